This design comes from an exercise in tuning for small area and a short achievable clock period on the open sky130 flow, not from production work. RTL that was checked went through simulation tests only; none was proved equivalent to the original. Order is by start time. A run may have started before the one above it ended, and the first run may already hold edits. Some runs may be left out. An edit can pass the tests and still lose a function that they never use. No functional check of the RTL was part of runs 1, 2, 5, 6, 8, 10, 14 and 24. No activity file was given, so power comes from the tool's default toggle rates.

==> design/flow/design.v <==
module mac (
        i_nrst,
        i_clk,
        i_a0,
        i_a1,
        i_a2,
        i_a3,
        i_a4,
        i_a5,
        i_a6,
        i_a7, 
        i_b0,
        i_b1,
        i_b2,
        i_b3,
        i_b4,
        i_b5,
        i_b6,
        i_b7,
        o_res
    );
    input                      i_nrst;
    input                      i_clk;
    input  logic signed  [7:0] i_a0, i_a1, i_a2, i_a3, i_a4, i_a5, i_a6, i_a7;  
    input  logic signed  [7:0] i_b0, i_b1, i_b2, i_b3, i_b4, i_b5, i_b6, i_b7;  
    output logic signed [18:0] o_res;                                           
    logic signed [15:0] mul2add_wire_0, mul2add_wire_1, mul2add_wire_2, mul2add_wire_3, mul2add_wire_4, mul2add_wire_5, mul2add_wire_6, mul2add_wire_7;
    logic signed [18:0] o_sum;
    multiplier_array mult_array
        (
            .i_nrst(i_nrst),
            .i_clk(i_clk),
            .i_a0(i_a0),
            .i_a1(i_a1),
            .i_a2(i_a2),
            .i_a3(i_a3),
            .i_a4(i_a4),
            .i_a5(i_a5),
            .i_a6(i_a6),
            .i_a7(i_a7), 
            .i_b0(i_b0),
            .i_b1(i_b1),
            .i_b2(i_b2),
            .i_b3(i_b3),
            .i_b4(i_b4),
            .i_b5(i_b5),
            .i_b6(i_b6),
            .i_b7(i_b7),
            .o_0(mul2add_wire_0),
            .o_1(mul2add_wire_1),
            .o_2(mul2add_wire_2),
            .o_3(mul2add_wire_3),
            .o_4(mul2add_wire_4),
            .o_5(mul2add_wire_5),
            .o_6(mul2add_wire_6),
            .o_7(mul2add_wire_7)
        );
    adder_tree adder_tree
        (
            .i_nrst(i_nrst),
            .i_clk(i_clk),
            .i_0(mul2add_wire_0),
            .i_1(mul2add_wire_1),
            .i_2(mul2add_wire_2),
            .i_3(mul2add_wire_3),
            .i_4(mul2add_wire_4),
            .i_5(mul2add_wire_5),
            .i_6(mul2add_wire_6),
            .i_7(mul2add_wire_7),
            .o_sum(o_sum)
        ); 
    assign o_res = o_sum;
endmodule
module adder_tree (
        i_nrst,
        i_clk,
        i_0,
        i_1,
        i_2,
        i_3,
        i_4,
        i_5,
        i_6,
        i_7,
        o_sum
    );
    input                      i_nrst;
    input                      i_clk;
    input  logic signed [15:0] i_0, i_1, i_2, i_3, i_4, i_5, i_6, i_7;
    output logic signed [18:0] o_sum;
    logic signed [16:0] sum_stage_0_0_wire, sum_stage_0_1_wire, sum_stage_0_2_wire, sum_stage_0_3_wire;  
    logic signed [17:0] sum_stage_1_0_wire, sum_stage_1_1_wire;                                          
    logic signed [18:0] sum_stage_2_0_wire;                                                              
    logic signed [16:0] sum_stage_0_0_reg, sum_stage_0_1_reg, sum_stage_0_2_reg, sum_stage_0_3_reg;  
    logic signed [18:0] sum_stage_2_0_reg;                                                           
    adder #(.BITWIDTH(16)) add_stage_0_0
        (
            .i_a(i_0),
            .i_b(i_1),
            .o_sum(sum_stage_0_0_wire)
        ); 
    adder #(.BITWIDTH(16)) add_stage_0_1
        (
            .i_a(i_2),
            .i_b(i_3),
            .o_sum(sum_stage_0_1_wire)
        ); 
    adder #(.BITWIDTH(16)) add_stage_0_2
        (
            .i_a(i_4),
            .i_b(i_5),
            .o_sum(sum_stage_0_2_wire)
        ); 
    adder #(.BITWIDTH(16)) add_stage_0_3
        (
            .i_a(i_6),
            .i_b(i_7),
            .o_sum(sum_stage_0_3_wire)
        ); 
    adder #(.BITWIDTH(17)) add_stage_1_0
        (
            .i_a(sum_stage_0_0_reg),
            .i_b(sum_stage_0_1_reg),
            .o_sum(sum_stage_1_0_wire)
        ); 
    adder #(.BITWIDTH(17)) add_stage_1_1
        (
            .i_a(sum_stage_0_2_reg),
            .i_b(sum_stage_0_3_reg),
            .o_sum(sum_stage_1_1_wire)
        ); 
    adder #(.BITWIDTH(18)) add_stage_2_0
        (
            .i_a(sum_stage_1_0_wire),
            .i_b(sum_stage_1_1_wire),
            .o_sum(sum_stage_2_0_wire)
        );
    always_ff @( posedge i_clk ) begin
        if ( !i_nrst ) begin
            sum_stage_0_0_reg <= 0;
            sum_stage_0_1_reg <= 0;
            sum_stage_0_2_reg <= 0;
            sum_stage_0_3_reg <= 0;
            sum_stage_2_0_reg <= 0;
        end else begin
            sum_stage_0_0_reg <= sum_stage_0_0_wire;
            sum_stage_0_1_reg <= sum_stage_0_1_wire;
            sum_stage_0_2_reg <= sum_stage_0_2_wire;
            sum_stage_0_3_reg <= sum_stage_0_3_wire;
            sum_stage_2_0_reg <= sum_stage_2_0_wire;
        end
    end
    assign o_sum = sum_stage_2_0_reg;
endmodule
module multiplier_array (
        i_nrst,
        i_clk,
        i_a0,
        i_a1,
        i_a2,
        i_a3,
        i_a4,
        i_a5,
        i_a6,
        i_a7, 
        i_b0,
        i_b1,
        i_b2,
        i_b3,
        i_b4,
        i_b5,
        i_b6,
        i_b7,
        o_0,
        o_1,
        o_2,
        o_3,
        o_4,
        o_5,
        o_6,
        o_7
    );
    input                      i_nrst;
    input                      i_clk;
    input  logic signed  [7:0] i_a0, i_a1, i_a2, i_a3, i_a4, i_a5, i_a6, i_a7;  
    input  logic signed  [7:0] i_b0, i_b1, i_b2, i_b3, i_b4, i_b5, i_b6, i_b7;  
    output logic signed [15:0] o_0, o_1, o_2, o_3, o_4, o_5, o_6, o_7;  
    logic signed [15:0] o_0_wire, o_1_wire, o_2_wire, o_3_wire, o_4_wire, o_5_wire, o_6_wire, o_7_wire;
    logic signed [15:0] o_0_reg, o_1_reg, o_2_reg, o_3_reg, o_4_reg, o_5_reg, o_6_reg, o_7_reg;
    multiplier mult_0
        (
            .i_a(i_a0),
            .i_b(i_b0),
            .o_p(o_0_wire)
        );
    multiplier mult_1
        (
            .i_a(i_a1),
            .i_b(i_b1),
            .o_p(o_1_wire)
        );
    multiplier mult_2
        (
            .i_a(i_a2),
            .i_b(i_b2),
            .o_p(o_2_wire)
        );
    multiplier mult_3
        (
            .i_a(i_a3),
            .i_b(i_b3),
            .o_p(o_3_wire)
        );
    multiplier mult_4
        (
            .i_a(i_a4),
            .i_b(i_b4),
            .o_p(o_4_wire)
        );
    multiplier mult_5
        (
            .i_a(i_a5),
            .i_b(i_b5),
            .o_p(o_5_wire)
        );
    multiplier mult_6
        (
            .i_a(i_a6),
            .i_b(i_b6),
            .o_p(o_6_wire)
        );
    multiplier mult_7
        (
            .i_a(i_a7),
            .i_b(i_b7),
            .o_p(o_7_wire)
        );
    always_ff @( posedge i_clk ) begin
        if ( !i_nrst ) begin
            o_0_reg <= 0;
            o_1_reg <= 0; 
            o_2_reg <= 0; 
            o_3_reg <= 0; 
            o_4_reg <= 0; 
            o_5_reg <= 0; 
            o_6_reg <= 0; 
            o_7_reg <= 0; 
        end else begin
            o_0_reg <= o_0_wire;
            o_1_reg <= o_1_wire; 
            o_2_reg <= o_2_wire; 
            o_3_reg <= o_3_wire; 
            o_4_reg <= o_4_wire; 
            o_5_reg <= o_5_wire; 
            o_6_reg <= o_6_wire; 
            o_7_reg <= o_7_wire; 
        end
    end
    assign o_0 = o_0_reg;
    assign o_1 = o_1_reg;
    assign o_2 = o_2_reg;
    assign o_3 = o_3_reg;
    assign o_4 = o_4_reg;
    assign o_5 = o_5_reg;
    assign o_6 = o_6_reg;
    assign o_7 = o_7_reg;
endmodule
module multiplier (
        i_a,
        i_b,
        o_p
    );
    input  logic signed  [7:0] i_a;
    input  logic signed  [7:0] i_b;
    output logic signed [15:0] o_p;
    assign o_p = $signed(i_a) * $signed(i_b);
endmodule
module adder #(parameter BITWIDTH = 8) (
        i_a,
        i_b,
        o_sum 
    );
    input  logic signed [BITWIDTH-1:0] i_a;
    input  logic signed [BITWIDTH-1:0] i_b;
    output logic signed   [BITWIDTH:0] o_sum;
    assign o_sum = $signed(i_a) + $signed(i_b);
endmodule
==> design/flow/run.sh <==
#!/bin/bash
# synth_recipe.tcl (not shown) runs the flow's synth.tcl, then flattens the netlist and writes it again
# the make line also repeats each setting of config.mk as NAME=value (left out here)
make -C /OpenROAD-flow-scripts/flow DESIGN_CONFIG=/design/flow/config.mk WORK_HOME=/design/flow/orfs CLKGATE_MAP_FILE= SYNTH_SCRIPT=/design/flow/synth_recipe.tcl finish
==> design/flow/config.mk <==
export PLATFORM = sky130hd
export DESIGN_NAME = mac
export DESIGN_NICKNAME = mac
export VERILOG_FILES = /design/flow/design.v
export SDC_FILE = /design/flow/constraint.sdc
export NUM_CORES = 4
export LEC_CHECK = 0
export CAP_MARGIN = 20
export CORE_MARGIN = 5
export CORE_UTILIZATION = 40
export SLEW_MARGIN = 20
==> design/flow/constraint.sdc <==
create_clock -name core_clock -period 5.5 [get_ports {i_clk}]
set_input_delay 1.1000 -clock core_clock [delete_from_list [all_inputs] [get_ports {i_clk}]]
set_output_delay 1.1000 -clock core_clock [all_outputs]
set_load 0.01 [all_outputs]
==> results of run 1 <==
==> kinds of logic after synthesis <==
family                   after synthesis
adder cells (fa/ha/maj)              793
AND/OR/NAND/NOR                      999
buffers and inverters                685
AO/OA/AOI/OAI                        374
multiplexers                          24
XOR/XNOR                             137
flip-flops                           215
==> per-stage QoR <==
stage / TNS (ns) / cells / hold WS [ns]
2_1_floorplan: 0 / 3227 / 0.522
3_3_place_gp: 0 / 4451 / 0.569
3_5_place_dp: -0.0346 / 4451 / 0.562
4_1_cts: 0 / 4499 / 0.585
5_1_grt: 0 / 4499 / 0.622
6_report: 0 / 4499 / 0.575
==> worst max-delay path by stage <==
| stage | endpoint | startpoint | slack, ns | cells after the start |
|---|---|---|---|---|
| final | mult_array.o_4_reg[15] | i_b4[4] | 0.50 | 16 |
| after detailed placement | mult_array.o_4_reg[15] | i_b4[4] | -0.03 | 16 |
| after floorplan | mult_array.o_1_reg[14] | i_a1[5] | 0.82 | 16 |
| after global placement | mult_array.o_4_reg[15] | i_b4[4] | 0.003 | 16 |
| after CTS | mult_array.o_4_reg[15] | i_b4[4] | 0.52 | 16 |
| after global routing | mult_array.o_4_reg[15] | i_b4[4] | 0.09 | 16 |
==> routing by layer <==
metal | share of wire | vias to the layer above | global-route usage
li1 | - | 10700 | -
met1 | 0.48 | 10400 | 0.229
met2 | 0.48 | 197 | 0.283
met3 | 0.023 | 35 | 0.0132
met4 | 0.012 | 0 | 0.0206
met5 | 0 | - | 0
==> placed cells by master, fill, tap and decap left out, types with 24 or more instances in the layout <==
master	n
xnor2_1	112
a211oi_1	36
clkbuf_16	26
nand2_1	184
xor2_1	25
fa_1	479
nand2b_1	47
o21ai_0	122
nor2b_1	88
buf_4	145
a21oi_1	93
inv_1	657
ha_1	314
clkdlybuf4s50_1	147
a21o_1	24
nor3_1	38
nor2_1	181
and2_1	370
dfxtp_1	215
==> power groups by stage <==
stage / Sequential (mW) / Clock (mW) / Combinational, mW
after CTS: 2.51 / 1.85 / 11.6
after global placement: 2.55 / 0 / 11.4
final: 2.48 / 1.80 / 11.5
after global routing: 2.54 / 1.92 / 13.3
after detailed placement: 2.53 / 0 / 11.5
after floorplan: 2.37 / 0 / 8.80
==> Yosys cell counts, drive strengths merged, types with 8 or more instances <==
| master | instances |
|---|---|
| a31oi | 11 |
| inv | 658 |
| nor2b | 89 |
| and3 | 9 |
| fa | 479 |
| o21a | 22 |
| and2 | 370 |
| nand2 | 184 |
| xor2 | 25 |
| xnor2 | 112 |
| nor3b | 15 |
| a21oi | 94 |
| dfxtp | 215 |
| nand2b | 47 |
| nand3 | 13 |
| o31a | 15 |
| a211oi | 39 |
| nand4b | 8 |
| mux2i | 13 |
| nor2 | 181 |
| ha | 314 |
| a21o | 24 |
| nor3 | 38 |
| o21ai | 127 |
| nor4 | 16 |
| mux2 | 11 |
| clkbuf | 21 |
| and3b | 9 |
==> final cells by class <==
type / count / area (sq um)
tap: 959 / 1200
clock inverter: 16 / 198
timing repair buffer: 292 / 2560
sequential: 215 / 4300
clock buffer: 32 / 723
fill: 7145 / 39000
inverter: 658 / 2470
multi-input combinational: 2327 / 22700
==> worst min-delay path, delay by kind of cell, from the launching register on <==
family / cells / cell delay (ns)
adder cells (fa/ha/maj): 1 / 0.12
flip-flops: 1 / 0.32
AND/OR/NAND/NOR: 1 / 0.11
==> impl_metrics.env, run 1 <==
export IMPL_run_status="timing/DRC/antenna clean"
export IMPL_grt_use_total=0.162
export IMPL_final_setup_viol_count=0
export IMPL_r2r_cells=11
export IMPL_wirelength_um=61900
export IMPL_ys_seq_area_frac=0.145
export IMPL_area_growth_pct=15.5
export IMPL_criticalPathCategory="in2reg"
export IMPL_synth_edf_count=0
export IMPL_holdPathEnd="adder_tree.sum_stage_0_1_reg[0]"
export IMPL_yosysTopAreaCellShare=0.324
export IMPL_cts_setup_buffers=0
export IMPL_crit_path_frequent_cell="fa_1"
export IMPL_syn_cell_area_sq_um=29600
export IMPL_setup_ws_ns=0.502
export IMPL_die_y_um=282
export IMPL_place_area_sq_um=33200
export IMPL_yosys_most_used_dff="dfxtp_1"
export IMPL_cts_tree="done"
export IMPL_io_buffers=148
export IMPL_synth_largest_area_cell="fa_1"
export IMPL_yosys_warnings=2
export IMPL_critPathMaxStageDelay_ns=0.68
export IMPL_grt_setup_unrepaired="no"
export IMPL_cts_buffers=26
export IMPL_p_comb_frac=0.728
export IMPL_drive_gt1_frac=0.0624
export IMPL_drt_pass1_iterations=7
export IMPL_ys_types=67
export IMPL_wl_per_cell_um=13.8
export IMPL_crit_family="adder cells"
export IMPL_htreeDepth=1
export IMPL_diodes=0
export IMPL_min_period_over_period=0.909
export IMPL_layout_min_cycle_time_ns=5.00
export IMPL_via_per_inst=4.73
export IMPL_hold_class="reg2reg"
export IMPL_power_density_nw_per_um2=462
export IMPL_row_count=99
export IMPL_synth_area_mux_share=0.00859
export IMPL_finalMaxSlewViolations=0
export IMPL_place_gp_congestion=0.848
export IMPL_post_place_ws_ns=-0.0346
export IMPL_core_area_sq_um=73200
export IMPL_min_path_cells=2
export IMPL_antenna_found_initial=0
export IMPL_required_ns=5.96
export IMPL_clkPwrFrac=0.114
export IMPL_finalClockSkew_ns=0.0157
export IMPL_cts_hold_buf=0
export IMPL_max_clock_path_buffers=3
export IMPL_vdd_drop_max_v=0.000333
export IMPL_synthSimpleGateAreaFrac=0.181
export IMPL_slew_headroom=0.471
export IMPL_vias=21300
export IMPL_internal_power_mw=8.62
export IMPL_numClockSinks=215
export IMPL_r2r_setup_slack_ns=2.00
export IMPL_worst_pin_slew_ns=0.794
export IMPL_grt_remaining_overflow=0
export IMPL_end_kind="register"
export IMPL_clock_fmax_mhz=200
export IMPL_p_switching_mw=7.16
export IMPL_rr_startpoint="adder_tree.sum_stage_0_3_reg[1]"
export IMPL_synth_top_family_by_area="adder cells"
export IMPL_design_area_sq_um=34200
export IMPL_p_leak_nw=16.5
export IMPL_sw_frac_of_total=0.454
export IMPL_cts_clk_slew_worst_paths_ns=0.06
export IMPL_cp_arrival_ns=5.46
export IMPL_cts_root_buffer="clkbuf_16"
export IMPL_grt_max_degree=77
export IMPL_start_util=0.404
export IMPL_ios=149
export IMPL_synthXorXnorAreaFrac=0.0406
export IMPL_synth_fa_ha_area_frac=0.457
export IMPL_clk_latency_ns=0.55
export IMPL_synthTopCellsByArea="fa_1 (32%), dfxtp_1 (15%), ha_1 (13%), inv_1 (8.3%), and2_1 (7.8%)"
export IMPL_synth_compound_area_frac=0.0801
export IMPL_maxCapViolCount=0
export IMPL_grt_pass1_vias=22700
export IMPL_dp_hpwl_um=53600
export IMPL_largest_reg_flops=19
export IMPL_ant_nets=0
export IMPL_p_seq_frac=0.157
export IMPL_utilization=0.467
export IMPL_critPathLaunchType="primary input"
export IMPL_grt_pass1_wl_um=109000
export IMPL_ys_ff_latch=215
export IMPL_hold_viol=0
export IMPL_total_power_mw=15.8
export IMPL_critical_path_cell_chain="clkdlybuf4s50_1 -> nand2_1 -> fa_1 -> inv_1 -> fa_1 -> fa_1 -> inv_1 -> fa_1 -> inv_1 -> ha_1 -> nor4_1 -> o21ai_0 -> nand4b_1 -> a21oi_1 -> or3_1 -> a21oi_1"
export IMPL_drcViolationCount=0
export IMPL_cp_max_fo=8
export IMPL_die_w_um=282
export IMPL_syn_avg_cell_area_sq_um=9.17
export IMPL_cts_resized=0
export IMPL_dieArea_sq_um=79500
export IMPL_ys_async_sr_fraction=0
export IMPL_hold_start="mult_array.o_3_reg[0]"
export IMPL_syn_inst=3227
export IMPL_nets=4443
export IMPL_cp_slowest_cell="clkdlybuf4s50_1"
export IMPL_worst_r2r_endpoint="adder_tree.sum_stage_2_0_reg[17]"
export IMPL_crit_buf_inv=4
export IMPL_drt_iter0_markers=719
==> inputs of run 2 (changes only) <==
==> design/flow/design.v (replaced) <==
module mac (
    input  logic               i_nrst,
    input  logic               i_clk,
    input  logic signed  [7:0] i_a0, i_a1, i_a2, i_a3, i_a4, i_a5, i_a6, i_a7,
    input  logic signed  [7:0] i_b0, i_b1, i_b2, i_b3, i_b4, i_b5, i_b6, i_b7,
    output logic signed [18:0] o_res
);
    logic [7:0] ra0, rb0;
    logic [7:0] ra1, rb1;
    logic [7:0] ra2, rb2;
    logic [7:0] ra3, rb3;
    logic [7:0] ra4, rb4;
    logic [7:0] ra5, rb5;
    logic [7:0] ra6, rb6;
    logic [7:0] ra7, rb7;
    always_ff @(posedge i_clk) begin
        ra0 <= i_a0;
        rb0 <= i_b0;
        ra1 <= i_a1;
        rb1 <= i_b1;
        ra2 <= i_a2;
        rb2 <= i_b2;
        ra3 <= i_a3;
        rb3 <= i_b3;
        ra4 <= i_a4;
        rb4 <= i_b4;
        ra5 <= i_a5;
        rb5 <= i_b5;
        ra6 <= i_a6;
        rb6 <= i_b6;
        ra7 <= i_a7;
        rb7 <= i_b7;
    end
    logic p1;
    logic p2;
    logic p3;
    logic p4;
    logic p5;
    logic p6;
    logic p7;
    logic p8;
    logic p9;
    logic p10;
    logic p11;
    logic p12;
    logic p13;
    logic p14;
    logic p15;
    logic p16;
    logic p17;
    logic p18;
    logic p19;
    logic p20;
    logic p21;
    logic p22;
    logic p23;
    logic p24;
    logic p25;
    logic p26;
    logic p27;
    logic p28;
    logic p29;
    logic p30;
    logic p31;
    logic p32;
    logic p33;
    logic p34;
    logic p35;
    logic p36;
    logic p37;
    logic p38;
    logic p39;
    logic p40;
    logic p41;
    logic p42;
    logic p43;
    logic p44;
    logic p45;
    logic p46;
    logic p47;
    logic p48;
    logic p49;
    logic p50;
    logic p51;
    logic p52;
    logic p53;
    logic p54;
    logic p55;
    logic p56;
    logic p57;
    logic p58;
    logic p59;
    logic p60;
    logic p61;
    logic p62;
    logic p63;
    logic p64;
    logic p65;
    logic p66;
    logic p67;
    logic p68;
    logic p69;
    logic p70;
    logic p71;
    logic p72;
    logic p73;
    logic p74;
    logic p75;
    logic p76;
    logic p77;
    logic p78;
    logic p79;
    logic p80;
    logic p81;
    logic p82;
    logic p83;
    logic p84;
    logic p85;
    logic p86;
    logic p87;
    logic p88;
    logic p89;
    logic p90;
    logic p91;
    logic p92;
    logic p93;
    logic p94;
    logic p95;
    logic p96;
    logic p97;
    logic p98;
    logic p99;
    logic p100;
    logic p101;
    logic p102;
    logic p103;
    logic p104;
    logic p105;
    logic p106;
    logic p107;
    logic p108;
    logic p109;
    logic p110;
    logic p111;
    logic p112;
    logic p113;
    logic p114;
    logic p115;
    logic p116;
    logic p117;
    logic p118;
    logic p119;
    logic p120;
    logic p121;
    logic p122;
    logic p123;
    logic p124;
    logic p125;
    logic p126;
    logic p127;
    logic p128;
    logic p129;
    logic p130;
    logic p131;
    logic p132;
    logic p133;
    logic p134;
    logic p135;
    logic p136;
    logic p137;
    logic p138;
    logic p139;
    logic p140;
    logic p141;
    logic p142;
    logic p143;
    logic p144;
    logic p145;
    logic p146;
    logic p147;
    logic p148;
    logic p149;
    logic p150;
    logic p151;
    logic p152;
    logic p153;
    logic p154;
    logic p155;
    logic p156;
    logic p157;
    logic p158;
    logic p159;
    logic p160;
    logic p161;
    logic p162;
    logic p163;
    logic p164;
    logic p165;
    logic p166;
    logic p167;
    logic p168;
    logic p169;
    logic p170;
    logic p171;
    logic p172;
    logic p173;
    logic p174;
    logic p175;
    logic p176;
    logic p177;
    logic p178;
    logic p179;
    logic p180;
    logic p181;
    logic p182;
    logic p183;
    logic p184;
    logic p185;
    logic p186;
    logic p187;
    logic p188;
    logic p189;
    logic p190;
    logic p191;
    logic p192;
    logic p193;
    logic p194;
    logic p195;
    logic p196;
    logic p197;
    logic p198;
    logic p199;
    logic p200;
    logic p201;
    logic p202;
    logic p203;
    logic p204;
    logic p205;
    logic p206;
    logic p207;
    logic p208;
    logic p209;
    logic p210;
    logic p211;
    logic p212;
    logic p213;
    logic p214;
    logic p215;
    logic p216;
    logic p217;
    logic p218;
    logic p219;
    logic p220;
    logic p221;
    logic p222;
    logic p223;
    logic p224;
    logic p225;
    logic p226;
    logic p227;
    logic p228;
    logic p229;
    logic p230;
    logic p231;
    logic p232;
    logic p233;
    logic p234;
    logic p235;
    logic p236;
    logic p237;
    logic p238;
    logic p239;
    logic p240;
    logic p241;
    logic p242;
    logic p243;
    logic p244;
    logic p245;
    logic p246;
    logic p247;
    logic p248;
    logic p249;
    logic p250;
    logic p251;
    logic p252;
    logic p253;
    logic p254;
    logic p255;
    logic p256;
    logic p257;
    logic p258;
    logic p259;
    logic p260;
    logic p261;
    logic p262;
    logic p263;
    logic p264;
    logic p265;
    logic p266;
    logic p267;
    logic p268;
    logic p269;
    logic p270;
    logic p271;
    logic p272;
    logic p273;
    logic p274;
    logic p275;
    logic p276;
    logic p277;
    logic p278;
    logic p279;
    logic p280;
    logic p281;
    logic p282;
    logic p283;
    logic p284;
    logic p285;
    logic p286;
    logic p287;
    logic p288;
    logic p289;
    logic p290;
    logic p291;
    logic p292;
    logic p293;
    logic p294;
    logic p295;
    logic p296;
    logic p297;
    logic p298;
    logic p299;
    logic p300;
    logic p301;
    logic p302;
    logic p303;
    logic p304;
    logic p305;
    logic p306;
    logic p307;
    logic p308;
    logic p309;
    logic p310;
    logic p311;
    logic p312;
    logic p313;
    logic p314;
    logic p315;
    logic p316;
    logic p317;
    logic p318;
    logic p319;
    logic p320;
    logic p321;
    logic p322;
    logic p323;
    logic p324;
    logic p325;
    logic p326;
    logic p327;
    logic p328;
    logic p329;
    logic p330;
    logic p331;
    logic p332;
    logic p333;
    logic p334;
    logic p335;
    logic p336;
    logic p337;
    logic p338;
    logic p339;
    logic p340;
    logic p341;
    logic p342;
    logic p343;
    logic p344;
    logic p345;
    logic p346;
    logic p347;
    logic p348;
    logic p349;
    logic p350;
    logic p351;
    logic p352;
    logic p353;
    logic p354;
    logic p355;
    logic p356;
    logic p357;
    logic p358;
    logic p359;
    logic p360;
    logic p361;
    logic p362;
    logic p363;
    logic p364;
    logic p365;
    logic p366;
    logic p367;
    logic p368;
    logic p369;
    logic p370;
    logic p371;
    logic p372;
    logic p373;
    logic p374;
    logic p375;
    logic p376;
    logic p377;
    logic p378;
    logic p379;
    logic p380;
    logic p381;
    logic p382;
    logic p383;
    logic p384;
    logic p385;
    logic p386;
    logic p387;
    logic p388;
    logic p389;
    logic p390;
    logic p391;
    logic p392;
    logic p393;
    logic p394;
    logic p395;
    logic p396;
    logic p397;
    logic p398;
    logic p399;
    logic p400;
    logic p401;
    logic p402;
    logic p403;
    logic p404;
    logic p405;
    logic p406;
    logic p407;
    logic p408;
    logic p409;
    logic p410;
    logic p411;
    logic p412;
    logic p413;
    logic p414;
    logic p415;
    logic p416;
    logic p417;
    logic p418;
    logic p419;
    logic p420;
    logic p421;
    logic p422;
    logic p423;
    logic p424;
    logic p425;
    logic p426;
    logic p427;
    logic p428;
    logic p429;
    logic p430;
    logic p431;
    logic p432;
    logic p433;
    logic p434;
    logic p435;
    logic p436;
    logic p437;
    logic p438;
    logic p439;
    logic p440;
    logic p441;
    logic p442;
    logic p443;
    logic p444;
    logic p445;
    logic p446;
    logic p447;
    logic p448;
    logic p449;
    logic p450;
    logic p451;
    logic p452;
    logic p453;
    logic p454;
    logic p455;
    logic p456;
    logic p457;
    logic p458;
    logic p459;
    logic p460;
    logic p461;
    logic p462;
    logic p463;
    logic p464;
    logic p465;
    logic p466;
    logic p467;
    logic p468;
    logic p469;
    logic p470;
    logic p471;
    logic p472;
    logic p473;
    logic p474;
    logic p475;
    logic p476;
    logic p477;
    logic p478;
    logic p479;
    logic p480;
    logic p481;
    logic p482;
    logic p483;
    logic p484;
    logic p485;
    logic p486;
    logic p487;
    logic p488;
    logic p489;
    logic p490;
    logic p491;
    logic p492;
    logic p493;
    logic p494;
    logic p495;
    logic p496;
    logic p497;
    logic p498;
    logic p499;
    logic p500;
    logic p501;
    logic p502;
    logic p503;
    logic p504;
    logic p505;
    logic p506;
    logic p507;
    logic p508;
    logic p509;
    logic p510;
    logic p511;
    logic p512;
    logic s513;
    logic c514;
    logic s515;
    logic c516;
    logic s517;
    logic c518;
    logic s519;
    logic c520;
    logic s521;
    logic c522;
    logic s523;
    logic c524;
    logic s525;
    logic c526;
    logic s527;
    logic c528;
    logic s529;
    logic c530;
    logic s531;
    logic c532;
    logic s533;
    logic c534;
    logic s535;
    logic c536;
    logic s537;
    logic c538;
    logic s539;
    logic c540;
    logic s541;
    logic c542;
    logic s543;
    logic c544;
    logic s545;
    logic c546;
    logic s547;
    logic c548;
    logic s549;
    logic c550;
    logic s551;
    logic c552;
    logic s553;
    logic c554;
    logic s555;
    logic c556;
    logic s557;
    logic c558;
    logic s559;
    logic c560;
    logic s561;
    logic c562;
    logic s563;
    logic c564;
    logic s565;
    logic c566;
    logic s567;
    logic c568;
    logic s569;
    logic c570;
    logic s571;
    logic c572;
    logic s573;
    logic c574;
    logic s575;
    logic c576;
    logic s577;
    logic c578;
    logic s579;
    logic c580;
    logic s581;
    logic c582;
    logic s583;
    logic c584;
    logic s585;
    logic c586;
    logic s587;
    logic c588;
    logic s589;
    logic c590;
    logic s591;
    logic c592;
    logic s593;
    logic c594;
    logic s595;
    logic c596;
    logic s597;
    logic c598;
    logic s599;
    logic c600;
    logic s601;
    logic c602;
    logic s603;
    logic c604;
    logic s605;
    logic c606;
    logic s607;
    logic c608;
    logic s609;
    logic c610;
    logic s611;
    logic c612;
    logic s613;
    logic c614;
    logic s615;
    logic c616;
    logic s617;
    logic c618;
    logic s619;
    logic c620;
    logic s621;
    logic c622;
    logic s623;
    logic c624;
    logic s625;
    logic c626;
    logic s627;
    logic c628;
    logic s629;
    logic c630;
    logic s631;
    logic c632;
    logic s633;
    logic c634;
    logic s635;
    logic c636;
    logic s637;
    logic c638;
    logic s639;
    logic c640;
    logic s641;
    logic c642;
    logic s643;
    logic c644;
    logic s645;
    logic c646;
    logic s647;
    logic c648;
    logic s649;
    logic c650;
    logic s651;
    logic c652;
    logic s653;
    logic c654;
    logic s655;
    logic c656;
    logic s657;
    logic c658;
    logic s659;
    logic c660;
    logic s661;
    logic c662;
    logic s663;
    logic c664;
    logic s665;
    logic c666;
    logic s667;
    logic c668;
    logic s669;
    logic c670;
    logic s671;
    logic c672;
    logic s673;
    logic c674;
    logic s675;
    logic c676;
    logic s677;
    logic c678;
    logic s679;
    logic c680;
    logic s681;
    logic c682;
    logic s683;
    logic c684;
    logic s685;
    logic c686;
    logic s687;
    logic c688;
    logic s689;
    logic c690;
    logic s691;
    logic c692;
    logic s693;
    logic c694;
    logic s695;
    logic c696;
    logic s697;
    logic c698;
    logic s699;
    logic c700;
    logic s701;
    logic c702;
    logic s703;
    logic c704;
    logic s705;
    logic c706;
    logic s707;
    logic c708;
    logic s709;
    logic c710;
    logic s711;
    logic c712;
    logic s713;
    logic c714;
    logic s715;
    logic c716;
    logic s717;
    logic c718;
    logic s719;
    logic c720;
    logic s721;
    logic c722;
    logic s723;
    logic c724;
    logic s725;
    logic c726;
    logic s727;
    logic c728;
    logic s729;
    logic c730;
    logic s731;
    logic c732;
    logic s733;
    logic c734;
    logic s735;
    logic c736;
    logic s737;
    logic c738;
    logic s739;
    logic c740;
    logic s741;
    logic c742;
    logic s743;
    logic c744;
    logic s745;
    logic c746;
    logic s747;
    logic c748;
    logic s749;
    logic c750;
    logic s751;
    logic c752;
    logic s753;
    logic c754;
    logic s755;
    logic c756;
    logic s757;
    logic c758;
    logic s759;
    logic c760;
    logic s761;
    logic c762;
    logic s763;
    logic c764;
    logic s765;
    logic c766;
    logic s767;
    logic c768;
    logic s769;
    logic c770;
    logic s771;
    logic c772;
    logic s773;
    logic c774;
    logic s775;
    logic c776;
    logic s777;
    logic c778;
    logic s779;
    logic c780;
    logic s781;
    logic c782;
    logic s783;
    logic c784;
    logic s785;
    logic c786;
    logic s787;
    logic c788;
    logic s789;
    logic c790;
    logic s791;
    logic c792;
    logic s793;
    logic c794;
    logic s795;
    logic c796;
    logic s797;
    logic c798;
    logic s799;
    logic c800;
    logic s801;
    logic c802;
    logic s803;
    logic c804;
    logic s805;
    logic c806;
    logic s807;
    logic c808;
    logic s809;
    logic c810;
    logic s811;
    logic c812;
    logic s813;
    logic c814;
    logic s815;
    logic c816;
    logic s817;
    logic c818;
    logic s819;
    logic c820;
    logic s821;
    logic c822;
    logic s823;
    logic c824;
    logic s825;
    logic c826;
    logic s827;
    logic c828;
    logic s829;
    logic c830;
    logic s831;
    logic c832;
    logic s833;
    logic c834;
    logic s835;
    logic c836;
    logic s837;
    logic c838;
    logic s839;
    logic c840;
    logic s841;
    logic c842;
    logic s843;
    logic c844;
    logic s845;
    logic c846;
    logic s847;
    logic c848;
    logic s849;
    logic c850;
    logic s851;
    logic c852;
    logic s853;
    logic c854;
    logic s855;
    logic c856;
    logic s857;
    logic c858;
    logic s859;
    logic c860;
    logic s861;
    logic c862;
    logic s863;
    logic c864;
    logic s865;
    logic c866;
    logic s867;
    logic c868;
    logic s869;
    logic c870;
    logic s871;
    logic c872;
    logic s873;
    logic c874;
    logic s875;
    logic c876;
    logic s877;
    logic c878;
    logic s879;
    logic c880;
    logic s881;
    logic c882;
    logic s883;
    logic c884;
    logic s885;
    logic c886;
    logic s887;
    logic c888;
    logic s889;
    logic c890;
    logic s891;
    logic c892;
    logic s893;
    logic c894;
    logic s895;
    logic c896;
    logic s897;
    logic c898;
    logic s899;
    logic c900;
    logic s901;
    logic c902;
    logic s903;
    logic c904;
    logic s905;
    logic c906;
    logic s907;
    logic c908;
    logic s909;
    logic c910;
    logic s911;
    logic c912;
    logic s913;
    logic c914;
    logic s915;
    logic c916;
    logic s917;
    logic c918;
    logic s919;
    logic c920;
    logic s921;
    logic c922;
    logic s923;
    logic c924;
    logic s925;
    logic c926;
    logic s927;
    logic c928;
    logic s929;
    logic c930;
    logic s931;
    logic c932;
    logic s933;
    logic c934;
    logic s935;
    logic c936;
    logic s937;
    logic c938;
    logic s939;
    logic c940;
    logic s941;
    logic c942;
    logic s943;
    logic c944;
    logic s945;
    logic c946;
    logic s947;
    logic c948;
    logic s949;
    logic c950;
    logic s951;
    logic c952;
    logic s953;
    logic c954;
    logic s955;
    logic c956;
    logic s957;
    logic c958;
    logic s959;
    logic c960;
    logic s961;
    logic c962;
    logic s963;
    logic c964;
    logic s965;
    logic c966;
    logic s967;
    logic c968;
    logic s969;
    logic c970;
    logic s971;
    logic c972;
    logic s973;
    logic c974;
    logic s975;
    logic c976;
    logic s977;
    logic c978;
    logic s979;
    logic c980;
    logic s981;
    logic c982;
    logic s983;
    logic c984;
    logic s985;
    logic c986;
    logic s987;
    logic c988;
    logic s989;
    logic c990;
    logic s991;
    logic c992;
    logic s993;
    logic c994;
    logic s995;
    logic c996;
    logic s997;
    logic c998;
    logic s999;
    logic c1000;
    logic s1001;
    logic c1002;
    logic s1003;
    logic c1004;
    logic s1005;
    logic c1006;
    logic s1007;
    logic c1008;
    logic s1009;
    logic c1010;
    logic s1011;
    logic c1012;
    logic s1013;
    logic c1014;
    logic s1015;
    logic c1016;
    logic s1017;
    logic c1018;
    logic s1019;
    logic c1020;
    logic s1021;
    logic c1022;
    logic s1023;
    logic c1024;
    logic s1025;
    logic c1026;
    logic s1027;
    logic c1028;
    logic s1029;
    logic c1030;
    logic s1031;
    logic c1032;
    logic s1033;
    logic c1034;
    logic s1035;
    logic c1036;
    logic s1037;
    logic c1038;
    logic s1039;
    logic c1040;
    logic s1041;
    logic c1042;
    logic s1043;
    logic c1044;
    logic s1045;
    logic c1046;
    logic s1047;
    logic c1048;
    logic s1049;
    logic c1050;
    logic s1051;
    logic c1052;
    logic s1053;
    logic c1054;
    logic s1055;
    logic c1056;
    logic s1057;
    logic c1058;
    logic s1059;
    logic c1060;
    logic s1061;
    logic c1062;
    logic s1063;
    logic c1064;
    logic s1065;
    logic c1066;
    logic s1067;
    logic c1068;
    logic s1069;
    logic c1070;
    logic s1071;
    logic c1072;
    logic s1073;
    logic c1074;
    logic s1075;
    logic c1076;
    logic s1077;
    logic c1078;
    logic s1079;
    logic c1080;
    logic s1081;
    logic c1082;
    logic s1083;
    logic c1084;
    logic s1085;
    logic c1086;
    logic s1087;
    logic c1088;
    logic s1089;
    logic c1090;
    logic s1091;
    logic c1092;
    logic s1093;
    logic c1094;
    logic s1095;
    logic c1096;
    logic s1097;
    logic c1098;
    logic s1099;
    logic c1100;
    logic s1101;
    logic c1102;
    logic s1103;
    logic c1104;
    logic s1105;
    logic c1106;
    logic s1107;
    logic c1108;
    logic s1109;
    logic c1110;
    logic s1111;
    logic c1112;
    logic s1113;
    logic c1114;
    logic s1115;
    logic c1116;
    logic s1117;
    logic c1118;
    logic s1119;
    logic c1120;
    logic s1121;
    logic c1122;
    logic s1123;
    logic c1124;
    logic s1125;
    logic c1126;
    logic s1127;
    logic c1128;
    logic s1129;
    logic c1130;
    logic s1131;
    logic c1132;
    logic s1133;
    logic c1134;
    logic s1135;
    logic c1136;
    logic s1137;
    logic c1138;
    logic s1139;
    logic c1140;
    logic s1141;
    logic c1142;
    logic s1143;
    logic c1144;
    logic s1145;
    logic c1146;
    logic s1147;
    logic c1148;
    logic s1149;
    logic c1150;
    logic s1151;
    logic c1152;
    logic s1153;
    logic c1154;
    logic s1155;
    logic c1156;
    logic s1157;
    logic c1158;
    logic s1159;
    logic c1160;
    logic s1161;
    logic c1162;
    logic s1163;
    logic c1164;
    logic s1165;
    logic c1166;
    logic s1167;
    logic c1168;
    logic s1169;
    logic c1170;
    logic s1171;
    logic c1172;
    logic s1173;
    logic c1174;
    logic s1175;
    logic c1176;
    logic s1177;
    logic c1178;
    logic s1179;
    logic c1180;
    logic s1181;
    logic c1182;
    logic s1183;
    logic c1184;
    logic s1185;
    logic c1186;
    logic s1187;
    logic c1188;
    logic s1189;
    logic c1190;
    logic s1191;
    logic c1192;
    logic s1193;
    logic c1194;
    logic s1195;
    logic c1196;
    logic s1197;
    logic c1198;
    logic s1199;
    logic c1200;
    logic s1201;
    logic c1202;
    logic s1203;
    logic c1204;
    logic s1205;
    logic c1206;
    logic s1207;
    logic c1208;
    logic s1209;
    logic c1210;
    logic s1211;
    logic c1212;
    logic s1213;
    logic c1214;
    logic s1215;
    logic c1216;
    logic s1217;
    logic c1218;
    logic s1219;
    logic c1220;
    logic s1221;
    logic c1222;
    logic s1223;
    logic c1224;
    logic s1225;
    logic c1226;
    logic s1227;
    logic c1228;
    logic s1229;
    logic c1230;
    logic s1231;
    logic c1232;
    logic s1233;
    logic c1234;
    logic s1235;
    logic c1236;
    logic s1237;
    logic c1238;
    logic s1239;
    logic c1240;
    logic s1241;
    logic c1242;
    logic s1243;
    logic c1244;
    logic s1245;
    logic c1246;
    logic s1247;
    logic c1248;
    logic s1249;
    logic c1250;
    logic s1251;
    logic c1252;
    logic s1253;
    logic c1254;
    logic s1255;
    logic c1256;
    logic s1257;
    logic c1258;
    logic s1259;
    logic c1260;
    logic s1261;
    logic c1262;
    logic s1263;
    logic c1264;
    logic s1265;
    logic c1266;
    logic s1267;
    logic c1268;
    logic s1269;
    logic c1270;
    logic s1271;
    logic c1272;
    logic s1273;
    logic c1274;
    logic s1275;
    logic c1276;
    logic s1277;
    logic c1278;
    logic s1279;
    logic c1280;
    logic s1281;
    logic c1282;
    logic s1283;
    logic c1284;
    logic s1285;
    logic c1286;
    logic s1287;
    logic c1288;
    logic s1289;
    logic c1290;
    logic s1291;
    logic c1292;
    logic s1293;
    logic c1294;
    logic s1295;
    logic c1296;
    logic s1297;
    logic c1298;
    logic s1299;
    logic c1300;
    logic s1301;
    logic c1302;
    logic s1303;
    logic c1304;
    logic s1305;
    logic c1306;
    logic s1307;
    logic c1308;
    logic s1309;
    logic c1310;
    logic s1311;
    logic c1312;
    logic s1313;
    logic c1314;
    logic s1315;
    logic c1316;
    logic s1317;
    logic c1318;
    logic s1319;
    logic c1320;
    logic s1321;
    logic c1322;
    logic s1323;
    logic c1324;
    logic s1325;
    logic c1326;
    logic s1327;
    logic c1328;
    logic s1329;
    logic c1330;
    logic s1331;
    logic c1332;
    logic s1333;
    logic c1334;
    logic s1335;
    logic c1336;
    logic s1337;
    logic c1338;
    logic s1339;
    logic c1340;
    logic s1341;
    logic c1342;
    logic s1343;
    logic c1344;
    logic s1345;
    logic c1346;
    logic s1347;
    logic c1348;
    logic s1349;
    logic c1350;
    logic s1351;
    logic c1352;
    logic s1353;
    logic c1354;
    logic s1355;
    logic c1356;
    logic s1357;
    logic c1358;
    logic s1359;
    logic c1360;
    logic s1361;
    logic c1362;
    logic s1363;
    logic c1364;
    logic s1365;
    logic c1366;
    logic [84:0] r2;
    logic s1367;
    logic c1368;
    logic s1369;
    logic c1370;
    logic s1371;
    logic c1372;
    logic s1373;
    logic c1374;
    logic s1375;
    logic c1376;
    logic s1377;
    logic c1378;
    logic s1379;
    logic c1380;
    logic s1381;
    logic c1382;
    logic s1383;
    logic c1384;
    logic s1385;
    logic c1386;
    logic s1387;
    logic c1388;
    logic s1389;
    logic c1390;
    logic s1391;
    logic c1392;
    logic s1393;
    logic c1394;
    logic s1395;
    logic c1396;
    logic s1397;
    logic c1398;
    logic s1399;
    logic c1400;
    logic s1401;
    logic c1402;
    logic s1403;
    logic c1404;
    logic s1405;
    logic c1406;
    logic s1407;
    logic c1408;
    logic s1409;
    logic c1410;
    logic s1411;
    logic c1412;
    logic s1413;
    logic c1414;
    logic s1415;
    logic c1416;
    logic s1417;
    logic c1418;
    logic s1419;
    logic c1420;
    logic s1421;
    logic c1422;
    logic s1423;
    logic c1424;
    logic s1425;
    logic c1426;
    logic s1427;
    logic c1428;
    logic s1429;
    logic c1430;
    logic s1431;
    logic c1432;
    logic s1433;
    logic c1434;
    logic s1435;
    logic c1436;
    logic s1437;
    logic c1438;
    logic s1439;
    logic c1440;
    logic s1441;
    logic c1442;
    logic s1443;
    logic c1444;
    logic s1445;
    logic c1446;
    logic s1447;
    logic c1448;
    logic s1449;
    logic c1450;
    logic s1451;
    logic c1452;
    logic s1453;
    logic c1454;
    logic s1455;
    logic c1456;
    logic s1457;
    logic c1458;
    logic s1459;
    logic c1460;
    logic s1461;
    logic c1462;
    logic s1463;
    logic c1464;
    logic s1465;
    logic c1466;
    logic s1467;
    logic c1468;
    logic s1469;
    logic c1470;
    logic s1471;
    logic c1472;
    logic s1473;
    logic c1474;
    logic s1475;
    logic c1476;
    logic s1477;
    logic c1478;
    logic s1479;
    logic c1480;
    logic s1481;
    logic c1482;
    logic s1483;
    logic c1484;
    logic [18:0] nx, ny, sum;
    assign p1 = ~(ra0[0] & rb0[0]);
    assign p2 = ~(ra0[0] & rb0[1]);
    assign p3 = ~(ra0[0] & rb0[2]);
    assign p4 = ~(ra0[0] & rb0[3]);
    assign p5 = ~(ra0[0] & rb0[4]);
    assign p6 = ~(ra0[0] & rb0[5]);
    assign p7 = ~(ra0[0] & rb0[6]);
    assign p8 = ra0[0] & rb0[7];
    assign p9 = ~(ra0[1] & rb0[0]);
    assign p10 = ~(ra0[1] & rb0[1]);
    assign p11 = ~(ra0[1] & rb0[2]);
    assign p12 = ~(ra0[1] & rb0[3]);
    assign p13 = ~(ra0[1] & rb0[4]);
    assign p14 = ~(ra0[1] & rb0[5]);
    assign p15 = ~(ra0[1] & rb0[6]);
    assign p16 = ra0[1] & rb0[7];
    assign p17 = ~(ra0[2] & rb0[0]);
    assign p18 = ~(ra0[2] & rb0[1]);
    assign p19 = ~(ra0[2] & rb0[2]);
    assign p20 = ~(ra0[2] & rb0[3]);
    assign p21 = ~(ra0[2] & rb0[4]);
    assign p22 = ~(ra0[2] & rb0[5]);
    assign p23 = ~(ra0[2] & rb0[6]);
    assign p24 = ra0[2] & rb0[7];
    assign p25 = ~(ra0[3] & rb0[0]);
    assign p26 = ~(ra0[3] & rb0[1]);
    assign p27 = ~(ra0[3] & rb0[2]);
    assign p28 = ~(ra0[3] & rb0[3]);
    assign p29 = ~(ra0[3] & rb0[4]);
    assign p30 = ~(ra0[3] & rb0[5]);
    assign p31 = ~(ra0[3] & rb0[6]);
    assign p32 = ra0[3] & rb0[7];
    assign p33 = ~(ra0[4] & rb0[0]);
    assign p34 = ~(ra0[4] & rb0[1]);
    assign p35 = ~(ra0[4] & rb0[2]);
    assign p36 = ~(ra0[4] & rb0[3]);
    assign p37 = ~(ra0[4] & rb0[4]);
    assign p38 = ~(ra0[4] & rb0[5]);
    assign p39 = ~(ra0[4] & rb0[6]);
    assign p40 = ra0[4] & rb0[7];
    assign p41 = ~(ra0[5] & rb0[0]);
    assign p42 = ~(ra0[5] & rb0[1]);
    assign p43 = ~(ra0[5] & rb0[2]);
    assign p44 = ~(ra0[5] & rb0[3]);
    assign p45 = ~(ra0[5] & rb0[4]);
    assign p46 = ~(ra0[5] & rb0[5]);
    assign p47 = ~(ra0[5] & rb0[6]);
    assign p48 = ra0[5] & rb0[7];
    assign p49 = ~(ra0[6] & rb0[0]);
    assign p50 = ~(ra0[6] & rb0[1]);
    assign p51 = ~(ra0[6] & rb0[2]);
    assign p52 = ~(ra0[6] & rb0[3]);
    assign p53 = ~(ra0[6] & rb0[4]);
    assign p54 = ~(ra0[6] & rb0[5]);
    assign p55 = ~(ra0[6] & rb0[6]);
    assign p56 = ra0[6] & rb0[7];
    assign p57 = ra0[7] & rb0[0];
    assign p58 = ra0[7] & rb0[1];
    assign p59 = ra0[7] & rb0[2];
    assign p60 = ra0[7] & rb0[3];
    assign p61 = ra0[7] & rb0[4];
    assign p62 = ra0[7] & rb0[5];
    assign p63 = ra0[7] & rb0[6];
    assign p64 = ~(ra0[7] & rb0[7]);
    assign p65 = ~(ra1[0] & rb1[0]);
    assign p66 = ~(ra1[0] & rb1[1]);
    assign p67 = ~(ra1[0] & rb1[2]);
    assign p68 = ~(ra1[0] & rb1[3]);
    assign p69 = ~(ra1[0] & rb1[4]);
    assign p70 = ~(ra1[0] & rb1[5]);
    assign p71 = ~(ra1[0] & rb1[6]);
    assign p72 = ra1[0] & rb1[7];
    assign p73 = ~(ra1[1] & rb1[0]);
    assign p74 = ~(ra1[1] & rb1[1]);
    assign p75 = ~(ra1[1] & rb1[2]);
    assign p76 = ~(ra1[1] & rb1[3]);
    assign p77 = ~(ra1[1] & rb1[4]);
    assign p78 = ~(ra1[1] & rb1[5]);
    assign p79 = ~(ra1[1] & rb1[6]);
    assign p80 = ra1[1] & rb1[7];
    assign p81 = ~(ra1[2] & rb1[0]);
    assign p82 = ~(ra1[2] & rb1[1]);
    assign p83 = ~(ra1[2] & rb1[2]);
    assign p84 = ~(ra1[2] & rb1[3]);
    assign p85 = ~(ra1[2] & rb1[4]);
    assign p86 = ~(ra1[2] & rb1[5]);
    assign p87 = ~(ra1[2] & rb1[6]);
    assign p88 = ra1[2] & rb1[7];
    assign p89 = ~(ra1[3] & rb1[0]);
    assign p90 = ~(ra1[3] & rb1[1]);
    assign p91 = ~(ra1[3] & rb1[2]);
    assign p92 = ~(ra1[3] & rb1[3]);
    assign p93 = ~(ra1[3] & rb1[4]);
    assign p94 = ~(ra1[3] & rb1[5]);
    assign p95 = ~(ra1[3] & rb1[6]);
    assign p96 = ra1[3] & rb1[7];
    assign p97 = ~(ra1[4] & rb1[0]);
    assign p98 = ~(ra1[4] & rb1[1]);
    assign p99 = ~(ra1[4] & rb1[2]);
    assign p100 = ~(ra1[4] & rb1[3]);
    assign p101 = ~(ra1[4] & rb1[4]);
    assign p102 = ~(ra1[4] & rb1[5]);
    assign p103 = ~(ra1[4] & rb1[6]);
    assign p104 = ra1[4] & rb1[7];
    assign p105 = ~(ra1[5] & rb1[0]);
    assign p106 = ~(ra1[5] & rb1[1]);
    assign p107 = ~(ra1[5] & rb1[2]);
    assign p108 = ~(ra1[5] & rb1[3]);
    assign p109 = ~(ra1[5] & rb1[4]);
    assign p110 = ~(ra1[5] & rb1[5]);
    assign p111 = ~(ra1[5] & rb1[6]);
    assign p112 = ra1[5] & rb1[7];
    assign p113 = ~(ra1[6] & rb1[0]);
    assign p114 = ~(ra1[6] & rb1[1]);
    assign p115 = ~(ra1[6] & rb1[2]);
    assign p116 = ~(ra1[6] & rb1[3]);
    assign p117 = ~(ra1[6] & rb1[4]);
    assign p118 = ~(ra1[6] & rb1[5]);
    assign p119 = ~(ra1[6] & rb1[6]);
    assign p120 = ra1[6] & rb1[7];
    assign p121 = ra1[7] & rb1[0];
    assign p122 = ra1[7] & rb1[1];
    assign p123 = ra1[7] & rb1[2];
    assign p124 = ra1[7] & rb1[3];
    assign p125 = ra1[7] & rb1[4];
    assign p126 = ra1[7] & rb1[5];
    assign p127 = ra1[7] & rb1[6];
    assign p128 = ~(ra1[7] & rb1[7]);
    assign p129 = ~(ra2[0] & rb2[0]);
    assign p130 = ~(ra2[0] & rb2[1]);
    assign p131 = ~(ra2[0] & rb2[2]);
    assign p132 = ~(ra2[0] & rb2[3]);
    assign p133 = ~(ra2[0] & rb2[4]);
    assign p134 = ~(ra2[0] & rb2[5]);
    assign p135 = ~(ra2[0] & rb2[6]);
    assign p136 = ra2[0] & rb2[7];
    assign p137 = ~(ra2[1] & rb2[0]);
    assign p138 = ~(ra2[1] & rb2[1]);
    assign p139 = ~(ra2[1] & rb2[2]);
    assign p140 = ~(ra2[1] & rb2[3]);
    assign p141 = ~(ra2[1] & rb2[4]);
    assign p142 = ~(ra2[1] & rb2[5]);
    assign p143 = ~(ra2[1] & rb2[6]);
    assign p144 = ra2[1] & rb2[7];
    assign p145 = ~(ra2[2] & rb2[0]);
    assign p146 = ~(ra2[2] & rb2[1]);
    assign p147 = ~(ra2[2] & rb2[2]);
    assign p148 = ~(ra2[2] & rb2[3]);
    assign p149 = ~(ra2[2] & rb2[4]);
    assign p150 = ~(ra2[2] & rb2[5]);
    assign p151 = ~(ra2[2] & rb2[6]);
    assign p152 = ra2[2] & rb2[7];
    assign p153 = ~(ra2[3] & rb2[0]);
    assign p154 = ~(ra2[3] & rb2[1]);
    assign p155 = ~(ra2[3] & rb2[2]);
    assign p156 = ~(ra2[3] & rb2[3]);
    assign p157 = ~(ra2[3] & rb2[4]);
    assign p158 = ~(ra2[3] & rb2[5]);
    assign p159 = ~(ra2[3] & rb2[6]);
    assign p160 = ra2[3] & rb2[7];
    assign p161 = ~(ra2[4] & rb2[0]);
    assign p162 = ~(ra2[4] & rb2[1]);
    assign p163 = ~(ra2[4] & rb2[2]);
    assign p164 = ~(ra2[4] & rb2[3]);
    assign p165 = ~(ra2[4] & rb2[4]);
    assign p166 = ~(ra2[4] & rb2[5]);
    assign p167 = ~(ra2[4] & rb2[6]);
    assign p168 = ra2[4] & rb2[7];
    assign p169 = ~(ra2[5] & rb2[0]);
    assign p170 = ~(ra2[5] & rb2[1]);
    assign p171 = ~(ra2[5] & rb2[2]);
    assign p172 = ~(ra2[5] & rb2[3]);
    assign p173 = ~(ra2[5] & rb2[4]);
    assign p174 = ~(ra2[5] & rb2[5]);
    assign p175 = ~(ra2[5] & rb2[6]);
    assign p176 = ra2[5] & rb2[7];
    assign p177 = ~(ra2[6] & rb2[0]);
    assign p178 = ~(ra2[6] & rb2[1]);
    assign p179 = ~(ra2[6] & rb2[2]);
    assign p180 = ~(ra2[6] & rb2[3]);
    assign p181 = ~(ra2[6] & rb2[4]);
    assign p182 = ~(ra2[6] & rb2[5]);
    assign p183 = ~(ra2[6] & rb2[6]);
    assign p184 = ra2[6] & rb2[7];
    assign p185 = ra2[7] & rb2[0];
    assign p186 = ra2[7] & rb2[1];
    assign p187 = ra2[7] & rb2[2];
    assign p188 = ra2[7] & rb2[3];
    assign p189 = ra2[7] & rb2[4];
    assign p190 = ra2[7] & rb2[5];
    assign p191 = ra2[7] & rb2[6];
    assign p192 = ~(ra2[7] & rb2[7]);
    assign p193 = ~(ra3[0] & rb3[0]);
    assign p194 = ~(ra3[0] & rb3[1]);
    assign p195 = ~(ra3[0] & rb3[2]);
    assign p196 = ~(ra3[0] & rb3[3]);
    assign p197 = ~(ra3[0] & rb3[4]);
    assign p198 = ~(ra3[0] & rb3[5]);
    assign p199 = ~(ra3[0] & rb3[6]);
    assign p200 = ra3[0] & rb3[7];
    assign p201 = ~(ra3[1] & rb3[0]);
    assign p202 = ~(ra3[1] & rb3[1]);
    assign p203 = ~(ra3[1] & rb3[2]);
    assign p204 = ~(ra3[1] & rb3[3]);
    assign p205 = ~(ra3[1] & rb3[4]);
    assign p206 = ~(ra3[1] & rb3[5]);
    assign p207 = ~(ra3[1] & rb3[6]);
    assign p208 = ra3[1] & rb3[7];
    assign p209 = ~(ra3[2] & rb3[0]);
    assign p210 = ~(ra3[2] & rb3[1]);
    assign p211 = ~(ra3[2] & rb3[2]);
    assign p212 = ~(ra3[2] & rb3[3]);
    assign p213 = ~(ra3[2] & rb3[4]);
    assign p214 = ~(ra3[2] & rb3[5]);
    assign p215 = ~(ra3[2] & rb3[6]);
    assign p216 = ra3[2] & rb3[7];
    assign p217 = ~(ra3[3] & rb3[0]);
    assign p218 = ~(ra3[3] & rb3[1]);
    assign p219 = ~(ra3[3] & rb3[2]);
    assign p220 = ~(ra3[3] & rb3[3]);
    assign p221 = ~(ra3[3] & rb3[4]);
    assign p222 = ~(ra3[3] & rb3[5]);
    assign p223 = ~(ra3[3] & rb3[6]);
    assign p224 = ra3[3] & rb3[7];
    assign p225 = ~(ra3[4] & rb3[0]);
    assign p226 = ~(ra3[4] & rb3[1]);
    assign p227 = ~(ra3[4] & rb3[2]);
    assign p228 = ~(ra3[4] & rb3[3]);
    assign p229 = ~(ra3[4] & rb3[4]);
    assign p230 = ~(ra3[4] & rb3[5]);
    assign p231 = ~(ra3[4] & rb3[6]);
    assign p232 = ra3[4] & rb3[7];
    assign p233 = ~(ra3[5] & rb3[0]);
    assign p234 = ~(ra3[5] & rb3[1]);
    assign p235 = ~(ra3[5] & rb3[2]);
    assign p236 = ~(ra3[5] & rb3[3]);
    assign p237 = ~(ra3[5] & rb3[4]);
    assign p238 = ~(ra3[5] & rb3[5]);
    assign p239 = ~(ra3[5] & rb3[6]);
    assign p240 = ra3[5] & rb3[7];
    assign p241 = ~(ra3[6] & rb3[0]);
    assign p242 = ~(ra3[6] & rb3[1]);
    assign p243 = ~(ra3[6] & rb3[2]);
    assign p244 = ~(ra3[6] & rb3[3]);
    assign p245 = ~(ra3[6] & rb3[4]);
    assign p246 = ~(ra3[6] & rb3[5]);
    assign p247 = ~(ra3[6] & rb3[6]);
    assign p248 = ra3[6] & rb3[7];
    assign p249 = ra3[7] & rb3[0];
    assign p250 = ra3[7] & rb3[1];
    assign p251 = ra3[7] & rb3[2];
    assign p252 = ra3[7] & rb3[3];
    assign p253 = ra3[7] & rb3[4];
    assign p254 = ra3[7] & rb3[5];
    assign p255 = ra3[7] & rb3[6];
    assign p256 = ~(ra3[7] & rb3[7]);
    assign p257 = ~(ra4[0] & rb4[0]);
    assign p258 = ~(ra4[0] & rb4[1]);
    assign p259 = ~(ra4[0] & rb4[2]);
    assign p260 = ~(ra4[0] & rb4[3]);
    assign p261 = ~(ra4[0] & rb4[4]);
    assign p262 = ~(ra4[0] & rb4[5]);
    assign p263 = ~(ra4[0] & rb4[6]);
    assign p264 = ra4[0] & rb4[7];
    assign p265 = ~(ra4[1] & rb4[0]);
    assign p266 = ~(ra4[1] & rb4[1]);
    assign p267 = ~(ra4[1] & rb4[2]);
    assign p268 = ~(ra4[1] & rb4[3]);
    assign p269 = ~(ra4[1] & rb4[4]);
    assign p270 = ~(ra4[1] & rb4[5]);
    assign p271 = ~(ra4[1] & rb4[6]);
    assign p272 = ra4[1] & rb4[7];
    assign p273 = ~(ra4[2] & rb4[0]);
    assign p274 = ~(ra4[2] & rb4[1]);
    assign p275 = ~(ra4[2] & rb4[2]);
    assign p276 = ~(ra4[2] & rb4[3]);
    assign p277 = ~(ra4[2] & rb4[4]);
    assign p278 = ~(ra4[2] & rb4[5]);
    assign p279 = ~(ra4[2] & rb4[6]);
    assign p280 = ra4[2] & rb4[7];
    assign p281 = ~(ra4[3] & rb4[0]);
    assign p282 = ~(ra4[3] & rb4[1]);
    assign p283 = ~(ra4[3] & rb4[2]);
    assign p284 = ~(ra4[3] & rb4[3]);
    assign p285 = ~(ra4[3] & rb4[4]);
    assign p286 = ~(ra4[3] & rb4[5]);
    assign p287 = ~(ra4[3] & rb4[6]);
    assign p288 = ra4[3] & rb4[7];
    assign p289 = ~(ra4[4] & rb4[0]);
    assign p290 = ~(ra4[4] & rb4[1]);
    assign p291 = ~(ra4[4] & rb4[2]);
    assign p292 = ~(ra4[4] & rb4[3]);
    assign p293 = ~(ra4[4] & rb4[4]);
    assign p294 = ~(ra4[4] & rb4[5]);
    assign p295 = ~(ra4[4] & rb4[6]);
    assign p296 = ra4[4] & rb4[7];
    assign p297 = ~(ra4[5] & rb4[0]);
    assign p298 = ~(ra4[5] & rb4[1]);
    assign p299 = ~(ra4[5] & rb4[2]);
    assign p300 = ~(ra4[5] & rb4[3]);
    assign p301 = ~(ra4[5] & rb4[4]);
    assign p302 = ~(ra4[5] & rb4[5]);
    assign p303 = ~(ra4[5] & rb4[6]);
    assign p304 = ra4[5] & rb4[7];
    assign p305 = ~(ra4[6] & rb4[0]);
    assign p306 = ~(ra4[6] & rb4[1]);
    assign p307 = ~(ra4[6] & rb4[2]);
    assign p308 = ~(ra4[6] & rb4[3]);
    assign p309 = ~(ra4[6] & rb4[4]);
    assign p310 = ~(ra4[6] & rb4[5]);
    assign p311 = ~(ra4[6] & rb4[6]);
    assign p312 = ra4[6] & rb4[7];
    assign p313 = ra4[7] & rb4[0];
    assign p314 = ra4[7] & rb4[1];
    assign p315 = ra4[7] & rb4[2];
    assign p316 = ra4[7] & rb4[3];
    assign p317 = ra4[7] & rb4[4];
    assign p318 = ra4[7] & rb4[5];
    assign p319 = ra4[7] & rb4[6];
    assign p320 = ~(ra4[7] & rb4[7]);
    assign p321 = ~(ra5[0] & rb5[0]);
    assign p322 = ~(ra5[0] & rb5[1]);
    assign p323 = ~(ra5[0] & rb5[2]);
    assign p324 = ~(ra5[0] & rb5[3]);
    assign p325 = ~(ra5[0] & rb5[4]);
    assign p326 = ~(ra5[0] & rb5[5]);
    assign p327 = ~(ra5[0] & rb5[6]);
    assign p328 = ra5[0] & rb5[7];
    assign p329 = ~(ra5[1] & rb5[0]);
    assign p330 = ~(ra5[1] & rb5[1]);
    assign p331 = ~(ra5[1] & rb5[2]);
    assign p332 = ~(ra5[1] & rb5[3]);
    assign p333 = ~(ra5[1] & rb5[4]);
    assign p334 = ~(ra5[1] & rb5[5]);
    assign p335 = ~(ra5[1] & rb5[6]);
    assign p336 = ra5[1] & rb5[7];
    assign p337 = ~(ra5[2] & rb5[0]);
    assign p338 = ~(ra5[2] & rb5[1]);
    assign p339 = ~(ra5[2] & rb5[2]);
    assign p340 = ~(ra5[2] & rb5[3]);
    assign p341 = ~(ra5[2] & rb5[4]);
    assign p342 = ~(ra5[2] & rb5[5]);
    assign p343 = ~(ra5[2] & rb5[6]);
    assign p344 = ra5[2] & rb5[7];
    assign p345 = ~(ra5[3] & rb5[0]);
    assign p346 = ~(ra5[3] & rb5[1]);
    assign p347 = ~(ra5[3] & rb5[2]);
    assign p348 = ~(ra5[3] & rb5[3]);
    assign p349 = ~(ra5[3] & rb5[4]);
    assign p350 = ~(ra5[3] & rb5[5]);
    assign p351 = ~(ra5[3] & rb5[6]);
    assign p352 = ra5[3] & rb5[7];
    assign p353 = ~(ra5[4] & rb5[0]);
    assign p354 = ~(ra5[4] & rb5[1]);
    assign p355 = ~(ra5[4] & rb5[2]);
    assign p356 = ~(ra5[4] & rb5[3]);
    assign p357 = ~(ra5[4] & rb5[4]);
    assign p358 = ~(ra5[4] & rb5[5]);
    assign p359 = ~(ra5[4] & rb5[6]);
    assign p360 = ra5[4] & rb5[7];
    assign p361 = ~(ra5[5] & rb5[0]);
    assign p362 = ~(ra5[5] & rb5[1]);
    assign p363 = ~(ra5[5] & rb5[2]);
    assign p364 = ~(ra5[5] & rb5[3]);
    assign p365 = ~(ra5[5] & rb5[4]);
    assign p366 = ~(ra5[5] & rb5[5]);
    assign p367 = ~(ra5[5] & rb5[6]);
    assign p368 = ra5[5] & rb5[7];
    assign p369 = ~(ra5[6] & rb5[0]);
    assign p370 = ~(ra5[6] & rb5[1]);
    assign p371 = ~(ra5[6] & rb5[2]);
    assign p372 = ~(ra5[6] & rb5[3]);
    assign p373 = ~(ra5[6] & rb5[4]);
    assign p374 = ~(ra5[6] & rb5[5]);
    assign p375 = ~(ra5[6] & rb5[6]);
    assign p376 = ra5[6] & rb5[7];
    assign p377 = ra5[7] & rb5[0];
    assign p378 = ra5[7] & rb5[1];
    assign p379 = ra5[7] & rb5[2];
    assign p380 = ra5[7] & rb5[3];
    assign p381 = ra5[7] & rb5[4];
    assign p382 = ra5[7] & rb5[5];
    assign p383 = ra5[7] & rb5[6];
    assign p384 = ~(ra5[7] & rb5[7]);
    assign p385 = ~(ra6[0] & rb6[0]);
    assign p386 = ~(ra6[0] & rb6[1]);
    assign p387 = ~(ra6[0] & rb6[2]);
    assign p388 = ~(ra6[0] & rb6[3]);
    assign p389 = ~(ra6[0] & rb6[4]);
    assign p390 = ~(ra6[0] & rb6[5]);
    assign p391 = ~(ra6[0] & rb6[6]);
    assign p392 = ra6[0] & rb6[7];
    assign p393 = ~(ra6[1] & rb6[0]);
    assign p394 = ~(ra6[1] & rb6[1]);
    assign p395 = ~(ra6[1] & rb6[2]);
    assign p396 = ~(ra6[1] & rb6[3]);
    assign p397 = ~(ra6[1] & rb6[4]);
    assign p398 = ~(ra6[1] & rb6[5]);
    assign p399 = ~(ra6[1] & rb6[6]);
    assign p400 = ra6[1] & rb6[7];
    assign p401 = ~(ra6[2] & rb6[0]);
    assign p402 = ~(ra6[2] & rb6[1]);
    assign p403 = ~(ra6[2] & rb6[2]);
    assign p404 = ~(ra6[2] & rb6[3]);
    assign p405 = ~(ra6[2] & rb6[4]);
    assign p406 = ~(ra6[2] & rb6[5]);
    assign p407 = ~(ra6[2] & rb6[6]);
    assign p408 = ra6[2] & rb6[7];
    assign p409 = ~(ra6[3] & rb6[0]);
    assign p410 = ~(ra6[3] & rb6[1]);
    assign p411 = ~(ra6[3] & rb6[2]);
    assign p412 = ~(ra6[3] & rb6[3]);
    assign p413 = ~(ra6[3] & rb6[4]);
    assign p414 = ~(ra6[3] & rb6[5]);
    assign p415 = ~(ra6[3] & rb6[6]);
    assign p416 = ra6[3] & rb6[7];
    assign p417 = ~(ra6[4] & rb6[0]);
    assign p418 = ~(ra6[4] & rb6[1]);
    assign p419 = ~(ra6[4] & rb6[2]);
    assign p420 = ~(ra6[4] & rb6[3]);
    assign p421 = ~(ra6[4] & rb6[4]);
    assign p422 = ~(ra6[4] & rb6[5]);
    assign p423 = ~(ra6[4] & rb6[6]);
    assign p424 = ra6[4] & rb6[7];
    assign p425 = ~(ra6[5] & rb6[0]);
    assign p426 = ~(ra6[5] & rb6[1]);
    assign p427 = ~(ra6[5] & rb6[2]);
    assign p428 = ~(ra6[5] & rb6[3]);
    assign p429 = ~(ra6[5] & rb6[4]);
    assign p430 = ~(ra6[5] & rb6[5]);
    assign p431 = ~(ra6[5] & rb6[6]);
    assign p432 = ra6[5] & rb6[7];
    assign p433 = ~(ra6[6] & rb6[0]);
    assign p434 = ~(ra6[6] & rb6[1]);
    assign p435 = ~(ra6[6] & rb6[2]);
    assign p436 = ~(ra6[6] & rb6[3]);
    assign p437 = ~(ra6[6] & rb6[4]);
    assign p438 = ~(ra6[6] & rb6[5]);
    assign p439 = ~(ra6[6] & rb6[6]);
    assign p440 = ra6[6] & rb6[7];
    assign p441 = ra6[7] & rb6[0];
    assign p442 = ra6[7] & rb6[1];
    assign p443 = ra6[7] & rb6[2];
    assign p444 = ra6[7] & rb6[3];
    assign p445 = ra6[7] & rb6[4];
    assign p446 = ra6[7] & rb6[5];
    assign p447 = ra6[7] & rb6[6];
    assign p448 = ~(ra6[7] & rb6[7]);
    assign p449 = ~(ra7[0] & rb7[0]);
    assign p450 = ~(ra7[0] & rb7[1]);
    assign p451 = ~(ra7[0] & rb7[2]);
    assign p452 = ~(ra7[0] & rb7[3]);
    assign p453 = ~(ra7[0] & rb7[4]);
    assign p454 = ~(ra7[0] & rb7[5]);
    assign p455 = ~(ra7[0] & rb7[6]);
    assign p456 = ra7[0] & rb7[7];
    assign p457 = ~(ra7[1] & rb7[0]);
    assign p458 = ~(ra7[1] & rb7[1]);
    assign p459 = ~(ra7[1] & rb7[2]);
    assign p460 = ~(ra7[1] & rb7[3]);
    assign p461 = ~(ra7[1] & rb7[4]);
    assign p462 = ~(ra7[1] & rb7[5]);
    assign p463 = ~(ra7[1] & rb7[6]);
    assign p464 = ra7[1] & rb7[7];
    assign p465 = ~(ra7[2] & rb7[0]);
    assign p466 = ~(ra7[2] & rb7[1]);
    assign p467 = ~(ra7[2] & rb7[2]);
    assign p468 = ~(ra7[2] & rb7[3]);
    assign p469 = ~(ra7[2] & rb7[4]);
    assign p470 = ~(ra7[2] & rb7[5]);
    assign p471 = ~(ra7[2] & rb7[6]);
    assign p472 = ra7[2] & rb7[7];
    assign p473 = ~(ra7[3] & rb7[0]);
    assign p474 = ~(ra7[3] & rb7[1]);
    assign p475 = ~(ra7[3] & rb7[2]);
    assign p476 = ~(ra7[3] & rb7[3]);
    assign p477 = ~(ra7[3] & rb7[4]);
    assign p478 = ~(ra7[3] & rb7[5]);
    assign p479 = ~(ra7[3] & rb7[6]);
    assign p480 = ra7[3] & rb7[7];
    assign p481 = ~(ra7[4] & rb7[0]);
    assign p482 = ~(ra7[4] & rb7[1]);
    assign p483 = ~(ra7[4] & rb7[2]);
    assign p484 = ~(ra7[4] & rb7[3]);
    assign p485 = ~(ra7[4] & rb7[4]);
    assign p486 = ~(ra7[4] & rb7[5]);
    assign p487 = ~(ra7[4] & rb7[6]);
    assign p488 = ra7[4] & rb7[7];
    assign p489 = ~(ra7[5] & rb7[0]);
    assign p490 = ~(ra7[5] & rb7[1]);
    assign p491 = ~(ra7[5] & rb7[2]);
    assign p492 = ~(ra7[5] & rb7[3]);
    assign p493 = ~(ra7[5] & rb7[4]);
    assign p494 = ~(ra7[5] & rb7[5]);
    assign p495 = ~(ra7[5] & rb7[6]);
    assign p496 = ra7[5] & rb7[7];
    assign p497 = ~(ra7[6] & rb7[0]);
    assign p498 = ~(ra7[6] & rb7[1]);
    assign p499 = ~(ra7[6] & rb7[2]);
    assign p500 = ~(ra7[6] & rb7[3]);
    assign p501 = ~(ra7[6] & rb7[4]);
    assign p502 = ~(ra7[6] & rb7[5]);
    assign p503 = ~(ra7[6] & rb7[6]);
    assign p504 = ra7[6] & rb7[7];
    assign p505 = ra7[7] & rb7[0];
    assign p506 = ra7[7] & rb7[1];
    assign p507 = ra7[7] & rb7[2];
    assign p508 = ra7[7] & rb7[3];
    assign p509 = ra7[7] & rb7[4];
    assign p510 = ra7[7] & rb7[5];
    assign p511 = ra7[7] & rb7[6];
    assign p512 = ~(ra7[7] & rb7[7]);
    mac_fa us513 (.a(p1), .b(p65), .ci(p129), .s(s513), .co(c514));
    mac_fa us515 (.a(p193), .b(p257), .ci(p321), .s(s515), .co(c516));
    mac_fa us517 (.a(p2), .b(p9), .ci(p66), .s(s517), .co(c518));
    mac_fa us519 (.a(p73), .b(p130), .ci(p137), .s(s519), .co(c520));
    mac_fa us521 (.a(p194), .b(p201), .ci(p258), .s(s521), .co(c522));
    mac_fa us523 (.a(p265), .b(p322), .ci(p329), .s(s523), .co(c524));
    mac_fa us525 (.a(p386), .b(p393), .ci(p450), .s(s525), .co(c526));
    mac_fa us527 (.a(p3), .b(p10), .ci(p17), .s(s527), .co(c528));
    mac_fa us529 (.a(p67), .b(p74), .ci(p81), .s(s529), .co(c530));
    mac_fa us531 (.a(p131), .b(p138), .ci(p145), .s(s531), .co(c532));
    mac_fa us533 (.a(p195), .b(p202), .ci(p209), .s(s533), .co(c534));
    mac_fa us535 (.a(p259), .b(p266), .ci(p273), .s(s535), .co(c536));
    mac_fa us537 (.a(p323), .b(p330), .ci(p337), .s(s537), .co(c538));
    mac_fa us539 (.a(p387), .b(p394), .ci(p401), .s(s539), .co(c540));
    mac_fa us541 (.a(p451), .b(p458), .ci(p465), .s(s541), .co(c542));
    mac_fa us543 (.a(p4), .b(p11), .ci(p18), .s(s543), .co(c544));
    mac_fa us545 (.a(p25), .b(p68), .ci(p75), .s(s545), .co(c546));
    mac_fa us547 (.a(p82), .b(p89), .ci(p132), .s(s547), .co(c548));
    mac_fa us549 (.a(p139), .b(p146), .ci(p153), .s(s549), .co(c550));
    mac_fa us551 (.a(p196), .b(p203), .ci(p210), .s(s551), .co(c552));
    mac_fa us553 (.a(p217), .b(p260), .ci(p267), .s(s553), .co(c554));
    mac_fa us555 (.a(p274), .b(p281), .ci(p324), .s(s555), .co(c556));
    mac_fa us557 (.a(p331), .b(p338), .ci(p345), .s(s557), .co(c558));
    mac_fa us559 (.a(p388), .b(p395), .ci(p402), .s(s559), .co(c560));
    mac_fa us561 (.a(p409), .b(p452), .ci(p459), .s(s561), .co(c562));
    mac_fa us563 (.a(p5), .b(p12), .ci(p19), .s(s563), .co(c564));
    mac_fa us565 (.a(p26), .b(p33), .ci(p69), .s(s565), .co(c566));
    mac_fa us567 (.a(p76), .b(p83), .ci(p90), .s(s567), .co(c568));
    mac_fa us569 (.a(p97), .b(p133), .ci(p140), .s(s569), .co(c570));
    mac_fa us571 (.a(p147), .b(p154), .ci(p161), .s(s571), .co(c572));
    mac_fa us573 (.a(p197), .b(p204), .ci(p211), .s(s573), .co(c574));
    mac_fa us575 (.a(p218), .b(p225), .ci(p261), .s(s575), .co(c576));
    mac_fa us577 (.a(p268), .b(p275), .ci(p282), .s(s577), .co(c578));
    mac_fa us579 (.a(p289), .b(p325), .ci(p332), .s(s579), .co(c580));
    mac_fa us581 (.a(p339), .b(p346), .ci(p353), .s(s581), .co(c582));
    mac_fa us583 (.a(p389), .b(p396), .ci(p403), .s(s583), .co(c584));
    mac_fa us585 (.a(p410), .b(p417), .ci(p453), .s(s585), .co(c586));
    mac_fa us587 (.a(p460), .b(p467), .ci(p474), .s(s587), .co(c588));
    mac_fa us589 (.a(p6), .b(p13), .ci(p20), .s(s589), .co(c590));
    mac_fa us591 (.a(p27), .b(p34), .ci(p41), .s(s591), .co(c592));
    mac_fa us593 (.a(p70), .b(p77), .ci(p84), .s(s593), .co(c594));
    mac_fa us595 (.a(p91), .b(p98), .ci(p105), .s(s595), .co(c596));
    mac_fa us597 (.a(p134), .b(p141), .ci(p148), .s(s597), .co(c598));
    mac_fa us599 (.a(p155), .b(p162), .ci(p169), .s(s599), .co(c600));
    mac_fa us601 (.a(p198), .b(p205), .ci(p212), .s(s601), .co(c602));
    mac_fa us603 (.a(p219), .b(p226), .ci(p233), .s(s603), .co(c604));
    mac_fa us605 (.a(p262), .b(p269), .ci(p276), .s(s605), .co(c606));
    mac_fa us607 (.a(p283), .b(p290), .ci(p297), .s(s607), .co(c608));
    mac_fa us609 (.a(p326), .b(p333), .ci(p340), .s(s609), .co(c610));
    mac_fa us611 (.a(p347), .b(p354), .ci(p361), .s(s611), .co(c612));
    mac_fa us613 (.a(p390), .b(p397), .ci(p404), .s(s613), .co(c614));
    mac_fa us615 (.a(p411), .b(p418), .ci(p425), .s(s615), .co(c616));
    mac_fa us617 (.a(p454), .b(p461), .ci(p468), .s(s617), .co(c618));
    mac_fa us619 (.a(p475), .b(p482), .ci(p489), .s(s619), .co(c620));
    mac_fa us621 (.a(p7), .b(p14), .ci(p21), .s(s621), .co(c622));
    mac_fa us623 (.a(p28), .b(p35), .ci(p42), .s(s623), .co(c624));
    mac_fa us625 (.a(p49), .b(p71), .ci(p78), .s(s625), .co(c626));
    mac_fa us627 (.a(p85), .b(p92), .ci(p99), .s(s627), .co(c628));
    mac_fa us629 (.a(p106), .b(p113), .ci(p135), .s(s629), .co(c630));
    mac_fa us631 (.a(p142), .b(p149), .ci(p156), .s(s631), .co(c632));
    mac_fa us633 (.a(p163), .b(p170), .ci(p177), .s(s633), .co(c634));
    mac_fa us635 (.a(p199), .b(p206), .ci(p213), .s(s635), .co(c636));
    mac_fa us637 (.a(p220), .b(p227), .ci(p234), .s(s637), .co(c638));
    mac_fa us639 (.a(p241), .b(p263), .ci(p270), .s(s639), .co(c640));
    mac_fa us641 (.a(p277), .b(p284), .ci(p291), .s(s641), .co(c642));
    mac_fa us643 (.a(p298), .b(p305), .ci(p327), .s(s643), .co(c644));
    mac_fa us645 (.a(p334), .b(p341), .ci(p348), .s(s645), .co(c646));
    mac_fa us647 (.a(p355), .b(p362), .ci(p369), .s(s647), .co(c648));
    mac_fa us649 (.a(p391), .b(p398), .ci(p405), .s(s649), .co(c650));
    mac_fa us651 (.a(p412), .b(p419), .ci(p426), .s(s651), .co(c652));
    mac_fa us653 (.a(p433), .b(p455), .ci(p462), .s(s653), .co(c654));
    mac_fa us655 (.a(p469), .b(p476), .ci(p483), .s(s655), .co(c656));
    mac_fa us657 (.a(p8), .b(p15), .ci(p22), .s(s657), .co(c658));
    mac_fa us659 (.a(p29), .b(p36), .ci(p43), .s(s659), .co(c660));
    mac_fa us661 (.a(p50), .b(p57), .ci(p72), .s(s661), .co(c662));
    mac_fa us663 (.a(p79), .b(p86), .ci(p93), .s(s663), .co(c664));
    mac_fa us665 (.a(p100), .b(p107), .ci(p114), .s(s665), .co(c666));
    mac_fa us667 (.a(p121), .b(p136), .ci(p143), .s(s667), .co(c668));
    mac_fa us669 (.a(p150), .b(p157), .ci(p164), .s(s669), .co(c670));
    mac_fa us671 (.a(p171), .b(p178), .ci(p185), .s(s671), .co(c672));
    mac_fa us673 (.a(p200), .b(p207), .ci(p214), .s(s673), .co(c674));
    mac_fa us675 (.a(p221), .b(p228), .ci(p235), .s(s675), .co(c676));
    mac_fa us677 (.a(p242), .b(p249), .ci(p264), .s(s677), .co(c678));
    mac_fa us679 (.a(p271), .b(p278), .ci(p285), .s(s679), .co(c680));
    mac_fa us681 (.a(p292), .b(p299), .ci(p306), .s(s681), .co(c682));
    mac_fa us683 (.a(p313), .b(p328), .ci(p335), .s(s683), .co(c684));
    mac_fa us685 (.a(p342), .b(p349), .ci(p356), .s(s685), .co(c686));
    mac_fa us687 (.a(p363), .b(p370), .ci(p377), .s(s687), .co(c688));
    mac_fa us689 (.a(p392), .b(p399), .ci(p406), .s(s689), .co(c690));
    mac_fa us691 (.a(p413), .b(p420), .ci(p427), .s(s691), .co(c692));
    mac_fa us693 (.a(p434), .b(p441), .ci(p456), .s(s693), .co(c694));
    mac_fa us695 (.a(p463), .b(p470), .ci(p477), .s(s695), .co(c696));
    mac_fa us697 (.a(p484), .b(p491), .ci(p498), .s(s697), .co(c698));
    mac_fa us699 (.a(p16), .b(p23), .ci(p30), .s(s699), .co(c700));
    mac_fa us701 (.a(p37), .b(p44), .ci(p51), .s(s701), .co(c702));
    mac_fa us703 (.a(p58), .b(p80), .ci(p87), .s(s703), .co(c704));
    mac_fa us705 (.a(p94), .b(p101), .ci(p108), .s(s705), .co(c706));
    mac_fa us707 (.a(p115), .b(p122), .ci(p144), .s(s707), .co(c708));
    mac_fa us709 (.a(p151), .b(p158), .ci(p165), .s(s709), .co(c710));
    mac_fa us711 (.a(p172), .b(p179), .ci(p186), .s(s711), .co(c712));
    mac_fa us713 (.a(p208), .b(p215), .ci(p222), .s(s713), .co(c714));
    mac_fa us715 (.a(p229), .b(p236), .ci(p243), .s(s715), .co(c716));
    mac_fa us717 (.a(p250), .b(p272), .ci(p279), .s(s717), .co(c718));
    mac_fa us719 (.a(p286), .b(p293), .ci(p300), .s(s719), .co(c720));
    mac_fa us721 (.a(p307), .b(p314), .ci(p336), .s(s721), .co(c722));
    mac_fa us723 (.a(p343), .b(p350), .ci(p357), .s(s723), .co(c724));
    mac_fa us725 (.a(p364), .b(p371), .ci(p378), .s(s725), .co(c726));
    mac_fa us727 (.a(p400), .b(p407), .ci(p414), .s(s727), .co(c728));
    mac_fa us729 (.a(p421), .b(p428), .ci(p435), .s(s729), .co(c730));
    mac_fa us731 (.a(p442), .b(p464), .ci(p471), .s(s731), .co(c732));
    mac_fa us733 (.a(p478), .b(p485), .ci(p492), .s(s733), .co(c734));
    mac_fa us735 (.a(p24), .b(p31), .ci(p38), .s(s735), .co(c736));
    mac_fa us737 (.a(p45), .b(p52), .ci(p59), .s(s737), .co(c738));
    mac_fa us739 (.a(p88), .b(p95), .ci(p102), .s(s739), .co(c740));
    mac_fa us741 (.a(p109), .b(p116), .ci(p123), .s(s741), .co(c742));
    mac_fa us743 (.a(p152), .b(p159), .ci(p166), .s(s743), .co(c744));
    mac_fa us745 (.a(p173), .b(p180), .ci(p187), .s(s745), .co(c746));
    mac_fa us747 (.a(p216), .b(p223), .ci(p230), .s(s747), .co(c748));
    mac_fa us749 (.a(p237), .b(p244), .ci(p251), .s(s749), .co(c750));
    mac_fa us751 (.a(p280), .b(p287), .ci(p294), .s(s751), .co(c752));
    mac_fa us753 (.a(p301), .b(p308), .ci(p315), .s(s753), .co(c754));
    mac_fa us755 (.a(p344), .b(p351), .ci(p358), .s(s755), .co(c756));
    mac_fa us757 (.a(p365), .b(p372), .ci(p379), .s(s757), .co(c758));
    mac_fa us759 (.a(p408), .b(p415), .ci(p422), .s(s759), .co(c760));
    mac_fa us761 (.a(p429), .b(p436), .ci(p443), .s(s761), .co(c762));
    mac_fa us763 (.a(p472), .b(p479), .ci(p486), .s(s763), .co(c764));
    mac_fa us765 (.a(p493), .b(p500), .ci(p507), .s(s765), .co(c766));
    mac_fa us767 (.a(p32), .b(p39), .ci(p46), .s(s767), .co(c768));
    mac_fa us769 (.a(p53), .b(p60), .ci(p96), .s(s769), .co(c770));
    mac_fa us771 (.a(p103), .b(p110), .ci(p117), .s(s771), .co(c772));
    mac_fa us773 (.a(p124), .b(p160), .ci(p167), .s(s773), .co(c774));
    mac_fa us775 (.a(p174), .b(p181), .ci(p188), .s(s775), .co(c776));
    mac_fa us777 (.a(p224), .b(p231), .ci(p238), .s(s777), .co(c778));
    mac_fa us779 (.a(p245), .b(p252), .ci(p288), .s(s779), .co(c780));
    mac_fa us781 (.a(p295), .b(p302), .ci(p309), .s(s781), .co(c782));
    mac_fa us783 (.a(p316), .b(p352), .ci(p359), .s(s783), .co(c784));
    mac_fa us785 (.a(p366), .b(p373), .ci(p380), .s(s785), .co(c786));
    mac_fa us787 (.a(p416), .b(p423), .ci(p430), .s(s787), .co(c788));
    mac_fa us789 (.a(p437), .b(p444), .ci(p480), .s(s789), .co(c790));
    mac_fa us791 (.a(p487), .b(p494), .ci(p501), .s(s791), .co(c792));
    mac_fa us793 (.a(p40), .b(p47), .ci(p54), .s(s793), .co(c794));
    mac_fa us795 (.a(p61), .b(p104), .ci(p111), .s(s795), .co(c796));
    mac_fa us797 (.a(p118), .b(p125), .ci(p168), .s(s797), .co(c798));
    mac_fa us799 (.a(p175), .b(p182), .ci(p189), .s(s799), .co(c800));
    mac_fa us801 (.a(p232), .b(p239), .ci(p246), .s(s801), .co(c802));
    mac_fa us803 (.a(p253), .b(p296), .ci(p303), .s(s803), .co(c804));
    mac_fa us805 (.a(p310), .b(p317), .ci(p360), .s(s805), .co(c806));
    mac_fa us807 (.a(p367), .b(p374), .ci(p381), .s(s807), .co(c808));
    mac_fa us809 (.a(p424), .b(p431), .ci(p438), .s(s809), .co(c810));
    mac_fa us811 (.a(p445), .b(p488), .ci(p495), .s(s811), .co(c812));
    mac_fa us813 (.a(p48), .b(p55), .ci(p62), .s(s813), .co(c814));
    mac_fa us815 (.a(p112), .b(p119), .ci(p126), .s(s815), .co(c816));
    mac_fa us817 (.a(p176), .b(p183), .ci(p190), .s(s817), .co(c818));
    mac_fa us819 (.a(p240), .b(p247), .ci(p254), .s(s819), .co(c820));
    mac_fa us821 (.a(p304), .b(p311), .ci(p318), .s(s821), .co(c822));
    mac_fa us823 (.a(p368), .b(p375), .ci(p382), .s(s823), .co(c824));
    mac_fa us825 (.a(p432), .b(p439), .ci(p446), .s(s825), .co(c826));
    mac_fa us827 (.a(p496), .b(p503), .ci(p510), .s(s827), .co(c828));
    mac_fa us829 (.a(p56), .b(p63), .ci(p120), .s(s829), .co(c830));
    mac_fa us831 (.a(p127), .b(p184), .ci(p191), .s(s831), .co(c832));
    mac_fa us833 (.a(p248), .b(p255), .ci(p312), .s(s833), .co(c834));
    mac_fa us835 (.a(p319), .b(p376), .ci(p383), .s(s835), .co(c836));
    mac_fa us837 (.a(p440), .b(p447), .ci(p504), .s(s837), .co(c838));
    mac_fa us839 (.a(p64), .b(p128), .ci(p192), .s(s839), .co(c840));
    mac_fa us841 (.a(p256), .b(p320), .ci(p384), .s(s841), .co(c842));
    mac_fa us843 (.a(s513), .b(s515), .ci(p385), .s(s843), .co(c844));
    mac_fa us845 (.a(c514), .b(c516), .ci(s517), .s(s845), .co(c846));
    mac_fa us847 (.a(s519), .b(s521), .ci(s523), .s(s847), .co(c848));
    mac_fa us849 (.a(c518), .b(c520), .ci(c522), .s(s849), .co(c850));
    mac_fa us851 (.a(c524), .b(c526), .ci(s527), .s(s851), .co(c852));
    mac_fa us853 (.a(s529), .b(s531), .ci(s533), .s(s853), .co(c854));
    mac_fa us855 (.a(s535), .b(s537), .ci(s539), .s(s855), .co(c856));
    mac_fa us857 (.a(c528), .b(c530), .ci(c532), .s(s857), .co(c858));
    mac_fa us859 (.a(c534), .b(c536), .ci(c538), .s(s859), .co(c860));
    mac_fa us861 (.a(c540), .b(c542), .ci(s543), .s(s861), .co(c862));
    mac_fa us863 (.a(s545), .b(s547), .ci(s549), .s(s863), .co(c864));
    mac_fa us865 (.a(s551), .b(s553), .ci(s555), .s(s865), .co(c866));
    mac_fa us867 (.a(s557), .b(s559), .ci(s561), .s(s867), .co(c868));
    mac_fa us869 (.a(c544), .b(c546), .ci(c548), .s(s869), .co(c870));
    mac_fa us871 (.a(c550), .b(c552), .ci(c554), .s(s871), .co(c872));
    mac_fa us873 (.a(c556), .b(c558), .ci(c560), .s(s873), .co(c874));
    mac_fa us875 (.a(c562), .b(s563), .ci(s565), .s(s875), .co(c876));
    mac_fa us877 (.a(s567), .b(s569), .ci(s571), .s(s877), .co(c878));
    mac_fa us879 (.a(s573), .b(s575), .ci(s577), .s(s879), .co(c880));
    mac_fa us881 (.a(s579), .b(s581), .ci(s583), .s(s881), .co(c882));
    mac_fa us883 (.a(s585), .b(s587), .ci(p481), .s(s883), .co(c884));
    mac_fa us885 (.a(c564), .b(c566), .ci(c568), .s(s885), .co(c886));
    mac_fa us887 (.a(c570), .b(c572), .ci(c574), .s(s887), .co(c888));
    mac_fa us889 (.a(c576), .b(c578), .ci(c580), .s(s889), .co(c890));
    mac_fa us891 (.a(c582), .b(c584), .ci(c586), .s(s891), .co(c892));
    mac_fa us893 (.a(c588), .b(s589), .ci(s591), .s(s893), .co(c894));
    mac_fa us895 (.a(s593), .b(s595), .ci(s597), .s(s895), .co(c896));
    mac_fa us897 (.a(s599), .b(s601), .ci(s603), .s(s897), .co(c898));
    mac_fa us899 (.a(s605), .b(s607), .ci(s609), .s(s899), .co(c900));
    mac_fa us901 (.a(s611), .b(s613), .ci(s615), .s(s901), .co(c902));
    mac_fa us903 (.a(c590), .b(c592), .ci(c594), .s(s903), .co(c904));
    mac_fa us905 (.a(c596), .b(c598), .ci(c600), .s(s905), .co(c906));
    mac_fa us907 (.a(c602), .b(c604), .ci(c606), .s(s907), .co(c908));
    mac_fa us909 (.a(c608), .b(c610), .ci(c612), .s(s909), .co(c910));
    mac_fa us911 (.a(c614), .b(c616), .ci(c618), .s(s911), .co(c912));
    mac_fa us913 (.a(c620), .b(s621), .ci(s623), .s(s913), .co(c914));
    mac_fa us915 (.a(s625), .b(s627), .ci(s629), .s(s915), .co(c916));
    mac_fa us917 (.a(s631), .b(s633), .ci(s635), .s(s917), .co(c918));
    mac_fa us919 (.a(s637), .b(s639), .ci(s641), .s(s919), .co(c920));
    mac_fa us921 (.a(s643), .b(s645), .ci(s647), .s(s921), .co(c922));
    mac_fa us923 (.a(s649), .b(s651), .ci(s653), .s(s923), .co(c924));
    mac_fa us925 (.a(s655), .b(p490), .ci(p497), .s(s925), .co(c926));
    mac_fa us927 (.a(c622), .b(c624), .ci(c626), .s(s927), .co(c928));
    mac_fa us929 (.a(c628), .b(c630), .ci(c632), .s(s929), .co(c930));
    mac_fa us931 (.a(c634), .b(c636), .ci(c638), .s(s931), .co(c932));
    mac_fa us933 (.a(c640), .b(c642), .ci(c644), .s(s933), .co(c934));
    mac_fa us935 (.a(c646), .b(c648), .ci(c650), .s(s935), .co(c936));
    mac_fa us937 (.a(c652), .b(c654), .ci(c656), .s(s937), .co(c938));
    mac_fa us939 (.a(s657), .b(s659), .ci(s661), .s(s939), .co(c940));
    mac_fa us941 (.a(s663), .b(s665), .ci(s667), .s(s941), .co(c942));
    mac_fa us943 (.a(s669), .b(s671), .ci(s673), .s(s943), .co(c944));
    mac_fa us945 (.a(s675), .b(s677), .ci(s679), .s(s945), .co(c946));
    mac_fa us947 (.a(s681), .b(s683), .ci(s685), .s(s947), .co(c948));
    mac_fa us949 (.a(s687), .b(s689), .ci(s691), .s(s949), .co(c950));
    mac_fa us951 (.a(s693), .b(s695), .ci(s697), .s(s951), .co(c952));
    mac_fa us953 (.a(c658), .b(c660), .ci(c662), .s(s953), .co(c954));
    mac_fa us955 (.a(c664), .b(c666), .ci(c668), .s(s955), .co(c956));
    mac_fa us957 (.a(c670), .b(c672), .ci(c674), .s(s957), .co(c958));
    mac_fa us959 (.a(c676), .b(c678), .ci(c680), .s(s959), .co(c960));
    mac_fa us961 (.a(c682), .b(c684), .ci(c686), .s(s961), .co(c962));
    mac_fa us963 (.a(c688), .b(c690), .ci(c692), .s(s963), .co(c964));
    mac_fa us965 (.a(c694), .b(c696), .ci(c698), .s(s965), .co(c966));
    mac_fa us967 (.a(s699), .b(s701), .ci(s703), .s(s967), .co(c968));
    mac_fa us969 (.a(s705), .b(s707), .ci(s709), .s(s969), .co(c970));
    mac_fa us971 (.a(s711), .b(s713), .ci(s715), .s(s971), .co(c972));
    mac_fa us973 (.a(s717), .b(s719), .ci(s721), .s(s973), .co(c974));
    mac_fa us975 (.a(s723), .b(s725), .ci(s727), .s(s975), .co(c976));
    mac_fa us977 (.a(s729), .b(s731), .ci(s733), .s(s977), .co(c978));
    mac_fa us979 (.a(c700), .b(c702), .ci(c704), .s(s979), .co(c980));
    mac_fa us981 (.a(c706), .b(c708), .ci(c710), .s(s981), .co(c982));
    mac_fa us983 (.a(c712), .b(c714), .ci(c716), .s(s983), .co(c984));
    mac_fa us985 (.a(c718), .b(c720), .ci(c722), .s(s985), .co(c986));
    mac_fa us987 (.a(c724), .b(c726), .ci(c728), .s(s987), .co(c988));
    mac_fa us989 (.a(c730), .b(c732), .ci(c734), .s(s989), .co(c990));
    mac_fa us991 (.a(s735), .b(s737), .ci(s739), .s(s991), .co(c992));
    mac_fa us993 (.a(s741), .b(s743), .ci(s745), .s(s993), .co(c994));
    mac_fa us995 (.a(s747), .b(s749), .ci(s751), .s(s995), .co(c996));
    mac_fa us997 (.a(s753), .b(s755), .ci(s757), .s(s997), .co(c998));
    mac_fa us999 (.a(s759), .b(s761), .ci(s763), .s(s999), .co(c1000));
    mac_fa us1001 (.a(c736), .b(c738), .ci(c740), .s(s1001), .co(c1002));
    mac_fa us1003 (.a(c742), .b(c744), .ci(c746), .s(s1003), .co(c1004));
    mac_fa us1005 (.a(c748), .b(c750), .ci(c752), .s(s1005), .co(c1006));
    mac_fa us1007 (.a(c754), .b(c756), .ci(c758), .s(s1007), .co(c1008));
    mac_fa us1009 (.a(c760), .b(c762), .ci(c764), .s(s1009), .co(c1010));
    mac_fa us1011 (.a(c766), .b(s767), .ci(s769), .s(s1011), .co(c1012));
    mac_fa us1013 (.a(s771), .b(s773), .ci(s775), .s(s1013), .co(c1014));
    mac_fa us1015 (.a(s777), .b(s779), .ci(s781), .s(s1015), .co(c1016));
    mac_fa us1017 (.a(s783), .b(s785), .ci(s787), .s(s1017), .co(c1018));
    mac_fa us1019 (.a(s789), .b(s791), .ci(p508), .s(s1019), .co(c1020));
    mac_fa us1021 (.a(c768), .b(c770), .ci(c772), .s(s1021), .co(c1022));
    mac_fa us1023 (.a(c774), .b(c776), .ci(c778), .s(s1023), .co(c1024));
    mac_fa us1025 (.a(c780), .b(c782), .ci(c784), .s(s1025), .co(c1026));
    mac_fa us1027 (.a(c786), .b(c788), .ci(c790), .s(s1027), .co(c1028));
    mac_fa us1029 (.a(c792), .b(s793), .ci(s795), .s(s1029), .co(c1030));
    mac_fa us1031 (.a(s797), .b(s799), .ci(s801), .s(s1031), .co(c1032));
    mac_fa us1033 (.a(s803), .b(s805), .ci(s807), .s(s1033), .co(c1034));
    mac_fa us1035 (.a(s809), .b(s811), .ci(p502), .s(s1035), .co(c1036));
    mac_fa us1037 (.a(c794), .b(c796), .ci(c798), .s(s1037), .co(c1038));
    mac_fa us1039 (.a(c800), .b(c802), .ci(c804), .s(s1039), .co(c1040));
    mac_fa us1041 (.a(c806), .b(c808), .ci(c810), .s(s1041), .co(c1042));
    mac_fa us1043 (.a(c812), .b(s813), .ci(s815), .s(s1043), .co(c1044));
    mac_fa us1045 (.a(s817), .b(s819), .ci(s821), .s(s1045), .co(c1046));
    mac_fa us1047 (.a(s823), .b(s825), .ci(s827), .s(s1047), .co(c1048));
    mac_fa us1049 (.a(c814), .b(c816), .ci(c818), .s(s1049), .co(c1050));
    mac_fa us1051 (.a(c820), .b(c822), .ci(c824), .s(s1051), .co(c1052));
    mac_fa us1053 (.a(c826), .b(c828), .ci(s829), .s(s1053), .co(c1054));
    mac_fa us1055 (.a(s831), .b(s833), .ci(s835), .s(s1055), .co(c1056));
    mac_fa us1057 (.a(c830), .b(c832), .ci(c834), .s(s1057), .co(c1058));
    mac_fa us1059 (.a(c836), .b(c838), .ci(s839), .s(s1059), .co(c1060));
    mac_fa us1061 (.a(s841), .b(p448), .ci(p512), .s(s1061), .co(c1062));
    mac_fa us1063 (.a(c844), .b(s845), .ci(s847), .s(s1063), .co(c1064));
    mac_fa us1065 (.a(c846), .b(c848), .ci(s849), .s(s1065), .co(c1066));
    mac_fa us1067 (.a(s851), .b(s853), .ci(s855), .s(s1067), .co(c1068));
    mac_fa us1069 (.a(c850), .b(c852), .ci(c854), .s(s1069), .co(c1070));
    mac_fa us1071 (.a(c856), .b(s857), .ci(s859), .s(s1071), .co(c1072));
    mac_fa us1073 (.a(s861), .b(s863), .ci(s865), .s(s1073), .co(c1074));
    mac_fa us1075 (.a(s867), .b(p466), .ci(p473), .s(s1075), .co(c1076));
    mac_fa us1077 (.a(c858), .b(c860), .ci(c862), .s(s1077), .co(c1078));
    mac_fa us1079 (.a(c864), .b(c866), .ci(c868), .s(s1079), .co(c1080));
    mac_fa us1081 (.a(s869), .b(s871), .ci(s873), .s(s1081), .co(c1082));
    mac_fa us1083 (.a(s875), .b(s877), .ci(s879), .s(s1083), .co(c1084));
    mac_fa us1085 (.a(c870), .b(c872), .ci(c874), .s(s1085), .co(c1086));
    mac_fa us1087 (.a(c876), .b(c878), .ci(c880), .s(s1087), .co(c1088));
    mac_fa us1089 (.a(c882), .b(c884), .ci(s885), .s(s1089), .co(c1090));
    mac_fa us1091 (.a(s887), .b(s889), .ci(s891), .s(s1091), .co(c1092));
    mac_fa us1093 (.a(s893), .b(s895), .ci(s897), .s(s1093), .co(c1094));
    mac_fa us1095 (.a(s899), .b(s901), .ci(s617), .s(s1095), .co(c1096));
    mac_fa us1097 (.a(c886), .b(c888), .ci(c890), .s(s1097), .co(c1098));
    mac_fa us1099 (.a(c892), .b(c894), .ci(c896), .s(s1099), .co(c1100));
    mac_fa us1101 (.a(c898), .b(c900), .ci(c902), .s(s1101), .co(c1102));
    mac_fa us1103 (.a(s903), .b(s905), .ci(s907), .s(s1103), .co(c1104));
    mac_fa us1105 (.a(s909), .b(s911), .ci(s913), .s(s1105), .co(c1106));
    mac_fa us1107 (.a(s915), .b(s917), .ci(s919), .s(s1107), .co(c1108));
    mac_fa us1109 (.a(s921), .b(s923), .ci(s925), .s(s1109), .co(c1110));
    mac_fa us1111 (.a(c904), .b(c906), .ci(c908), .s(s1111), .co(c1112));
    mac_fa us1113 (.a(c910), .b(c912), .ci(c914), .s(s1113), .co(c1114));
    mac_fa us1115 (.a(c916), .b(c918), .ci(c920), .s(s1115), .co(c1116));
    mac_fa us1117 (.a(c922), .b(c924), .ci(c926), .s(s1117), .co(c1118));
    mac_fa us1119 (.a(s927), .b(s929), .ci(s931), .s(s1119), .co(c1120));
    mac_fa us1121 (.a(s933), .b(s935), .ci(s937), .s(s1121), .co(c1122));
    mac_fa us1123 (.a(s939), .b(s941), .ci(s943), .s(s1123), .co(c1124));
    mac_fa us1125 (.a(s945), .b(s947), .ci(s949), .s(s1125), .co(c1126));
    mac_fa us1127 (.a(c928), .b(c930), .ci(c932), .s(s1127), .co(c1128));
    mac_fa us1129 (.a(c934), .b(c936), .ci(c938), .s(s1129), .co(c1130));
    mac_fa us1131 (.a(c940), .b(c942), .ci(c944), .s(s1131), .co(c1132));
    mac_fa us1133 (.a(c946), .b(c948), .ci(c950), .s(s1133), .co(c1134));
    mac_fa us1135 (.a(c952), .b(s953), .ci(s955), .s(s1135), .co(c1136));
    mac_fa us1137 (.a(s957), .b(s959), .ci(s961), .s(s1137), .co(c1138));
    mac_fa us1139 (.a(s963), .b(s965), .ci(s967), .s(s1139), .co(c1140));
    mac_fa us1141 (.a(s969), .b(s971), .ci(s973), .s(s1141), .co(c1142));
    mac_fa us1143 (.a(s975), .b(s977), .ci(p499), .s(s1143), .co(c1144));
    mac_fa us1145 (.a(c954), .b(c956), .ci(c958), .s(s1145), .co(c1146));
    mac_fa us1147 (.a(c960), .b(c962), .ci(c964), .s(s1147), .co(c1148));
    mac_fa us1149 (.a(c966), .b(c968), .ci(c970), .s(s1149), .co(c1150));
    mac_fa us1151 (.a(c972), .b(c974), .ci(c976), .s(s1151), .co(c1152));
    mac_fa us1153 (.a(c978), .b(s979), .ci(s981), .s(s1153), .co(c1154));
    mac_fa us1155 (.a(s983), .b(s985), .ci(s987), .s(s1155), .co(c1156));
    mac_fa us1157 (.a(s989), .b(s991), .ci(s993), .s(s1157), .co(c1158));
    mac_fa us1159 (.a(s995), .b(s997), .ci(s999), .s(s1159), .co(c1160));
    mac_fa us1161 (.a(c980), .b(c982), .ci(c984), .s(s1161), .co(c1162));
    mac_fa us1163 (.a(c986), .b(c988), .ci(c990), .s(s1163), .co(c1164));
    mac_fa us1165 (.a(c992), .b(c994), .ci(c996), .s(s1165), .co(c1166));
    mac_fa us1167 (.a(c998), .b(c1000), .ci(s1001), .s(s1167), .co(c1168));
    mac_fa us1169 (.a(s1003), .b(s1005), .ci(s1007), .s(s1169), .co(c1170));
    mac_fa us1171 (.a(s1009), .b(s1011), .ci(s1013), .s(s1171), .co(c1172));
    mac_fa us1173 (.a(s1015), .b(s1017), .ci(s1019), .s(s1173), .co(c1174));
    mac_fa us1175 (.a(c1002), .b(c1004), .ci(c1006), .s(s1175), .co(c1176));
    mac_fa us1177 (.a(c1008), .b(c1010), .ci(c1012), .s(s1177), .co(c1178));
    mac_fa us1179 (.a(c1014), .b(c1016), .ci(c1018), .s(s1179), .co(c1180));
    mac_fa us1181 (.a(c1020), .b(s1021), .ci(s1023), .s(s1181), .co(c1182));
    mac_fa us1183 (.a(s1025), .b(s1027), .ci(s1029), .s(s1183), .co(c1184));
    mac_fa us1185 (.a(s1031), .b(s1033), .ci(s1035), .s(s1185), .co(c1186));
    mac_fa us1187 (.a(c1022), .b(c1024), .ci(c1026), .s(s1187), .co(c1188));
    mac_fa us1189 (.a(c1028), .b(c1030), .ci(c1032), .s(s1189), .co(c1190));
    mac_fa us1191 (.a(c1034), .b(c1036), .ci(s1037), .s(s1191), .co(c1192));
    mac_fa us1193 (.a(s1039), .b(s1041), .ci(s1043), .s(s1193), .co(c1194));
    mac_fa us1195 (.a(c1038), .b(c1040), .ci(c1042), .s(s1195), .co(c1196));
    mac_fa us1197 (.a(c1044), .b(c1046), .ci(c1048), .s(s1197), .co(c1198));
    mac_fa us1199 (.a(s1049), .b(s1051), .ci(s1053), .s(s1199), .co(c1200));
    mac_fa us1201 (.a(s1055), .b(s837), .ci(p511), .s(s1201), .co(c1202));
    mac_fa us1203 (.a(c1050), .b(c1052), .ci(c1054), .s(s1203), .co(c1204));
    mac_fa us1205 (.a(c1056), .b(s1057), .ci(s1059), .s(s1205), .co(c1206));
    mac_fa us1207 (.a(c1058), .b(c1060), .ci(c1062), .s(s1207), .co(c1208));
    mac_fa us1209 (.a(s1063), .b(s525), .ci(p457), .s(s1209), .co(c1210));
    mac_fa us1211 (.a(c1064), .b(s1065), .ci(s1067), .s(s1211), .co(c1212));
    mac_fa us1213 (.a(c1066), .b(c1068), .ci(s1069), .s(s1213), .co(c1214));
    mac_fa us1215 (.a(s1071), .b(s1073), .ci(s1075), .s(s1215), .co(c1216));
    mac_fa us1217 (.a(c1070), .b(c1072), .ci(c1074), .s(s1217), .co(c1218));
    mac_fa us1219 (.a(c1076), .b(s1077), .ci(s1079), .s(s1219), .co(c1220));
    mac_fa us1221 (.a(s1081), .b(s1083), .ci(s881), .s(s1221), .co(c1222));
    mac_fa us1223 (.a(c1078), .b(c1080), .ci(c1082), .s(s1223), .co(c1224));
    mac_fa us1225 (.a(c1084), .b(s1085), .ci(s1087), .s(s1225), .co(c1226));
    mac_fa us1227 (.a(s1089), .b(s1091), .ci(s1093), .s(s1227), .co(c1228));
    mac_fa us1229 (.a(c1086), .b(c1088), .ci(c1090), .s(s1229), .co(c1230));
    mac_fa us1231 (.a(c1092), .b(c1094), .ci(c1096), .s(s1231), .co(c1232));
    mac_fa us1233 (.a(s1097), .b(s1099), .ci(s1101), .s(s1233), .co(c1234));
    mac_fa us1235 (.a(s1103), .b(s1105), .ci(s1107), .s(s1235), .co(c1236));
    mac_fa us1237 (.a(c1098), .b(c1100), .ci(c1102), .s(s1237), .co(c1238));
    mac_fa us1239 (.a(c1104), .b(c1106), .ci(c1108), .s(s1239), .co(c1240));
    mac_fa us1241 (.a(c1110), .b(s1111), .ci(s1113), .s(s1241), .co(c1242));
    mac_fa us1243 (.a(s1115), .b(s1117), .ci(s1119), .s(s1243), .co(c1244));
    mac_fa us1245 (.a(s1121), .b(s1123), .ci(s1125), .s(s1245), .co(c1246));
    mac_fa us1247 (.a(c1112), .b(c1114), .ci(c1116), .s(s1247), .co(c1248));
    mac_fa us1249 (.a(c1118), .b(c1120), .ci(c1122), .s(s1249), .co(c1250));
    mac_fa us1251 (.a(c1124), .b(c1126), .ci(s1127), .s(s1251), .co(c1252));
    mac_fa us1253 (.a(s1129), .b(s1131), .ci(s1133), .s(s1253), .co(c1254));
    mac_fa us1255 (.a(s1135), .b(s1137), .ci(s1139), .s(s1255), .co(c1256));
    mac_fa us1257 (.a(s1141), .b(s1143), .ci(p506), .s(s1257), .co(c1258));
    mac_fa us1259 (.a(c1128), .b(c1130), .ci(c1132), .s(s1259), .co(c1260));
    mac_fa us1261 (.a(c1134), .b(c1136), .ci(c1138), .s(s1261), .co(c1262));
    mac_fa us1263 (.a(c1140), .b(c1142), .ci(c1144), .s(s1263), .co(c1264));
    mac_fa us1265 (.a(s1145), .b(s1147), .ci(s1149), .s(s1265), .co(c1266));
    mac_fa us1267 (.a(s1151), .b(s1153), .ci(s1155), .s(s1267), .co(c1268));
    mac_fa us1269 (.a(s1157), .b(s1159), .ci(s765), .s(s1269), .co(c1270));
    mac_fa us1271 (.a(c1146), .b(c1148), .ci(c1150), .s(s1271), .co(c1272));
    mac_fa us1273 (.a(c1152), .b(c1154), .ci(c1156), .s(s1273), .co(c1274));
    mac_fa us1275 (.a(c1158), .b(c1160), .ci(s1161), .s(s1275), .co(c1276));
    mac_fa us1277 (.a(s1163), .b(s1165), .ci(s1167), .s(s1277), .co(c1278));
    mac_fa us1279 (.a(s1169), .b(s1171), .ci(s1173), .s(s1279), .co(c1280));
    mac_fa us1281 (.a(c1162), .b(c1164), .ci(c1166), .s(s1281), .co(c1282));
    mac_fa us1283 (.a(c1168), .b(c1170), .ci(c1172), .s(s1283), .co(c1284));
    mac_fa us1285 (.a(c1174), .b(s1175), .ci(s1177), .s(s1285), .co(c1286));
    mac_fa us1287 (.a(s1179), .b(s1181), .ci(s1183), .s(s1287), .co(c1288));
    mac_fa us1289 (.a(c1176), .b(c1178), .ci(c1180), .s(s1289), .co(c1290));
    mac_fa us1291 (.a(c1182), .b(c1184), .ci(c1186), .s(s1291), .co(c1292));
    mac_fa us1293 (.a(s1187), .b(s1189), .ci(s1191), .s(s1293), .co(c1294));
    mac_fa us1295 (.a(s1193), .b(s1045), .ci(s1047), .s(s1295), .co(c1296));
    mac_fa us1297 (.a(c1188), .b(c1190), .ci(c1192), .s(s1297), .co(c1298));
    mac_fa us1299 (.a(c1194), .b(s1195), .ci(s1197), .s(s1299), .co(c1300));
    mac_fa us1301 (.a(c1196), .b(c1198), .ci(c1200), .s(s1301), .co(c1302));
    mac_fa us1303 (.a(c1202), .b(s1203), .ci(s1205), .s(s1303), .co(c1304));
    mac_fa us1305 (.a(c1204), .b(c1206), .ci(s1207), .s(s1305), .co(c1306));
    mac_fa us1307 (.a(c1210), .b(s1211), .ci(s541), .s(s1307), .co(c1308));
    mac_fa us1309 (.a(c1212), .b(s1213), .ci(s1215), .s(s1309), .co(c1310));
    mac_fa us1311 (.a(c1214), .b(c1216), .ci(s1217), .s(s1311), .co(c1312));
    mac_fa us1313 (.a(s1219), .b(s1221), .ci(s883), .s(s1313), .co(c1314));
    mac_fa us1315 (.a(c1218), .b(c1220), .ci(c1222), .s(s1315), .co(c1316));
    mac_fa us1317 (.a(s1223), .b(s1225), .ci(s1227), .s(s1317), .co(c1318));
    mac_fa us1319 (.a(c1224), .b(c1226), .ci(c1228), .s(s1319), .co(c1320));
    mac_fa us1321 (.a(s1229), .b(s1231), .ci(s1233), .s(s1321), .co(c1322));
    mac_fa us1323 (.a(c1230), .b(c1232), .ci(c1234), .s(s1323), .co(c1324));
    mac_fa us1325 (.a(c1236), .b(s1237), .ci(s1239), .s(s1325), .co(c1326));
    mac_fa us1327 (.a(s1241), .b(s1243), .ci(s1245), .s(s1327), .co(c1328));
    mac_fa us1329 (.a(c1238), .b(c1240), .ci(c1242), .s(s1329), .co(c1330));
    mac_fa us1331 (.a(c1244), .b(c1246), .ci(s1247), .s(s1331), .co(c1332));
    mac_fa us1333 (.a(s1249), .b(s1251), .ci(s1253), .s(s1333), .co(c1334));
    mac_fa us1335 (.a(c1248), .b(c1250), .ci(c1252), .s(s1335), .co(c1336));
    mac_fa us1337 (.a(c1254), .b(c1256), .ci(c1258), .s(s1337), .co(c1338));
    mac_fa us1339 (.a(s1259), .b(s1261), .ci(s1263), .s(s1339), .co(c1340));
    mac_fa us1341 (.a(s1265), .b(s1267), .ci(s1269), .s(s1341), .co(c1342));
    mac_fa us1343 (.a(c1260), .b(c1262), .ci(c1264), .s(s1343), .co(c1344));
    mac_fa us1345 (.a(c1266), .b(c1268), .ci(c1270), .s(s1345), .co(c1346));
    mac_fa us1347 (.a(s1271), .b(s1273), .ci(s1275), .s(s1347), .co(c1348));
    mac_fa us1349 (.a(c1272), .b(c1274), .ci(c1276), .s(s1349), .co(c1350));
    mac_fa us1351 (.a(c1278), .b(c1280), .ci(s1281), .s(s1351), .co(c1352));
    mac_fa us1353 (.a(s1283), .b(s1285), .ci(s1287), .s(s1353), .co(c1354));
    mac_fa us1355 (.a(c1282), .b(c1284), .ci(c1286), .s(s1355), .co(c1356));
    mac_fa us1357 (.a(c1288), .b(s1289), .ci(s1291), .s(s1357), .co(c1358));
    mac_fa us1359 (.a(c1290), .b(c1292), .ci(c1294), .s(s1359), .co(c1360));
    mac_fa us1361 (.a(c1296), .b(s1297), .ci(s1299), .s(s1361), .co(c1362));
    mac_fa us1363 (.a(c1298), .b(c1300), .ci(s1301), .s(s1363), .co(c1364));
    mac_fa us1365 (.a(c1302), .b(c1304), .ci(s1305), .s(s1365), .co(c1366));
    always_ff @(posedge i_clk) begin
        r2[0] <= s843;
        r2[1] <= p449;
        r2[2] <= s1209;
        r2[3] <= s1307;
        r2[4] <= c1308;
        r2[5] <= s1309;
        r2[6] <= c1310;
        r2[7] <= s1311;
        r2[8] <= s1313;
        r2[9] <= c1312;
        r2[10] <= c1314;
        r2[11] <= s1315;
        r2[12] <= s1317;
        r2[13] <= s1095;
        r2[14] <= s619;
        r2[15] <= c1316;
        r2[16] <= c1318;
        r2[17] <= s1319;
        r2[18] <= s1321;
        r2[19] <= s1235;
        r2[20] <= s1109;
        r2[21] <= c1320;
        r2[22] <= c1322;
        r2[23] <= s1323;
        r2[24] <= s1325;
        r2[25] <= s1327;
        r2[26] <= s951;
        r2[27] <= p505;
        r2[28] <= c1324;
        r2[29] <= c1326;
        r2[30] <= c1328;
        r2[31] <= s1329;
        r2[32] <= s1331;
        r2[33] <= s1333;
        r2[34] <= s1255;
        r2[35] <= s1257;
        r2[36] <= c1330;
        r2[37] <= c1332;
        r2[38] <= c1334;
        r2[39] <= s1335;
        r2[40] <= s1337;
        r2[41] <= s1339;
        r2[42] <= s1341;
        r2[43] <= c1336;
        r2[44] <= c1338;
        r2[45] <= c1340;
        r2[46] <= c1342;
        r2[47] <= s1343;
        r2[48] <= s1345;
        r2[49] <= s1347;
        r2[50] <= s1277;
        r2[51] <= s1279;
        r2[52] <= c1344;
        r2[53] <= c1346;
        r2[54] <= c1348;
        r2[55] <= s1349;
        r2[56] <= s1351;
        r2[57] <= s1353;
        r2[58] <= s1185;
        r2[59] <= p509;
        r2[60] <= c1350;
        r2[61] <= c1352;
        r2[62] <= c1354;
        r2[63] <= s1355;
        r2[64] <= s1357;
        r2[65] <= s1293;
        r2[66] <= s1295;
        r2[67] <= c1356;
        r2[68] <= c1358;
        r2[69] <= s1359;
        r2[70] <= s1361;
        r2[71] <= s1199;
        r2[72] <= s1201;
        r2[73] <= c1360;
        r2[74] <= c1362;
        r2[75] <= s1363;
        r2[76] <= s1303;
        r2[77] <= s1061;
        r2[78] <= c1364;
        r2[79] <= s1365;
        r2[80] <= c840;
        r2[81] <= c842;
        r2[82] <= c1366;
        r2[83] <= c1306;
        r2[84] <= c1208;
    end
    mac_ha us1367 (.a(r2[21]), .b(r2[22]), .s(s1367), .co(c1368));
    mac_fa us1369 (.a(r2[28]), .b(r2[29]), .ci(r2[30]), .s(s1369), .co(c1370));
    mac_ha us1371 (.a(r2[31]), .b(r2[32]), .s(s1371), .co(c1372));
    mac_fa us1373 (.a(r2[36]), .b(r2[37]), .ci(r2[38]), .s(s1373), .co(c1374));
    mac_ha us1375 (.a(r2[39]), .b(r2[40]), .s(s1375), .co(c1376));
    mac_fa us1377 (.a(r2[43]), .b(r2[44]), .ci(r2[45]), .s(s1377), .co(c1378));
    mac_fa us1379 (.a(r2[46]), .b(r2[47]), .ci(r2[48]), .s(s1379), .co(c1380));
    mac_ha us1381 (.a(r2[49]), .b(r2[50]), .s(s1381), .co(c1382));
    mac_fa us1383 (.a(r2[52]), .b(r2[53]), .ci(r2[54]), .s(s1383), .co(c1384));
    mac_fa us1385 (.a(r2[55]), .b(r2[56]), .ci(r2[57]), .s(s1385), .co(c1386));
    mac_ha us1387 (.a(r2[58]), .b(r2[59]), .s(s1387), .co(c1388));
    mac_fa us1389 (.a(r2[60]), .b(r2[61]), .ci(r2[62]), .s(s1389), .co(c1390));
    mac_fa us1391 (.a(r2[63]), .b(r2[64]), .ci(r2[65]), .s(s1391), .co(c1392));
    mac_fa us1393 (.a(r2[67]), .b(r2[68]), .ci(r2[69]), .s(s1393), .co(c1394));
    mac_fa us1395 (.a(r2[9]), .b(r2[10]), .ci(r2[11]), .s(s1395), .co(c1396));
    mac_fa us1397 (.a(r2[15]), .b(r2[16]), .ci(r2[17]), .s(s1397), .co(c1398));
    mac_ha us1399 (.a(r2[18]), .b(r2[19]), .s(s1399), .co(c1400));
    mac_fa us1401 (.a(s1367), .b(r2[23]), .ci(r2[24]), .s(s1401), .co(c1402));
    mac_fa us1403 (.a(r2[25]), .b(r2[26]), .ci(r2[27]), .s(s1403), .co(c1404));
    mac_fa us1405 (.a(c1368), .b(s1369), .ci(s1371), .s(s1405), .co(c1406));
    mac_fa us1407 (.a(r2[33]), .b(r2[34]), .ci(r2[35]), .s(s1407), .co(c1408));
    mac_fa us1409 (.a(c1370), .b(c1372), .ci(s1373), .s(s1409), .co(c1410));
    mac_fa us1411 (.a(s1375), .b(r2[41]), .ci(r2[42]), .s(s1411), .co(c1412));
    mac_fa us1413 (.a(c1374), .b(c1376), .ci(s1377), .s(s1413), .co(c1414));
    mac_fa us1415 (.a(s1379), .b(s1381), .ci(r2[51]), .s(s1415), .co(c1416));
    mac_fa us1417 (.a(c1378), .b(c1380), .ci(c1382), .s(s1417), .co(c1418));
    mac_fa us1419 (.a(s1383), .b(s1385), .ci(s1387), .s(s1419), .co(c1420));
    mac_fa us1421 (.a(c1384), .b(c1386), .ci(c1388), .s(s1421), .co(c1422));
    mac_fa us1423 (.a(s1389), .b(s1391), .ci(r2[66]), .s(s1423), .co(c1424));
    mac_fa us1425 (.a(c1390), .b(c1392), .ci(s1393), .s(s1425), .co(c1426));
    mac_fa us1427 (.a(r2[70]), .b(r2[71]), .ci(r2[72]), .s(s1427), .co(c1428));
    mac_fa us1429 (.a(c1394), .b(r2[73]), .ci(r2[74]), .s(s1429), .co(c1430));
    mac_fa us1431 (.a(r2[75]), .b(r2[76]), .ci(r2[77]), .s(s1431), .co(c1432));
    mac_fa us1433 (.a(r2[78]), .b(r2[79]), .ci(r2[80]), .s(s1433), .co(c1434));
    mac_ha us1435 (.a(s1395), .b(r2[12]), .s(s1435), .co(c1436));
    mac_fa us1437 (.a(c1396), .b(s1397), .ci(s1399), .s(s1437), .co(c1438));
    mac_fa us1439 (.a(c1398), .b(c1400), .ci(s1401), .s(s1439), .co(c1440));
    mac_fa us1441 (.a(c1402), .b(c1404), .ci(s1405), .s(s1441), .co(c1442));
    mac_fa us1443 (.a(c1406), .b(c1408), .ci(s1409), .s(s1443), .co(c1444));
    mac_fa us1445 (.a(c1410), .b(c1412), .ci(s1413), .s(s1445), .co(c1446));
    mac_fa us1447 (.a(c1414), .b(c1416), .ci(s1417), .s(s1447), .co(c1448));
    mac_fa us1449 (.a(c1418), .b(c1420), .ci(s1421), .s(s1449), .co(c1450));
    mac_fa us1451 (.a(c1422), .b(c1424), .ci(s1425), .s(s1451), .co(c1452));
    mac_fa us1453 (.a(c1426), .b(c1428), .ci(s1429), .s(s1453), .co(c1454));
    mac_fa us1455 (.a(c1430), .b(c1432), .ci(s1433), .s(s1455), .co(c1456));
    mac_fa us1457 (.a(c1434), .b(r2[82]), .ci(r2[83]), .s(s1457), .co(c1458));
    mac_ha us1459 (.a(r2[6]), .b(r2[7]), .s(s1459), .co(c1460));
    mac_fa us1461 (.a(s1435), .b(r2[13]), .ci(r2[14]), .s(s1461), .co(c1462));
    mac_fa us1463 (.a(c1436), .b(s1437), .ci(r2[20]), .s(s1463), .co(c1464));
    mac_fa us1465 (.a(c1438), .b(s1439), .ci(s1403), .s(s1465), .co(c1466));
    mac_fa us1467 (.a(c1440), .b(s1441), .ci(s1407), .s(s1467), .co(c1468));
    mac_fa us1469 (.a(c1442), .b(s1443), .ci(s1411), .s(s1469), .co(c1470));
    mac_fa us1471 (.a(c1444), .b(s1445), .ci(s1415), .s(s1471), .co(c1472));
    mac_fa us1473 (.a(c1446), .b(s1447), .ci(s1419), .s(s1473), .co(c1474));
    mac_fa us1475 (.a(c1448), .b(s1449), .ci(s1423), .s(s1475), .co(c1476));
    mac_fa us1477 (.a(c1450), .b(s1451), .ci(s1427), .s(s1477), .co(c1478));
    mac_fa us1479 (.a(c1452), .b(s1453), .ci(s1431), .s(s1479), .co(c1480));
    mac_fa us1481 (.a(c1454), .b(s1455), .ci(r2[81]), .s(s1481), .co(c1482));
    mac_fa us1483 (.a(c1456), .b(s1457), .ci(r2[84]), .s(s1483), .co(c1484));
    assign nx = {1'b1, c1484, c1482, c1480, c1478, c1476, c1474, c1472, c1470, c1468, c1466, c1464, c1462, c1460, s1459, r2[4], r2[3], r2[2], r2[0]};
    assign ny = {1'b1, c1458, s1483, s1481, s1479, s1477, s1475, s1473, s1471, s1469, s1467, s1465, s1463, s1461, r2[8], r2[5], 1'b1, 1'b1, r2[1]};
    logic nrst_d1, nrst_d2;
    logic [18:0] rx, ry;
    always_ff @(posedge i_clk) begin
        nrst_d1 <= i_nrst;
        nrst_d2 <= nrst_d1;
        if (!(i_nrst && nrst_d1 && nrst_d2)) begin
            rx <= '0;
            ry <= 19'd260096;
        end else begin
            rx <= ~nx;
            ry <= ~ny;
        end
    end
    assign o_res = rx + ry + 19'd264192;
endmodule
module mac_fa (input logic a, b, ci, output logic s, co);
    assign s  = a ^ b ^ ci;
    assign co = (a & b) | (a & ci) | (b & ci);
endmodule
module mac_ha (input logic a, b, output logic s, co);
    assign s  = ~(a ^ b);
    assign co = a | b;
endmodule
--- a/design/flow/config.mk
+++ b/design/flow/config.mk
@@ -10,2 +10,4 @@
 export CORE_UTILIZATION = 40
 export SLEW_MARGIN = 20
+export SYNTH_HIERARCHICAL = 1
+export SYNTH_MINIMUM_KEEP_SIZE = 0
==> run 2 against run 1 <==
- clock skew decreased by 0.0034 ns
- critical path type is now reg2out
- first-iteration DRC count increased by 2.1%
- still clean
- critical path depth decreased by 7
- largest power group unchanged
==> impl_metrics.env, run 2 <==
export IMPL_run_status="timing/DRC/antenna clean"
export IMPL_drcViolationCount=0
export IMPL_row_count=78
export IMPL_cts_resized=0
export IMPL_cp_max_fo=4
export IMPL_finalMaxSlewViolations=0
export IMPL_setup_ws_ns=1.01
export IMPL_min_path_cells=0
export IMPL_htreeDepth=1
export IMPL_holdWs_ns=0.371
export IMPL_min_period_over_period=0.817
export IMPL_utilization=0.464
export IMPL_drt_iter0_markers=734
export IMPL_yosysMostFrequentCell="fa_1"
export IMPL_final_cell_mix="fa_1 (478), nand2_1 (416), dfxtp_1 (249), clkdlybuf4s50_1 (148), and2_1 (112)"
export IMPL_grt_pass1_wl_um=78000
export IMPL_ys_types=33
export IMPL_die_w_um=225
export IMPL_clock_fmax_mhz=222
export IMPL_ys_seq_area_frac=0.270
export IMPL_cts_clk_slew_worst_paths_ns=0.06
export IMPL_cts_buffers=27
export IMPL_worst_pin_slew_ns=1.02
export IMPL_instances_no_fill=2223
export IMPL_finalClockSkew_ns=0.0123
export IMPL_ys_async_sr_fraction=0
export IMPL_largest_reg_flops=85
export IMPL_power_density_nw_per_um2=508
export IMPL_critPathLaunchType="register"
export IMPL_via_per_inst=5.04
export IMPL_numClockSinks=249
export IMPL_drive_gt1_frac=0.0283
export IMPL_syn_cell_area_sq_um=18500
export IMPL_grt_max_degree=28
export IMPL_syn_inst=1547
export IMPL_vias=11200
export IMPL_slew_headroom=0.321
export IMPL_worst_r2r_endpoint="r2[42]"
export IMPL_start_util=0.405
export IMPL_maxCapViolCount=0
export IMPL_die_y_um=225
export IMPL_synth_common_cells="fa_1 (478), nand2_1 (416), dfxtp_1 (249)"
export IMPL_r2r_setup_slack_ns=1.93
export IMPL_end_kind="output port"
export IMPL_wirelength_um=49800
export IMPL_wl_per_cell_um=22.4
export IMPL_final_common_cell="fa_1"
export IMPL_fin_setup_tns_ns=0
export IMPL_yosys_most_used_dff="dfxtp_1"
export IMPL_nets=2257
export IMPL_r2r_cells=6
export IMPL_vdd_drop_max_v=0.000325
export IMPL_place_gp_congestion=0.959
export IMPL_final_setup_viol_count=0
export IMPL_post_place_ws_ns=1.53
export IMPL_top_regs="r2: 85 flops, rx: 18 flops, ry: 16 flops"
export IMPL_core_area_sq_um=45600
export IMPL_cts_tree="done"
export IMPL_synth_edf_count=0
export IMPL_hold_start="nrst_d1"
export IMPL_holdPathEnd="nrst_d2"
export IMPL_ant_nets=0
export IMPL_hold_viol=0
export IMPL_cts_hold_buf=0
export IMPL_diodes=0
export IMPL_syn_avg_cell_area_sq_um=11.9
export IMPL_dp_cells=2180
export IMPL_layout_min_cycle_time_ns=4.49
export IMPL_clk_latency_ns=0.53
export IMPL_dieArea_sq_um=50600
export IMPL_synth_largest_area_cell="fa_1"
export IMPL_antenna_found_initial=0
export IMPL_drt_pass1_iterations=5
export IMPL_cts_root_buffer="clkbuf_16"
export IMPL_grt_remaining_overflow=0
export IMPL_max_clock_path_buffers=3
export IMPL_area_growth_pct=14.3
export IMPL_ios=149
export IMPL_yosysTopAreaCellShare=0.518
export IMPL_criticalPathCategory="reg2out"
export IMPL_synthTopCellsByArea="fa_1 (52%), dfxtp_1 (27%), nand2_1 (8.5%), and2_1 (3.8%), ha_1 (2.7%)"
export IMPL_ys_ff_latch=249
export IMPL_io_buffers=148
export IMPL_cts_setup_buffers=0
export IMPL_grt_use_total=0.203
export IMPL_p_leak_nw=8.04
export IMPL_required_ns=4.40
export IMPL_dp_hpwl_um=44300
export IMPL_fill_cells=4102
export IMPL_rr_startpoint="rb1[4]"
export IMPL_cp_arrival_ns=3.39
export IMPL_hold_class="reg2reg"
export IMPL_yosys_warnings=7
export IMPL_grt_setup_unrepaired="no"
export IMPL_grt_pass1_vias=13200
-- run 2: cell count changes after synthesis, moves of 82 or more --
cell,change
inv_1,-619
ha_1,-274
and2_1,-258
nand2_1,+232
nor2_1,-146
o21ai_0,-116
xnor2_1,-104
clkbuf_1,+94
nor2b_1,-86
a21oi_1,-82
-- run 2: critical path, cell delays in order (launching register included) --
cell and delay [ns]:
dfxtp_1 0.30, ha_1 0.30, ha_1 0.36, nand3_1 0.13, a211oi_2 0.32, a221oi_1 0.19, o21bai_1 0.23, o31ai_1 0.31
xor2_1 0.17, clkdlybuf4s50_1 0.55
-- run 2: worst max-delay path by stage --
stage | slack [ns] | endpoint | from | cells past startpoint
6_report | 1.01 | o_res[17] | rx[4] | 9
5_1_grt | 0.75 | o_res[18] | rx[5] | 9
4_1_cts | 0.96 | o_res[18] | rx[7] | 9
3_5_place_dp | 1.53 | o_res[17] | rx[4] | 9
3_3_place_gp | 1.56 | o_res[17] | rx[4] | 9
2_1_floorplan | 2.25 | o_res[18] | rx[6] | 8
-- run 2: cell families after synthesis --
family,share of synthesized area
simple gates,0.135
fa+ha+maj,0.545
flops,0.270
buf+inv,0.0311
compound gates,0.0114
xor+xnor,0.00711
mux,0.000542
-- run 2: through the flow --
| stage | cell area, sq um | power (mW) |
|---|---|---|
| 2_1_floorplan | 18500 | 6.49 |
| 3_3_place_gp | 20300 | 8.90 |
| 3_5_place_dp | 20300 | 9.04 |
| 4_1_cts | 21100 | 10.8 |
| 5_1_grt | 21100 | 11.8 |
| 6_report | 21100 | 10.7 |
-- run 2: layer usage --
metal	global-route usage	vias to the layer above	routed length, um
li1	-	4738	-
met1	0.269	5969	20400
met2	0.352	399	24900
met3	0.0350	98	3290
met4	0.0509	0	1200
met5	0	-	0
-- run 2: power by group --
part	total, mW	internal [mW]	switching [mW]
Combinational	6.38	3.02	3.36
Sequential	2.60	2.30	0.300
Clock	1.74	1.04	0.706
Total	10.7	6.36	4.37
-- run 2: layout make-up --
cell class,count,area (sq um),share of cell area
Clock buffer,34,742,0.0351
Clock inverter,9,108,0.00509
Inverter,38,143,0.00675
Multi-Input combinational cell,1145,12900,0.611
Sequential cell,249,4980,0.236
Tap cell,600,751,0.0355
Timing Repair Buffer,148,1480,0.0701
-- run 2: per-module statistics from Yosys (local to each module, per instance) --
module	cells	copies in the design
mac	1029	1
mac_fa	1	478
mac_ha	5	8
==> inputs of run 3 (changes only) <==
--- a/design/flow/design.v
+++ b/design/flow/design.v
@@ -2606,17 +2606,13 @@
     assign ny = {1'b1, c1458, s1483, s1481, s1479, s1477, s1475, s1473, s1471, s1469, s1467, s1465, s1463, s1461, r2[8], r2[5], 1'b1, 1'b1, r2[1]};
     logic nrst_d1, nrst_d2;
-    logic [18:0] rx, ry;
+    assign sum = ~nx + ~ny + 19'd264192;
+    logic [18:0] res;
     always_ff @(posedge i_clk) begin
         nrst_d1 <= i_nrst;
         nrst_d2 <= nrst_d1;
-        if (!(i_nrst && nrst_d1 && nrst_d2)) begin
-            rx <= '0;
-            ry <= 19'd260096;
-        end else begin
-            rx <= ~nx;
-            ry <= ~ny;
-        end
+        if (!(i_nrst && nrst_d1 && nrst_d2)) res <= '0;
+        else res <= sum;
     end
-    assign o_res = rx + ry + 19'd264192;
+    assign o_res = res;
 endmodule
 module mac_fa (input logic a, b, ci, output logic s, co);
==> run 3 against run 2 <==
- first-iteration DRC count fell by 14%
- worst hold slack barely moved
- die area decreased by 0.60%
- critical endpoint is now res[14]
- largest cell class unchanged
- synthesized cell count up 1.2%
==> impl_metrics.env, run 3 <==
export IMPL_final_cell_mix="fa_1 (478), nand2_1 (417), dfxtp_1 (234), clkdlybuf4s50_1 (148), and2_1 (116)"
export IMPL_dp_hpwl_um=44800
export IMPL_synth_compound_area_frac=0.0177
export IMPL_grt_max_degree=15
export IMPL_wl_per_cell_um=22.7
export IMPL_yosys_most_used_dff="dfxtp_1"
export IMPL_criticalPathCategory="reg2reg"
export IMPL_synth_largest_area_cell="fa_1"
export IMPL_ant_nets=0
export IMPL_layout_min_cycle_time_ns=4.26
export IMPL_drive_gt1_frac=0.0322
export IMPL_ios=149
export IMPL_finalMaxSlewViolations=0
export IMPL_worst_pin_slew_ns=0.606
export IMPL_max_clock_path_buffers=3
export IMPL_synthXorXnorAreaFrac=0.00382
export IMPL_synth_edf_count=0
export IMPL_run_status="timing/DRC/antenna clean"
export IMPL_yosysMostFrequentCell="fa_1"
export IMPL_cts_buffers=27
export IMPL_synth_common_cells="fa_1 (478), nand2_1 (417), dfxtp_1 (234)"
export IMPL_wirelength_um=50900
export IMPL_die_w_um=224
export IMPL_grt_use_total=0.208
export IMPL_die_y_um=224
export IMPL_via_per_inst=5.06
export IMPL_maxCapViolCount=0
export IMPL_drcViolationCount=0
export IMPL_end_kind="register"
export IMPL_yosysTopAreaCellShare=0.521
export IMPL_ys_seq_area_frac=0.255
export IMPL_ys_async_sr_fraction=0
export IMPL_htreeDepth=1
export IMPL_start_util=0.405
export IMPL_top_regs="r2: 85 flops, res: 19 flops"
export IMPL_hold_viol=0
export IMPL_diodes=0
export IMPL_drt_pass1_iterations=5
export IMPL_vias=11400
export IMPL_row_count=78
export IMPL_required_ns=5.95
export IMPL_yosys_warnings=7
export IMPL_worst_r2r_endpoint="res[14]"
export IMPL_nets=2276
export IMPL_grt_pass1_vias=13300
export IMPL_grt_setup_unrepaired="no"
export IMPL_synthTopCellsByArea="fa_1 (52%), dfxtp_1 (26%), nand2_1 (8.5%), and2_1 (4.0%), ha_1 (2.7%)"
export IMPL_cts_tree="done"
export IMPL_grt_pass1_wl_um=79300
export IMPL_ys_types=39
export IMPL_cp_max_fo=5
export IMPL_syn_cell_area_sq_um=18400
export IMPL_antenna_found_initial=0
export IMPL_grt_remaining_overflow=0
export IMPL_cts_root_buffer="clkbuf_16"
export IMPL_syn_avg_cell_area_sq_um=11.7
export IMPL_area_growth_pct=15.1
export IMPL_clk_latency_ns=0.54
export IMPL_critPathLaunchType="register"
export IMPL_final_common_cell="fa_1"
export IMPL_largest_reg_flops=85
export IMPL_synth_area_mux_share=0.00218
export IMPL_cts_hold_buf=0
export IMPL_synthSimpleGateAreaFrac=0.134
export IMPL_core_area_sq_um=45400
export IMPL_cp_arrival_ns=4.71
export IMPL_final_setup_viol_count=0
export IMPL_r2r_cells=12
export IMPL_cts_setup_buffers=0
export IMPL_cts_resized=0
export IMPL_min_path_cells=0
export IMPL_slew_headroom=0.595
export IMPL_fin_setup_tns_ns=0
export IMPL_rr_startpoint="r2[28]"
export IMPL_ys_ff_latch=234
export IMPL_place_gp_congestion=0.925
export IMPL_io_buffers=148
export IMPL_synth_fa_ha_area_frac=0.548
export IMPL_cts_clk_slew_worst_paths_ns=0.06
export IMPL_hold_class="reg2reg"
export IMPL_min_period_over_period=0.774
export IMPL_r2r_setup_slack_ns=1.24
export IMPL_hold_start="nrst_d1"
export IMPL_synth_top_family_by_area="adder cells"
export IMPL_dieArea_sq_um=50300
export IMPL_holdPathEnd="nrst_d2"
export IMPL_drt_iter0_markers=629
export IMPL_syn_inst=1566
export IMPL_clock_fmax_mhz=235
export IMPL_numClockSinks=234
export IMPL_finalClockSkew_ns=0.0130
run 3: worst max path at each step:
stage / endpoint / from / slack, ns
5_1_grt: res[14] / r2[28] / 0.94
4_1_cts: res[14] / r2[28] / 1.21
3_3_place_gp: res[18] / r2[28] / 1.34
3_5_place_dp: res[18] / r2[28] / 1.25
6_report: res[14] / r2[28] / 1.24
2_1_floorplan: res[17] / r2[60] / 1.65
run 3: critical path: stages (launching register included):
cell	delay, ns
dfxtp_1	0.33
fa_1	0.51
fa_1	0.44
fa_1	0.51
fa_1	0.51
inv_1	0.04
ha_1	0.28
ha_1	0.36
a21oi_1	0.34
nand2_1	0.08
o21ai_0	0.45
nand3_1	0.15
a21oi_1	0.17
run 3: layer usage:
metal | part of all wire | global-route usage | vias to the layer above
met3 | 0.070 | 0.0415 | 92
met1 | 0.40 | 0.269 | 6072
met5 | 0 | 0 | -
met4 | 0.024 | 0.0485 | 0
met2 | 0.50 | 0.364 | 407
li1 | - | - | 4796
run 3: logic make-up after synthesis:
kind of cell	Yosys count
AOI/OAI and AO/OA	48
adders and majority gates	518
and+or+nand+nor	567
DFF	234
buffers and inverters	187
muxes	4
xor gates and xnor gates	8
run 3: through the flow:
step           hold WS [ns]  setup WS (ns)   util  cell area (sq um)  cells
6_report              0.371           1.24  0.466              21100   2248
5_1_grt               0.382          0.937  0.466              21100   2248
4_1_cts               0.371           1.21  0.466              21100   2248
3_5_place_dp          0.357           1.25  0.444              20200   2199
3_3_place_gp          0.353           1.34  0.444              20200   2199
2_1_floorplan         0.343           1.65      -              18400   1566
run 3: area by class of cell:
cell class / instances / area, sq um
timing repair buffer: 148 / 1480
multi-input combinational: 1145 / 13000
sequential: 234 / 4680
fill: 4086 / 24200
clock buffer: 34 / 752
tap: 600 / 751
clock inverter: 15 / 228
inverter: 72 / 270
run 3: Yosys stat by module (local to each module, per instance):
module  cells  flip-flops and latches
mac      1048                     234
mac_ha      5                       0
mac_fa      1                       0
Power of run 3 is left out: the tool's default activity adds up to more than one toggle a clock period on the data nets, which glitch-free logic cannot reach.
==> inputs of run 4 (changes only) <==
--- a/design/flow/config.mk
+++ b/design/flow/config.mk
@@ -6,4 +6,5 @@
 export NUM_CORES = 4
 export LEC_CHECK = 0
+export ABC_CLOCK_PERIOD_IN_PS = 1000
 export CAP_MARGIN = 20
 export CORE_MARGIN = 5
==> run 4 against run 3 <==
- still clean
- critical path depth unchanged
- setup slack unchanged
- die area unchanged
- synthesized area unchanged
- cell count unchanged
- fmax unchanged
- sequential share of layout area unchanged
==> impl_metrics.env, run 4 <==
export IMPL_diodes=0
export IMPL_grt_remaining_overflow=0
export IMPL_syn_avg_cell_area_sq_um=11.7
export IMPL_rr_startpoint="r2[28]"
export IMPL_ys_seq_area_frac=0.255
export IMPL_finalClockSkew_ns=0.0130
export IMPL_via_per_inst=5.06
export IMPL_cp_max_fo=5
export IMPL_min_period_over_period=0.774
export IMPL_hold_class="reg2reg"
export IMPL_die_y_um=224
export IMPL_grt_use_total=0.208
export IMPL_ios=149
export IMPL_gr_usage_met1=0.269
export IMPL_crit_family="adder cells"
export IMPL_antenna_found_initial=0
export IMPL_required_ns=5.95
export IMPL_slew_headroom=0.595
export IMPL_final_common_cell="fa_1"
export IMPL_hold_viol=0
export IMPL_finalMaxSlewViolations=0
export IMPL_crit_buf_inv=1
export IMPL_min_path_cells=0
export IMPL_clock_fmax_mhz=235
export IMPL_vias=11400
export IMPL_cts_buffers=27
export IMPL_hold_start="nrst_d1"
export IMPL_top_regs="r2: 85 flops, res: 19 flops"
export IMPL_cp_slowest_cell="fa_1"
export IMPL_worst_r2r_endpoint="res[14]"
export IMPL_final_setup_viol_count=0
export IMPL_row_count=78
export IMPL_drive_gt1_frac=0.0322
export IMPL_syn_inst=1566
export IMPL_htreeDepth=1
export IMPL_io_buffers=148
export IMPL_fin_setup_tns_ns=0
export IMPL_ys_types=39
export IMPL_synth_edf_count=0
export IMPL_cts_setup_buffers=0
export IMPL_cts_tree="done"
export IMPL_yosysTopAreaCellShare=0.521
export IMPL_ant_nets=0
export IMPL_layout_min_cycle_time_ns=4.26
export IMPL_r2r_setup_slack_ns=1.24
export IMPL_crit_path_frequent_cell="fa_1"
export IMPL_grt_setup_unrepaired="no"
export IMPL_worst_pin_slew_ns=0.606
export IMPL_synthTopCellsByArea="fa_1 (52%), dfxtp_1 (26%), nand2_1 (8.5%), and2_1 (4.0%), ha_1 (2.7%)"
export IMPL_grt_pass1_wl_um=79300
export IMPL_place_gp_congestion=0.925
export IMPL_syn_cell_area_sq_um=18400
export IMPL_criticalPathCategory="reg2reg"
export IMPL_critPathMaxStageDelay_ns=0.51
export IMPL_cts_root_buffer="clkbuf_16"
export IMPL_wirelength_um=50900
export IMPL_yosys_warnings=7
export IMPL_clk_latency_ns=0.54
export IMPL_max_clock_path_buffers=3
export IMPL_dp_hpwl_um=44800
export IMPL_drt_iter0_markers=629
export IMPL_yosys_most_used_dff="dfxtp_1"
export IMPL_end_kind="register"
export IMPL_fill_cells=4086
export IMPL_dieArea_sq_um=50300
export IMPL_busiest_layer="met2"
export IMPL_ys_async_sr_fraction=0
export IMPL_critPathLaunchType="register"
export IMPL_cts_resized=0
export IMPL_synth_largest_area_cell="fa_1"
export IMPL_ys_ff_latch=234
export IMPL_largest_reg_flops=85
export IMPL_final_cell_mix="fa_1 (478), nand2_1 (417), dfxtp_1 (234), clkdlybuf4s50_1 (148), and2_1 (116)"
export IMPL_holdPathEnd="nrst_d2"
export IMPL_synth_common_cells="fa_1 (478), nand2_1 (417), dfxtp_1 (234)"
export IMPL_run_status="timing/DRC/antenna clean"
export IMPL_r2r_cells=12
export IMPL_grt_pass1_vias=13300
export IMPL_maxCapViolCount=0
export IMPL_grt_use_met3=0.0415
export IMPL_die_w_um=224
export IMPL_grt_max_degree=15
export IMPL_area_growth_pct=15.1
export IMPL_cts_clk_slew_worst_paths_ns=0.06
export IMPL_drcViolationCount=0
export IMPL_use_met2=0.364
export IMPL_drt_pass1_iterations=5
export IMPL_start_util=0.405
export IMPL_wl_per_cell_um=22.7
export IMPL_cp_arrival_ns=4.71
export IMPL_core_area_sq_um=45400
export IMPL_nets=2276
export IMPL_yosysMostFrequentCell="fa_1"
export IMPL_cts_hold_buf=0
export IMPL_numClockSinks=234
export IMPL_critical_path_cell_chain="fa_1 -> fa_1 -> fa_1 -> fa_1 -> inv_1 -> ha_1 -> ha_1 -> a21oi_1 -> nand2_1 -> o21ai_0 -> nand3_1 -> a21oi_1"
==> run 4: worst register-to-register path, delay by kind of cell, from the launching register on <==
family	cells	cell delay, ns
and+or+nand+nor	2	0.23
AOI/OAI and AO/OA	3	0.96
DFF	1	0.33
buffers and inverters	1	0.04
adders and majority gates	6	2.61
==> run 4: how the worst max path moves through the flow <==
stage / startpoint / end / depth (start not counted)
floorplan: r2[60] / res[17] / 13
global placement: r2[28] / res[18] / 12
detailed placement: r2[28] / res[18] / 12
CTS: r2[28] / res[14] / 12
global route: r2[28] / res[14] / 12
finish: r2[28] / res[14] / 12
==> run 4: metal layers <==
layer	up-vias	routed length [um]	share of wire
met2	407	25600	0.50
met3	92	3550	0.070
li1	4796	-	-
met4	0	1210	0.024
met1	6072	20600	0.40
met5	-	0	0
==> run 4: through the flow <==
step	instances	setup slack (ns)	hold WS, ns	utilization	instance area, sq um
finish	2248	1.24	0.371	0.466	21100
global route	2248	0.937	0.382	0.466	21100
CTS	2248	1.21	0.371	0.466	21100
detailed placement	2199	1.25	0.357	0.444	20200
global placement	2199	1.34	0.353	0.444	20200
floorplan	1566	1.65	0.343	-	18400
==> run 4: layout make-up <==
cell class                 count  area, sq um  area share
clock buffer                  34          752      0.0356
multi-input combinational   1145        13000       0.614
inverter                      72          270      0.0128
tap                          600          751      0.0355
sequential                   234         4680       0.222
timing repair buffer         148         1480      0.0701
clock inverter                15          228      0.0108
==> run 4: cell families (layout without fill, tap and decap cells) <==
kind of cell / after synthesis / in the layout / share of synthesized area
muxes: 4 / 4 / 0.00218
buffers and inverters: 187 / 269 / 0.0382
DFF: 234 / 234 / 0.255
adders and majority gates: 518 / 518 / 0.548
AOI/OAI and AO/OA: 48 / 48 / 0.0177
and+or+nand+nor: 567 / 567 / 0.134
xor gates and xnor gates: 8 / 8 / 0.00382
==> run 4: modules after synthesis (local to each module, per instance) <==
module,cells inside,copies in the design,flip-flops and latches
mac_fa,1,478,0
mac,1048,1,234
mac_ha,5,8,0
Power of run 4 is left out for the same reason.
## Run 5: large edit since run 4, in outline
design/flow/design.v: 2625 -> 2622 lines; modules unchanged: 1
  mac: edited, 2617 -> 2618 lines, shown in part
  removed: mac_ha
==> module mac as of run 5, first 95 of 2618 lines <==
module mac (
    input  logic               i_nrst,
    input  logic               i_clk,
    input  logic signed  [7:0] i_a0, i_a1, i_a2, i_a3, i_a4, i_a5, i_a6, i_a7,
    input  logic signed  [7:0] i_b0, i_b1, i_b2, i_b3, i_b4, i_b5, i_b6, i_b7,
    output logic signed [18:0] o_res
);
    logic [7:0] ra0, rb0;
    logic [7:0] ra1, rb1;
    logic [7:0] ra2, rb2;
    logic [7:0] ra3, rb3;
    logic [7:0] ra4, rb4;
    logic [7:0] ra5, rb5;
    logic [7:0] ra6, rb6;
    logic [7:0] ra7, rb7;
    always_ff @(posedge i_clk) begin
        ra0 <= i_a0;
        rb0 <= i_b0;
        ra1 <= i_a1;
        rb1 <= i_b1;
        ra2 <= i_a2;
        rb2 <= i_b2;
        ra3 <= i_a3;
        rb3 <= i_b3;
        ra4 <= i_a4;
        rb4 <= i_b4;
        ra5 <= i_a5;
        rb5 <= i_b5;
        ra6 <= i_a6;
        rb6 <= i_b6;
        ra7 <= i_a7;
        rb7 <= i_b7;
    end
    logic p1;
    logic p2;
    logic p3;
    logic p4;
    logic p5;
    logic p6;
    logic p7;
    logic p8;
    logic p9;
    logic p10;
    logic p11;
    logic p12;
    logic p13;
    logic p14;
    logic p15;
    logic p16;
    logic p17;
    logic p18;
    logic p19;
    logic p20;
    logic p21;
    logic p22;
    logic p23;
    logic p24;
    logic p25;
    logic p26;
    logic p27;
    logic p28;
    logic p29;
    logic p30;
    logic p31;
    logic p32;
    logic p33;
    logic p34;
    logic p35;
    logic p36;
    logic p37;
    logic p38;
    logic p39;
    logic p40;
    logic p41;
    logic p42;
    logic p43;
    logic p44;
    logic p45;
    logic p46;
    logic p47;
    logic p48;
    logic p49;
    logic p50;
    logic p51;
    logic p52;
    logic p53;
    logic p54;
    logic p55;
    logic p56;
    logic p57;
    logic p58;
    logic p59;
    logic p60;
    logic p61;
    logic p62;
--- a/design/flow/config.mk
+++ b/design/flow/config.mk
@@ -6,8 +6,8 @@
 export NUM_CORES = 4
 export LEC_CHECK = 0
-export ABC_CLOCK_PERIOD_IN_PS = 1000
 export CAP_MARGIN = 20
 export CORE_MARGIN = 5
 export CORE_UTILIZATION = 40
+export SETUP_SLACK_MARGIN = 2.5
 export SLEW_MARGIN = 20
 export SYNTH_HIERARCHICAL = 1
==> run 5 against run 4 <==
- fmax is 20% higher
- routed wire length up 19%
- cell count grew 2.2%
- worst hold slack lost 0.016 ns
- design area increased by 12%
- global-route usage increased by 3.9 points
- clock skew decreased by 0.00083 ns
- setup slack improved by 0.72 ns
- core utilization increased by 5.6 points
- non-clock buffer count is 88 higher
- critical path type is now reg2out
- critical endpoint is now o_res[18]
==> impl_metrics.env, run 5 <==
export IMPL_run_status="timing/DRC/antenna clean"
export IMPL_critical_path_cell_chain="ha_4 -> nand3_4 -> a211oi_4 -> buf_12 -> nand4_1 -> a311o_1 -> a31oi_1 -> buf_2"
export IMPL_drt_pass1_iterations=5
export IMPL_nets=2312
export IMPL_cts_hold_buf=0
export IMPL_final_common_cell="nand2_1"
export IMPL_critPathLaunchType="register"
export IMPL_synthTopCellsByArea="fa_1 (53%), dfxtp_1 (27%), nand2_1 (8.4%), and2_1 (3.8%), clkbuf_1 (2.4%)"
export IMPL_internal_power_mw=6.39
export IMPL_dp_cells=2162
export IMPL_fill_cells=3841
export IMPL_hold_viol=0
export IMPL_finalClockSkew_ns=0.0121
export IMPL_clock_fmax_mhz=282
export IMPL_dp_hpwl_um=49400
export IMPL_vias=12000
export IMPL_yosys_warnings=7
export IMPL_top_regs="r2: 82 flops, rx: 19 flops, ry: 16 flops"
export IMPL_die_w_um=224
export IMPL_cp_max_fo=4
export IMPL_drt_iter0_markers=1126
export IMPL_drcViolationCount=0
export IMPL_final_setup_viol_count=0
export IMPL_start_util=0.405
export IMPL_core_area_sq_um=45400
export IMPL_p_leak_nw=8.52
export IMPL_numClockSinks=247
export IMPL_grt_max_degree=36
export IMPL_hold_class="reg2reg"
export IMPL_p_comb_frac=0.569
export IMPL_row_count=78
export IMPL_wl_per_cell_um=26.5
export IMPL_end_kind="output port"
export IMPL_yosysMostFrequentCell="fa_1"
export IMPL_ys_ff_latch=247
export IMPL_dieArea_sq_um=50300
export IMPL_grt_pass1_vias=14100
export IMPL_area_growth_pct=29.0
export IMPL_grt_setup_unrepaired="yes"
export IMPL_cts_clk_slew_worst_paths_ns=0.06
export IMPL_yosysTopAreaCellShare=0.530
export IMPL_antenna_found_initial=0
export IMPL_ant_nets=0
export IMPL_finalMaxSlewViolations=0
export IMPL_syn_avg_cell_area_sq_um=12.0
export IMPL_die_y_um=224
export IMPL_yosys_most_used_dff="dfxtp_1"
export IMPL_cts_buffers=28
export IMPL_wirelength_um=60800
export IMPL_criticalPathCategory="reg2out"
export IMPL_layout_min_cycle_time_ns=3.54
export IMPL_largest_reg_flops=82
export IMPL_ios=149
export IMPL_required_ns=4.40
export IMPL_sw_frac_of_total=0.399
export IMPL_min_period_over_period=0.644
export IMPL_critPathMaxStageDelay_ns=0.33
export IMPL_htreeDepth=1
export IMPL_p_switching_mw=4.25
export IMPL_grt_pass1_wl_um=90800
export IMPL_ys_async_sr_fraction=0
export IMPL_synth_largest_area_cell="fa_1"
export IMPL_synth_edf_count=0
export IMPL_final_cell_mix="nand2_1 (361), fa_2 (265), fa_1 (221), clkdlybuf4s50_1 (131), dfxtp_4 (121)"
export IMPL_instances_no_fill=2297
export IMPL_fin_setup_tns_ns=0
export IMPL_max_clock_path_buffers=3
export IMPL_cts_tree="done"
export IMPL_grt_use_total=0.247
export IMPL_maxCapViolCount=0
export IMPL_cp_slowest_cell="dfxtp_2"
export IMPL_vdd_drop_max_v=0.000371
export IMPL_via_per_inst=5.22
export IMPL_io_buffers=148
export IMPL_grt_remaining_overflow=0
export IMPL_cts_root_buffer="clkbuf_16"
export IMPL_diodes=0
export IMPL_power_density_nw_per_um2=449
export IMPL_drive_gt1_frac=0.398
export IMPL_place_gp_congestion=1.01
export IMPL_syn_cell_area_sq_um=18400
export IMPL_ys_seq_area_frac=0.269
export IMPL_synth_common_cells="fa_1 (486), nand2_1 (413), dfxtp_1 (247)"
export IMPL_p_seq_frac=0.248
export IMPL_clkPwrFrac=0.182
export IMPL_syn_inst=1526
export IMPL_ys_types=38
export IMPL_clk_latency_ns=0.55
export IMPL_cp_arrival_ns=2.44
==> run 5: cell type report <==
| cell class | instances | area (sq um) | area share |
|---|---|---|---|
| multi-input combinational | 1163 | 14200 | 0.601 |
| clock buffer | 36 | 782 | 0.0330 |
| inverter | 3 | 11.3 | 0.000475 |
| timing repair buffer | 236 | 2300 | 0.0972 |
| clock inverter | 12 | 179 | 0.00755 |
| sequential | 247 | 5420 | 0.229 |
| tap | 600 | 751 | 0.0317 |
==> run 5: worst max-delay path, delay by kind of cell (launching register included) <==
kind / cells / cell delay [ns]
DFF: 1 / 0.33
and+or+nand+nor: 2 / 0.23
buffers and inverters: 2 / 0.31
AOI/OAI and AO/OA: 3 / 0.72
adders and majority gates: 1 / 0.30
==> run 5: logic make-up (layout without fill, tap and decap cells) <==
group                    Yosys count  in the layout  synth area share
flip-flops                       247            247             0.269
buffers and inverters            122            287            0.0251
adder cells (fa/ha/maj)          503            503             0.541
other                              2              8          0.000409
AO/OA/AOI/OAI                     43             43            0.0159
AND/OR/NAND/NOR                  595            595             0.141
XOR/XNOR                          14             14           0.00668
==> run 5: metal layers <==
metal | GRT usage | vias up | share of wire
li1 | - | 4899 | -
met1 | 0.315 | 6317 | 0.37
met2 | 0.412 | 621 | 0.49
met3 | 0.0611 | 163 | 0.094
met4 | 0.0943 | 0 | 0.046
met5 | 0 | - | 0
==> run 5: path summary, 6_finish.rpt <==
| check | cells after the start | from | endpoint | slack (ns) |
|---|---|---|---|---|
| min | 0 | nrst_d1 | nrst_d2 | 0.35 |
| max | 8 | rx[3] | o_res[18] | 1.96 |
| min reg2reg | 0 | nrst_d1 | nrst_d2 | 0.35 |
| max reg2reg | 7 | rb5[3] | r2[5] | 2.26 |
==> run 5: what timing repair did <==
| item | in CTS | in global routing |
|---|---|---|
| gates resized for setup | 574 | 169 |
| setup buffers | 51 | 36 |
| setup endpoints to repair | 92 | 69 |
| pin swaps | 155 | 153 |
==> run 5: power groups by stage <==
stage | Combinational (mW) | Sequential (mW) | Clock, mW
6_report | 6.06 | 2.64 | 1.94
3_5_place_dp | 5.65 | 2.69 | 0
2_1_floorplan | 3.61 | 2.48 | 0
5_1_grt | 6.88 | 2.69 | 2.07
4_1_cts | 5.96 | 2.64 | 2.00
3_3_place_gp | 5.53 | 2.68 | 0
==> run 5: through the flow <==
step	area (sq um)	hold slack (ns)	setup WS, ns	util	power [mW]
final	23700	0.355	1.96	0.522	10.6
after global routing	23700	0.361	1.85	0.522	11.6
after CTS	22900	0.357	1.87	0.504	10.6
after detailed placement	20200	0.349	1.79	0.446	8.34
after global placement	20200	0.339	1.79	0.446	8.21
after floorplan	18700	0.330	2.41	-	6.09
==> run 5: Yosys stat by module (local to each module, per instance) <==
module,flip-flops and latches,copies in the design
mac,247,1
mac_fa,0,486
==> inputs of run 6 (changes only) <==
--- a/design/flow/design.v
+++ b/design/flow/design.v
@@ -1406,5 +1406,4 @@
     logic s1373;
     logic c1374;
-    logic [81:0] r2;
     logic s1375;
     logic c1376;
@@ -1451,4 +1450,5 @@
     logic s1417;
     logic c1418;
+    logic [59:0] r2;
     logic s1419;
     logic c1420;
@@ -2461,4 +2461,26 @@
     mac_fa us1371 (.a(s1305), .b(c1304), .ci(s1307), .s(s1371), .co(c1372));
     mac_fa us1373 (.a(c1210), .b(s1211), .ci(c1306), .s(s1373), .co(c1374));
+    mac_fa us1375 (.a(s1315), .b(c1314), .ci(s1317), .s(s1375), .co(c1376));
+    mac_fa us1377 (.a(s1229), .b(s1231), .ci(s1319), .s(s1377), .co(c1378));
+    mac_fa us1379 (.a(c1316), .b(c1318), .ci(s1321), .s(s1379), .co(c1380));
+    mac_fa us1381 (.a(s1237), .b(s1239), .ci(c1320), .s(s1381), .co(c1382));
+    mac_fa us1383 (.a(c1322), .b(s1323), .ci(s1325), .s(s1383), .co(c1384));
+    mac_fa us1385 (.a(s1247), .b(s1249), .ci(c1324), .s(s1385), .co(c1386));
+    mac_fa us1387 (.a(s1327), .b(c1326), .ci(s1329), .s(s1387), .co(c1388));
+    mac_fa us1389 (.a(s1259), .b(s1261), .ci(c1328), .s(s1389), .co(c1390));
+    mac_fa us1391 (.a(c1330), .b(s1333), .ci(c1332), .s(s1391), .co(c1392));
+    mac_fa us1393 (.a(c1334), .b(c1336), .ci(s1339), .s(s1393), .co(c1394));
+    mac_fa us1395 (.a(c1338), .b(s1341), .ci(s1343), .s(s1395), .co(c1396));
+    mac_fa us1397 (.a(s1281), .b(s1283), .ci(c1340), .s(s1397), .co(c1398));
+    mac_fa us1399 (.a(c1342), .b(s1347), .ci(c1344), .s(s1399), .co(c1400));
+    mac_fa us1401 (.a(s1349), .b(c1346), .ci(s1351), .s(s1401), .co(c1402));
+    mac_fa us1403 (.a(s1291), .b(c1348), .ci(c1350), .s(s1403), .co(c1404));
+    mac_fa us1405 (.a(s1353), .b(c1352), .ci(s1355), .s(s1405), .co(c1406));
+    mac_fa us1407 (.a(c1354), .b(c1356), .ci(s1359), .s(s1407), .co(c1408));
+    mac_fa us1409 (.a(c1358), .b(s1361), .ci(s1363), .s(s1409), .co(c1410));
+    mac_fa us1411 (.a(c1360), .b(c1362), .ci(c1364), .s(s1411), .co(c1412));
+    mac_fa us1413 (.a(c1366), .b(s1369), .ci(c1368), .s(s1413), .co(c1414));
+    mac_fa us1415 (.a(s1309), .b(c1308), .ci(c1370), .s(s1415), .co(c1416));
+    mac_fa us1417 (.a(c1212), .b(c1310), .ci(c1374), .s(s1417), .co(c1418));
     always_ff @(posedge i_clk) begin
         r2[0] <= s515;
@@ -2468,138 +2490,94 @@
         r2[4] <= c1312;
         r2[5] <= s1313;
-        r2[6] <= c1314;
-        r2[7] <= s1315;
-        r2[8] <= s1317;
-        r2[9] <= c1316;
-        r2[10] <= c1318;
-        r2[11] <= s1319;
-        r2[12] <= s1321;
-        r2[13] <= s1229;
-        r2[14] <= s1231;
-        r2[15] <= c1320;
-        r2[16] <= c1322;
-        r2[17] <= s1323;
-        r2[18] <= s1325;
-        r2[19] <= s1237;
-        r2[20] <= s1239;
-        r2[21] <= c1324;
-        r2[22] <= c1326;
-        r2[23] <= s1327;
-        r2[24] <= s1329;
-        r2[25] <= s1331;
-        r2[26] <= s1247;
-        r2[27] <= s1249;
-        r2[28] <= c1328;
-        r2[29] <= c1330;
-        r2[30] <= c1332;
-        r2[31] <= s1333;
-        r2[32] <= s1335;
-        r2[33] <= s1337;
-        r2[34] <= s1259;
-        r2[35] <= s1261;
-        r2[36] <= c1334;
-        r2[37] <= c1336;
-        r2[38] <= c1338;
-        r2[39] <= s1339;
-        r2[40] <= s1341;
-        r2[41] <= s1343;
-        r2[42] <= s1345;
-        r2[43] <= c1340;
-        r2[44] <= c1342;
-        r2[45] <= c1344;
-        r2[46] <= c1346;
-        r2[47] <= s1347;
-        r2[48] <= s1349;
-        r2[49] <= s1351;
-        r2[50] <= s1281;
-        r2[51] <= s1283;
-        r2[52] <= c1348;
-        r2[53] <= c1350;
-        r2[54] <= c1352;
-        r2[55] <= s1353;
-        r2[56] <= s1355;
-        r2[57] <= s1357;
-        r2[58] <= s1291;
-        r2[59] <= c1354;
-        r2[60] <= c1356;
-        r2[61] <= c1358;
-        r2[62] <= s1359;
-        r2[63] <= s1361;
-        r2[64] <= s1363;
-        r2[65] <= c1360;
-        r2[66] <= c1362;
-        r2[67] <= c1364;
-        r2[68] <= s1365;
-        r2[69] <= s1367;
-        r2[70] <= c1366;
-        r2[71] <= c1368;
-        r2[72] <= s1369;
-        r2[73] <= s1371;
-        r2[74] <= c1370;
-        r2[75] <= c1372;
-        r2[76] <= s1373;
-        r2[77] <= s1309;
-        r2[78] <= c1308;
-        r2[79] <= c1374;
-        r2[80] <= c1212;
-        r2[81] <= c1310;
+        r2[6] <= s1375;
+        r2[7] <= c1376;
+        r2[8] <= s1377;
+        r2[9] <= s1379;
+        r2[10] <= c1378;
+        r2[11] <= c1380;
+        r2[12] <= s1381;
+        r2[13] <= s1383;
+        r2[14] <= c1382;
+        r2[15] <= c1384;
+        r2[16] <= s1385;
+        r2[17] <= s1387;
+        r2[18] <= s1331;
+        r2[19] <= c1386;
+        r2[20] <= c1388;
+        r2[21] <= s1389;
+        r2[22] <= s1391;
+        r2[23] <= s1335;
+        r2[24] <= s1337;
+        r2[25] <= c1390;
+        r2[26] <= c1392;
+        r2[27] <= s1393;
+        r2[28] <= s1395;
+        r2[29] <= s1345;
+        r2[30] <= c1394;
+        r2[31] <= c1396;
+        r2[32] <= s1397;
+        r2[33] <= s1399;
+        r2[34] <= s1401;
+        r2[35] <= c1398;
+        r2[36] <= c1400;
+        r2[37] <= c1402;
+        r2[38] <= s1403;
+        r2[39] <= s1405;
+        r2[40] <= s1357;
+        r2[41] <= c1404;
+        r2[42] <= c1406;
+        r2[43] <= s1407;
+        r2[44] <= s1409;
+        r2[45] <= c1408;
+        r2[46] <= c1410;
+        r2[47] <= s1411;
+        r2[48] <= s1365;
+        r2[49] <= s1367;
+        r2[50] <= c1412;
+        r2[51] <= s1413;
+        r2[52] <= s1371;
+        r2[53] <= c1414;
+        r2[54] <= s1415;
+        r2[55] <= s1373;
+        r2[56] <= c1372;
+        r2[57] <= c1416;
+        r2[58] <= s1417;
+        r2[59] <= c1418;
     end
-    mac_fa us1375 (.a(1'b1), .b(r2[21]), .ci(r2[22]), .s(s1375), .co(c1376));
-    mac_fa us1377 (.a(r2[28]), .b(r2[29]), .ci(r2[30]), .s(s1377), .co(c1378));
-    mac_fa us1379 (.a(1'b1), .b(r2[31]), .ci(r2[32]), .s(s1379), .co(c1380));
-    mac_fa us1381 (.a(r2[36]), .b(r2[37]), .ci(r2[38]), .s(s1381), .co(c1382));
-    mac_fa us1383 (.a(1'b1), .b(r2[39]), .ci(r2[40]), .s(s1383), .co(c1384));
-    mac_fa us1385 (.a(r2[43]), .b(r2[44]), .ci(r2[45]), .s(s1385), .co(c1386));
-    mac_fa us1387 (.a(r2[46]), .b(r2[47]), .ci(r2[48]), .s(s1387), .co(c1388));
-    mac_fa us1389 (.a(1'b1), .b(r2[49]), .ci(r2[50]), .s(s1389), .co(c1390));
-    mac_fa us1391 (.a(r2[52]), .b(r2[53]), .ci(r2[54]), .s(s1391), .co(c1392));
-    mac_fa us1393 (.a(r2[55]), .b(r2[56]), .ci(r2[57]), .s(s1393), .co(c1394));
-    mac_fa us1395 (.a(r2[59]), .b(r2[60]), .ci(r2[61]), .s(s1395), .co(c1396));
-    mac_fa us1397 (.a(r2[10]), .b(r2[11]), .ci(r2[12]), .s(s1397), .co(c1398));
-    mac_fa us1399 (.a(r2[15]), .b(r2[16]), .ci(r2[17]), .s(s1399), .co(c1400));
-    mac_fa us1401 (.a(1'b1), .b(r2[18]), .ci(r2[19]), .s(s1401), .co(c1402));
-    mac_fa us1403 (.a(r2[23]), .b(r2[24]), .ci(r2[25]), .s(s1403), .co(c1404));
-    mac_fa us1405 (.a(r2[26]), .b(r2[27]), .ci(s1375), .s(s1405), .co(c1406));
-    mac_fa us1407 (.a(r2[33]), .b(r2[34]), .ci(r2[35]), .s(s1407), .co(c1408));
-    mac_fa us1409 (.a(c1376), .b(s1377), .ci(s1379), .s(s1409), .co(c1410));
-    mac_fa us1411 (.a(r2[41]), .b(r2[42]), .ci(c1378), .s(s1411), .co(c1412));
-    mac_fa us1413 (.a(c1380), .b(s1381), .ci(s1383), .s(s1413), .co(c1414));
-    mac_fa us1415 (.a(r2[51]), .b(c1382), .ci(c1384), .s(s1415), .co(c1416));
-    mac_fa us1417 (.a(s1385), .b(s1387), .ci(s1389), .s(s1417), .co(c1418));
-    mac_fa us1419 (.a(r2[58]), .b(c1386), .ci(c1388), .s(s1419), .co(c1420));
-    mac_fa us1421 (.a(c1390), .b(s1391), .ci(s1393), .s(s1421), .co(c1422));
-    mac_fa us1423 (.a(r2[62]), .b(r2[63]), .ci(r2[64]), .s(s1423), .co(c1424));
-    mac_fa us1425 (.a(c1392), .b(c1394), .ci(s1395), .s(s1425), .co(c1426));
-    mac_fa us1427 (.a(r2[65]), .b(r2[66]), .ci(r2[67]), .s(s1427), .co(c1428));
-    mac_fa us1429 (.a(r2[68]), .b(r2[69]), .ci(c1396), .s(s1429), .co(c1430));
-    mac_fa us1431 (.a(r2[70]), .b(r2[71]), .ci(r2[72]), .s(s1431), .co(c1432));
-    mac_fa us1433 (.a(r2[74]), .b(r2[75]), .ci(r2[76]), .s(s1433), .co(c1434));
-    mac_fa us1435 (.a(1'b1), .b(r2[13]), .ci(r2[14]), .s(s1435), .co(c1436));
-    mac_fa us1437 (.a(r2[20]), .b(c1398), .ci(s1399), .s(s1437), .co(c1438));
-    mac_fa us1439 (.a(c1400), .b(c1402), .ci(s1403), .s(s1439), .co(c1440));
-    mac_fa us1441 (.a(c1404), .b(s1407), .ci(c1406), .s(s1441), .co(c1442));
-    mac_fa us1443 (.a(c1408), .b(c1410), .ci(s1411), .s(s1443), .co(c1444));
-    mac_fa us1445 (.a(c1412), .b(c1414), .ci(s1415), .s(s1445), .co(c1446));
-    mac_fa us1447 (.a(c1416), .b(c1418), .ci(s1419), .s(s1447), .co(c1448));
-    mac_fa us1449 (.a(s1423), .b(c1420), .ci(c1422), .s(s1449), .co(c1450));
-    mac_fa us1451 (.a(c1424), .b(s1427), .ci(c1426), .s(s1451), .co(c1452));
-    mac_fa us1453 (.a(r2[73]), .b(c1428), .ci(s1431), .s(s1453), .co(c1454));
-    mac_fa us1455 (.a(r2[77]), .b(r2[78]), .ci(c1432), .s(s1455), .co(c1456));
-    mac_fa us1457 (.a(r2[79]), .b(r2[80]), .ci(r2[81]), .s(s1457), .co(c1458));
-    mac_fa us1459 (.a(1'b1), .b(r2[6]), .ci(r2[7]), .s(s1459), .co(c1460));
-    mac_fa us1461 (.a(r2[9]), .b(s1397), .ci(s1435), .s(s1461), .co(c1462));
-    mac_fa us1463 (.a(c1436), .b(s1401), .ci(s1437), .s(s1463), .co(c1464));
-    mac_fa us1465 (.a(c1438), .b(s1405), .ci(s1439), .s(s1465), .co(c1466));
-    mac_fa us1467 (.a(c1440), .b(s1409), .ci(s1441), .s(s1467), .co(c1468));
-    mac_fa us1469 (.a(s1413), .b(c1442), .ci(s1443), .s(s1469), .co(c1470));
-    mac_fa us1471 (.a(s1417), .b(c1444), .ci(s1445), .s(s1471), .co(c1472));
-    mac_fa us1473 (.a(s1421), .b(c1446), .ci(s1447), .s(s1473), .co(c1474));
-    mac_fa us1475 (.a(s1425), .b(c1448), .ci(s1449), .s(s1475), .co(c1476));
-    mac_fa us1477 (.a(s1429), .b(c1450), .ci(s1451), .s(s1477), .co(c1478));
-    mac_fa us1479 (.a(c1430), .b(s1453), .ci(c1452), .s(s1479), .co(c1480));
-    mac_fa us1481 (.a(s1433), .b(c1454), .ci(s1455), .s(s1481), .co(c1482));
-    mac_fa us1483 (.a(c1434), .b(s1457), .ci(c1456), .s(s1483), .co(c1484));
-    assign nx = {1'b0, c1484, c1482, c1480, c1478, c1476, c1474, c1472, c1470, c1468, c1466, c1464, c1462, c1460, s1459, r2[4], r2[3], r2[2], r2[0]};
-    assign ny = {1'b1, c1458, s1483, s1481, s1479, s1477, s1475, s1473, s1471, s1469, s1467, s1465, s1463, s1461, r2[8], r2[5], 1'b1, 1'b1, r2[1]};
+    mac_fa us1419 (.a(1'b1), .b(r2[14]), .ci(r2[15]), .s(s1419), .co(c1420));
+    mac_fa us1421 (.a(r2[19]), .b(r2[20]), .ci(r2[21]), .s(s1421), .co(c1422));
+    mac_fa us1423 (.a(1'b1), .b(r2[22]), .ci(r2[23]), .s(s1423), .co(c1424));
+    mac_fa us1425 (.a(r2[25]), .b(r2[26]), .ci(r2[27]), .s(s1425), .co(c1426));
+    mac_fa us1427 (.a(1'b1), .b(r2[28]), .ci(r2[29]), .s(s1427), .co(c1428));
+    mac_fa us1429 (.a(r2[30]), .b(r2[31]), .ci(r2[32]), .s(s1429), .co(c1430));
+    mac_fa us1431 (.a(1'b1), .b(r2[33]), .ci(r2[34]), .s(s1431), .co(c1432));
+    mac_fa us1433 (.a(r2[35]), .b(r2[36]), .ci(r2[37]), .s(s1433), .co(c1434));
+    mac_fa us1435 (.a(r2[38]), .b(r2[39]), .ci(r2[40]), .s(s1435), .co(c1436));
+    mac_fa us1437 (.a(r2[41]), .b(r2[42]), .ci(r2[43]), .s(s1437), .co(c1438));
+    mac_fa us1439 (.a(r2[45]), .b(r2[46]), .ci(r2[47]), .s(s1439), .co(c1440));
+    mac_fa us1441 (.a(1'b1), .b(r2[10]), .ci(r2[11]), .s(s1441), .co(c1442));
+    mac_fa us1443 (.a(r2[16]), .b(r2[17]), .ci(r2[18]), .s(s1443), .co(c1444));
+    mac_fa us1445 (.a(r2[24]), .b(c1420), .ci(s1421), .s(s1445), .co(c1446));
+    mac_fa us1447 (.a(c1422), .b(c1424), .ci(s1425), .s(s1447), .co(c1448));
+    mac_fa us1449 (.a(c1426), .b(c1428), .ci(s1429), .s(s1449), .co(c1450));
+    mac_fa us1451 (.a(c1430), .b(c1432), .ci(s1433), .s(s1451), .co(c1452));
+    mac_fa us1453 (.a(r2[44]), .b(c1434), .ci(c1436), .s(s1453), .co(c1454));
+    mac_fa us1455 (.a(r2[48]), .b(r2[49]), .ci(c1438), .s(s1455), .co(c1456));
+    mac_fa us1457 (.a(r2[50]), .b(r2[51]), .ci(r2[52]), .s(s1457), .co(c1458));
+    mac_fa us1459 (.a(r2[53]), .b(r2[54]), .ci(r2[55]), .s(s1459), .co(c1460));
+    mac_fa us1461 (.a(1'b1), .b(r2[7]), .ci(r2[8]), .s(s1461), .co(c1462));
+    mac_fa us1463 (.a(r2[12]), .b(r2[13]), .ci(s1441), .s(s1463), .co(c1464));
+    mac_fa us1465 (.a(c1442), .b(s1419), .ci(s1443), .s(s1465), .co(c1466));
+    mac_fa us1467 (.a(c1444), .b(s1423), .ci(s1445), .s(s1467), .co(c1468));
+    mac_fa us1469 (.a(s1427), .b(c1446), .ci(s1447), .s(s1469), .co(c1470));
+    mac_fa us1471 (.a(s1431), .b(c1448), .ci(s1449), .s(s1471), .co(c1472));
+    mac_fa us1473 (.a(s1435), .b(c1450), .ci(s1451), .s(s1473), .co(c1474));
+    mac_fa us1475 (.a(s1437), .b(c1452), .ci(s1453), .s(s1475), .co(c1476));
+    mac_fa us1477 (.a(s1439), .b(c1454), .ci(s1455), .s(s1477), .co(c1478));
+    mac_fa us1479 (.a(c1440), .b(s1457), .ci(c1456), .s(s1479), .co(c1480));
+    mac_fa us1481 (.a(r2[56]), .b(c1458), .ci(s1459), .s(s1481), .co(c1482));
+    mac_fa us1483 (.a(r2[57]), .b(r2[58]), .ci(c1460), .s(s1483), .co(c1484));
+    assign nx = {1'b0, c1484, c1482, c1480, c1478, c1476, c1474, c1472, c1470, c1468, c1466, c1464, c1462, s1461, r2[6], r2[4], r2[3], r2[2], r2[0]};
+    assign ny = {1'b1, r2[59], s1483, s1481, s1479, s1477, s1475, s1473, s1471, s1469, s1467, s1465, s1463, r2[9], 1'b1, r2[5], 1'b1, 1'b1, r2[1]};
     logic nrst_d1, nrst_d2;
     logic [18:0] rx, ry;
==> run 6 against run 5 <==
- largest cell class unchanged
- sequential cell count is 23 lower
- worst hold slack got worse by 0.0011 ns
- largest power group unchanged
- design area is 1.2% lower
- routed wire length increased by 1.3%
- critical endpoint is now o_res[10]
- highest routed layer unchanged
- fmax fell by 3.1%
- die area shrank 2.4%
- total power fell by 0.52%
==> impl_metrics.env, run 6 <==
export IMPL_dp_hpwl_um=50300
export IMPL_cts_root_buffer="clkbuf_16"
export IMPL_antenna_found_initial=1
export IMPL_final_cell_mix="fa_2 (344), nand2_1 (338), fa_1 (142), clkdlybuf4s50_1 (131), dfxtp_4 (117)"
export IMPL_hold_viol=0
export IMPL_finalClockSkew_ns=0.00983
export IMPL_clock_fmax_mhz=274
export IMPL_cts_tree="done"
export IMPL_finalMaxSlewViolations=0
export IMPL_synth_edf_count=0
export IMPL_synthXorXnorAreaFrac=0.00587
export IMPL_syn_cell_area_sq_um=17900
export IMPL_drt_pass1_iterations=5
export IMPL_fin_setup_tns_ns=0
export IMPL_syn_avg_cell_area_sq_um=11.9
export IMPL_cts_buffers=25
export IMPL_htreeDepth=1
export IMPL_largest_reg_flops=60
export IMPL_run_status="timing/DRC/antenna clean"
export IMPL_ant_nets=0
export IMPL_die_w_um=222
export IMPL_p_leak_nw=8.33
export IMPL_yosys_most_used_dff="dfxtp_1"
export IMPL_clk_latency_ns=0.53
export IMPL_yosysMostFrequentCell="fa_1"
export IMPL_criticalPathCategory="reg2out"
export IMPL_numClockSinks=224
export IMPL_required_ns=4.40
export IMPL_design_area_sq_um=23400
export IMPL_grt_pass1_vias=13800
export IMPL_cp_slowest_cell="or3_4"
export IMPL_cp_max_fo=3
export IMPL_maxCapViolCount=0
export IMPL_syn_inst=1501
export IMPL_wl_per_cell_um=27.2
export IMPL_die_y_um=222
export IMPL_max_clock_path_buffers=3
export IMPL_drive_gt1_frac=0.460
export IMPL_grt_max_degree=35
export IMPL_layout_min_cycle_time_ns=3.65
export IMPL_synth_fa_ha_area_frac=0.555
export IMPL_cts_hold_buf=0
export IMPL_ios=149
export IMPL_vdd_drop_max_v=0.000268
export IMPL_area_growth_pct=30.8
export IMPL_critical_path_cell_chain="ha_4 -> ha_4 -> a311o_1 -> and3_4 -> or3_4 -> a21oi_4 -> xnor2_2 -> buf_2"
export IMPL_crit_path_frequent_cell="ha_4"
export IMPL_synth_largest_area_cell="fa_1"
export IMPL_grt_remaining_overflow=0
export IMPL_min_period_over_period=0.664
export IMPL_synthSimpleGateAreaFrac=0.143
export IMPL_yosys_warnings=7
export IMPL_end_kind="output port"
export IMPL_synth_common_cells="fa_1 (486), nand2_1 (408), dfxtp_1 (224)"
export IMPL_io_buffers=148
export IMPL_top_regs="r2: 60 flops, rx: 19 flops, ry: 15 flops"
export IMPL_final_setup_viol_count=0
export IMPL_drcViolationCount=0
export IMPL_nets=2285
export IMPL_wirelength_um=61600
export IMPL_row_count=77
export IMPL_grt_pass1_wl_um=90800
export IMPL_final_common_cell="fa_2"
export IMPL_place_gp_congestion=0.935
export IMPL_vias=11900
export IMPL_drt_iter0_markers=860
export IMPL_ys_types=44
export IMPL_total_power_mw=10.6
export IMPL_dieArea_sq_um=49100
export IMPL_start_util=0.405
export IMPL_critPathMaxStageDelay_ns=0.41
export IMPL_synth_top_family_by_area="adder cells"
export IMPL_core_area_sq_um=44200
export IMPL_ys_seq_area_frac=0.251
export IMPL_grt_setup_unrepaired="yes"
export IMPL_ys_async_sr_fraction=0
export IMPL_hold_class="reg2reg"
export IMPL_synthTopCellsByArea="fa_1 (54%), dfxtp_1 (25%), nand2_1 (8.6%), and2_1 (3.9%), clkbuf_1 (2.5%)"
export IMPL_power_density_nw_per_um2=452
export IMPL_yosysTopAreaCellShare=0.544
export IMPL_cts_clk_slew_worst_paths_ns=0.06
export IMPL_grt_use_total=0.253
export IMPL_via_per_inst=5.25
export IMPL_critPathLaunchType="register"
export IMPL_synth_compound_area_frac=0.0173
export IMPL_r2r_setup_slack_ns=1.89
export IMPL_fill_cells=3751
export IMPL_cp_arrival_ns=2.55
export IMPL_place_area_sq_um=20300
export IMPL_synth_area_mux_share=0.000839
export IMPL_ys_ff_latch=224
==> run 6: repair_timing <==
| item | 4_1_cts | 5_1_grt |
|---|---|---|
| buffers inserted | 56 | 37 |
| pin swaps | 154 | 115 |
| gates resized for setup | 518 | 106 |
| gates cloned | 0 | 0 |
| setup endpoints to repair | 75 | 71 |
==> run 6: per-module statistics from Yosys, one instance, submodules excluded <==
module	area, sq um	copies in the design
mac	8170	1
mac_fa	20.0	486
==> run 6: through the flow <==
| step | instances | hold WS [ns] | worst slack, ns | utilization |
|---|---|---|---|---|
| 2_1_floorplan | 1506 | 0.330 | 2.00 | - |
| 5_1_grt | 2263 | 0.374 | 1.75 | 0.529 |
| 6_report | 2264 | 0.354 | 1.85 | 0.529 |
| 4_1_cts | 2226 | 0.359 | 1.77 | 0.516 |
| 3_3_place_gp | 2125 | 0.335 | 1.54 | 0.460 |
| 3_5_place_dp | 2125 | 0.349 | 1.50 | 0.460 |
==> run 6: area by class of cell <==
cell class,count,area (sq um),share of cell area
multi-input combinational,1155,14500,0.620
clock inverter,11,120,0.00513
timing repair buffer,242,2380,0.102
sequential,224,4940,0.211
clock buffer,34,699,0.0299
tap,592,741,0.0316
inverter,5,18.8,0.000802
antenna,1,2.50,0.000107
==> run 6: where the power goes <==
group	leakage (nW)	internal, mW	switching, mW
clock network	0.408	0.987	0.665
registers	1.92	2.08	0.340
logic	6.00	3.22	3.29
total	8.33	6.28	4.30
==> run 6: worst paths after layout <==
| kind | start | end | cells after the start |
|---|---|---|---|
| setup / recovery | ry[0] | o_res[10] | 8 |
| setup reg to reg | ra4[4] | r2[44] | 7 |
| hold / removal | nrst_d1 | nrst_d2 | 0 |
| hold reg to reg | nrst_d1 | nrst_d2 | 0 |
==> run 6: logic make-up (layout without fill, tap and decap cells) <==
logic type                 count (synthesis)  after routing
muxes                                      1              1
AOI/OAI and AO/OA                         43             43
and+or+nand+nor                          590            590
buffers and inverters                    127            292
xor gates and xnor gates                  12             12
other                                      2              8
adders and majority gates                502            502
DFF                                      224            224
==> run 6: layer usage <==
layer / track usage / part of all wire / wire, um / up-vias
met5: 0 / 0 / 0 / -
met4: 0.117 / 0.060 / 3680 / 0
met3: 0.0596 / 0.090 / 5540 / 177
met2: 0.423 / 0.48 / 29700 / 616
met1: 0.313 / 0.37 / 22700 / 6259
li1: - / - / - / 4833
==> run 6: worst max-delay path, delay by kind of cell (launching register included) <==
family	cells	cell delay (ns)
flops	1	0.33
buf+inv	1	0.14
compound gates	2	0.50
simple gates	2	0.62
xor+xnor	1	0.11
fa+ha+maj	2	0.33
==> inputs of run 7 (changes only) <==
==> design/flow/design.v: back to that of run 3 <==
--- a/design/flow/config.mk
+++ b/design/flow/config.mk
@@ -6,8 +6,9 @@
 export NUM_CORES = 4
 export LEC_CHECK = 0
+export ABC_CLOCK_PERIOD_IN_PS = 1000
 export CAP_MARGIN = 20
 export CORE_MARGIN = 5
 export CORE_UTILIZATION = 40
-export SETUP_SLACK_MARGIN = 2.5
+export SETUP_SLACK_MARGIN = 2.0
 export SLEW_MARGIN = 20
 export SYNTH_HIERARCHICAL = 1
==> run 7 against run 6 <==
- fmax decreased by 2.3%
- setup slack lost 0.084 ns
- register-to-register slack lost 0.13 ns
- routed wire length fell by 17%
- design area decreased by 7.1%
- clock skew grew 0.016 ns
==> impl_metrics.env, run 7 <==
export IMPL_run_status="timing/DRC/antenna clean"
export IMPL_hold_class="reg2reg"
export IMPL_ys_seq_area_frac=0.255
export IMPL_ys_types=39
export IMPL_final_cell_mix="fa_1 (458), nand2_1 (414), dfxtp_1 (153), clkdlybuf4s50_1 (148), and2_1 (116)"
export IMPL_die_w_um=224
export IMPL_synth_largest_area_cell="fa_1"
export IMPL_rr_startpoint="r2[45]"
export IMPL_finalClockSkew_ns=0.0257
export IMPL_start_util=0.405
export IMPL_numClockSinks=234
export IMPL_drcViolationCount=0
export IMPL_cts_tree="done"
export IMPL_slew_headroom=0.561
export IMPL_synthTopCellsByArea="fa_1 (52%), dfxtp_1 (26%), nand2_1 (8.5%), and2_1 (4.0%), ha_1 (2.7%)"
export IMPL_syn_avg_cell_area_sq_um=11.7
export IMPL_max_clock_path_buffers=3
export IMPL_cts_clk_slew_worst_paths_ns=0.06
export IMPL_min_path_cells=0
export IMPL_fin_setup_tns_ns=0
export IMPL_final_setup_viol_count=0
export IMPL_cts_hold_buf=0
export IMPL_yosys_most_used_dff="dfxtp_1"
export IMPL_drt_iter0_markers=660
export IMPL_top_regs="r2: 85 flops, res: 19 flops"
export IMPL_nets=2288
export IMPL_maxCapViolCount=0
export IMPL_hold_start="nrst_d1"
export IMPL_grt_remaining_overflow=0
export IMPL_grt_pass1_wl_um=80000
export IMPL_via_per_inst=5.02
export IMPL_synth_common_cells="fa_1 (478), nand2_1 (417), dfxtp_1 (234)"
export IMPL_place_gp_congestion=0.940
export IMPL_largest_reg_flops=85
export IMPL_critPathLaunchType="register"
export IMPL_required_ns=5.91
export IMPL_hold_viol=0
export IMPL_dieArea_sq_um=50300
export IMPL_min_period_over_period=0.679
export IMPL_holdWs_ns=0.368
export IMPL_criticalPathCategory="reg2reg"
export IMPL_yosys_warnings=7
export IMPL_wl_per_cell_um=22.7
export IMPL_clk_latency_ns=0.57
export IMPL_cts_buffers=26
export IMPL_cp_arrival_ns=4.15
export IMPL_grt_max_degree=15
export IMPL_layout_min_cycle_time_ns=3.74
export IMPL_drt_pass1_iterations=5
export IMPL_core_area_sq_um=45400
export IMPL_synth_edf_count=0
export IMPL_end_kind="register"
export IMPL_area_growth_pct=18.4
export IMPL_vias=11300
export IMPL_worst_r2r_endpoint="res[13]"
export IMPL_die_y_um=224
export IMPL_wirelength_um=51200
export IMPL_r2r_cells=12
export IMPL_yosysTopAreaCellShare=0.521
export IMPL_ios=149
export IMPL_clock_fmax_mhz=268
export IMPL_final_common_cell="fa_1"
export IMPL_antenna_found_initial=1
export IMPL_ant_nets=0
export IMPL_holdPathEnd="nrst_d2"
export IMPL_io_buffers=148
export IMPL_yosysMostFrequentCell="fa_1"
export IMPL_dp_hpwl_um=44700
export IMPL_htreeDepth=1
export IMPL_r2r_setup_slack_ns=1.76
export IMPL_ys_ff_latch=234
export IMPL_grt_setup_unrepaired="yes"
export IMPL_finalMaxSlewViolations=0
export IMPL_drive_gt1_frac=0.131
export IMPL_row_count=78
export IMPL_cp_max_fo=6
export IMPL_syn_cell_area_sq_um=18400
export IMPL_grt_pass1_vias=13600
export IMPL_diodes=0
export IMPL_syn_inst=1566
export IMPL_cts_root_buffer="clkbuf_16"
export IMPL_worst_pin_slew_ns=0.656
export IMPL_grt_use_total=0.210
export IMPL_ys_async_sr_fraction=0
run 7: cell types whose count changed after synthesis, sizes merged, moves of 4 or more:
cell / change
ha: +24
nor2: -33
and2: +4
inv: +67
fa: -8
buf: -4
dfxtp: +10
nand2: +9
xnor2: -5
mux2i: +4
a21oi: +4
run 7: worst max-delay path: stages, from the launching register on:
cell and delay (ns):
dfxtp_2 0.32, fa_2 0.57, fa_2 0.44, fa_2 0.54
fa_1 0.41, inv_2 0.08, ha_4 0.20, ha_4 0.27
a21oi_4 0.14, o21ai_4 0.10, a221oi_2 0.27, xor2_1 0.18
nor2_1 0.05
run 7: area by class of cell:
class	count	area, sq um
clock inverters	12	141
flip-flops and latches	234	4790
fillers	4070	23600
inverters	72	270
clock buffers	33	727
multi-input cells	1145	13500
well taps	600	751
repair buffers	161	1590
run 7: how the worst max path moves through the flow:
stage / from / end / slack [ns] / cells past startpoint
2_1_floorplan: r2[69] / res[17] / 1.71 / 13
3_3_place_gp: r2[69] / res[17] / 1.60 / 12
3_5_place_dp: r2[69] / res[17] / 1.59 / 12
4_1_cts: r2[45] / res[13] / 1.75 / 12
5_1_grt: r2[45] / res[13] / 1.60 / 12
6_report: r2[45] / res[13] / 1.76 / 12
run 7: cell families after synthesis:
| logic type | after synthesis | synth area share |
|---|---|---|
| AOI/OAI and AO/OA | 48 | 0.0177 |
| xor gates and xnor gates | 8 | 0.00382 |
| adders and majority gates | 518 | 0.548 |
| buffers and inverters | 187 | 0.0382 |
| DFF | 234 | 0.255 |
| muxes | 4 | 0.00218 |
| and+or+nand+nor | 567 | 0.134 |
run 7: repair_timing:
action	CTS	global route
endpoints found under the setup margin	17	38
resized for setup	56	89
pin swaps	26	28
buffers inserted	5	8
run 7: per-module statistics from Yosys (local to each module, per instance):
module	area, sq um	flops+latches	cells
mac	8570	234	1048
mac_ha	27.5	0	5
mac_fa	20.0	0	1
run 7: metal layers:
| metal | part of all wire | wire [um] | global-route usage | vias to the layer above |
|---|---|---|---|---|
| met5 | 0 | 0 | 0 | - |
| li1 | - | - | - | 4816 |
| met1 | 0.40 | 20500 | 0.268 | 6004 |
| met2 | 0.50 | 25600 | 0.360 | 400 |
| met3 | 0.069 | 3520 | 0.0479 | 110 |
| met4 | 0.032 | 1660 | 0.0605 | 0 |
run 7: through the flow:
step | cells | util | cell area (sq um) | worst slack, ns
5_1_grt | 2257 | 0.479 | 21700 | 1.60
4_1_cts | 2249 | 0.474 | 21500 | 1.75
2_1_floorplan | 1566 | - | 18600 | 1.71
6_report | 2257 | 0.479 | 21700 | 1.76
3_3_place_gp | 2199 | 0.448 | 20400 | 1.60
3_5_place_dp | 2199 | 0.448 | 20400 | 1.59
Power of run 7 is left out: the tool's default activity adds up to more than one toggle a clock period on the data nets, which glitch-free logic cannot reach.
==> inputs of run 8 (changes only) <==
==> design/flow/design.v: back to that of run 5 <==
==> design/flow/flow/run.sh (new file) <==
#!/bin/bash
set -e
export BUFFER_PORTS_ARGS="-buffer_cell sky130_fd_sc_hd__buf_1"
bash standard.sh > standard.log 2>&1
==> design/flow/standard.sh (new file) <==
#!/bin/bash
# synth_recipe.tcl (not shown) runs the flow's synth.tcl, then flattens the netlist and writes it again
# the make line also repeats each setting of config.mk as NAME=value (left out here)
make -C /OpenROAD-flow-scripts/flow DESIGN_CONFIG=/design/flow/config.mk WORK_HOME=/design/flow/orfs CLKGATE_MAP_FILE= SYNTH_SCRIPT=/design/flow/synth_recipe.tcl "${@:-finish}"
--- a/design/flow/config.mk
+++ b/design/flow/config.mk
@@ -6,5 +6,4 @@
 export NUM_CORES = 4
 export LEC_CHECK = 0
-export ABC_CLOCK_PERIOD_IN_PS = 1000
 export CAP_MARGIN = 20
 export CORE_MARGIN = 5
removed: design/flow/run.sh
==> run 8 against run 7 <==
- synthesized area hardly changed
- design area is 5.5% lower
- worst hold slack worse by 0.017 ns
- sequential cell count is 13 higher
- setup slack better by 0.23 ns
- still clean on timing, DRC and antenna
- critical path depth is 4 lower
- via count is 2.5% higher
- fmax is 6.6% higher
- largest cell class unchanged
- sequential share of layout area is 2.4 points higher
==> impl_metrics.env, run 8 <==
export IMPL_run_status="timing/DRC/antenna clean"
export IMPL_vias=11600
export IMPL_wl_per_cell_um=27.1
export IMPL_grt_pass1_wl_um=89500
export IMPL_holdWs_ns=0.351
export IMPL_drt_iter0_markers=900
export IMPL_synth_area_mux_share=0
export IMPL_start_util=0.405
export IMPL_top_regs="r2: 82 flops, rx: 19 flops, ry: 16 flops"
export IMPL_place_gp_congestion=0.957
export IMPL_grt_pass1_vias=13700
export IMPL_row_count=78
export IMPL_p_switching_mw=4.30
export IMPL_ys_async_sr_fraction=0
export IMPL_dp_hpwl_um=50200
export IMPL_syn_cell_area_sq_um=18400
export IMPL_min_path_cells=0
export IMPL_final_setup_viol_count=0
export IMPL_via_per_inst=5.23
export IMPL_cts_clk_slew_worst_paths_ns=0.06
export IMPL_drive_gt1_frac=0.0988
export IMPL_hold_class="reg2reg"
export IMPL_sw_frac_of_total=0.420
export IMPL_synthSimpleGateAreaFrac=0.141
export IMPL_grt_max_degree=36
export IMPL_ys_seq_area_frac=0.269
export IMPL_end_kind="output port"
export IMPL_slew_headroom=0.650
export IMPL_required_ns=4.40
export IMPL_yosysMostFrequentCell="fa_1"
export IMPL_synthXorXnorAreaFrac=0.00668
export IMPL_clock_fmax_mhz=285
export IMPL_p_leak_nw=7.59
export IMPL_cp_arrival_ns=2.41
export IMPL_max_clock_path_buffers=3
export IMPL_grt_remaining_overflow=0
export IMPL_largest_reg_flops=82
export IMPL_grt_use_total=0.246
export IMPL_cts_root_buffer="clkbuf_16"
export IMPL_drt_pass1_iterations=5
export IMPL_cts_buffers=28
export IMPL_drcViolationCount=0
export IMPL_internal_power_mw=5.95
export IMPL_antenna_found_initial=1
export IMPL_core_area_sq_um=45400
export IMPL_vdd_drop_max_v=0.000369
export IMPL_yosysTopAreaCellShare=0.530
export IMPL_ys_types=38
export IMPL_die_w_um=224
export IMPL_numClockSinks=247
export IMPL_power_density_nw_per_um2=499
export IMPL_syn_inst=1526
export IMPL_yosys_most_used_dff="dfxtp_1"
export IMPL_criticalPathCategory="reg2out"
export IMPL_cts_tree="done"
export IMPL_fin_setup_tns_ns=0
export IMPL_ant_nets=0
export IMPL_wirelength_um=60200
export IMPL_min_period_over_period=0.637
export IMPL_nets=2232
export IMPL_synth_compound_area_frac=0.0159
export IMPL_finalMaxSlewViolations=0
export IMPL_diodes=0
export IMPL_maxCapViolCount=0
export IMPL_clk_latency_ns=0.57
export IMPL_final_cell_mix="fa_1 (486), nand2_1 (411), dfxtp_1 (182), buf_1 (138), and2_1 (113)"
export IMPL_grt_setup_unrepaired="yes"
export IMPL_hold_viol=0
export IMPL_finalClockSkew_ns=0.00776
export IMPL_ios=149
export IMPL_synth_common_cells="fa_1 (486), nand2_1 (413), dfxtp_1 (247)"
export IMPL_synth_fa_ha_area_frac=0.541
export IMPL_cp_max_fo=3
export IMPL_p_comb_frac=0.556
export IMPL_die_y_um=224
export IMPL_synthTopCellsByArea="fa_1 (53%), dfxtp_1 (27%), nand2_1 (8.4%), and2_1 (3.8%), clkbuf_1 (2.4%)"
export IMPL_dieArea_sq_um=50300
export IMPL_critPathLaunchType="register"
export IMPL_htreeDepth=1
export IMPL_yosys_warnings=7
export IMPL_final_common_cell="fa_1"
export IMPL_syn_avg_cell_area_sq_um=12.0
export IMPL_p_seq_frac=0.261
export IMPL_ys_ff_latch=247
export IMPL_r2r_cells=6
export IMPL_synth_largest_area_cell="fa_1"
export IMPL_area_growth_pct=11.9
export IMPL_synth_top_family_by_area="adder cells"
export IMPL_synth_edf_count=0
export IMPL_layout_min_cycle_time_ns=3.51
export IMPL_worst_pin_slew_ns=0.525
export IMPL_clkPwrFrac=0.183
export IMPL_io_buffers=148
==> run 8: cell count changes in the layout (fill, tap and decap cells not counted), moves of 9 or more <==
cell             delta
fa_1               +28
inv_1              -60
ha_4               -12
ha_1               -13
inv_2               -9
dfxtp_1            +29
buf_1             +138
dfxtp_2            -15
clkdlybuf4s50_1   -148
fa_2               -20
nor2_1             +31
==> run 8: kinds of logic after synthesis <==
group                    after synthesis
AO/OA/AOI/OAI                         43
AND/OR/NAND/NOR                      595
buffers and inverters                122
flip-flops                           247
XOR/XNOR                              14
adder cells (fa/ha/maj)              503
other                                  2
==> run 8: path summary, 6_finish.rpt <==
check	start	to	slack (ns)
setup / recovery	ry[0]	o_res[18]	1.99
hold / removal	nrst_d1	nrst_d2	0.35
setup reg to reg	rb4[0]	r2[25]	2.08
hold reg to reg	nrst_d1	nrst_d2	0.35
==> run 8: worst max-delay path, stage by stage, from the launching register on <==
cell      delay [ns]
dfxtp_2         0.34
ha_4            0.14
ha_4            0.14
nand3_4         0.07
a211oi_4        0.33
nand4_1         0.20
a311o_1         0.30
a31oi_1         0.15
buf_2           0.16
==> run 8: per-layer routing <==
metal | track usage | up-vias | part of all wire | routed length (um)
li1 | - | 4732 | - | -
met1 | 0.301 | 6157 | 0.37 | 22600
met2 | 0.418 | 539 | 0.49 | 29500
met3 | 0.0480 | 181 | 0.072 | 4350
met4 | 0.126 | 2 | 0.063 | 3770
met5 | 0 | - | 0.00022 | 13
==> run 8: modules after synthesis, one instance, submodules excluded <==
module,times used,cell area [sq um],cells inside,flops+latches
mac,1,8630,1040,247
mac_fa,486,20.0,1,0
==> run 8: cell type report <==
class | instances | area [sq um]
clock buffers | 37 | 806
clock inverters | 13 | 129
fillers | 4167 | 24800
inverters | 3 | 11.3
multi-input cells | 1163 | 13200
flip-flops and latches | 247 | 5030
well taps | 600 | 751
repair buffers | 156 | 632
==> run 8: what timing repair did <==
| action | in CTS | in global routing |
|---|---|---|
| pin swaps | 9 | 8 |
| endpoints found under the hold margin | 0 | 0 |
| buffers inserted | 6 | 1 |
| resized for setup | 46 | 75 |
| hold buffers | 0 | 0 |
| setup endpoints to repair | 39 | 34 |
==> run 8: per-stage QoR <==
step           cell area, sq um  setup slack (ns)  power [mW]   util  instances
5_1_grt                   20500              1.88        11.1  0.453       2219
4_1_cts                   20400              1.90        10.3  0.449       2218
3_3_place_gp              19300              1.90        8.18  0.424       2162
3_5_place_dp              19300              1.90        8.32  0.424       2162
6_report                  20500              1.99        10.3  0.453       2219
2_1_floorplan             18400              2.35        6.03      -       1532
==> run 8: power by group through the flow <==
| stage | sequential, mW | clock (mW) | combinational [mW] |
|---|---|---|---|
| after global routing | 2.72 | 2.00 | 6.39 |
| final | 2.67 | 1.88 | 5.70 |
| after detailed placement | 2.69 | 0 | 5.62 |
| after CTS | 2.67 | 1.93 | 5.67 |
| after global placement | 2.69 | 0 | 5.49 |
| after floorplan | 2.48 | 0 | 3.55 |
--- run 9: outline of the changes from run 8 ---
design/flow/design.v: 2622 -> 2662 lines; modules unchanged: 1
  mac: edited, 2618 -> 2658 lines, shown in part
==> module mac as of run 9, first 108 of 2658 lines <==
module mac (
    input  logic               i_nrst,
    input  logic               i_clk,
    input  logic signed  [7:0] i_a0, i_a1, i_a2, i_a3, i_a4, i_a5, i_a6, i_a7,
    input  logic signed  [7:0] i_b0, i_b1, i_b2, i_b3, i_b4, i_b5, i_b6, i_b7,
    output logic signed [18:0] o_res
);
    logic p1;
    logic p2;
    logic p3;
    logic p4;
    logic p5;
    logic p6;
    logic p7;
    logic p8;
    logic p9;
    logic p10;
    logic p11;
    logic p12;
    logic p13;
    logic p14;
    logic p15;
    logic p16;
    logic p17;
    logic p18;
    logic p19;
    logic p20;
    logic p21;
    logic p22;
    logic p23;
    logic p24;
    logic p25;
    logic p26;
    logic p27;
    logic p28;
    logic p29;
    logic p30;
    logic p31;
    logic p32;
    logic p33;
    logic p34;
    logic p35;
    logic p36;
    logic p37;
    logic p38;
    logic p39;
    logic p40;
    logic p41;
    logic p42;
    logic p43;
    logic p44;
    logic p45;
    logic p46;
    logic p47;
    logic p48;
    logic p49;
    logic p50;
    logic p51;
    logic p52;
    logic p53;
    logic p54;
    logic p55;
    logic p56;
    logic p57;
    logic p58;
    logic p59;
    logic p60;
    logic p61;
    logic p62;
    logic p63;
    logic p64;
    logic p65;
    logic p66;
    logic p67;
    logic p68;
    logic p69;
    logic p70;
    logic p71;
    logic p72;
    logic p73;
    logic p74;
    logic p75;
    logic p76;
    logic p77;
    logic p78;
    logic p79;
    logic p80;
    logic p81;
    logic p82;
    logic p83;
    logic p84;
    logic p85;
    logic p86;
    logic p87;
    logic p88;
    logic p89;
    logic p90;
    logic p91;
    logic p92;
    logic p93;
    logic p94;
    logic p95;
    logic p96;
    logic p97;
    logic p98;
    logic p99;
    logic p100;
    logic p101;
--- a/design/flow/config.mk
+++ b/design/flow/config.mk
@@ -9,5 +9,5 @@
 export CORE_MARGIN = 5
 export CORE_UTILIZATION = 40
-export SETUP_SLACK_MARGIN = 2.0
+export SETUP_SLACK_MARGIN = 2.5
 export SLEW_MARGIN = 20
 export SYNTH_HIERARCHICAL = 1
==> run 9 against run 8 <==
- still clean
- register-to-register slack improved by 0.50 ns
- core utilization rose by 4.6 points
- clock power fell by 34%
- synthesized cell count fell by 2.6%
- setup slack improved by 0.38 ns
- total power rose by 11%
- clock-buffer cell count fell by 20
- design area rose by 2.3%
- fmax rose by 12%
- global-route usage rose by 1.2 points
- critical path type is now in2reg
==> impl_metrics.env, run 9 <==
export IMPL_syn_inst=1487
export IMPL_min_period_over_period=0.569
export IMPL_grt_pass1_vias=12900
export IMPL_grt_remaining_overflow=0
export IMPL_synth_common_cells="fa_1 (486), nand2_1 (409), dfxtp_1 (170)"
export IMPL_holdWs_ns=0.333
export IMPL_grt_max_degree=22
export IMPL_numClockSinks=170
export IMPL_max_clock_path_buffers=2
export IMPL_cts_buffers=17
export IMPL_syn_cell_area_sq_um=17100
export IMPL_crit_buf_inv=1
export IMPL_die_y_um=217
export IMPL_drt_pass1_iterations=7
export IMPL_total_power_mw=11.4
export IMPL_drt_iter0_markers=1044
export IMPL_r2r_setup_slack_ns=2.58
export IMPL_power_density_nw_per_um2=541
export IMPL_ys_ff_latch=170
export IMPL_final_cell_mix="nand2_1 (316), fa_2 (309), fa_1 (177), dfxtp_1 (170), buf_6 (87)"
export IMPL_die_w_um=217
export IMPL_synth_edf_count=0
export IMPL_syn_avg_cell_area_sq_um=11.5
export IMPL_critPathLaunchType="primary input"
export IMPL_ys_types=51
export IMPL_dieArea_sq_um=46900
export IMPL_hold_viol=0
export IMPL_nets=2185
export IMPL_grt_use_total=0.258
export IMPL_clock_fmax_mhz=320
export IMPL_yosys_most_used_dff="dfxtp_1"
export IMPL_vdd_drop_max_v=0.000412
export IMPL_post_place_ws_ns=1.38
export IMPL_place_gp_congestion=0.958
export IMPL_antenna_found_initial=1
export IMPL_hold_class="reg2reg"
export IMPL_vias=11500
export IMPL_drcViolationCount=0
export IMPL_ys_async_sr_fraction=0
export IMPL_criticalPathCategory="in2reg"
export IMPL_crit_path_frequent_cell="fa_2"
export IMPL_clk_latency_ns=0.45
export IMPL_grt_setup_unrepaired="yes"
export IMPL_grt_pass1_wl_um=87400
export IMPL_required_ns=5.83
export IMPL_cts_hold_buf=0
export IMPL_run_status="timing/DRC/antenna clean"
export IMPL_slew_headroom=0.419
export IMPL_dp_hpwl_um=50200
export IMPL_ios=149
export IMPL_htreeDepth=4
export IMPL_synthTopCellsByArea="fa_1 (57%), dfxtp_1 (20%), nand2_1 (9.0%), and2_1 (4.2%), clkbuf_1 (2.5%)"
export IMPL_wirelength_um=58800
export IMPL_yosysMostFrequentCell="fa_1"
export IMPL_ant_nets=0
export IMPL_yosys_warnings=7
export IMPL_cp_arrival_ns=3.46
export IMPL_worst_pin_slew_ns=0.869
export IMPL_p_leak_nw=7.78
export IMPL_start_util=0.405
export IMPL_cp_max_fo=4
export IMPL_area_growth_pct=23.0
export IMPL_io_buffers=148
export IMPL_synth_largest_area_cell="fa_1"
export IMPL_critical_path_cell_chain="buf_8 -> and2_4 -> fa_2 -> fa_1 -> fa_2 -> fa_2"
export IMPL_row_count=75
export IMPL_cts_root_buffer="clkbuf_16"
export IMPL_setup_ws_ns=2.37
export IMPL_crit_family="adder cells"
export IMPL_maxCapViolCount=0
export IMPL_final_common_cell="nand2_1"
export IMPL_critPathMaxStageDelay_ns=0.63
export IMPL_end_kind="register"
export IMPL_yosysTopAreaCellShare=0.570
export IMPL_cts_clk_slew_worst_paths_ns=0.08
export IMPL_cts_tree="done"
export IMPL_via_per_inst=5.45
export IMPL_drive_gt1_frac=0.418
export IMPL_fin_setup_tns_ns=0
export IMPL_finalMaxSlewViolations=0
export IMPL_cp_slowest_cell="fa_2"
export IMPL_ys_seq_area_frac=0.199
export IMPL_finalClockSkew_ns=0.0129
export IMPL_layout_min_cycle_time_ns=3.13
export IMPL_largest_reg_flops=114
export IMPL_final_setup_viol_count=0
export IMPL_top_regs="r1: 114 flops, r2: 35 flops, res: 19 flops"
export IMPL_wl_per_cell_um=28.0
export IMPL_diodes=0
export IMPL_core_area_sq_um=42100
-- run 9: final timing paths --
path / start / to / depth (start not counted)
setup / recovery: i_b1[7] / r1[100] / 6
hold / removal: r1[0] / r2[0] / 0
setup reg to reg: r1[86] / r2[26] / 5
hold reg to reg: r1[0] / r2[0] / 0
-- run 9: layout make-up --
class                   instances  area, sq um
clock buffers                  17          425
fillers                      3671        21100
multi-input cells            1163        14500
flip-flops and latches        170         3400
repair buffers                157         1660
inverters                      42          158
clock inverters                15          209
well taps                     539          674
-- run 9: kinds of logic after synthesis --
kind of cell | share of synthesized area
and+or+nand+nor | 0.148
other | 0.000440
xor gates and xnor gates | 0.00256
DFF | 0.199
buffers and inverters | 0.0358
adders and majority gates | 0.583
AOI/OAI and AO/OA | 0.0283
muxes | 0.00293
-- run 9: where the power goes --
part	leakage, nW	switching (mW)	total (mW)	internal [mW]
clock network	0.306	0.622	1.25	0.632
registers	1.43	0.260	2.28	2.02
logic	6.05	4.28	7.83	3.55
-- run 9: modules after synthesis, one instance, submodules excluded --
module / flip-flops and latches / area [sq um] / cells / copies in the design
mac: 170 / 7350 / 1001 / 1
mac_fa: 0 / 20.0 / 1 / 486
-- run 9: what timing repair did --
action / CTS / global route
setup endpoints to repair: 107 / 27
buffers inserted: 6 / 1
gates resized for setup: 382 / 76
pin swaps: 57 / 61
-- run 9: per-stage QoR --
step | utilization | area, sq um | cells
floorplan | - | 20000 | 1494
global placement | 0.454 | 19100 | 2064
detailed placement | 0.454 | 19100 | 2064
CTS | 0.492 | 20700 | 2102
global route | 0.499 | 21000 | 2103
finish | 0.499 | 21000 | 2103
-- run 9: layer usage --
metal | GRT usage | part of all wire | vias up
met4 | 0.0608 | 0.026 | 2
met3 | 0.0745 | 0.10 | 93
met5 | 0.0125 | 0.0011 | -
met2 | 0.410 | 0.47 | 619
li1 | - | - | 4605
met1 | 0.352 | 0.40 | 6151
-- run 9: worst reg2reg max path: stages (launching register included) --
cell and delay (ns):
dfxtp_1 0.32, fa_1 0.56, fa_1 0.45, fa_1 0.43, fa_1 0.60, fa_1 0.44
==> inputs of run 10 (changes only) <==
--- a/design/flow/design.v
+++ b/design/flow/design.v
@@ -1461,4 +1461,5 @@
     logic s1453;
     logic c1454;
+    logic [48:0] r2;
     logic s1455;
     logic c1456;
@@ -1491,5 +1492,4 @@
     logic s1483;
     logic c1484;
-    logic [34:0] r2;
     logic [18:0] nx, ny, sum;
     assign p1 = ~(i_a0[0] & i_b0[0]);
@@ -2592,58 +2592,72 @@
     mac_fa us1451 (.a(c1422), .b(s1425), .ci(c1424), .s(s1451), .co(c1452));
     mac_fa us1453 (.a(r1[112]), .b(r1[113]), .ci(c1426), .s(s1453), .co(c1454));
-    mac_fa us1455 (.a(1'b1), .b(r1[3]), .ci(r1[4]), .s(s1455), .co(c1456));
-    mac_fa us1457 (.a(r1[6]), .b(r1[7]), .ci(r1[8]), .s(s1457), .co(c1458));
-    mac_fa us1459 (.a(r1[9]), .b(s1383), .ci(s1429), .s(s1459), .co(c1460));
-    mac_fa us1461 (.a(c1430), .b(s1387), .ci(s1431), .s(s1461), .co(c1462));
-    mac_fa us1463 (.a(c1432), .b(s1391), .ci(s1433), .s(s1463), .co(c1464));
-    mac_fa us1465 (.a(c1434), .b(s1395), .ci(s1435), .s(s1465), .co(c1466));
-    mac_fa us1467 (.a(c1436), .b(s1437), .ci(s1399), .s(s1467), .co(c1468));
-    mac_fa us1469 (.a(c1438), .b(s1403), .ci(s1439), .s(s1469), .co(c1470));
-    mac_fa us1471 (.a(s1407), .b(c1440), .ci(s1441), .s(s1471), .co(c1472));
-    mac_fa us1473 (.a(s1411), .b(c1442), .ci(s1443), .s(s1473), .co(c1474));
-    mac_fa us1475 (.a(s1415), .b(c1444), .ci(s1445), .s(s1475), .co(c1476));
-    mac_fa us1477 (.a(s1419), .b(c1446), .ci(s1447), .s(s1477), .co(c1478));
-    mac_fa us1479 (.a(c1420), .b(s1449), .ci(c1448), .s(s1479), .co(c1480));
-    mac_fa us1481 (.a(s1427), .b(c1450), .ci(s1451), .s(s1481), .co(c1482));
-    mac_fa us1483 (.a(c1428), .b(s1453), .ci(c1452), .s(s1483), .co(c1484));
     always_ff @(posedge i_clk) begin
         r2[0] <= r1[0];
         r2[1] <= r1[1];
         r2[2] <= r1[2];
-        r2[3] <= s1455;
-        r2[4] <= r1[5];
-        r2[5] <= c1456;
-        r2[6] <= s1457;
-        r2[7] <= c1458;
-        r2[8] <= s1459;
-        r2[9] <= c1460;
-        r2[10] <= s1461;
-        r2[11] <= c1462;
-        r2[12] <= s1463;
-        r2[13] <= c1464;
-        r2[14] <= s1465;
-        r2[15] <= c1466;
-        r2[16] <= s1467;
-        r2[17] <= c1468;
-        r2[18] <= s1469;
-        r2[19] <= c1470;
-        r2[20] <= s1471;
-        r2[21] <= c1472;
-        r2[22] <= s1473;
-        r2[23] <= c1474;
-        r2[24] <= s1475;
-        r2[25] <= c1476;
-        r2[26] <= s1477;
-        r2[27] <= c1478;
-        r2[28] <= s1479;
-        r2[29] <= c1480;
-        r2[30] <= s1481;
-        r2[31] <= c1482;
-        r2[32] <= s1483;
-        r2[33] <= c1484;
-        r2[34] <= c1454;
+        r2[3] <= r1[3];
+        r2[4] <= r1[4];
+        r2[5] <= r1[5];
+        r2[6] <= r1[6];
+        r2[7] <= r1[7];
+        r2[8] <= r1[8];
+        r2[9] <= s1429;
+        r2[10] <= r1[9];
+        r2[11] <= s1383;
+        r2[12] <= c1430;
+        r2[13] <= s1431;
+        r2[14] <= s1387;
+        r2[15] <= c1432;
+        r2[16] <= s1433;
+        r2[17] <= s1391;
+        r2[18] <= c1434;
+        r2[19] <= s1435;
+        r2[20] <= s1395;
+        r2[21] <= c1436;
+        r2[22] <= s1437;
+        r2[23] <= s1399;
+        r2[24] <= c1438;
+        r2[25] <= s1439;
+        r2[26] <= s1403;
+        r2[27] <= c1440;
+        r2[28] <= s1441;
+        r2[29] <= s1407;
+        r2[30] <= c1442;
+        r2[31] <= s1443;
+        r2[32] <= s1411;
+        r2[33] <= c1444;
+        r2[34] <= s1445;
+        r2[35] <= s1415;
+        r2[36] <= c1446;
+        r2[37] <= s1447;
+        r2[38] <= s1419;
+        r2[39] <= c1448;
+        r2[40] <= s1449;
+        r2[41] <= c1420;
+        r2[42] <= c1450;
+        r2[43] <= s1451;
+        r2[44] <= s1427;
+        r2[45] <= c1452;
+        r2[46] <= s1453;
+        r2[47] <= c1428;
+        r2[48] <= c1454;
     end
-    assign nx = {1'b0, r2[33], r2[31], r2[29], r2[27], r2[25], r2[23], r2[21], r2[19], r2[17], r2[15], r2[13], r2[11], r2[9], r2[7], r2[5], r2[3], r2[2], r2[0]};
-    assign ny = {1'b1, r2[34], r2[32], r2[30], r2[28], r2[26], r2[24], r2[22], r2[20], r2[18], r2[16], r2[14], r2[12], r2[10], r2[8], r2[6], r2[4], 1'b1, r2[1]};
+    mac_fa us1455 (.a(1'b1), .b(r2[3]), .ci(r2[4]), .s(s1455), .co(c1456));
+    mac_fa us1457 (.a(r2[6]), .b(r2[7]), .ci(r2[8]), .s(s1457), .co(c1458));
+    mac_fa us1459 (.a(r2[10]), .b(r2[11]), .ci(r2[9]), .s(s1459), .co(c1460));
+    mac_fa us1461 (.a(r2[12]), .b(r2[13]), .ci(r2[14]), .s(s1461), .co(c1462));
+    mac_fa us1463 (.a(r2[15]), .b(r2[16]), .ci(r2[17]), .s(s1463), .co(c1464));
+    mac_fa us1465 (.a(r2[18]), .b(r2[19]), .ci(r2[20]), .s(s1465), .co(c1466));
+    mac_fa us1467 (.a(r2[21]), .b(r2[22]), .ci(r2[23]), .s(s1467), .co(c1468));
+    mac_fa us1469 (.a(r2[24]), .b(r2[25]), .ci(r2[26]), .s(s1469), .co(c1470));
+    mac_fa us1471 (.a(r2[27]), .b(r2[28]), .ci(r2[29]), .s(s1471), .co(c1472));
+    mac_fa us1473 (.a(r2[30]), .b(r2[31]), .ci(r2[32]), .s(s1473), .co(c1474));
+    mac_fa us1475 (.a(r2[33]), .b(r2[34]), .ci(r2[35]), .s(s1475), .co(c1476));
+    mac_fa us1477 (.a(r2[36]), .b(r2[37]), .ci(r2[38]), .s(s1477), .co(c1478));
+    mac_fa us1479 (.a(r2[39]), .b(r2[40]), .ci(r2[41]), .s(s1479), .co(c1480));
+    mac_fa us1481 (.a(r2[42]), .b(r2[43]), .ci(r2[44]), .s(s1481), .co(c1482));
+    mac_fa us1483 (.a(r2[45]), .b(r2[46]), .ci(r2[47]), .s(s1483), .co(c1484));
+    assign nx = {1'b0, c1484, c1482, c1480, c1478, c1476, c1474, c1472, c1470, c1468, c1466, c1464, c1462, c1460, c1458, c1456, s1455, r2[2], r2[0]};
+    assign ny = {1'b1, r2[48], s1483, s1481, s1479, s1477, s1475, s1473, s1471, s1469, s1467, s1465, s1463, s1461, s1459, s1457, r2[5], 1'b1, r2[1]};
     assign sum = ~nx + ~ny;
     logic nrst_d1, nrst_d2;
==> run 10 against run 9 <==
- global-route usage grew 0.16 points
- setup slack improved by 0.0019 ns
- critical endpoint is now r1[64]
- synthesized cell count increased by 0.94%
- routed wire length rose by 2.2%
- sequential cell count rose by 14
- combinational power down 0.9%
- fmax barely moved
- register-to-register slack better by 0.27 ns
- first-iteration DRC count decreased by 14%
- largest power group unchanged
- total power rose by 1.2%
- critical path depth did not move
- still clean
- die area grew 1.6%
==> impl_metrics.env, run 10 <==
export IMPL_run_status="timing/DRC/antenna clean"
export IMPL_final_setup_viol_count=0
export IMPL_nets=2209
export IMPL_layout_min_cycle_time_ns=3.13
export IMPL_die_w_um=218
export IMPL_hold_viol=0
export IMPL_yosys_most_used_dff="dfxtp_1"
export IMPL_cts_hold_buf=0
export IMPL_synth_largest_area_cell="fa_1"
export IMPL_finalMaxSlewViolations=0
export IMPL_final_common_cell="nand2_1"
export IMPL_fin_setup_tns_ns=0
export IMPL_grt_use_total=0.259
export IMPL_critPathMaxStageDelay_ns=0.61
export IMPL_synth_edf_count=0
export IMPL_die_y_um=218
export IMPL_dieArea_sq_um=47700
export IMPL_met2_length_um=28900
export IMPL_vdd_drop_max_v=0.000287
export IMPL_holdPathEnd="r2[1]"
export IMPL_slew_headroom=0.394
export IMPL_largest_reg_flops=114
export IMPL_yosysMostFrequentCell="fa_1"
export IMPL_ys_seq_area_frac=0.212
export IMPL_crit_family="adder cells"
export IMPL_drcViolationCount=0
export IMPL_clk_latency_ns=0.46
export IMPL_syn_cell_area_sq_um=17400
export IMPL_cp_slowest_cell="fa_2"
export IMPL_drt_pass1_iterations=5
export IMPL_critPathLaunchType="primary input"
export IMPL_p_leak_nw=8.05
export IMPL_numClockSinks=184
export IMPL_finalClockSkew_ns=0.0145
export IMPL_setup_ws_ns=2.37
export IMPL_critical_path_cell_chain="buf_8 -> and2_4 -> fa_2 -> fa_2 -> fa_2 -> fa_1"
export IMPL_syn_avg_cell_area_sq_um=11.6
export IMPL_wirelength_um=60100
export IMPL_drt_met1_wl_um=23400
export IMPL_synthTopCellsByArea="fa_1 (56%), dfxtp_1 (21%), nand2_1 (8.8%), and2_1 (4.2%), clkbuf_1 (2.5%)"
export IMPL_worst_pin_slew_ns=0.906
export IMPL_maxCapViolCount=0
export IMPL_grt_remaining_overflow=0
export IMPL_r2r_cells=8
export IMPL_end_kind="register"
export IMPL_ys_async_sr_fraction=0
export IMPL_ys_types=51
export IMPL_cp_depth=6
export IMPL_cts_buffers=17
export IMPL_post_place_ws_ns=1.40
export IMPL_antenna_found_initial=0
export IMPL_cts_root_buffer="clkbuf_16"
export IMPL_htreeDepth=4
export IMPL_cp_max_fo=8
export IMPL_cts_tree="done"
export IMPL_required_ns=5.83
export IMPL_seq_area_sq_um=3680
export IMPL_min_period_over_period=0.569
export IMPL_grt_pass1_wl_um=89100
export IMPL_grt_max_degree=23
export IMPL_hold_class="reg2reg"
export IMPL_drt_iter0_markers=899
export IMPL_diodes=0
export IMPL_syn_inst=1501
export IMPL_grt_pass1_vias=13300
export IMPL_ios=149
export IMPL_top_regs="r1: 114 flops, r2: 49 flops, res: 19 flops"
export IMPL_yosys_warnings=7
export IMPL_criticalPathCategory="in2reg"
export IMPL_area_growth_pct=24.8
export IMPL_grt_setup_unrepaired="yes"
export IMPL_synth_common_cells="fa_1 (486), nand2_1 (409), dfxtp_1 (184)"
export IMPL_final_cell_mix="nand2_1 (309), fa_2 (304), dfxtp_1 (184), fa_1 (182), and2_4 (68)"
export IMPL_top_layer="met4"
export IMPL_via_per_inst=5.37
export IMPL_dp_hpwl_um=50500
export IMPL_cts_clk_slew_worst_paths_ns=0.08
export IMPL_multiInputGateArea_sq_um=14500
export IMPL_r2r_setup_slack_ns=2.85
export IMPL_power_density_nw_per_um2=531
export IMPL_worst_r2r_endpoint="res[18]"
export IMPL_start_util=0.404
export IMPL_vias=11700
export IMPL_min_path_cells=0
export IMPL_rr_startpoint="r2[10]"
export IMPL_crit_path_frequent_cell="fa_2"
export IMPL_place_gp_congestion=1.00
export IMPL_ys_ff_latch=184
export IMPL_yosysTopAreaCellShare=0.560
export IMPL_hold_start="r1[1]"
export IMPL_clock_fmax_mhz=320
export IMPL_wl_per_cell_um=27.6
export IMPL_drive_gt1_frac=0.416
export IMPL_utilization=0.504
export IMPL_max_clock_path_buffers=2
export IMPL_core_area_sq_um=43000
export IMPL_ant_nets=0
export IMPL_fill_cells=3724
export IMPL_io_buffers=148
export IMPL_crit_buf_inv=1
export IMPL_met3_length_um=5560
export IMPL_row_count=76
export IMPL_cp_arrival_ns=3.45
## run 10: stage by stage
stage | hold WS (ns) | instances | cell area, sq um | total power, mW
floorplan | 0.310 | 1508 | 20300 | 7.68
global placement | 0.313 | 2123 | 19500 | 9.91
detailed placement | 0.316 | 2123 | 19500 | 10.1
CTS | 0.336 | 2162 | 21200 | 11.5
global route | 0.348 | 2173 | 21700 | 12.6
finish | 0.333 | 2173 | 21700 | 11.5
## run 10: final cells by class
| type | count | area share |
|---|---|---|
| multi-input cells | 1163 | 0.669 |
| flip-flops and latches | 184 | 0.170 |
| repair buffers | 167 | 0.0905 |
| well taps | 585 | 0.0338 |
| clock buffers | 17 | 0.0196 |
| clock inverters | 15 | 0.00976 |
| inverters | 42 | 0.00728 |
## run 10: report_power, final
part | total (mW) | internal [mW] | switching (mW)
clock | 1.29 | 0.633 | 0.660
combinational | 7.76 | 3.45 | 4.31
sequential | 2.44 | 2.11 | 0.331
total | 11.5 | 6.19 | 5.30
## run 10: timing repair
item                       4_1_cts  5_1_grt
hold endpoints to repair         0        0
setup buffers                    7       11
gates resized for setup        411       95
pin swaps                       54       72
setup endpoints to repair      107       25
## run 10: worst max path at each step
stage	from	end	slack, ns
after global routing	i_b3[7]	r1[52]	2.38
after CTS	i_b3[7]	r1[52]	2.39
after floorplan	i_b0[3]	r1[75]	2.04
after global placement	i_a0[2]	r1[64]	1.38
after detailed placement	i_b0[6]	r1[64]	1.40
final	i_a3[7]	r1[64]	2.37
## run 10: logic make-up (layout without fill, tap and decap cells)
group	count (synthesis)	after routing	synth area share
AO/OA/AOI/OAI	68	68	0.0278
other	2	9	0.000433
buffers and inverters	161	241	0.0352
AND/OR/NAND/NOR	573	573	0.146
XOR/XNOR	5	5	0.00252
flip-flops	184	184	0.212
multiplexers	4	4	0.00288
adder cells (fa/ha/maj)	504	504	0.573
## run 10: layer usage
metal,vias to the layer above,track usage
li1,4674,-
met1,6218,0.339
met2,647,0.425
met3,134,0.0647
met4,0,0.0885
met5,-,0
## run 10: per-module statistics from Yosys (local to each module, per instance)
module / times used / flops+latches
mac: 1 / 184
mac_fa: 486 / 0
## run 10: worst reg2reg max path, stage by stage, from the launching register on
cell and delay (ns):
dfxtp_1 0.32, fa_1 0.53, inv_1 0.04, ha_1 0.34, a21o_1 0.24, a21o_1 0.21, o2111ai_1 0.29, nand3_1 0.20
a2111oi_2 0.35
==> inputs of run 11 (changes only) <==
==> design/flow/design.v: back to that of run 9 <==
--- a/design/flow/config.mk
+++ b/design/flow/config.mk
@@ -9,5 +9,5 @@
 export CORE_MARGIN = 5
 export CORE_UTILIZATION = 40
-export SETUP_SLACK_MARGIN = 2.5
+export SETUP_SLACK_MARGIN = 2.0
 export SLEW_MARGIN = 20
 export SYNTH_HIERARCHICAL = 1
==> run 11 against run 10 <==
- global-route usage fell by 0.69 points
- worst hold slack got worse by 0.0051 ns
- non-clock buffer count fell by 19
- core utilization fell by 6.4 points
- synthesized area fell by 1.6%
- clock power fell by 5%
- via count fell by 1.5%
- die area fell by 1.5%
- sequential power fell by 5%
- setup slack got worse by 0.38 ns
==> impl_metrics.env, run 11 <==
export IMPL_required_ns=5.81
export IMPL_min_period_over_period=0.637
export IMPL_largest_reg_flops=114
export IMPL_worst_pin_slew_ns=0.893
export IMPL_cts_root_buffer="clkbuf_16"
export IMPL_drive_gt1_frac=0.0624
export IMPL_utilization=0.440
export IMPL_place_gp_congestion=0.962
export IMPL_ios=149
export IMPL_synth_largest_area_cell="fa_1"
export IMPL_row_count=75
export IMPL_slew_headroom=0.403
export IMPL_die_w_um=217
export IMPL_cts_clk_slew_worst_paths_ns=0.07
export IMPL_fill_cells=3956
export IMPL_hold_viol=0
export IMPL_cp_slowest_cell="fa_1"
export IMPL_synth_common_cells="fa_1 (486), nand2_1 (409), dfxtp_1 (170)"
export IMPL_ys_async_sr_fraction=0
export IMPL_area_growth_pct=8.62
export IMPL_place_area_sq_um=17900
export IMPL_holdWs_ns=0.328
export IMPL_cp_max_fo=8
export IMPL_finalMaxSlewViolations=0
export IMPL_finalClockSkew_ns=0.0124
export IMPL_clk_latency_ns=0.45
export IMPL_synth_edf_count=0
export IMPL_cp_arrival_ns=3.82
export IMPL_vdd_drop_max_v=0.000412
export IMPL_wl_per_cell_um=27.2
export IMPL_power_density_nw_per_um2=576
export IMPL_dieArea_sq_um=46900
export IMPL_critPathMaxStageDelay_ns=0.61
export IMPL_design_area_sq_um=18600
export IMPL_antenna_found_initial=0
export IMPL_grt_remaining_overflow=0
export IMPL_numClockSinks=170
export IMPL_start_util=0.405
export IMPL_crit_path_frequent_cell="fa_1"
export IMPL_ys_types=51
export IMPL_top_regs="r1: 114 flops, r2: 35 flops, res: 19 flops"
export IMPL_final_setup_viol_count=0
export IMPL_drcViolationCount=0
export IMPL_p_leak_nw=7.01
export IMPL_critical_path_cell_chain="buf_1 -> and2_1 -> fa_1 -> fa_1 -> fa_1 -> fa_1"
export IMPL_via_per_inst=5.49
export IMPL_fin_setup_tns_ns=0
export IMPL_core_area_sq_um=42100
export IMPL_yosys_most_used_dff="dfxtp_1"
export IMPL_grt_pass1_wl_um=84900
export IMPL_cts_buffers=17
export IMPL_synthTopCellsByArea="fa_1 (57%), dfxtp_1 (20%), nand2_1 (9.0%), and2_1 (4.2%), clkbuf_1 (2.5%)"
export IMPL_criticalPathCategory="in2reg"
export IMPL_vias=11500
export IMPL_max_clock_path_buffers=2
export IMPL_critPathLaunchType="primary input"
export IMPL_maxCapViolCount=0
export IMPL_nets=2176
export IMPL_syn_cell_area_sq_um=17100
export IMPL_grt_setup_unrepaired="yes"
export IMPL_die_y_um=217
export IMPL_drt_iter0_markers=928
export IMPL_clock_fmax_mhz=286
export IMPL_grt_use_total=0.252
export IMPL_yosysMostFrequentCell="fa_1"
export IMPL_htreeDepth=4
export IMPL_drt_pass1_iterations=5
export IMPL_ys_ff_latch=170
export IMPL_end_kind="register"
export IMPL_syn_avg_cell_area_sq_um=11.5
export IMPL_cts_tree="done"
export IMPL_yosys_warnings=7
export IMPL_io_buffers=148
export IMPL_dp_hpwl_um=48100
export IMPL_yosysTopAreaCellShare=0.570
export IMPL_grt_pass1_vias=13200
export IMPL_layout_min_cycle_time_ns=3.50
export IMPL_ys_seq_area_frac=0.199
export IMPL_hold_class="reg2reg"
export IMPL_ant_nets=0
export IMPL_run_status="timing/DRC/antenna clean"
export IMPL_final_cell_mix="fa_1 (486), nand2_1 (409), dfxtp_1 (170), and2_1 (116), buf_1 (93)"
export IMPL_syn_inst=1487
export IMPL_grt_max_degree=22
export IMPL_wirelength_um=57100
export IMPL_final_common_cell="fa_1"
## run 11: changes by cell type in the layout (fill, tap and decap cells not counted), sizes merged
cell	previous run	this run
clkbuf	17	68
inv	50	48
buf	167	100
clkinv	7	2
clkinvlp	0	3
bufinv	0	1
diode	0	1
dfxtp	184	170
## run 11: stage by stage
step,power [mW],cells,worst slack (ns)
after CTS,10.8,2094,2.00
final,10.7,2095,2.00
after global routing,11.9,2094,1.99
after detailed placement,9.57,2062,1.44
after global placement,9.33,2062,1.47
after floorplan,7.07,1494,2.00
## run 11: logic make-up after synthesis
kind of cell,synth area share
buf+inv,0.0358
other cells,0.000440
mux,0.00293
simple gates,0.148
fa+ha+maj,0.583
flops,0.199
compound gates,0.0283
xor+xnor,0.00256
## run 11: final cells by class
class                           instances  area [sq um]  share of cell area
Multi-Input combinational cell       1163         13100               0.706
Sequential cell                       170          3400               0.183
Clock buffer                           20           467              0.0252
Tap cell                              539           674              0.0364
Antenna cell                            1          2.50            0.000135
Timing Repair Buffer                  148           624              0.0337
Clock inverter                         12           130             0.00701
Inverter                               42           158             0.00850
## run 11: timing repair
item | 4_1_cts | 5_1_grt
setup buffers | 0 | 0
pin swaps | 0 | 0
gates resized for setup | 7 | 48
endpoints found under the setup margin | 13 | 41
hold buffers | 0 | 0
## run 11: critical path, delay by kind of cell
kind / cells / cell delay, ns
fa+ha+maj: 4 / 2.08
buf+inv: 1 / 0.41
simple gates: 1 / 0.23
## run 11: final timing paths
check / from / endpoint / slack, ns / cells past startpoint
hold / removal: r1[5] / r2[4] / 0.33 / 0
setup / recovery: i_b4[7] / r1[52] / 2.00 / 6
hold reg to reg: r1[5] / r2[4] / 0.33 / 0
setup reg to reg: r1[31] / r2[20] / 2.68 / 5
## run 11: routing by layer
layer | wire length (um) | global-route usage | share of wire
met2 | 27100 | 0.404 | 0.47
met4 | 3430 | 0.132 | 0.060
met5 | 0 | 0 | 0
met3 | 5140 | 0.0643 | 0.090
met1 | 21400 | 0.318 | 0.38
## run 11: power by group
part | switching [mW] | internal, mW
logic | 3.96 | 3.17
clock network | 0.552 | 0.674
registers | 0.307 | 2.02
total | 4.82 | 5.86
## run 11: per-module statistics from Yosys, one instance, submodules excluded
module	flip-flops and latches	times used
mac	170	1
mac_fa	0	486
==> inputs of run 12 (changes only) <==
--- a/design/flow/config.mk
+++ b/design/flow/config.mk
@@ -9,5 +9,5 @@
 export CORE_MARGIN = 5
 export CORE_UTILIZATION = 40
-export SETUP_SLACK_MARGIN = 2.0
+export SETUP_SLACK_MARGIN = 2.3
 export SLEW_MARGIN = 20
 export SYNTH_HIERARCHICAL = 1
==> run 12 against run 11 <==
- synthesized cell count is the same
- sequential share of layout area fell by 0.95 points
- clock skew fell by 0.0028 ns
- setup slack better by 0.29 ns
==> impl_metrics.env, run 12 <==
export IMPL_finalMaxSlewViolations=0
export IMPL_grt_max_degree=22
export IMPL_worst_pin_slew_ns=0.853
export IMPL_wl_per_cell_um=27.8
export IMPL_synth_largest_area_cell="fa_1"
export IMPL_grt_remaining_overflow=0
export IMPL_cp_slowest_cell="fa_2"
export IMPL_total_power_mw=11.1
export IMPL_io_buffers=148
export IMPL_die_w_um=217
export IMPL_post_place_ws_ns=1.38
export IMPL_yosys_most_used_dff="dfxtp_1"
export IMPL_cp_arrival_ns=3.55
export IMPL_drt_pass1_iterations=5
export IMPL_r2r_cells=5
export IMPL_vias=11400
export IMPL_grt_setup_unrepaired="yes"
export IMPL_run_status="timing/DRC/antenna clean"
export IMPL_ys_async_sr_fraction=0
export IMPL_antenna_found_initial=1
export IMPL_layout_min_cycle_time_ns=3.22
export IMPL_vdd_drop_max_v=0.000353
export IMPL_p_seq_frac=0.207
export IMPL_final_cell_mix="nand2_1 (367), fa_1 (302), fa_2 (184), dfxtp_1 (170), buf_2 (71)"
export IMPL_start_util=0.405
export IMPL_power_density_nw_per_um2=569
export IMPL_die_y_um=217
export IMPL_synth_common_cells="fa_1 (486), nand2_1 (409), dfxtp_1 (170)"
export IMPL_maxCapViolCount=0
export IMPL_final_setup_viol_count=0
export IMPL_ant_nets=0
export IMPL_ios=149
export IMPL_syn_inst=1487
export IMPL_sw_frac_of_total=0.453
export IMPL_drcViolationCount=0
export IMPL_rr_startpoint="r1[76]"
export IMPL_cts_root_buffer="clkbuf_16"
export IMPL_syn_cell_area_sq_um=17100
export IMPL_core_area_sq_um=42100
export IMPL_p_switching_mw=5.05
export IMPL_wirelength_um=58200
export IMPL_ys_seq_area_frac=0.199
export IMPL_hold_start="r1[1]"
export IMPL_min_period_over_period=0.585
export IMPL_final_common_cell="nand2_1"
export IMPL_dieArea_sq_um=46900
export IMPL_cp_max_fo=8
export IMPL_clk_latency_ns=0.45
export IMPL_required_ns=5.83
export IMPL_critical_path_cell_chain="buf_2 -> nand2_1 -> fa_2 -> fa_2 -> fa_2 -> fa_2"
export IMPL_top_regs="r1: 114 flops, r2: 35 flops, res: 19 flops"
export IMPL_numClockSinks=170
export IMPL_place_gp_congestion=0.972
export IMPL_p_leak_nw=7.34
export IMPL_max_clock_path_buffers=2
export IMPL_grt_pass1_wl_um=86400
export IMPL_clock_fmax_mhz=311
export IMPL_holdPathEnd="r2[1]"
export IMPL_largest_reg_flops=114
export IMPL_critPathMaxStageDelay_ns=0.62
export IMPL_worst_r2r_endpoint="r2[24]"
export IMPL_end_kind="register"
export IMPL_grt_use_total=0.256
export IMPL_fin_setup_tns_ns=0
export IMPL_slew_headroom=0.429
export IMPL_ys_ff_latch=170
export IMPL_ys_types=51
export IMPL_yosysMostFrequentCell="fa_1"
export IMPL_r2r_setup_slack_ns=2.64
export IMPL_internal_power_mw=6.09
export IMPL_min_path_cells=0
export IMPL_clkPwrFrac=0.108
export IMPL_cts_tree="done"
export IMPL_synthTopCellsByArea="fa_1 (57%), dfxtp_1 (20%), nand2_1 (9.0%), and2_1 (4.2%), clkbuf_1 (2.5%)"
export IMPL_synth_edf_count=0
export IMPL_area_growth_pct=14.5
export IMPL_hold_class="reg2reg"
export IMPL_p_comb_frac=0.685
export IMPL_htreeDepth=4
export IMPL_finalClockSkew_ns=0.00962
export IMPL_criticalPathCategory="in2reg"
export IMPL_row_count=75
export IMPL_dp_hpwl_um=50300
export IMPL_yosysTopAreaCellShare=0.570
export IMPL_cts_clk_slew_worst_paths_ns=0.07
export IMPL_nets=2177
export IMPL_yosys_warnings=7
export IMPL_drive_gt1_frac=0.285
export IMPL_cts_buffers=17
export IMPL_diodes=0
export IMPL_grt_pass1_vias=13000
export IMPL_hold_viol=0
export IMPL_setup_ws_ns=2.28
export IMPL_syn_avg_cell_area_sq_um=11.5
export IMPL_critPathLaunchType="primary input"
export IMPL_via_per_inst=5.43
export IMPL_holdWs_ns=0.329
export IMPL_drt_iter0_markers=866
export IMPL_crit_path_frequent_cell="fa_2"
export IMPL_crit_path_start="i_a4[1]"
==> run 12: cell count changes in the layout (fill, tap and decap cells not counted), moves of 49 or more <==
| cell | delta |
|---|---|
| and2_4 | +49 |
| fa_1 | -184 |
| buf_1 | -72 |
| and2_1 | -49 |
| buf_2 | +64 |
| fa_2 | +184 |
==> run 12: worst max path at each step <==
stage | depth (start not counted) | endpoint
global route | 6 | r1[52]
floorplan | 6 | r1[75]
finish | 6 | r1[29]
global placement | 6 | r1[29]
CTS | 6 | r1[29]
detailed placement | 6 | r1[29]
==> run 12: modules after synthesis, one instance, submodules excluded <==
module	cell area [sq um]	flops+latches	times used
mac	7350	170	1
mac_fa	20.0	0	486
==> run 12: area by class of cell <==
class,instances,area [sq um]
inverters,42,158
well taps,539,674
flip-flops and latches,170,3400
fillers,3845,22600
clock inverters,13,150
clock buffers,19,443
repair buffers,149,866
multi-input cells,1163,13900
==> run 12: worst max-delay path: cells and delay by family <==
family | cells | cell delay, ns
and+or+nand+nor | 1 | 0.12
buffers and inverters | 1 | 0.23
adders and majority gates | 4 | 2.10
==> run 12: cells by family (layout without fill, tap and decap cells) <==
kind of cell | Yosys count | in the layout | share of synthesized area
muxes | 4 | 4 | 0.00293
DFF | 170 | 170 | 0.199
and+or+nand+nor | 573 | 573 | 0.148
buffers and inverters | 161 | 223 | 0.0358
AOI/OAI and AO/OA | 68 | 68 | 0.0283
adders and majority gates | 504 | 504 | 0.583
other | 2 | 9 | 0.000440
xor gates and xnor gates | 5 | 5 | 0.00256
==> run 12: power groups by stage <==
stage / clock network, mW / logic, mW / registers (mW)
after global placement: 0 / 7.45 / 2.32
after global routing: 1.29 / 8.76 / 2.37
after CTS: 1.24 / 7.72 / 2.31
after detailed placement: 0 / 7.61 / 2.33
after floorplan: 0 / 5.06 / 2.27
final: 1.21 / 7.63 / 2.30
==> run 12: routing by layer <==
layer | routed length (um) | vias up | GRT usage
met5 | 0 | - | 0
met4 | 1870 | 0 | 0.0808
met3 | 4830 | 96 | 0.0572
met2 | 28300 | 589 | 0.424
met1 | 23200 | 6095 | 0.339
li1 | - | 4590 | -
==> run 12: per-stage QoR <==
stage          cells  cell area (sq um)   util
2_1_floorplan   1494              19100      -
3_3_place_gp    2063              18600  0.442
3_5_place_dp    2063              18600  0.442
4_1_cts         2095              19400  0.462
5_1_grt         2095              19600  0.464
6_report        2095              19600  0.464
==> run 12: timing repair <==
item | 4_1_cts | 5_1_grt
pin swaps | 2 | 6
resized for setup | 149 | 45
hold buffers | 0 | 0
endpoints found under the setup margin | 94 | 16
setup buffers | 0 | 0
==> inputs of run 13 (changes only) <==
--- a/design/flow/design.v
+++ b/design/flow/design.v
@@ -1218,4 +1218,5 @@
     logic s1211;
     logic c1212;
+    logic [162:0] r1;
     logic s1213;
     logic c1214;
@@ -1316,5 +1317,4 @@
     logic s1309;
     logic c1310;
-    logic [113:0] r1;
     logic s1311;
     logic c1312;
@@ -1461,4 +1461,5 @@
     logic s1453;
     logic c1454;
+    logic [48:0] r2;
     logic s1455;
     logic c1456;
@@ -1491,5 +1492,4 @@
     logic s1483;
     logic c1484;
-    logic [34:0] r2;
     logic [18:0] nx, ny, sum;
     assign p1 = ~(i_a0[0] & i_b0[0]);
@@ -2355,209 +2355,258 @@
     mac_fa us1209 (.a(c1058), .b(s1059), .ci(s1061), .s(s1209), .co(c1210));
     mac_fa us1211 (.a(c842), .b(c844), .ci(c1060), .s(s1211), .co(c1212));
-    mac_fa us1213 (.a(s847), .b(s849), .ci(s1065), .s(s1213), .co(c1214));
-    mac_fa us1215 (.a(s857), .b(c1066), .ci(s1067), .s(s1215), .co(c1216));
-    mac_fa us1217 (.a(c1068), .b(s1071), .ci(c1070), .s(s1217), .co(c1218));
-    mac_fa us1219 (.a(s1073), .b(s1075), .ci(s1077), .s(s1219), .co(c1220));
-    mac_fa us1221 (.a(s883), .b(s885), .ci(c1072), .s(s1221), .co(c1222));
-    mac_fa us1223 (.a(c1074), .b(c1076), .ci(s1079), .s(s1223), .co(c1224));
-    mac_fa us1225 (.a(c1078), .b(s1081), .ci(s1083), .s(s1225), .co(c1226));
-    mac_fa us1227 (.a(s903), .b(c1080), .ci(c1082), .s(s1227), .co(c1228));
-    mac_fa us1229 (.a(c1084), .b(s1087), .ci(c1086), .s(s1229), .co(c1230));
-    mac_fa us1231 (.a(s1089), .b(s1091), .ci(s1093), .s(s1231), .co(c1232));
-    mac_fa us1233 (.a(c1088), .b(c1090), .ci(c1092), .s(s1233), .co(c1234));
-    mac_fa us1235 (.a(c1094), .b(s1099), .ci(c1096), .s(s1235), .co(c1236));
-    mac_fa us1237 (.a(c1098), .b(s1101), .ci(s1103), .s(s1237), .co(c1238));
-    mac_fa us1239 (.a(s1105), .b(s1107), .ci(s1109), .s(s1239), .co(c1240));
-    mac_fa us1241 (.a(s951), .b(s953), .ci(c1100), .s(s1241), .co(c1242));
-    mac_fa us1243 (.a(c1102), .b(c1104), .ci(c1106), .s(s1243), .co(c1244));
-    mac_fa us1245 (.a(c1108), .b(s1113), .ci(s1115), .s(s1245), .co(c1246));
-    mac_fa us1247 (.a(c1110), .b(c1112), .ci(s1117), .s(s1247), .co(c1248));
-    mac_fa us1249 (.a(s1119), .b(s1121), .ci(s1123), .s(s1249), .co(c1250));
-    mac_fa us1251 (.a(s979), .b(c1114), .ci(c1116), .s(s1251), .co(c1252));
-    mac_fa us1253 (.a(c1118), .b(c1120), .ci(c1122), .s(s1253), .co(c1254));
-    mac_fa us1255 (.a(c1124), .b(s1129), .ci(s1131), .s(s1255), .co(c1256));
-    mac_fa us1257 (.a(c1126), .b(c1128), .ci(s1133), .s(s1257), .co(c1258));
-    mac_fa us1259 (.a(s1135), .b(s1137), .ci(s1139), .s(s1259), .co(c1260));
-    mac_fa us1261 (.a(s1141), .b(s1143), .ci(s1145), .s(s1261), .co(c1262));
-    mac_fa us1263 (.a(s999), .b(c1130), .ci(c1132), .s(s1263), .co(c1264));
-    mac_fa us1265 (.a(c1134), .b(c1136), .ci(c1138), .s(s1265), .co(c1266));
-    mac_fa us1267 (.a(c1140), .b(c1142), .ci(s1147), .s(s1267), .co(c1268));
-    mac_fa us1269 (.a(s1149), .b(c1144), .ci(c1146), .s(s1269), .co(c1270));
-    mac_fa us1271 (.a(s1151), .b(s1153), .ci(s1155), .s(s1271), .co(c1272));
-    mac_fa us1273 (.a(s1157), .b(s1159), .ci(s1161), .s(s1273), .co(c1274));
-    mac_fa us1275 (.a(c1148), .b(c1150), .ci(c1152), .s(s1275), .co(c1276));
-    mac_fa us1277 (.a(c1154), .b(c1156), .ci(c1158), .s(s1277), .co(c1278));
-    mac_fa us1279 (.a(s1163), .b(s1165), .ci(c1160), .s(s1279), .co(c1280));
-    mac_fa us1281 (.a(c1162), .b(s1167), .ci(s1169), .s(s1281), .co(c1282));
-    mac_fa us1283 (.a(s1171), .b(s1173), .ci(s1175), .s(s1283), .co(c1284));
-    mac_fa us1285 (.a(c1164), .b(c1166), .ci(c1168), .s(s1285), .co(c1286));
-    mac_fa us1287 (.a(c1170), .b(c1172), .ci(s1177), .s(s1287), .co(c1288));
-    mac_fa us1289 (.a(c1174), .b(c1176), .ci(s1179), .s(s1289), .co(c1290));
-    mac_fa us1291 (.a(s1181), .b(s1183), .ci(s1185), .s(s1291), .co(c1292));
-    mac_fa us1293 (.a(c1178), .b(c1180), .ci(c1182), .s(s1293), .co(c1294));
-    mac_fa us1295 (.a(c1184), .b(s1189), .ci(c1186), .s(s1295), .co(c1296));
-    mac_fa us1297 (.a(c1188), .b(s1191), .ci(s1193), .s(s1297), .co(c1298));
-    mac_fa us1299 (.a(c1190), .b(c1192), .ci(c1194), .s(s1299), .co(c1300));
-    mac_fa us1301 (.a(c1196), .b(s1199), .ci(c1198), .s(s1301), .co(c1302));
-    mac_fa us1303 (.a(s1201), .b(s1203), .ci(s1205), .s(s1303), .co(c1304));
-    mac_fa us1305 (.a(s1063), .b(c1200), .ci(c1202), .s(s1305), .co(c1306));
-    mac_fa us1307 (.a(c1204), .b(s1207), .ci(c1206), .s(s1307), .co(c1308));
-    mac_fa us1309 (.a(c1062), .b(c1064), .ci(c1208), .s(s1309), .co(c1310));
     always_ff @(posedge i_clk) begin
         r1[0] <= s515;
         r1[1] <= s845;
-        r1[2] <= s1213;
-        r1[3] <= c1214;
-        r1[4] <= s1215;
-        r1[5] <= s1069;
-        r1[6] <= c1216;
-        r1[7] <= s1217;
-        r1[8] <= s1219;
-        r1[9] <= c1218;
-        r1[10] <= c1220;
-        r1[11] <= s1221;
-        r1[12] <= s1223;
-        r1[13] <= s1225;
-        r1[14] <= s1085;
-        r1[15] <= c1222;
-        r1[16] <= c1224;
-        r1[17] <= c1226;
-        r1[18] <= s1227;
-        r1[19] <= s1229;
-        r1[20] <= s1231;
-        r1[21] <= s1095;
-        r1[22] <= s1097;
-        r1[23] <= c1228;
-        r1[24] <= c1230;
-        r1[25] <= c1232;
-        r1[26] <= s1233;
-        r1[27] <= s1235;
-        r1[28] <= s1237;
-        r1[29] <= s1239;
-        r1[30] <= s1111;
-        r1[31] <= c1234;
-        r1[32] <= c1236;
-        r1[33] <= c1238;
-        r1[34] <= c1240;
-        r1[35] <= s1241;
-        r1[36] <= s1243;
-        r1[37] <= s1245;
-        r1[38] <= s1247;
-        r1[39] <= s1249;
-        r1[40] <= s1125;
-        r1[41] <= s1127;
-        r1[42] <= c1242;
-        r1[43] <= c1244;
-        r1[44] <= c1246;
-        r1[45] <= c1248;
-        r1[46] <= c1250;
-        r1[47] <= s1251;
-        r1[48] <= s1253;
-        r1[49] <= s1255;
-        r1[50] <= s1257;
-        r1[51] <= s1259;
-        r1[52] <= s1261;
-        r1[53] <= c1252;
-        r1[54] <= c1254;
-        r1[55] <= c1256;
-        r1[56] <= c1258;
-        r1[57] <= c1260;
-        r1[58] <= c1262;
-        r1[59] <= s1263;
-        r1[60] <= s1265;
-        r1[61] <= s1267;
-        r1[62] <= s1269;
-        r1[63] <= s1271;
-        r1[64] <= s1273;
-        r1[65] <= c1264;
-        r1[66] <= c1266;
-        r1[67] <= c1268;
-        r1[68] <= c1270;
-        r1[69] <= c1272;
-        r1[70] <= c1274;
-        r1[71] <= s1275;
-        r1[72] <= s1277;
-        r1[73] <= s1279;
-        r1[74] <= s1281;
-        r1[75] <= s1283;
-        r1[76] <= c1276;
-        r1[77] <= c1278;
-        r1[78] <= c1280;
-        r1[79] <= c1282;
-        r1[80] <= c1284;
-        r1[81] <= s1285;
-        r1[82] <= s1287;
-        r1[83] <= s1289;
-        r1[84] <= s1291;
-        r1[85] <= s1187;
-        r1[86] <= c1286;
-        r1[87] <= c1288;
-        r1[88] <= c1290;
-        r1[89] <= c1292;
-        r1[90] <= s1293;
-        r1[91] <= s1295;
-        r1[92] <= s1297;
-        r1[93] <= s1195;
-        r1[94] <= s1197;
-        r1[95] <= c1294;
-        r1[96] <= c1296;
-        r1[97] <= c1298;
-        r1[98] <= s1299;
-        r1[99] <= s1301;
-        r1[100] <= s1303;
-        r1[101] <= c1300;
-        r1[102] <= c1302;
-        r1[103] <= c1304;
-        r1[104] <= s1305;
-        r1[105] <= s1307;
-        r1[106] <= s1209;
-        r1[107] <= c1306;
-        r1[108] <= c1308;
-        r1[109] <= s1309;
-        r1[110] <= c1210;
-        r1[111] <= s1211;
-        r1[112] <= c1310;
-        r1[113] <= c1212;
+        r1[2] <= s1065;
+        r1[3] <= s847;
+        r1[4] <= s849;
+        r1[5] <= c1066;
+        r1[6] <= s1067;
+        r1[7] <= s1069;
+        r1[8] <= s857;
+        r1[9] <= c1068;
+        r1[10] <= c1070;
+        r1[11] <= s1071;
+        r1[12] <= s1073;
+        r1[13] <= s1075;
+        r1[14] <= s1077;
+        r1[15] <= c1072;
+        r1[16] <= c1074;
+        r1[17] <= c1076;
+        r1[18] <= c1078;
+        r1[19] <= s1079;
+        r1[20] <= s1081;
+        r1[21] <= s1083;
+        r1[22] <= s1085;
+        r1[23] <= s883;
+        r1[24] <= s885;
+        r1[25] <= c1080;
+        r1[26] <= c1082;
+        r1[27] <= c1084;
+        r1[28] <= c1086;
+        r1[29] <= s1087;
+        r1[30] <= s1089;
+        r1[31] <= s1091;
+        r1[32] <= s1093;
+        r1[33] <= s1095;
+        r1[34] <= s1097;
+        r1[35] <= s903;
+        r1[36] <= c1088;
+        r1[37] <= c1090;
+        r1[38] <= c1092;
+        r1[39] <= c1094;
+        r1[40] <= c1096;
+        r1[41] <= c1098;
+        r1[42] <= s1099;
+        r1[43] <= s1101;
+        r1[44] <= s1103;
+        r1[45] <= s1105;
+        r1[46] <= s1107;
+        r1[47] <= s1109;
+        r1[48] <= s1111;
+        r1[49] <= c1100;
+        r1[50] <= c1102;
+        r1[51] <= c1104;
+        r1[52] <= c1106;
+        r1[53] <= c1108;
+        r1[54] <= c1110;
+        r1[55] <= c1112;
+        r1[56] <= s1113;
+        r1[57] <= s1115;
+        r1[58] <= s1117;
+        r1[59] <= s1119;
+        r1[60] <= s1121;
+        r1[61] <= s1123;
+        r1[62] <= s1125;
+        r1[63] <= s1127;
+        r1[64] <= s951;
+        r1[65] <= s953;
+        r1[66] <= c1114;
+        r1[67] <= c1116;
+        r1[68] <= c1118;
+        r1[69] <= c1120;
+        r1[70] <= c1122;
+        r1[71] <= c1124;
+        r1[72] <= c1126;
+        r1[73] <= c1128;
+        r1[74] <= s1129;
+        r1[75] <= s1131;
+        r1[76] <= s1133;
+        r1[77] <= s1135;
+        r1[78] <= s1137;
+        r1[79] <= s1139;
+        r1[80] <= s1141;
+        r1[81] <= s1143;
+        r1[82] <= s1145;
+        r1[83] <= s979;
+        r1[84] <= c1130;
+        r1[85] <= c1132;
+        r1[86] <= c1134;
+        r1[87] <= c1136;
+        r1[88] <= c1138;
+        r1[89] <= c1140;
+        r1[90] <= c1142;
+        r1[91] <= c1144;
+        r1[92] <= c1146;
+        r1[93] <= s1147;
+        r1[94] <= s1149;
+        r1[95] <= s1151;
+        r1[96] <= s1153;
+        r1[97] <= s1155;
+        r1[98] <= s1157;
+        r1[99] <= s1159;
+        r1[100] <= s1161;
+        r1[101] <= s999;
+        r1[102] <= c1148;
+        r1[103] <= c1150;
+        r1[104] <= c1152;
+        r1[105] <= c1154;
+        r1[106] <= c1156;
+        r1[107] <= c1158;
+        r1[108] <= c1160;
+        r1[109] <= c1162;
+        r1[110] <= s1163;
+        r1[111] <= s1165;
+        r1[112] <= s1167;
+        r1[113] <= s1169;
+        r1[114] <= s1171;
+        r1[115] <= s1173;
+        r1[116] <= s1175;
+        r1[117] <= c1164;
+        r1[118] <= c1166;
+        r1[119] <= c1168;
+        r1[120] <= c1170;
+        r1[121] <= c1172;
+        r1[122] <= c1174;
+        r1[123] <= c1176;
+        r1[124] <= s1177;
+        r1[125] <= s1179;
+        r1[126] <= s1181;
+        r1[127] <= s1183;
+        r1[128] <= s1185;
+        r1[129] <= s1187;
+        r1[130] <= c1178;
+        r1[131] <= c1180;
+        r1[132] <= c1182;
+        r1[133] <= c1184;
+        r1[134] <= c1186;
+        r1[135] <= c1188;
+        r1[136] <= s1189;
+        r1[137] <= s1191;
+        r1[138] <= s1193;
+        r1[139] <= s1195;
+        r1[140] <= s1197;
+        r1[141] <= c1190;
+        r1[142] <= c1192;
+        r1[143] <= c1194;
+        r1[144] <= c1196;
+        r1[145] <= c1198;
+        r1[146] <= s1199;
+        r1[147] <= s1201;
+        r1[148] <= s1203;
+        r1[149] <= s1205;
+        r1[150] <= c1200;
+        r1[151] <= c1202;
+        r1[152] <= c1204;
+        r1[153] <= c1206;
+        r1[154] <= s1207;
+        r1[155] <= s1209;
+        r1[156] <= s1063;
+        r1[157] <= c1208;
+        r1[158] <= c1210;
+        r1[159] <= s1211;
+        r1[160] <= c1062;
+        r1[161] <= c1064;
+        r1[162] <= c1212;
     end
-    mac_fa us1311 (.a(r1[31]), .b(r1[32]), .ci(r1[33]), .s(s1311), .co(c1312));
-    mac_fa us1313 (.a(r1[42]), .b(r1[43]), .ci(r1[44]), .s(s1313), .co(c1314));
-    mac_fa us1315 (.a(1'b1), .b(r1[45]), .ci(r1[46]), .s(s1315), .co(c1316));
-    mac_fa us1317 (.a(r1[53]), .b(r1[54]), .ci(r1[55]), .s(s1317), .co(c1318));
-    mac_fa us1319 (.a(r1[56]), .b(r1[57]), .ci(r1[58]), .s(s1319), .co(c1320));
-    mac_fa us1321 (.a(1'b1), .b(r1[59]), .ci(r1[60]), .s(s1321), .co(c1322));
-    mac_fa us1323 (.a(r1[65]), .b(r1[66]), .ci(r1[67]), .s(s1323), .co(c1324));
-    mac_fa us1325 (.a(r1[68]), .b(r1[69]), .ci(r1[70]), .s(s1325), .co(c1326));
-    mac_fa us1327 (.a(1'b1), .b(r1[71]), .ci(r1[72]), .s(s1327), .co(c1328));
-    mac_fa us1329 (.a(r1[76]), .b(r1[77]), .ci(r1[78]), .s(s1329), .co(c1330));
-    mac_fa us1331 (.a(r1[79]), .b(r1[80]), .ci(r1[81]), .s(s1331), .co(c1332));
-    mac_fa us1333 (.a(r1[86]), .b(r1[87]), .ci(r1[88]), .s(s1333), .co(c1334));
-    mac_fa us1335 (.a(r1[15]), .b(r1[16]), .ci(r1[17]), .s(s1335), .co(c1336));
-    mac_fa us1337 (.a(r1[23]), .b(r1[24]), .ci(r1[25]), .s(s1337), .co(c1338));
-    mac_fa us1339 (.a(1'b1), .b(r1[26]), .ci(r1[27]), .s(s1339), .co(c1340));
-    mac_fa us1341 (.a(r1[34]), .b(r1[35]), .ci(r1[36]), .s(s1341), .co(c1342));
-    mac_fa us1343 (.a(r1[37]), .b(r1[38]), .ci(r1[39]), .s(s1343), .co(c1344));
-    mac_fa us1345 (.a(1'b1), .b(r1[40]), .ci(r1[41]), .s(s1345), .co(c1346));
-    mac_fa us1347 (.a(r1[47]), .b(r1[48]), .ci(r1[49]), .s(s1347), .co(c1348));
-    mac_fa us1349 (.a(r1[50]), .b(r1[51]), .ci(r1[52]), .s(s1349), .co(c1350));
+    mac_fa us1213 (.a(r1[2]), .b(r1[3]), .ci(r1[4]), .s(s1213), .co(c1214));
+    mac_fa us1215 (.a(r1[5]), .b(r1[6]), .ci(r1[7]), .s(s1215), .co(c1216));
+    mac_fa us1217 (.a(r1[10]), .b(r1[11]), .ci(r1[12]), .s(s1217), .co(c1218));
+    mac_fa us1219 (.a(r1[13]), .b(r1[14]), .ci(r1[9]), .s(s1219), .co(c1220));
+    mac_fa us1221 (.a(r1[15]), .b(r1[16]), .ci(r1[17]), .s(s1221), .co(c1222));
+    mac_fa us1223 (.a(r1[18]), .b(r1[19]), .ci(r1[20]), .s(s1223), .co(c1224));
+    mac_fa us1225 (.a(r1[21]), .b(r1[22]), .ci(r1[23]), .s(s1225), .co(c1226));
+    mac_fa us1227 (.a(r1[25]), .b(r1[26]), .ci(r1[27]), .s(s1227), .co(c1228));
+    mac_fa us1229 (.a(r1[28]), .b(r1[29]), .ci(r1[30]), .s(s1229), .co(c1230));
+    mac_fa us1231 (.a(r1[31]), .b(r1[32]), .ci(r1[33]), .s(s1231), .co(c1232));
+    mac_fa us1233 (.a(r1[36]), .b(r1[37]), .ci(r1[38]), .s(s1233), .co(c1234));
+    mac_fa us1235 (.a(r1[39]), .b(r1[40]), .ci(r1[41]), .s(s1235), .co(c1236));
+    mac_fa us1237 (.a(r1[42]), .b(r1[43]), .ci(r1[44]), .s(s1237), .co(c1238));
+    mac_fa us1239 (.a(r1[45]), .b(r1[46]), .ci(r1[47]), .s(s1239), .co(c1240));
+    mac_fa us1241 (.a(r1[49]), .b(r1[50]), .ci(r1[51]), .s(s1241), .co(c1242));
+    mac_fa us1243 (.a(r1[52]), .b(r1[53]), .ci(r1[54]), .s(s1243), .co(c1244));
+    mac_fa us1245 (.a(r1[55]), .b(r1[56]), .ci(r1[57]), .s(s1245), .co(c1246));
+    mac_fa us1247 (.a(r1[58]), .b(r1[59]), .ci(r1[60]), .s(s1247), .co(c1248));
+    mac_fa us1249 (.a(r1[61]), .b(r1[62]), .ci(r1[63]), .s(s1249), .co(c1250));
+    mac_fa us1251 (.a(r1[66]), .b(r1[67]), .ci(r1[68]), .s(s1251), .co(c1252));
+    mac_fa us1253 (.a(r1[69]), .b(r1[70]), .ci(r1[71]), .s(s1253), .co(c1254));
+    mac_fa us1255 (.a(r1[72]), .b(r1[73]), .ci(r1[74]), .s(s1255), .co(c1256));
+    mac_fa us1257 (.a(r1[75]), .b(r1[76]), .ci(r1[77]), .s(s1257), .co(c1258));
+    mac_fa us1259 (.a(r1[78]), .b(r1[79]), .ci(r1[80]), .s(s1259), .co(c1260));
+    mac_fa us1261 (.a(r1[81]), .b(r1[82]), .ci(r1[83]), .s(s1261), .co(c1262));
+    mac_fa us1263 (.a(r1[100]), .b(r1[101]), .ci(r1[84]), .s(s1263), .co(c1264));
+    mac_fa us1265 (.a(r1[85]), .b(r1[86]), .ci(r1[87]), .s(s1265), .co(c1266));
+    mac_fa us1267 (.a(r1[88]), .b(r1[89]), .ci(r1[90]), .s(s1267), .co(c1268));
+    mac_fa us1269 (.a(r1[91]), .b(r1[92]), .ci(r1[93]), .s(s1269), .co(c1270));
+    mac_fa us1271 (.a(r1[94]), .b(r1[95]), .ci(r1[96]), .s(s1271), .co(c1272));
+    mac_fa us1273 (.a(r1[97]), .b(r1[98]), .ci(r1[99]), .s(s1273), .co(c1274));
+    mac_fa us1275 (.a(r1[102]), .b(r1[103]), .ci(r1[104]), .s(s1275), .co(c1276));
+    mac_fa us1277 (.a(r1[105]), .b(r1[106]), .ci(r1[107]), .s(s1277), .co(c1278));
+    mac_fa us1279 (.a(r1[108]), .b(r1[109]), .ci(r1[110]), .s(s1279), .co(c1280));
+    mac_fa us1281 (.a(r1[111]), .b(r1[112]), .ci(r1[113]), .s(s1281), .co(c1282));
+    mac_fa us1283 (.a(r1[114]), .b(r1[115]), .ci(r1[116]), .s(s1283), .co(c1284));
+    mac_fa us1285 (.a(r1[117]), .b(r1[118]), .ci(r1[119]), .s(s1285), .co(c1286));
+    mac_fa us1287 (.a(r1[120]), .b(r1[121]), .ci(r1[122]), .s(s1287), .co(c1288));
+    mac_fa us1289 (.a(r1[123]), .b(r1[124]), .ci(r1[125]), .s(s1289), .co(c1290));
+    mac_fa us1291 (.a(r1[126]), .b(r1[127]), .ci(r1[128]), .s(s1291), .co(c1292));
+    mac_fa us1293 (.a(r1[130]), .b(r1[131]), .ci(r1[132]), .s(s1293), .co(c1294));
+    mac_fa us1295 (.a(r1[133]), .b(r1[134]), .ci(r1[135]), .s(s1295), .co(c1296));
+    mac_fa us1297 (.a(r1[136]), .b(r1[137]), .ci(r1[138]), .s(s1297), .co(c1298));
+    mac_fa us1299 (.a(r1[141]), .b(r1[142]), .ci(r1[143]), .s(s1299), .co(c1300));
+    mac_fa us1301 (.a(r1[144]), .b(r1[145]), .ci(r1[146]), .s(s1301), .co(c1302));
+    mac_fa us1303 (.a(r1[147]), .b(r1[148]), .ci(r1[149]), .s(s1303), .co(c1304));
+    mac_fa us1305 (.a(r1[150]), .b(r1[151]), .ci(r1[152]), .s(s1305), .co(c1306));
+    mac_fa us1307 (.a(r1[153]), .b(r1[154]), .ci(r1[155]), .s(s1307), .co(c1308));
+    mac_fa us1309 (.a(r1[157]), .b(r1[158]), .ci(r1[159]), .s(s1309), .co(c1310));
+    mac_fa us1311 (.a(r1[64]), .b(r1[65]), .ci(c1234), .s(s1311), .co(c1312));
+    mac_fa us1313 (.a(c1242), .b(c1244), .ci(c1246), .s(s1313), .co(c1314));
+    mac_fa us1315 (.a(1'b1), .b(c1248), .ci(c1250), .s(s1315), .co(c1316));
+    mac_fa us1317 (.a(c1252), .b(c1254), .ci(c1256), .s(s1317), .co(c1318));
+    mac_fa us1319 (.a(c1258), .b(c1260), .ci(c1262), .s(s1319), .co(c1320));
+    mac_fa us1321 (.a(1'b1), .b(s1263), .ci(s1265), .s(s1321), .co(c1322));
+    mac_fa us1323 (.a(c1264), .b(c1266), .ci(c1268), .s(s1323), .co(c1324));
+    mac_fa us1325 (.a(c1270), .b(c1272), .ci(c1274), .s(s1325), .co(c1326));
+    mac_fa us1327 (.a(1'b1), .b(s1275), .ci(s1277), .s(s1327), .co(c1328));
+    mac_fa us1329 (.a(r1[129]), .b(c1276), .ci(c1278), .s(s1329), .co(c1330));
+    mac_fa us1331 (.a(c1280), .b(c1282), .ci(c1284), .s(s1331), .co(c1332));
+    mac_fa us1333 (.a(r1[139]), .b(r1[140]), .ci(c1286), .s(s1333), .co(c1334));
+    mac_fa us1335 (.a(r1[34]), .b(r1[35]), .ci(c1222), .s(s1335), .co(c1336));
+    mac_fa us1337 (.a(r1[48]), .b(c1228), .ci(c1230), .s(s1337), .co(c1338));
+    mac_fa us1339 (.a(1'b1), .b(c1232), .ci(s1233), .s(s1339), .co(c1340));
+    mac_fa us1341 (.a(c1236), .b(c1238), .ci(c1240), .s(s1341), .co(c1342));
+    mac_fa us1343 (.a(s1241), .b(s1243), .ci(s1245), .s(s1343), .co(c1344));
+    mac_fa us1345 (.a(1'b1), .b(s1247), .ci(s1249), .s(s1345), .co(c1346));
+    mac_fa us1347 (.a(s1251), .b(s1253), .ci(s1255), .s(s1347), .co(c1348));
+    mac_fa us1349 (.a(s1257), .b(s1259), .ci(s1261), .s(s1349), .co(c1350));
     mac_fa us1351 (.a(c1312), .b(s1313), .ci(s1315), .s(s1351), .co(c1352));
-    mac_fa us1353 (.a(r1[61]), .b(r1[62]), .ci(r1[63]), .s(s1353), .co(c1354));
-    mac_fa us1355 (.a(r1[64]), .b(c1314), .ci(c1316), .s(s1355), .co(c1356));
+    mac_fa us1353 (.a(s1267), .b(s1269), .ci(s1271), .s(s1353), .co(c1354));
+    mac_fa us1355 (.a(s1273), .b(c1314), .ci(c1316), .s(s1355), .co(c1356));
     mac_fa us1357 (.a(s1317), .b(s1319), .ci(s1321), .s(s1357), .co(c1358));
-    mac_fa us1359 (.a(r1[73]), .b(r1[74]), .ci(r1[75]), .s(s1359), .co(c1360));
+    mac_fa us1359 (.a(s1279), .b(s1281), .ci(s1283), .s(s1359), .co(c1360));
     mac_fa us1361 (.a(c1318), .b(c1320), .ci(c1322), .s(s1361), .co(c1362));
     mac_fa us1363 (.a(s1323), .b(s1325), .ci(s1327), .s(s1363), .co(c1364));
-    mac_fa us1365 (.a(r1[82]), .b(r1[83]), .ci(r1[84]), .s(s1365), .co(c1366));
-    mac_fa us1367 (.a(r1[85]), .b(c1324), .ci(c1326), .s(s1367), .co(c1368));
+    mac_fa us1365 (.a(s1285), .b(s1287), .ci(s1289), .s(s1365), .co(c1366));
+    mac_fa us1367 (.a(s1291), .b(c1324), .ci(c1326), .s(s1367), .co(c1368));
     mac_fa us1369 (.a(c1328), .b(s1329), .ci(s1331), .s(s1369), .co(c1370));
-    mac_fa us1371 (.a(r1[89]), .b(r1[90]), .ci(r1[91]), .s(s1371), .co(c1372));
-    mac_fa us1373 (.a(r1[92]), .b(r1[93]), .ci(r1[94]), .s(s1373), .co(c1374));
+    mac_fa us1371 (.a(c1288), .b(c1290), .ci(c1292), .s(s1371), .co(c1372));
+    mac_fa us1373 (.a(s1293), .b(s1295), .ci(s1297), .s(s1373), .co(c1374));
     mac_fa us1375 (.a(c1330), .b(c1332), .ci(s1333), .s(s1375), .co(c1376));
-    mac_fa us1377 (.a(r1[100]), .b(r1[95]), .ci(r1[96]), .s(s1377), .co(c1378));
-    mac_fa us1379 (.a(r1[97]), .b(r1[98]), .ci(r1[99]), .s(s1379), .co(c1380));
-    mac_fa us1381 (.a(r1[101]), .b(r1[102]), .ci(r1[103]), .s(s1381), .co(c1382));
-    mac_fa us1383 (.a(r1[10]), .b(r1[11]), .ci(r1[12]), .s(s1383), .co(c1384));
-    mac_fa us1385 (.a(r1[18]), .b(r1[19]), .ci(r1[20]), .s(s1385), .co(c1386));
-    mac_fa us1387 (.a(1'b1), .b(r1[21]), .ci(r1[22]), .s(s1387), .co(c1388));
-    mac_fa us1389 (.a(r1[28]), .b(r1[29]), .ci(r1[30]), .s(s1389), .co(c1390));
+    mac_fa us1377 (.a(c1294), .b(c1296), .ci(c1298), .s(s1377), .co(c1378));
+    mac_fa us1379 (.a(s1299), .b(s1301), .ci(s1303), .s(s1379), .co(c1380));
+    mac_fa us1381 (.a(r1[156]), .b(c1300), .ci(c1302), .s(s1381), .co(c1382));
+    mac_fa us1383 (.a(r1[24]), .b(c1218), .ci(c1220), .s(s1383), .co(c1384));
+    mac_fa us1385 (.a(c1224), .b(c1226), .ci(s1227), .s(s1385), .co(c1386));
+    mac_fa us1387 (.a(1'b1), .b(s1229), .ci(s1231), .s(s1387), .co(c1388));
+    mac_fa us1389 (.a(s1235), .b(s1237), .ci(s1239), .s(s1389), .co(c1390));
     mac_fa us1391 (.a(c1336), .b(s1337), .ci(s1339), .s(s1391), .co(c1392));
     mac_fa us1393 (.a(c1338), .b(c1340), .ci(s1311), .s(s1393), .co(c1394));
@@ -2570,14 +2619,14 @@
     mac_fa us1407 (.a(c1358), .b(s1361), .ci(s1363), .s(s1407), .co(c1408));
     mac_fa us1409 (.a(c1360), .b(s1365), .ci(c1362), .s(s1409), .co(c1410));
-    mac_fa us1411 (.a(c1364), .b(s1367), .ci(s1369), .s(s1411), .co(c1412));
+    mac_fa us1411 (.a(s1367), .b(c1364), .ci(s1369), .s(s1411), .co(c1412));
     mac_fa us1413 (.a(c1366), .b(s1371), .ci(s1373), .s(s1413), .co(c1414));
     mac_fa us1415 (.a(c1368), .b(c1370), .ci(s1375), .s(s1415), .co(c1416));
     mac_fa us1417 (.a(c1334), .b(c1372), .ci(c1374), .s(s1417), .co(c1418));
     mac_fa us1419 (.a(s1377), .b(s1379), .ci(c1376), .s(s1419), .co(c1420));
-    mac_fa us1421 (.a(r1[104]), .b(r1[105]), .ci(r1[106]), .s(s1421), .co(c1422));
+    mac_fa us1421 (.a(c1304), .b(s1305), .ci(s1307), .s(s1421), .co(c1422));
     mac_fa us1423 (.a(c1378), .b(c1380), .ci(s1381), .s(s1423), .co(c1424));
-    mac_fa us1425 (.a(r1[107]), .b(r1[108]), .ci(r1[109]), .s(s1425), .co(c1426));
-    mac_fa us1427 (.a(r1[110]), .b(r1[111]), .ci(c1382), .s(s1427), .co(c1428));
-    mac_fa us1429 (.a(1'b1), .b(r1[13]), .ci(r1[14]), .s(s1429), .co(c1430));
+    mac_fa us1425 (.a(r1[160]), .b(r1[161]), .ci(c1306), .s(s1425), .co(c1426));
+    mac_fa us1427 (.a(c1308), .b(s1309), .ci(c1382), .s(s1427), .co(c1428));
+    mac_fa us1429 (.a(1'b1), .b(s1221), .ci(s1223), .s(s1429), .co(c1430));
     mac_fa us1431 (.a(c1384), .b(s1335), .ci(s1385), .s(s1431), .co(c1432));
     mac_fa us1433 (.a(c1386), .b(c1388), .ci(s1389), .s(s1433), .co(c1434));
@@ -2591,59 +2640,73 @@
     mac_fa us1449 (.a(s1421), .b(c1418), .ci(s1423), .s(s1449), .co(c1450));
     mac_fa us1451 (.a(c1422), .b(s1425), .ci(c1424), .s(s1451), .co(c1452));
-    mac_fa us1453 (.a(r1[112]), .b(r1[113]), .ci(c1426), .s(s1453), .co(c1454));
-    mac_fa us1455 (.a(1'b1), .b(r1[3]), .ci(r1[4]), .s(s1455), .co(c1456));
-    mac_fa us1457 (.a(r1[6]), .b(r1[7]), .ci(r1[8]), .s(s1457), .co(c1458));
-    mac_fa us1459 (.a(r1[9]), .b(s1383), .ci(s1429), .s(s1459), .co(c1460));
-    mac_fa us1461 (.a(c1430), .b(s1387), .ci(s1431), .s(s1461), .co(c1462));
-    mac_fa us1463 (.a(c1432), .b(s1391), .ci(s1433), .s(s1463), .co(c1464));
-    mac_fa us1465 (.a(c1434), .b(s1395), .ci(s1435), .s(s1465), .co(c1466));
-    mac_fa us1467 (.a(c1436), .b(s1437), .ci(s1399), .s(s1467), .co(c1468));
-    mac_fa us1469 (.a(c1438), .b(s1403), .ci(s1439), .s(s1469), .co(c1470));
-    mac_fa us1471 (.a(s1407), .b(c1440), .ci(s1441), .s(s1471), .co(c1472));
-    mac_fa us1473 (.a(s1411), .b(c1442), .ci(s1443), .s(s1473), .co(c1474));
-    mac_fa us1475 (.a(s1415), .b(c1444), .ci(s1445), .s(s1475), .co(c1476));
-    mac_fa us1477 (.a(s1419), .b(c1446), .ci(s1447), .s(s1477), .co(c1478));
-    mac_fa us1479 (.a(c1420), .b(s1449), .ci(c1448), .s(s1479), .co(c1480));
-    mac_fa us1481 (.a(s1427), .b(c1450), .ci(s1451), .s(s1481), .co(c1482));
-    mac_fa us1483 (.a(c1428), .b(s1453), .ci(c1452), .s(s1483), .co(c1484));
+    mac_fa us1453 (.a(r1[162]), .b(c1310), .ci(c1426), .s(s1453), .co(c1454));
     always_ff @(posedge i_clk) begin
         r2[0] <= r1[0];
         r2[1] <= r1[1];
-        r2[2] <= r1[2];
-        r2[3] <= s1455;
-        r2[4] <= r1[5];
-        r2[5] <= c1456;
-        r2[6] <= s1457;
-        r2[7] <= c1458;
-        r2[8] <= s1459;
-        r2[9] <= c1460;
-        r2[10] <= s1461;
-        r2[11] <= c1462;
-        r2[12] <= s1463;
-        r2[13] <= c1464;
-        r2[14] <= s1465;
-        r2[15] <= c1466;
-        r2[16] <= s1467;
-        r2[17] <= c1468;
-        r2[18] <= s1469;
-        r2[19] <= c1470;
-        r2[20] <= s1471;
-        r2[21] <= c1472;
-        r2[22] <= s1473;
-        r2[23] <= c1474;
-        r2[24] <= s1475;
-        r2[25] <= c1476;
-        r2[26] <= s1477;
-        r2[27] <= c1478;
-        r2[28] <= s1479;
-        r2[29] <= c1480;
-        r2[30] <= s1481;
-        r2[31] <= c1482;
-        r2[32] <= s1483;
-        r2[33] <= c1484;
-        r2[34] <= c1454;
+        r2[2] <= s1213;
+        r2[3] <= r1[8];
+        r2[4] <= c1214;
+        r2[5] <= s1215;
+        r2[6] <= c1216;
+        r2[7] <= s1217;
+        r2[8] <= s1219;
+        r2[9] <= s1429;
+        r2[10] <= s1225;
+        r2[11] <= s1383;
+        r2[12] <= c1430;
+        r2[13] <= s1431;
+        r2[14] <= s1387;
+        r2[15] <= c1432;
+        r2[16] <= s1433;
+        r2[17] <= s1391;
+        r2[18] <= c1434;
+        r2[19] <= s1435;
+        r2[20] <= s1395;
+        r2[21] <= c1436;
+        r2[22] <= s1437;
+        r2[23] <= s1399;
+        r2[24] <= c1438;
+        r2[25] <= s1439;
+        r2[26] <= s1403;
+        r2[27] <= c1440;
+        r2[28] <= s1441;
+        r2[29] <= s1407;
+        r2[30] <= c1442;
+        r2[31] <= s1443;
+        r2[32] <= s1411;
+        r2[33] <= c1444;
+        r2[34] <= s1445;
+        r2[35] <= s1415;
+        r2[36] <= c1446;
+        r2[37] <= s1447;
+        r2[38] <= s1419;
+        r2[39] <= c1448;
+        r2[40] <= s1449;
+        r2[41] <= c1420;
+        r2[42] <= c1450;
+        r2[43] <= s1451;
+        r2[44] <= s1427;
+        r2[45] <= c1452;
+        r2[46] <= s1453;
+        r2[47] <= c1428;
+        r2[48] <= c1454;
     end
-    assign nx = {1'b0, r2[33], r2[31], r2[29], r2[27], r2[25], r2[23], r2[21], r2[19], r2[17], r2[15], r2[13], r2[11], r2[9], r2[7], r2[5], r2[3], r2[2], r2[0]};
-    assign ny = {1'b1, r2[34], r2[32], r2[30], r2[28], r2[26], r2[24], r2[22], r2[20], r2[18], r2[16], r2[14], r2[12], r2[10], r2[8], r2[6], r2[4], 1'b1, r2[1]};
+    mac_fa us1455 (.a(1'b1), .b(r2[3]), .ci(r2[4]), .s(s1455), .co(c1456));
+    mac_fa us1457 (.a(r2[6]), .b(r2[7]), .ci(r2[8]), .s(s1457), .co(c1458));
+    mac_fa us1459 (.a(r2[10]), .b(r2[11]), .ci(r2[9]), .s(s1459), .co(c1460));
+    mac_fa us1461 (.a(r2[12]), .b(r2[13]), .ci(r2[14]), .s(s1461), .co(c1462));
+    mac_fa us1463 (.a(r2[15]), .b(r2[16]), .ci(r2[17]), .s(s1463), .co(c1464));
+    mac_fa us1465 (.a(r2[18]), .b(r2[19]), .ci(r2[20]), .s(s1465), .co(c1466));
+    mac_fa us1467 (.a(r2[21]), .b(r2[22]), .ci(r2[23]), .s(s1467), .co(c1468));
+    mac_fa us1469 (.a(r2[24]), .b(r2[25]), .ci(r2[26]), .s(s1469), .co(c1470));
+    mac_fa us1471 (.a(r2[27]), .b(r2[28]), .ci(r2[29]), .s(s1471), .co(c1472));
+    mac_fa us1473 (.a(r2[30]), .b(r2[31]), .ci(r2[32]), .s(s1473), .co(c1474));
+    mac_fa us1475 (.a(r2[33]), .b(r2[34]), .ci(r2[35]), .s(s1475), .co(c1476));
+    mac_fa us1477 (.a(r2[36]), .b(r2[37]), .ci(r2[38]), .s(s1477), .co(c1478));
+    mac_fa us1479 (.a(r2[39]), .b(r2[40]), .ci(r2[41]), .s(s1479), .co(c1480));
+    mac_fa us1481 (.a(r2[42]), .b(r2[43]), .ci(r2[44]), .s(s1481), .co(c1482));
+    mac_fa us1483 (.a(r2[45]), .b(r2[46]), .ci(r2[47]), .s(s1483), .co(c1484));
+    assign nx = {1'b0, c1484, c1482, c1480, c1478, c1476, c1474, c1472, c1470, c1468, c1466, c1464, c1462, c1460, c1458, c1456, s1455, r2[2], r2[0]};
+    assign ny = {1'b1, r2[48], s1483, s1481, s1479, s1477, s1475, s1473, s1471, s1469, s1467, s1465, s1463, s1461, s1459, s1457, r2[5], 1'b1, r2[1]};
     assign sum = ~nx + ~ny;
     logic nrst_d1, nrst_d2;
--- a/design/flow/config.mk
+++ b/design/flow/config.mk
@@ -9,5 +9,5 @@
 export CORE_MARGIN = 5
 export CORE_UTILIZATION = 40
-export SETUP_SLACK_MARGIN = 2.3
+export SETUP_SLACK_MARGIN = 2.6
 export SLEW_MARGIN = 20
 export SYNTH_HIERARCHICAL = 1
==> run 13 against run 12 <==
- first-iteration DRC count grew 8.0%
- critical path depth shrank 1
- register-to-register slack gained 0.07 ns
- global-route usage shrank 1.5 points
- clock skew shrank 0.0018 ns
- via count grew 3.2%
- synthesized area grew 6.6%
- non-clock buffer count shrank 1
- core utilization shrank 1.6 points
- critical endpoint is now r1[62]
- synthesized cell count grew 3.0%
==> impl_metrics.env, run 13 <==
export IMPL_ys_ff_latch=233
export IMPL_row_count=78
export IMPL_cts_tree="done"
export IMPL_drt_iter0_markers=935
export IMPL_use_met2=0.400
export IMPL_seq_area_sq_um=4670
export IMPL_criticalPathCategory="in2reg"
export IMPL_busiest_layer="met2"
export IMPL_layout_min_cycle_time_ns=2.92
export IMPL_finalMaxSlewViolations=0
export IMPL_grt_max_degree=18
export IMPL_critical_path_cell_chain="buf_1 -> nand2_1 -> fa_1 -> fa_1 -> fa_1"
export IMPL_critPathLaunchType="primary input"
export IMPL_min_period_over_period=0.530
export IMPL_synth_edf_count=0
export IMPL_sw_frac_of_total=0.437
export IMPL_ys_async_sr_fraction=0
export IMPL_worst_pin_slew_ns=0.697
export IMPL_drt_pass1_iterations=4
export IMPL_final_cell_mix="fa_1 (480), nand2_1 (415), dfxtp_1 (232), buf_1 (97), and2_1 (65)"
export IMPL_ios=149
export IMPL_grt_remaining_overflow=0
export IMPL_antenna_found_initial=1
export IMPL_numClockSinks=233
export IMPL_area_growth_pct=11.2
export IMPL_p_switching_mw=5.59
export IMPL_yosysMostFrequentCell="fa_1"
export IMPL_grt_setup_unrepaired="yes"
export IMPL_final_common_cell="fa_1"
export IMPL_synth_common_cells="fa_1 (486), nand2_1 (415), dfxtp_1 (233)"
export IMPL_cts_buffers=27
export IMPL_core_area_sq_um=45200
export IMPL_max_clock_path_buffers=3
export IMPL_slew_headroom=0.536
export IMPL_wirelength_um=59100
export IMPL_p_leak_nw=7.74
export IMPL_critPathMaxStageDelay_ns=0.67
export IMPL_clock_fmax_mhz=343
export IMPL_hold_viol=0
export IMPL_total_power_mw=12.8
export IMPL_synth_largest_area_cell="fa_1"
export IMPL_place_gp_congestion=0.993
export IMPL_cts_hold_buf=0
export IMPL_die_w_um=223
export IMPL_dieArea_sq_um=49900
export IMPL_die_y_um=223
export IMPL_htreeDepth=1
export IMPL_run_status="timing/DRC/antenna clean"
export IMPL_io_buffers=148
export IMPL_design_area_sq_um=20200
export IMPL_end_kind="register"
export IMPL_vias=11700
export IMPL_grt_pass1_vias=13600
export IMPL_multiInputGateArea_sq_um=13100
export IMPL_power_density_nw_per_um2=632
export IMPL_ys_types=43
export IMPL_syn_avg_cell_area_sq_um=11.9
export IMPL_start_util=0.403
export IMPL_yosys_warnings=7
export IMPL_hold_class="reg2reg"
export IMPL_cts_setup_buffers=0
export IMPL_top_regs="r1: 163 flops, r2: 49 flops, res: 19 flops"
export IMPL_crit_path_frequent_cell="fa_1"
export IMPL_final_setup_viol_count=0
export IMPL_cts_clk_slew_worst_paths_ns=0.06
export IMPL_vdd_drop_max_v=0.000318
export IMPL_drive_gt1_frac=0.0984
export IMPL_grt_use_met3=0.0642
export IMPL_place_area_sq_um=19200
export IMPL_via_per_inst=5.30
export IMPL_cp_max_fo=8
export IMPL_clkPwrFrac=0.147
export IMPL_internal_power_mw=7.20
export IMPL_wl_per_cell_um=26.7
export IMPL_largest_reg_flops=163
export IMPL_cp_slowest_cell="fa_1"
export IMPL_p_seq_frac=0.233
export IMPL_required_ns=5.92
export IMPL_diodes=0
export IMPL_ant_nets=0
export IMPL_gr_usage_met1=0.299
export IMPL_clk_latency_ns=0.55
export IMPL_dp_hpwl_um=49800
export IMPL_nets=2231
export IMPL_syn_inst=1531
export IMPL_ys_seq_area_frac=0.256
export IMPL_drcViolationCount=0
export IMPL_cp_arrival_ns=3.33
export IMPL_fill_cells=4108
export IMPL_finalClockSkew_ns=0.00781
export IMPL_grt_use_total=0.241
export IMPL_cts_root_buffer="clkbuf_16"
export IMPL_p_comb_frac=0.620
export IMPL_fin_setup_tns_ns=0
export IMPL_synthTopCellsByArea="fa_1 (53%), dfxtp_1 (26%), nand2_1 (8.6%), and2_1 (4.0%), clkbuf_1 (2.4%)"
export IMPL_yosysTopAreaCellShare=0.534
export IMPL_yosys_most_used_dff="dfxtp_1"
export IMPL_grt_pass1_wl_um=87700
export IMPL_syn_cell_area_sq_um=18200
export IMPL_cts_resized=14
export IMPL_r2r_setup_slack_ns=2.71
export IMPL_maxCapViolCount=0
run 13: cell types whose count changed after synthesis, sizes merged, moves of 3 or more:
cell / delta
dfxtp: +63
nor3: -8
nand3: -4
o21a: -4
inv: -4
a31oi: +4
xor2: +3
mux2i: +3
a2111oi: -3
nor3b: +3
nand2: +6
a21oi: -7
run 13: area by class of cell:
class / instances / share of cell area
repair buffers: 148 / 0.0306
clock buffers: 34 / 0.0371
clock inverters: 14 / 0.00939
inverters: 38 / 0.00704
multi-input cells: 1149 / 0.648
flip-flops and latches: 233 / 0.230
well taps: 600 / 0.0371
run 13: power by group through the flow:
stage / registers (mW) / logic [mW] / clock network (mW)
3_5_place_dp: 3.02 / 7.98 / 0
4_1_cts: 2.98 / 8.04 / 1.93
3_3_place_gp: 3.01 / 7.78 / 0
2_1_floorplan: 2.90 / 5.48 / 0
6_report: 2.98 / 7.93 / 1.89
5_1_grt: 3.06 / 9.16 / 1.99
run 13: path summary, 6_finish.rpt:
check / start / to / cells after the start
worst max-delay path: i_b0[6] / r1[62] / 5
worst min register to register: r1[0] / r2[0] / 0
worst min-delay path: r1[0] / r2[0] / 0
worst max register to register: r1[66] / r2[31] / 5
run 13: cell families (layout without fill, tap and decap cells):
group | count (synthesis) | in the layout | synth area share
other | 2 | 9 | 0.000412
buffers and inverters | 156 | 234 | 0.0322
adder cells (fa/ha/maj) | 504 | 504 | 0.547
AO/OA/AOI/OAI | 52 | 52 | 0.0199
flip-flops | 233 | 233 | 0.256
XOR/XNOR | 7 | 7 | 0.00337
multiplexers | 5 | 5 | 0.00275
AND/OR/NAND/NOR | 572 | 572 | 0.139
run 13: worst max-delay path: cells and delay by family:
family	cells	cell delay [ns]
AND/OR/NAND/NOR	1	0.15
buffers and inverters	1	0.46
adder cells (fa/ha/maj)	3	1.62
run 13: modules after synthesis (local to each module, per instance):
module  flops+latches  copies in the design  cell area, sq um  cells
mac               233                     1              8480   1045
mac_fa              0                   486              20.0      1
run 13: layer usage:
layer / up-vias / routed length (um)
met2: 642 / 28300
met3: 164 / 5390
met5: - / 0
met4: 0 / 2930
li1: 4716 / -
met1: 6215 / 22400
run 13: metrics by stage:
| step | std cells | setup slack [ns] | hold slack, ns | util |
|---|---|---|---|---|
| after floorplan | 1538 | 2.54 | 0.310 | - |
| after global placement | 2168 | 1.96 | 0.314 | 0.426 |
| after detailed placement | 2168 | 1.91 | 0.320 | 0.426 |
| after CTS | 2216 | 2.58 | 0.334 | 0.447 |
| after global routing | 2216 | 2.57 | 0.335 | 0.448 |
| final | 2216 | 2.58 | 0.330 | 0.448 |
==> run 14: too many edits to list; what changed since run 13 <==
design/flow/design.v: 2725 -> 1789 lines; modules unchanged: 1
  mac: edited, 2721 -> 1777 lines, shown in part
  mac_benc: new, 5 lines
  mac_bpp: new, 3 lines
==> module mac, changes in run 14, first 106 of 3106 lines <==
@@ -6,7 +6,7 @@
     output logic signed [18:0] o_res
 );
-    logic p1;
-    logic p2;
-    logic p3;
+    logic one1;
+    logic two2;
+    logic nneg3;
     logic p4;
     logic p5;
@@ -18,7 +18,7 @@
     logic p11;
     logic p12;
-    logic p13;
-    logic p14;
-    logic p15;
+    logic one13;
+    logic two14;
+    logic nneg15;
     logic p16;
     logic p17;
@@ -30,7 +30,7 @@
     logic p23;
     logic p24;
-    logic p25;
-    logic p26;
-    logic p27;
+    logic one25;
+    logic two26;
+    logic nneg27;
     logic p28;
     logic p29;
@@ -42,7 +42,7 @@
     logic p35;
     logic p36;
-    logic p37;
-    logic p38;
-    logic p39;
+    logic one37;
+    logic two38;
+    logic nneg39;
     logic p40;
     logic p41;
@@ -54,7 +54,7 @@
     logic p47;
     logic p48;
-    logic p49;
-    logic p50;
-    logic p51;
+    logic one49;
+    logic two50;
+    logic nneg51;
     logic p52;
     logic p53;
@@ -66,7 +66,7 @@
     logic p59;
     logic p60;
-    logic p61;
-    logic p62;
-    logic p63;
+    logic one61;
+    logic two62;
+    logic nneg63;
     logic p64;
     logic p65;
@@ -78,7 +78,7 @@
     logic p71;
     logic p72;
-    logic p73;
-    logic p74;
-    logic p75;
+    logic one73;
+    logic two74;
+    logic nneg75;
     logic p76;
     logic p77;
@@ -90,7 +90,7 @@
     logic p83;
     logic p84;
-    logic p85;
-    logic p86;
-    logic p87;
+    logic one85;
+    logic two86;
+    logic nneg87;
     logic p88;
     logic p89;
@@ -102,7 +102,7 @@
     logic p95;
     logic p96;
-    logic p97;
-    logic p98;
-    logic p99;
+    logic one97;
+    logic two98;
+    logic nneg99;
     logic p100;
     logic p101;
@@ -114,7 +114,7 @@
     logic p107;
     logic p108;
-    logic p109;
-    logic p110;
-    logic p111;
+    logic one109;
==> module mac_benc as of run 14 <==
module mac_benc (input logic b1, b0, bm, output logic one, two, nneg);
    assign one  = b0 ^ bm;
    assign two  = (b1 & ~b0 & ~bm) | (~b1 & b0 & bm);
    assign nneg = ~b1;
endmodule
==> module mac_bpp as of run 14 <==
module mac_bpp (input logic one, two, x, y, inv, output logic p);
    assign p = ((one & x) | (two & y)) ^ inv;
endmodule
==> run 14 against run 13 <==
- via count is 9.5% higher
- register-to-register slack got worse by 0.03 ns
- worst hold slack got worse by 0.00085 ns
- synthesized cell count fell by 9.9%
- critical endpoint is now r1[91]
- largest cell class unchanged
==> impl_metrics.env, run 14 <==
export IMPL_run_status="timing/DRC/antenna clean"
export IMPL_antenna_found_initial=0
export IMPL_maxCapViolCount=0
export IMPL_hold_start="r1[4]"
export IMPL_crit_family="adder cells"
export IMPL_critPathLaunchType="primary input"
export IMPL_diodes=0
export IMPL_required_ns=5.81
export IMPL_hold_viol=0
export IMPL_fill_cells=3506
export IMPL_dp_cells=2191
export IMPL_worst_r2r_endpoint="r2[25]"
export IMPL_syn_inst=1379
export IMPL_io_buffers=148
export IMPL_sw_frac_of_total=0.444
export IMPL_yosys_warnings=7
export IMPL_grt_pass1_vias=13900
export IMPL_clk_latency_ns=0.43
export IMPL_drt_iter0_markers=825
export IMPL_power_density_nw_per_um2=491
export IMPL_finalMaxSlewViolations=0
export IMPL_fin_setup_tns_ns=0
export IMPL_cts_root_buffer="clkbuf_16"
export IMPL_final_setup_viol_count=0
export IMPL_end_kind="register"
export IMPL_cts_buffers=17
export IMPL_htreeDepth=4
export IMPL_crit_buf_inv=2
export IMPL_critical_path_cell_chain="buf_2 -> nand2b_4 -> o22ai_4 -> buf_4 -> a22oi_2 -> xnor2_1 -> fa_1 -> fa_2 -> fa_1"
export IMPL_start_util=0.403
export IMPL_worst_pin_slew_ns=0.707
export IMPL_vias=12900
export IMPL_rr_startpoint="r1[70]"
export IMPL_syn_avg_cell_area_sq_um=12.9
export IMPL_r2r_setup_slack_ns=2.68
export IMPL_yosysTopAreaCellShare=0.341
export IMPL_dp_hpwl_um=47900
export IMPL_top_regs="r1: 107 flops, r2: 36 flops, res: 19 flops"
export IMPL_crit_path_frequent_cell="fa_1"
export IMPL_p_seq_frac=0.183
export IMPL_ios=149
export IMPL_yosys_most_used_dff="dfxtp_1"
export IMPL_cts_hold_buf=0
export IMPL_ant_nets=0
export IMPL_grt_setup_unrepaired="yes"
export IMPL_p_comb_frac=0.721
export IMPL_clock_fmax_mhz=297
export IMPL_drive_gt1_frac=0.598
export IMPL_synth_largest_area_cell="fa_1"
export IMPL_largest_reg_flops=107
export IMPL_holdPathEnd="r2[3]"
export IMPL_drcViolationCount=0
export IMPL_row_count=77
export IMPL_grt_use_total=0.248
export IMPL_critPathMaxStageDelay_ns=0.63
export IMPL_p_switching_mw=5.65
export IMPL_internal_power_mw=7.07
export IMPL_nets=2307
export IMPL_drt_pass1_iterations=5
export IMPL_synth_common_cells="fa_1 (302), xnor2_1 (293), a22oi_2 (288)"
export IMPL_core_area_sq_um=44000
export IMPL_numClockSinks=164
export IMPL_ys_types=45
export IMPL_die_y_um=221
export IMPL_via_per_inst=5.22
export IMPL_layout_min_cycle_time_ns=3.37
export IMPL_min_period_over_period=0.612
export IMPL_grt_pass1_wl_um=89400
export IMPL_clkPwrFrac=0.096
export IMPL_instances_no_fill=2461
export IMPL_total_power_mw=12.7
export IMPL_dieArea_sq_um=48600
export IMPL_grt_max_degree=17
export IMPL_min_path_cells=0
export IMPL_wirelength_um=59300
export IMPL_vdd_drop_max_v=0.000469
export IMPL_yosysMostFrequentCell="fa_1"
export IMPL_final_common_cell="a22oi_2"
export IMPL_ys_async_sr_fraction=0
export IMPL_ys_ff_latch=164
export IMPL_slew_headroom=0.526
export IMPL_cp_max_fo=3
export IMPL_die_w_um=221
export IMPL_cts_clk_slew_worst_paths_ns=0.07
export IMPL_cp_arrival_ns=3.67
export IMPL_ys_seq_area_frac=0.185
export IMPL_r2r_cells=5
export IMPL_final_cell_mix="a22oi_2 (288), fa_2 (183), dfxtp_1 (164), xnor2_2 (149), buf_4 (148)"
export IMPL_finalClockSkew_ns=0.0230
export IMPL_max_clock_path_buffers=2
export IMPL_hold_class="reg2reg"
export IMPL_cp_slowest_cell="fa_2"
export IMPL_area_growth_pct=46.3
export IMPL_p_leak_nw=9.64
export IMPL_wl_per_cell_um=24.1
export IMPL_synth_edf_count=0
export IMPL_syn_cell_area_sq_um=17700
export IMPL_criticalPathCategory="in2reg"
export IMPL_grt_remaining_overflow=0
export IMPL_place_gp_congestion=0.936
export IMPL_cts_tree="done"
export IMPL_synthTopCellsByArea="fa_1 (34%), a22oi_2 (20%), dfxtp_1 (19%), xnor2_1 (14%), o22ai_2 (2.3%)"
-- run 14: worst max-delay path by stage --
stage / start / endpoint / slack, ns / cells past startpoint
floorplan: i_b3[6] / r1[58] / 2.09 / 7
global placement: i_b6[1] / r1[77] / 0.99 / 8
detailed placement: i_b6[1] / r1[77] / 0.94 / 8
CTS: i_b6[4] / r1[77] / 2.19 / 9
global route: i_b4[3] / r1[58] / 2.13 / 10
finish: i_b7[4] / r1[91] / 2.13 / 9
-- run 14: worst register-to-register path: cells and delay by family (launching register included) --
family / cells / cell delay, ns
adders and majority gates: 5 / 2.35
DFF: 1 / 0.33
-- run 14: power by group through the flow --
stage	clock network, mW	logic (mW)	registers (mW)
final	1.22	9.18	2.32
after detailed placement	0	8.39	2.36
after global placement	0	8.23	2.35
after CTS	1.25	8.99	2.33
after floorplan	0	5.56	2.28
after global routing	1.30	10.3	2.39
-- run 14: cells by family after synthesis --
group	Yosys count	synth area share
flops	164	0.185
buf+inv	73	0.0163
mux	2	0.00113
xor+xnor	331	0.164
fa+ha+maj	320	0.354
other cells	2	0.000424
compound gates	371	0.247
simple gates	116	0.0325
-- run 14: routing by layer --
metal	track usage	wire length (um)
met1	0.333	24800
met2	0.432	30000
met3	0.0279	2540
met4	0.0604	1960
met5	0	0
-- run 14: cell type report --
type	instances	area [sq um]	share of cell area
Sequential cell	164	3280	0.127
Timing Repair Buffer	391	3800	0.147
Inverter	70	338	0.0130
Clock inverter	13	165	0.00637
Tap cell	592	741	0.0286
Clock buffer	18	439	0.0169
Multi-Input combinational cell	1213	17200	0.662
-- run 14: Yosys stat by module (local to each module, per instance) --
module / cell area [sq um] / cells inside
mac: 4450 / 342
mac_benc: 35.0 / 5
mac_bpp: 21.3 / 2
mac_fa: 20.0 / 1
-- run 14: what timing repair did --
action / CTS / global route
pin swaps: 166 / 105
setup endpoints to repair: 107 / 95
cloned: 5 / 1
buffers inserted: 203 / 30
resized for setup: 401 / 115
-- run 14: through the flow --
step                      cell area, sq um   util  hold slack, ns  worst slack [ns]
after floorplan                      19300      -           0.310              2.09
after global placement               20600  0.468           0.313             0.991
after detailed placement             20600  0.468           0.315             0.940
after CTS                            25100  0.569           0.332              2.19
after global routing                 25900  0.589           0.339              2.13
final                                25900  0.589           0.329              2.13
==> inputs of run 15 (changes only) <==
==> design/flow/design.v: back to that of run 13 <==
--- a/design/flow/config.mk
+++ b/design/flow/config.mk
@@ -9,5 +9,5 @@
 export CORE_MARGIN = 5
 export CORE_UTILIZATION = 40
-export SETUP_SLACK_MARGIN = 2.6
+export SETUP_SLACK_MARGIN = 2.8
 export SLEW_MARGIN = 20
 export SYNTH_HIERARCHICAL = 1
==> run 15 against run 14 <==
- setup slack better by 0.66 ns
- first-iteration DRC count is 7.2% lower
- core utilization is 12 points lower
- non-clock buffer count is 241 lower
- critical path type is now reg2reg
- critical endpoint is now r2[28]
- largest power group unchanged
==> impl_metrics.env, run 15 <==
export IMPL_run_status="timing/DRC/antenna clean"
export IMPL_critPathMaxStageDelay_ns=0.54
export IMPL_die_y_um=223
export IMPL_p_leak_nw=8.06
export IMPL_critPathLaunchType="register"
export IMPL_post_place_ws_ns=1.85
export IMPL_fin_setup_tns_ns=0
export IMPL_cp_endpoint="r2[28]"
export IMPL_cts_hold_buf=0
export IMPL_dieArea_sq_um=49900
export IMPL_syn_inst=1531
export IMPL_ys_seq_area_frac=0.256
export IMPL_clock_fmax_mhz=369
export IMPL_p_seq_frac=0.226
export IMPL_drive_gt1_frac=0.355
export IMPL_power_density_nw_per_um2=621
export IMPL_top_regs="r1: 163 flops, r2: 49 flops, res: 19 flops"
export IMPL_cts_clk_slew_worst_paths_ns=0.07
export IMPL_synth_largest_area_cell="fa_1"
export IMPL_crit_family="adder cells"
export IMPL_synth_top_family_by_area="adder cells"
export IMPL_finalMaxSlewViolations=0
export IMPL_io_buffers=148
export IMPL_htreeDepth=1
export IMPL_synth_common_cells="fa_1 (486), nand2_1 (415), dfxtp_1 (233)"
export IMPL_design_area_sq_um=21400
export IMPL_via_per_inst=5.25
export IMPL_row_count=78
export IMPL_numClockSinks=233
export IMPL_syn_cell_area_sq_um=18200
export IMPL_grt_setup_unrepaired="yes"
export IMPL_grt_use_total=0.245
export IMPL_crit_path_start="r1[101]"
export IMPL_grt_max_degree=18
export IMPL_grt_pass1_wl_um=89400
export IMPL_cp_max_fo=1
export IMPL_required_ns=5.93
export IMPL_worst_r2r_endpoint="r2[28]"
export IMPL_cts_buffers=27
export IMPL_instances_no_fill=2220
export IMPL_synth_edf_count=0
export IMPL_hold_viol=0
export IMPL_core_area_sq_um=45200
export IMPL_grt_remaining_overflow=0
export IMPL_vias=11700
export IMPL_end_kind="register"
export IMPL_crit_path_frequent_cell="fa_2"
export IMPL_sw_frac_of_total=0.436
export IMPL_yosys_warnings=7
export IMPL_synth_area_mux_share=0.00275
export IMPL_final_setup_viol_count=0
export IMPL_clkPwrFrac=0.146
export IMPL_synthTopCellsByArea="fa_1 (53%), dfxtp_1 (26%), nand2_1 (8.6%), and2_1 (4.0%), clkbuf_1 (2.4%)"
export IMPL_critical_path_cell_chain="fa_2 -> fa_1 -> fa_2 -> fa_2 -> fa_1"
export IMPL_ys_async_sr_fraction=0
export IMPL_synthXorXnorAreaFrac=0.00337
export IMPL_vdd_drop_max_v=0.000378
export IMPL_slew_headroom=0.513
export IMPL_cp_arrival_ns=3.14
export IMPL_hold_class="reg2reg"
export IMPL_r2r_setup_slack_ns=2.79
export IMPL_ios=149
export IMPL_antenna_found_initial=4
export IMPL_max_clock_path_buffers=3
export IMPL_rr_startpoint="r1[101]"
export IMPL_syn_avg_cell_area_sq_um=11.9
export IMPL_maxCapViolCount=0
export IMPL_finalClockSkew_ns=0.00994
export IMPL_yosysMostFrequentCell="fa_1"
export IMPL_nets=2233
export IMPL_drt_iter0_markers=766
export IMPL_drcViolationCount=0
export IMPL_clk_latency_ns=0.56
export IMPL_wirelength_um=60200
export IMPL_wl_per_cell_um=27.1
export IMPL_ant_nets=0
export IMPL_cp_slowest_cell="fa_1"
export IMPL_cts_tree="done"
export IMPL_largest_reg_flops=163
export IMPL_dp_hpwl_um=51000
export IMPL_synth_fa_ha_area_frac=0.547
export IMPL_synthSimpleGateAreaFrac=0.139
export IMPL_r2r_cells=5
export IMPL_utilization=0.473
export IMPL_place_area_sq_um=20100
export IMPL_cp_depth=5
export IMPL_drt_pass1_iterations=5
export IMPL_final_cell_mix="nand2_1 (333), fa_1 (259), dfxtp_1 (228), fa_2 (227), buf_2 (116)"
export IMPL_start_util=0.403
export IMPL_ys_types=43
export IMPL_p_switching_mw=5.79
export IMPL_area_growth_pct=17.4
export IMPL_crit_buf_inv=0
export IMPL_setup_ws_ns=2.79
export IMPL_yosysTopAreaCellShare=0.534
export IMPL_cts_root_buffer="clkbuf_16"
export IMPL_internal_power_mw=7.48
export IMPL_die_w_um=223
export IMPL_p_comb_frac=0.629
export IMPL_layout_min_cycle_time_ns=2.71
export IMPL_synth_compound_area_frac=0.0199
export IMPL_grt_pass1_vias=13600
export IMPL_dp_cells=2168
export IMPL_yosys_most_used_dff="dfxtp_1"
export IMPL_ys_ff_latch=233
export IMPL_place_gp_congestion=0.972
export IMPL_min_period_over_period=0.493
export IMPL_final_common_cell="nand2_1"
export IMPL_criticalPathCategory="reg2reg"
export IMPL_worst_pin_slew_ns=0.731
-- run 15: worst reg2reg max path: cells and delay by family, from the launching register on --
| kind | cells | cell delay [ns] |
|---|---|---|
| fa+ha+maj | 5 | 2.20 |
| flops | 1 | 0.38 |
-- run 15: repair_timing --
action / in CTS / in global routing
setup endpoints to repair: 148 / 31
setup buffers: 0 / 2
pin swaps: 9 / 8
gates resized for setup: 153 / 18
-- run 15: cell families after synthesis --
logic type               count (synthesis)
AO/OA/AOI/OAI                           52
AND/OR/NAND/NOR                        572
adder cells (fa/ha/maj)                504
other                                    2
XOR/XNOR                                 7
multiplexers                             5
buffers and inverters                  156
flip-flops                             233
-- run 15: routing by layer --
| metal | global-route usage | part of all wire |
|---|---|---|
| met3 | 0.0601 | 0.083 |
| met5 | 0 | 0.00063 |
| met4 | 0.0727 | 0.033 |
| met2 | 0.409 | 0.49 |
| met1 | 0.319 | 0.40 |
-- run 15: power by group through the flow --
stage / logic [mW] / registers, mW / clock network (mW)
6_report: 8.35 / 2.99 / 1.93
5_1_grt: 9.65 / 3.07 / 2.05
4_1_cts: 8.39 / 3.00 / 1.97
3_5_place_dp: 8.21 / 3.03 / 0
3_3_place_gp: 8.02 / 3.00 / 0
2_1_floorplan: 5.67 / 2.90 / 0
-- run 15: final cells by class --
class	count	area [sq um]
fillers	4059	23800
diodes	1	2.50
multi-input cells	1149	14100
inverters	38	143
repair buffers	150	737
clock buffers	33	748
well taps	600	751
clock inverters	16	221
flip-flops and latches	233	4680
-- run 15: per-module statistics from Yosys (local to each module, per instance) --
module / flops+latches / cell area (sq um) / cells inside / times used
mac_fa: 0 / 20.0 / 1 / 486
mac: 233 / 8480 / 1045 / 1
-- run 15: stage by stage --
step                hold WS [ns]  power, mW
global placement           0.314       11.0
global route               0.335       14.8
finish                     0.327       13.3
CTS                        0.328       13.4
floorplan                  0.310       8.57
detailed placement         0.316       11.2
-- run 15: worst min path at each step --
stage / startpoint / to / slack [ns] / cells past startpoint
final: r1[0] / r2[0] / 0.33 / 0
after global routing: r1[0] / r2[0] / 0.33 / 0
after CTS: r1[0] / r2[0] / 0.33 / 0
after detailed placement: r1[1] / r2[1] / 0.32 / 0
after global placement: r1[8] / r2[3] / 0.31 / 0
after floorplan: r1[0] / r2[0] / 0.31 / 0
==> inputs of run 16 (changes only) <==
--- a/design/flow/config.mk
+++ b/design/flow/config.mk
@@ -9,4 +9,5 @@
 export CORE_MARGIN = 5
 export CORE_UTILIZATION = 40
+export CTS_BUF_LIST = sky130_fd_sc_hd__clkbuf_8
 export SETUP_SLACK_MARGIN = 2.8
 export SLEW_MARGIN = 20
==> run 16 against run 15 <==
- non-clock buffer count stayed put
- sequential share of layout area grew 0.12 points
- synthesized cell count is the same
- clock power decreased by 13%
- cell count increased by 1.1%
- design area shrank 0.55%
- setup slack got worse by 0.012 ns
- sequential cell count unchanged
- sequential power barely moved
- total power down 1.7%
- critical path type unchanged
- largest cell class unchanged
- largest power group unchanged
==> impl_metrics.env, run 16 <==
export IMPL_fin_setup_tns_ns=0
export IMPL_criticalPathCategory="reg2reg"
export IMPL_synth_compound_area_frac=0.0199
export IMPL_max_clock_path_buffers=3
export IMPL_yosysMostFrequentCell="fa_1"
export IMPL_yosys_most_used_dff="dfxtp_1"
export IMPL_ys_ff_latch=233
export IMPL_hold_class="reg2reg"
export IMPL_top_regs="r1: 163 flops, r2: 49 flops, res: 19 flops"
export IMPL_clock_fmax_mhz=367
export IMPL_cts_root_buffer="clkbuf_8"
export IMPL_cp_max_fo=1
export IMPL_synth_common_cells="fa_1 (486), nand2_1 (415), dfxtp_1 (233)"
export IMPL_dieArea_sq_um=49900
export IMPL_synth_edf_count=0
export IMPL_run_status="timing/DRC/antenna clean"
export IMPL_ys_types=43
export IMPL_synthXorXnorAreaFrac=0.00337
export IMPL_area_growth_pct=16.8
export IMPL_cts_tree="done"
export IMPL_hold_viol=0
export IMPL_worst_r2r_endpoint="r2[31]"
export IMPL_r2r_cells=5
export IMPL_nets=2248
export IMPL_synthSimpleGateAreaFrac=0.139
export IMPL_synth_largest_area_cell="fa_1"
export IMPL_wl_per_cell_um=27.0
export IMPL_required_ns=5.96
export IMPL_antenna_found_initial=2
export IMPL_cp_slowest_cell="fa_1"
export IMPL_drt_iter0_markers=887
export IMPL_start_util=0.403
export IMPL_rr_startpoint="r1[99]"
export IMPL_via_per_inst=5.18
export IMPL_clk_latency_ns=0.61
export IMPL_final_common_cell="nand2_1"
export IMPL_seq_area_sq_um=4670
export IMPL_crit_path_frequent_cell="fa_1"
export IMPL_largest_reg_flops=163
export IMPL_wirelength_um=60600
export IMPL_cts_buffers=42
export IMPL_cts_hold_buf=0
export IMPL_synth_fa_ha_area_frac=0.547
export IMPL_multiInputGateArea_sq_um=14100
export IMPL_htreeDepth=2
export IMPL_vdd_drop_max_v=0.000372
export IMPL_worst_pin_slew_ns=0.679
export IMPL_grt_pass1_vias=13600
export IMPL_yosys_warnings=7
export IMPL_ys_seq_area_frac=0.256
export IMPL_slew_headroom=0.547
export IMPL_synthTopCellsByArea="fa_1 (53%), dfxtp_1 (26%), nand2_1 (8.6%), and2_1 (4.0%), clkbuf_1 (2.4%)"
export IMPL_critical_path_cell_chain="fa_1 -> fa_1 -> fa_1 -> fa_2 -> fa_1"
export IMPL_cp_arrival_ns=3.19
export IMPL_syn_inst=1531
export IMPL_grt_remaining_overflow=0
export IMPL_grt_setup_unrepaired="yes"
export IMPL_critPathMaxStageDelay_ns=0.52
export IMPL_diodes=0
export IMPL_finalClockSkew_ns=0.0445
export IMPL_min_period_over_period=0.495
export IMPL_min_path_cells=0
export IMPL_grt_max_degree=18
export IMPL_yosysTopAreaCellShare=0.534
export IMPL_syn_cell_area_sq_um=18200
export IMPL_end_kind="register"
export IMPL_final_cell_mix="nand2_1 (333), fa_1 (259), dfxtp_1 (229), fa_2 (227), buf_2 (91)"
export IMPL_ios=149
export IMPL_power_density_nw_per_um2=613
export IMPL_hold_start="r1[0]"
export IMPL_drt_pass1_iterations=5
export IMPL_die_y_um=223
export IMPL_ys_async_sr_fraction=0
export IMPL_syn_avg_cell_area_sq_um=11.9
export IMPL_holdPathEnd="r2[0]"
export IMPL_vias=11600
export IMPL_drive_gt1_frac=0.357
export IMPL_cts_clk_slew_worst_paths_ns=0.07
export IMPL_die_w_um=223
export IMPL_finalMaxSlewViolations=0
export IMPL_core_area_sq_um=45200
export IMPL_io_buffers=148
export IMPL_dp_hpwl_um=51000
export IMPL_fill_cells=4074
export IMPL_place_gp_congestion=0.972
export IMPL_grt_pass1_wl_um=89700
export IMPL_row_count=78
export IMPL_synth_top_family_by_area="adder cells"
export IMPL_layout_min_cycle_time_ns=2.72
export IMPL_numClockSinks=233
export IMPL_total_power_mw=13.0
export IMPL_final_setup_viol_count=0
export IMPL_critPathLaunchType="register"
export IMPL_r2r_setup_slack_ns=2.78
export IMPL_maxCapViolCount=0
export IMPL_drcViolationCount=0
export IMPL_synth_area_mux_share=0.00275
export IMPL_grt_use_total=0.248
export IMPL_p_leak_nw=8.07
export IMPL_ant_nets=0
==> run 16: worst max path at each step <==
stage / startpoint / slack [ns] / to / depth (start not counted)
after detailed placement: i_b2[4] / 1.85 / r1[62] / 5
final: r1[99] / 2.78 / r2[31] / 5
after floorplan: i_b6[3] / 2.54 / r1[116] / 5
after global placement: i_b6[5] / 1.90 / r1[82] / 5
after CTS: r1[101] / 2.73 / r2[28] / 5
after global routing: r1[103] / 2.73 / r2[31] / 5
==> run 16: kinds of logic after synthesis <==
family	count (synthesis)
and+or+nand+nor	572
AOI/OAI and AO/OA	52
adders and majority gates	504
xor gates and xnor gates	7
muxes	5
DFF	233
buffers and inverters	156
other	2
==> run 16: worst max-delay path, delay by kind of cell (launching register included) <==
kind / cells / cell delay [ns]
adder cells (fa/ha/maj): 5 / 2.15
flip-flops: 1 / 0.42
==> run 16: repair_timing <==
action                                  in CTS  in global routing
buffers inserted                             0                  2
endpoints found under the setup margin     124                 40
resized for setup                          116                 46
pin swaps                                    8                  8
==> run 16: modules after synthesis, one instance, submodules excluded <==
| module | area, sq um | flip-flops and latches | cells inside |
|---|---|---|---|
| mac | 8480 | 233 | 1045 |
| mac_fa | 20.0 | 0 | 1 |
==> run 16: layout make-up <==
cell class | instances | share of cell area
repair buffers | 150 | 0.0344
multi-input cells | 1149 | 0.663
clock buffers | 53 | 0.0343
clock inverters | 21 | 0.00624
inverters | 38 | 0.00671
flip-flops and latches | 233 | 0.220
well taps | 600 | 0.0353
==> run 16: per-stage QoR <==
step / instances / hold WS, ns / worst slack [ns] / util / instance area [sq um]
6_report: 2244 / 0.322 / 2.78 / 0.471 / 21300
5_1_grt: 2244 / 0.335 / 2.73 / 0.471 / 21300
4_1_cts: 2242 / 0.326 / 2.73 / 0.469 / 21200
3_5_place_dp: 2168 / 0.316 / 1.85 / 0.446 / 20100
3_3_place_gp: 2168 / 0.314 / 1.90 / 0.446 / 20100
2_1_floorplan: 1538 / 0.310 / 2.54 / - / 20900
==> run 16: per-layer routing <==
metal | routed length [um] | part of all wire | vias up | global-route usage
met1 | 24200 | 0.40 | 6177 | 0.322
met3 | 4960 | 0.082 | 123 | 0.0641
li1 | - | - | 4758 | -
met5 | 13 | 0.00021 | - | 0
met4 | 1760 | 0.029 | 2 | 0.0743
met2 | 29700 | 0.49 | 559 | 0.412
==> run 16: where the power goes <==
part	internal [mW]	total [mW]	switching, mW
Combinational	3.76	8.38	4.62
Sequential	2.57	2.99	0.425
Clock	0.919	1.67	0.756
Total	7.25	13.0	5.80
==> inputs of run 17 (changes only) <==
--- a/design/flow/config.mk
+++ b/design/flow/config.mk
@@ -8,6 +8,5 @@
 export CAP_MARGIN = 20
 export CORE_MARGIN = 5
-export CORE_UTILIZATION = 40
-export CTS_BUF_LIST = sky130_fd_sc_hd__clkbuf_8
+export CORE_UTILIZATION = 60
 export SETUP_SLACK_MARGIN = 2.8
 export SLEW_MARGIN = 20
==> run 17 against run 16 <==
- first-iteration DRC count up 6.0%
- via count rose by 3.1%
- clock-buffer cell count is 20 lower
- largest cell class unchanged
- critical path type unchanged
- cell count down 11%
==> impl_metrics.env, run 17 <==
export IMPL_wl_per_cell_um=29.6
export IMPL_drive_gt1_frac=0.351
export IMPL_min_period_over_period=0.494
export IMPL_yosys_most_used_dff="dfxtp_1"
export IMPL_slew_headroom=0.519
export IMPL_maxCapViolCount=0
export IMPL_finalMaxSlewViolations=0
export IMPL_drcViolationCount=0
export IMPL_ys_seq_area_frac=0.256
export IMPL_cp_slowest_cell="fa_1"
export IMPL_vias=12000
export IMPL_dieArea_sq_um=33900
export IMPL_ys_async_sr_fraction=0
export IMPL_finalClockSkew_ns=0.0135
export IMPL_clock_fmax_mhz=368
export IMPL_synthTopCellsByArea="fa_1 (53%), dfxtp_1 (26%), nand2_1 (8.6%), and2_1 (4.0%), clkbuf_1 (2.4%)"
export IMPL_p_seq_frac=0.227
export IMPL_synth_largest_area_cell="fa_1"
export IMPL_top_regs="r1: 163 flops, r2: 49 flops, res: 19 flops"
export IMPL_nets=2231
export IMPL_fin_setup_tns_ns=0
export IMPL_sw_frac_of_total=0.437
export IMPL_vdd_drop_max_v=0.000408
export IMPL_area_growth_pct=15.6
export IMPL_grt_setup_unrepaired="yes"
export IMPL_io_buffers=148
export IMPL_final_setup_viol_count=0
export IMPL_cts_buffers=25
export IMPL_drt_iter0_markers=940
export IMPL_power_density_nw_per_um2=626
export IMPL_cp_arrival_ns=3.12
export IMPL_post_place_ws_ns=1.88
export IMPL_grt_pass1_vias=13500
export IMPL_cts_root_buffer="clkbuf_16"
export IMPL_crit_path_frequent_cell="fa_2"
export IMPL_criticalPathCategory="reg2reg"
export IMPL_core_area_sq_um=29800
export IMPL_yosysTopAreaCellShare=0.534
export IMPL_start_util=0.611
export IMPL_layout_min_cycle_time_ns=2.72
export IMPL_crit_buf_inv=0
export IMPL_synth_edf_count=0
export IMPL_critPathLaunchType="register"
export IMPL_grt_pass1_wl_um=88400
export IMPL_clkPwrFrac=0.133
export IMPL_ys_ff_latch=233
export IMPL_syn_cell_area_sq_um=18200
export IMPL_grt_remaining_overflow=0
export IMPL_cp_max_fo=1
export IMPL_r2r_setup_slack_ns=2.78
export IMPL_numClockSinks=233
export IMPL_hold_class="reg2reg"
export IMPL_syn_inst=1531
export IMPL_yosys_warnings=7
export IMPL_critPathMaxStageDelay_ns=0.53
export IMPL_row_count=63
export IMPL_dp_hpwl_um=49900
export IMPL_ys_types=43
export IMPL_ant_nets=0
export IMPL_grt_use_total=0.366
export IMPL_htreeDepth=1
export IMPL_final_cell_mix="nand2_1 (333), fa_1 (259), fa_2 (227), dfxtp_1 (226), buf_2 (104)"
export IMPL_syn_avg_cell_area_sq_um=11.9
export IMPL_required_ns=5.90
export IMPL_crit_family="adder cells"
export IMPL_hold_viol=0
export IMPL_wirelength_um=59400
export IMPL_die_w_um=184
export IMPL_grt_max_degree=18
export IMPL_setup_ws_ns=2.78
export IMPL_cts_tree="done"
export IMPL_antenna_found_initial=3
export IMPL_final_common_cell="nand2_1"
export IMPL_largest_reg_flops=163
export IMPL_yosysMostFrequentCell="fa_1"
export IMPL_via_per_inst=5.98
export IMPL_synth_common_cells="fa_1 (486), nand2_1 (415), dfxtp_1 (233)"
export IMPL_place_gp_congestion=0.971
export IMPL_p_comb_frac=0.640
export IMPL_clk_latency_ns=0.52
export IMPL_run_status="timing/DRC/antenna clean"
export IMPL_die_y_um=184
export IMPL_max_clock_path_buffers=3
export IMPL_worst_pin_slew_ns=0.721
export IMPL_p_switching_mw=5.77
export IMPL_internal_power_mw=7.41
export IMPL_critical_path_cell_chain="fa_2 -> fa_1 -> fa_2 -> fa_2 -> fa_1"
export IMPL_cts_clk_slew_worst_paths_ns=0.06
export IMPL_ios=149
export IMPL_end_kind="register"
export IMPL_drt_pass1_iterations=5
export IMPL_p_leak_nw=8.03
-- run 17: cell counts after synthesis --
No cell type changed its count.
-- run 17: cells by family (layout without fill, tap and decap cells) --
group	after synthesis	in the layout	share of synthesized area
DFF	233	233	0.256
adders and majority gates	504	504	0.547
AOI/OAI and AO/OA	52	52	0.0199
buffers and inverters	156	232	0.0322
other	2	10	0.000412
muxes	5	5	0.00275
xor gates and xnor gates	7	7	0.00337
and+or+nand+nor	572	572	0.139
-- run 17: modules after synthesis, one instance, submodules excluded --
module	cell area, sq um	cells inside	times used
mac	8480	1045	1
mac_fa	20.0	1	486
-- run 17: repair_timing --
item | 4_1_cts | 5_1_grt
gates resized for setup | 150 | 33
setup endpoints to repair | 153 | 32
hold buffers | 0 | 0
pin swaps | 1 | 9
setup buffers | 0 | 2
-- run 17: final timing paths --
kind	from	endpoint	cells after the start
setup / recovery	r1[101]	r2[28]	5
hold / removal	r1[8]	r2[3]	0
setup reg to reg	r1[101]	r2[28]	5
hold reg to reg	r1[8]	r2[3]	0
-- run 17: per-layer routing --
layer | vias up | routed length [um] | track usage
met2 | 759 | 28400 | 0.590
met3 | 126 | 6860 | 0.113
met5 | - | 23 | 0
li1 | 4721 | - | -
met4 | 4 | 1720 | 0.0911
met1 | 6371 | 22400 | 0.495
-- run 17: final cells by class --
class	instances	area [sq um]
multi-input cells	1149	14100
fillers	2128	8750
flip-flops and latches	233	4680
repair buffers	150	776
clock buffers	33	696
well taps	390	488
clock inverters	11	165
inverters	38	143
diodes	1	2.50
-- run 17: per-stage QoR --
step	area [sq um]	instances	total power [mW]	utilization	hold WS (ns)
2_1_floorplan	20900	1538	8.57	-	0.310
3_5_place_dp	19900	1958	11.2	0.667	0.318
4_1_cts	21000	2002	13.1	0.703	0.328
3_3_place_gp	19900	1958	10.8	0.667	0.313
6_report	21000	2005	13.2	0.706	0.326
5_1_grt	21000	2004	14.5	0.706	0.336
-- run 17: power groups by stage --
stage               clock [mW]  sequential (mW)  combinational, mW
global route              1.86             3.08               9.60
global placement             0             2.99               7.83
CTS                       1.78             3.00               8.29
finish                    1.75             3.00               8.43
floorplan                    0             2.90               5.67
detailed placement           0             3.02               8.14
==> inputs of run 18 (changes only) <==
==> design/flow/flow/run.sh (replaced) <==
#!/bin/bash
set -e
export BUFFER_PORTS_ARGS="-buffer_cell sky130_fd_sc_hd__buf_1"
sed -E 's/SETUP_SLACK_MARGIN=[-0-9.]+/SETUP_SLACK_MARGIN=0/' standard.sh > standard_fp.sh
bash standard_fp.sh synth floorplan > standard_fp.log 2>&1
bash standard.sh > standard.log 2>&1
==> run 18 against run 17 <==
- still clean
- fmax shrank 1.2%
- clock skew grew 0.0039 ns
- worst hold slack lost 0.0015 ns
- critical path depth is the same
- core utilization shrank 3.4 points
- synthesized cell count is the same
- global-route usage shrank 3.1 points
==> impl_metrics.env, run 18 <==
export IMPL_run_status="timing/DRC/antenna clean"
export IMPL_synthTopCellsByArea="fa_1 (53%), dfxtp_1 (26%), nand2_1 (8.6%), and2_1 (4.0%), clkbuf_1 (2.4%)"
export IMPL_hold_viol=0
export IMPL_area_growth_pct=10.0
export IMPL_yosysMostFrequentCell="fa_1"
export IMPL_power_density_nw_per_um2=634
export IMPL_clock_fmax_mhz=363
export IMPL_yosys_warnings=7
export IMPL_cts_clk_slew_worst_paths_ns=0.07
export IMPL_r2r_setup_slack_ns=2.75
export IMPL_design_area_sq_um=20000
export IMPL_grt_pass1_vias=13000
export IMPL_yosys_most_used_dff="dfxtp_1"
export IMPL_cts_buffers=26
export IMPL_synth_largest_area_cell="fa_1"
export IMPL_max_clock_path_buffers=3
export IMPL_cp_max_fo=1
export IMPL_setup_ws_ns=2.75
export IMPL_place_area_sq_um=18800
export IMPL_holdWs_ns=0.324
export IMPL_nets=2230
export IMPL_syn_avg_cell_area_sq_um=11.9
export IMPL_ios=149
export IMPL_die_w_um=184
export IMPL_finalMaxSlewViolations=0
export IMPL_place_gp_congestion=0.971
export IMPL_wirelength_um=54500
export IMPL_cts_tree="done"
export IMPL_required_ns=5.90
export IMPL_syn_cell_area_sq_um=18200
export IMPL_start_util=0.611
export IMPL_htreeDepth=1
export IMPL_clk_latency_ns=0.52
export IMPL_vias=11500
export IMPL_dp_hpwl_um=46500
export IMPL_synth_edf_count=0
export IMPL_grt_use_total=0.335
export IMPL_criticalPathCategory="reg2reg"
export IMPL_worst_pin_slew_ns=0.740
export IMPL_grt_pass1_wl_um=81800
export IMPL_ys_async_sr_fraction=0
export IMPL_largest_reg_flops=163
export IMPL_cts_root_buffer="clkbuf_16"
export IMPL_drive_gt1_frac=0.142
export IMPL_numClockSinks=233
export IMPL_grt_max_degree=18
export IMPL_dieArea_sq_um=33900
export IMPL_min_period_over_period=0.500
export IMPL_core_area_sq_um=29800
export IMPL_via_per_inst=5.73
export IMPL_drt_iter0_markers=851
export IMPL_yosysTopAreaCellShare=0.534
export IMPL_antenna_found_initial=1
export IMPL_io_buffers=148
export IMPL_critPathLaunchType="register"
export IMPL_ys_ff_latch=233
export IMPL_grt_setup_unrepaired="yes"
export IMPL_end_kind="register"
export IMPL_fin_setup_tns_ns=0
export IMPL_slew_headroom=0.507
export IMPL_vdd_drop_max_v=0.000365
export IMPL_final_setup_viol_count=0
export IMPL_cp_arrival_ns=3.15
export IMPL_grt_remaining_overflow=0
export IMPL_die_y_um=184
export IMPL_final_common_cell="fa_1"
export IMPL_maxCapViolCount=0
export IMPL_layout_min_cycle_time_ns=2.75
export IMPL_ant_nets=0
export IMPL_synth_common_cells="fa_1 (486), nand2_1 (415), dfxtp_1 (233)"
export IMPL_ys_types=43
export IMPL_post_place_ws_ns=1.89
export IMPL_drcViolationCount=0
export IMPL_drt_pass1_iterations=5
export IMPL_hold_class="reg2reg"
export IMPL_final_cell_mix="fa_1 (442), nand2_1 (415), dfxtp_1 (227), and2_1 (113), buf_2 (99)"
export IMPL_syn_inst=1531
export IMPL_row_count=63
export IMPL_wl_per_cell_um=27.2
export IMPL_p_leak_nw=7.82
export IMPL_finalClockSkew_ns=0.0174
export IMPL_ys_seq_area_frac=0.256
export IMPL_top_regs="r1: 163 flops, r2: 49 flops, res: 19 flops"
run 18: cell types whose count changed in the layout (fill, tap and decap cells not counted), sizes merged:
cell	change
clkbuf	+6
buf	-5
bufinv	-3
clkinv	+3
run 18: where the power goes:
group	leakage [nW]	internal, mW	switching [mW]	total, mW
registers	1.95	2.57	0.434	3.00
logic	5.43	3.59	4.41	7.99
clock network	0.432	1.03	0.693	1.72
total	7.82	7.18	5.53	12.7
run 18: timing repair:
item,CTS,global route
endpoints found under the setup margin,150,50
resized for setup,153,51
endpoints found under the hold margin,0,0
hold buffers,0,0
pin swaps,5,14
setup buffers,0,0
run 18: path summary, 6_finish.rpt:
check | from | end | depth (start not counted)
setup reg to reg | r1[100] | r2[28] | 5
hold / removal | r1[8] | r2[3] | 0
hold reg to reg | r1[8] | r2[3] | 0
setup / recovery | r1[100] | r2[28] | 5
run 18: logic make-up after synthesis:
logic type                 share of synthesized area
other                                       0.000412
AOI/OAI and AO/OA                             0.0199
buffers and inverters                         0.0322
muxes                                        0.00275
xor gates and xnor gates                     0.00337
DFF                                            0.256
and+or+nand+nor                                0.139
adders and majority gates                      0.547
run 18: worst max-delay path, cell delays in order (launching register included):
cell and delay, ns:
dfxtp_4 0.36, fa_1 0.48, fa_2 0.56, fa_2 0.44, fa_2 0.36, fa_1 0.42
run 18: area by class of cell:
| type | count | area [sq um] |
|---|---|---|
| Sequential cell | 233 | 4670 |
| Clock buffer | 36 | 769 |
| Clock inverter | 11 | 96.3 |
| Timing Repair Buffer | 148 | 761 |
| Multi-Input combinational cell | 1149 | 13100 |
| Antenna cell | 1 | 2.50 |
| Inverter | 38 | 143 |
| Tap cell | 390 | 488 |
| Fill cell | 2276 | 9760 |
run 18: modules after synthesis, one instance, submodules excluded:
module | area (sq um) | cells inside | flops+latches | times used
mac | 8480 | 1045 | 233 | 1
mac_fa | 20.0 | 1 | 0 | 486
run 18: metal layers:
layer,part of all wire,wire (um),global-route usage
met3,0.13,7240,0.134
met5,0.00037,20,0
met4,0.022,1180,0.0639
met2,0.45,24800,0.520
met1,0.39,21300,0.460
run 18: metrics by stage:
step           total power [mW]   util  std cells
2_1_floorplan              8.31      -       1538
3_3_place_gp               10.5  0.632       1958
3_5_place_dp               10.8  0.632       1958
4_1_cts                    12.7  0.669       2005
5_1_grt                    14.1  0.672       2005
6_report                   12.7  0.673       2006
==> inputs of run 19 (changes only) <==
--- a/design/flow/config.mk
+++ b/design/flow/config.mk
@@ -9,5 +9,5 @@
 export CORE_MARGIN = 5
 export CORE_UTILIZATION = 60
-export SETUP_SLACK_MARGIN = 2.8
+export SETUP_SLACK_MARGIN = 3.3
 export SLEW_MARGIN = 20
 export SYNTH_HIERARCHICAL = 1
==> run 19 against run 18 <==
- still clean on timing, DRC and antenna
- critical path type unchanged
- critical path depth stayed put
- die area stayed put
- synthesized area did not move
==> impl_metrics.env, run 19 <==
export IMPL_area_growth_pct=33.5
export IMPL_drive_gt1_frac=0.542
export IMPL_grt_pass1_wl_um=90300
export IMPL_setup_ws_ns=2.78
export IMPL_syn_avg_cell_area_sq_um=11.9
export IMPL_drcViolationCount=0
export IMPL_slew_headroom=0.525
export IMPL_cts_tree="done"
export IMPL_cts_root_buffer="clkbuf_16"
export IMPL_multiInputGateArea_sq_um=15200
export IMPL_worst_pin_slew_ns=0.712
export IMPL_crit_path_start="r1[100]"
export IMPL_finalMaxSlewViolations=0
export IMPL_cts_buffers=26
export IMPL_vdd_drop_max_v=0.000403
export IMPL_yosys_warnings=7
export IMPL_antenna_found_initial=5
export IMPL_ant_nets=0
export IMPL_ios=149
export IMPL_cp_arrival_ns=3.13
export IMPL_wirelength_um=63100
export IMPL_ys_async_sr_fraction=0
export IMPL_ys_ff_latch=233
export IMPL_cp_max_fo=1
export IMPL_p_leak_nw=9.08
export IMPL_critPathMaxStageDelay_ns=0.55
export IMPL_final_setup_viol_count=0
export IMPL_fill_cells=1556
export IMPL_row_count=63
export IMPL_crit_path_frequent_cell="fa_2"
export IMPL_die_w_um=184
export IMPL_core_area_sq_um=29800
export IMPL_seq_area_sq_um=4700
export IMPL_hold_start="r1[8]"
export IMPL_synth_edf_count=0
export IMPL_io_buffers=148
export IMPL_htreeDepth=1
export IMPL_final_common_cell="fa_2"
export IMPL_synth_largest_area_cell="fa_1"
export IMPL_start_util=0.611
export IMPL_numClockSinks=233
export IMPL_post_place_ws_ns=1.89
export IMPL_final_cell_mix="fa_2 (373), nand2_1 (246), dfxtp_1 (207), fa_1 (113), nand2_2 (103)"
export IMPL_fin_setup_tns_ns=0
export IMPL_end_kind="register"
export IMPL_via_per_inst=6.09
export IMPL_max_clock_path_buffers=3
export IMPL_ys_types=43
export IMPL_yosys_most_used_dff="dfxtp_1"
export IMPL_wl_per_cell_um=30.7
export IMPL_synthTopCellsByArea="fa_1 (53%), dfxtp_1 (26%), nand2_1 (8.6%), and2_1 (4.0%), clkbuf_1 (2.4%)"
export IMPL_run_status="timing/DRC/antenna clean"
export IMPL_largest_reg_flops=163
export IMPL_layout_min_cycle_time_ns=2.72
export IMPL_syn_inst=1531
export IMPL_ys_seq_area_frac=0.256
export IMPL_vias=12500
export IMPL_yosysTopAreaCellShare=0.534
export IMPL_grt_setup_unrepaired="yes"
export IMPL_clock_fmax_mhz=367
export IMPL_top_regs="r1: 163 flops, r2: 49 flops, res: 19 flops"
export IMPL_grt_use_total=0.370
export IMPL_drt_iter0_markers=1187
export IMPL_criticalPathCategory="reg2reg"
export IMPL_dp_hpwl_um=46500
export IMPL_critical_path_cell_chain="fa_2 -> fa_1 -> fa_2 -> fa_2 -> fa_1"
export IMPL_dieArea_sq_um=33900
export IMPL_maxCapViolCount=0
export IMPL_cp_slowest_cell="fa_1"
export IMPL_critPathLaunchType="register"
export IMPL_min_period_over_period=0.495
export IMPL_power_density_nw_per_um2=606
export IMPL_required_ns=5.90
export IMPL_grt_remaining_overflow=0
export IMPL_grt_pass1_vias=13900
export IMPL_finalClockSkew_ns=0.0197
export IMPL_clk_latency_ns=0.53
export IMPL_synth_common_cells="fa_1 (486), nand2_1 (415), dfxtp_1 (233)"
export IMPL_hold_class="reg2reg"
export IMPL_dp_cells=1958
export IMPL_drt_pass1_iterations=5
export IMPL_nets=2276
export IMPL_hold_viol=0
export IMPL_cts_clk_slew_worst_paths_ns=0.07
export IMPL_design_area_sq_um=24300
export IMPL_instances_no_fill=2052
export IMPL_place_area_sq_um=18800
export IMPL_syn_cell_area_sq_um=18200
export IMPL_rr_startpoint="r1[100]"
export IMPL_grt_max_degree=18
export IMPL_die_y_um=184
export IMPL_place_gp_congestion=0.971
export IMPL_yosysMostFrequentCell="fa_1"
export IMPL_utilization=0.816
-- run 19: metal layers --
| layer | global-route usage | share of wire | vias up |
|---|---|---|---|
| met5 | 0 | 0.00098 | - |
| met4 | 0.113 | 0.055 | 10 |
| met3 | 0.129 | 0.13 | 297 |
| met2 | 0.584 | 0.46 | 996 |
| met1 | 0.493 | 0.36 | 6346 |
| li1 | - | - | 4845 |
-- run 19: cell type report --
| cell class | instances | area share |
|---|---|---|
| tap | 390 | 0.0201 |
| clock buffer | 36 | 0.0317 |
| clock inverter | 11 | 0.00396 |
| timing repair buffer | 194 | 0.121 |
| sequential | 233 | 0.193 |
| inverter | 38 | 0.00587 |
| multi-input combinational | 1149 | 0.624 |
| antenna | 1 | 0.000103 |
-- run 19: critical path: cells and delay by family (launching register included) --
family	cells	cell delay [ns]
flops	1	0.37
fa+ha+maj	5	2.24
-- run 19: cell families after synthesis --
family	Yosys count	synth area share
AND/OR/NAND/NOR	572	0.139
XOR/XNOR	7	0.00337
AO/OA/AOI/OAI	52	0.0199
other	2	0.000412
flip-flops	233	0.256
multiplexers	5	0.00275
adder cells (fa/ha/maj)	504	0.547
buffers and inverters	156	0.0322
-- run 19: Yosys stat by module (local to each module, per instance) --
module	cells inside	area (sq um)	times used	flops+latches
mac	1045	8480	1	233
mac_fa	1	20.0	486	0
-- run 19: what timing repair did --
action	CTS	global route
setup endpoints to repair	197	169
gates resized for setup	1216	181
setup buffers	33	13
pin swaps	344	201
hold endpoints to repair	0	0
hold buffers	0	0
-- run 19: worst paths after layout --
path,endpoint,slack (ns),cells after the start
hold reg to reg,r2[3],0.32,0
hold / removal,r2[3],0.32,0
setup / recovery,r2[28],2.78,5
setup reg to reg,r2[28],2.78,5
-- run 19: metrics by stage --
step                hold WS (ns)  power, mW
finish                     0.324       14.7
global route               0.335       16.2
CTS                        0.327       14.4
detailed placement         0.314       10.8
global placement           0.313       10.5
floorplan                  0.310       8.31
-- run 19: where the power goes --
part	switching, mW	internal, mW	leakage (nW)	total, mW
registers	0.445	2.58	1.95	3.03
clock network	0.700	1.03	0.432	1.73
logic	5.16	4.81	6.70	9.98
total	6.31	8.42	9.08	14.7
==> inputs of run 20 (changes only) <==
--- a/design/flow/config.mk
+++ b/design/flow/config.mk
@@ -9,5 +9,5 @@
 export CORE_MARGIN = 5
 export CORE_UTILIZATION = 60
-export SETUP_SLACK_MARGIN = 3.3
+export SETUP_SLACK_MARGIN = 3.0
 export SLEW_MARGIN = 20
 export SYNTH_HIERARCHICAL = 1
==> run 20 against run 19 <==
- still clean
- sequential share of layout area rose by 2.6 points
- sequential cell count did not move
- clock skew rose by 0.0032 ns
- synthesized cell count did not move
- cell count fell by 1.9%
- worst hold slack improved by 0.0011 ns
- highest routed layer unchanged
==> impl_metrics.env, run 20 <==
export IMPL_p_leak_nw=8.20
export IMPL_finalMaxSlewViolations=0
export IMPL_run_status="timing/DRC/antenna clean"
export IMPL_cp_arrival_ns=3.19
export IMPL_antenna_found_initial=1
export IMPL_hold_viol=0
export IMPL_yosysMostFrequentCell="fa_1"
export IMPL_drcViolationCount=0
export IMPL_max_clock_path_buffers=3
export IMPL_synth_common_cells="fa_1 (486), nand2_1 (415), dfxtp_1 (233)"
export IMPL_hold_start="r1[8]"
export IMPL_layout_min_cycle_time_ns=2.71
export IMPL_clk_latency_ns=0.53
export IMPL_grt_remaining_overflow=0
export IMPL_worst_r2r_endpoint="r2[31]"
export IMPL_largest_reg_flops=163
export IMPL_rr_startpoint="r1[94]"
export IMPL_core_area_sq_um=29800
export IMPL_cp_slowest_cell="fa_2"
export IMPL_wirelength_um=55700
export IMPL_numClockSinks=233
export IMPL_fin_setup_tns_ns=0
export IMPL_cts_clk_slew_worst_paths_ns=0.06
export IMPL_drt_iter0_markers=881
export IMPL_synthTopCellsByArea="fa_1 (53%), dfxtp_1 (26%), nand2_1 (8.6%), and2_1 (4.0%), clkbuf_1 (2.4%)"
export IMPL_ios=149
export IMPL_min_period_over_period=0.493
export IMPL_crit_family="adder cells"
export IMPL_cts_tree="done"
export IMPL_min_path_cells=0
export IMPL_ant_nets=0
export IMPL_utilization=0.717
export IMPL_critical_path_cell_chain="fa_2 -> fa_2 -> fa_2 -> fa_2 -> fa_2"
export IMPL_wl_per_cell_um=27.6
export IMPL_grt_pass1_wl_um=83300
export IMPL_r2r_setup_slack_ns=2.79
export IMPL_crit_buf_inv=0
export IMPL_top_regs="r1: 163 flops, r2: 49 flops, res: 19 flops"
export IMPL_syn_avg_cell_area_sq_um=11.9
export IMPL_worst_pin_slew_ns=0.721
export IMPL_cts_buffers=26
export IMPL_grt_use_total=0.341
export IMPL_holdPathEnd="r2[3]"
export IMPL_syn_cell_area_sq_um=18200
export IMPL_slew_headroom=0.519
export IMPL_io_buffers=148
export IMPL_area_growth_pct=17.3
export IMPL_design_area_sq_um=21400
export IMPL_critPathMaxStageDelay_ns=0.56
export IMPL_ys_seq_area_frac=0.256
export IMPL_hold_class="reg2reg"
export IMPL_crit_path_start="r1[94]"
export IMPL_start_util=0.611
export IMPL_post_place_ws_ns=1.89
export IMPL_die_w_um=184
export IMPL_dp_hpwl_um=46500
export IMPL_criticalPathCategory="reg2reg"
export IMPL_place_area_sq_um=18800
export IMPL_power_density_nw_per_um2=619
export IMPL_grt_max_degree=18
export IMPL_maxCapViolCount=0
export IMPL_finalClockSkew_ns=0.0229
export IMPL_die_y_um=184
export IMPL_vdd_drop_max_v=0.000397
export IMPL_setup_ws_ns=2.79
export IMPL_cp_max_fo=1
export IMPL_crit_path_frequent_cell="fa_2"
export IMPL_syn_inst=1531
export IMPL_cts_root_buffer="clkbuf_16"
export IMPL_grt_setup_unrepaired="yes"
export IMPL_final_common_cell="nand2_1"
export IMPL_vias=11600
export IMPL_via_per_inst=5.78
export IMPL_dieArea_sq_um=33900
export IMPL_drive_gt1_frac=0.250
export IMPL_row_count=63
export IMPL_ys_ff_latch=233
export IMPL_cts_hold_buf=0
export IMPL_nets=2238
export IMPL_final_cell_mix="nand2_1 (389), fa_1 (367), dfxtp_1 (219), fa_2 (119), buf_6 (75)"
export IMPL_drt_pass1_iterations=7
export IMPL_place_gp_congestion=0.971
export IMPL_final_setup_viol_count=0
export IMPL_ys_async_sr_fraction=0
export IMPL_grt_pass1_vias=13100
export IMPL_synth_largest_area_cell="fa_1"
export IMPL_yosys_warnings=7
export IMPL_yosysTopAreaCellShare=0.534
export IMPL_end_kind="register"
export IMPL_yosys_most_used_dff="dfxtp_1"
export IMPL_clock_fmax_mhz=368
export IMPL_critPathLaunchType="register"
export IMPL_synth_edf_count=0
export IMPL_r2r_cells=5
export IMPL_required_ns=5.97
export IMPL_ys_types=43
export IMPL_htreeDepth=1
run 20: cell count changes in the layout (fill, tap and decap cells not counted), moves of 12 or more:
| cell | before | now |
|---|---|---|
| nand2_4 | 64 | 2 |
| buf_4 | 14 | 31 |
| dfxtp_1 | 207 | 219 |
| nand2_1 | 246 | 389 |
| fa_2 | 373 | 119 |
| buf_12 | 100 | 10 |
| and2_4 | 80 | 45 |
| and2_1 | 35 | 70 |
| nand2_2 | 103 | 24 |
| dfxtp_2 | 25 | 12 |
| buf_6 | 40 | 75 |
| fa_1 | 113 | 367 |
run 20: what timing repair did:
item	CTS	global route
pin swaps	114	115
resized for setup	455	170
setup buffers	6	2
hold endpoints to repair	0	0
endpoints found under the setup margin	163	80
run 20: cell families (layout without fill, tap and decap cells):
group / after synthesis / count (layout) / share of synthesized area
AO/OA/AOI/OAI: 52 / 52 / 0.0199
buffers and inverters: 156 / 241 / 0.0322
AND/OR/NAND/NOR: 572 / 572 / 0.139
multiplexers: 5 / 5 / 0.00275
other: 2 / 10 / 0.000412
flip-flops: 233 / 233 / 0.256
XOR/XNOR: 7 / 7 / 0.00337
adder cells (fa/ha/maj): 504 / 504 / 0.547
run 20: cell type report:
class / count / area, sq um
Antenna cell: 1 / 2.50
Sequential cell: 233 / 4690
Timing Repair Buffer: 156 / 1630
Multi-Input combinational cell: 1149 / 13500
Inverter: 38 / 143
Clock inverter: 11 / 96.3
Fill cell: 2082 / 8440
Tap cell: 390 / 488
Clock buffer: 36 / 769
run 20: per-layer routing:
metal,part of all wire,global-route usage
met3,0.14,0.150
met1,0.38,0.454
met5,0.00036,0
met2,0.46,0.534
met4,0.025,0.0665
run 20: worst max path at each step:
stage / to / slack, ns / depth (start not counted)
finish: r2[31] / 2.79 / 5
global route: r2[31] / 2.72 / 5
CTS: r2[28] / 2.78 / 5
detailed placement: r1[82] / 1.89 / 5
global placement: r1[82] / 1.88 / 5
floorplan: r1[82] / 2.47 / 5
run 20: worst register-to-register path: stages, from the launching register on:
cell and delay, ns:
dfxtp_4 0.37, fa_2 0.41, fa_2 0.56, fa_2 0.44
fa_2 0.35, fa_2 0.52
run 20: report_power, final:
| group | switching, mW | total [mW] | internal [mW] |
|---|---|---|---|
| sequential | 0.436 | 3.01 | 2.58 |
| clock | 0.693 | 1.72 | 1.03 |
| combinational | 4.56 | 8.49 | 3.92 |
| total | 5.69 | 13.2 | 7.53 |
run 20: per-stage QoR:
| step | instances | power [mW] | hold slack (ns) |
|---|---|---|---|
| after floorplan | 1538 | 8.31 | 0.310 |
| after global placement | 1958 | 10.5 | 0.313 |
| after detailed placement | 1958 | 10.8 | 0.314 |
| after CTS | 2011 | 13.1 | 0.327 |
| after global routing | 2013 | 14.7 | 0.335 |
| final | 2014 | 13.2 | 0.325 |
run 20: modules after synthesis (local to each module, per instance):
module  times used  flip-flops and latches  cells  cell area [sq um]
mac_fa         486                       0      1               20.0
mac              1                     233   1045               8480
==> inputs of run 21 (changes only) <==
--- a/design/flow/config.mk
+++ b/design/flow/config.mk
@@ -9,5 +9,5 @@
 export CORE_MARGIN = 5
 export CORE_UTILIZATION = 60
-export SETUP_SLACK_MARGIN = 3.0
+export SETUP_SLACK_MARGIN = 2.7
 export SLEW_MARGIN = 20
 export SYNTH_HIERARCHICAL = 1
==> run 21 against run 20 <==
- sequential share of layout area is 1.5 points higher
- non-clock buffer count is 8 lower
- clock skew is 0.0024 ns higher
- clock-buffer cell count stayed put
- first-iteration DRC count is 10% higher
- sequential cell count stayed put
- synthesized cell count stayed put
- design area is 6.8% lower
- synthesized area stayed put
- die area stayed put
- global-route usage is 0.70 points lower
- combinational power is 7.3% lower
- critical path type is now in2reg
- largest cell class unchanged
- highest routed layer unchanged
==> impl_metrics.env, run 21 <==
export IMPL_wirelength_um=54400
export IMPL_via_per_inst=5.72
export IMPL_rr_startpoint="r1[100]"
export IMPL_crit_family="adder cells"
export IMPL_required_ns=5.88
export IMPL_synthTopCellsByArea="fa_1 (53%), dfxtp_1 (26%), nand2_1 (8.6%), and2_1 (4.0%), clkbuf_1 (2.4%)"
export IMPL_synth_edf_count=0
export IMPL_critPathLaunchType="primary input"
export IMPL_drive_gt1_frac=0.114
export IMPL_dp_hpwl_um=46500
export IMPL_criticalPathCategory="in2reg"
export IMPL_critPathMaxStageDelay_ns=0.54
export IMPL_grt_setup_unrepaired="yes"
export IMPL_place_area_sq_um=18800
export IMPL_start_util=0.611
export IMPL_grt_use_total=0.334
export IMPL_power_density_nw_per_um2=633
export IMPL_min_period_over_period=0.510
export IMPL_die_w_um=184
export IMPL_yosysMostFrequentCell="fa_1"
export IMPL_synth_common_cells="fa_1 (486), nand2_1 (415), dfxtp_1 (233)"
export IMPL_dp_cells=1958
export IMPL_yosys_warnings=7
export IMPL_layout_min_cycle_time_ns=2.80
export IMPL_p_leak_nw=7.77
export IMPL_setup_ws_ns=2.70
export IMPL_io_buffers=148
export IMPL_wl_per_cell_um=27.1
export IMPL_run_status="timing/DRC/antenna clean"
export IMPL_design_area_sq_um=19900
export IMPL_htreeDepth=1
export IMPL_utilization=0.668
export IMPL_ant_nets=0
export IMPL_crit_path_frequent_cell="fa_1"
export IMPL_max_clock_path_buffers=3
export IMPL_largest_reg_flops=163
export IMPL_ios=149
export IMPL_place_gp_congestion=0.971
export IMPL_fin_setup_tns_ns=0
export IMPL_worst_r2r_endpoint="r2[28]"
export IMPL_grt_use_met3=0.132
export IMPL_synth_largest_area_cell="fa_1"
export IMPL_core_area_sq_um=29800
export IMPL_hold_class="reg2reg"
export IMPL_cts_tree="done"
export IMPL_cts_buffers=26
export IMPL_numClockSinks=233
export IMPL_critical_path_cell_chain="buf_1 -> nand2_1 -> fa_1 -> fa_1 -> fa_1"
export IMPL_end_kind="register"
export IMPL_cp_arrival_ns=3.18
export IMPL_dieArea_sq_um=33900
export IMPL_final_common_cell="fa_1"
export IMPL_final_setup_viol_count=0
export IMPL_hold_start="r1[8]"
export IMPL_die_y_um=184
export IMPL_nets=2230
export IMPL_ys_seq_area_frac=0.256
export IMPL_crit_buf_inv=1
export IMPL_row_count=63
export IMPL_final_cell_mix="fa_1 (464), nand2_1 (415), dfxtp_1 (231), and2_1 (115), buf_2 (67)"
export IMPL_finalMaxSlewViolations=0
export IMPL_grt_max_degree=18
export IMPL_min_path_cells=0
export IMPL_cts_setup_buffers=0
export IMPL_instances_no_fill=2007
export IMPL_drt_pass1_iterations=5
export IMPL_worst_pin_slew_ns=0.734
export IMPL_syn_cell_area_sq_um=18200
export IMPL_ys_types=43
export IMPL_yosys_most_used_dff="dfxtp_1"
export IMPL_drt_iter0_markers=973
export IMPL_r2r_setup_slack_ns=2.76
export IMPL_r2r_cells=5
export IMPL_ys_ff_latch=233
export IMPL_use_met2=0.519
export IMPL_grt_remaining_overflow=0
export IMPL_crit_path_start="i_a1[3]"
export IMPL_cts_root_buffer="clkbuf_16"
export IMPL_vias=11500
export IMPL_finalClockSkew_ns=0.0252
export IMPL_hold_viol=0
export IMPL_slew_headroom=0.510
export IMPL_gr_usage_met1=0.461
export IMPL_cts_clk_slew_worst_paths_ns=0.06
export IMPL_clk_latency_ns=0.53
export IMPL_cp_depth=5
export IMPL_clock_fmax_mhz=357
export IMPL_area_growth_pct=9.32
export IMPL_syn_inst=1531
export IMPL_maxCapViolCount=0
export IMPL_antenna_found_initial=1
export IMPL_top_regs="r1: 163 flops, r2: 49 flops, res: 19 flops"
export IMPL_drcViolationCount=0
export IMPL_cp_max_fo=8
export IMPL_syn_avg_cell_area_sq_um=11.9
export IMPL_busiest_layer="met2"
export IMPL_ys_async_sr_fraction=0
export IMPL_cp_slowest_cell="fa_1"
export IMPL_grt_pass1_wl_um=81600
export IMPL_vdd_drop_max_v=0.000361
export IMPL_post_place_ws_ns=1.89
export IMPL_grt_pass1_vias=12900
export IMPL_cts_hold_buf=0
export IMPL_holdPathEnd="r2[3]"
export IMPL_yosysTopAreaCellShare=0.534
==> run 21: cell counts after synthesis <==
Identical to the previous run, type by type.
==> run 21: cell families (layout without fill, tap and decap cells) <==
family,after synthesis,after routing,synth area share
multiplexers,5,5,0.00275
AO/OA/AOI/OAI,52,52,0.0199
buffers and inverters,156,233,0.0322
AND/OR/NAND/NOR,572,572,0.139
flip-flops,233,233,0.256
XOR/XNOR,7,7,0.00337
adder cells (fa/ha/maj),504,504,0.547
other,2,11,0.000412
==> run 21: worst max path at each step <==
| stage | end | slack (ns) |
|---|---|---|
| 6_report | r1[46] | 2.70 |
| 3_5_place_dp | r1[82] | 1.89 |
| 3_3_place_gp | r1[82] | 1.88 |
| 2_1_floorplan | r1[82] | 2.47 |
| 4_1_cts | r1[82] | 2.66 |
| 5_1_grt | r2[28] | 2.69 |
==> run 21: layer usage <==
layer / vias to the layer above / wire length [um]
met5: - / 10
met4: 2 / 1010
met3: 88 / 7230
met2: 641 / 24900
met1: 6023 / 21200
li1: 4722 / -
==> run 21: stage by stage <==
stage	hold slack (ns)	total power [mW]
final	0.325	12.6
after CTS	0.327	12.6
after floorplan	0.310	8.31
after detailed placement	0.314	10.8
after global routing	0.335	14.0
after global placement	0.313	10.5
==> run 21: final cells by class <==
class	instances	area (sq um)
Multi-Input combinational cell	1149	13000
Fill cell	2291	9890
Sequential cell	233	4670
Clock buffer	36	769
Timing Repair Buffer	148	698
Tap cell	390	488
Inverter	38	143
Clock inverter	11	96.3
Antenna cell	2	5.00
==> run 21: power breakdown <==
group / switching, mW / internal, mW / leakage (nW)
sequential: 0.433 / 2.56 / 1.95
combinational: 4.36 / 3.51 / 5.38
clock: 0.695 / 1.03 / 0.432
==> run 21: modules after synthesis (local to each module, per instance) <==
module  copies in the design  cells inside  flip-flops and latches  area, sq um
mac                        1          1045                     233         8480
mac_fa                   486             1                       0         20.0
==> run 21: what timing repair did <==
| item | in CTS | in global routing |
|---|---|---|
| cloned | 0 | 0 |
| hold endpoints to repair | 0 | 0 |
| pin swaps | 1 | 4 |
| gates resized for setup | 76 | 62 |
| setup endpoints to repair | 95 | 65 |
==> inputs of run 22 (changes only) <==
--- a/design/flow/config.mk
+++ b/design/flow/config.mk
@@ -9,5 +9,5 @@
 export CORE_MARGIN = 5
 export CORE_UTILIZATION = 60
-export SETUP_SLACK_MARGIN = 2.7
+export SETUP_SLACK_MARGIN = 2.6
 export SLEW_MARGIN = 20
 export SYNTH_HIERARCHICAL = 1
==> run 22 against run 21 <==
- fmax decreased by 6.1%
- non-clock buffer count unchanged
- sequential cell count unchanged
- synthesized area is the same
- worst hold slack is essentially flat
- cell count about the same
- total power down 1.1%
- still clean
- routed wire length down 0.24%
- sequential power about the same
- synthesized cell count stayed put
- largest cell class unchanged
- critical endpoint is now r1[82]
- die area did not move
==> impl_metrics.env, run 22 <==
export IMPL_dp_cells=1958
export IMPL_nets=2230
export IMPL_grt_use_total=0.334
export IMPL_place_gp_congestion=0.971
export IMPL_grt_max_degree=18
export IMPL_drive_gt1_frac=0.0663
export IMPL_synth_largest_area_cell="fa_1"
export IMPL_synthTopCellsByArea="fa_1 (53%), dfxtp_1 (26%), nand2_1 (8.6%), and2_1 (4.0%), clkbuf_1 (2.4%)"
export IMPL_layout_min_cycle_time_ns=2.98
export IMPL_run_status="timing/DRC/antenna clean"
export IMPL_area_growth_pct=8.60
export IMPL_ys_seq_area_frac=0.256
export IMPL_final_setup_viol_count=0
export IMPL_cp_max_fo=8
export IMPL_cts_root_buffer="clkbuf_16"
export IMPL_diodes=0
export IMPL_finalMaxSlewViolations=0
export IMPL_synth_common_cells="fa_1 (486), nand2_1 (415), dfxtp_1 (233)"
export IMPL_drt_iter0_markers=966
export IMPL_ys_types=43
export IMPL_clock_fmax_mhz=335
export IMPL_via_per_inst=5.76
export IMPL_core_area_sq_um=29800
export IMPL_criticalPathCategory="in2reg"
export IMPL_end_kind="register"
export IMPL_numClockSinks=233
export IMPL_drcViolationCount=0
export IMPL_grt_remaining_overflow=0
export IMPL_ios=149
export IMPL_ys_ff_latch=233
export IMPL_grt_pass1_vias=12900
export IMPL_dieArea_sq_um=33900
export IMPL_yosys_warnings=7
export IMPL_cts_hold_buf=0
export IMPL_largest_reg_flops=163
export IMPL_wl_per_cell_um=27.1
export IMPL_final_cell_mix="fa_1 (485), nand2_1 (415), dfxtp_1 (232), and2_1 (115), buf_1 (91)"
export IMPL_htreeDepth=1
export IMPL_slew_headroom=0.526
export IMPL_hold_class="reg2reg"
export IMPL_clk_latency_ns=0.54
export IMPL_io_buffers=148
export IMPL_maxCapViolCount=0
export IMPL_syn_avg_cell_area_sq_um=11.9
export IMPL_row_count=63
export IMPL_cts_buffers=26
export IMPL_antenna_found_initial=1
export IMPL_grt_pass1_wl_um=81400
export IMPL_die_w_um=184
export IMPL_yosysTopAreaCellShare=0.534
export IMPL_finalClockSkew_ns=0.0241
export IMPL_post_place_ws_ns=1.89
export IMPL_r2r_cells=5
export IMPL_ys_async_sr_fraction=0
export IMPL_drt_pass1_iterations=5
export IMPL_cp_arrival_ns=3.42
export IMPL_instances_no_fill=2005
export IMPL_yosysMostFrequentCell="fa_1"
export IMPL_final_common_cell="fa_1"
export IMPL_worst_pin_slew_ns=0.710
export IMPL_setup_ws_ns=2.52
export IMPL_cts_tree="done"
export IMPL_min_period_over_period=0.543
export IMPL_power_density_nw_per_um2=630
export IMPL_synth_edf_count=0
export IMPL_max_clock_path_buffers=3
export IMPL_vdd_drop_max_v=0.000363
export IMPL_syn_inst=1531
export IMPL_yosys_most_used_dff="dfxtp_1"
export IMPL_min_path_cells=0
export IMPL_total_power_mw=12.5
export IMPL_syn_cell_area_sq_um=18200
export IMPL_die_y_um=184
export IMPL_start_util=0.611
export IMPL_hold_viol=0
export IMPL_top_regs="r1: 163 flops, r2: 49 flops, res: 19 flops"
export IMPL_dp_hpwl_um=46500
export IMPL_vias=11600
export IMPL_grt_setup_unrepaired="yes"
export IMPL_critPathLaunchType="primary input"
export IMPL_fin_setup_tns_ns=0
export IMPL_required_ns=5.93
export IMPL_wirelength_um=54300
export IMPL_cts_clk_slew_worst_paths_ns=0.06
export IMPL_ant_nets=0
export IMPL_p_leak_nw=7.63
==> run 22: kinds of logic (layout without fill, tap and decap cells) <==
logic type / count (synthesis) / count (layout) / synth area share
AO/OA/AOI/OAI: 52 / 52 / 0.0199
XOR/XNOR: 7 / 7 / 0.00337
adder cells (fa/ha/maj): 504 / 504 / 0.547
buffers and inverters: 156 / 233 / 0.0322
flip-flops: 233 / 233 / 0.256
multiplexers: 5 / 5 / 0.00275
other: 2 / 9 / 0.000412
AND/OR/NAND/NOR: 572 / 572 / 0.139
==> run 22: worst paths after layout <==
| check | startpoint | end | slack [ns] |
|---|---|---|---|
| setup / recovery | i_b3[4] | r1[82] | 2.52 |
| hold / removal | r1[8] | r2[3] | 0.33 |
| setup reg to reg | r1[94] | r2[34] | 2.68 |
| hold reg to reg | r1[8] | r2[3] | 0.33 |
==> run 22: Yosys stat by module, one instance, submodules excluded <==
module / times used / cells
mac_fa: 486 / 1
mac: 1 / 1045
==> run 22: area by class of cell <==
class,instances,area [sq um]
Timing Repair Buffer,148,627
Tap cell,390,488
Inverter,38,143
Sequential cell,233,4670
Clock inverter,11,96.3
Clock buffer,36,769
Fill cell,2321,10000
Multi-Input combinational cell,1149,13000
==> run 22: power by group <==
group          switching, mW  internal (mW)  total, mW
clock network          0.693           1.03       1.72
logic                   4.32           3.42       7.75
registers              0.427           2.56       2.99
total                   5.44           7.01       12.5
==> run 22: repair_timing <==
action / in CTS / in global routing
resized for setup: 8 / 52
setup buffers: 0 / 0
endpoints found under the setup margin: 30 / 61
==> run 22: stage by stage <==
stage                      util  hold slack (ns)  instance area (sq um)
after floorplan               -            0.310                  18200
after global placement    0.632            0.313                  18800
after detailed placement  0.632            0.314                  18800
after CTS                 0.662            0.327                  19700
after global routing      0.664            0.335                  19800
final                     0.664            0.325                  19800
==> run 22: worst max-delay path, cell delays in order <==
cell and delay (ns):
buf_1 0.37, nand2_1 0.16, fa_1 0.59, fa_1 0.49
fa_1 0.70
==> run 22: layer usage <==
layer / global-route usage / up-vias / share of wire
met5: 0 / - / 0.00024
met4: 0.0618 / 2 / 0.020
met3: 0.131 / 97 / 0.14
met2: 0.516 / 739 / 0.45
met1: 0.462 / 5996 / 0.39
li1: - / 4722 / -
==> inputs of run 23 (changes only) <==
--- a/design/flow/config.mk
+++ b/design/flow/config.mk
@@ -9,5 +9,5 @@
 export CORE_MARGIN = 5
 export CORE_UTILIZATION = 60
-export SETUP_SLACK_MARGIN = 2.6
+export SETUP_SLACK_MARGIN = 2.9
 export SLEW_MARGIN = 20
 export SYNTH_HIERARCHICAL = 1
==> run 23 against run 22 <==
- still clean
- core utilization rose by 2.5 points
- critical path depth did not move
- combinational power increased by 6.1%
- die area unchanged
- first-iteration DRC count is 1.2% lower
- sequential power is essentially flat
- worst hold slack lost 0.00070 ns
- setup slack improved by 0.23 ns
- largest cell class unchanged
==> impl_metrics.env, run 23 <==
export IMPL_hold_class="reg2reg"
export IMPL_grt_setup_unrepaired="yes"
export IMPL_cts_tree="done"
export IMPL_ios=149
export IMPL_via_per_inst=5.76
export IMPL_syn_cell_area_sq_um=18200
export IMPL_yosys_warnings=7
export IMPL_numClockSinks=233
export IMPL_power_density_nw_per_um2=631
export IMPL_slew_headroom=0.525
export IMPL_critPathLaunchType="primary input"
export IMPL_antenna_found_initial=1
export IMPL_ys_seq_area_frac=0.256
export IMPL_cp_max_fo=8
export IMPL_top_regs="r1: 163 flops, r2: 49 flops, res: 19 flops"
export IMPL_cp_arrival_ns=3.20
export IMPL_final_setup_viol_count=0
export IMPL_grt_pass1_wl_um=82200
export IMPL_clk_latency_ns=0.53
export IMPL_drive_gt1_frac=0.183
export IMPL_fin_setup_tns_ns=0
export IMPL_dieArea_sq_um=33900
export IMPL_design_area_sq_um=20500
export IMPL_final_common_cell="fa_1"
export IMPL_yosys_most_used_dff="dfxtp_1"
export IMPL_grt_pass1_vias=12900
export IMPL_drt_iter0_markers=954
export IMPL_finalMaxSlewViolations=0
export IMPL_drt_pass1_iterations=7
export IMPL_hold_viol=0
export IMPL_area_growth_pct=12.6
export IMPL_place_area_sq_um=18800
export IMPL_core_area_sq_um=29800
export IMPL_drcViolationCount=0
export IMPL_ant_nets=0
export IMPL_wl_per_cell_um=27.2
export IMPL_vias=11600
export IMPL_cts_root_buffer="clkbuf_16"
export IMPL_yosysMostFrequentCell="fa_1"
export IMPL_synth_largest_area_cell="fa_1"
export IMPL_htreeDepth=1
export IMPL_end_kind="register"
export IMPL_criticalPathCategory="in2reg"
export IMPL_nets=2234
export IMPL_synthTopCellsByArea="fa_1 (53%), dfxtp_1 (26%), nand2_1 (8.6%), and2_1 (4.0%), clkbuf_1 (2.4%)"
export IMPL_row_count=63
export IMPL_ys_ff_latch=233
export IMPL_place_gp_congestion=0.971
export IMPL_worst_pin_slew_ns=0.712
export IMPL_synth_common_cells="fa_1 (486), nand2_1 (415), dfxtp_1 (233)"
export IMPL_run_status="timing/DRC/antenna clean"
export IMPL_die_y_um=184
export IMPL_finalClockSkew_ns=0.0220
export IMPL_grt_use_total=0.337
export IMPL_post_place_ws_ns=1.89
export IMPL_vdd_drop_max_v=0.000379
export IMPL_clock_fmax_mhz=363
export IMPL_ys_async_sr_fraction=0
export IMPL_layout_min_cycle_time_ns=2.75
export IMPL_min_period_over_period=0.501
export IMPL_start_util=0.611
export IMPL_cts_clk_slew_worst_paths_ns=0.06
export IMPL_p_leak_nw=7.94
export IMPL_grt_max_degree=18
export IMPL_total_power_mw=12.9
export IMPL_dp_hpwl_um=46500
export IMPL_die_w_um=184
export IMPL_required_ns=5.95
export IMPL_syn_inst=1531
export IMPL_utilization=0.688
export IMPL_final_cell_mix="fa_1 (411), nand2_1 (410), dfxtp_1 (223), and2_1 (97), fa_2 (75)"
export IMPL_cts_buffers=26
export IMPL_synth_edf_count=0
export IMPL_wirelength_um=54600
export IMPL_grt_remaining_overflow=0
export IMPL_syn_avg_cell_area_sq_um=11.9
export IMPL_max_clock_path_buffers=3
export IMPL_ys_types=43
export IMPL_io_buffers=148
export IMPL_largest_reg_flops=163
export IMPL_setup_ws_ns=2.75
export IMPL_maxCapViolCount=0
export IMPL_yosysTopAreaCellShare=0.534
## run 23: cell counts after synthesis
No cell type changed its count.
## run 23: timing repair
item	CTS	global route
setup endpoints to repair	159	78
endpoints found under the hold margin	0	0
hold buffers	0	0
buffers inserted	2	2
gates resized for setup	234	152
pin swaps	24	67
## run 23: cell families (layout without fill, tap and decap cells)
family / count (synthesis) / in the layout / share of synthesized area
multiplexers: 5 / 5 / 0.00275
XOR/XNOR: 7 / 7 / 0.00337
other: 2 / 11 / 0.000412
adder cells (fa/ha/maj): 504 / 504 / 0.547
flip-flops: 233 / 233 / 0.256
AO/OA/AOI/OAI: 52 / 52 / 0.0199
AND/OR/NAND/NOR: 572 / 572 / 0.139
buffers and inverters: 156 / 237 / 0.0322
## run 23: cell type report
cell class / instances / area [sq um]
Multi-Input combinational cell: 1149 / 13300
Timing Repair Buffer: 152 / 1070
Clock inverter: 11 / 96.3
Sequential cell: 233 / 4680
Antenna cell: 2 / 5.00
Clock buffer: 36 / 769
Fill cell: 2206 / 9280
Inverter: 38 / 143
Tap cell: 390 / 488
## run 23: critical path, cell delays in order
cell      delay [ns]
clkbuf_4        0.17
and2_1          0.19
fa_1            0.51
fa_1            0.56
fa_2            0.67
## run 23: final timing paths
kind,startpoint,to,slack [ns],cells past startpoint
setup / recovery,i_a3[1],r1[82],2.75,5
hold / removal,r1[8],r2[3],0.32,0
setup reg to reg,r1[100],r2[28],2.79,5
hold reg to reg,r1[8],r2[3],0.32,0
## run 23: per-stage QoR
step / hold WS [ns] / std cells
after detailed placement: 0.314 / 1958
after floorplan: 0.310 / 1538
final: 0.324 / 2011
after global placement: 0.313 / 1958
after global routing: 0.335 / 2009
after CTS: 0.327 / 2007
## run 23: metal layers
metal | GRT usage | share of wire
met1 | 0.462 | 0.39
met2 | 0.524 | 0.46
met3 | 0.136 | 0.13
met4 | 0.0597 | 0.023
met5 | 0 | 0.00024
## run 23: modules after synthesis (local to each module, per instance)
module  area, sq um  cells
mac_fa         20.0      1
mac            8480   1045
## run 23: where the power goes
part,switching (mW),total (mW),internal [mW]
registers,0.437,3.01,2.57
logic,4.47,8.22,3.75
clock network,0.689,1.72,1.03
total,5.60,12.9,7.35
==> inputs of run 24 (changes only) <==
--- a/design/flow/design.v
+++ b/design/flow/design.v
@@ -2005,172 +2005,172 @@
     assign p511 = i_a7[7] & i_b7[6];
     assign p512 = ~(i_a7[7] & i_b7[7]);
-    mac_fa us513 (.a(p1), .b(p129), .ci(p193), .s(s513), .co(c514));
-    mac_fa us515 (.a(p257), .b(p321), .ci(p385), .s(s515), .co(c516));
-    mac_fa us517 (.a(p130), .b(p137), .ci(p194), .s(s517), .co(c518));
-    mac_fa us519 (.a(p2), .b(p201), .ci(p258), .s(s519), .co(c520));
-    mac_fa us521 (.a(p265), .b(p322), .ci(p329), .s(s521), .co(c522));
-    mac_fa us523 (.a(p386), .b(p393), .ci(p450), .s(s523), .co(c524));
-    mac_fa us525 (.a(p457), .b(p66), .ci(p73), .s(s525), .co(c526));
-    mac_fa us527 (.a(p10), .b(p131), .ci(p138), .s(s527), .co(c528));
-    mac_fa us529 (.a(p145), .b(p17), .ci(p195), .s(s529), .co(c530));
-    mac_fa us531 (.a(p202), .b(p209), .ci(p259), .s(s531), .co(c532));
-    mac_fa us533 (.a(p266), .b(p273), .ci(p3), .s(s533), .co(c534));
-    mac_fa us535 (.a(p323), .b(p330), .ci(p337), .s(s535), .co(c536));
-    mac_fa us537 (.a(p387), .b(p394), .ci(p401), .s(s537), .co(c538));
-    mac_fa us539 (.a(p451), .b(p458), .ci(p465), .s(s539), .co(c540));
-    mac_fa us541 (.a(p67), .b(p74), .ci(p81), .s(s541), .co(c542));
-    mac_fa us543 (.a(p11), .b(p132), .ci(p139), .s(s543), .co(c544));
-    mac_fa us545 (.a(p146), .b(p153), .ci(p18), .s(s545), .co(c546));
-    mac_fa us547 (.a(p196), .b(p203), .ci(p210), .s(s547), .co(c548));
-    mac_fa us549 (.a(p217), .b(p25), .ci(p260), .s(s549), .co(c550));
-    mac_fa us551 (.a(p267), .b(p274), .ci(p281), .s(s551), .co(c552));
-    mac_fa us553 (.a(p324), .b(p331), .ci(p338), .s(s553), .co(c554));
-    mac_fa us555 (.a(p345), .b(p388), .ci(p395), .s(s555), .co(c556));
-    mac_fa us557 (.a(p4), .b(p402), .ci(p409), .s(s557), .co(c558));
-    mac_fa us559 (.a(p452), .b(p459), .ci(p466), .s(s559), .co(c560));
-    mac_fa us561 (.a(p473), .b(p68), .ci(p75), .s(s561), .co(c562));
-    mac_fa us563 (.a(p12), .b(p133), .ci(p140), .s(s563), .co(c564));
-    mac_fa us565 (.a(p147), .b(p154), .ci(p161), .s(s565), .co(c566));
-    mac_fa us567 (.a(p19), .b(p197), .ci(p204), .s(s567), .co(c568));
-    mac_fa us569 (.a(p211), .b(p218), .ci(p225), .s(s569), .co(c570));
-    mac_fa us571 (.a(p26), .b(p261), .ci(p268), .s(s571), .co(c572));
-    mac_fa us573 (.a(p275), .b(p282), .ci(p289), .s(s573), .co(c574));
-    mac_fa us575 (.a(p325), .b(p33), .ci(p332), .s(s575), .co(c576));
-    mac_fa us577 (.a(p339), .b(p346), .ci(p353), .s(s577), .co(c578));
-    mac_fa us579 (.a(p389), .b(p396), .ci(p403), .s(s579), .co(c580));
-    mac_fa us581 (.a(p410), .b(p417), .ci(p453), .s(s581), .co(c582));
-    mac_fa us583 (.a(p460), .b(p467), .ci(p474), .s(s583), .co(c584));
-    mac_fa us585 (.a(p481), .b(p5), .ci(p69), .s(s585), .co(c586));
-    mac_fa us587 (.a(p76), .b(p83), .ci(p90), .s(s587), .co(c588));
-    mac_fa us589 (.a(p105), .b(p13), .ci(p134), .s(s589), .co(c590));
-    mac_fa us591 (.a(p141), .b(p148), .ci(p155), .s(s591), .co(c592));
-    mac_fa us593 (.a(p162), .b(p169), .ci(p198), .s(s593), .co(c594));
-    mac_fa us595 (.a(p20), .b(p205), .ci(p212), .s(s595), .co(c596));
-    mac_fa us597 (.a(p219), .b(p226), .ci(p233), .s(s597), .co(c598));
-    mac_fa us599 (.a(p262), .b(p269), .ci(p27), .s(s599), .co(c600));
-    mac_fa us601 (.a(p276), .b(p283), .ci(p290), .s(s601), .co(c602));
-    mac_fa us603 (.a(p297), .b(p326), .ci(p333), .s(s603), .co(c604));
-    mac_fa us605 (.a(p34), .b(p340), .ci(p347), .s(s605), .co(c606));
-    mac_fa us607 (.a(p354), .b(p361), .ci(p390), .s(s607), .co(c608));
-    mac_fa us609 (.a(p397), .b(p404), .ci(p41), .s(s609), .co(c610));
-    mac_fa us611 (.a(p411), .b(p418), .ci(p425), .s(s611), .co(c612));
-    mac_fa us613 (.a(p454), .b(p461), .ci(p468), .s(s613), .co(c614));
-    mac_fa us615 (.a(p475), .b(p482), .ci(p489), .s(s615), .co(c616));
-    mac_fa us617 (.a(p6), .b(p70), .ci(p77), .s(s617), .co(c618));
-    mac_fa us619 (.a(p84), .b(p91), .ci(p98), .s(s619), .co(c620));
-    mac_fa us621 (.a(p106), .b(p113), .ci(p135), .s(s621), .co(c622));
-    mac_fa us623 (.a(p14), .b(p142), .ci(p149), .s(s623), .co(c624));
-    mac_fa us625 (.a(p156), .b(p163), .ci(p170), .s(s625), .co(c626));
-    mac_fa us627 (.a(p177), .b(p199), .ci(p206), .s(s627), .co(c628));
-    mac_fa us629 (.a(p21), .b(p213), .ci(p220), .s(s629), .co(c630));
-    mac_fa us631 (.a(p227), .b(p234), .ci(p241), .s(s631), .co(c632));
-    mac_fa us633 (.a(p263), .b(p270), .ci(p277), .s(s633), .co(c634));
-    mac_fa us635 (.a(p28), .b(p284), .ci(p291), .s(s635), .co(c636));
-    mac_fa us637 (.a(p298), .b(p305), .ci(p327), .s(s637), .co(c638));
-    mac_fa us639 (.a(p334), .b(p341), .ci(p348), .s(s639), .co(c640));
-    mac_fa us641 (.a(p35), .b(p355), .ci(p362), .s(s641), .co(c642));
-    mac_fa us643 (.a(p369), .b(p391), .ci(p398), .s(s643), .co(c644));
-    mac_fa us645 (.a(p405), .b(p412), .ci(p419), .s(s645), .co(c646));
-    mac_fa us647 (.a(p42), .b(p426), .ci(p433), .s(s647), .co(c648));
-    mac_fa us649 (.a(p455), .b(p462), .ci(p469), .s(s649), .co(c650));
-    mac_fa us651 (.a(p476), .b(p483), .ci(p49), .s(s651), .co(c652));
-    mac_fa us653 (.a(p490), .b(p497), .ci(p7), .s(s653), .co(c654));
-    mac_fa us655 (.a(p71), .b(p78), .ci(p85), .s(s655), .co(c656));
-    mac_fa us657 (.a(p100), .b(p107), .ci(p114), .s(s657), .co(c658));
-    mac_fa us659 (.a(p121), .b(p136), .ci(p143), .s(s659), .co(c660));
-    mac_fa us661 (.a(p15), .b(p150), .ci(p157), .s(s661), .co(c662));
-    mac_fa us663 (.a(p164), .b(p171), .ci(p178), .s(s663), .co(c664));
-    mac_fa us665 (.a(p185), .b(p200), .ci(p207), .s(s665), .co(c666));
-    mac_fa us667 (.a(p214), .b(p22), .ci(p221), .s(s667), .co(c668));
-    mac_fa us669 (.a(p228), .b(p235), .ci(p242), .s(s669), .co(c670));
-    mac_fa us671 (.a(p249), .b(p264), .ci(p271), .s(s671), .co(c672));
-    mac_fa us673 (.a(p278), .b(p285), .ci(p29), .s(s673), .co(c674));
-    mac_fa us675 (.a(p292), .b(p299), .ci(p306), .s(s675), .co(c676));
-    mac_fa us677 (.a(p313), .b(p328), .ci(p335), .s(s677), .co(c678));
-    mac_fa us679 (.a(p342), .b(p349), .ci(p356), .s(s679), .co(c680));
-    mac_fa us681 (.a(p36), .b(p363), .ci(p370), .s(s681), .co(c682));
-    mac_fa us683 (.a(p377), .b(p392), .ci(p399), .s(s683), .co(c684));
-    mac_fa us685 (.a(p406), .b(p413), .ci(p420), .s(s685), .co(c686));
-    mac_fa us687 (.a(p427), .b(p43), .ci(p434), .s(s687), .co(c688));
-    mac_fa us689 (.a(p441), .b(p456), .ci(p463), .s(s689), .co(c690));
-    mac_fa us691 (.a(p470), .b(p477), .ci(p484), .s(s691), .co(c692));
-    mac_fa us693 (.a(p491), .b(p498), .ci(p50), .s(s693), .co(c694));
-    mac_fa us695 (.a(p505), .b(p57), .ci(p72), .s(s695), .co(c696));
-    mac_fa us697 (.a(p79), .b(p8), .ci(p86), .s(s697), .co(c698));
-    mac_fa us699 (.a(p101), .b(p108), .ci(p115), .s(s699), .co(c700));
-    mac_fa us701 (.a(p122), .b(p144), .ci(p151), .s(s701), .co(c702));
-    mac_fa us703 (.a(p158), .b(p16), .ci(p165), .s(s703), .co(c704));
-    mac_fa us705 (.a(p172), .b(p179), .ci(p186), .s(s705), .co(c706));
-    mac_fa us707 (.a(p208), .b(p215), .ci(p222), .s(s707), .co(c708));
-    mac_fa us709 (.a(p229), .b(p23), .ci(p236), .s(s709), .co(c710));
-    mac_fa us711 (.a(p243), .b(p250), .ci(p272), .s(s711), .co(c712));
-    mac_fa us713 (.a(p279), .b(p286), .ci(p293), .s(s713), .co(c714));
-    mac_fa us715 (.a(p30), .b(p300), .ci(p307), .s(s715), .co(c716));
-    mac_fa us717 (.a(p314), .b(p336), .ci(p343), .s(s717), .co(c718));
-    mac_fa us719 (.a(p350), .b(p357), .ci(p364), .s(s719), .co(c720));
-    mac_fa us721 (.a(p37), .b(p371), .ci(p378), .s(s721), .co(c722));
-    mac_fa us723 (.a(p400), .b(p407), .ci(p414), .s(s723), .co(c724));
-    mac_fa us725 (.a(p421), .b(p428), .ci(p435), .s(s725), .co(c726));
-    mac_fa us727 (.a(p44), .b(p442), .ci(p464), .s(s727), .co(c728));
-    mac_fa us729 (.a(p471), .b(p478), .ci(p485), .s(s729), .co(c730));
-    mac_fa us731 (.a(p492), .b(p499), .ci(p506), .s(s731), .co(c732));
-    mac_fa us733 (.a(p51), .b(p58), .ci(p80), .s(s733), .co(c734));
-    mac_fa us735 (.a(p102), .b(p109), .ci(p116), .s(s735), .co(c736));
-    mac_fa us737 (.a(p123), .b(p152), .ci(p159), .s(s737), .co(c738));
-    mac_fa us739 (.a(p166), .b(p173), .ci(p180), .s(s739), .co(c740));
-    mac_fa us741 (.a(p187), .b(p216), .ci(p223), .s(s741), .co(c742));
-    mac_fa us743 (.a(p230), .b(p237), .ci(p24), .s(s743), .co(c744));
-    mac_fa us745 (.a(p244), .b(p251), .ci(p280), .s(s745), .co(c746));
-    mac_fa us747 (.a(p287), .b(p294), .ci(p301), .s(s747), .co(c748));
-    mac_fa us749 (.a(p308), .b(p31), .ci(p315), .s(s749), .co(c750));
-    mac_fa us751 (.a(p344), .b(p351), .ci(p358), .s(s751), .co(c752));
-    mac_fa us753 (.a(p365), .b(p372), .ci(p379), .s(s753), .co(c754));
-    mac_fa us755 (.a(p38), .b(p408), .ci(p415), .s(s755), .co(c756));
-    mac_fa us757 (.a(p422), .b(p429), .ci(p436), .s(s757), .co(c758));
-    mac_fa us759 (.a(p443), .b(p45), .ci(p472), .s(s759), .co(c760));
-    mac_fa us761 (.a(p479), .b(p486), .ci(p493), .s(s761), .co(c762));
-    mac_fa us763 (.a(p500), .b(p507), .ci(p52), .s(s763), .co(c764));
-    mac_fa us765 (.a(p59), .b(p88), .ci(p95), .s(s765), .co(c766));
-    mac_fa us767 (.a(p103), .b(p110), .ci(p117), .s(s767), .co(c768));
-    mac_fa us769 (.a(p124), .b(p160), .ci(p167), .s(s769), .co(c770));
-    mac_fa us771 (.a(p174), .b(p181), .ci(p188), .s(s771), .co(c772));
-    mac_fa us773 (.a(p224), .b(p231), .ci(p238), .s(s773), .co(c774));
-    mac_fa us775 (.a(p245), .b(p252), .ci(p288), .s(s775), .co(c776));
-    mac_fa us777 (.a(p295), .b(p302), .ci(p309), .s(s777), .co(c778));
-    mac_fa us779 (.a(p316), .b(p32), .ci(p352), .s(s779), .co(c780));
-    mac_fa us781 (.a(p359), .b(p366), .ci(p373), .s(s781), .co(c782));
-    mac_fa us783 (.a(p380), .b(p39), .ci(p416), .s(s783), .co(c784));
-    mac_fa us785 (.a(p423), .b(p430), .ci(p437), .s(s785), .co(c786));
-    mac_fa us787 (.a(p444), .b(p46), .ci(p480), .s(s787), .co(c788));
-    mac_fa us789 (.a(p487), .b(p494), .ci(p501), .s(s789), .co(c790));
-    mac_fa us791 (.a(p508), .b(p53), .ci(p60), .s(s791), .co(c792));
-    mac_fa us793 (.a(1'b0), .b(p104), .ci(p111), .s(s793), .co(c794));
-    mac_fa us795 (.a(p118), .b(p125), .ci(p168), .s(s795), .co(c796));
-    mac_fa us797 (.a(p175), .b(p182), .ci(p189), .s(s797), .co(c798));
-    mac_fa us799 (.a(p232), .b(p239), .ci(p246), .s(s799), .co(c800));
-    mac_fa us801 (.a(p253), .b(p296), .ci(p303), .s(s801), .co(c802));
-    mac_fa us803 (.a(p310), .b(p317), .ci(p360), .s(s803), .co(c804));
-    mac_fa us805 (.a(p367), .b(p374), .ci(p381), .s(s805), .co(c806));
-    mac_fa us807 (.a(p40), .b(p424), .ci(p431), .s(s807), .co(c808));
-    mac_fa us809 (.a(p438), .b(p445), .ci(p47), .s(s809), .co(c810));
-    mac_fa us811 (.a(p488), .b(p495), .ci(p502), .s(s811), .co(c812));
-    mac_fa us813 (.a(p509), .b(p54), .ci(p61), .s(s813), .co(c814));
-    mac_fa us815 (.a(p112), .b(p119), .ci(p126), .s(s815), .co(c816));
-    mac_fa us817 (.a(p176), .b(p183), .ci(p190), .s(s817), .co(c818));
-    mac_fa us819 (.a(p240), .b(p247), .ci(p254), .s(s819), .co(c820));
-    mac_fa us821 (.a(p304), .b(p311), .ci(p318), .s(s821), .co(c822));
-    mac_fa us823 (.a(p368), .b(p375), .ci(p382), .s(s823), .co(c824));
-    mac_fa us825 (.a(p432), .b(p439), .ci(p446), .s(s825), .co(c826));
-    mac_fa us827 (.a(p48), .b(p496), .ci(p503), .s(s827), .co(c828));
-    mac_fa us829 (.a(p510), .b(p55), .ci(p62), .s(s829), .co(c830));
-    mac_fa us831 (.a(p120), .b(p127), .ci(p184), .s(s831), .co(c832));
-    mac_fa us833 (.a(p191), .b(p248), .ci(p255), .s(s833), .co(c834));
-    mac_fa us835 (.a(p312), .b(p319), .ci(p376), .s(s835), .co(c836));
-    mac_fa us837 (.a(p383), .b(p440), .ci(p447), .s(s837), .co(c838));
-    mac_fa us839 (.a(p504), .b(p511), .ci(p56), .s(s839), .co(c840));
-    mac_fa us841 (.a(p128), .b(p192), .ci(p256), .s(s841), .co(c842));
-    mac_fa us843 (.a(p320), .b(p384), .ci(p448), .s(s843), .co(c844));
-    mac_fa us845 (.a(p449), .b(p65), .ci(s513), .s(s845), .co(c846));
-    mac_fa us847 (.a(p9), .b(c514), .ci(c516), .s(s847), .co(c848));
+    mac_fa us513 (.a(p1), .b(p65), .ci(p129), .s(s513), .co(c514));
+    mac_fa us515 (.a(p193), .b(p257), .ci(p321), .s(s515), .co(c516));
+    mac_fa us517 (.a(p2), .b(p9), .ci(p66), .s(s517), .co(c518));
+    mac_fa us519 (.a(p73), .b(p130), .ci(p137), .s(s519), .co(c520));
+    mac_fa us521 (.a(p194), .b(p201), .ci(p258), .s(s521), .co(c522));
+    mac_fa us523 (.a(p265), .b(p322), .ci(p329), .s(s523), .co(c524));
+    mac_fa us525 (.a(p386), .b(p393), .ci(p450), .s(s525), .co(c526));
+    mac_fa us527 (.a(p3), .b(p10), .ci(p17), .s(s527), .co(c528));
+    mac_fa us529 (.a(p67), .b(p74), .ci(p81), .s(s529), .co(c530));
+    mac_fa us531 (.a(p131), .b(p138), .ci(p145), .s(s531), .co(c532));
+    mac_fa us533 (.a(p195), .b(p202), .ci(p209), .s(s533), .co(c534));
+    mac_fa us535 (.a(p259), .b(p266), .ci(p273), .s(s535), .co(c536));
+    mac_fa us537 (.a(p323), .b(p330), .ci(p337), .s(s537), .co(c538));
+    mac_fa us539 (.a(p387), .b(p394), .ci(p401), .s(s539), .co(c540));
+    mac_fa us541 (.a(p451), .b(p458), .ci(p465), .s(s541), .co(c542));
+    mac_fa us543 (.a(p4), .b(p11), .ci(p18), .s(s543), .co(c544));
+    mac_fa us545 (.a(p25), .b(p68), .ci(p75), .s(s545), .co(c546));
+    mac_fa us547 (.a(p82), .b(p89), .ci(p132), .s(s547), .co(c548));
+    mac_fa us549 (.a(p139), .b(p146), .ci(p153), .s(s549), .co(c550));
+    mac_fa us551 (.a(p196), .b(p203), .ci(p210), .s(s551), .co(c552));
+    mac_fa us553 (.a(p217), .b(p260), .ci(p267), .s(s553), .co(c554));
+    mac_fa us555 (.a(p274), .b(p281), .ci(p324), .s(s555), .co(c556));
+    mac_fa us557 (.a(p331), .b(p338), .ci(p345), .s(s557), .co(c558));
+    mac_fa us559 (.a(p388), .b(p395), .ci(p402), .s(s559), .co(c560));
+    mac_fa us561 (.a(p409), .b(p452), .ci(p459), .s(s561), .co(c562));
+    mac_fa us563 (.a(p5), .b(p12), .ci(p19), .s(s563), .co(c564));
+    mac_fa us565 (.a(p26), .b(p33), .ci(p69), .s(s565), .co(c566));
+    mac_fa us567 (.a(p76), .b(p83), .ci(p90), .s(s567), .co(c568));
+    mac_fa us569 (.a(p97), .b(p133), .ci(p140), .s(s569), .co(c570));
+    mac_fa us571 (.a(p147), .b(p154), .ci(p161), .s(s571), .co(c572));
+    mac_fa us573 (.a(p197), .b(p204), .ci(p211), .s(s573), .co(c574));
+    mac_fa us575 (.a(p218), .b(p225), .ci(p261), .s(s575), .co(c576));
+    mac_fa us577 (.a(p268), .b(p275), .ci(p282), .s(s577), .co(c578));
+    mac_fa us579 (.a(p289), .b(p325), .ci(p332), .s(s579), .co(c580));
+    mac_fa us581 (.a(p339), .b(p346), .ci(p353), .s(s581), .co(c582));
+    mac_fa us583 (.a(p389), .b(p396), .ci(p403), .s(s583), .co(c584));
+    mac_fa us585 (.a(p410), .b(p417), .ci(p453), .s(s585), .co(c586));
+    mac_fa us587 (.a(p460), .b(p467), .ci(p474), .s(s587), .co(c588));
+    mac_fa us589 (.a(p6), .b(p13), .ci(p20), .s(s589), .co(c590));
+    mac_fa us591 (.a(p27), .b(p34), .ci(p41), .s(s591), .co(c592));
+    mac_fa us593 (.a(p70), .b(p77), .ci(p84), .s(s593), .co(c594));
+    mac_fa us595 (.a(p91), .b(p98), .ci(p105), .s(s595), .co(c596));
+    mac_fa us597 (.a(p134), .b(p141), .ci(p148), .s(s597), .co(c598));
+    mac_fa us599 (.a(p155), .b(p162), .ci(p169), .s(s599), .co(c600));
+    mac_fa us601 (.a(p198), .b(p205), .ci(p212), .s(s601), .co(c602));
+    mac_fa us603 (.a(p219), .b(p226), .ci(p233), .s(s603), .co(c604));
+    mac_fa us605 (.a(p262), .b(p269), .ci(p276), .s(s605), .co(c606));
+    mac_fa us607 (.a(p283), .b(p290), .ci(p297), .s(s607), .co(c608));
+    mac_fa us609 (.a(p326), .b(p333), .ci(p340), .s(s609), .co(c610));
+    mac_fa us611 (.a(p347), .b(p354), .ci(p361), .s(s611), .co(c612));
+    mac_fa us613 (.a(p390), .b(p397), .ci(p404), .s(s613), .co(c614));
+    mac_fa us615 (.a(p411), .b(p418), .ci(p425), .s(s615), .co(c616));
+    mac_fa us617 (.a(p454), .b(p461), .ci(p468), .s(s617), .co(c618));
+    mac_fa us619 (.a(p475), .b(p482), .ci(p489), .s(s619), .co(c620));
+    mac_fa us621 (.a(p7), .b(p14), .ci(p21), .s(s621), .co(c622));
+    mac_fa us623 (.a(p28), .b(p35), .ci(p42), .s(s623), .co(c624));
+    mac_fa us625 (.a(p49), .b(p71), .ci(p78), .s(s625), .co(c626));
+    mac_fa us627 (.a(p85), .b(p92), .ci(p99), .s(s627), .co(c628));
+    mac_fa us629 (.a(p106), .b(p113), .ci(p135), .s(s629), .co(c630));
+    mac_fa us631 (.a(p142), .b(p149), .ci(p156), .s(s631), .co(c632));
+    mac_fa us633 (.a(p163), .b(p170), .ci(p177), .s(s633), .co(c634));
+    mac_fa us635 (.a(p199), .b(p206), .ci(p213), .s(s635), .co(c636));
+    mac_fa us637 (.a(p220), .b(p227), .ci(p234), .s(s637), .co(c638));
+    mac_fa us639 (.a(p241), .b(p263), .ci(p270), .s(s639), .co(c640));
+    mac_fa us641 (.a(p277), .b(p284), .ci(p291), .s(s641), .co(c642));
+    mac_fa us643 (.a(p298), .b(p305), .ci(p327), .s(s643), .co(c644));
+    mac_fa us645 (.a(p334), .b(p341), .ci(p348), .s(s645), .co(c646));
+    mac_fa us647 (.a(p355), .b(p362), .ci(p369), .s(s647), .co(c648));
+    mac_fa us649 (.a(p391), .b(p398), .ci(p405), .s(s649), .co(c650));
+    mac_fa us651 (.a(p412), .b(p419), .ci(p426), .s(s651), .co(c652));
+    mac_fa us653 (.a(p433), .b(p455), .ci(p462), .s(s653), .co(c654));
+    mac_fa us655 (.a(p469), .b(p476), .ci(p483), .s(s655), .co(c656));
+    mac_fa us657 (.a(p8), .b(p15), .ci(p22), .s(s657), .co(c658));
+    mac_fa us659 (.a(p29), .b(p36), .ci(p43), .s(s659), .co(c660));
+    mac_fa us661 (.a(p50), .b(p57), .ci(p72), .s(s661), .co(c662));
+    mac_fa us663 (.a(p79), .b(p86), .ci(p93), .s(s663), .co(c664));
+    mac_fa us665 (.a(p100), .b(p107), .ci(p114), .s(s665), .co(c666));
+    mac_fa us667 (.a(p121), .b(p136), .ci(p143), .s(s667), .co(c668));
+    mac_fa us669 (.a(p150), .b(p157), .ci(p164), .s(s669), .co(c670));
+    mac_fa us671 (.a(p171), .b(p178), .ci(p185), .s(s671), .co(c672));
+    mac_fa us673 (.a(p200), .b(p207), .ci(p214), .s(s673), .co(c674));
+    mac_fa us675 (.a(p221), .b(p228), .ci(p235), .s(s675), .co(c676));
+    mac_fa us677 (.a(p242), .b(p249), .ci(p264), .s(s677), .co(c678));
+    mac_fa us679 (.a(p271), .b(p278), .ci(p285), .s(s679), .co(c680));
+    mac_fa us681 (.a(p292), .b(p299), .ci(p306), .s(s681), .co(c682));
+    mac_fa us683 (.a(p313), .b(p328), .ci(p335), .s(s683), .co(c684));
+    mac_fa us685 (.a(p342), .b(p349), .ci(p356), .s(s685), .co(c686));
+    mac_fa us687 (.a(p363), .b(p370), .ci(p377), .s(s687), .co(c688));
+    mac_fa us689 (.a(p392), .b(p399), .ci(p406), .s(s689), .co(c690));
+    mac_fa us691 (.a(p413), .b(p420), .ci(p427), .s(s691), .co(c692));
+    mac_fa us693 (.a(p434), .b(p441), .ci(p456), .s(s693), .co(c694));
+    mac_fa us695 (.a(p463), .b(p470), .ci(p477), .s(s695), .co(c696));
+    mac_fa us697 (.a(p484), .b(p491), .ci(p498), .s(s697), .co(c698));
+    mac_fa us699 (.a(p16), .b(p23), .ci(p30), .s(s699), .co(c700));
+    mac_fa us701 (.a(p37), .b(p44), .ci(p51), .s(s701), .co(c702));
+    mac_fa us703 (.a(p58), .b(p80), .ci(p87), .s(s703), .co(c704));
+    mac_fa us705 (.a(p94), .b(p101), .ci(p108), .s(s705), .co(c706));
+    mac_fa us707 (.a(p115), .b(p122), .ci(p144), .s(s707), .co(c708));
+    mac_fa us709 (.a(p151), .b(p158), .ci(p165), .s(s709), .co(c710));
+    mac_fa us711 (.a(p172), .b(p179), .ci(p186), .s(s711), .co(c712));
+    mac_fa us713 (.a(p208), .b(p215), .ci(p222), .s(s713), .co(c714));
+    mac_fa us715 (.a(p229), .b(p236), .ci(p243), .s(s715), .co(c716));
+    mac_fa us717 (.a(p250), .b(p272), .ci(p279), .s(s717), .co(c718));
+    mac_fa us719 (.a(p286), .b(p293), .ci(p300), .s(s719), .co(c720));
+    mac_fa us721 (.a(p307), .b(p314), .ci(p336), .s(s721), .co(c722));
+    mac_fa us723 (.a(p343), .b(p350), .ci(p357), .s(s723), .co(c724));
+    mac_fa us725 (.a(p364), .b(p371), .ci(p378), .s(s725), .co(c726));
+    mac_fa us727 (.a(p400), .b(p407), .ci(p414), .s(s727), .co(c728));
+    mac_fa us729 (.a(p421), .b(p428), .ci(p435), .s(s729), .co(c730));
+    mac_fa us731 (.a(p442), .b(p464), .ci(p471), .s(s731), .co(c732));
+    mac_fa us733 (.a(p478), .b(p485), .ci(p492), .s(s733), .co(c734));
+    mac_fa us735 (.a(p24), .b(p31), .ci(p38), .s(s735), .co(c736));
+    mac_fa us737 (.a(p45), .b(p52), .ci(p59), .s(s737), .co(c738));
+    mac_fa us739 (.a(p88), .b(p95), .ci(p102), .s(s739), .co(c740));
+    mac_fa us741 (.a(p109), .b(p116), .ci(p123), .s(s741), .co(c742));
+    mac_fa us743 (.a(p152), .b(p159), .ci(p166), .s(s743), .co(c744));
+    mac_fa us745 (.a(p173), .b(p180), .ci(p187), .s(s745), .co(c746));
+    mac_fa us747 (.a(p216), .b(p223), .ci(p230), .s(s747), .co(c748));
+    mac_fa us749 (.a(p237), .b(p244), .ci(p251), .s(s749), .co(c750));
+    mac_fa us751 (.a(p280), .b(p287), .ci(p294), .s(s751), .co(c752));
+    mac_fa us753 (.a(p301), .b(p308), .ci(p315), .s(s753), .co(c754));
+    mac_fa us755 (.a(p344), .b(p351), .ci(p358), .s(s755), .co(c756));
+    mac_fa us757 (.a(p365), .b(p372), .ci(p379), .s(s757), .co(c758));
+    mac_fa us759 (.a(p408), .b(p415), .ci(p422), .s(s759), .co(c760));
+    mac_fa us761 (.a(p429), .b(p436), .ci(p443), .s(s761), .co(c762));
+    mac_fa us763 (.a(p472), .b(p479), .ci(p486), .s(s763), .co(c764));
+    mac_fa us765 (.a(p493), .b(p500), .ci(p507), .s(s765), .co(c766));
+    mac_fa us767 (.a(p32), .b(p39), .ci(p46), .s(s767), .co(c768));
+    mac_fa us769 (.a(p53), .b(p60), .ci(p96), .s(s769), .co(c770));
+    mac_fa us771 (.a(p103), .b(p110), .ci(p117), .s(s771), .co(c772));
+    mac_fa us773 (.a(p124), .b(p160), .ci(p167), .s(s773), .co(c774));
+    mac_fa us775 (.a(p174), .b(p181), .ci(p188), .s(s775), .co(c776));
+    mac_fa us777 (.a(p224), .b(p231), .ci(p238), .s(s777), .co(c778));
+    mac_fa us779 (.a(p245), .b(p252), .ci(p288), .s(s779), .co(c780));
+    mac_fa us781 (.a(p295), .b(p302), .ci(p309), .s(s781), .co(c782));
+    mac_fa us783 (.a(p316), .b(p352), .ci(p359), .s(s783), .co(c784));
+    mac_fa us785 (.a(p366), .b(p373), .ci(p380), .s(s785), .co(c786));
+    mac_fa us787 (.a(p416), .b(p423), .ci(p430), .s(s787), .co(c788));
+    mac_fa us789 (.a(p437), .b(p444), .ci(p480), .s(s789), .co(c790));
+    mac_fa us791 (.a(p487), .b(p494), .ci(p501), .s(s791), .co(c792));
+    mac_fa us793 (.a(1'b0), .b(p40), .ci(p47), .s(s793), .co(c794));
+    mac_fa us795 (.a(p54), .b(p61), .ci(p104), .s(s795), .co(c796));
+    mac_fa us797 (.a(p111), .b(p118), .ci(p125), .s(s797), .co(c798));
+    mac_fa us799 (.a(p168), .b(p175), .ci(p182), .s(s799), .co(c800));
+    mac_fa us801 (.a(p189), .b(p232), .ci(p239), .s(s801), .co(c802));
+    mac_fa us803 (.a(p246), .b(p253), .ci(p296), .s(s803), .co(c804));
+    mac_fa us805 (.a(p303), .b(p310), .ci(p317), .s(s805), .co(c806));
+    mac_fa us807 (.a(p360), .b(p367), .ci(p374), .s(s807), .co(c808));
+    mac_fa us809 (.a(p381), .b(p424), .ci(p431), .s(s809), .co(c810));
+    mac_fa us811 (.a(p438), .b(p445), .ci(p488), .s(s811), .co(c812));
+    mac_fa us813 (.a(p495), .b(p502), .ci(p509), .s(s813), .co(c814));
+    mac_fa us815 (.a(p48), .b(p55), .ci(p62), .s(s815), .co(c816));
+    mac_fa us817 (.a(p112), .b(p119), .ci(p126), .s(s817), .co(c818));
+    mac_fa us819 (.a(p176), .b(p183), .ci(p190), .s(s819), .co(c820));
+    mac_fa us821 (.a(p240), .b(p247), .ci(p254), .s(s821), .co(c822));
+    mac_fa us823 (.a(p304), .b(p311), .ci(p318), .s(s823), .co(c824));
+    mac_fa us825 (.a(p368), .b(p375), .ci(p382), .s(s825), .co(c826));
+    mac_fa us827 (.a(p432), .b(p439), .ci(p446), .s(s827), .co(c828));
+    mac_fa us829 (.a(p496), .b(p503), .ci(p510), .s(s829), .co(c830));
+    mac_fa us831 (.a(p56), .b(p63), .ci(p120), .s(s831), .co(c832));
+    mac_fa us833 (.a(p127), .b(p184), .ci(p191), .s(s833), .co(c834));
+    mac_fa us835 (.a(p248), .b(p255), .ci(p312), .s(s835), .co(c836));
+    mac_fa us837 (.a(p319), .b(p376), .ci(p383), .s(s837), .co(c838));
+    mac_fa us839 (.a(p440), .b(p447), .ci(p504), .s(s839), .co(c840));
+    mac_fa us841 (.a(p64), .b(p128), .ci(p192), .s(s841), .co(c842));
+    mac_fa us843 (.a(p256), .b(p320), .ci(p384), .s(s843), .co(c844));
+    mac_fa us845 (.a(p385), .b(p449), .ci(s513), .s(s845), .co(c846));
+    mac_fa us847 (.a(p457), .b(c514), .ci(c516), .s(s847), .co(c848));
     mac_fa us849 (.a(s517), .b(s519), .ci(s521), .s(s849), .co(c850));
     mac_fa us851 (.a(c518), .b(c520), .ci(c522), .s(s851), .co(c852));
@@ -2178,5 +2178,5 @@
     mac_fa us855 (.a(s529), .b(s531), .ci(s533), .s(s855), .co(c856));
     mac_fa us857 (.a(s535), .b(s537), .ci(s539), .s(s857), .co(c858));
-    mac_fa us859 (.a(p82), .b(p89), .ci(c528), .s(s859), .co(c860));
+    mac_fa us859 (.a(p466), .b(p473), .ci(c528), .s(s859), .co(c860));
     mac_fa us861 (.a(c530), .b(c532), .ci(c534), .s(s861), .co(c862));
     mac_fa us863 (.a(c536), .b(c538), .ci(c540), .s(s863), .co(c864));
@@ -2184,5 +2184,5 @@
     mac_fa us867 (.a(s547), .b(s549), .ci(s551), .s(s867), .co(c868));
     mac_fa us869 (.a(s553), .b(s555), .ci(s557), .s(s869), .co(c870));
-    mac_fa us871 (.a(p97), .b(c544), .ci(c546), .s(s871), .co(c872));
+    mac_fa us871 (.a(p481), .b(c544), .ci(c546), .s(s871), .co(c872));
     mac_fa us873 (.a(c548), .b(c550), .ci(c552), .s(s873), .co(c874));
     mac_fa us875 (.a(c554), .b(c556), .ci(c558), .s(s875), .co(c876));
@@ -2201,5 +2201,5 @@
     mac_fa us901 (.a(s605), .b(s607), .ci(s609), .s(s901), .co(c902));
     mac_fa us903 (.a(s611), .b(s613), .ci(s615), .s(s903), .co(c904));
-    mac_fa us905 (.a(p92), .b(p99), .ci(c590), .s(s905), .co(c906));
+    mac_fa us905 (.a(p490), .b(p497), .ci(c590), .s(s905), .co(c906));
     mac_fa us907 (.a(c592), .b(c594), .ci(c596), .s(s907), .co(c908));
     mac_fa us909 (.a(c598), .b(c600), .ci(c602), .s(s909), .co(c910));
@@ -2213,5 +2213,5 @@
     mac_fa us925 (.a(s645), .b(s647), .ci(s649), .s(s925), .co(c926));
     mac_fa us927 (.a(s651), .b(s653), .ci(s655), .s(s927), .co(c928));
-    mac_fa us929 (.a(p93), .b(c622), .ci(c624), .s(s929), .co(c930));
+    mac_fa us929 (.a(p505), .b(c622), .ci(c624), .s(s929), .co(c930));
     mac_fa us931 (.a(c626), .b(c628), .ci(c630), .s(s931), .co(c932));
     mac_fa us933 (.a(c632), .b(c634), .ci(c636), .s(s933), .co(c934));
@@ -2226,5 +2226,5 @@
     mac_fa us951 (.a(s685), .b(s687), .ci(s689), .s(s951), .co(c952));
     mac_fa us953 (.a(s691), .b(s693), .ci(s695), .s(s953), .co(c954));
-    mac_fa us955 (.a(p87), .b(p94), .ci(c658), .s(s955), .co(c956));
+    mac_fa us955 (.a(p499), .b(p506), .ci(c658), .s(s955), .co(c956));
     mac_fa us957 (.a(c660), .b(c662), .ci(c664), .s(s957), .co(c958));
     mac_fa us959 (.a(c666), .b(c668), .ci(c670), .s(s959), .co(c960));
@@ -2250,5 +2250,5 @@
     mac_fa us999 (.a(s753), .b(s755), .ci(s757), .s(s999), .co(c1000));
     mac_fa us1001 (.a(s759), .b(s761), .ci(s763), .s(s1001), .co(c1002));
-    mac_fa us1003 (.a(p96), .b(c736), .ci(c738), .s(s1003), .co(c1004));
+    mac_fa us1003 (.a(p508), .b(c736), .ci(c738), .s(s1003), .co(c1004));
     mac_fa us1005 (.a(c740), .b(c742), .ci(c744), .s(s1005), .co(c1006));
     mac_fa us1007 (.a(c746), .b(c748), .ci(c750), .s(s1007), .co(c1008));
@@ -2274,9 +2274,9 @@
     mac_fa us1047 (.a(s817), .b(s819), .ci(s821), .s(s1047), .co(c1048));
     mac_fa us1049 (.a(s823), .b(s825), .ci(s827), .s(s1049), .co(c1050));
-    mac_fa us1051 (.a(p63), .b(c816), .ci(c818), .s(s1051), .co(c1052));
+    mac_fa us1051 (.a(p511), .b(c816), .ci(c818), .s(s1051), .co(c1052));
     mac_fa us1053 (.a(c820), .b(c822), .ci(c824), .s(s1053), .co(c1054));
     mac_fa us1055 (.a(c826), .b(c828), .ci(c830), .s(s1055), .co(c1056));
     mac_fa us1057 (.a(s831), .b(s833), .ci(s835), .s(s1057), .co(c1058));
-    mac_fa us1059 (.a(p512), .b(p64), .ci(c832), .s(s1059), .co(c1060));
+    mac_fa us1059 (.a(p448), .b(p512), .ci(c832), .s(s1059), .co(c1060));
     mac_fa us1061 (.a(c834), .b(c836), .ci(c838), .s(s1061), .co(c1062));
     mac_fa us1063 (.a(c840), .b(s841), .ci(s843), .s(s1063), .co(c1064));
@@ -2328,10 +2328,10 @@
     mac_fa us1155 (.a(c978), .b(c980), .ci(s981), .s(s1155), .co(c1156));
     mac_fa us1157 (.a(s983), .b(s985), .ci(s987), .s(s1157), .co(c1158));
-    mac_fa us1159 (.a(s989), .b(s991), .ci(s1001), .s(s1159), .co(c1160));
-    mac_fa us1161 (.a(s993), .b(s995), .ci(s997), .s(s1161), .co(c1162));
+    mac_fa us1159 (.a(s989), .b(s991), .ci(s993), .s(s1159), .co(c1160));
+    mac_fa us1161 (.a(s995), .b(s997), .ci(s999), .s(s1161), .co(c1162));
     mac_fa us1163 (.a(c982), .b(c984), .ci(c986), .s(s1163), .co(c1164));
     mac_fa us1165 (.a(c988), .b(c990), .ci(c992), .s(s1165), .co(c1166));
-    mac_fa us1167 (.a(c1000), .b(c1002), .ci(c994), .s(s1167), .co(c1168));
-    mac_fa us1169 (.a(c996), .b(c998), .ci(s1003), .s(s1169), .co(c1170));
+    mac_fa us1167 (.a(c994), .b(c996), .ci(c998), .s(s1167), .co(c1168));
+    mac_fa us1169 (.a(c1000), .b(c1002), .ci(s1003), .s(s1169), .co(c1170));
     mac_fa us1171 (.a(s1005), .b(s1007), .ci(s1009), .s(s1171), .co(c1172));
     mac_fa us1173 (.a(s1011), .b(s1013), .ci(s1015), .s(s1173), .co(c1174));
@@ -2457,5 +2457,5 @@
         r1[99] <= s1159;
         r1[100] <= s1161;
-        r1[101] <= s999;
+        r1[101] <= s1001;
         r1[102] <= c1148;
         r1[103] <= c1150;
@@ -2520,35 +2520,35 @@
         r1[162] <= c1212;
     end
-    mac_fa us1213 (.a(r1[2]), .b(r1[3]), .ci(r1[4]), .s(s1213), .co(c1214));
-    mac_fa us1215 (.a(r1[5]), .b(r1[6]), .ci(r1[7]), .s(s1215), .co(c1216));
-    mac_fa us1217 (.a(r1[10]), .b(r1[11]), .ci(r1[12]), .s(s1217), .co(c1218));
-    mac_fa us1219 (.a(r1[13]), .b(r1[14]), .ci(r1[9]), .s(s1219), .co(c1220));
-    mac_fa us1221 (.a(r1[15]), .b(r1[16]), .ci(r1[17]), .s(s1221), .co(c1222));
-    mac_fa us1223 (.a(r1[18]), .b(r1[19]), .ci(r1[20]), .s(s1223), .co(c1224));
-    mac_fa us1225 (.a(r1[21]), .b(r1[22]), .ci(r1[23]), .s(s1225), .co(c1226));
-    mac_fa us1227 (.a(r1[25]), .b(r1[26]), .ci(r1[27]), .s(s1227), .co(c1228));
-    mac_fa us1229 (.a(r1[28]), .b(r1[29]), .ci(r1[30]), .s(s1229), .co(c1230));
-    mac_fa us1231 (.a(r1[31]), .b(r1[32]), .ci(r1[33]), .s(s1231), .co(c1232));
+    mac_fa us1213 (.a(r1[3]), .b(r1[4]), .ci(r1[2]), .s(s1213), .co(c1214));
+    mac_fa us1215 (.a(r1[8]), .b(r1[5]), .ci(r1[6]), .s(s1215), .co(c1216));
+    mac_fa us1217 (.a(r1[9]), .b(r1[10]), .ci(r1[11]), .s(s1217), .co(c1218));
+    mac_fa us1219 (.a(r1[12]), .b(r1[13]), .ci(r1[14]), .s(s1219), .co(c1220));
+    mac_fa us1221 (.a(r1[23]), .b(r1[24]), .ci(r1[15]), .s(s1221), .co(c1222));
+    mac_fa us1223 (.a(r1[16]), .b(r1[17]), .ci(r1[18]), .s(s1223), .co(c1224));
+    mac_fa us1225 (.a(r1[19]), .b(r1[20]), .ci(r1[21]), .s(s1225), .co(c1226));
+    mac_fa us1227 (.a(r1[35]), .b(r1[25]), .ci(r1[26]), .s(s1227), .co(c1228));
+    mac_fa us1229 (.a(r1[27]), .b(r1[28]), .ci(r1[29]), .s(s1229), .co(c1230));
+    mac_fa us1231 (.a(r1[30]), .b(r1[31]), .ci(r1[32]), .s(s1231), .co(c1232));
     mac_fa us1233 (.a(r1[36]), .b(r1[37]), .ci(r1[38]), .s(s1233), .co(c1234));
     mac_fa us1235 (.a(r1[39]), .b(r1[40]), .ci(r1[41]), .s(s1235), .co(c1236));
     mac_fa us1237 (.a(r1[42]), .b(r1[43]), .ci(r1[44]), .s(s1237), .co(c1238));
     mac_fa us1239 (.a(r1[45]), .b(r1[46]), .ci(r1[47]), .s(s1239), .co(c1240));
-    mac_fa us1241 (.a(r1[49]), .b(r1[50]), .ci(r1[51]), .s(s1241), .co(c1242));
-    mac_fa us1243 (.a(r1[52]), .b(r1[53]), .ci(r1[54]), .s(s1243), .co(c1244));
-    mac_fa us1245 (.a(r1[55]), .b(r1[56]), .ci(r1[57]), .s(s1245), .co(c1246));
-    mac_fa us1247 (.a(r1[58]), .b(r1[59]), .ci(r1[60]), .s(s1247), .co(c1248));
-    mac_fa us1249 (.a(r1[61]), .b(r1[62]), .ci(r1[63]), .s(s1249), .co(c1250));
-    mac_fa us1251 (.a(r1[66]), .b(r1[67]), .ci(r1[68]), .s(s1251), .co(c1252));
-    mac_fa us1253 (.a(r1[69]), .b(r1[70]), .ci(r1[71]), .s(s1253), .co(c1254));
-    mac_fa us1255 (.a(r1[72]), .b(r1[73]), .ci(r1[74]), .s(s1255), .co(c1256));
-    mac_fa us1257 (.a(r1[75]), .b(r1[76]), .ci(r1[77]), .s(s1257), .co(c1258));
-    mac_fa us1259 (.a(r1[78]), .b(r1[79]), .ci(r1[80]), .s(s1259), .co(c1260));
-    mac_fa us1261 (.a(r1[81]), .b(r1[82]), .ci(r1[83]), .s(s1261), .co(c1262));
-    mac_fa us1263 (.a(r1[100]), .b(r1[101]), .ci(r1[84]), .s(s1263), .co(c1264));
-    mac_fa us1265 (.a(r1[85]), .b(r1[86]), .ci(r1[87]), .s(s1265), .co(c1266));
-    mac_fa us1267 (.a(r1[88]), .b(r1[89]), .ci(r1[90]), .s(s1267), .co(c1268));
-    mac_fa us1269 (.a(r1[91]), .b(r1[92]), .ci(r1[93]), .s(s1269), .co(c1270));
-    mac_fa us1271 (.a(r1[94]), .b(r1[95]), .ci(r1[96]), .s(s1271), .co(c1272));
-    mac_fa us1273 (.a(r1[97]), .b(r1[98]), .ci(r1[99]), .s(s1273), .co(c1274));
+    mac_fa us1241 (.a(r1[64]), .b(r1[65]), .ci(r1[49]), .s(s1241), .co(c1242));
+    mac_fa us1243 (.a(r1[50]), .b(r1[51]), .ci(r1[52]), .s(s1243), .co(c1244));
+    mac_fa us1245 (.a(r1[53]), .b(r1[54]), .ci(r1[55]), .s(s1245), .co(c1246));
+    mac_fa us1247 (.a(r1[56]), .b(r1[57]), .ci(r1[58]), .s(s1247), .co(c1248));
+    mac_fa us1249 (.a(r1[59]), .b(r1[60]), .ci(r1[61]), .s(s1249), .co(c1250));
+    mac_fa us1251 (.a(r1[83]), .b(r1[66]), .ci(r1[67]), .s(s1251), .co(c1252));
+    mac_fa us1253 (.a(r1[68]), .b(r1[69]), .ci(r1[70]), .s(s1253), .co(c1254));
+    mac_fa us1255 (.a(r1[71]), .b(r1[72]), .ci(r1[73]), .s(s1255), .co(c1256));
+    mac_fa us1257 (.a(r1[74]), .b(r1[75]), .ci(r1[76]), .s(s1257), .co(c1258));
+    mac_fa us1259 (.a(r1[77]), .b(r1[78]), .ci(r1[79]), .s(s1259), .co(c1260));
+    mac_fa us1261 (.a(r1[80]), .b(r1[81]), .ci(r1[82]), .s(s1261), .co(c1262));
+    mac_fa us1263 (.a(r1[101]), .b(r1[84]), .ci(r1[85]), .s(s1263), .co(c1264));
+    mac_fa us1265 (.a(r1[86]), .b(r1[87]), .ci(r1[88]), .s(s1265), .co(c1266));
+    mac_fa us1267 (.a(r1[89]), .b(r1[90]), .ci(r1[91]), .s(s1267), .co(c1268));
+    mac_fa us1269 (.a(r1[92]), .b(r1[93]), .ci(r1[94]), .s(s1269), .co(c1270));
+    mac_fa us1271 (.a(r1[95]), .b(r1[96]), .ci(r1[97]), .s(s1271), .co(c1272));
+    mac_fa us1273 (.a(r1[98]), .b(r1[99]), .ci(r1[100]), .s(s1273), .co(c1274));
     mac_fa us1275 (.a(r1[102]), .b(r1[103]), .ci(r1[104]), .s(s1275), .co(c1276));
     mac_fa us1277 (.a(r1[105]), .b(r1[106]), .ci(r1[107]), .s(s1277), .co(c1278));
@@ -2566,8 +2566,8 @@
     mac_fa us1301 (.a(r1[144]), .b(r1[145]), .ci(r1[146]), .s(s1301), .co(c1302));
     mac_fa us1303 (.a(r1[147]), .b(r1[148]), .ci(r1[149]), .s(s1303), .co(c1304));
-    mac_fa us1305 (.a(r1[150]), .b(r1[151]), .ci(r1[152]), .s(s1305), .co(c1306));
-    mac_fa us1307 (.a(r1[153]), .b(r1[154]), .ci(r1[155]), .s(s1307), .co(c1308));
-    mac_fa us1309 (.a(r1[157]), .b(r1[158]), .ci(r1[159]), .s(s1309), .co(c1310));
-    mac_fa us1311 (.a(r1[64]), .b(r1[65]), .ci(c1234), .s(s1311), .co(c1312));
+    mac_fa us1305 (.a(r1[156]), .b(r1[150]), .ci(r1[151]), .s(s1305), .co(c1306));
+    mac_fa us1307 (.a(r1[152]), .b(r1[153]), .ci(r1[154]), .s(s1307), .co(c1308));
+    mac_fa us1309 (.a(r1[160]), .b(r1[161]), .ci(r1[157]), .s(s1309), .co(c1310));
+    mac_fa us1311 (.a(r1[62]), .b(r1[63]), .ci(c1234), .s(s1311), .co(c1312));
     mac_fa us1313 (.a(c1242), .b(c1244), .ci(c1246), .s(s1313), .co(c1314));
     mac_fa us1315 (.a(1'b1), .b(c1248), .ci(c1250), .s(s1315), .co(c1316));
@@ -2581,5 +2581,5 @@
     mac_fa us1331 (.a(c1280), .b(c1282), .ci(c1284), .s(s1331), .co(c1332));
     mac_fa us1333 (.a(r1[139]), .b(r1[140]), .ci(c1286), .s(s1333), .co(c1334));
-    mac_fa us1335 (.a(r1[34]), .b(r1[35]), .ci(c1222), .s(s1335), .co(c1336));
+    mac_fa us1335 (.a(r1[33]), .b(r1[34]), .ci(c1222), .s(s1335), .co(c1336));
     mac_fa us1337 (.a(r1[48]), .b(c1228), .ci(c1230), .s(s1337), .co(c1338));
     mac_fa us1339 (.a(1'b1), .b(c1232), .ci(s1233), .s(s1339), .co(c1340));
@@ -2604,11 +2604,11 @@
     mac_fa us1377 (.a(c1294), .b(c1296), .ci(c1298), .s(s1377), .co(c1378));
     mac_fa us1379 (.a(s1299), .b(s1301), .ci(s1303), .s(s1379), .co(c1380));
-    mac_fa us1381 (.a(r1[156]), .b(c1300), .ci(c1302), .s(s1381), .co(c1382));
-    mac_fa us1383 (.a(r1[24]), .b(c1218), .ci(c1220), .s(s1383), .co(c1384));
+    mac_fa us1381 (.a(r1[155]), .b(c1300), .ci(c1302), .s(s1381), .co(c1382));
+    mac_fa us1383 (.a(r1[22]), .b(c1218), .ci(c1220), .s(s1383), .co(c1384));
     mac_fa us1385 (.a(c1224), .b(c1226), .ci(s1227), .s(s1385), .co(c1386));
     mac_fa us1387 (.a(1'b1), .b(s1229), .ci(s1231), .s(s1387), .co(c1388));
     mac_fa us1389 (.a(s1235), .b(s1237), .ci(s1239), .s(s1389), .co(c1390));
     mac_fa us1391 (.a(c1336), .b(s1337), .ci(s1339), .s(s1391), .co(c1392));
-    mac_fa us1393 (.a(c1338), .b(c1340), .ci(s1311), .s(s1393), .co(c1394));
+    mac_fa us1393 (.a(c1338), .b(s1311), .ci(c1340), .s(s1393), .co(c1394));
     mac_fa us1395 (.a(s1341), .b(s1343), .ci(s1345), .s(s1395), .co(c1396));
     mac_fa us1397 (.a(c1342), .b(c1344), .ci(c1346), .s(s1397), .co(c1398));
@@ -2626,5 +2626,5 @@
     mac_fa us1421 (.a(c1304), .b(s1305), .ci(s1307), .s(s1421), .co(c1422));
     mac_fa us1423 (.a(c1378), .b(c1380), .ci(s1381), .s(s1423), .co(c1424));
-    mac_fa us1425 (.a(r1[160]), .b(r1[161]), .ci(c1306), .s(s1425), .co(c1426));
+    mac_fa us1425 (.a(r1[158]), .b(r1[159]), .ci(c1306), .s(s1425), .co(c1426));
     mac_fa us1427 (.a(c1308), .b(s1309), .ci(c1382), .s(s1427), .co(c1428));
     mac_fa us1429 (.a(1'b1), .b(s1221), .ci(s1223), .s(s1429), .co(c1430));
@@ -2645,5 +2645,5 @@
         r2[1] <= r1[1];
         r2[2] <= s1213;
-        r2[3] <= r1[8];
+        r2[3] <= r1[7];
         r2[4] <= c1214;
         r2[5] <= s1215;
@@ -2695,16 +2695,16 @@
     mac_fa us1457 (.a(r2[6]), .b(r2[7]), .ci(r2[8]), .s(s1457), .co(c1458));
     mac_fa us1459 (.a(r2[10]), .b(r2[11]), .ci(r2[9]), .s(s1459), .co(c1460));
-    mac_fa us1461 (.a(r2[12]), .b(r2[13]), .ci(r2[14]), .s(s1461), .co(c1462));
-    mac_fa us1463 (.a(r2[15]), .b(r2[16]), .ci(r2[17]), .s(s1463), .co(c1464));
-    mac_fa us1465 (.a(r2[18]), .b(r2[19]), .ci(r2[20]), .s(s1465), .co(c1466));
-    mac_fa us1467 (.a(r2[21]), .b(r2[22]), .ci(r2[23]), .s(s1467), .co(c1468));
-    mac_fa us1469 (.a(r2[24]), .b(r2[25]), .ci(r2[26]), .s(s1469), .co(c1470));
-    mac_fa us1471 (.a(r2[27]), .b(r2[28]), .ci(r2[29]), .s(s1471), .co(c1472));
-    mac_fa us1473 (.a(r2[30]), .b(r2[31]), .ci(r2[32]), .s(s1473), .co(c1474));
-    mac_fa us1475 (.a(r2[33]), .b(r2[34]), .ci(r2[35]), .s(s1475), .co(c1476));
-    mac_fa us1477 (.a(r2[36]), .b(r2[37]), .ci(r2[38]), .s(s1477), .co(c1478));
-    mac_fa us1479 (.a(r2[39]), .b(r2[40]), .ci(r2[41]), .s(s1479), .co(c1480));
-    mac_fa us1481 (.a(r2[42]), .b(r2[43]), .ci(r2[44]), .s(s1481), .co(c1482));
-    mac_fa us1483 (.a(r2[45]), .b(r2[46]), .ci(r2[47]), .s(s1483), .co(c1484));
+    mac_fa us1461 (.a(r2[14]), .b(r2[12]), .ci(r2[13]), .s(s1461), .co(c1462));
+    mac_fa us1463 (.a(r2[17]), .b(r2[15]), .ci(r2[16]), .s(s1463), .co(c1464));
+    mac_fa us1465 (.a(r2[20]), .b(r2[18]), .ci(r2[19]), .s(s1465), .co(c1466));
+    mac_fa us1467 (.a(r2[23]), .b(r2[21]), .ci(r2[22]), .s(s1467), .co(c1468));
+    mac_fa us1469 (.a(r2[26]), .b(r2[24]), .ci(r2[25]), .s(s1469), .co(c1470));
+    mac_fa us1471 (.a(r2[29]), .b(r2[27]), .ci(r2[28]), .s(s1471), .co(c1472));
+    mac_fa us1473 (.a(r2[32]), .b(r2[30]), .ci(r2[31]), .s(s1473), .co(c1474));
+    mac_fa us1475 (.a(r2[35]), .b(r2[33]), .ci(r2[34]), .s(s1475), .co(c1476));
+    mac_fa us1477 (.a(r2[38]), .b(r2[36]), .ci(r2[37]), .s(s1477), .co(c1478));
+    mac_fa us1479 (.a(r2[41]), .b(r2[39]), .ci(r2[40]), .s(s1479), .co(c1480));
+    mac_fa us1481 (.a(r2[44]), .b(r2[42]), .ci(r2[43]), .s(s1481), .co(c1482));
+    mac_fa us1483 (.a(r2[47]), .b(r2[45]), .ci(r2[46]), .s(s1483), .co(c1484));
     assign nx = {1'b0, c1484, c1482, c1480, c1478, c1476, c1474, c1472, c1470, c1468, c1466, c1464, c1462, c1460, c1458, c1456, s1455, r2[2], r2[0]};
     assign ny = {1'b1, r2[48], s1483, s1481, s1479, s1477, s1475, s1473, s1471, s1469, s1467, s1465, s1463, s1461, s1459, s1457, r2[5], 1'b1, r2[1]};
--- a/design/flow/config.mk
+++ b/design/flow/config.mk
@@ -9,5 +9,5 @@
 export CORE_MARGIN = 5
 export CORE_UTILIZATION = 60
-export SETUP_SLACK_MARGIN = 2.9
+export SETUP_SLACK_MARGIN = 2.8
 export SLEW_MARGIN = 20
 export SYNTH_HIERARCHICAL = 1
==> run 24 against run 23 <==
- synthesized area is the same
- clock-buffer cell count is 2 lower
- setup slack gained 0.021 ns
- synthesized cell count unchanged
- sequential power is essentially flat
- routed wire length fell by 3.0%
- clock skew down 0.0086 ns
- critical endpoint is now r2[31]
==> impl_metrics.env, run 24 <==
export IMPL_grt_pass1_vias=12900
export IMPL_hold_viol=0
export IMPL_run_status="timing/DRC/antenna clean"
export IMPL_wl_per_cell_um=26.4
export IMPL_ys_async_sr_fraction=0
export IMPL_cp_max_fo=1
export IMPL_worst_pin_slew_ns=0.686
export IMPL_min_path_cells=0
export IMPL_synth_edf_count=0
export IMPL_critPathLaunchType="register"
export IMPL_htreeDepth=1
export IMPL_row_count=63
export IMPL_syn_inst=1531
export IMPL_grt_pass1_wl_um=80400
export IMPL_cts_root_buffer="clkbuf_16"
export IMPL_final_common_cell="fa_1"
export IMPL_grt_use_total=0.328
export IMPL_vias=11400
export IMPL_clk_latency_ns=0.54
export IMPL_place_gp_congestion=0.948
export IMPL_yosys_warnings=7
export IMPL_r2r_cells=5
export IMPL_synthTopCellsByArea="fa_1 (53%), dfxtp_1 (26%), nand2_1 (8.6%), and2_1 (4.0%), clkbuf_1 (2.4%)"
export IMPL_holdPathEnd="r2[1]"
export IMPL_syn_avg_cell_area_sq_um=11.9
export IMPL_r2r_setup_slack_ns=2.77
export IMPL_p_comb_frac=0.618
export IMPL_dieArea_sq_um=33900
export IMPL_sw_frac_of_total=0.433
export IMPL_end_kind="register"
export IMPL_ant_nets=0
export IMPL_finalMaxSlewViolations=0
export IMPL_drive_gt1_frac=0.141
export IMPL_ys_ff_latch=233
export IMPL_clock_fmax_mhz=366
export IMPL_ys_types=43
export IMPL_fin_setup_tns_ns=0
export IMPL_via_per_inst=5.67
export IMPL_final_cell_mix="fa_1 (450), nand2_1 (414), dfxtp_1 (223), and2_1 (112), buf_2 (106)"
export IMPL_cts_tree="done"
export IMPL_wirelength_um=53000
export IMPL_rr_startpoint="r1[106]"
export IMPL_synth_largest_area_cell="fa_1"
export IMPL_cts_buffers=27
export IMPL_yosysTopAreaCellShare=0.534
export IMPL_clkPwrFrac=0.150
export IMPL_area_growth_pct=10.5
export IMPL_p_seq_frac=0.232
export IMPL_nets=2231
export IMPL_dp_cells=1958
export IMPL_cts_hold_buf=0
export IMPL_hold_start="r1[1]"
export IMPL_p_leak_nw=7.87
export IMPL_hold_class="reg2reg"
export IMPL_worst_r2r_endpoint="r2[31]"
export IMPL_required_ns=5.91
export IMPL_antenna_found_initial=6
export IMPL_top_regs="r1: 163 flops, r2: 49 flops, res: 19 flops"
export IMPL_holdWs_ns=0.328
export IMPL_vdd_drop_max_v=0.000364
export IMPL_yosys_most_used_dff="dfxtp_1"
export IMPL_synth_common_cells="fa_1 (486), nand2_1 (415), dfxtp_1 (233)"
export IMPL_power_density_nw_per_um2=648
export IMPL_layout_min_cycle_time_ns=2.73
export IMPL_dp_hpwl_um=46000
export IMPL_fill_cells=2237
export IMPL_drcViolationCount=0
export IMPL_min_period_over_period=0.497
export IMPL_numClockSinks=233
export IMPL_cp_arrival_ns=3.14
export IMPL_max_clock_path_buffers=3
export IMPL_criticalPathCategory="reg2reg"
export IMPL_drt_iter0_markers=1010
export IMPL_syn_cell_area_sq_um=18200
export IMPL_final_setup_viol_count=0
export IMPL_io_buffers=148
export IMPL_core_area_sq_um=29800
export IMPL_die_w_um=184
export IMPL_die_y_um=184
export IMPL_p_switching_mw=5.65
export IMPL_instances_no_fill=2007
export IMPL_yosysMostFrequentCell="fa_1"
export IMPL_largest_reg_flops=163
export IMPL_drt_pass1_iterations=5
export IMPL_maxCapViolCount=0
export IMPL_grt_max_degree=18
export IMPL_slew_headroom=0.543
export IMPL_ys_seq_area_frac=0.256
export IMPL_grt_remaining_overflow=0
export IMPL_finalClockSkew_ns=0.0134
export IMPL_cts_clk_slew_worst_paths_ns=0.06
export IMPL_ios=149
export IMPL_grt_setup_unrepaired="yes"
export IMPL_start_util=0.611
export IMPL_internal_power_mw=7.39
## run 24: cell types whose count changed in the layout (fill, tap and decap cells not counted), moves of 15 or more
| cell | previous run | this run |
|---|---|---|
| buf_2 | 33 | 106 |
| buf_4 | 50 | 1 |
| fa_1 | 411 | 450 |
| fa_2 | 75 | 36 |
| clkbuf_4 | 30 | 9 |
| buf_6 | 17 | 0 |
| and2_1 | 97 | 112 |
| and2_4 | 18 | 3 |
## run 24: cells by family after synthesis
logic type / Yosys count / synth area share
xor+xnor: 7 / 0.00337
fa+ha+maj: 504 / 0.547
buf+inv: 156 / 0.0322
simple gates: 572 / 0.139
compound gates: 52 / 0.0199
other cells: 2 / 0.000412
flops: 233 / 0.256
mux: 5 / 0.00275
## run 24: critical path, cell delays in order (launching register included)
cell and delay [ns]:
dfxtp_2 0.33, fa_2 0.51, fa_2 0.56, fa_2 0.44, fa_2 0.35, fa_1 0.42
## run 24: stage by stage
stage / utilization / total power, mW / setup slack, ns / instance area, sq um
after floorplan: - / 8.35 / 2.47 / 18200
after global placement: 0.632 / 10.6 / 2.00 / 18800
after detailed placement: 0.632 / 10.9 / 1.99 / 18800
after CTS: 0.672 / 13.1 / 2.73 / 20000
after global routing: 0.675 / 14.5 / 2.72 / 20100
final: 0.675 / 13.0 / 2.77 / 20100
## run 24: power by group through the flow
stage | Sequential, mW | Clock (mW) | Combinational (mW)
after floorplan | 2.90 | 0 | 5.44
after global placement | 3.02 | 0 | 7.57
after detailed placement | 3.04 | 0 | 7.86
after CTS | 3.02 | 1.99 | 8.08
after global routing | 3.09 | 2.06 | 9.35
final | 3.02 | 1.96 | 8.05
## run 24: Yosys stat by module (local to each module, per instance)
| module | area [sq um] | cells | flops+latches | copies in the design |
|---|---|---|---|---|
| mac | 8480 | 1045 | 233 | 1 |
| mac_fa | 20.0 | 1 | 0 | 486 |
## run 24: repair_timing
action                                  in CTS  in global routing
endpoints found under the setup margin      90                 33
hold endpoints to repair                     0                  0
resized for setup                          147                 43
buffers inserted                             0                  0
pin swaps                                    7                 19
## run 24: cell type report
cell class                 count  area (sq um)  share of cell area
antenna                        1          2.50            0.000124
clock buffer                  34           762              0.0379
timing repair buffer         148           738              0.0367
clock inverter                14           218              0.0108
inverter                      38           143             0.00709
tap                          390           488              0.0243
multi-input combinational   1149         13100               0.651
sequential                   233          4680               0.232
## run 24: routing by layer
metal  up-vias  GRT usage  wire, um
li1       4724          -         -
met1      5992      0.462     21600
met2       573      0.537     25300
met3        78     0.0906      5250
met4         8     0.0426       786
met5         -          0        46
## run 24: worst max path at each step
stage | slack (ns) | endpoint | from
final | 2.77 | r2[31] | r1[106]
after global routing | 2.72 | r2[28] | r1[68]
after CTS | 2.73 | r1[100] | i_b5[7]
after detailed placement | 1.99 | r1[100] | i_b4[4]
after global placement | 2.00 | r1[100] | i_b4[4]
after floorplan | 2.47 | r1[63] | i_b1[0]
==> inputs of run 25 (changes only) <==
==> design/flow/design.v: back to that of run 13 <==
--- a/design/flow/config.mk
+++ b/design/flow/config.mk
@@ -9,4 +9,6 @@
 export CORE_MARGIN = 5
 export CORE_UTILIZATION = 60
+export CTS_CLUSTER_DIAMETER = 100
+export CTS_CLUSTER_SIZE = 30
 export SETUP_SLACK_MARGIN = 2.8
 export SLEW_MARGIN = 20
==> run 25 against run 24 <==
- combinational power fell by 2%
- fmax shrank 0.23%
- design area decreased by 2.5%
- total power fell by 8.2%
- register-to-register slack barely moved
- via count rose by 0.36%
- largest cell class unchanged
==> impl_metrics.env, run 25 <==
export IMPL_core_area_sq_um=29800
export IMPL_syn_cell_area_sq_um=18200
export IMPL_grt_max_degree=31
export IMPL_die_w_um=184
export IMPL_diodes=0
export IMPL_total_power_mw=12.0
export IMPL_hold_class="reg2reg"
export IMPL_grt_remaining_overflow=0
export IMPL_yosys_warnings=7
export IMPL_yosysTopAreaCellShare=0.534
export IMPL_cp_arrival_ns=3.12
export IMPL_htreeDepth=1
export IMPL_utilization=0.658
export IMPL_cp_max_fo=1
export IMPL_power_density_nw_per_um2=610
export IMPL_design_area_sq_um=19600
export IMPL_vias=11400
export IMPL_grt_pass1_vias=12700
export IMPL_cts_root_buffer="clkbuf_16"
export IMPL_critPathLaunchType="register"
export IMPL_fin_setup_tns_ns=0
export IMPL_hold_viol=0
export IMPL_seq_area_sq_um=4680
export IMPL_start_util=0.611
export IMPL_final_setup_viol_count=0
export IMPL_syn_avg_cell_area_sq_um=11.9
export IMPL_rr_startpoint="r1[79]"
export IMPL_wirelength_um=54200
export IMPL_finalClockSkew_ns=0.0298
export IMPL_final_common_cell="fa_1"
export IMPL_worst_pin_slew_ns=0.669
export IMPL_antenna_found_initial=1
export IMPL_criticalPathCategory="reg2reg"
export IMPL_holdPathEnd="r2[0]"
export IMPL_layout_min_cycle_time_ns=2.74
export IMPL_grt_pass1_wl_um=81200
export IMPL_post_place_ws_ns=1.89
export IMPL_synth_common_cells="fa_1 (486), nand2_1 (415), dfxtp_1 (233)"
export IMPL_finalMaxSlewViolations=0
export IMPL_end_kind="register"
export IMPL_clock_fmax_mhz=365
export IMPL_drcViolationCount=0
export IMPL_ys_ff_latch=233
export IMPL_ys_types=43
export IMPL_r2r_setup_slack_ns=2.76
export IMPL_ios=149
export IMPL_grt_setup_unrepaired="yes"
export IMPL_io_buffers=148
export IMPL_die_y_um=184
export IMPL_yosys_most_used_dff="dfxtp_1"
export IMPL_final_cell_mix="fa_1 (435), nand2_1 (415), dfxtp_1 (225), and2_1 (111), buf_2 (95)"
export IMPL_grt_use_total=0.334
export IMPL_cts_clk_slew_worst_paths_ns=0.11
export IMPL_max_clock_path_buffers=3
export IMPL_ant_nets=0
export IMPL_via_per_inst=5.78
export IMPL_r2r_cells=5
export IMPL_cts_buffers=13
export IMPL_row_count=63
export IMPL_vdd_drop_max_v=0.000373
export IMPL_fill_cells=2319
export IMPL_numClockSinks=233
export IMPL_maxCapViolCount=0
export IMPL_wl_per_cell_um=27.4
export IMPL_instances_no_fill=1975
export IMPL_drt_pass1_iterations=5
export IMPL_dp_hpwl_um=46500
export IMPL_top_regs="r1: 163 flops, r2: 49 flops, res: 19 flops"
export IMPL_nets=2217
export IMPL_place_area_sq_um=18800
export IMPL_clk_latency_ns=0.49
export IMPL_multiInputGateArea_sq_um=13100
export IMPL_worst_r2r_endpoint="r2[28]"
export IMPL_setup_ws_ns=2.76
export IMPL_hold_start="r1[0]"
export IMPL_dp_cells=1958
export IMPL_ys_async_sr_fraction=0
export IMPL_dieArea_sq_um=33900
export IMPL_min_period_over_period=0.498
export IMPL_area_growth_pct=7.74
export IMPL_ys_seq_area_frac=0.256
export IMPL_run_status="timing/DRC/antenna clean"
export IMPL_p_leak_nw=7.58
export IMPL_slew_headroom=0.554
export IMPL_holdWs_ns=0.340
export IMPL_required_ns=5.88
export IMPL_syn_inst=1531
export IMPL_synth_edf_count=0
export IMPL_synth_largest_area_cell="fa_1"
export IMPL_min_path_cells=0
export IMPL_yosysMostFrequentCell="fa_1"
export IMPL_largest_reg_flops=163
export IMPL_synthTopCellsByArea="fa_1 (53%), dfxtp_1 (26%), nand2_1 (8.6%), and2_1 (4.0%), clkbuf_1 (2.4%)"
export IMPL_place_gp_congestion=0.971
export IMPL_drt_iter0_markers=989
export IMPL_drive_gt1_frac=0.134
export IMPL_cts_tree="done"
-- run 25: cell types whose count changed in the layout (fill, tap and decap cells not counted), sizes merged --
cell	previous run	this run
clkinvlp	3	0
clkinv	5	3
diode	1	0
bufinv	5	0
buf	129	120
clkbuf	53	41
-- run 25: area by class of cell --
cell class / count / area share
clock buffer: 13 / 0.0166
clock inverter: 4 / 0.00408
inverter: 38 / 0.00727
multi-input combinational: 1149 / 0.669
sequential: 233 / 0.238
tap: 390 / 0.0249
timing repair buffer: 148 / 0.0398
-- run 25: what timing repair did --
action / 4_1_cts / 5_1_grt
gates cloned: 0 / 0
endpoints found under the setup margin: 155 / 56
setup buffers: 0 / 0
hold buffers: 0 / 0
pin swaps: 4 / 17
endpoints found under the hold margin: 0 / 0
gates resized for setup: 153 / 70
-- run 25: logic make-up (layout without fill, tap and decap cells) --
logic type	Yosys count	in the layout	share of synthesized area
flops	233	233	0.256
other cells	2	9	0.000412
compound gates	52	52	0.0199
buf+inv	156	203	0.0322
simple gates	572	572	0.139
mux	5	5	0.00275
xor+xnor	7	7	0.00337
fa+ha+maj	504	504	0.547
-- run 25: where the power goes --
group	internal [mW]	switching [mW]
sequential	2.56	0.437
combinational	3.56	4.34
clock	0.460	0.604
total	6.58	5.38
-- run 25: how the worst max path moves through the flow --
stage / start / to / slack, ns
2_1_floorplan: i_a3[1] / r1[82] / 2.47
3_3_place_gp: i_b0[6] / r1[82] / 1.88
3_5_place_dp: i_b0[6] / r1[82] / 1.89
4_1_cts: i_a3[1] / r1[82] / 2.73
5_1_grt: r1[75] / r2[28] / 2.71
6_report: r1[79] / r2[28] / 2.76
-- run 25: per-module statistics from Yosys (local to each module, per instance) --
module  flip-flops and latches  copies in the design
mac_fa                       0                   486
mac                        233                     1
-- run 25: critical path: stages (launching register included) --
cell and delay (ns):
dfxtp_1 0.40, fa_1 0.46, fa_2 0.57, fa_2 0.44, fa_2 0.35, fa_1 0.42
-- run 25: per-layer routing --
| metal | track usage | routed length [um] | vias up |
|---|---|---|---|
| li1 | - | - | 4666 |
| met2 | 0.521 | 24800 | 668 |
| met4 | 0.0565 | 954 | 2 |
| met3 | 0.133 | 7350 | 83 |
| met1 | 0.460 | 21000 | 5997 |
| met5 | 0 | 20 | - |
==> inputs of run 26 (changes only) <==
--- a/design/flow/config.mk
+++ b/design/flow/config.mk
@@ -8,5 +8,5 @@
 export CAP_MARGIN = 20
 export CORE_MARGIN = 5
-export CORE_UTILIZATION = 60
+export CORE_UTILIZATION = 70
 export CTS_CLUSTER_DIAMETER = 100
 export CTS_CLUSTER_SIZE = 30
==> run 26 against run 25 <==
- fmax barely moved
- routed wire length fell by 0.67%
- global-route usage is 5.2 points higher
- largest cell class unchanged
- clock power about the same
- clock skew is 0.022 ns lower
- first-iteration DRC count increased by 47%
- core utilization up 9.5 points
- critical path depth unchanged
- combinational power up 3.2%
- register-to-register slack barely moved
==> impl_metrics.env, run 26 <==
export IMPL_run_status="timing/DRC/antenna clean"
export IMPL_grt_setup_unrepaired="yes"
export IMPL_grt_pass1_wl_um=80900
export IMPL_syn_inst=1531
export IMPL_clk_latency_ns=0.49
export IMPL_diodes=0
export IMPL_p_leak_nw=7.58
export IMPL_drt_pass1_iterations=5
export IMPL_cts_hold_buf=0
export IMPL_vias=11900
export IMPL_critical_path_cell_chain="fa_1 -> fa_2 -> fa_2 -> fa_2 -> fa_1"
export IMPL_worst_pin_slew_ns=0.661
export IMPL_cp_arrival_ns=3.11
export IMPL_core_area_sq_um=25800
export IMPL_maxCapViolCount=0
export IMPL_drt_iter0_markers=1458
export IMPL_place_gp_congestion=1.06
export IMPL_final_cell_mix="fa_1 (449), nand2_1 (414), dfxtp_1 (226), and2_1 (113), buf_2 (96)"
export IMPL_finalClockSkew_ns=0.00809
export IMPL_dieArea_sq_um=29300
export IMPL_required_ns=5.88
export IMPL_fin_setup_tns_ns=0
export IMPL_syn_cell_area_sq_um=18200
export IMPL_place_area_sq_um=18800
export IMPL_synth_common_cells="fa_1 (486), nand2_1 (415), dfxtp_1 (233)"
export IMPL_grt_pass1_vias=13200
export IMPL_nets=2217
export IMPL_min_path_cells=0
export IMPL_ys_seq_area_frac=0.256
export IMPL_rr_startpoint="r1[98]"
export IMPL_design_area_sq_um=19500
export IMPL_post_place_ws_ns=1.90
export IMPL_ios=149
export IMPL_cp_max_fo=1
export IMPL_htreeDepth=1
export IMPL_slew_headroom=0.559
export IMPL_hold_start="r1[8]"
export IMPL_criticalPathCategory="reg2reg"
export IMPL_ys_ff_latch=233
export IMPL_yosysTopAreaCellShare=0.534
export IMPL_largest_reg_flops=163
export IMPL_synth_top_family_by_area="adder cells"
export IMPL_hold_class="reg2reg"
export IMPL_ys_async_sr_fraction=0
export IMPL_area_growth_pct=6.97
export IMPL_syn_avg_cell_area_sq_um=11.9
export IMPL_vdd_drop_max_v=0.000930
export IMPL_min_period_over_period=0.498
export IMPL_row_count=59
export IMPL_grt_remaining_overflow=0
export IMPL_dp_hpwl_um=45800
export IMPL_start_util=0.705
export IMPL_hold_viol=0
export IMPL_top_regs="r1: 163 flops, r2: 49 flops, res: 19 flops"
export IMPL_utilization=0.754
export IMPL_die_w_um=171
export IMPL_via_per_inst=6.18
export IMPL_worst_r2r_endpoint="r2[31]"
export IMPL_final_common_cell="fa_1"
export IMPL_cp_slowest_cell="fa_2"
export IMPL_crit_path_frequent_cell="fa_2"
export IMPL_layout_min_cycle_time_ns=2.74
export IMPL_clock_fmax_mhz=365
export IMPL_grt_use_total=0.386
export IMPL_grt_max_degree=31
export IMPL_antenna_found_initial=2
export IMPL_crit_family="adder cells"
export IMPL_cts_tree="done"
export IMPL_synth_largest_area_cell="fa_1"
export IMPL_yosysMostFrequentCell="fa_1"
export IMPL_synthXorXnorAreaFrac=0.00337
export IMPL_synth_area_mux_share=0.00275
export IMPL_critPathLaunchType="register"
export IMPL_crit_buf_inv=0
export IMPL_io_buffers=148
export IMPL_r2r_cells=5
export IMPL_holdPathEnd="r2[3]"
export IMPL_r2r_setup_slack_ns=2.76
export IMPL_synth_compound_area_frac=0.0199
export IMPL_yosys_warnings=7
export IMPL_wirelength_um=53800
export IMPL_synth_fa_ha_area_frac=0.547
export IMPL_power_density_nw_per_um2=626
export IMPL_numClockSinks=233
export IMPL_cts_buffers=12
export IMPL_critPathMaxStageDelay_ns=0.56
export IMPL_synthTopCellsByArea="fa_1 (53%), dfxtp_1 (26%), nand2_1 (8.6%), and2_1 (4.0%), clkbuf_1 (2.4%)"
export IMPL_end_kind="register"
export IMPL_drive_gt1_frac=0.124
export IMPL_synth_edf_count=0
export IMPL_ys_types=43
export IMPL_finalMaxSlewViolations=0
export IMPL_wl_per_cell_um=28.0
export IMPL_max_clock_path_buffers=3
export IMPL_synthSimpleGateAreaFrac=0.139
export IMPL_drcViolationCount=0
export IMPL_cts_root_buffer="clkbuf_16"
export IMPL_die_y_um=171
export IMPL_ant_nets=0
export IMPL_yosys_most_used_dff="dfxtp_1"
export IMPL_setup_ws_ns=2.76
export IMPL_final_setup_viol_count=0
export IMPL_cts_clk_slew_worst_paths_ns=0.11
run 26: cells by family (layout without fill, tap and decap cells):
logic type	after synthesis	count (layout)
AO/OA/AOI/OAI	52	52
XOR/XNOR	7	7
adder cells (fa/ha/maj)	504	504
buffers and inverters	156	203
flip-flops	233	233
multiplexers	5	5
other	2	9
AND/OR/NAND/NOR	572	572
run 26: worst max-delay path by stage:
stage                 start      to  slack [ns]  cells after the start
CTS                 r1[105]  r2[31]        2.75                      5
global placement    i_b0[6]  r1[62]        1.92                      5
finish               r1[98]  r2[31]        2.76                      5
floorplan           i_a3[1]  r1[82]        2.47                      5
detailed placement  i_b0[6]  r1[62]        1.90                      5
global route         r1[69]  r2[31]        2.73                      5
run 26: report_power, final:
| group | internal, mW | total, mW | switching [mW] |
|---|---|---|---|
| combinational | 3.64 | 8.15 | 4.51 |
| sequential | 2.56 | 3.01 | 0.448 |
| clock | 0.447 | 1.03 | 0.579 |
run 26: what timing repair did:
action                                  CTS  global route
endpoints found under the setup margin  148            48
pin swaps                                 7            17
gates resized for setup                 152            51
setup buffers                             0             1
cloned                                    0             0
run 26: cell type report:
| class | instances | area (sq um) |
|---|---|---|
| multi-input cells | 1149 | 13100 |
| fillers | 1692 | 6360 |
| flip-flops and latches | 233 | 4670 |
| repair buffers | 149 | 786 |
| well taps | 335 | 419 |
| clock buffers | 13 | 325 |
| inverters | 38 | 143 |
| clock inverters | 3 | 45.0 |
run 26: metrics by stage:
stage | hold slack [ns] | total power [mW] | cells
final | 0.337 | 12.2 | 1920
after global routing | 0.350 | 13.5 | 1920
after CTS | 0.340 | 12.1 | 1919
after detailed placement | 0.314 | 10.9 | 1903
after global placement | 0.312 | 10.3 | 1903
after floorplan | 0.310 | 8.31 | 1538
run 26: Yosys stat by module (local to each module, per instance):
module  cells  copies in the design  cell area [sq um]  flops+latches
mac_fa      1                   486               20.0              0
mac      1045                     1               8480            233
run 26: per-layer routing:
metal	GRT usage	routed length [um]	part of all wire
met5	0	0	0
met1	0.523	19200	0.36
met4	0.0872	1680	0.031
met2	0.610	24900	0.46
met3	0.148	8010	0.15
run 26: worst reg2reg max path, cell delays in order (launching register included):
cell,delay [ns]
dfxtp_1,0.37
fa_1,0.46
fa_2,0.56
fa_2,0.45
fa_2,0.36
fa_1,0.43
==> inputs of run 27 (changes only) <==
--- a/design/flow/config.mk
+++ b/design/flow/config.mk
@@ -6,11 +6,11 @@
 export NUM_CORES = 4
 export LEC_CHECK = 0
-export CAP_MARGIN = 20
+export CAP_MARGIN = 0
 export CORE_MARGIN = 5
-export CORE_UTILIZATION = 70
+export CORE_UTILIZATION = 60
 export CTS_CLUSTER_DIAMETER = 100
 export CTS_CLUSTER_SIZE = 30
 export SETUP_SLACK_MARGIN = 2.8
-export SLEW_MARGIN = 20
+export SLEW_MARGIN = 0
 export SYNTH_HIERARCHICAL = 1
 export SYNTH_MINIMUM_KEEP_SIZE = 0
==> run 27 against run 26 <==
- still clean on timing, DRC and antenna
- design area is 0.72% higher
- via count is 3.8% lower
- register-to-register slack hardly changed
- total power is 1.8% lower
- synthesized cell count stayed put
- critical path depth stayed put
- clock-buffer cell count stayed put
- die area is 16% higher
- routed wire length is 0.67% higher
- fmax hardly changed
- global-route usage is 5.2 points lower
- first-iteration DRC count is 32% lower
- critical path type unchanged
==> impl_metrics.env, run 27 <==
export IMPL_cts_clk_slew_worst_paths_ns=0.11
export IMPL_critical_path_cell_chain="fa_1 -> fa_2 -> fa_2 -> fa_2 -> fa_1"
export IMPL_ys_types=43
export IMPL_place_gp_congestion=0.971
export IMPL_htreeDepth=1
export IMPL_crit_path_frequent_cell="fa_2"
export IMPL_ant_nets=0
export IMPL_synth_common_cells="fa_1 (486), nand2_1 (415), dfxtp_1 (233)"
export IMPL_cts_root_buffer="clkbuf_16"
export IMPL_finalClockSkew_ns=0.0298
export IMPL_multiInputGateArea_sq_um=13100
export IMPL_synthTopCellsByArea="fa_1 (53%), dfxtp_1 (26%), nand2_1 (8.6%), and2_1 (4.0%), clkbuf_1 (2.4%)"
export IMPL_synth_edf_count=0
export IMPL_internal_power_mw=6.58
export IMPL_drt_iter0_markers=989
export IMPL_syn_avg_cell_area_sq_um=11.9
export IMPL_maxCapViolCount=0
export IMPL_fin_setup_tns_ns=0
export IMPL_synth_largest_area_cell="fa_1"
export IMPL_hold_class="reg2reg"
export IMPL_layout_min_cycle_time_ns=2.74
export IMPL_seq_area_sq_um=4680
export IMPL_clock_fmax_mhz=365
export IMPL_nets=2217
export IMPL_cp_depth=5
export IMPL_drt_pass1_iterations=5
export IMPL_vdd_drop_max_v=0.000373
export IMPL_cp_arrival_ns=3.12
export IMPL_p_leak_nw=7.58
export IMPL_crit_family="adder cells"
export IMPL_grt_pass1_wl_um=81200
export IMPL_clk_latency_ns=0.49
export IMPL_grt_setup_unrepaired="yes"
export IMPL_r2r_cells=5
export IMPL_p_switching_mw=5.38
export IMPL_wirelength_um=54200
export IMPL_ios=149
export IMPL_slew_headroom=0.554
export IMPL_yosysTopAreaCellShare=0.534
export IMPL_finalMaxSlewViolations=0
export IMPL_dieArea_sq_um=33900
export IMPL_yosys_most_used_dff="dfxtp_1"
export IMPL_cts_tree="done"
export IMPL_yosys_warnings=7
export IMPL_sw_frac_of_total=0.450
export IMPL_final_common_cell="fa_1"
export IMPL_final_cell_mix="fa_1 (435), nand2_1 (415), dfxtp_1 (225), and2_1 (111), buf_2 (95)"
export IMPL_top_regs="r1: 163 flops, r2: 49 flops, res: 19 flops"
export IMPL_dp_hpwl_um=46500
export IMPL_worst_pin_slew_ns=0.669
export IMPL_diodes=0
export IMPL_end_kind="register"
export IMPL_drive_gt1_frac=0.134
export IMPL_min_period_over_period=0.498
export IMPL_cts_buffers=13
export IMPL_ys_ff_latch=233
export IMPL_crit_buf_inv=0
export IMPL_wl_per_cell_um=27.4
export IMPL_required_ns=5.88
export IMPL_grt_use_total=0.334
export IMPL_dp_cells=1958
export IMPL_fill_cells=2319
export IMPL_grt_pass1_vias=12700
export IMPL_total_power_mw=12.0
export IMPL_die_w_um=184
export IMPL_row_count=63
export IMPL_critPathMaxStageDelay_ns=0.57
export IMPL_die_y_um=184
export IMPL_grt_max_degree=31
export IMPL_design_area_sq_um=19600
export IMPL_criticalPathCategory="reg2reg"
export IMPL_place_area_sq_um=18800
export IMPL_max_clock_path_buffers=3
export IMPL_ys_seq_area_frac=0.256
export IMPL_vias=11400
export IMPL_instances_no_fill=1975
export IMPL_cp_slowest_cell="fa_2"
export IMPL_grt_remaining_overflow=0
export IMPL_ys_async_sr_fraction=0
export IMPL_via_per_inst=5.78
export IMPL_syn_inst=1531
export IMPL_yosysMostFrequentCell="fa_1"
export IMPL_final_setup_viol_count=0
export IMPL_cp_max_fo=1
export IMPL_critPathLaunchType="register"
export IMPL_run_status="timing/DRC/antenna clean"
export IMPL_numClockSinks=233
export IMPL_antenna_found_initial=1
export IMPL_p_seq_frac=0.251
export IMPL_cts_hold_buf=0
export IMPL_io_buffers=148
export IMPL_start_util=0.611
export IMPL_hold_viol=0
export IMPL_syn_cell_area_sq_um=18200
export IMPL_clkPwrFrac=0.089
export IMPL_core_area_sq_um=29800
export IMPL_area_growth_pct=7.74
export IMPL_power_density_nw_per_um2=610
export IMPL_p_comb_frac=0.660
export IMPL_min_path_cells=0
export IMPL_drcViolationCount=0
export IMPL_largest_reg_flops=163
[run 27: kinds of logic after synthesis]
family | Yosys count | synth area share
and+or+nand+nor | 572 | 0.139
xor gates and xnor gates | 7 | 0.00337
buffers and inverters | 156 | 0.0322
muxes | 5 | 0.00275
AOI/OAI and AO/OA | 52 | 0.0199
other | 2 | 0.000412
adders and majority gates | 504 | 0.547
DFF | 233 | 0.256
[run 27: path summary, 6_finish.rpt]
path	to	from	slack, ns
hold / removal	r2[0]	r1[0]	0.34
setup / recovery	r2[28]	r1[79]	2.76
setup reg to reg	r2[28]	r1[79]	2.76
hold reg to reg	r2[0]	r1[0]	0.34
[run 27: area by class of cell]
| cell class | count | area share |
|---|---|---|
| Clock buffer | 13 | 0.0166 |
| Timing Repair Buffer | 148 | 0.0398 |
| Tap cell | 390 | 0.0249 |
| Clock inverter | 4 | 0.00408 |
| Multi-Input combinational cell | 1149 | 0.669 |
| Inverter | 38 | 0.00727 |
| Sequential cell | 233 | 0.238 |
[run 27: repair_timing]
action | in CTS | in global routing
pin swaps | 4 | 17
resized for setup | 153 | 70
setup endpoints to repair | 155 | 56
buffers inserted | 0 | 0
[run 27: per-stage QoR]
step,util,worst slack (ns),hold slack [ns]
after floorplan,-,2.47,0.310
after global placement,0.632,1.88,0.313
after detailed placement,0.632,1.89,0.314
after CTS,0.653,2.73,0.338
after global routing,0.658,2.71,0.343
final,0.658,2.76,0.340
[run 27: per-module statistics from Yosys (local to each module, per instance)]
module  area [sq um]  flip-flops and latches  copies in the design  cells inside
mac_fa          20.0                       0                   486             1
mac             8480                     233                     1          1045
[run 27: power by group through the flow]
stage | clock network, mW | logic (mW) | registers (mW)
CTS | 1.09 | 7.93 | 2.99
global route | 1.16 | 9.17 | 3.08
floorplan | 0 | 5.41 | 2.90
finish | 1.06 | 7.90 | 3.00
global placement | 0 | 7.52 | 3.00
detailed placement | 0 | 7.77 | 3.02
[run 27: layer usage]
layer | share of wire | up-vias | global-route usage
met3 | 0.14 | 83 | 0.133
li1 | - | 4666 | -
met1 | 0.39 | 5997 | 0.460
met5 | 0.00037 | - | 0
met4 | 0.018 | 2 | 0.0565
met2 | 0.46 | 668 | 0.521
==> inputs of run 28 (changes only) <==
--- a/design/flow/config.mk
+++ b/design/flow/config.mk
@@ -6,11 +6,12 @@
 export NUM_CORES = 4
 export LEC_CHECK = 0
-export CAP_MARGIN = 0
+export CAP_MARGIN = 20
 export CORE_MARGIN = 5
 export CORE_UTILIZATION = 60
 export CTS_CLUSTER_DIAMETER = 100
 export CTS_CLUSTER_SIZE = 30
+export GPL_ROUTABILITY_DRIVEN = 0
 export SETUP_SLACK_MARGIN = 2.8
-export SLEW_MARGIN = 0
+export SLEW_MARGIN = 20
 export SYNTH_HIERARCHICAL = 1
 export SYNTH_MINIMUM_KEEP_SIZE = 0
==> run 28 against run 27 <==
- routed wire length down 2.1%
- setup slack lost 0.0014 ns
- cell count grew 0.10%
==> impl_metrics.env, run 28 <==
export IMPL_cts_buffers=12
export IMPL_crit_path_start="r1[100]"
export IMPL_syn_avg_cell_area_sq_um=11.9
export IMPL_row_count=63
export IMPL_place_area_sq_um=18800
export IMPL_wirelength_um=53000
export IMPL_ys_async_sr_fraction=0
export IMPL_run_status="timing/DRC/antenna clean"
export IMPL_dp_cells=1958
export IMPL_drt_iter0_markers=1112
export IMPL_vias=11500
export IMPL_area_growth_pct=7.28
export IMPL_post_place_ws_ns=1.93
export IMPL_die_w_um=184
export IMPL_ios=149
export IMPL_max_clock_path_buffers=3
export IMPL_critical_path_cell_chain="fa_1 -> fa_1 -> fa_2 -> fa_2 -> fa_1"
export IMPL_r2r_setup_slack_ns=2.76
export IMPL_p_leak_nw=7.58
export IMPL_diodes=0
export IMPL_nets=2219
export IMPL_layout_min_cycle_time_ns=2.74
export IMPL_dp_hpwl_um=45800
export IMPL_cp_arrival_ns=3.12
export IMPL_maxCapViolCount=0
export IMPL_cts_tree="done"
export IMPL_instances_no_fill=1977
export IMPL_grt_pass1_vias=12800
export IMPL_finalClockSkew_ns=0.0120
export IMPL_p_switching_mw=5.32
export IMPL_core_area_sq_um=29800
export IMPL_p_comb_frac=0.664
export IMPL_yosysTopAreaCellShare=0.534
export IMPL_synth_largest_area_cell="fa_1"
export IMPL_start_util=0.611
export IMPL_grt_use_total=0.325
export IMPL_hold_class="reg2reg"
export IMPL_cp_slowest_cell="fa_1"
export IMPL_cts_root_buffer="clkbuf_16"
export IMPL_clk_latency_ns=0.49
export IMPL_top_regs="r1: 163 flops, r2: 49 flops, res: 19 flops"
export IMPL_min_period_over_period=0.498
export IMPL_total_power_mw=11.9
export IMPL_syn_inst=1531
export IMPL_synthTopCellsByArea="fa_1 (53%), dfxtp_1 (26%), nand2_1 (8.6%), and2_1 (4.0%), clkbuf_1 (2.4%)"
export IMPL_setup_ws_ns=2.76
export IMPL_dieArea_sq_um=33900
export IMPL_r2r_cells=5
export IMPL_drcViolationCount=0
export IMPL_htreeDepth=1
export IMPL_yosys_warnings=7
export IMPL_clkPwrFrac=0.086
export IMPL_required_ns=5.88
export IMPL_p_seq_frac=0.250
export IMPL_largest_reg_flops=163
export IMPL_cp_endpoint="r2[28]"
export IMPL_internal_power_mw=6.57
export IMPL_hold_viol=0
export IMPL_grt_pass1_wl_um=80000
export IMPL_cp_depth=5
export IMPL_ys_ff_latch=233
export IMPL_final_setup_viol_count=0
export IMPL_drt_pass1_iterations=5
export IMPL_ys_types=43
export IMPL_synth_edf_count=0
export IMPL_yosysMostFrequentCell="fa_1"
export IMPL_clock_fmax_mhz=365
export IMPL_syn_cell_area_sq_um=18200
export IMPL_cp_max_fo=1
export IMPL_antenna_found_initial=2
export IMPL_utilization=0.656
export IMPL_grt_remaining_overflow=0
export IMPL_sw_frac_of_total=0.448
export IMPL_critPathLaunchType="register"
export IMPL_power_density_nw_per_um2=609
export IMPL_slew_headroom=0.523
export IMPL_worst_pin_slew_ns=0.715
export IMPL_criticalPathCategory="reg2reg"
export IMPL_crit_family="adder cells"
export IMPL_holdWs_ns=0.335
export IMPL_crit_path_frequent_cell="fa_1"
export IMPL_rr_startpoint="r1[100]"
export IMPL_wl_per_cell_um=26.8
export IMPL_end_kind="register"
export IMPL_critPathMaxStageDelay_ns=0.54
export IMPL_ant_nets=0
export IMPL_worst_r2r_endpoint="r2[28]"
export IMPL_yosys_most_used_dff="dfxtp_1"
export IMPL_fin_setup_tns_ns=0
export IMPL_grt_setup_unrepaired="yes"
export IMPL_crit_buf_inv=0
export IMPL_finalMaxSlewViolations=0
export IMPL_die_y_um=184
export IMPL_ys_seq_area_frac=0.256
export IMPL_final_common_cell="fa_1"
export IMPL_design_area_sq_um=19500
export IMPL_final_cell_mix="fa_1 (451), nand2_1 (415), dfxtp_1 (227), and2_1 (113), buf_2 (107)"
export IMPL_via_per_inst=5.82
export IMPL_drive_gt1_frac=0.122
export IMPL_numClockSinks=233
export IMPL_synth_common_cells="fa_1 (486), nand2_1 (415), dfxtp_1 (233)"
export IMPL_vdd_drop_max_v=0.000366
export IMPL_cts_clk_slew_worst_paths_ns=0.12
export IMPL_io_buffers=148
export IMPL_grt_max_degree=31
## run 28: cell counts after synthesis
No cell type changed its count.
## run 28: final cells by class
class	count	area, sq um
multi-input cells	1149	13100
fillers	2359	10300
flip-flops and latches	233	4670
repair buffers	151	786
well taps	390	488
clock buffers	13	325
inverters	38	143
clock inverters	3	45.0
## run 28: worst min-delay path by stage
stage	startpoint	end	slack [ns]	depth (start not counted)
global placement	r1[0]	r2[0]	0.31	0
global route	r1[0]	r2[0]	0.35	0
detailed placement	r1[0]	r2[0]	0.32	0
finish	r1[0]	r2[0]	0.33	0
CTS	r1[0]	r2[0]	0.34	0
floorplan	r1[0]	r2[0]	0.31	0
## run 28: layer usage
metal | up-vias | part of all wire | track usage
met4 | 2 | 0.019 | 0.0518
met1 | 6022 | 0.40 | 0.465
met5 | - | 0.00013 | 0
li1 | 4673 | - | -
met2 | 714 | 0.45 | 0.510
met3 | 100 | 0.13 | 0.102
## run 28: what timing repair did
item,CTS,global route
endpoints found under the setup margin,152,40
gates resized for setup,155,38
buffers inserted,0,3
hold buffers,0,0
pin swaps,9,21
## run 28: per-module statistics from Yosys, one instance, submodules excluded
module | copies in the design | flops+latches | cells inside | cell area [sq um]
mac_fa | 486 | 0 | 1 | 20.0
mac | 1 | 233 | 1045 | 8480
## run 28: power groups by stage
stage,sequential [mW],combinational (mW),clock (mW)
final,2.98,7.89,1.02
after global routing,3.05,9.15,1.10
after CTS,2.97,7.87,1.05
after detailed placement,3.01,7.73,0
after global placement,2.99,7.54,0
after floorplan,2.90,5.41,0
## run 28: cells by family (layout without fill, tap and decap cells)
family,after synthesis,in the layout,synth area share
buffers and inverters,156,205,0.0322
flip-flops,233,233,0.256
XOR/XNOR,7,7,0.00337
other,2,9,0.000412
AND/OR/NAND/NOR,572,572,0.139
AO/OA/AOI/OAI,52,52,0.0199
multiplexers,5,5,0.00275
adder cells (fa/ha/maj),504,504,0.547
==> inputs of run 29 (changes only) <==
--- a/design/flow/config.mk
+++ b/design/flow/config.mk
@@ -11,5 +11,5 @@
 export CTS_CLUSTER_DIAMETER = 100
 export CTS_CLUSTER_SIZE = 30
-export GPL_ROUTABILITY_DRIVEN = 0
+export PLACE_DENSITY = 0.75
 export SETUP_SLACK_MARGIN = 2.8
 export SLEW_MARGIN = 20
==> run 29 against run 28 <==
- critical path depth stayed put
- total power is 2.5% higher
- non-clock buffer count is 3 lower
- sequential cell count stayed put
- synthesized cell count stayed put
- routed wire length is 6.2% higher
- first-iteration DRC count is 7.5% lower
- combinational power is 3.9% higher
- worst hold slack better by 0.0041 ns
- clock-buffer cell count stayed put
- sequential share of layout area hardly changed
==> impl_metrics.env, run 29 <==
export IMPL_slew_headroom=0.527
export IMPL_use_met2=0.560
export IMPL_ios=149
export IMPL_grt_use_met3=0.0916
export IMPL_worst_pin_slew_ns=0.710
export IMPL_final_setup_viol_count=0
export IMPL_nets=2216
export IMPL_synth_largest_area_cell="fa_1"
export IMPL_hold_start="r1[0]"
export IMPL_holdPathEnd="r2[0]"
export IMPL_syn_inst=1531
export IMPL_clock_fmax_mhz=363
export IMPL_rr_startpoint="r1[100]"
export IMPL_grt_setup_unrepaired="yes"
export IMPL_ys_ff_latch=233
export IMPL_synth_edf_count=0
export IMPL_ys_seq_area_frac=0.256
export IMPL_criticalPathCategory="reg2reg"
export IMPL_dp_hpwl_um=47800
export IMPL_gr_usage_met1=0.468
export IMPL_cts_buffers=12
export IMPL_drive_gt1_frac=0.128
export IMPL_vias=11900
export IMPL_grt_pass1_vias=13400
export IMPL_top_regs="r1: 163 flops, r2: 49 flops, res: 19 flops"
export IMPL_die_y_um=184
export IMPL_required_ns=5.88
export IMPL_crit_path_frequent_cell="fa_2"
export IMPL_wirelength_um=56300
export IMPL_hold_class="reg2reg"
export IMPL_drt_pass1_iterations=5
export IMPL_grt_use_total=0.345
export IMPL_end_kind="register"
export IMPL_vdd_drop_max_v=0.000343
export IMPL_final_common_cell="fa_1"
export IMPL_grt_max_degree=31
export IMPL_multiInputGateArea_sq_um=13100
export IMPL_largest_reg_flops=163
export IMPL_ys_types=43
export IMPL_drt_iter0_markers=1029
export IMPL_wl_per_cell_um=28.5
export IMPL_synth_common_cells="fa_1 (486), nand2_1 (415), dfxtp_1 (233)"
export IMPL_cts_clk_slew_worst_paths_ns=0.12
export IMPL_finalClockSkew_ns=0.0275
export IMPL_cp_max_fo=1
export IMPL_seq_area_sq_um=4680
export IMPL_final_cell_mix="fa_1 (442), nand2_1 (415), dfxtp_1 (224), and2_1 (114), buf_2 (95)"
export IMPL_power_density_nw_per_um2=623
export IMPL_cp_arrival_ns=3.14
export IMPL_r2r_setup_slack_ns=2.74
export IMPL_critPathMaxStageDelay_ns=0.56
export IMPL_hold_viol=0
export IMPL_min_path_cells=0
export IMPL_htreeDepth=1
export IMPL_yosys_most_used_dff="dfxtp_1"
export IMPL_layout_min_cycle_time_ns=2.76
export IMPL_ys_async_sr_fraction=0
export IMPL_cts_setup_buffers=0
export IMPL_sw_frac_of_total=0.453
export IMPL_start_util=0.611
export IMPL_via_per_inst=6.02
export IMPL_total_power_mw=12.2
export IMPL_yosys_warnings=7
export IMPL_r2r_cells=5
export IMPL_clkPwrFrac=0.083
export IMPL_critical_path_cell_chain="fa_2 -> fa_2 -> fa_2 -> fa_2 -> fa_1"
export IMPL_syn_cell_area_sq_um=18200
export IMPL_die_w_um=184
export IMPL_syn_avg_cell_area_sq_um=11.9
export IMPL_grt_pass1_wl_um=84300
export IMPL_yosysMostFrequentCell="fa_1"
export IMPL_internal_power_mw=6.67
export IMPL_busiest_layer="met2"
export IMPL_core_area_sq_um=29800
export IMPL_cts_root_buffer="clkbuf_16"
export IMPL_p_comb_frac=0.673
export IMPL_min_period_over_period=0.501
export IMPL_p_switching_mw=5.52
export IMPL_clk_latency_ns=0.50
export IMPL_worst_r2r_endpoint="r2[28]"
export IMPL_numClockSinks=233
export IMPL_max_clock_path_buffers=3
export IMPL_yosysTopAreaCellShare=0.534
export IMPL_grt_remaining_overflow=0
export IMPL_finalMaxSlewViolations=0
export IMPL_place_gp_congestion=1.02
export IMPL_fill_cells=2298
export IMPL_maxCapViolCount=0
export IMPL_ant_nets=0
export IMPL_drcViolationCount=0
export IMPL_critPathLaunchType="register"
export IMPL_antenna_found_initial=1
export IMPL_synthTopCellsByArea="fa_1 (53%), dfxtp_1 (26%), nand2_1 (8.6%), and2_1 (4.0%), clkbuf_1 (2.4%)"
export IMPL_p_leak_nw=7.56
export IMPL_cts_tree="done"
export IMPL_io_buffers=148
export IMPL_p_seq_frac=0.244
export IMPL_cp_slowest_cell="fa_2"
export IMPL_dieArea_sq_um=33900
export IMPL_fin_setup_tns_ns=0
export IMPL_area_growth_pct=7.44
export IMPL_run_status="timing/DRC/antenna clean"
export IMPL_row_count=63
run 29: cell counts after synthesis:
Identical to the previous run, type by type.
run 29: logic make-up (layout without fill, tap and decap cells):
logic type,after synthesis,in the layout,share of synthesized area
AND/OR/NAND/NOR,572,572,0.139
AO/OA/AOI/OAI,52,52,0.0199
adder cells (fa/ha/maj),504,504,0.547
other,2,10,0.000412
multiplexers,5,5,0.00275
buffers and inverters,156,202,0.0322
flip-flops,233,233,0.256
XOR/XNOR,7,7,0.00337
run 29: routing by layer:
layer | part of all wire | wire length, um
met4 | 0.037 | 2110
met1 | 0.37 | 21000
met5 | 0.00023 | 13
met2 | 0.47 | 26600
met3 | 0.12 | 6550
run 29: final cells by class:
class                           count  share of cell area
Inverter                           38             0.00729
Sequential cell                   233               0.239
Tap cell                          390              0.0249
Clock inverter                      3             0.00224
Timing Repair Buffer              148              0.0400
Clock buffer                       13              0.0166
Multi-Input combinational cell   1149               0.670
Antenna cell                        1            0.000128
run 29: Yosys stat by module (local to each module, per instance):
| module | cells | times used |
|---|---|---|
| mac | 1045 | 1 |
| mac_fa | 1 | 486 |
run 29: timing repair:
action	in CTS	in global routing
pin swaps	9	16
gates resized for setup	162	51
hold buffers	0	0
setup endpoints to repair	152	53
run 29: worst max-delay path by stage:
stage / depth (start not counted) / start / to / slack [ns]
6_report: 5 / r1[100] / r2[28] / 2.74
5_1_grt: 5 / r1[100] / r2[28] / 2.71
4_1_cts: 5 / i_a0[2] / r1[63] / 2.73
3_5_place_dp: 5 / i_b0[5] / r1[63] / 1.78
3_3_place_gp: 5 / i_b0[5] / r1[63] / 1.81
2_1_floorplan: 5 / i_a3[1] / r1[82] / 2.47
run 29: per-stage QoR:
| stage | cells | utilization | hold WS (ns) | worst slack (ns) | cell area, sq um |
|---|---|---|---|---|---|
| after floorplan | 1538 | - | 0.310 | 2.47 | 18200 |
| after global placement | 1958 | 0.632 | 0.313 | 1.81 | 18800 |
| after detailed placement | 1958 | 0.632 | 0.322 | 1.78 | 18800 |
| after CTS | 1974 | 0.653 | 0.341 | 2.73 | 19500 |
| after global routing | 1974 | 0.657 | 0.352 | 2.71 | 19600 |
| final | 1975 | 0.657 | 0.339 | 2.74 | 19600 |
run 29: critical path: cells and delay by family (launching register included):
kind / cells / cell delay (ns)
adders and majority gates: 5 / 2.26
DFF: 1 / 0.38
run 29: power by group through the flow:
stage	Sequential (mW)	Combinational (mW)	Clock, mW
3_3_place_gp	2.98	7.57	0
4_1_cts	2.98	8.19	1.03
6_report	2.98	8.20	1.01
5_1_grt	3.05	9.30	1.09
3_5_place_dp	3.01	8.04	0
2_1_floorplan	2.90	5.41	0

==> afterwards: timing with drivers on the ports <==
In the flow no input, the clock included, has a driving cell. The finished layouts below were timed again as built, in two steps.
Step 1 sets driving cells, clkbuf_16 on the clock port and buf_2 on the other inputs (assumed; they add their load-dependent delay and slew).
Step 2 also shifts input and output timing later by t, the mid clock arrival at the registers, as if the neighbouring blocks saw the same clock.
a / b / c = no drivers / after step 1 / after step 2; a / b = the first two.
| run | t (ns) | setup WS [ns] | worst setup path at the end | slew at the worst register clock pin (ns) | cell pins on the clock port's net |
|---|---|---|---|---|---|
| run 1 | 0.594 | 0.502 / 0.530 / -0.064 | input to register | 0.07 / 0.07 | 1 |
| run 2 | 0.583 | 1.005 / 0.950 / 1.534 | register to output | 0.07 / 0.07 | 1 |
| run 3 | 0.586 | 1.244 / 1.244 / 1.244 | register to register | 0.07 / 0.07 | 1 |
| run 4 | 0.586 | 1.244 / 1.244 / 1.244 | register to register | 0.07 / 0.07 | 1 |
| run 5 | 0.601 | 1.959 / 1.904 / 2.262 | register to register | 0.07 / 0.07 | 1 |
| run 6 | 0.579 | 1.848 / 1.794 / 1.891 | register to register | 0.07 / 0.07 | 1 |
| run 7 | 0.613 | 1.763 / 1.763 / 1.763 | register to register | 0.07 / 0.07 | 1 |
| run 8 | 0.615 | 1.995 / 1.943 / 2.080 | register to register | 0.07 / 0.07 | 1 |
| run 9 | 0.495 | 2.371 / 2.371 / 1.876 | input to register | 0.08 / 0.08 | 1 |
| run 10 | 0.504 | 2.373 / 2.375 / 1.871 | input to register | 0.09 / 0.09 | 1 |
| run 11 | 0.497 | 1.998 / 2.029 / 1.532 | input to register | 0.08 / 0.08 | 1 |
| run 12 | 0.493 | 2.283 / 2.286 / 1.793 | input to register | 0.07 / 0.07 | 1 |
| run 13 | 0.598 | 2.585 / 2.608 / 2.010 | input to register | 0.06 / 0.06 | 1 |
| run 14 | 0.467 | 2.134 / 2.158 / 1.691 | input to register | 0.07 / 0.07 | 1 |
| run 15 | 0.606 | 2.790 / 2.790 / 2.227 | input to register | 0.07 / 0.07 | 1 |
| run 16 | 0.635 | 2.778 / 2.778 / 2.170 | input to register | 0.07 / 0.07 | 1 |
| run 17 | 0.572 | 2.781 / 2.781 / 2.249 | input to register | 0.06 / 0.06 | 1 |
| run 18 | 0.573 | 2.749 / 2.749 / 2.231 | input to register | 0.07 / 0.07 | 1 |
| run 19 | 0.573 | 2.776 / 2.776 / 2.297 | input to register | 0.07 / 0.07 | 1 |
| run 20 | 0.575 | 2.786 / 2.786 / 2.275 | input to register | 0.07 / 0.07 | 1 |
| run 21 | 0.574 | 2.697 / 2.720 / 2.146 | input to register | 0.07 / 0.07 | 1 |
| run 22 | 0.576 | 2.516 / 2.545 / 1.969 | input to register | 0.07 / 0.07 | 1 |
| run 23 | 0.572 | 2.746 / 2.775 / 2.203 | input to register | 0.07 / 0.07 | 1 |
| run 24 | 0.582 | 2.768 / 2.768 / 2.229 | input to register | 0.07 / 0.07 | 1 |
| run 25 | 0.528 | 2.761 / 2.761 / 2.269 | input to register | 0.11 / 0.11 | 1 |
| run 26 | 0.540 | 2.763 / 2.763 / 2.266 | input to register | 0.11 / 0.11 | 1 |
| run 27 | 0.528 | 2.761 / 2.761 / 2.269 | input to register | 0.11 / 0.11 | 1 |
| run 28 | 0.536 | 2.760 / 2.760 / 2.282 | input to register | 0.12 / 0.12 | 1 |
| run 29 | 0.536 | 2.744 / 2.744 / 2.238 | input to register | 0.12 / 0.12 | 1 |
Met with ideal ports but missed after step 2: setup timing in run 1. For run 16, which loses most, drivers alone change the setup slack by 0.000 ns; drivers and shift together by -0.608 ns.
